What follows belongs to an exercise in optimizing a design on an open flow for small area and a short achievable clock period; a production flow would make more cautious choices.
RTL that was checked went through simulation tests only; none was proved equivalent to the original.
Runs are listed by start time; runs that overlapped did not see each other's results, and the first one shown may already differ from the original design.
Not every run is shown, and edits may drop behaviour that the tests do not exercise.
Only the layout flow was run in runs 2, 4 to 10, 12, 13, 20 and 21; the RTL was not checked for function there.
Power and IR drop assume default switching activity.

==> design.v <==
`timescale 1ns / 1ps
module delay
#
(
parameter DELAY = 1,
parameter WIDTH = 1
)
(
input rstn,
input clk,
input [WIDTH-1:0] a,
output [WIDTH-1:0] c
);
integer i;
reg [WIDTH-1:0] a_delay[DELAY];
assign c = a_delay[DELAY-1];
always @(posedge clk)
  if (!rstn)
    for (int i = 0; i < DELAY; i = i + 1)
      a_delay[i] <= 0;
  else
    begin
      a_delay[0] <= a;
      for (int i = 1; i < DELAY; i = i + 1)
        a_delay[i] <= a_delay[i-1];
    end
endmodule
`timescale 1ns / 1ps
module leading_zero_count
#
(
parameter WIDTH = 64
)
(
input [WIDTH-1:0] a,
output reg [$clog2(WIDTH):0] c
);
integer i;
always @(a)
  begin
    c = WIDTH;
    for (i = 0; i < WIDTH; i = i + 1)
      if (a[i]) c = WIDTH - 1 - i;
  end
endmodule
`timescale 1ns / 1ps
module integer_divide
#(
parameter WIDTH = 32
)
(
input rstn,
input clk,
input in_valid,
input [WIDTH-1:0] dividend,
input [WIDTH-1:0] divisor,
output out_valid,
output reg [WIDTH-1:0] quotient,
output reg [WIDTH-1:0] remainder
);
reg [2*WIDTH-1:0] dividend_copy[WIDTH+1];
reg [2*WIDTH-1:0] divisor_copy[WIDTH+1];
reg [WIDTH-1:0] result[WIDTH+1];
integer i;
always @(posedge clk)
  if (!rstn)
    for (i = 0; i < WIDTH+1; i = i + 1)
      begin
        dividend_copy[i] <= 0;
        divisor_copy[i] <= {WIDTH*2{1'b1}};
        result[i] <= 0;
      end
  else
    begin
      if (divisor != 0)
        begin
          dividend_copy[0] <= {{WIDTH{1'b0}},dividend};
          divisor_copy[0] <= {1'b0,divisor,{{WIDTH-1{1'b0}}}};
          result[0] <= 0;
        end
      else
        begin
          dividend_copy[0] <= 0;
          divisor_copy[0] <= {WIDTH*2{1'b1}};
          result[0] <= 0;
        end
      for (int i = 1; i < WIDTH+1; i = i + 1)
        begin
          if (dividend_copy[i-1] >= divisor_copy[i-1])
            begin
              dividend_copy[i] <= dividend_copy[i-1] - divisor_copy[i-1];
              result[i] <= result[i-1] | 1 << (WIDTH-i);
            end
          else
            begin
              dividend_copy[i] <= dividend_copy[i-1];
              result[i] <= result[i-1];
            end
          divisor_copy[i] <= {1'b0,divisor_copy[i-1][2*WIDTH-1:1]};
        end
    end
always @(posedge clk)
  if (!rstn)
    quotient <= 0;
  else
    quotient <= result[WIDTH];
 always @(posedge clk)
   if (!rstn)
     remainder <= 0;
   else
     remainder <= dividend_copy[WIDTH];  
delay #(.DELAY(WIDTH+2), .WIDTH(1))
     delay_outv
     (
     .rstn(rstn),
     .clk(clk),
     .a(in_valid),
     .c(out_valid)
     );      
endmodule
`timescale 1ns / 1ps
module half_add(
input rstn,
input clk,
input in_valid,
input [15:0] a,
input [15:0] b,
output reg out_valid,
output wire [15:0] c
);
localparam SUM_SHIFT = 24 - 12;
reg [15:0] c_int;
wire [23:0] sum;
wire a_zero;
wire b_zero;
wire expa_gt_expb;
wire expb_gt_expa;
wire mana_gt_manb;
wire manb_gt_mana;
wire a_gt_b;
wire [3:0] ashift;
wire [3:0] bshift;
wire minus;
wire extra_leading_zero_bit_for_exact_power_of_two;
wire [4:0] leading_zeros;
assign c = c_int;
assign a_zero = (a[14:10] == 5'b0) ? 1 : 0; 
assign b_zero = (b[14:10] == 5'b0) ? 1 : 0;     
assign expa_gt_expb = (a[14:10] > b[14:10]) ? 1 : 0;
assign expb_gt_expa = (b[14:10] > a[14:10]) ? 1 : 0;
assign mana_gt_manb = (a[9:0] > b[9:0]) ? 1 : 0;
assign manb_gt_mana = (b[9:0] > a[9:0]) ? 1 : 0;
assign a_gt_b = (expa_gt_expb | (!expb_gt_expa & mana_gt_manb));
assign ashift = expb_gt_expa ? 
                    (b[14:10] - a[14:10] < 11) ? b[14:10] - a[14:10] : 11
                    : 0;
assign bshift = expa_gt_expb ? 
                    (a[14:10] - b[14:10] < 11) ? a[14:10] - b[14:10] : 11                     
                    : 0;                    
assign minus = ((a[15] != b[15]) & (!a_zero & !b_zero));  
always @(posedge clk)
  out_valid <= in_valid;                    
always @(posedge clk)
  if (!rstn)
    c_int[15] <= 0;
  else
    c_int[15] <= (a[15] == b[15]) ? a[15] :
             expa_gt_expb ? a[15] :
             expb_gt_expa ? b[15] :
             mana_gt_manb ? a[15] : 
             manb_gt_mana ? b[15] : 0;
always @(posedge clk)
  if (!rstn)
    c_int[14:10] <= 0;
  else             
    c_int[14:10] <= (leading_zeros < 20) ?
                    expb_gt_expa ?
                    b[14:10] + (5'b1 - leading_zeros):
                    a[14:10] + (5'b1 - leading_zeros):
                    0;
always @(posedge clk)
  if (!rstn)
    c_int[9:0] <= 0;
  else
    c_int[9:0] <= (leading_zeros < 24) ?
                       (leading_zeros < 13) ?
                            sum >> (13 - leading_zeros):
                            sum << (leading_zeros - 13): 
                       0;
assign sum = (minus) ?
                (a_gt_b) ?
                    ({1'b1,a[9:0]} << (SUM_SHIFT - ashift)) - ({1'b1,b[9:0]} << (SUM_SHIFT - bshift)) :
                    ({1'b1,b[9:0]} << (SUM_SHIFT - bshift)) - ({1'b1,a[9:0]} << (SUM_SHIFT - ashift)) :
                (a_zero) ?
                    (b_zero) ?
                         0 :
                    ({1'b1,b[9:0]} << (SUM_SHIFT - bshift)) :
                (b_zero) ?
                    ({1'b1,a[9:0]} << (SUM_SHIFT - ashift)) :
                    ({1'b1,a[9:0]} << (SUM_SHIFT - ashift)) + ({1'b1,b[9:0]} << (SUM_SHIFT - bshift));            
leading_zero_count #(.WIDTH(24))
leading_zero_count1
(
.a(sum),
.c({extra_leading_zero_bit_for_exact_power_of_two,leading_zeros})
);
endmodule
`timescale 1ns / 1ps
module half_multiply(
input rstn,
input clk,
input in_valid,
input [15:0] a,
input [15:0] b,
output reg out_valid,
output reg [15:0] c
);
reg [21:0] temp;
reg sign;
reg [5:0] exp;
reg in_valid_d;
wire [5:0] exp_minus_E;
wire [5:0] exp_minus_F;
always @(posedge clk)
  in_valid_d <= in_valid;
always @(posedge clk)
  out_valid <= in_valid_d;
always @(posedge clk)
  if ((a == 0) | (b==0))
    temp <= 0;
  else
    temp <= {10'b1,a[9:0]} * {10'b1,b[9:0]};
always @(posedge clk)
  sign <= a[15] ^ b[15];
always @(posedge clk)
  if (!rstn)
    c[15] <= 0;
  else
    c[15] <= sign;
always @(posedge clk)
  exp <= {1'b0,a[14:10]} + {1'b0,b[14:10]};
assign exp_minus_E = exp - 6'h0E;
assign exp_minus_F = exp - 6'h0F;
always @(posedge clk)
  if (!rstn)
    c[14:10] <= 0;
  else
    if (temp[21])
      c[14:10] <= (exp < 5'he) ? 5'h0 : (exp > (6'b011111 + 6'h0E)) ? 5'b11111 : exp_minus_E[4:0]; 
    else
      if (temp == 0)
        c[14:10] <= 0;
      else
        c[14:10] <= (exp < 5'hf) ? 5'h0 : (exp > (6'b011111 + 6'h0F)) ? 5'b11111 : exp_minus_F[4:0];    
always @(posedge clk)
  if (!rstn)
    c[9:0] <= 0;
  else
    if (temp[21])
      c[9:0] <= (exp < 5'hE) ? 10'h0 : (exp > (6'b011111 + 6'h0E)) ? 10'h3FF : temp  >> 11;
    else
      c[9:0] <= (exp < 5'hF) ? 10'h0 : (exp > (6'b011111 + 6'h0F)) ? 10'h3FF : temp  >> 10;
endmodule
`timescale 1ns / 1ps
module half_divide(
input rstn,
input clk,
input in_valid,
input [15:0] a,
input [15:0] b,
output out_valid,
output [15:0] c
);
reg c_sign;
reg [4:0] c_exp;
wire [9:0] c_mantissa;
wire c_sign_d;
wire [4:0] c_exp_d;
wire [4:0] c_exp_corrected;
wire [21:0] quotient;
wire [4:0] leading_zeros;
wire extra_leading_zero_bit_for_exact_power_of_two;
wire [10:0] a_in;
wire [10:0] b_in;
wire a_zero;
wire b_zero;
assign a_zero = a[14:10] == 0;
assign b_zero = b[14:10] == 0;
assign a_in = (a_zero) ?
                0 :
                {1'b1,a[9:0]};
assign b_in = (b_zero) ?
                0 :
                {1'b1,b[9:0]};
assign c = {c_sign_d,c_exp_corrected,c_mantissa};          
assign c_mantissa = (leading_zeros == 22) ?
                        0 :
                        (leading_zeros == 10) ?
                        quotient >> 1 :
                        quotient << leading_zeros - 11;
assign c_exp_corrected = (leading_zeros == 22) ?
                        0 :
                        c_exp_d - (leading_zeros - 10);
always @(posedge clk)
  if (!rstn)
    c_sign <= 0;
  else
    c_sign <= a[15] ^ b[15];
always @(posedge clk)
      if (!rstn)
        c_exp <= 0;
      else
        c_exp <= (!a_zero & !b_zero) ?
            15 + a[14:10] - b[14:10] :
            0;  
integer_divide
#(
.WIDTH(22)
)
integer_divide1
(
.rstn(rstn),
.clk(clk),
.in_valid(in_valid),
.dividend({a_in,11'b0}),
.divisor({11'b0,b_in}),
.out_valid(out_valid),
.quotient(quotient),
.remainder()
);
leading_zero_count #(.WIDTH(22))
leading_zero_count1
(
.a(quotient),
.c({extra_leading_zero_bit_for_exact_power_of_two,leading_zeros})
);    
delay #(.DELAY(23), .WIDTH(1))
delay_sign1
(
.rstn(rstn),
.clk(clk),
.a(c_sign),
.c(c_sign_d)
); 
delay #(.DELAY(23), .WIDTH(5))
delay_exp1
(
.rstn(rstn),
.clk(clk),
.a(c_exp),
.c(c_exp_d)
);   
endmodule
`timescale 1ns / 1ps
module half_integer_part(
input rstn,
input clk,
input in_valid,
input [15:0] a,
output reg out_valid,
output reg [15:0] c
);
int half_bit_offset;
assign half_bit_offset = (a[14:10] > 13) ? 
                            10 - (a[14:10] - 14) :
                            10;  
always @(posedge clk)
  if (!rstn)
    out_valid <= 0;
  else
    out_valid <= in_valid;
always @(posedge clk)
  if (!rstn)
    c <= 0;
  else
    c <= (a[14:10] > 14) ?
            {a[15:10], ((a[9:0] >> (half_bit_offset + 1)) << (half_bit_offset + 1))} :
            0;
endmodule
`timescale 1ns / 1ps
module half_two_int_power(
input rstn,
input clk,
input in_valid,
input [15:0] a,
output reg out_valid,
output reg [15:0] c
);
wire [4:0] exp;
assign exp = (a[14:10] > 14) ?
                (a[15]) ?
                    15 - ({1'b1,a[9:0]} >> (11 - (a[14:10] - 14) )) :
                    15 + ({1'b1,a[9:0]} >> (11 - (a[14:10] - 14) )) :
                15;
 always @(posedge clk)
   if (!rstn)     
     out_valid <= 0;
   else
     out_valid <= in_valid;          
always @(posedge clk)
  if (!rstn)
    c <= 0;
  else
    c <= {1'b0, exp , 10'b0 };
endmodule
`timescale 1ns / 1ps
module half_pade_approximation_exp(
input rstn,
input clk,
input [15:0] fpart,
output [15:0] x
);
wire [15:0] fpart_sqr;
wire [15:0] fm_exp2_q[2];
wire [15:0] fm_exp2_p[3];
wire [15:0] px,px2,px3,px4,px5;
wire [15:0] qx,qx2,qx3;
wire [15:0] qx3_m_px5;
wire [15:0] px5_d_qx3_m_px5;
wire [15:0] px5_d_qx3_m_px5_m_2;
wire [15:0] px5_d1, qx3_d4;
wire [15:0] fpart_sqr_d1, fpart_sqr_d3;
wire [15:0] fpart_d8;
assign fm_exp2_q[0] = 16'h5b49;  
assign fm_exp2_q[1] = 16'h6c44;  
assign fm_exp2_p[0] = 16'h25e9;  
assign fm_exp2_p[1] = 16'h4d0c;  
assign fm_exp2_p[2] = 16'h65e9;  
half_multiply half_multiply1(
.rstn(rstn),
.clk(clk),
.in_valid(1'b1),
.a(fpart),
.b(fpart),
.out_valid(),
.c(fpart_sqr)
);      
half_multiply half_multiply2(
.rstn(rstn),
.clk(clk),
.in_valid(1'b1),
.a(fm_exp2_p[0]),
.b(fpart_sqr),
.out_valid(),
.c(px)
); 
half_add half_add1(
.rstn(rstn),
.clk(clk),
.in_valid(1'b1),
.a(px),
.b(fm_exp2_p[1]),
.out_valid(),
.c(px2)
);
half_add half_add2(
.rstn(rstn),
.clk(clk),
.in_valid(1'b1),
.a(fpart_sqr),
.b(fm_exp2_q[0]),
.out_valid(),
.c(qx)
);
delay #(.DELAY(1), .WIDTH(16))
delay_fpart_sqr1
(
.rstn(rstn),
.clk(clk),
.a(fpart_sqr),
.c(fpart_sqr_d1)
); 
delay #(.DELAY(3), .WIDTH(16))
delay_fpart_sqr3
(
.rstn(rstn),
.clk(clk),
.a(fpart_sqr),
.c(fpart_sqr_d3)
); 
half_multiply half_multiply3(
.rstn(rstn),
.clk(clk),
.in_valid(1'b1),
.a(px2),
.b(fpart_sqr_d3),
.out_valid(),
.c(px3)
); 
half_add half_add3(
.rstn(rstn),
.clk(clk),
.in_valid(1'b1),
.a(px3),
.b(fm_exp2_p[2]),
.out_valid(),
.c(px4)
);
half_multiply half_multiply4(
.rstn(rstn),
.clk(clk),
.in_valid(1'b1),
.a(qx),
.b(fpart_sqr_d1),
.out_valid(),
.c(qx2)
); 
half_add half_add4(
.rstn(rstn),
.clk(clk),
.in_valid(1'b1),
.a(qx2),
.b(fm_exp2_q[1]),
.out_valid(),
.c(qx3)
);
delay #(.DELAY(8), .WIDTH(16))
delay_fpart_8
(
.rstn(rstn),
.clk(clk),
.a(fpart),
.c(fpart_d8)
); 
half_multiply half_multiply5(
.rstn(rstn),
.clk(clk),
.in_valid(1'b1),
.a(px4),
.b(fpart_d8),
.out_valid(),
.c(px5)
); 
delay #(.DELAY(4), .WIDTH(16))
delay_qx3_d4
(
.rstn(rstn),
.clk(clk),
.a(qx3),
.c(qx3_d4)
); 
delay #(.DELAY(1), .WIDTH(16))
delay_px5_d1
(
.rstn(rstn),
.clk(clk),
.a(px5),
.c(px5_d1)
); 
half_add half_add5(
.rstn(rstn),
.clk(clk),
.in_valid(1'b1),
.a(qx3_d4),
.b({~px5[15],px5[14:0]}),
.out_valid(),
.c(qx3_m_px5)
);
half_divide half_divide1(
.rstn(rstn),
.clk(clk),
.a(px5_d1),
.b(qx3_m_px5),
.c(px5_d_qx3_m_px5)
);
half_multiply half_multiply6(
.rstn(rstn),
.clk(clk),
.in_valid(1'b1),
.a(16'h4000),   
.b(px5_d_qx3_m_px5),
.out_valid(),
.c(px5_d_qx3_m_px5_m_2)
); 
half_add half_add6(
.rstn(rstn),
.clk(clk),
.in_valid(1'b1),
.a(16'h3c00),  
.b(px5_d_qx3_m_px5_m_2),
.out_valid(),
.c(x)
);
endmodule
`timescale 1ns / 1ps
module half_fm_exp2(
input rstn,
input clk,
input in_valid,
input [15:0] a,
output out_valid,
output reg [15:0] c
);
reg [15:0] a_d;
reg [15:0] a_d2;
wire [15:0] ipart;
wire [15:0] fpart;
wire [15:0] epart;
wire [15:0] x;
wire [15:0] epart_d;
wire [15:0] pos_or_neg_one_half;
wire [15:0] a_plus_or_minus_one_half;    
wire out_valid_sa1; 
wire out_valid_ips;
wire out_valid_sa2;
wire out_valid_2ips;
assign pos_or_neg_one_half = (a[15]) ?
        16'hb800 :  
        16'h3800;   
always @(posedge clk)
  a_d <= a;                                                                                     
always @(posedge clk)
  a_d2 <= a_d;                    
half_add half_add1(
.rstn(rstn),
.clk(clk),
.in_valid(in_valid),
.a(a),
.b(pos_or_neg_one_half),
.out_valid(out_valid_sa1),
.c(a_plus_or_minus_one_half)
);
half_integer_part half_integer_part1(
.rstn(rstn),
.clk(clk),
.in_valid(out_valid_sa1),
.a(a_plus_or_minus_one_half),
.out_valid(out_valid_ips),
.c(ipart)
); 
half_add half_add2(
.rstn(rstn),
.clk(clk),
.in_valid(out_valid_ips),
.a(a_d2),
.b({~ipart[15],ipart[14:0]}),
.out_valid(out_valid_sa2),
.c(fpart)
);
half_two_int_power half_two_int_power1(
.rstn(rstn),
.clk(clk),
.in_valid(out_valid_ips),
.a(ipart),
.out_valid(out_valid_2ips),
.c(epart)
);
half_pade_approximation_exp half_pade_approximation_exp1(
.rstn(rstn),
.clk(clk),
.fpart(fpart),
.x(x)
);
delay #(.DELAY(38), .WIDTH(16))
delay_epart
(
.rstn(rstn),
.clk(clk),
.a(epart),
.c(epart_d)
); 
delay #(.DELAY(38), .WIDTH(1))
delay_outv
(
.rstn(rstn),
.clk(clk),
.a(out_valid_2ips),
.c(out_valid_epart_d)
); 
half_multiply half_multiply1(
.rstn(rstn),
.clk(clk),
.in_valid(out_valid_epart_d),
.a(epart_d),
.b(x),
.out_valid(out_valid),
.c(c)
);
endmodule
`timescale 1ns / 1ps
module half_exp(
input rstn,
input clk,
input in_valid,
input [15:0] a,
output out_valid,
output [15:0] c
);
wire out_valid_m1;
wire [15:0] a_x_log2e;
wire [15:0] a_in;
assign a_in = (a[15] == 1) ?
                 (a[14:10] > 17) ?
                    16'b1100100000000000 :  
                    a :
                 (a[14:10] > 17) ?
                    16'b0100100000000000 :  
                    a;
half_multiply half_multiply1(
.rstn(rstn),
.clk(clk),
.in_valid(in_valid),
.a(a_in),
.b(16'h3dc5),  
.out_valid(out_valid_m1),
.c(a_x_log2e)
); 
half_fm_exp2 half_fm_exp2_1(
.rstn(rstn),
.clk(clk),
.in_valid(out_valid_m1),
.a(a_x_log2e),
.out_valid(out_valid),
.c(c)
);
endmodule
`timescale 1ns / 1ps
module half_sigmoid(
input rstn,
input clk,
input in_valid,
input [15:0] a,
output out_valid,
output [15:0] c
);
wire [15:0] m_a;
wire [15:0] exp_m_a;
wire [15:0] exp_m_a_p1;
wire out_valid_exp;
wire out_valid_exp_m_ap1;
assign m_a = (a[14:10]==0) ?
                0:
                {{~a[15],a[14:0]}};
half_exp half_exp1(
.rstn(rstn),
.clk(clk),
.in_valid(in_valid),
.a(m_a),
.out_valid(out_valid_exp),
.c(exp_m_a)
);
half_add half_add(
.rstn(rstn),
.clk(clk),
.in_valid(out_valid_exp),
.a(exp_m_a),
.b(16'h3c00),  
.out_valid(out_valid_exp_m_ap1),
.c(exp_m_a_p1)
);
half_divide half_divide1(
.rstn(rstn),
.clk(clk),
.in_valid(out_valid_exp_m_ap1),
.a(16'h3c00),  
.b(exp_m_a_p1),
.out_valid(out_valid),
.c(c)
);
endmodule
==> run.sh <==
#!/bin/bash
# synth_recipe.tcl (not shown) runs the flow's synth.tcl, then flattens the netlist and writes it again
# the make line also repeats each setting of config.mk as NAME=value (left out here)
make -C /OpenROAD-flow-scripts/flow DESIGN_CONFIG=/design/flow/config.mk WORK_HOME=/design/flow/orfs CLKGATE_MAP_FILE= SYNTH_SCRIPT=/design/flow/synth_recipe.tcl finish
==> config.mk <==
export PLATFORM = sky130hd
export DESIGN_NAME = half_sigmoid
export DESIGN_NICKNAME = half_sigmoid
export VERILOG_FILES = /design/flow/design.v
export SDC_FILE = /design/flow/constraint.sdc
export NUM_CORES = 8
export LEC_CHECK = 0
export CAP_MARGIN = 20
export CORE_MARGIN = 2
export CORE_UTILIZATION = 40
export SLEW_MARGIN = 20
==> constraint.sdc <==
create_clock -name core_clock -period 9.5 [get_ports {clk}]
set_input_delay 1.9000 -clock core_clock [delete_from_list [all_inputs] [get_ports {clk}]]
set_output_delay 1.9000 -clock core_clock [all_outputs]
set_load 0.01 [all_outputs]
==> summary.txt, run 1 <==
Status
  – Status: complete, no violations

Power and ir drop
  – Pwr Density: 230 mW/mm^2
  – Peak VDD IR: 0.948 mV
  – Lkg Pwr: 148 nW

Cells and area
  – NumNets Final: 37600
  – Commonest cells after routing, fill and taps aside: 4218 x dfxtp_1, 3735 x nor2_1, 2798 x ha_1
  – Commonest non-fill, non-tap cell in the layout: dfxtp_1
  – P&R area growth vs syn: 11.1%
  – Layout cells sized above 1: 6.61%

Routing
  – TritonRoute pass-1 iters: 8
  – Post-DR vias/cell: 5.41
  – Post-Route WL: 790000 microns
  – Post-route DRC: 0
  – Vias post-DR: 240000
  – Post-DRT Antenna Nets: 0
  – WL per Instance: 17.8 microns
  – Number of DRC markers in iteration 0: 15500

Floorplan
  – Die W: 847 microns
  – Die height: 847 microns
  – Die ar.: 0.717 sq mm
  – Initial core utilization: 40.1%
  – I/O pins: 36
  – Rows: 309
  – Core box area: 0.708 sq mm

Logic synthesis
  – FFs w/ async S/R, synth: 0%
  – EDFF count, synth: 0
  – Syn_area_per_cell: 8.28 sq um
  – Register bit total from synthesis: 4220
  – Sequential area share after synthesis: 29.7%
  – Post-synth design cell area: 0.284 sq mm
  – Synthesis warning total: 32
  – Synth unique cells: 143
  – Top FF cell, synth: dfxtp_1
  – Post-Syn Instances: 34300

STA
  – Fin worst setup slack: 487 ps
  – Fin. max-slew vios: 0
  – Skew final: 79.0 ps
  – Max-slew headroom: 19.2%
  – Worst hold slack: 316 ps
  – Slew @ Worst Pin: 1200 ps
  – RSZ-0062 raised after global routing: yes
  – Period minus WS final: 9010 ps
  – Fin. Hold Viols: 0
  – Period utilization: 94.9%
  – Finish-stage setup viols: 0
  – Fmax: 0.111 GHz

Place
  – Dpl hpwl: 609000 microns
  – Setup WS pre-CTS: 290 ps
  – PortBufs: 35
  – Gpl congestion: 0.939

Worst setup path
  – CP endpoint: half_exp1.half_fm_exp2_1.half_add2.c_int[9]$_SDFF_PN0_
  – CP max stage delay: 480 ps
  – Crit path max fanout: 9
  – WP data required: 10390 ps
  – Crit path capture type: flip-flop
  – Worst R2R Path Depth: 40
  – Crit Reg-Reg Endpoint: half_exp1.half_fm_exp2_1.half_add2.c_int[9]$_SDFF_PN0_
  – Startpoint types: flip-flop
  – WP buf/inv: 7
  – Critical path class: reg2reg
  – R2R Path Start: half_exp1.half_fm_exp2_1.half_integer_part1.c[10]$_SDFF_PN0_
  – Number of cells on the critical path: 40
  – FF-to-FF setup slack: 490 ps
  – CP Launch Point: half_exp1.half_fm_exp2_1.half_integer_part1.c[10]$_SDFF_PN0_
  – CP max stage cell: or3_1
  – WP data arrival: 9900 ps
  – CP top delay family: compound AO/OA/AOI/OAI gates

CTS
  – Clock buffer count from CTS: 475
  – CTS tree: built
  – Clk sinks: 4220
  – Hold_buf cts: 0
  – Clk latency of the worst-skew pair: 1080 ps
  – CTS H-tree depth: 5
  – CTS clk-pin slew, worst paths: 60 ps
  – Clock Path Buffers: 4
  – Root buffer cell: clkbuf_16

Global route
  – Grt total ovfl: 0
  – Largest net degree at the start of global routing: 205
  – Vias in the first global route: 232000
  – Antenna violations before repair: 37
  – First-pass GRT wire length: 1260000 microns
  – Total Routing Usage GR: 21.1%

Job
  – Max Cap Viol: 0

Min path
  – Hold Path Class: reg2reg
[cells in the mapped netlist, types with 63 or more instances]
cell	n	area (sq um)
a211o_1	78	683
a211oi_1	351	2640
a21boi_0	199	1490
a21o_1	1080	8110
a21oi_1	2542	12700
a31o_2	66	578
a31oi_1	251	1570
and2_1	1682	10500
and3_1	235	1470
and4_1	63	552
buf_1	109	409
clkbuf_1	1157	4340
dfxtp_1	4220	84500
fa_1	449	8990
ha_1	2804	35100
inv_1	2217	8320
mux2_2	93	1050
mux2i_1	1503	15000
nand2_1	2559	9610
nand2b_1	376	2350
nand3_1	687	3440
nand4_1	350	2190
nor2_1	3741	14000
nor2b_1	375	2350
nor3_1	594	2970
nor4_1	177	1110
o211ai_1	212	1590
o21a_1	274	2060
o21ai_0	1582	7920
o21bai_1	324	2430
o22ai_1	140	876
o31a_1	83	727
o31ai_1	183	1370
or2_2	178	1110
or3_1	196	1230
xnor2_1	1214	10600
xor2_1	624	5470
[what timing repair did]
item | CTS | global route
hold endpoints to repair | 0 | 0
endpoints found under the setup margin | 0 | 76
buffers inserted | 0 | 4
resized for setup | 0 | 57
[kinds of logic (layout without fill, tap and decap cells)]
| kind of cell | count (synthesis) | after routing | synth area share (%) |
|---|---|---|---|
| mux | 1650 | 1650 | 6.09 |
| simple gates | 11500 | 11500 | 19.5 |
| buf+inv | 3585 | 3995 | 4.81 |
| other cells | 2 | 143 | 0.00264 |
| fa+ha+maj | 3253 | 3253 | 15.5 |
| compound gates | 8257 | 8257 | 18.7 |
| xor+xnor | 1844 | 1844 | 5.70 |
| flops | 4220 | 4220 | 29.7 |
[worst reg2reg max path, delay by kind of cell (launching register included)]
kind	cells	cell delay, ps
buffers and inverters	7	840
AND/OR/NAND/NOR	5	1080
AO/OA/AOI/OAI	21	4610
adder cells (fa/ha/maj)	5	1370
multiplexers	2	540
flip-flops	1	350
[stage by stage]
step	std cells	area (sq um)	setup TNS [ps]	total power, mW	utilization, %
after CTS	44200	315000	0	72.8	44.5
final	44300	316000	0	72.6	44.6
after global placement	43300	298000	0	52.8	42.1
after floorplan	34300	284000	0	41.7	-
after global routing	44300	316000	-6.80	77.2	44.6
after detailed placement	43300	298000	0	52.7	42.1
[area by class of cell]
class | count | area (sq um)
Inverter | 2238 | 8420
Clock buffer | 627 | 13300
Sequential cell | 4220 | 84500
Tap cell | 9485 | 11900
Timing Repair Buffer | 873 | 6980
Fill cell | 70000 | 392000
Multi-Input combinational cell | 26500 | 187000
Clock inverter | 257 | 3700
Antenna cell | 128 | 320
[worst min-delay path by stage]
stage                                                                   start  slack, ps  cells after the start                                         to
floorplan           half_exp1.half_fm_exp2_1.half_multiply1.out_valid$_DFF_P_        310                      0                 half_add.out_valid$_DFF_P_
global placement                      half_exp1.half_fm_exp2_1.a_d[3]$_DFF_P_        310                      0   half_exp1.half_fm_exp2_1.a_d2[3]$_DFF_P_
detailed placement                   half_exp1.half_fm_exp2_1.a_d[15]$_DFF_P_        310                      0  half_exp1.half_fm_exp2_1.a_d2[15]$_DFF_P_
CTS                                   half_exp1.half_fm_exp2_1.a_d[7]$_DFF_P_        320                      0   half_exp1.half_fm_exp2_1.a_d2[7]$_DFF_P_
global route                          half_exp1.half_fm_exp2_1.a_d[1]$_DFF_P_        330                      0   half_exp1.half_fm_exp2_1.a_d2[1]$_DFF_P_
finish                                half_exp1.half_fm_exp2_1.a_d[7]$_DFF_P_        320                      0   half_exp1.half_fm_exp2_1.a_d2[7]$_DFF_P_
[layer usage]
layer / track usage (%) / share of wire (%)
met1: 28.4 / 46
met2: 35.8 / 46
met3: 1.86 / 3.9
met4: 6.39 / 3.2
met5: 0 / 0.0016
[power by group]
part / internal [mW] / switching, mW / total (mW) / leakage [nW]
clock: 11.9 / 7.87 / 19.7 / 8.27
sequential: 18.4 / 0.810 / 19.2 / 34.1
combinational: 13.6 / 20.1 / 33.7 / 106
--- run 2: outline of the changes from run 1 ---
design.v: 760 -> 1206 lines; modules unchanged: 0
  recip_rom: new, 1031 lines, shown in part
  half_sigmoid: edited, 43 -> 175 lines, not shown
  removed: delay, leading_zero_count, integer_divide, half_add, half_multiply, half_divide, half_integer_part, half_two_int_power, half_pade_approximation_exp, half_fm_exp2, half_exp
  code outside the modules changed too, not shown
==> module recip_rom as of run 2, first 71 of 1031 lines <==
module recip_rom(input [9:0] m, output reg [9:0] r);
always @* begin
  case (m)
    10'd0: r = 10'd0;
    10'd1: r = 10'd1022;
    10'd2: r = 10'd1020;
    10'd3: r = 10'd1018;
    10'd4: r = 10'd1016;
    10'd5: r = 10'd1014;
    10'd6: r = 10'd1012;
    10'd7: r = 10'd1010;
    10'd8: r = 10'd1008;
    10'd9: r = 10'd1006;
    10'd10: r = 10'd1004;
    10'd11: r = 10'd1002;
    10'd12: r = 10'd1000;
    10'd13: r = 10'd998;
    10'd14: r = 10'd996;
    10'd15: r = 10'd994;
    10'd16: r = 10'd992;
    10'd17: r = 10'd990;
    10'd18: r = 10'd988;
    10'd19: r = 10'd986;
    10'd20: r = 10'd984;
    10'd21: r = 10'd982;
    10'd22: r = 10'd980;
    10'd23: r = 10'd979;
    10'd24: r = 10'd977;
    10'd25: r = 10'd975;
    10'd26: r = 10'd973;
    10'd27: r = 10'd971;
    10'd28: r = 10'd969;
    10'd29: r = 10'd967;
    10'd30: r = 10'd965;
    10'd31: r = 10'd963;
    10'd32: r = 10'd961;
    10'd33: r = 10'd960;
    10'd34: r = 10'd958;
    10'd35: r = 10'd956;
    10'd36: r = 10'd954;
    10'd37: r = 10'd952;
    10'd38: r = 10'd950;
    10'd39: r = 10'd948;
    10'd40: r = 10'd947;
    10'd41: r = 10'd945;
    10'd42: r = 10'd943;
    10'd43: r = 10'd941;
    10'd44: r = 10'd939;
    10'd45: r = 10'd937;
    10'd46: r = 10'd935;
    10'd47: r = 10'd934;
    10'd48: r = 10'd932;
    10'd49: r = 10'd930;
    10'd50: r = 10'd928;
    10'd51: r = 10'd926;
    10'd52: r = 10'd925;
    10'd53: r = 10'd923;
    10'd54: r = 10'd921;
    10'd55: r = 10'd919;
    10'd56: r = 10'd917;
    10'd57: r = 10'd916;
    10'd58: r = 10'd914;
    10'd59: r = 10'd912;
    10'd60: r = 10'd910;
    10'd61: r = 10'd908;
    10'd62: r = 10'd907;
    10'd63: r = 10'd905;
    10'd64: r = 10'd903;
    10'd65: r = 10'd901;
    10'd66: r = 10'd899;
    10'd67: r = 10'd898;
==> run 2 against run 1 <==
Against the previous run: the run now fails in synthesis (1_2_yosys).
==> summary.txt, run 2 <==
Status
  – Status: aborted with a tool error (was complete, no violations)
  – Halt Stage: synthesis (1_2_yosys)
  – Error: ERROR: TCL interpreter returned an error: Source files actually used in the design:

Logic synthesis
  – Synthesis warning total: 11 (was 32)
==> inputs of run 3 (changes only) <==
==> design.v (replaced) <==
module recip_rom(input [9:0] m, output [9:0] r);
localparam [10239:0] TBL = 10240'h1004020080300c0401005014060180701c08020090240a0280b02c0c0300d0340e0380f03c1004011044120481304c14050150541605c1706018064190681a06c1b0701c0741d0781e07c1f08021084220882308c240902509426098270a0280a4290a82a0ac2b0b02c0b42d0b82f0bc300c0310c4320c8330d0340d4350d8360dc370e0390e43a0e83b0ec3c0f03d0f83e0fc3f10040104411084310c44110451144611c4712048124491284b12c4c1304d1384e13c4f14050144521485314c54154551585615c57160591645a1685b1705c1745d1785f17c60180611886218c631906519466198671a0681a4691a86b1ac6c1b06d1b86e1bc701c0711c4721cc731d0741d4761d8771e0781e4791e87b1ec7c1f47d1f87f1fc80200812088220c84210852188621c87220892248a22c8b2308d2348e23c8f240902449224893250942549625897260982649a2689b2709c2749e2789f280a0284a2288a3290a4294a6298a72a0a82a4aa2a8ab2b0ad2b4ae2bcaf2c0b12c4b22ccb32d0b52d4b62dcb82e0b92e8ba2ecbc2f0bd2f8bf2fcc0304c1308c330cc4314c6318c7320c8324ca32ccb330cd338ce33cd0340d1348d334cd4354d5358d7360d8364da36cdb370dd378de37ce0384e1388e3390e4394e639ce73a0e93a8ea3acec3b4ed3b8ef3c0f03c4f23ccf33d0f53d8f73dcf83e4fa3e8fb3f0fd3f4fe3fd004050140903411054150641d08421094290b4310c4350e43d104411144913451144551645d18465194691b4711d4751e47d204852248923491254992649d284a52a4ad2b4b12d4b92f4c1304c5324cd344d5364d9374e1394e93b4f13c4f53e4fd4050542509435114551947521495254a52d4c5354e53d5054151549535515555957561585655a56d5c5755e57d60581615896359165599675a1695a96b5ad6c5b56e5bd705c5725cd745d5765dd775e1795e97b5f17d5f97f60181609836118561987621886258a62d8c6358e63d906459264d946559665d986659a66d9c6759e67da0685a268da4695a669da86a5aa6adac6b5ae6bdb06c5b26cdb46d5b66ddb86e5ba6edbc6f5be6fdc0705c270dc4715c671dc9729cb731cd739cf741d1749d3751d5759d7761d976ddc775de77de0785e278de4795e67a1e97a9eb7b1ed7b9ef7c1f17c9f47d5f67ddf87e5fa7edfd7f9ff8020180a038120681e088260a82e0c83a0f8421184a138521685e188661a86e1d87a1f8822188a248962689e288a62b8b22d8ba2f8c6328ce348d6378e2398ea3c8f63e8fe4090a439124591e489264a92e4d93a4f9425294e54956579625996a5c9765e9826198a639966699e689aa6b9b26e9be709ca739d2759de789e67b9f27d9fe80a0683a1285a1e88a268ba328da3e90a4693a5295a5e98a669ba729da7ea0a8aa3a92a6a9ea9aaaabab6aeabeb1acab4ad6b6ae2b9aeebcafabfb02c2b0ec5b1ac8b26cab32cdb3ed0b4ad3b56d6b62d9b6adcb76dfb82e2b8ee5b9ae8ba6ebbb2eebbef1bcaf4bd6f7be2fabeefdbfb00c0703c1706c2309c2f0cc3b0fc4713c5316c5f19c6b1cc7b1fc8722c9325c9f29cab2ccb72fcc732cd336cdf39ceb3ccfb3fd0743d1346d2349d2f4dd3b50d4b53d5757d635ad735dd7f61d8f64d9b68da76bdb76fdc372dd375ddf79def7cdfb80e0b83e1787e278be338ee4392e5395e5f99e6f9de7ba0e8ba4e9ba7ea7abeb7afec7b3ed3b6ee3baef3bef03c1f0fc5f1fc9f2fcdf3fd1f4fd4f5bd8f6bdcf7be0f8be4f9be8fabecfbbf0fcbf4fdbf8febfcff800;
assign r = TBL[m*10 +: 10];
endmodule
module half_sigmoid(
input rstn,
input clk,
input in_valid,
input [15:0] a,
output out_valid,
output [15:0] c
);
localparam DROWS = 3;               
localparam DSTG  = (12 + DROWS - 1) / DROWS;
localparam LAT   = 7 + DSTG;        
reg [LAT:0] vpipe;
always @(posedge clk)
  if (!rstn) vpipe <= 0;
  else       vpipe <= {vpipe[LAT-1:0], in_valid};
assign out_valid = vpipe[LAT];
reg [15:0] a_r;
always @(posedge clk) a_r <= a;
wire        s_a = a_r[15];
wire [4:0]  E_a = a_r[14:10];
wire [10:0] N_a = {1'b1, a_r[9:0]};
wire [21:0] t_a = N_a * 11'd1477;
wire        t21 = t_a[21];
wire [10:0] ym_a = t21 ? t_a[21:11] : t_a[20:10];
wire [4:0]  ey_a = E_a + {4'b0, t21};
reg  [2:0]  code_a;
always @* begin
  if (E_a >= 5'd18)      code_a = s_a ? 3'd5 : 3'd4;
  else if (E_a <= 5'd4)  code_a = (!s_a && E_a == 5'd1 && a_r[9:1] == 9'd0) ? 3'd7 : 3'd6;
  else                   code_a = 3'd0;
end
reg [10:0] ym_1; reg [4:0] ey_1; reg sy_1; reg [2:0] code_1;
always @(posedge clk) begin
  ym_1 <= ym_a; ey_1 <= ey_a; sy_1 <= ~s_a; code_1 <= code_a;
end
wire        big_b = ey_1 >= 5'd14;
wire [2:0]  ysh_b = ey_1[2:0] - 3'd6;           
wire [14:0] Y_b   = {4'b0, ym_1} << ysh_b;
wire [3:0]  ip_b  = Y_b[14:11] + {3'b0, Y_b[10]};
wire [10:0] Fa_b  = Y_b[10] ? (11'd0 - Y_b[10:0]) : Y_b[10:0];
wire        Fz_b  = (Y_b[10:0] == 11'd0);
reg  [3:0]  lz_b;
integer ib;
always @* begin
  lz_b = 4'd11;
  for (ib = 0; ib < 11; ib = ib + 1)
    if (Fa_b[ib]) lz_b = 4'd10 - ib[3:0];
end
wire [10:0] Fn_b = Fa_b << lz_b;
wire [10:0] fm_b = big_b ? Fn_b : ym_1;
wire [4:0]  fe_b = big_b ? (5'd14 - {1'b0, lz_b}) : ey_1;
wire        fs_b = big_b ? (sy_1 ^ Y_b[10]) : sy_1;
wire        fz_b = big_b & Fz_b;
wire [4:0]  ipv_b = big_b ? (sy_1 ? (5'd0 - {1'b0, ip_b}) : {1'b0, ip_b}) : 5'd0;
reg [10:0] fm_2; reg [4:0] fe_2; reg fs_2, fz_2; reg [4:0] ipv_2; reg [2:0] code_2;
always @(posedge clk) begin
  fm_2 <= fm_b; fe_2 <= fe_b; fs_2 <= fs_b; fz_2 <= fz_b; ipv_2 <= ipv_b; code_2 <= code_1;
end
wire [14:0] fmag_c = {fe_2, fm_2[9:0]};
wire [2:0] j_c = (fmag_c >= 15'h3320) + (fmag_c >= 15'h350a) + (fmag_c >= 15'h362c) +
                 (fmag_c >= 15'h3720) + (fmag_c >= 15'h37f7);
wire [3:0] k_c = (fmag_c >= 15'h3032) + (fmag_c >= 15'h31ee) + (fmag_c >= 15'h3343) +
                 (fmag_c >= 15'h3432) + (fmag_c >= 15'h34b0) + (fmag_c >= 15'h3523) +
                 (fmag_c >= 15'h358c) + (fmag_c >= 15'h35ee) + (fmag_c >= 15'h364a) +
                 (fmag_c >= 15'h36a1) + (fmag_c >= 15'h36f4) + (fmag_c >= 15'h3743) +
                 (fmag_c >= 15'h378f) + (fmag_c >= 15'h37d8);
wire [21:0] tp_c = fm_2 * (11'd1513 + {8'b0, j_c});
wire        tp21 = tp_c[21];
wire [10:0] mp_c = tp21 ? tp_c[21:11] : tp_c[20:10];
wire [4:0]  ep_c = fe_2 + 5'd10 + {4'b0, tp21};
reg [10:0] mp_3; reg [4:0] ep_3; reg [3:0] k_3; reg fs_3, fz_3; reg [4:0] ipv_3; reg [2:0] code_3;
always @(posedge clk) begin
  mp_3 <= mp_c; ep_3 <= ep_c; k_3 <= k_c; fs_3 <= fs_2; fz_3 <= fz_2; ipv_3 <= ipv_2; code_3 <= code_2;
end
wire [4:0]  epe_d = (ep_3 < 5'd16) ? 5'd16 : ep_3;
wire [3:0]  sh_d  = 5'd25 - epe_d;               
wire [10:0] pint_d = mp_3 >> sh_d;
wire [10:0] msk_d  = ~(11'h7ff << sh_d);
wire        stk_d  = |(mp_3 & msk_d);
wire [12:0] q3_d   = {(11'd1092 + {7'b0, k_3}), 2'b00};
wire [12:0] n_d    = fs_3 ? (q3_d + {2'b0, pint_d}) : (q3_d - {2'b0, pint_d} - {12'b0, stk_d});
wire        e27_d  = n_d[12];
wire [10:0] Mq_d   = e27_d ? n_d[12:2] : n_d[11:1];
reg [10:0] drem [0:DSTG];
reg [10:0] dden [0:DSTG];
reg [11:0] dq   [0:DSTG];
reg [4:0]  dep  [0:DSTG];
reg        de27 [0:DSTG];
reg        dfs  [0:DSTG];
reg        dfz  [0:DSTG];
reg [4:0]  dipv [0:DSTG];
reg [2:0]  dcode[0:DSTG];
always @(posedge clk) begin
  drem[0] <= mp_3; dden[0] <= Mq_d; dq[0] <= 12'd0; dep[0] <= ep_3; de27[0] <= e27_d;
  dfs[0] <= fs_3; dfz[0] <= fz_3; dipv[0] <= ipv_3; dcode[0] <= code_3;
end
genvar gs;
generate for (gs = 0; gs < DSTG; gs = gs + 1) begin : dstage
  reg [10:0] rem_o; reg [11:0] q_o;
  reg [11:0] r2; reg [12:0] df;
  integer rr, bit_i;
  always @* begin
    rem_o = drem[gs]; q_o = dq[gs];
    for (rr = 0; rr < DROWS; rr = rr + 1) begin
      bit_i = 11 - (gs*DROWS + rr);
      if (bit_i >= 0) begin
        if (bit_i == 11) r2 = {1'b0, rem_o};
        else             r2 = {rem_o, 1'b0};
        df = {1'b0, r2} - {2'b0, dden[gs]};
        if (!df[12]) begin q_o[bit_i] = 1'b1; rem_o = df[10:0]; end
        else         begin q_o[bit_i] = 1'b0; rem_o = r2[10:0]; end
      end
    end
  end
  always @(posedge clk) begin
    drem[gs+1] <= rem_o; dq[gs+1] <= q_o; dden[gs+1] <= dden[gs];
    dep[gs+1] <= dep[gs]; de27[gs+1] <= de27[gs]; dfs[gs+1] <= dfs[gs];
    dfz[gs+1] <= dfz[gs]; dipv[gs+1] <= dipv[gs]; dcode[gs+1] <= dcode[gs];
  end
end endgenerate
wire [11:0] q12_f = dq[DSTG];
wire [4:0]  ep_f  = dep[DSTG];
wire        bq_f  = q12_f[11];
wire [10:0] dm_f  = bq_f ? q12_f[11:1] : q12_f[10:0];
wire [4:0]  ed_f  = ep_f - 5'd11 - {4'b0, de27[DSTG]} - {4'b0, ~bq_f};
wire [3:0]  sr_f  = 5'd14 - ed_f;                
wire [3:0]  k2_f  = 5'd13 - ed_f;                
wire [10:0] dpos_f = dm_f >> sr_f;
wire [10:0] dneg_f = dm_f >> k2_f;
wire        dstk_f = |(dm_f & ~(11'h7ff << k2_f));
wire [11:0] X_f = dfz[DSTG] ? 12'd2048 :
                  (!dfs[DSTG] ? (12'd2048 + {dpos_f, 1'b0}) :
                                (12'd2048 - {1'b0, dneg_f} - {11'b0, dstk_f}));
reg [11:0] X_6; reg [4:0] ipv_6; reg [2:0] code_6;
always @(posedge clk) begin
  X_6 <= X_f; ipv_6 <= dipv[DSTG]; code_6 <= dcode[DSTG];
end
wire        ipneg_g = ipv_6[4];
wire        ipz_g   = (ipv_6 == 5'd0);
wire [4:0]  nsh_g   = 5'd1 - ipv_6;              
wire [11:0] Xs_g    = X_6 >> nsh_g;
wire [3:0]  psh_g   = 4'd12 - ipv_6[3:0];        
wire [13:0] S_g     = {1'b0, X_6, 1'b0} + (14'd1 << psh_g);
reg  [9:0]  p1m_g; reg [4:0] ep1_g;
always @* begin
  if (ipneg_g || ipz_g) begin
    if (ipz_g && X_6[11]) begin p1m_g = {1'b0, X_6[10:2]}; ep1_g = 5'd16; end
    else                  begin p1m_g = Xs_g[9:0];         ep1_g = 5'd15; end
  end else begin
    if (S_g[13])      begin p1m_g = S_g[12:3]; ep1_g = ipv_6 + 5'd16; end
    else if (S_g[12]) begin p1m_g = S_g[11:2]; ep1_g = ipv_6 + 5'd15; end
    else              begin p1m_g = S_g[10:1]; ep1_g = ipv_6 + 5'd14; end
  end
end
reg [9:0] p1m_7; reg [4:0] ep1_7; reg [2:0] code_7;
always @(posedge clk) begin
  p1m_7 <= p1m_g; ep1_7 <= ep1_g; code_7 <= code_6;
end
wire [9:0] rcp_h;
recip_rom u_rom(.m(p1m_7), .r(rcp_h));
wire [4:0] ce_h = (p1m_7 == 10'd0) ? (5'd30 - ep1_7) : (5'd29 - ep1_7);
reg [15:0] c_h;
always @* begin
  case (code_7)
    3'd4:    c_h = 16'h3c00;
    3'd5:    c_h = 16'h0d81;
    3'd6:    c_h = 16'h3800;
    3'd7:    c_h = 16'hf801;
    default: c_h = {1'b0, ce_h, rcp_h};
  endcase
end
reg [15:0] c_r;
always @(posedge clk) c_r <= c_h;
assign c = c_r;
endmodule
==> run 3 against run 2 <==
Against the previous run: now clean on timing, DRC and antenna.
==> summary.txt, run 3 <==
Floorplan
  – Initial core utilization: 40.4%
  – Die ar.: 0.0820 sq mm
  – Core box area: 0.0790 sq mm
  – I/O pins: 36
  – Die W: 286 microns
  – Die height: 286 microns
  – Rows: 103

Logic synthesis
  – EDFF count, synth: 0
  – Post-synth design cell area: 0.0319 sq mm
  – Synthesis warning total: 10 (was 11)
  – Sequential area share after synthesis: 22.0%
  – Cell with the most instances after synthesis: ha_1
  – FFs w/ async S/R, synth: 0%
  – Top cells by count, synth: 395 x ha_1, 362 x inv_1, 351 x dfxtp_1, 340 x nor2_1, 320 x nand2_1
  – Synth unique cells: 97
  – Top post-synthesis cells by area: dfxtp_1 22%, ha_1 15%, fa_1 6.4%, o21ai_0 4.7%, a21oi_1 4.4%
  – Top FF cell, synth: dfxtp_1
  – Area share of the largest cell type after synthesis: 22.0%
  – Register bit total from synthesis: 351
  – Leading area contributor after synthesis: dfxtp_1
  – Post-Syn Instances: 3921
  – Syn_area_per_cell: 8.13 sq um

CTS
  – Root buffer cell: clkbuf_16
  – CTS H-tree depth: 2
  – Hold_buf cts: 0
  – Clock Path Buffers: 3
  – Clock buffer count from CTS: 44
  – Clk latency of the worst-skew pair: 590 ps
  – CTS tree: built
  – Clk sinks: 351
  – CTS clk-pin slew, worst paths: 60 ps

Global route
  – Antenna violations before repair: 0
  – First-pass GRT wire length: 140000 microns
  – Largest net degree at the start of global routing: 82
  – Total Routing Usage GR: 20.6%
  – Grt total ovfl: 0
  – Vias in the first global route: 26700

Cells and area
  – Layout cells sized above 1: 7.61%
  – NumNets Final: 4374
  – P&R area growth vs syn: 8.67%
  – Area of the multi-input gates: 0.0227 sq mm
  – # diodes: 0
  – Commonest cells after routing, fill and taps aside: 395 x ha_1, 362 x inv_1, 346 x dfxtp_1
  – Final instance area: 0.0347 sq mm
  – Fill count: 7857
  – Area taken by flip-flops and latches: 0.00704 sq mm
  – Commonest non-fill, non-tap cell in the layout: ha_1
  – Final cell count without fillers: 4942
  – Largest regs: dden (44), drem (44), dq (30)

STA
  – RSZ-0062 raised after global routing: no
  – Period utilization: 93.1%
  – Period minus WS final: 8850 ps
  – Fin. max-slew vios: 0
  – Setup TNS: 0 ps
  – Skew final: 24.2 ps
  – Fmax: 0.113 GHz
  – Max-slew headroom: 26.7%
  – Slew @ Worst Pin: 1090 ps
  – Finish-stage setup viols: 0
  – Fin. Hold Viols: 0

Routing
  – Post-DRT Antenna Nets: 0
  – Post-Route WL: 84800 microns
  – Number of DRC markers in iteration 0: 2555
  – Vias post-DR: 27700
  – WL per Instance: 17.2 microns
  – Post-route DRC: 0
  – Post-DR vias/cell: 5.61
  – TritonRoute pass-1 iters: 8

Worst setup path
  – Critical path class: reg2reg
  – Startpoint types: flip-flop
  – Crit path max fanout: 11
  – CP max stage cell: fa_2
  – WP buf/inv: 10
  – Crit path capture type: flip-flop
  – Crit path top cell by count: inv_1
  – WP data required: 10000 ps
  – CP top delay family: adder cells
  – CP max stage delay: 670 ps
  – WP data arrival: 9350 ps

Place
  – Inst Count DP: 4862
  – Placed inst area: 0.0331 sq mm
  – PortBufs: 35
  – Gpl congestion: 0.948
  – Dpl hpwl: 63700 microns

Min path
  – Hold Path Class: reg2reg

Job
  – Max Cap Viol: 0

Status
  – Status: complete, no violations (was aborted with a tool error)
==> run 3: repair_timing <==
action                                 in CTS  in global routing
endpoints found under the hold margin       0                  0
resized for setup                           0                  2
buffers inserted                            0                  0
setup endpoints to repair                   0                  1
==> run 3: cells by family after synthesis <==
group	after synthesis	share of synthesized area (%)
other	1	0.0118
adders and majority gates	498	21.9
and+or+nand+nor	1065	15.3
AOI/OAI and AO/OA	1100	22.0
xor gates and xnor gates	139	3.82
DFF	351	22.0
muxes	208	8.09
buffers and inverters	559	6.81
==> run 3: layer usage <==
metal  part of all wire (%)  vias to the layer above  GRT usage (%)
met1                     47                    12900           29.0
met4                    2.8                        0           6.37
met5                      0                        -              0
met2                     44                      921           32.0
li1                       -                    13700              -
met3                    6.9                      184           3.40
==> run 3: area by class of cell <==
type	instances	area share, %
repair buffers	79	1.96
flip-flops and latches	351	20.3
clock inverters	30	0.993
multi-input cells	3011	65.5
well taps	1050	3.79
inverters	371	4.02
clock buffers	50	3.39
==> run 3: stage by stage <==
step	worst slack, ps	utilization [%]	hold WS [ps]
2_1_floorplan	849	-	310
3_3_place_gp	650	41.9	310
3_5_place_dp	548	41.9	312
4_1_cts	473	43.8	317
5_1_grt	88.1	43.9	326
6_report	652	43.9	309
==> run 3: worst register-to-register path: cells and delay by family (launching register included) <==
| kind | cells | cell delay [ps] |
|---|---|---|
| AO/OA/AOI/OAI | 11 | 2200 |
| XOR/XNOR | 2 | 320 |
| adder cells (fa/ha/maj) | 13 | 4560 |
| buffers and inverters | 10 | 890 |
| flip-flops | 1 | 400 |
| AND/OR/NAND/NOR | 3 | 380 |
==> run 3: path summary, 6_finish.rpt <==
check        slack (ps)  cells past startpoint       startpoint         endpoint
max reg2reg         650                     39  fm_2[6]$_DFF_P_  ep_3[4]$_DFF_P_
max                 650                     39  fm_2[6]$_DFF_P_  ep_3[4]$_DFF_P_
min reg2reg         310                      0   dfs[3]$_DFF_P_   dfs[4]$_DFF_P_
min                 310                      0   dfs[3]$_DFF_P_   dfs[4]$_DFF_P_
Power of run 3 is not shown: default switching activity piles up to over one toggle a cycle in this logic, so the estimate is an artifact.
--- run 4: outline of the changes from run 3 ---
design.v: 179 -> 178 lines; modules unchanged: 1
  half_sigmoid: edited, 175 -> 174 lines, shown in part
==> module half_sigmoid, changes in run 4, first 47 of 217 lines <==
@@ -8,5 +8,5 @@
 );
-localparam DROWS = 3;               
-localparam DSTG  = (12 + DROWS - 1) / DROWS;
-localparam LAT   = 7 + DSTG;        
+localparam DROWS = 2;                           
+localparam DSTG  = (12 + DROWS - 1) / DROWS;    
+localparam LAT   = 8 + DSTG;                    
 reg [LAT:0] vpipe;
@@ -16,27 +16,26 @@
 assign out_valid = vpipe[LAT];
-reg [15:0] a_r;
-always @(posedge clk) a_r <= a;
-wire        s_a = a_r[15];
-wire [4:0]  E_a = a_r[14:10];
-wire [10:0] N_a = {1'b1, a_r[9:0]};
-wire [21:0] t_a = N_a * 11'd1477;
-wire        t21 = t_a[21];
-wire [10:0] ym_a = t21 ? t_a[21:11] : t_a[20:10];
-wire [4:0]  ey_a = E_a + {4'b0, t21};
-reg  [2:0]  code_a;
-always @* begin
-  if (E_a >= 5'd18)      code_a = s_a ? 3'd5 : 3'd4;
-  else if (E_a <= 5'd4)  code_a = (!s_a && E_a == 5'd1 && a_r[9:1] == 9'd0) ? 3'd7 : 3'd6;
-  else                   code_a = 3'd0;
+wire [4:0] E_i   = a[14:10];
+wire       clp_i = (E_i > 5'd17);
+reg  [9:0] M_0; reg [4:0] E_0; reg s_0, sp_0;
+always @(posedge clk) begin
+  M_0  <= clp_i ? 10'd0 : a[9:0];
+  E_0  <= clp_i ? 5'd18 : E_i;
+  s_0  <= a[15];
+  sp_0 <= (a[15:1] == 15'h0200);
 end
-reg [10:0] ym_1; reg [4:0] ey_1; reg sy_1; reg [2:0] code_1;
+wire        ez_a = (E_0 == 5'd0);
+wire [21:0] N_a  = {11'b0, 1'b1, M_0};
+wire [21:0] t_a  = (N_a << 10) + (N_a << 9) - (N_a << 6) + (N_a << 2) + N_a;
+wire        t21  = t_a[21];
+wire [10:0] ym_a = ez_a ? 11'd0 : (t21 ? t_a[21:11] : t_a[20:10]);
+reg [10:0] ym_1; reg [4:0] E_1; reg t21_1, sy_1, sp_1;
 always @(posedge clk) begin
-  ym_1 <= ym_a; ey_1 <= ey_a; sy_1 <= ~s_a; code_1 <= code_a;
+  ym_1 <= ym_a; E_1 <= E_0; t21_1 <= t21 & ~ez_a; sy_1 <= ~s_0; sp_1 <= sp_0;
 end
-wire        big_b = ey_1 >= 5'd14;
-wire [2:0]  ysh_b = ey_1[2:0] - 3'd6;           
--- a/config.mk
+++ b/config.mk
@@ -7,2 +7,3 @@
 export LEC_CHECK = 0
+export ABC_AREA = 1
 export CAP_MARGIN = 20
==> run 4 against run 3 <==
Against the previous run: global-route usage grew 1.6 points; critical endpoint is now X_6[11]$_DFF_P_; routed wire length rose by 9.1%; cell count up 13%; area after synthesis up 0.47%; utilization rose by 0.67 points; worst hold slack worse by 2.4 ps; sequential share of layout area rose by 5.4 points; critical path depth decreased by 12.
==> summary.txt, run 4 <==
Worst setup path
  – WP data arrival: 6140 ps (was 9350 ps)
  – R2R Path Start: dq[6][11]$_DFF_P_ (was fm_2[6]$_DFF_P_)
  – CP max stage cell: dfxtp_1 (was fa_2)
  – Startpoint types: flip-flop (unchanged)
  – Crit path capture type: flip-flop (unchanged)
  – CP Launch Point: dq[6][11]$_DFF_P_ (was fm_2[6]$_DFF_P_)
  – WP data required: 10030 ps (was 10000 ps)
  – CP max stage delay: 540 ps (was 670 ps)
  – Critical path class: reg2reg (unchanged)
  – CP top delay family: adder cells (unchanged)
  – Crit Reg-Reg Endpoint: X_6[11]$_DFF_P_ (was ep_3[4]$_DFF_P_)
  – Crit path max fanout: 14 (was 11)
  – WP buf/inv: 7 (was 10)
  – FF-to-FF setup slack: 3890 ps (was 650 ps)
  – Worst R2R Path Depth: 27 (was 39)

STA
  – Setup TNS: 0 ps (unchanged)
  – Period minus WS final: 5610 ps (was 8850 ps)
  – Fin. Hold Viols: 0 (unchanged)
  – Finish-stage setup viols: 0 (unchanged)
  – Max-slew headroom: 27.0% (was 26.7%)
  – Fin. max-slew vios: 0 (unchanged)
  – Skew final: 23.0 ps (was 24.2 ps)
  – Fmax: 0.178 GHz (was 0.113 GHz)
  – RSZ-0062 raised after global routing: no (unchanged)
  – Slew @ Worst Pin: 1090 ps (about the same)
  – Period utilization: 59.0% (was 93.1%)

CTS
  – Root buffer cell: clkbuf_16 (unchanged)
  – CTS tree: built (unchanged)
  – Hold_buf cts: 0 (unchanged)
  – Clock buffer count from CTS: 51 (was 44)
  – Clk latency of the worst-skew pair: 620 ps (was 590 ps)
  – Post-CTS Setup Inserts: 0 (unchanged)
  – Clk sinks: 452 (was 351)
  – CTS H-tree depth: 2 (unchanged)
  – CTS clk-pin slew, worst paths: 70 ps (was 60 ps)
  – Post-cts resize count: 0 (unchanged)
  – Clock Path Buffers: 3 (unchanged)

Logic synthesis
  – Sequential area share after synthesis: 28.2% (was 22.0%)
  – Top FF cell, synth: dfxtp_1 (unchanged)
  – Synthesis warning total: 8 (was 10)
  – Simple-gate share of the synthesized area: 20.9% (was 15.3%)
  – EDFF count, synth: 0 (unchanged)
  – Area share of the largest cell type after synthesis: 28.2% (was 22.0%)
  – Leading area contributor after synthesis: dfxtp_1 (unchanged)
  – FFs w/ async S/R, synth: 0% (unchanged)
  – Largest family of logic cells by synthesized area: simple AND/OR/NAND/NOR gates (was compound AO/OA/AOI/OAI gates)
  – Synth Area in Adders: 17.6% (was 21.9%)
  – Top cells by count, synth: 900 x nand2_1, 677 x inv_1, 452 x dfxtp_1, 403 x o21ai_0, 363 x nor2_1 (was 395 x ha_1, 362 x inv_1, 351 x dfxtp_1, 340 x nor2_1, 320 x nand2_1)
  – Register bit total from synthesis: 452 (was 351)
  – Xor and xnor area share after synthesis: 4.75% (was 3.82%)
  – Post-Syn Instances: 4490 (was 3921)
  – Syn_area_per_cell: 7.14 sq um (was 8.13 sq um)
  – Mux contribution to synthesized area: 0.0937% (was 8.09%)
  – Synth unique cells: 67 (was 97)
  – Post-synth design cell area: 0.0320 sq mm (was 0.0319 sq mm)
  – Cell with the most instances after synthesis: nand2_1 (was ha_1)
  – Top post-synthesis cells by area: dfxtp_1 28%, ha_1 14%, nand2_1 11%, inv_1 7.9%, o21ai_0 6.3% (was dfxtp_1 22%, ha_1 15%, fa_1 6.4%, o21ai_0 4.7%, a21oi_1 4.4%)
  – Compound-Gate Fraction of Synth Area: 18.6% (was 22.0%)

Cells and area
  – Commonest non-fill, non-tap cell in the layout: nand2_1 (was ha_1)
  – Layout cells sized above 1: 4.53% (was 7.61%)
  – Commonest cells after routing, fill and taps aside: 900 x nand2_1, 676 x inv_1, 451 x dfxtp_1 (was 395 x ha_1, 362 x inv_1, 346 x dfxtp_1)
  – NumNets Final: 4920 (was 4374)
  – P&R area growth vs syn: 9.98% (was 8.67%)
  – Largest regs: dden (66), drem (66), dq (42) (was dden (44), drem (44), dq (30))

Place
  – PortBufs: 35 (unchanged)
  – Dpl hpwl: 69900 microns (was 63700 microns)
  – Gpl congestion: 0.980 (was 0.948)

Floorplan
  – Initial core utilization: 40.5% (was 40.4%)
  – Core box area: 0.0791 sq mm (was 0.0790 sq mm)
  – I/O pins: 36 (unchanged)
  – Rows: 103 (unchanged)
  – Die ar.: 0.0824 sq mm (was 0.0820 sq mm)
  – Die height: 287 microns (was 286 microns)
  – Die W: 287 microns (was 286 microns)

Routing
  – Post-DR vias/cell: 5.28 (was 5.61)
  – Number of DRC markers in iteration 0: 2548 (was 2555)
  – Post-Route WL: 92600 microns (was 84800 microns)
  – Post-route DRC: 0 (unchanged)
  – Post-DRT Antenna Nets: 0 (unchanged)
  – TritonRoute pass-1 iters: 6 (was 8)
  – WL per Instance: 16.6 microns (was 17.2 microns)
  – Vias post-DR: 29500 (was 27700)

Global route
  – Antenna violations before repair: 0 (unchanged)
  – Total Routing Usage GR: 22.1% (was 20.6%)
  – Grt total ovfl: 0 (unchanged)
  – First-pass GRT wire length: 148000 microns (was 140000 microns)
  – Largest net degree at the start of global routing: 55 (was 82)
  – Vias in the first global route: 27700 (was 26700)

Min path
  – Hold Path End: dedb[6][2]$_DFF_P_ (was dfs[4]$_DFF_P_)
  – Hold depth: 0 (unchanged)
  – Hold Path Class: reg2reg (unchanged)
  – Min-delay src: dedb[5][2]$_DFF_P_ (was dfs[3]$_DFF_P_)

Job
  – Max Cap Viol: 0 (unchanged)

Status
  – Status: complete, no violations (unchanged)
==> run 4: logic make-up after synthesis <==
logic type / Yosys count
simple gates: 1608
compound gates: 1026
buf+inv: 816
flops: 452
fa+ha+maj: 414
xor+xnor: 170
mux: 3
other cells: 1
==> run 4: layout make-up <==
class                      count  area, sq um
antenna                        1         2.50
clock buffer                  65         1410
clock inverter                31          418
fill                        8150        43900
inverter                     699         2630
multi-input combinational   3222        19900
sequential                   452         9050
tap                         1050         1310
timing repair buffer          61          546
==> run 4: how the worst max path moves through the flow <==
stage                       to  depth (start not counted)
3_5_place_dp   X_6[11]$_DFF_P_                         27
6_report       X_6[11]$_DFF_P_                         27
2_1_floorplan  X_6[11]$_DFF_P_                         30
4_1_cts        X_6[11]$_DFF_P_                         27
5_1_grt        X_6[11]$_DFF_P_                         27
3_3_place_gp   X_6[11]$_DFF_P_                         27
==> run 4: stage by stage <==
stage	instance area, sq um	cells	setup WS (ps)	util [%]	hold WS, ps
2_1_floorplan	32000	4490	4640	-	310
3_3_place_gp	33400	5484	3960	42.2	310
3_5_place_dp	33400	5484	3920	42.2	312
4_1_cts	35200	5580	3900	44.5	312
5_1_grt	35200	5580	3100	44.5	325
6_report	35200	5581	3890	44.5	307
==> run 4: per-layer routing <==
layer | GRT usage, % | part of all wire (%) | up-vias
li1 | - | - | 14800
met1 | 30.6 | 46 | 13300
met2 | 34.9 | 44 | 1106
met3 | 3.67 | 7.1 | 222
met4 | 7.63 | 3.0 | 0
met5 | 0 | 0 | -
Power of run 4 is left out for the same reason.
==> inputs of run 5 (changes only) <==
--- a/design.v
+++ b/design.v
@@ -75,6 +75,6 @@
 wire [21:0] tA_c = (F_c << 10) + (F_c << 9) - (F_c << 5) + (F_c << 3) + F_c;
-reg [21:0] tA_3; reg [10:0] fm_3; reg [2:0] j_3; reg [3:0] k_3; reg [4:0] fe_3;
+reg [21:0] tA_3; reg [10:0] fm_3; reg [2:0] j_3; reg [3:0] k_3; reg [4:0] fe10_3;
 reg fs_3, sp_3; reg [4:0] ipv_3;
 always @(posedge clk) begin
-  tA_3 <= tA_c; fm_3 <= fm_2; j_3 <= j_c; k_3 <= k_c; fe_3 <= fe_2;
+  tA_3 <= tA_c; fm_3 <= fm_2; j_3 <= j_c; k_3 <= k_c; fe10_3 <= fe_2 + 5'd10;
   fs_3 <= fs_2; ipv_3 <= ipv_2; sp_3 <= sp_2;
@@ -86,7 +86,7 @@
 wire [10:0] mp_d = tp21 ? tp_d[21:11] : tp_d[20:10];
-wire [4:0]  ep_d = fe_3 + 5'd10 + {4'b0, tp21};
-reg [10:0] mp_4; reg [4:0] ep_4; reg [3:0] k_4; reg fs_4, sp_4; reg [4:0] ipv_4;
+reg [10:0] mp_4; reg [4:0] fe10_4; reg tp21_4; reg [3:0] k_4; reg fs_4, sp_4; reg [4:0] ipv_4;
 always @(posedge clk) begin
-  mp_4 <= mp_d; ep_4 <= ep_d; k_4 <= k_3; fs_4 <= fs_3; ipv_4 <= ipv_3; sp_4 <= sp_3;
+  mp_4 <= mp_d; fe10_4 <= fe10_3; tp21_4 <= tp21; k_4 <= k_3; fs_4 <= fs_3; ipv_4 <= ipv_3; sp_4 <= sp_3;
 end
+wire [4:0]  ep_4   = fe10_4 + {4'b0, tp21_4};
 wire [4:0]  epe_e  = (ep_4 < 5'd16) ? 5'd16 : ep_4;
@@ -100,3 +100,3 @@
 wire [10:0] Mq_e   = e27_e ? n_e[12:2] : n_e[11:1];
-wire [4:0]  edb_e  = ep_4 - 5'd11 - {4'b0, e27_e};
+wire [3:0]  S_e    = 5'd25 - ep_4 + {4'b0, e27_e};
 reg [10:0] drem [0:DSTG];
@@ -104,3 +104,3 @@
 reg [11:0] dq   [0:DSTG];
-reg [4:0]  dedb [0:DSTG];
+reg [3:0]  dS   [0:DSTG];
 reg        dfs  [0:DSTG];
@@ -109,3 +109,3 @@
 always @(posedge clk) begin
-  drem[0] <= mp_4; dden[0] <= Mq_e; dq[0] <= 12'd0; dedb[0] <= edb_e;
+  drem[0] <= mp_4; dden[0] <= Mq_e; dq[0] <= 12'd0; dS[0] <= S_e;
   dfs[0] <= fs_4; dsp[0] <= sp_4; dipv[0] <= ipv_4;
@@ -132,3 +132,3 @@
     drem[gs+1] <= rem_o; dq[gs+1] <= q_o; dden[gs+1] <= dden[gs];
-    dedb[gs+1] <= dedb[gs]; dfs[gs+1] <= dfs[gs]; dsp[gs+1] <= dsp[gs]; dipv[gs+1] <= dipv[gs];
+    dS[gs+1] <= dS[gs]; dfs[gs+1] <= dfs[gs]; dsp[gs+1] <= dsp[gs]; dipv[gs+1] <= dipv[gs];
   end
@@ -137,11 +137,8 @@
 wire        bq_f  = q12_f[11];
-wire [10:0] dm_f  = bq_f ? q12_f[11:1] : q12_f[10:0];
-wire [4:0]  ed_f  = dedb[DSTG] - {4'b0, ~bq_f};
-wire [3:0]  sr_f  = 5'd14 - ed_f;                  
-wire [3:0]  k2_f  = 5'd13 - ed_f;                  
-wire [10:0] dpos_f = dm_f >> sr_f;
-wire [10:0] dneg_f = dm_f >> k2_f;
-wire        dstk_f = |(dm_f & ~(11'h7ff << k2_f));
-wire [11:0] X_f = !dfs[DSTG] ? (12'd2048 + {dpos_f, 1'b0}) :
-                               (12'd2048 - {1'b0, dneg_f} - {11'b0, dstk_f});
+wire [3:0]  S_f   = dS[DSTG];                      
+wire [10:0] Qs_f  = q12_f >> S_f;
+wire [11:0] low_f = q12_f & ~(12'hfff << S_f);
+wire        dstk_f = |{low_f[11:1], low_f[0] & ~bq_f};
+wire [11:0] X_f = !dfs[DSTG] ? (12'd2048 + {1'b0, Qs_f[10:1], 1'b0}) :
+                               (12'd2048 - {1'b0, Qs_f} - {11'b0, dstk_f});
 reg [11:0] X_6; reg [4:0] ipv_6; reg sp_6;
--- a/config.mk
+++ b/config.mk
@@ -11,2 +11,3 @@
 export CORE_UTILIZATION = 40
+export SETUP_SLACK_MARGIN = 5
 export SLEW_MARGIN = 20
==> run 5 against run 4 <==
Against the previous run: still clean; die area down 1.3%; maximum frequency up 32%; routed wire length up 2.1%; critical path depth down 12; critical endpoint is now tA_3[21]$_DFF_P_; highest routed layer unchanged.
==> summary.txt, run 5 <==
Status
  – Status: complete, no violations (unchanged)

Logic synthesis
  – Area share of the largest cell type after synthesis: 28.7% (was 28.2%)
  – Leading area contributor after synthesis: dfxtp_1 (unchanged)
  – Sequential area share after synthesis: 28.7% (was 28.2%)
  – Register bit total from synthesis: 453 (was 452)
  – Top cells by count, synth: 947 x nand2_1, 612 x inv_1, 453 x dfxtp_1, 355 x o21ai_0, 344 x ha_1 (was 900 x nand2_1, 677 x inv_1, 452 x dfxtp_1, 403 x o21ai_0, 363 x nor2_1)
  – Top post-synthesis cells by area: dfxtp_1 29%, ha_1 14%, nand2_1 11%, inv_1 7.3%, o21ai_0 5.6% (was dfxtp_1 28%, ha_1 14%, nand2_1 11%, inv_1 7.9%, o21ai_0 6.3%)
  – Cell with the most instances after synthesis: nand2_1 (unchanged)
  – Syn_area_per_cell: 7.16 sq um (was 7.14 sq um)
  – Top FF cell, synth: dfxtp_1 (unchanged)
  – Synthesis warning total: 8 (unchanged)
  – FFs w/ async S/R, synth: 0% (unchanged)
  – EDFF count, synth: 0 (unchanged)
  – Post-synth design cell area: 0.0316 sq mm (was 0.0320 sq mm)
  – Post-Syn Instances: 4414 (was 4490)
  – Synth unique cells: 71 (was 67)

Worst setup path
  – Crit path capture type: flip-flop (unchanged)
  – CP max stage delay: 660 ps (was 540 ps)
  – WP data required: 9970 ps (was 10030 ps)
  – Critical path class: reg2reg (unchanged)
  – WP data arrival: 4720 ps (was 6140 ps)
  – Crit path max fanout: 10 (was 14)
  – Startpoint types: flip-flop (unchanged)
  – Worst-path cell chain: clkinvlp_4, fa_1, inv_1, fa_1, fa_1, ha_1, nand2_1, o21ai_0, a21oi_1, nand2_1, nand3_1, nand2_1, nand3_1, o311ai_1, xor2_1
  – CP max stage cell: dfxtp_1 (unchanged)

Floorplan
  – Die height: 285 microns (was 287 microns)
  – I/O pins: 36 (unchanged)
  – Die W: 285 microns (was 287 microns)
  – Initial core utilization: 40.2% (was 40.5%)
  – Rows: 103 (unchanged)
  – Die ar.: 0.0813 sq mm (was 0.0824 sq mm)
  – Core box area: 0.0786 sq mm (was 0.0791 sq mm)

Cells and area
  – NumNets Final: 4872 (was 4920)
  – Layout cells sized above 1: 6.95% (was 4.53%)
  – Commonest non-fill, non-tap cell in the layout: nand2_1 (unchanged)
  – P&R area growth vs syn: 12.1% (was 9.98%)
  – Largest regs: dden (66), drem (66), dq (42) (unchanged)
  – Commonest cells after routing, fill and taps aside: 939 x nand2_1, 599 x inv_1, 440 x dfxtp_1 (was 900 x nand2_1, 676 x inv_1, 451 x dfxtp_1)
  – Final cell count without fillers: 5540 (was 5581)

Routing
  – Vias post-DR: 29400 (was 29500)
  – TritonRoute pass-1 iters: 6 (unchanged)
  – Number of DRC markers in iteration 0: 2643 (was 2548)
  – Post-route DRC: 0 (unchanged)
  – Post-DRT Antenna Nets: 0 (unchanged)
  – WL per Instance: 17.1 microns (was 16.6 microns)
  – Post-DR vias/cell: 5.31 (was 5.28)
  – Post-Route WL: 94500 microns (was 92600 microns)

STA
  – Slew @ Worst Pin: 1030 ps (was 1090 ps)
  – Setup TNS: 0 ps (unchanged)
  – Period minus WS final: 4240 ps (was 5610 ps)
  – Worst hold slack: 314 ps (was 307 ps)
  – Finish-stage setup viols: 0 (unchanged)
  – Max-slew headroom: 29.9% (was 27.0%)
  – Fmax: 0.236 GHz (was 0.178 GHz)
  – Skew final: 15.5 ps (was 23.0 ps)
  – Fin. max-slew vios: 0 (unchanged)
  – Fin. Hold Viols: 0 (unchanged)
  – Period utilization: 44.7% (was 59.0%)
  – RSZ-0062 raised after global routing: yes (was no)

Job
  – Max Cap Viol: 0 (unchanged)

CTS
  – Root buffer cell: clkbuf_16 (unchanged)
  – CTS H-tree depth: 2 (unchanged)
  – CTS tree: built (unchanged)
  – Clock Path Buffers: 3 (unchanged)
  – Clock buffer count from CTS: 51 (unchanged)
  – CTS clk-pin slew, worst paths: 60 ps (was 70 ps)
  – Clk latency of the worst-skew pair: 610 ps (was 620 ps)
  – Clk sinks: 453 (was 452)

Global route
  – Grt total ovfl: 0 (unchanged)
  – Largest net degree at the start of global routing: 58 (was 55)
  – Antenna violations before repair: 0 (unchanged)
  – Total Routing Usage GR: 22.5% (was 22.1%)
  – Vias in the first global route: 28200 (was 27700)
  – First-pass GRT wire length: 149000 microns (was 148000 microns)

Place
  – PortBufs: 35 (unchanged)
  – Gpl congestion: 1.03 (was 0.980)
  – Inst Count DP: 5405 (was 5484)
  – Dpl hpwl: 70800 microns (was 69900 microns)

Min path
  – Hold Path Class: reg2reg (unchanged)
## run 5: final timing paths
path                           start          endpoint  slack (ps)  cells past startpoint
setup / recovery     fm_2[6]$_DFF_P_  tA_3[21]$_DFF_P_        5260                     15
setup reg to reg     fm_2[6]$_DFF_P_  tA_3[21]$_DFF_P_        5260                     15
hold reg to reg   dipv[6][3]$_DFF_P_  ipv_6[3]$_DFF_P_         310                      0
hold / removal    dipv[6][3]$_DFF_P_  ipv_6[3]$_DFF_P_         310                      0
## run 5: area by class of cell
cell class	count	area, sq um
antenna	1	2.50
clock buffer	66	1420
clock inverter	29	389
fill	8030	43200
inverter	642	2470
multi-input combinational	3207	20000
sequential	453	9090
tap	1050	1310
timing repair buffer	86	737
timing repair inverter	6	43.8
## run 5: logic make-up (layout without fill, tap and decap cells)
group	after synthesis	in the layout	synth area share, %
simple gates	1671	1673	22.3
flops	453	453	28.7
buf+inv	756	829	9.22
fa+ha+maj	406	406	17.5
mux	7	7	0.222
compound gates	948	948	17.1
xor+xnor	172	172	4.90
other cells	1	2	0.0119
## run 5: worst max-delay path: cells and delay by family, from the launching register on
kind,cells,cell delay [ps]
compound gates,3,730
xor+xnor,1,110
fa+ha+maj,4,1750
buf+inv,2,300
flops,1,660
simple gates,5,550
## run 5: repair_timing
action | 4_1_cts | 5_1_grt
pin swaps | 1 | 20
endpoints found under the setup margin | 81 | 111
buffers inserted | 10 | 21
cloned | 1 | 7
hold buffers | 0 | 0
gates resized for setup | 27 | 90
## run 5: layer usage
metal / global-route usage (%) / vias to the layer above / wire length [microns]
met2: 37.6 / 1115 / 42900
met4: 9.44 / 0 / 4120
li1: - / 14700 / -
met5: 0 / - / 0
met1: 29.1 / 13400 / 41200
met3: 3.30 / 285 / 6280
## run 5: per-stage QoR
stage,instance area (sq um),util (%),setup WS [ps]
floorplan,31600,-,5090
global placement,32900,41.9,4460
detailed placement,32900,41.9,4350
CTS,34900,44.4,5000
global route,35400,45.1,4970
finish,35400,45.1,5260
Power of run 5 is left out for the same reason.
==> inputs of run 6 (changes only) <==
--- a/config.mk
+++ b/config.mk
@@ -7,3 +7,4 @@
 export LEC_CHECK = 0
-export ABC_AREA = 1
+export ABC_AREA = 0
+export ABC_CLOCK_PERIOD_IN_PS = 4000
 export CAP_MARGIN = 20
==> run 6 against run 5 <==
Against the previous run: worst setup slack got worse by 610 ps; worst hold slack got worse by 6.3 ps; sequential share of layout area fell by 2.7 points; area after synthesis rose by 6.8%; synthesized cell count fell by 6.5%; clock skew rose by 4.9 ps; register-to-register slack got worse by 610 ps; flip-flop and latch count did not move; critical path type unchanged.
==> summary.txt, run 6 <==
Logic synthesis
  – Area share of the largest cell type after synthesis: 26.9% (was 28.7%)
  – Post-synth design cell area: 0.0338 sq mm (was 0.0316 sq mm)
  – Synthesis warning total: 8 (unchanged)
  – Synth unique cells: 113 (was 71)
  – Top FF cell, synth: dfxtp_1 (unchanged)
  – FFs w/ async S/R, synth: 0% (unchanged)
  – Top post-synthesis cells by area: dfxtp_1 27%, ha_1 13%, o21ai_0 4.4%, a21oi_1 4.3%, nand2_1 4.0% (was dfxtp_1 29%, ha_1 14%, nand2_1 11%, inv_1 7.3%, o21ai_0 5.6%)
  – Cell with the most instances after synthesis: dfxtp_1 (was nand2_1)
  – Register bit total from synthesis: 453 (unchanged)
  – Top cells by count, synth: 453 x dfxtp_1, 362 x nand2_1, 355 x nor2_1, 344 x ha_1, 331 x inv_1 (was 947 x nand2_1, 612 x inv_1, 453 x dfxtp_1, 355 x o21ai_0, 344 x ha_1)
  – EDFF count, synth: 0 (unchanged)
  – Post-Syn Instances: 4126 (was 4414)
  – Syn_area_per_cell: 8.18 sq um (was 7.16 sq um)
  – Leading area contributor after synthesis: dfxtp_1 (unchanged)
  – Sequential area share after synthesis: 26.9% (was 28.7%)

Place
  – Gpl congestion: 0.960 (was 1.03)
  – PortBufs: 35 (unchanged)
  – Dpl hpwl: 64100 microns (was 70800 microns)

Routing
  – Post-DR vias/cell: 5.73 (was 5.31)
  – TritonRoute pass-1 iters: 7 (was 6)
  – WL per Instance: 17.5 microns (was 17.1 microns)
  – Vias post-DR: 30700 (was 29400)
  – Post-route DRC: 0 (unchanged)
  – Post-DRT Antenna Nets: 0 (unchanged)
  – Number of DRC markers in iteration 0: 2907 (was 2643)
  – Post-Route WL: 94200 microns (was 94500 microns)

Cells and area
  – Fill count: 7983 (was 8030)
  – NumNets Final: 4672 (was 4872)
  – Area of the multi-input gates: 0.0241 sq mm (was 0.0200 sq mm)
  – Commonest non-fill, non-tap cell in the layout: dfxtp_1 (was nand2_1)
  – Commonest cells after routing, fill and taps aside: 400 x dfxtp_1, 353 x nor2_1, 352 x nand2_1 (was 939 x nand2_1, 599 x inv_1, 440 x dfxtp_1)
  – # diodes: 0 (was 1)
  – P&R area growth vs syn: 18.7% (was 12.1%)
  – Area taken by flip-flops and latches: 0.00920 sq mm (was 0.00909 sq mm)
  – Largest regs: dden (66), drem (66), dq (42) (unchanged)
  – Layout cells sized above 1: 18.4% (was 6.95%)

Floorplan
  – Rows: 106 (was 103)
  – Core box area: 0.0836 sq mm (was 0.0786 sq mm)
  – Die W: 294 microns (was 285 microns)
  – I/O pins: 36 (unchanged)
  – Initial core utilization: 40.4% (was 40.2%)
  – Die ar.: 0.0867 sq mm (was 0.0813 sq mm)
  – Die height: 294 microns (was 285 microns)

Global route
  – Vias in the first global route: 29200 (was 28200)
  – Grt total ovfl: 0 (unchanged)
  – Largest net degree at the start of global routing: 88 (was 58)
  – Antenna violations before repair: 3 (was 0)
  – First-pass GRT wire length: 151000 microns (was 149000 microns)
  – Total Routing Usage GR: 20.9% (was 22.5%)

Min path
  – Hold Path Class: reg2reg (unchanged)
  – Hold depth: 0 (unchanged)

Job
  – Max Cap Viol: 0 (unchanged)

CTS
  – Hold_buf cts: 0 (unchanged)
  – Clock buffer count from CTS: 51 (unchanged)
  – CTS H-tree depth: 2 (unchanged)
  – CTS tree: built (unchanged)
  – Clk latency of the worst-skew pair: 600 ps (was 610 ps)
  – CTS clk-pin slew, worst paths: 70 ps (was 60 ps)
  – Root buffer cell: clkbuf_16 (unchanged)
  – Clk sinks: 453 (unchanged)
  – Clock Path Buffers: 3 (unchanged)

Worst setup path
  – WP data required: 9970 ps (about the same)
  – Critical path class: reg2reg (unchanged)
  – WP data arrival: 5330 ps (was 4720 ps)
  – Worst R2R Path Depth: 26 (was 15)
  – Startpoint types: flip-flop (unchanged)
  – Crit path max fanout: 7 (was 10)
  – Crit path capture type: flip-flop (unchanged)

STA
  – Fin. Hold Viols: 0 (unchanged)
  – Period minus WS final: 4860 ps (was 4240 ps)
  – Skew final: 20.3 ps (was 15.5 ps)
  – Period utilization: 51.1% (was 44.7%)
  – Max-slew headroom: 32.8% (was 29.9%)
  – Fmax: 0.206 GHz (was 0.236 GHz)
  – Fin. max-slew vios: 0 (unchanged)
  – Setup TNS: 0 ps (unchanged)
  – Slew @ Worst Pin: 1000 ps (was 1030 ps)
  – RSZ-0062 raised after global routing: yes (unchanged)
  – Finish-stage setup viols: 0 (unchanged)

Status
  – Status: complete, no violations (unchanged)
run 6: changes by cell type in the layout (fill, tap and decap cells not counted), moves of 61 or more:
cell	change
mux2i_1	+63
o21ai_0	-79
nand3_1	-151
xor2_1	-61
mux2_2	+71
inv_1	-291
nand2_1	-587
buf_4	+158
run 6: what timing repair did:
item	4_1_cts	5_1_grt
setup buffers	131	76
resized for setup	157	189
gates cloned	5	3
pin swaps	73	74
endpoints found under the hold margin	0	0
setup endpoints to repair	130	120
run 6: final timing paths:
path / startpoint / to / slack, ps
max: tp21_4$_DFF_P_ / dS[0][3]$_DFF_P_ / 4640
min: ipv_2[4]$_SDFF_PN0_ / ipv_3[4]$_DFF_P_ / 310
max reg2reg: tp21_4$_DFF_P_ / dS[0][3]$_DFF_P_ / 4640
min reg2reg: ipv_2[4]$_SDFF_PN0_ / ipv_3[4]$_DFF_P_ / 310
run 6: critical path, stage by stage (launching register included):
cell and delay, ps:
dfxtp_2 340, ha_4 140, ha_4 150, and3_4 220, mux2i_4 260, ha_4 160, nand2_2 60, or4_4 450
o2111a_4 210, a221o_1 320, o2bb2ai_4 140, ha_2 190, nor2b_4 130, o21ai_2 150, a21boi_1 80, o21ai_1 260
a21oi_2 110, o21ai_2 210, nand2_2 100, a21oi_4 150, and2_4 190, inv_6 50, ha_4 160, o21ai_2 130
xor2_1 150, o21ai_1 80, xnor2_1 120
run 6: cells by family (layout without fill, tap and decap cells):
| kind of cell | Yosys count | in the layout | synth area share [%] |
|---|---|---|---|
| AOI/OAI and AO/OA | 1188 | 1192 | 22.8 |
| and+or+nand+nor | 1183 | 1185 | 16.3 |
| buffers and inverters | 551 | 709 | 6.39 |
| DFF | 453 | 453 | 26.9 |
| adders and majority gates | 410 | 410 | 16.5 |
| muxes | 196 | 196 | 7.30 |
| xor gates and xnor gates | 144 | 144 | 3.74 |
| other | 1 | 1 | 0.0111 |
run 6: layout make-up:
class                   count  area share [%]
clock buffers              65            3.54
inverters                 341            3.36
clock inverters            31            1.03
well taps                1080            3.37
flip-flops and latches    453            23.0
multi-input cells        3128            60.1
repair buffers            272            5.65
run 6: metal layers:
layer,up-vias,wire length (microns),global-route usage (%)
li1,14900,-,-
met2,1170,43600,34.3
met3,234,6380,3.00
met4,4,2870,7.16
met1,14400,41300,27.9
met5,-,22,0
run 6: per-stage QoR:
step	setup slack [ps]	hold WS, ps	std cells	util (%)	cell area [sq um]
detailed placement	3850	312	5059	42.1	35200
floorplan	4590	310	4126	-	34200
global route	4450	316	5370	48.0	40100
global placement	3950	310	5059	42.1	35200
CTS	4770	313	5291	46.3	38700
finish	4640	307	5370	48.0	40100
Power of run 6 is left out for the same reason.
==> inputs of run 7 (changes only) <==
==> flow/run.sh (new file) <==
#!/bin/bash
# standard layout, logged
bash standard.sh > standard.log 2>&1
==> standard.sh (new file) <==
#!/bin/bash
# synth_recipe.tcl (not shown) runs the flow's synth.tcl, then flattens the netlist and writes it again
# the make line also repeats each setting of config.mk as NAME=value (left out here)
make -C /OpenROAD-flow-scripts/flow DESIGN_CONFIG=/design/flow/config.mk WORK_HOME=/design/flow/orfs CLKGATE_MAP_FILE= SYNTH_SCRIPT=/design/flow/synth_recipe.tcl "${@:-finish}"
--- a/config.mk
+++ b/config.mk
@@ -7,4 +7,3 @@
 export LEC_CHECK = 0
-export ABC_AREA = 0
-export ABC_CLOCK_PERIOD_IN_PS = 4000
+export ABC_AREA = 1
 export CAP_MARGIN = 20
removed: run.sh
==> run 7 against run 6 <==
Against the previous run: utilization fell by 2.9 points; via count fell by 4.3%; highest routed layer is now met4; die area fell by 6.2%; critical endpoint is now tA_3[21]$_DFF_P_; first-iteration DRC count fell by 9.1%; cell count rose by 3.2%; register-to-register slack improved by 610 ps.
==> summary.txt, run 7 <==
Global route
  – Total Routing Usage GR: 22.5% (was 20.9%)
  – First-pass GRT wire length: 149000 microns (was 151000 microns)
  – Grt total ovfl: 0 (unchanged)
  – Largest net degree at the start of global routing: 58 (was 88)
  – Antenna violations before repair: 0 (was 3)
  – Vias in the first global route: 28200 (was 29200)

Cells and area
  – Largest regs: dden (66), drem (66), dq (42) (unchanged)
  – Area of the multi-input gates: 0.0200 sq mm (was 0.0241 sq mm)
  – Fill count: 8030 (was 7983)
  – NumNets Final: 4872 (was 4672)
  – P&R area growth vs syn: 12.1% (was 18.7%)
  – Area taken by flip-flops and latches: 0.00909 sq mm (was 0.00920 sq mm)
  – Commonest cells after routing, fill and taps aside: 939 x nand2_1, 599 x inv_1, 440 x dfxtp_1 (was 400 x dfxtp_1, 353 x nor2_1, 352 x nand2_1)
  – Layout cells sized above 1: 6.95% (was 18.4%)
  – Commonest non-fill, non-tap cell in the layout: nand2_1 (was dfxtp_1)

Min path
  – Min-delay src: dipv[6][3]$_DFF_P_ (was ipv_2[4]$_SDFF_PN0_)
  – Hold Path End: ipv_6[3]$_DFF_P_ (was ipv_3[4]$_DFF_P_)
  – Hold depth: 0 (unchanged)
  – Hold Path Class: reg2reg (unchanged)

Status
  – Status: complete, no violations (unchanged)

Logic synthesis
  – Synth unique cells: 71 (was 113)
  – Cell with the most instances after synthesis: nand2_1 (was dfxtp_1)
  – Post-Syn Instances: 4414 (was 4126)
  – Register bit total from synthesis: 453 (unchanged)
  – Syn_area_per_cell: 7.16 sq um (was 8.18 sq um)
  – FFs w/ async S/R, synth: 0% (unchanged)
  – Leading area contributor after synthesis: dfxtp_1 (unchanged)
  – Sequential area share after synthesis: 28.7% (was 26.9%)
  – Top FF cell, synth: dfxtp_1 (unchanged)
  – Area share of the largest cell type after synthesis: 28.7% (was 26.9%)
  – Synthesis warning total: 8 (unchanged)
  – Post-synth design cell area: 0.0316 sq mm (was 0.0338 sq mm)
  – EDFF count, synth: 0 (unchanged)
  – Top cells by count, synth: 947 x nand2_1, 612 x inv_1, 453 x dfxtp_1, 355 x o21ai_0, 344 x ha_1 (was 453 x dfxtp_1, 362 x nand2_1, 355 x nor2_1, 344 x ha_1, 331 x inv_1)
  – Top post-synthesis cells by area: dfxtp_1 29%, ha_1 14%, nand2_1 11%, inv_1 7.3%, o21ai_0 5.6% (was dfxtp_1 27%, ha_1 13%, o21ai_0 4.4%, a21oi_1 4.3%, nand2_1 4.0%)

STA
  – Fin. Hold Viols: 0 (unchanged)
  – Setup TNS: 0 ps (unchanged)
  – Max-slew headroom: 29.9% (was 32.8%)
  – Skew final: 15.5 ps (was 20.3 ps)
  – Period utilization: 44.7% (was 51.1%)
  – Fmax: 0.236 GHz (was 0.206 GHz)
  – Period minus WS final: 4240 ps (was 4860 ps)
  – Fin. max-slew vios: 0 (unchanged)
  – Finish-stage setup viols: 0 (unchanged)
  – Slew @ Worst Pin: 1030 ps (was 1000 ps)
  – RSZ-0062 raised after global routing: yes (unchanged)

Routing
  – Number of DRC markers in iteration 0: 2643 (was 2907)
  – Post-DRT Antenna Nets: 0 (unchanged)
  – Vias post-DR: 29400 (was 30700)
  – TritonRoute pass-1 iters: 6 (was 7)
  – Post-DR vias/cell: 5.31 (was 5.73)
  – WL per Instance: 17.1 microns (was 17.5 microns)
  – Post-route DRC: 0 (unchanged)
  – Post-Route WL: 94500 microns (was 94200 microns)

CTS
  – Clock buffer count from CTS: 51 (unchanged)
  – Clk latency of the worst-skew pair: 610 ps (was 600 ps)
  – Clock Path Buffers: 3 (unchanged)
  – CTS H-tree depth: 2 (unchanged)
  – Clk sinks: 453 (unchanged)
  – CTS tree: built (unchanged)
  – Hold_buf cts: 0 (unchanged)
  – CTS clk-pin slew, worst paths: 60 ps (was 70 ps)
  – Root buffer cell: clkbuf_16 (unchanged)

Floorplan
  – Initial core utilization: 40.2% (was 40.4%)
  – Core box area: 0.0786 sq mm (was 0.0836 sq mm)
  – Die ar.: 0.0813 sq mm (was 0.0867 sq mm)
  – Die W: 285 microns (was 294 microns)
  – Rows: 103 (was 106)
  – I/O pins: 36 (unchanged)
  – Die height: 285 microns (was 294 microns)

Worst setup path
  – R2R Path Start: fm_2[6]$_DFF_P_ (was tp21_4$_DFF_P_)
  – Number of cells on the critical path: 15 (was 26)
  – Crit path capture type: flip-flop (unchanged)
  – CP max stage cell: dfxtp_1 (was or4_4)
  – WP data required: 9970 ps (about the same)
  – Critical path class: reg2reg (unchanged)
  – WP buf/inv: 2 (was 1)
  – Worst R2R Path Depth: 15 (was 26)
  – Crit Reg-Reg Endpoint: tA_3[21]$_DFF_P_ (was dS[0][3]$_DFF_P_)
  – Startpoint types: flip-flop (unchanged)
  – CP top delay family: adder cells (was compound AO/OA/AOI/OAI gates)
  – Worst-path cell chain: clkinvlp_4, fa_1, inv_1, fa_1, fa_1, ha_1, nand2_1, o21ai_0, a21oi_1, nand2_1, nand3_1, nand2_1, nand3_1, o311ai_1, xor2_1
  – Crit path max fanout: 10 (was 7)
  – FF-to-FF setup slack: 5260 ps (was 4640 ps)
  – WP data arrival: 4720 ps (was 5330 ps)
  – CP Launch Point: fm_2[6]$_DFF_P_ (was tp21_4$_DFF_P_)
  – CP max stage delay: 660 ps (was 450 ps)

Place
  – PortBufs: 35 (unchanged)
  – Gpl congestion: 1.03 (was 0.960)
  – Dpl hpwl: 70800 microns (was 64100 microns)

Job
  – Max Cap Viol: 0 (unchanged)
run 7: worst max-delay path by stage:
stage                                    end  slack (ps)
after floorplan             dS[0][2]$_DFF_P_        5090
after global placement      p1m_7[9]$_DFF_P_        4460
after detailed placement    p1m_7[6]$_DFF_P_        4350
after CTS                   p1m_7[6]$_DFF_P_        5000
after global routing      drem[1][7]$_DFF_P_        4970
final                       tA_3[21]$_DFF_P_        5260
run 7: area by class of cell:
| type | count | share of cell area, % |
|---|---|---|
| flip-flops and latches | 453 | 25.6 |
| repair buffers | 86 | 2.08 |
| clock buffers | 66 | 4.01 |
| repair inverters | 6 | 0.124 |
| diodes | 1 | 0.00706 |
| inverters | 642 | 6.98 |
| clock inverters | 29 | 1.10 |
| multi-input cells | 3207 | 56.3 |
| well taps | 1050 | 3.71 |
run 7: logic make-up after synthesis:
| family | after synthesis | share of synthesized area [%] |
|---|---|---|
| AND/OR/NAND/NOR | 1671 | 22.3 |
| AO/OA/AOI/OAI | 948 | 17.1 |
| buffers and inverters | 756 | 9.22 |
| flip-flops | 453 | 28.7 |
| adder cells (fa/ha/maj) | 406 | 17.5 |
| XOR/XNOR | 172 | 4.90 |
| multiplexers | 7 | 0.222 |
| other | 1 | 0.0119 |
run 7: metrics by stage:
step,utilization (%),setup slack [ps],instances,cell area [sq um],hold slack [ps]
3_5_place_dp,41.9,4350,5405,32900,312
3_3_place_gp,41.9,4460,5405,32900,310
5_1_grt,45.1,4970,5539,35400,312
2_1_floorplan,-,5090,4414,31600,310
6_report,45.1,5260,5540,35400,314
4_1_cts,44.4,5000,5511,34900,309
run 7: per-layer routing:
layer | vias to the layer above | track usage [%] | routed length (microns)
li1 | 14700 | - | -
met2 | 1115 | 37.6 | 42900
met1 | 13400 | 29.1 | 41200
met4 | 0 | 9.44 | 4120
met3 | 285 | 3.30 | 6280
met5 | - | 0 | 0
run 7: timing repair:
item | in CTS | in global routing
resized for setup | 27 | 90
setup buffers | 10 | 21
pin swaps | 1 | 20
hold endpoints to repair | 0 | 0
endpoints found under the setup margin | 81 | 111
cloned | 1 | 7
Power of run 7 is left out for the same reason.
==> inputs of run 8 (changes only) <==
==> flow/run.sh (replaced) <==
#!/bin/bash
# standard layout, with timing repair aimed at a 3.5 ns period (setup margin 6 ns at 9.5 ns)
bash standard.sh finish SETUP_SLACK_MARGIN=6 > standard.log 2>&1
==> run 8 against run 7 <==
Against the previous run: via count rose by 7.5%; synthesized cell count did not move; die area did not move; critical path type unchanged; highest routed layer unchanged.
==> summary.txt, run 8 <==
Status
  – Status: complete, no violations (unchanged)

Routing
  – Post-DRT Antenna Nets: 0 (unchanged)
  – WL per Instance: 17.4 microns (was 17.1 microns)
  – TritonRoute pass-1 iters: 6 (unchanged)
  – Number of DRC markers in iteration 0: 2840 (was 2643)
  – Post-Route WL: 102000 microns (was 94500 microns)
  – Post-route DRC: 0 (unchanged)
  – Vias post-DR: 31600 (was 29400)
  – Post-DR vias/cell: 5.39 (was 5.31)

Place
  – Setup WS pre-CTS: 4800 ps (was 4350 ps)
  – Gpl congestion: 1.01 (was 1.03)
  – PortBufs: 35 (unchanged)
  – Dpl hpwl: 67500 microns (was 70800 microns)

Floorplan
  – Die height: 285 microns (unchanged)
  – Die W: 285 microns (unchanged)
  – Die ar.: 0.0813 sq mm (unchanged)
  – I/O pins: 36 (unchanged)
  – Initial core utilization: 40.2% (unchanged)
  – Core box area: 0.0786 sq mm (unchanged)
  – Rows: 103 (unchanged)

Worst setup path
  – Crit Reg-Reg Endpoint: dS[0][2]$_DFF_P_ (was tA_3[21]$_DFF_P_)
  – CP max stage cell: dfxtp_2 (was dfxtp_1)
  – WP data required: 9990 ps (was 9970 ps)
  – Worst R2R Path Depth: 28 (was 15)
  – CP Launch Point: fe10_4[0]$_DFF_P_ (was fm_2[6]$_DFF_P_)
  – Crit path top cell by count: ha_4
  – FF-to-FF setup slack: 5560 ps (was 5260 ps)
  – Crit path max fanout: 6 (was 10)
  – Crit path capture type: flip-flop (unchanged)
  – CP max stage delay: 330 ps (was 660 ps)
  – Critical path class: reg2reg (unchanged)
  – R2R Path Start: fe10_4[0]$_DFF_P_ (was fm_2[6]$_DFF_P_)
  – Startpoint types: flip-flop (unchanged)
  – CP endpoint: dS[0][2]$_DFF_P_ (was tA_3[21]$_DFF_P_)
  – WP data arrival: 4430 ps (was 4720 ps)

Logic synthesis
  – FFs w/ async S/R, synth: 0% (unchanged)
  – Register bit total from synthesis: 453 (unchanged)
  – Top post-synthesis cells by area: dfxtp_1 29%, ha_1 14%, nand2_1 11%, inv_1 7.3%, o21ai_0 5.6% (unchanged)
  – Synthesis warning total: 8 (unchanged)
  – EDFF count, synth: 0 (unchanged)
  – Sequential area share after synthesis: 28.7% (unchanged)
  – Syn_area_per_cell: 7.16 sq um (unchanged)
  – Leading area contributor after synthesis: dfxtp_1 (unchanged)
  – Cell with the most instances after synthesis: nand2_1 (unchanged)
  – Post-Syn Instances: 4414 (unchanged)
  – Area share of the largest cell type after synthesis: 28.7% (unchanged)
  – Top FF cell, synth: dfxtp_1 (unchanged)
  – Synth unique cells: 71 (unchanged)
  – Top cells by count, synth: 947 x nand2_1, 612 x inv_1, 453 x dfxtp_1, 355 x o21ai_0, 344 x ha_1 (unchanged)
  – Post-synth design cell area: 0.0316 sq mm (unchanged)

Cells and area
  – Layout cells sized above 1: 25.4% (was 6.95%)
  – Largest regs: dden (66), drem (66), dq (42) (unchanged)
  – Commonest cells after routing, fill and taps aside: 794 x nand2_1, 525 x inv_1, 399 x dfxtp_1 (was 939 x nand2_1, 599 x inv_1, 440 x dfxtp_1)
  – Final core area utilization: 52.7% (was 45.1%)
  – Area of the multi-input gates: 0.0231 sq mm (was 0.0200 sq mm)
  – NumNets Final: 5202 (was 4872)
  – Fill count: 7305 (was 8030)
  – Area taken by flip-flops and latches: 0.00919 sq mm (was 0.00909 sq mm)
  – Commonest non-fill, non-tap cell in the layout: nand2_1 (unchanged)
  – P&R area growth vs syn: 31.0% (was 12.1%)

STA
  – Setup TNS: 0 ps (unchanged)
  – Period minus WS final: 3940 ps (was 4240 ps)
  – Fin. Hold Viols: 0 (unchanged)
  – Fmax: 0.254 GHz (was 0.236 GHz)
  – Slew @ Worst Pin: 1150 ps (was 1030 ps)
  – Fin. max-slew vios: 0 (unchanged)
  – Fin worst setup slack: 5560 ps (was 5260 ps)
  – Period utilization: 41.4% (was 44.7%)
  – Worst hold slack: 311 ps (was 314 ps)
  – Skew final: 26.9 ps (was 15.5 ps)
  – Max-slew headroom: 21.2% (was 29.9%)
  – RSZ-0062 raised after global routing: yes (unchanged)
  – Finish-stage setup viols: 0 (unchanged)

Min path
  – Hold Path Class: reg2reg (unchanged)

Global route
  – Antenna violations before repair: 0 (unchanged)
  – Largest net degree at the start of global routing: 72 (was 58)
  – Grt total ovfl: 0 (unchanged)
  – Vias in the first global route: 29700 (was 28200)
  – First-pass GRT wire length: 155000 microns (was 149000 microns)
  – Total Routing Usage GR: 23.3% (was 22.5%)

CTS
  – Clk latency of the worst-skew pair: 630 ps (was 610 ps)
  – Clock buffer count from CTS: 52 (was 51)
  – Root buffer cell: clkbuf_16 (unchanged)
  – CTS tree: built (unchanged)
  – CTS H-tree depth: 2 (unchanged)
  – Clock Path Buffers: 3 (unchanged)
  – CTS clk-pin slew, worst paths: 60 ps (about the same)
  – Clk sinks: 453 (unchanged)

Job
  – Max Cap Viol: 0 (unchanged)
-- run 8: through the flow --
| stage | cell area [sq um] | cells |
|---|---|---|
| finish | 41400 | 5867 |
| global route | 41400 | 5866 |
| CTS | 38300 | 5715 |
| detailed placement | 33300 | 5400 |
| global placement | 33300 | 5400 |
| floorplan | 32100 | 4414 |
-- run 8: per-layer routing --
metal	vias to the layer above	track usage, %	part of all wire (%)
met5	-	0	0
li1	15300	-	-
met3	327	4.06	7.3
met1	14600	29.5	41
met2	1346	39.2	47
met4	0	9.80	4.5
-- run 8: cells by family (layout without fill, tap and decap cells) --
kind of cell	Yosys count	after routing	share of synthesized area [%]
AOI/OAI and AO/OA	948	948	17.1
xor gates and xnor gates	172	172	4.90
adders and majority gates	406	406	17.5
buffers and inverters	756	1149	9.22
DFF	453	453	28.7
muxes	7	7	0.222
other	1	2	0.0119
and+or+nand+nor	1671	1680	22.3
-- run 8: worst min-delay path by stage --
| stage | startpoint | endpoint | slack, ps | cells after the start |
|---|---|---|---|---|
| final | dq[2][10]$_DFF_P_ | dq[3][10]$_DFF_P_ | 310 | 0 |
| after global routing | dfs[5]$_DFF_P_ | dfs[6]$_DFF_P_ | 320 | 0 |
| after CTS | dq[2][10]$_DFF_P_ | dq[3][10]$_DFF_P_ | 310 | 0 |
| after detailed placement | dipv[6][1]$_DFF_P_ | ipv_6[1]$_DFF_P_ | 310 | 0 |
| after global placement | dS[5][2]$_DFF_P_ | dS[6][2]$_DFF_P_ | 310 | 0 |
| after floorplan | dipv[6][1]$_DFF_P_ | ipv_6[1]$_DFF_P_ | 310 | 0 |
-- run 8: cell type report --
type / count / area share [%]
multi-input cells: 3214 / 55.8
inverters: 642 / 6.35
well taps: 1050 / 3.17
repair buffers: 400 / 8.06
flip-flops and latches: 453 / 22.2
repair inverters: 14 / 0.269
clock buffers: 65 / 3.38
diodes: 1 / 0.00604
clock inverters: 28 / 0.776
-- run 8: what timing repair did --
item	CTS	global route
hold buffers	0	0
buffers inserted	205	145
pin swaps	191	265
setup endpoints to repair	152	143
cloned	17	6
gates resized for setup	416	531
-- run 8: critical path, delay by kind of cell (launching register included) --
kind                     cells  cell delay (ps)
AO/OA/AOI/OAI                3              290
XOR/XNOR                     2              400
adder cells (fa/ha/maj)      6             1250
buffers and inverters        6              480
flip-flops                   1              330
AND/OR/NAND/NOR             11             1060
Power of run 8 is left out for the same reason.
==> inputs of run 9 (changes only) <==
==> flow/run.sh (replaced) <==
#!/bin/bash
# Standard ORFS layout, except that after the standard synthesis the
# combinational logic between the registers is re-mapped by ABC for area
# (flip-flops, their names and cell types are kept as synthesis made them).
set -euo pipefail
RES=$PWD/orfs/results/$FLOW_PLATFORM/half_sigmoid/base
YOSYS=$FLOW_HOME/../tools/install/yosys/bin/yosys
bash standard.sh synth > synth.log 2>&1
cp $RES/1_2_yosys.v $RES/1_2_yosys_std.v
LIB=$FLOW_HOME/platforms/$FLOW_PLATFORM/lib/sky130_fd_sc_hd__tt_025C_1v80.lib \
IN=$RES/1_2_yosys_std.v OUT=$RES/1_2_yosys.v TOP=$FLOW_TOP \
  $YOSYS -c flow/remap.tcl > remap.log 2>&1
bash standard.sh > standard.log 2>&1
==> flow/remap.tcl (new file) <==
yosys -import
set lib $::env(LIB)
set dont {}
foreach c {probe_p_8 probec_p_8} { lappend dont -dont_use sky130_fd_sc_hd__$c }
lappend dont -dont_use {sky130_fd_sc_hd__lpflow_*} -dont_use {sky130_fd_sc_hd__fill_*}
read_liberty -ignore_miss_func $lib
read_verilog $::env(IN)
hierarchy -top $::env(TOP)
set seq {}
foreach m [split [string trim [tee -q -s result.string select -list-mod =A:liberty_cell]] "\n"] { }
# keep flip-flops and tie cells as cells
foreach c [split [exec grep -o {sky130_fd_sc_hd__\(df\|conb\|dl\|sdf\|ed\)[a-z0-9_]*} $::env(IN) | sort -u] "\n"] {
  if {$c ne ""} { setattr -mod -set keep_hierarchy 1 $c; lappend seq $c }
}
flatten
opt_clean
abc -liberty $lib {*}$dont -script "+strash;dch,-f;map,-a;topo"
opt_clean -purge
foreach c $seq { blackbox $c }
hierarchy -top $::env(TOP)
hilomap -singleton -hicell sky130_fd_sc_hd__conb_1 HI -locell sky130_fd_sc_hd__conb_1 LO
splitnets
opt_clean -purge
tee -o $::env(OUT).stat stat -liberty $lib
write_verilog -noattr -noexpr -nohex -nodec $::env(OUT)
==> run 9 against run 8 <==
Against the previous run: design area decreased by 8.4%; first-iteration DRC count decreased by 11%; register-to-register slack got worse by 1200 ps; die area decreased by 13%; highest routed layer unchanged; still clean; worst setup slack got worse by 1200 ps.
==> summary.txt, run 9 <==
CTS
  – CTS H-tree depth: 2 (unchanged)
  – Clock buffer count from CTS: 53 (was 52)
  – Hold_buf cts: 0 (unchanged)
  – Root buffer cell: clkbuf_16 (unchanged)
  – CTS clk-pin slew, worst paths: 60 ps (about the same)
  – Clk sinks: 453 (unchanged)
  – Clock Path Buffers: 3 (unchanged)
  – Clk latency of the worst-skew pair: 650 ps (was 630 ps)
  – CTS tree: built (unchanged)

Cells and area
  – Commonest non-fill, non-tap cell in the layout: nor2_1 (was nand2_1)
  – # diodes: 0 (was 1)
  – P&R area growth vs syn: 38.4% (was 31.0%)
  – Layout cells sized above 1: 24.9% (was 25.4%)
  – NumNets Final: 4992 (was 5202)
  – Final instance area: 0.0379 sq mm (was 0.0414 sq mm)
  – Largest regs: dden (66), drem (66), dq (42) (unchanged)
  – Commonest cells after routing, fill and taps aside: 897 x nor2_1, 650 x clkinv_1, 588 x nand2_1 (was 794 x nand2_1, 525 x inv_1, 399 x dfxtp_1)

Floorplan
  – Rows: 95 (was 103)
  – I/O pins: 36 (unchanged)
  – Die W: 266 microns (was 285 microns)
  – Die ar.: 0.0706 sq mm (was 0.0813 sq mm)
  – Core box area: 0.0675 sq mm (was 0.0786 sq mm)
  – Initial core utilization: 40.6% (was 40.2%)
  – Die height: 266 microns (was 285 microns)

STA
  – Finish-stage setup viols: 0 (unchanged)
  – Period minus WS final: 5120 ps (was 3940 ps)
  – Slew @ Worst Pin: 872 ps (was 1150 ps)
  – Fin. max-slew vios: 0 (unchanged)
  – Max-slew headroom: 41.7% (was 21.2%)
  – Worst hold slack: 302 ps (was 311 ps)
  – Fin. Hold Viols: 0 (unchanged)
  – Skew final: 43.9 ps (was 26.9 ps)
  – Period utilization: 53.9% (was 41.4%)
  – Setup TNS: 0 ps (unchanged)
  – RSZ-0062 raised after global routing: yes (unchanged)
  – Fmax: 0.195 GHz (was 0.254 GHz)

Min path
  – Hold depth: 0 (unchanged)
  – Hold Path Class: reg2reg (unchanged)
  – Hold Path End: ipv_4[2]$_DFF_P_ (was dq[3][10]$_DFF_P_)
  – Min-delay src: ipv_3[2]$_DFF_P_ (was dq[2][10]$_DFF_P_)

Global route
  – Vias in the first global route: 28500 (was 29700)
  – Grt total ovfl: 0 (unchanged)
  – Antenna violations before repair: 3 (was 0)
  – Largest net degree at the start of global routing: 41 (was 72)
  – First-pass GRT wire length: 149000 microns (was 155000 microns)
  – Total Routing Usage GR: 26.1% (was 23.3%)

Worst setup path
  – CP max stage cell: dfxtp_4 (was dfxtp_2)
  – Crit Reg-Reg Endpoint: drem[1][8]$_DFF_P_ (was dS[0][2]$_DFF_P_)
  – FF-to-FF setup slack: 4380 ps (was 5560 ps)
  – Startpoint types: flip-flop (unchanged)
  – Crit path top cell by count: nor2_1 (was ha_4)
  – CP top delay family: compound AO/OA/AOI/OAI gates (was adder cells)
  – Worst R2R Path Depth: 35 (was 28)
  – Critical path class: reg2reg (unchanged)
  – CP max stage delay: 370 ps (was 330 ps)
  – Crit path max fanout: 8 (was 6)
  – Crit path capture type: flip-flop (unchanged)
  – R2R Path Start: dden[0][1]$_DFF_P_ (was fe10_4[0]$_DFF_P_)
  – WP data arrival: 5670 ps (was 4430 ps)
  – WP data required: 10050 ps (was 9990 ps)
  – WP buf/inv: 4 (was 6)

Place
  – Placed inst area: 0.0297 sq mm (was 0.0333 sq mm)
  – Dpl hpwl: 63000 microns (was 67500 microns)
  – PortBufs: 35 (unchanged)
  – Gpl congestion: 1.01 (about the same)

Routing
  – Post-route DRC: 0 (unchanged)
  – Post-DRT Antenna Nets: 0 (unchanged)
  – Post-DR vias/cell: 5.27 (was 5.39)
  – TritonRoute pass-1 iters: 10 (was 6)
  – Post-Route WL: 99000 microns (was 102000 microns)
  – Number of DRC markers in iteration 0: 2514 (was 2840)
  – WL per Instance: 16.8 microns (was 17.4 microns)
  – Vias post-DR: 31000 (was 31600)

Logic synthesis
  – Post-Syn Instances: 4370 (was 4414)
  – Post-synth design cell area: 0.0274 sq mm (was 0.0316 sq mm)
  – Synthesis warning total: 8 (unchanged)
  – Syn_area_per_cell: 6.27 sq um (was 7.16 sq um)

Job
  – Max Cap Viol: 0 (unchanged)

Status
  – Status: complete, no violations (unchanged)
-- run 9: metal layers --
metal / global-route usage [%] / part of all wire [%] / up-vias
met5: 0 / 0 / -
met4: 11.2 / 5.1 / 0
met3: 4.38 / 6.9 / 322
met2: 42.8 / 46 / 1110
met1: 33.7 / 42 / 14100
li1: - / - / 15500
-- run 9: what timing repair did --
action	in CTS	in global routing
resized for setup	343	443
setup endpoints to repair	131	131
pin swaps	150	188
gates cloned	11	3
setup buffers	354	115
-- run 9: worst max-delay path by stage --
stage	from	end	slack, ps	depth (start not counted)
after floorplan	dden[0][0]$_DFF_P_	drem[1][8]$_DFF_P_	4520	35
after global placement	dden[0][1]$_DFF_P_	drem[1][8]$_DFF_P_	4020	35
after detailed placement	dden[0][1]$_DFF_P_	drem[1][8]$_DFF_P_	3920	35
after CTS	dden[4][0]$_DFF_P_	drem[5][1]$_DFF_P_	4610	39
after global routing	dden[0][1]$_DFF_P_	drem[1][4]$_DFF_P_	4040	35
final	dden[0][1]$_DFF_P_	drem[1][8]$_DFF_P_	4380	35
-- run 9: metrics by stage --
stage | util [%] | cells | setup WS [ps]
2_1_floorplan | - | 4370 | 4520
3_3_place_gp | 44.0 | 5307 | 4020
3_5_place_dp | 44.0 | 5307 | 3920
4_1_cts | 52.6 | 5769 | 4610
5_1_grt | 56.2 | 5888 | 4040
6_report | 56.2 | 5888 | 4380
-- run 9: final cells by class --
type / count / area (sq um)
Clock buffer: 71 / 1500
Clock inverter: 26 / 380
Fill cell: 6194 / 29600
Inverter: 775 / 3240
Multi-Input combinational cell: 3151 / 18100
Sequential cell: 453 / 9200
Tap cell: 873 / 1090
Timing Repair Buffer: 536 / 4430
Timing Repair inverter: 3 / 33.8
Power of run 9 is left out for the same reason.
==> inputs of run 10 (changes only) <==
--- a/flow/remap.tcl
+++ b/flow/remap.tcl
@@ -16,3 +16,3 @@
 opt_clean
-abc -liberty $lib {*}$dont -script "+strash;dch,-f;map,-a;topo"
+abc -liberty $lib {*}$dont -script "+strash;dch,-f;map,-B,0.9;topo"
 opt_clean -purge
==> run 10 against run 9 <==
Against the previous run: sequential share of layout area increased by 3.1 points; cell count increased by 3.3%; worst hold slack improved by 8.2 ps; design area decreased by 13%; area after synthesis increased by 7.9%; clock skew decreased by 13 ps; worst setup slack improved by 910 ps; maximum frequency increased by 22%; routed wire length decreased by 9.9%; die area increased by 7.8%; synthesized cell count increased by 14%; critical endpoint is now c_r[2]$_SDFF_PP0_; highest routed layer unchanged.
==> summary.txt, run 10 <==
Status
  – Status: complete, no violations (unchanged)

Global route
  – Vias in the first global route: 28900 (was 28500)
  – Grt total ovfl: 0 (unchanged)
  – Largest net degree at the start of global routing: 42 (was 41)
  – Total Routing Usage GR: 23.2% (was 26.1%)
  – First-pass GRT wire length: 145000 microns (was 149000 microns)
  – Antenna violations before repair: 1 (was 3)

Logic synthesis
  – Post-synth design cell area: 0.0296 sq mm (was 0.0274 sq mm)
  – Syn_area_per_cell: 5.95 sq um (was 6.27 sq um)
  – Synthesis warning total: 8 (unchanged)
  – Post-Syn Instances: 4971 (was 4370)

Worst setup path
  – WP data required: 10000 ps (was 10050 ps)
  – Crit path top cell by count: nand2_1 (was nor2_1)
  – CP max stage cell: o41ai_1 (was dfxtp_4)
  – Crit path max fanout: 11 (was 8)
  – Crit path capture type: flip-flop (unchanged)
  – Critical path class: reg2reg (unchanged)
  – Worst-path cell chain: clkinv_1, nor2_1, clkinv_1, nand2_1, nand2_1, nand2_1, a21oi_1, o41ai_1, o2111ai_1, a32o_1
  – WP data arrival: 4710 ps (was 5670 ps)
  – Startpoint types: flip-flop (unchanged)
  – CP max stage delay: 700 ps (was 370 ps)

STA
  – Period utilization: 44.3% (was 53.9%)
  – Fin. max-slew vios: 0 (unchanged)
  – Setup TNS: 0 ps (unchanged)
  – Fin. Hold Viols: 0 (unchanged)
  – Finish-stage setup viols: 0 (unchanged)
  – Period minus WS final: 4210 ps (was 5120 ps)
  – Skew final: 31.3 ps (was 43.9 ps)
  – Slew @ Worst Pin: 995 ps (was 872 ps)
  – Max-slew headroom: 33.5% (was 41.7%)
  – RSZ-0062 raised after global routing: no (was yes)
  – Fmax: 0.238 GHz (was 0.195 GHz)

CTS
  – Clk sinks: 453 (unchanged)
  – CTS clk-pin slew, worst paths: 70 ps (was 60 ps)
  – Clock buffer count from CTS: 49 (was 53)
  – CTS tree: built (unchanged)
  – Clock Path Buffers: 3 (unchanged)
  – Post-CTS Setup Inserts: 0 (was 354)
  – Clk latency of the worst-skew pair: 620 ps (was 650 ps)
  – Root buffer cell: clkbuf_16 (unchanged)
  – CTS H-tree depth: 2 (unchanged)

Place
  – Gpl congestion: 1.02 (was 1.01)
  – PortBufs: 35 (unchanged)
  – Dpl hpwl: 68000 microns (was 63000 microns)

Min path
  – Hold Path Class: reg2reg (unchanged)

Routing
  – Met2 wire length: 39300 microns (was 45200 microns)
  – DR top layer: met4 (unchanged)
  – WL met1: 39200 microns (was 42000 microns)
  – WL per Instance: 14.7 microns (was 16.8 microns)
  – Post-DR vias/cell: 5.17 (was 5.27)
  – Met3 WL post-DR: 6950 microns (was 6810 microns)
  – Number of DRC markers in iteration 0: 2496 (was 2514)
  – Vias post-DR: 31400 (was 31000)
  – Post-DRT Antenna Nets: 0 (unchanged)
  – TritonRoute pass-1 iters: 6 (was 10)
  – Post-Route WL: 89200 microns (was 99000 microns)
  – Post-route DRC: 0 (unchanged)

Floorplan
  – Core box area: 0.0731 sq mm (was 0.0675 sq mm)
  – Die height: 276 microns (was 266 microns)
  – I/O pins: 36 (unchanged)
  – Rows: 99 (was 95)
  – Die ar.: 0.0762 sq mm (was 0.0706 sq mm)
  – Die W: 276 microns (was 266 microns)
  – Initial core utilization: 40.5% (was 40.6%)

Job
  – Max Cap Viol: 0 (unchanged)

Cells and area
  – Largest regs: dden (66), drem (66), dq (42) (unchanged)
  – Layout cells sized above 1: 3.49% (was 24.9%)
  – P&R area growth vs syn: 12.1% (was 38.4%)
  – NumNets Final: 5101 (was 4992)
  – Commonest cells after routing, fill and taps aside: 1666 x nand2_1, 725 x clkinv_1, 546 x nor2_1 (was 897 x nor2_1, 650 x clkinv_1, 588 x nand2_1)
  – Commonest non-fill, non-tap cell in the layout: nand2_1 (was nor2_1)
==> run 10: critical path, delay by kind of cell (launching register included) <==
family          cells  cell delay [ps]
compound gates      4             1480
flops               1              630
buf+inv             2              850
simple gates        4             1110
==> run 10: routing by layer <==
layer | track usage (%) | vias to the layer above
li1 | - | 16400
met1 | 29.6 | 13700
met2 | 38.6 | 1079
met3 | 4.33 | 273
met4 | 9.44 | 0
met5 | 0 | -
==> run 10: final timing paths <==
path / from / end / slack [ps] / cells past startpoint
worst max-delay path: p1m_7[0]$_DFF_P_ / c_r[2]$_SDFF_PP0_ / 5290 / 10
worst min-delay path: dq[5][6]$_DFF_P_ / dq[6][6]$_DFF_P_ / 310 / 0
worst min register to register: dq[5][6]$_DFF_P_ / dq[6][6]$_DFF_P_ / 310 / 0
worst max register to register: p1m_7[0]$_DFF_P_ / c_r[2]$_SDFF_PP0_ / 5290 / 10
==> run 10: cell type report <==
| class | count | area, sq um |
|---|---|---|
| inverters | 730 | 2760 |
| repair buffers | 61 | 546 |
| fillers | 7876 | 39900 |
| clock buffers | 65 | 1410 |
| clock inverters | 26 | 350 |
| flip-flops and latches | 453 | 9070 |
| diodes | 1 | 2.50 |
| multi-input cells | 3787 | 17800 |
| well taps | 959 | 1200 |
==> run 10: metrics by stage <==
step / cells / util (%) / hold slack (ps) / setup slack [ps] / cell area (sq um)
2_1_floorplan: 4971 / - / 310 / 5840 / 29600
3_3_place_gp: 5990 / 42.9 / 310 / 5070 / 31300
3_5_place_dp: 5990 / 42.9 / 312 / 4990 / 31300
4_1_cts: 6081 / 45.3 / 311 / 5090 / 33100
5_1_grt: 6081 / 45.4 / 322 / 5020 / 33200
6_report: 6082 / 45.4 / 310 / 5290 / 33200
==> run 10: what timing repair did <==
action                     in CTS  in global routing
resized for setup               1                 30
hold buffers                    0                  0
setup endpoints to repair       1                 90
Power of run 10 is left out for the same reason.
==> inputs of run 11 (changes only) <==
--- a/design.v
+++ b/design.v
@@ -14,3 +14,3 @@
 localparam DSTG  = (12 + DROWS - 1) / DROWS;    
-localparam LAT   = 8 + DSTG;                    
+localparam LAT   = 7 + DSTG;                    
 reg [LAT:0] vpipe;
@@ -56,16 +56,23 @@
 wire [4:0]  ipv_b = big_b ? (sy_1 ? (5'd0 - {1'b0, ip_b}) : {1'b0, ip_b}) : 5'd0;
-reg [10:0] fm_2; reg [4:0] fe_2; reg fs_2, sp_2; reg [4:0] ipv_2;
-always @(posedge clk) begin
-  fm_2 <= fm_b; fe_2 <= fe_b; fs_2 <= fs_b; ipv_2 <= ipv_b; sp_2 <= sp_1;
-end
-wire [14:0] fmag_c = {fe_2, fm_2[9:0]};
-wire u1 = fmag_c >= 15'h3320, u2 = fmag_c >= 15'h350a, u3 = fmag_c >= 15'h362c,
-     u4 = fmag_c >= 15'h3720, u5 = fmag_c >= 15'h37f7;
-wire [2:0] j_c = {u4, u2 & ~u4, (u1 & ~u2) | (u3 & ~u4) | u5};
-wire v1  = fmag_c >= 15'h3032, v2  = fmag_c >= 15'h31ee, v3  = fmag_c >= 15'h3343,
-     v4  = fmag_c >= 15'h3432, v5  = fmag_c >= 15'h34b0, v6  = fmag_c >= 15'h3523,
-     v7  = fmag_c >= 15'h358c, v8  = fmag_c >= 15'h35ee, v9  = fmag_c >= 15'h364a,
-     v10 = fmag_c >= 15'h36a1, v11 = fmag_c >= 15'h36f4, v12 = fmag_c >= 15'h3743,
-     v13 = fmag_c >= 15'h378f, v14 = fmag_c >= 15'h37d8;
-wire [3:0] k_c = {v8, (v4 & ~v8) | v12,
+wire [14:0] ymag_b = {ey_b, ym_1[9:0]};
+wire u1 = big_b ? (Fa_b >= 11'd456) : (ymag_b >= 15'h3320);
+wire u2 = big_b ? (Fa_b >= 11'd645) : (ymag_b >= 15'h350a);
+wire u3 = big_b ? (Fa_b >= 11'd790) : (ymag_b >= 15'h362c);
+wire u4 = big_b ? (Fa_b >= 11'd912) : (ymag_b >= 15'h3720);
+wire u5 = big_b ? (Fa_b >= 11'd1020) : (ymag_b >= 15'h37f7);
+wire v1  = big_b ? (Fa_b >= 11'd269) : (ymag_b >= 15'h3032);
+wire v2  = big_b ? (Fa_b >= 11'd380) : (ymag_b >= 15'h31ee);
+wire v3  = big_b ? (Fa_b >= 11'd465) : (ymag_b >= 15'h3343);
+wire v4  = big_b ? (Fa_b >= 11'd537) : (ymag_b >= 15'h3432);
+wire v5  = big_b ? (Fa_b >= 11'd600) : (ymag_b >= 15'h34b0);
+wire v6  = big_b ? (Fa_b >= 11'd658) : (ymag_b >= 15'h3523);
+wire v7  = big_b ? (Fa_b >= 11'd710) : (ymag_b >= 15'h358c);
+wire v8  = big_b ? (Fa_b >= 11'd759) : (ymag_b >= 15'h35ee);
+wire v9  = big_b ? (Fa_b >= 11'd805) : (ymag_b >= 15'h364a);
+wire v10 = big_b ? (Fa_b >= 11'd849) : (ymag_b >= 15'h36a1);
+wire v11 = big_b ? (Fa_b >= 11'd890) : (ymag_b >= 15'h36f4);
+wire v12 = big_b ? (Fa_b >= 11'd930) : (ymag_b >= 15'h3743);
+wire v13 = big_b ? (Fa_b >= 11'd968) : (ymag_b >= 15'h378f);
+wire v14 = big_b ? (Fa_b >= 11'd1004) : (ymag_b >= 15'h37d8);
+wire [3:0] k_b = {v8, (v4 & ~v8) | v12,
                   (v2 & ~v4) | (v6 & ~v8) | (v10 & ~v12) | v14,
@@ -73,18 +80,23 @@
                   (v9 & ~v10) | (v11 & ~v12) | (v13 & ~v14)};
+wire [2:0] w_b = {u3, (u1 & ~u3) | u5, ~u1 | (u2 & ~u3) | (u4 & ~u5)};
+reg [10:0] fm_2; reg [4:0] fe_2; reg fs_2, sp_2; reg [4:0] ipv_2; reg [3:0] k_2; reg [2:0] w_2;
+always @(posedge clk) begin
+  fm_2 <= fm_b; fe_2 <= fe_b; fs_2 <= fs_b; ipv_2 <= ipv_b; sp_2 <= sp_1; k_2 <= k_b; w_2 <= w_b;
+end
 wire [21:0] F_c  = {11'b0, fm_2};
-wire [21:0] tA_c = (F_c << 10) + (F_c << 9) - (F_c << 5) + (F_c << 3) + F_c;
-reg [21:0] tA_3; reg [10:0] fm_3; reg [2:0] j_3; reg [3:0] k_3; reg [4:0] fe10_3;
-reg fs_3, sp_3; reg [4:0] ipv_3;
-always @(posedge clk) begin
-  tA_3 <= tA_c; fm_3 <= fm_2; j_3 <= j_c; k_3 <= k_c; fe10_3 <= fe_2 + 5'd10;
-  fs_3 <= fs_2; ipv_3 <= ipv_2; sp_3 <= sp_2;
-end
-wire [21:0] F_d  = {11'b0, fm_3};
-wire [21:0] tp_d = tA_3 + (j_3[0] ? F_d : 22'd0) + (j_3[1] ? (F_d << 1) : 22'd0) +
-                          (j_3[2] ? (F_d << 2) : 22'd0);
-wire        tp21 = tp_d[21];
-wire [10:0] mp_d = tp21 ? tp_d[21:11] : tp_d[20:10];
+wire [21:0] x0 = F_c << 10, x1 = F_c << 9, x2 = ~(F_c << 5), x3 = F_c << 3,
+            x4 = w_2[2] ? (F_c << 2) : 22'd0, x5 = w_2[1] ? (F_c << 1) : 22'd0,
+            x6 = w_2[0] ? F_c : 22'd0;
+wire [21:0] s0 = x0 ^ x1 ^ x2,  c0 = {(x0 & x1) | (x0 & x2) | (x1 & x2), 1'b0};
+wire [21:0] s1 = x3 ^ x4 ^ x5,  c1 = {(x3 & x4) | (x3 & x5) | (x4 & x5), 1'b0};
+wire [21:0] s2 = s0 ^ c0 ^ s1,  c2 = {(s0 & c0) | (s0 & s1) | (c0 & s1), 1'b0};
+wire [21:0] s3 = c1 ^ x6 ^ 22'd1, c3 = {(c1 & x6) | (c1 & 22'd1) | (x6 & 22'd1), 1'b0};
+wire [21:0] s4 = s2 ^ c2 ^ s3,  c4 = {(s2 & c2) | (s2 & s3) | (c2 & s3), 1'b0};
+wire [21:0] s5 = s4 ^ c4 ^ c3,  c5 = {(s4 & c4) | (s4 & c3) | (c4 & c3), 1'b0};
+wire [21:0] tp_c = s5 + c5;
+wire        tp21 = tp_c[21];
+wire [10:0] mp_c = tp21 ? tp_c[21:11] : tp_c[20:10];
 reg [10:0] mp_4; reg [4:0] fe10_4; reg tp21_4; reg [3:0] k_4; reg fs_4, sp_4; reg [4:0] ipv_4;
 always @(posedge clk) begin
-  mp_4 <= mp_d; fe10_4 <= fe10_3; tp21_4 <= tp21; k_4 <= k_3; fs_4 <= fs_3; ipv_4 <= ipv_3; sp_4 <= sp_3;
+  mp_4 <= mp_c; fe10_4 <= fe_2 + 5'd10; tp21_4 <= tp21; k_4 <= k_2; fs_4 <= fs_2; ipv_4 <= ipv_2; sp_4 <= sp_2;
 end
==> run.sh (new file) <==
#!/bin/bash
# synth_recipe.tcl (not shown) runs the flow's synth.tcl, then flattens the netlist and writes it again
# the make line also repeats each setting of config.mk as NAME=value (left out here)
make -C /OpenROAD-flow-scripts/flow DESIGN_CONFIG=/design/flow/config.mk WORK_HOME=/design/flow/orfs CLKGATE_MAP_FILE= SYNTH_SCRIPT=/design/flow/synth_recipe.tcl finish
removed: flow/run.sh
removed: flow/remap.tcl
removed: standard.sh
==> run 11 against run 10 <==
Against the previous run: utilization barely moved; worst setup slack got worse by 67 ps; first-iteration DRC count rose by 28%; via count fell by 5.1%; clock-buffer cell count fell by 8; design area rose by 4.5%; register-to-register slack got worse by 70 ps; largest cell class unchanged.
==> summary.txt, run 11 <==
Routing
  – TritonRoute pass-1 iters: 9 (was 6)
  – Post-Route WL: 93000 microns (was 89200 microns)
  – Post-DR vias/cell: 5.37 (was 5.17)
  – Post-DRT Antenna Nets: 0 (unchanged)
  – WL per Instance: 16.7 microns (was 14.7 microns)
  – Vias post-DR: 29800 (was 31400)
  – Number of DRC markers in iteration 0: 3200 (was 2496)
  – Post-route DRC: 0 (unchanged)

Worst setup path
  – CP max stage cell: fa_1 (was o41ai_1)
  – R2R Path Start: w_2[1]$_DFF_P_ (was p1m_7[0]$_DFF_P_)
  – Crit path capture type: flip-flop (unchanged)
  – WP data arrival: 4730 ps (was 4710 ps)
  – Crit path max fanout: 6 (was 11)
  – CP Launch Point: w_2[1]$_DFF_P_ (was p1m_7[0]$_DFF_P_)
  – Crit Reg-Reg Endpoint: mp_4[1]$_DFF_P_ (was c_r[2]$_SDFF_PP0_)
  – Worst-path cell chain: nand2_1, inv_1, fa_1, fa_1, fa_1, inv_1, fa_1, inv_1, ha_4, nand2_2, nor2_1, nand2_1, o211ai_1, nand2_1, nand3_2, a21o_1, or2_4, nand2_4, clkinvlp_4, nand2_1, o21ai_0 (was clkinv_1, nor2_1, clkinv_1, nand2_1, nand2_1, nand2_1, a21oi_1, o41ai_1, o2111ai_1, a32o_1)
  – Critical path class: reg2reg (unchanged)
  – Startpoint types: flip-flop (unchanged)
  – Worst R2R Path Depth: 21 (was 10)
  – FF-to-FF setup slack: 5220 ps (was 5290 ps)
  – CP max stage delay: 530 ps (was 700 ps)
  – WP data required: 9950 ps (was 10000 ps)

Min path
  – Hold depth: 0 (unchanged)
  – Hold Path End: dipv[1][3]$_DFF_P_ (was dq[6][6]$_DFF_P_)
  – Hold Path Class: reg2reg (unchanged)
  – Min-delay src: dipv[0][3]$_DFF_P_ (was dq[5][6]$_DFF_P_)

Logic synthesis
  – Area share of the largest cell type after synthesis: 26.5%
  – Post-synth design cell area: 0.0309 sq mm (was 0.0296 sq mm)
  – Cell with the most instances after synthesis: nand2_1
  – Synth unique cells: 76
  – Synthesis warning total: 8 (unchanged)
  – Register bit total from synthesis: 409
  – Sequential area share after synthesis: 26.5%
  – Leading area contributor after synthesis: dfxtp_1
  – Top FF cell, synth: dfxtp_1
  – Syn_area_per_cell: 6.94 sq um (was 5.95 sq um)
  – EDFF count, synth: 0
  – Top cells by count, synth: 1027 x nand2_1, 637 x inv_1, 409 x dfxtp_1, 350 x o21ai_0, 323 x nor2_1
  – FFs w/ async S/R, synth: 0%
  – Post-Syn Instances: 4462 (was 4971)
  – Top post-synthesis cells by area: dfxtp_1 26%, ha_1 13%, nand2_1 12%, inv_1 7.7%, o21ai_0 5.7%

Global route
  – Largest net degree at the start of global routing: 67 (was 42)
  – Antenna violations before repair: 0 (was 1)
  – Total Routing Usage GR: 22.9% (was 23.2%)
  – Grt total ovfl: 0 (unchanged)
  – Vias in the first global route: 28000 (was 28900)
  – First-pass GRT wire length: 148000 microns (was 145000 microns)

Cells and area
  – Layout cells sized above 1: 8.42% (was 3.49%)
  – # diodes: 0 (was 1)
  – Final instance area: 0.0347 sq mm (was 0.0332 sq mm)
  – Final core area utilization: 45.4% (about the same)
  – Fill count: 7886 (was 7876)
  – NumNets Final: 4895 (was 5101)
  – Largest regs: dden (66), drem (66), dq (42) (unchanged)
  – P&R area growth vs syn: 12.0% (was 12.1%)
  – Commonest non-fill, non-tap cell in the layout: nand2_1 (unchanged)
  – Commonest cells after routing, fill and taps aside: 1011 x nand2_1, 623 x inv_1, 388 x dfxtp_1 (was 1666 x nand2_1, 725 x clkinv_1, 546 x nor2_1)

Job
  – Max Cap Viol: 0 (unchanged)

Place
  – Dpl hpwl: 70000 microns (was 68000 microns)
  – PortBufs: 35 (unchanged)
  – Gpl congestion: 1.01 (was 1.02)
  – Placed inst area: 0.0322 sq mm (was 0.0313 sq mm)
  – Setup WS pre-CTS: 4310 ps (was 4990 ps)

STA
  – Finish-stage setup viols: 0 (unchanged)
  – Max-slew headroom: 23.4% (was 33.5%)
  – Period utilization: 45.0% (was 44.3%)
  – RSZ-0062 raised after global routing: yes (was no)
  – Fmax: 0.234 GHz (was 0.238 GHz)
  – Setup TNS: 0 ps (unchanged)
  – Period minus WS final: 4280 ps (was 4210 ps)
  – Fin worst setup slack: 5220 ps (was 5290 ps)
  – Fin. max-slew vios: 0 (unchanged)
  – Slew @ Worst Pin: 1140 ps (was 995 ps)
  – Fin. Hold Viols: 0 (unchanged)
  – Skew final: 25.6 ps (was 31.3 ps)

Floorplan
  – Die ar.: 0.0796 sq mm (was 0.0762 sq mm)
  – Rows: 101 (was 99)
  – Die height: 282 microns (was 276 microns)
  – Die W: 282 microns (was 276 microns)
  – I/O pins: 36 (unchanged)
  – Initial core utilization: 40.5% (about the same)
  – Core box area: 0.0763 sq mm (was 0.0731 sq mm)

CTS
  – Clock buffer count from CTS: 46 (was 49)
  – Clk latency of the worst-skew pair: 590 ps (was 620 ps)
  – CTS tree: built (unchanged)
  – Clock Path Buffers: 3 (unchanged)
  – Clk sinks: 409 (was 453)
  – Root buffer cell: clkbuf_16 (unchanged)
  – CTS H-tree depth: 2 (unchanged)
  – CTS clk-pin slew, worst paths: 60 ps (was 70 ps)

Status
  – Status: complete, no violations (unchanged)
[run 11: critical path: cells and delay by family, from the launching register on]
kind	cells	cell delay, ps
buffers and inverters	4	310
DFF	1	370
and+or+nand+nor	9	810
adders and majority gates	5	2310
AOI/OAI and AO/OA	3	360
[run 11: timing repair]
item,CTS,global route
hold endpoints to repair,0,0
gates resized for setup,43,125
setup endpoints to repair,75,125
pin swaps,3,38
cloned,2,2
setup buffers,5,40
hold buffers,0,0
[run 11: cell families (layout without fill, tap and decap cells)]
family	after synthesis	in the layout	share of synthesized area, %
AOI/OAI and AO/OA	952	952	17.9
xor gates and xnor gates	152	152	4.35
other	1	1	0.0121
muxes	5	5	0.162
and+or+nand+nor	1753	1755	23.9
DFF	409	409	26.5
adders and majority gates	384	384	17.1
buffers and inverters	806	868	10.1
[run 11: through the flow]
stage	cells	hold WS (ps)
3_5_place_dp	5424	312
4_1_cts	5513	300
3_3_place_gp	5424	310
5_1_grt	5556	318
6_report	5556	314
2_1_floorplan	4462	310
[run 11: cell type report]
cell class              instances  area, sq um  area share (%)
clock buffers                  57         1260            3.64
clock inverters                25          256           0.740
inverters                     681         2620            7.56
multi-input cells            3249        20100            58.0
flip-flops and latches        409         8240            23.8
well taps                    1030         1290            3.72
repair buffers                103          873            2.52
repair inverters                2         15.0          0.0433
[run 11: how the worst max path moves through the flow]
stage                       endpoint  slack [ps]  cells past startpoint
CTS                  mp_4[9]$_DFF_P_        5010                     18
floorplan            mp_4[1]$_DFF_P_        5020                     21
detailed placement  p1m_7[6]$_DFF_P_        4310                     26
global placement    p1m_7[4]$_DFF_P_        4410                     26
global route        p1m_7[1]$_DFF_P_        4960                     25
finish               mp_4[1]$_DFF_P_        5220                     21
[run 11: per-layer routing]
layer | share of wire (%) | GRT usage (%) | vias up
met5 | 0 | 0 | -
met4 | 4.8 | 10.4 | 0
met3 | 8.4 | 3.84 | 330
met2 | 44 | 36.7 | 1321
met1 | 43 | 30.2 | 13400
li1 | - | - | 14700
Power of run 11 is left out for the same reason.
==> inputs of run 12 (changes only) <==
==> design.v: back to that of run 5 <==
==> flow/run.sh (new file) <==
#!/bin/bash
# Standard ORFS layout, except that after the standard synthesis the
# combinational logic between the registers is re-mapped by ABC for area
# (flip-flops, their names and cell types are kept as synthesis made them).
set -euo pipefail
RES=$PWD/orfs/results/$FLOW_PLATFORM/half_sigmoid/base
YOSYS=$FLOW_HOME/../tools/install/yosys/bin/yosys
bash standard.sh synth > synth.log 2>&1
cp $RES/1_2_yosys.v $RES/1_2_yosys_std.v
LIB=$FLOW_HOME/platforms/$FLOW_PLATFORM/lib/sky130_fd_sc_hd__tt_025C_1v80.lib \
IN=$RES/1_2_yosys_std.v OUT=$RES/1_2_yosys.v TOP=$FLOW_TOP \
  $YOSYS -c flow/remap.tcl > remap.log 2>&1
bash standard.sh > standard.log 2>&1
==> flow/remap.tcl (new file) <==
yosys -import
set lib $::env(LIB)
set dont {}
foreach c {probe_p_8 probec_p_8} { lappend dont -dont_use sky130_fd_sc_hd__$c }
lappend dont -dont_use {sky130_fd_sc_hd__lpflow_*} -dont_use {sky130_fd_sc_hd__fill_*}
read_liberty -ignore_miss_func $lib
read_verilog $::env(IN)
hierarchy -top $::env(TOP)
set seq {}
foreach m [split [string trim [tee -q -s result.string select -list-mod =A:liberty_cell]] "\n"] { }
# keep flip-flops and tie cells as cells
foreach c [split [exec grep -o {sky130_fd_sc_hd__\(df\|conb\|dl\|sdf\|ed\)[a-z0-9_]*} $::env(IN) | sort -u] "\n"] {
  if {$c ne ""} { setattr -mod -set keep_hierarchy 1 $c; lappend seq $c }
}
flatten
opt_clean
abc -liberty $lib {*}$dont -script "+strash;dc2;dch,-f;map,-B,0.9;topo"
opt_clean -purge
foreach c $seq { blackbox $c }
hierarchy -top $::env(TOP)
hilomap -singleton -hicell sky130_fd_sc_hd__conb_1 HI -locell sky130_fd_sc_hd__conb_1 LO
splitnets
opt_clean -purge
tee -o $::env(OUT).stat stat -liberty $lib
write_verilog -noattr -noexpr -nohex -nodec $::env(OUT)
==> standard.sh (new file) <==
#!/bin/bash
# synth_recipe.tcl (not shown) runs the flow's synth.tcl, then flattens the netlist and writes it again
# the make line also repeats each setting of config.mk as NAME=value (left out here)
make -C /OpenROAD-flow-scripts/flow DESIGN_CONFIG=/design/flow/config.mk WORK_HOME=/design/flow/orfs CLKGATE_MAP_FILE= SYNTH_SCRIPT=/design/flow/synth_recipe.tcl "${@:-finish}"
removed: run.sh
==> run 12 against run 11 <==
Against the previous run: cell count increased by 2.7%; flip-flop and latch count up 44; critical path type unchanged; design area fell by 7.1%; critical path depth down 7; maximum frequency fell by 3.7%; largest cell class unchanged; sequential share of layout area rose by 4.5 points; critical endpoint is now c_r[3]$_SDFF_PP0_; clock-buffer cell count is 14 higher.
==> summary.txt, run 12 <==
STA
  – RSZ-0062 raised after global routing: yes (unchanged)
  – Fin. max-slew vios: 0 (unchanged)
  – Skew final: 14.2 ps (was 25.6 ps)
  – Fmax: 0.225 GHz (was 0.234 GHz)
  – Setup TNS: 0 ps (unchanged)
  – Period minus WS final: 4440 ps (was 4280 ps)
  – Period utilization: 46.7% (was 45.0%)
  – Max-slew headroom: 29.0% (was 23.4%)
  – Fin. Hold Viols: 0 (unchanged)
  – Finish-stage setup viols: 0 (unchanged)
  – Slew @ Worst Pin: 1060 ps (was 1140 ps)

Routing
  – Vias post-DR: 29200 (was 29800)
  – WL per Instance: 14.9 microns (was 16.7 microns)
  – Post-route DRC: 0 (unchanged)
  – TritonRoute pass-1 iters: 6 (was 9)
  – Post-DRT Antenna Nets: 0 (unchanged)
  – Post-DR vias/cell: 5.12 (was 5.37)
  – Number of DRC markers in iteration 0: 2132 (was 3200)
  – Post-Route WL: 85300 microns (was 93000 microns)

Worst setup path
  – R2R Path Start: p1m_7[2]$_DFF_P_ (was w_2[1]$_DFF_P_)
  – WP data arrival: 4930 ps (was 4730 ps)
  – Startpoint types: flip-flop (unchanged)
  – Crit path capture type: flip-flop (unchanged)
  – WP data required: 9990 ps (was 9950 ps)
  – Crit path max fanout: 18 (was 6)
  – CP Launch Point: p1m_7[2]$_DFF_P_ (was w_2[1]$_DFF_P_)
  – Critical path class: reg2reg (unchanged)

CTS
  – Clk sinks: 453 (was 409)
  – Root buffer cell: clkbuf_16 (unchanged)
  – Hold_buf cts: 0 (unchanged)
  – CTS tree: built (unchanged)
  – Clk latency of the worst-skew pair: 600 ps (was 590 ps)
  – CTS clk-pin slew, worst paths: 60 ps (about the same)
  – Clock Path Buffers: 3 (unchanged)
  – Clock buffer count from CTS: 51 (was 46)
  – CTS H-tree depth: 2 (unchanged)

Min path
  – Min-delay src: dsp[6]$_DFF_P_ (was dipv[0][3]$_DFF_P_)
  – Hold Path Class: reg2reg (unchanged)

Floorplan
  – Die ar.: 0.0720 sq mm (was 0.0796 sq mm)
  – Core box area: 0.0689 sq mm (was 0.0763 sq mm)
  – I/O pins: 36 (unchanged)
  – Die height: 268 microns (was 282 microns)
  – Initial core utilization: 40.5% (about the same)
  – Rows: 96 (was 101)
  – Die W: 268 microns (was 282 microns)

Place
  – Placed inst area: 0.0296 sq mm (was 0.0322 sq mm)
  – Dpl hpwl: 63100 microns (was 70000 microns)
  – Gpl congestion: 0.994 (was 1.01)
  – PortBufs: 35 (unchanged)

Cells and area
  – Layout cells sized above 1: 7.10% (was 8.42%)
  – # diodes: 0 (unchanged)
  – Commonest non-fill, non-tap cell in the layout: nand2_1 (unchanged)
  – Commonest cells after routing, fill and taps aside: 1415 x nand2_1, 755 x clkinv_1, 486 x nor2_1 (was 1011 x nand2_1, 623 x inv_1, 388 x dfxtp_1)
  – Fill count: 7364 (was 7886)
  – P&R area growth vs syn: 15.3% (was 12.0%)
  – Largest regs: dden (66), drem (66), dq (42) (unchanged)
  – Final instance area: 0.0322 sq mm (was 0.0347 sq mm)
  – Area of the multi-input gates: 0.0165 sq mm (was 0.0201 sq mm)
  – NumNets Final: 4754 (was 4895)
  – Area taken by flip-flops and latches: 0.00910 sq mm (was 0.00824 sq mm)

Global route
  – Vias in the first global route: 26100 (was 28000)
  – Antenna violations before repair: 0 (unchanged)
  – Total Routing Usage GR: 23.0% (was 22.9%)
  – Grt total ovfl: 0 (unchanged)
  – First-pass GRT wire length: 134000 microns (was 148000 microns)
  – Largest net degree at the start of global routing: 42 (was 67)

Logic synthesis
  – Post-synth design cell area: 0.0280 sq mm (was 0.0309 sq mm)
  – Syn_area_per_cell: 6.10 sq um (was 6.94 sq um)
  – Synthesis warning total: 8 (unchanged)
  – Post-Syn Instances: 4583 (was 4462)

Status
  – Status: complete, no violations (unchanged)

Job
  – Max Cap Viol: 0 (unchanged)
[run 12: path summary, 6_finish.rpt]
path | to | slack [ps] | cells after the start
max | c_r[3]$_SDFF_PP0_ | 5060 | 14
min | sp_6$_DFF_P_ | 320 | 0
max reg2reg | c_r[3]$_SDFF_PP0_ | 5060 | 14
min reg2reg | sp_6$_DFF_P_ | 320 | 0
[run 12: critical path, cell delays in order (launching register included)]
cell and delay (ps):
dfxtp_1 660, nor2_1 770, clkinv_1 700, nand2_1 500, clkinv_1 290, nand2_1 120
clkinv_1 120, o21ai_0 170, o2111ai_1 150, nand3_1 140, o311ai_0 200, o21ai_0 210
o21ai_0 160, nand2_1 90, clkinv_1 60
[run 12: repair_timing]
item | 4_1_cts | 5_1_grt
gates resized for setup | 34 | 126
gates cloned | 0 | 10
setup buffers | 3 | 31
setup endpoints to repair | 86 | 135
pin swaps | 0 | 17
[run 12: stage by stage]
stage / worst slack, ps / util (%) / cells / hold slack [ps]
after floorplan: 5290 / - / 4583 / 310
after global routing: 4950 / 46.7 / 5708 / 318
final: 5060 / 46.7 / 5708 / 319
after global placement: 4350 / 43.0 / 5569 / 310
after detailed placement: 4260 / 43.0 / 5569 / 312
after CTS: 5010 / 45.7 / 5667 / 320
[run 12: cell type report]
type / instances / area share [%]
timing repair buffer: 90 / 2.45
inverter: 769 / 9.06
multi-input combinational: 3369 / 51.1
sequential: 453 / 28.2
timing repair inverter: 1 / 0.0233
clock inverter: 24 / 0.819
tap: 931 / 3.61
clock buffer: 71 / 4.66
[run 12: layer usage]
metal | wire length [microns] | global-route usage, % | part of all wire, %
met1 | 39600 | 31.2 | 46
met2 | 36400 | 36.0 | 43
met3 | 6280 | 4.35 | 7.4
met4 | 3140 | 8.56 | 3.7
met5 | 0 | 0 | 0
Power of run 12 is left out for the same reason.
==> inputs of run 13 (changes only) <==
--- a/design.v
+++ b/design.v
@@ -14,3 +14,3 @@
 localparam DSTG  = (12 + DROWS - 1) / DROWS;    
-localparam LAT   = 8 + DSTG;                    
+localparam LAT   = 7 + DSTG;                    
 reg [LAT:0] vpipe;
@@ -56,16 +56,23 @@
 wire [4:0]  ipv_b = big_b ? (sy_1 ? (5'd0 - {1'b0, ip_b}) : {1'b0, ip_b}) : 5'd0;
-reg [10:0] fm_2; reg [4:0] fe_2; reg fs_2, sp_2; reg [4:0] ipv_2;
-always @(posedge clk) begin
-  fm_2 <= fm_b; fe_2 <= fe_b; fs_2 <= fs_b; ipv_2 <= ipv_b; sp_2 <= sp_1;
-end
-wire [14:0] fmag_c = {fe_2, fm_2[9:0]};
-wire u1 = fmag_c >= 15'h3320, u2 = fmag_c >= 15'h350a, u3 = fmag_c >= 15'h362c,
-     u4 = fmag_c >= 15'h3720, u5 = fmag_c >= 15'h37f7;
-wire [2:0] j_c = {u4, u2 & ~u4, (u1 & ~u2) | (u3 & ~u4) | u5};
-wire v1  = fmag_c >= 15'h3032, v2  = fmag_c >= 15'h31ee, v3  = fmag_c >= 15'h3343,
-     v4  = fmag_c >= 15'h3432, v5  = fmag_c >= 15'h34b0, v6  = fmag_c >= 15'h3523,
-     v7  = fmag_c >= 15'h358c, v8  = fmag_c >= 15'h35ee, v9  = fmag_c >= 15'h364a,
-     v10 = fmag_c >= 15'h36a1, v11 = fmag_c >= 15'h36f4, v12 = fmag_c >= 15'h3743,
-     v13 = fmag_c >= 15'h378f, v14 = fmag_c >= 15'h37d8;
-wire [3:0] k_c = {v8, (v4 & ~v8) | v12,
+wire [14:0] ymag_b = {ey_b, ym_1[9:0]};
+wire u1 = big_b ? (Fa_b >= 11'd456) : (ymag_b >= 15'h3320);
+wire u2 = big_b ? (Fa_b >= 11'd645) : (ymag_b >= 15'h350a);
+wire u3 = big_b ? (Fa_b >= 11'd790) : (ymag_b >= 15'h362c);
+wire u4 = big_b ? (Fa_b >= 11'd912) : (ymag_b >= 15'h3720);
+wire u5 = big_b ? (Fa_b >= 11'd1020) : (ymag_b >= 15'h37f7);
+wire v1  = big_b ? (Fa_b >= 11'd269) : (ymag_b >= 15'h3032);
+wire v2  = big_b ? (Fa_b >= 11'd380) : (ymag_b >= 15'h31ee);
+wire v3  = big_b ? (Fa_b >= 11'd465) : (ymag_b >= 15'h3343);
+wire v4  = big_b ? (Fa_b >= 11'd537) : (ymag_b >= 15'h3432);
+wire v5  = big_b ? (Fa_b >= 11'd600) : (ymag_b >= 15'h34b0);
+wire v6  = big_b ? (Fa_b >= 11'd658) : (ymag_b >= 15'h3523);
+wire v7  = big_b ? (Fa_b >= 11'd710) : (ymag_b >= 15'h358c);
+wire v8  = big_b ? (Fa_b >= 11'd759) : (ymag_b >= 15'h35ee);
+wire v9  = big_b ? (Fa_b >= 11'd805) : (ymag_b >= 15'h364a);
+wire v10 = big_b ? (Fa_b >= 11'd849) : (ymag_b >= 15'h36a1);
+wire v11 = big_b ? (Fa_b >= 11'd890) : (ymag_b >= 15'h36f4);
+wire v12 = big_b ? (Fa_b >= 11'd930) : (ymag_b >= 15'h3743);
+wire v13 = big_b ? (Fa_b >= 11'd968) : (ymag_b >= 15'h378f);
+wire v14 = big_b ? (Fa_b >= 11'd1004) : (ymag_b >= 15'h37d8);
+wire [3:0] k_b = {v8, (v4 & ~v8) | v12,
                   (v2 & ~v4) | (v6 & ~v8) | (v10 & ~v12) | v14,
@@ -73,18 +80,23 @@
                   (v9 & ~v10) | (v11 & ~v12) | (v13 & ~v14)};
+wire [2:0] w_b = {u3, (u1 & ~u3) | u5, ~u1 | (u2 & ~u3) | (u4 & ~u5)};
+reg [10:0] fm_2; reg [4:0] fe_2; reg fs_2, sp_2; reg [4:0] ipv_2; reg [3:0] k_2; reg [2:0] w_2;
+always @(posedge clk) begin
+  fm_2 <= fm_b; fe_2 <= fe_b; fs_2 <= fs_b; ipv_2 <= ipv_b; sp_2 <= sp_1; k_2 <= k_b; w_2 <= w_b;
+end
 wire [21:0] F_c  = {11'b0, fm_2};
-wire [21:0] tA_c = (F_c << 10) + (F_c << 9) - (F_c << 5) + (F_c << 3) + F_c;
-reg [21:0] tA_3; reg [10:0] fm_3; reg [2:0] j_3; reg [3:0] k_3; reg [4:0] fe10_3;
-reg fs_3, sp_3; reg [4:0] ipv_3;
-always @(posedge clk) begin
-  tA_3 <= tA_c; fm_3 <= fm_2; j_3 <= j_c; k_3 <= k_c; fe10_3 <= fe_2 + 5'd10;
-  fs_3 <= fs_2; ipv_3 <= ipv_2; sp_3 <= sp_2;
-end
-wire [21:0] F_d  = {11'b0, fm_3};
-wire [21:0] tp_d = tA_3 + (j_3[0] ? F_d : 22'd0) + (j_3[1] ? (F_d << 1) : 22'd0) +
-                          (j_3[2] ? (F_d << 2) : 22'd0);
-wire        tp21 = tp_d[21];
-wire [10:0] mp_d = tp21 ? tp_d[21:11] : tp_d[20:10];
+wire [21:0] x0 = F_c << 10, x1 = F_c << 9, x2 = ~(F_c << 5), x3 = F_c << 3,
+            x4 = w_2[2] ? (F_c << 2) : 22'd0, x5 = w_2[1] ? (F_c << 1) : 22'd0,
+            x6 = w_2[0] ? F_c : 22'd0;
+wire [21:0] s0 = x0 ^ x1 ^ x2,  c0 = {(x0 & x1) | (x0 & x2) | (x1 & x2), 1'b0};
+wire [21:0] s1 = x3 ^ x4 ^ x5,  c1 = {(x3 & x4) | (x3 & x5) | (x4 & x5), 1'b0};
+wire [21:0] s2 = s0 ^ c0 ^ s1,  c2 = {(s0 & c0) | (s0 & s1) | (c0 & s1), 1'b0};
+wire [21:0] s3 = c1 ^ x6 ^ 22'd1, c3 = {(c1 & x6) | (c1 & 22'd1) | (x6 & 22'd1), 1'b0};
+wire [21:0] s4 = s2 ^ c2 ^ s3,  c4 = {(s2 & c2) | (s2 & s3) | (c2 & s3), 1'b0};
+wire [21:0] s5 = s4 ^ c4 ^ c3,  c5 = {(s4 & c4) | (s4 & c3) | (c4 & c3), 1'b0};
+wire [21:0] tp_c = s5 + c5;
+wire        tp21 = tp_c[21];
+wire [10:0] mp_c = tp21 ? tp_c[21:11] : tp_c[20:10];
 reg [10:0] mp_4; reg [4:0] fe10_4; reg tp21_4; reg [3:0] k_4; reg fs_4, sp_4; reg [4:0] ipv_4;
 always @(posedge clk) begin
-  mp_4 <= mp_d; fe10_4 <= fe10_3; tp21_4 <= tp21; k_4 <= k_3; fs_4 <= fs_3; ipv_4 <= ipv_3; sp_4 <= sp_3;
+  mp_4 <= mp_c; fe10_4 <= fe_2 + 5'd10; tp21_4 <= tp21; k_4 <= k_2; fs_4 <= fs_2; ipv_4 <= ipv_2; sp_4 <= sp_2;
 end
@@ -115,3 +127,3 @@
   reg [10:0] rem_o; reg [11:0] q_o;
-  reg [11:0] r2; reg [12:0] df;
+  reg [11:0] r2, df; reg ge;
   integer rr, bit_i;
@@ -124,5 +136,6 @@
         else             r2 = {rem_o, 1'b0};
-        df = {1'b0, r2} - {2'b0, dden[gs]};
-        if (!df[12]) begin q_o[bit_i] = 1'b1; rem_o = df[10:0]; end
-        else         begin q_o[bit_i] = 1'b0; rem_o = r2[10:0]; end
+        df = {1'b0, r2[10:0]} - {1'b0, dden[gs]};
+        ge = r2[11] | ~df[11];
+        q_o[bit_i] = ge;
+        rem_o = ge ? df[10:0] : r2[10:0];
       end
--- a/flow/remap.tcl
+++ b/flow/remap.tcl
@@ -16,3 +16,3 @@
 opt_clean
-abc -liberty $lib {*}$dont -script "+strash;dc2;dch,-f;map,-B,0.9;topo"
+abc -liberty $lib {*}$dont -script "+strash;dch,-f;map,-B,0.9;topo"
 opt_clean -purge
==> run 13 against run 12 <==
Against the previous run: design area rose by 0.42%; utilization fell by 1.2 points; clock-buffer cell count fell by 11; worst hold slack got worse by 3.9 ps; worst setup slack improved by 140 ps; critical path depth fell by 1; cell count rose by 5.6%; synthesized cell count rose by 7.4%; register-to-register slack improved by 140 ps; sequential share of layout area fell by 2.9 points; maximum frequency rose by 3.4%; routed wire length rose by 6.6%; largest cell class unchanged.
==> summary.txt, run 13 <==
CTS
  – CTS H-tree depth: 2 (unchanged)
  – Clk sinks: 409 (was 453)
  – Clock buffer count from CTS: 48 (was 51)
  – CTS clk-pin slew, worst paths: 70 ps (was 60 ps)
  – Clock Path Buffers: 3 (unchanged)
  – Clk latency of the worst-skew pair: 610 ps (was 600 ps)
  – Root buffer cell: clkbuf_16 (unchanged)
  – CTS tree: built (unchanged)

STA
  – Fin. max-slew vios: 0 (unchanged)
  – Skew final: 24.1 ps (was 14.2 ps)
  – Slew @ Worst Pin: 1040 ps (was 1060 ps)
  – Fmax: 0.233 GHz (was 0.225 GHz)
  – Period utilization: 45.2% (was 46.7%)
  – Finish-stage setup viols: 0 (unchanged)
  – Max-slew headroom: 30.7% (was 29.0%)
  – Setup TNS: 0 ps (unchanged)
  – Period minus WS final: 4300 ps (was 4440 ps)
  – RSZ-0062 raised after global routing: no (was yes)
  – Fin. Hold Viols: 0 (unchanged)

Floorplan
  – Die height: 271 microns (was 268 microns)
  – Die ar.: 0.0736 sq mm (was 0.0720 sq mm)
  – Rows: 98 (was 96)
  – Die W: 271 microns (was 268 microns)
  – Core box area: 0.0711 sq mm (was 0.0689 sq mm)
  – Initial core utilization: 40.2% (was 40.5%)
  – I/O pins: 36 (unchanged)

Routing
  – Vias post-DR: 31400 (was 29200)
  – Post-DRT Antenna Nets: 0 (unchanged)
  – TritonRoute pass-1 iters: 8 (was 6)
  – Post-Route WL: 90900 microns (was 85300 microns)
  – Post-route DRC: 0 (unchanged)
  – WL per Instance: 15.1 microns (was 14.9 microns)
  – Number of DRC markers in iteration 0: 2768 (was 2132)
  – Post-DR vias/cell: 5.21 (was 5.12)

Place
  – PortBufs: 35 (unchanged)
  – Dpl hpwl: 70500 microns (was 63100 microns)
  – Gpl congestion: 1.01 (was 0.994)

Worst setup path
  – Crit path max fanout: 50 (was 18)
  – CP max stage delay: 620 ps (was 770 ps)
  – Crit path capture type: flip-flop (unchanged)
  – CP max stage cell: nand2_1 (was nor2_1)
  – WP data required: 9960 ps (was 9990 ps)
  – Startpoint types: flip-flop (unchanged)
  – Worst-path cell chain: buf_4, nand2_1, nand2_1, clkinv_1, nand2_1, clkinv_1, nor2_1, clkinv_1, nand3_1, o2111a_1, o211ai_1, o311ai_0, a31oi_1 (was nor2_1, clkinv_1, nand2_1, clkinv_1, nand2_1, clkinv_1, o21ai_0, o2111ai_1, nand3_1, o311ai_0, o21ai_0, o21ai_0, nand2_1, clkinv_1)
  – Critical path class: reg2reg (unchanged)
  – WP data arrival: 4760 ps (was 4930 ps)

Logic synthesis
  – Post-synth design cell area: 0.0286 sq mm (was 0.0280 sq mm)
  – Syn_area_per_cell: 5.81 sq um (was 6.10 sq um)
  – Synthesis warning total: 8 (unchanged)
  – Post-Syn Instances: 4923 (was 4583)

Cells and area
  – Commonest cells after routing, fill and taps aside: 1640 x nand2_1, 717 x clkinv_1, 569 x nor2_1 (was 1415 x nand2_1, 755 x clkinv_1, 486 x nor2_1)
  – Fill count: 7673 (was 7364)
  – Layout cells sized above 1: 4.57% (was 7.10%)
  – Largest regs: dden (66), drem (66), dq (42) (unchanged)
  – NumNets Final: 5057 (was 4754)
  – P&R area growth vs syn: 13.2% (was 15.3%)
  – Commonest non-fill, non-tap cell in the layout: nand2_1 (unchanged)

Global route
  – Grt total ovfl: 0 (unchanged)
  – Gr busiest metal: met2 (unchanged)
  – Grt met1 use: 33.7% (was 31.2%)
  – Antenna violations before repair: 1 (was 0)
  – Largest net degree at the start of global routing: 51 (was 42)
  – Met3 usage: 3.66% (was 4.35%)
  – First-pass GRT wire length: 150000 microns (was 134000 microns)
  – GR Util met2: 38.9% (was 36.0%)
  – Vias in the first global route: 29000 (was 26100)
  – Total Routing Usage GR: 24.6% (was 23.0%)

Min path
  – Hold Path Class: reg2reg (unchanged)

Job
  – Max Cap Viol: 0 (unchanged)

Status
  – Status: complete, no violations (unchanged)
run 13: critical path, delay by kind of cell, from the launching register on:
family,cells,cell delay [ps]
AO/OA/AOI/OAI,4,870
buffers and inverters,4,1120
flip-flops,1,300
AND/OR/NAND/NOR,5,1830
run 13: per-layer routing:
metal	wire (microns)	part of all wire [%]
met5	0	0
met4	3570	3.9
met3	6250	6.9
met2	39100	43
met1	42000	46
run 13: worst paths after layout:
check | startpoint | endpoint | slack, ps | cells after the start
worst max-delay path | p1m_7[3]$_DFF_P_ | c_r[1]$_SDFF_PP0_ | 5200 | 13
worst max register to register | p1m_7[3]$_DFF_P_ | c_r[1]$_SDFF_PP0_ | 5200 | 13
worst min register to register | dipv[3][3]$_DFF_P_ | dipv[4][3]$_DFF_P_ | 310 | 0
worst min-delay path | dipv[3][3]$_DFF_P_ | dipv[4][3]$_DFF_P_ | 310 | 0
run 13: repair_timing:
item                                    4_1_cts  5_1_grt
resized for setup                             7       51
pin swaps                                     0        1
setup buffers                                 0        2
endpoints found under the setup margin       27      119
hold buffers                                  0        0
run 13: area by class of cell:
class	instances	area, sq um	area share [%]
tap	950	1190	3.67
clock buffer	60	1320	4.07
clock inverter	29	502	1.55
timing repair buffer	65	576	1.78
antenna	1	2.50	0.00773
sequential	409	8200	25.3
multi-input combinational	3790	17800	55.1
inverter	724	2740	8.45
run 13: metrics by stage:
step	cell area [sq um]	cells	setup WS [ps]	hold slack, ps	util (%)
after CTS	32200	6025	4960	319	45.3
after global routing	32400	6027	4970	325	45.5
after global placement	30300	5936	4540	310	42.7
after detailed placement	30300	5936	4510	312	42.7
after floorplan	28600	4923	5080	310	-
final	32400	6028	5200	315	45.5
Power of run 13 is left out for the same reason.
==> inputs of run 14 (changes only) <==
--- a/design.v
+++ b/design.v
@@ -1,4 +1,12 @@
-module recip_rom(input [9:0] m, output [9:0] r);
-localparam [10239:0] TBL = 10240'h1004020080300c0401005014060180701c08020090240a0280b02c0c0300d0340e0380f03c1004011044120481304c14050150541605c1706018064190681a06c1b0701c0741d0781e07c1f08021084220882308c240902509426098270a0280a4290a82a0ac2b0b02c0b42d0b82f0bc300c0310c4320c8330d0340d4350d8360dc370e0390e43a0e83b0ec3c0f03d0f83e0fc3f10040104411084310c44110451144611c4712048124491284b12c4c1304d1384e13c4f14050144521485314c54154551585615c57160591645a1685b1705c1745d1785f17c60180611886218c631906519466198671a0681a4691a86b1ac6c1b06d1b86e1bc701c0711c4721cc731d0741d4761d8771e0781e4791e87b1ec7c1f47d1f87f1fc80200812088220c84210852188621c87220892248a22c8b2308d2348e23c8f240902449224893250942549625897260982649a2689b2709c2749e2789f280a0284a2288a3290a4294a6298a72a0a82a4aa2a8ab2b0ad2b4ae2bcaf2c0b12c4b22ccb32d0b52d4b62dcb82e0b92e8ba2ecbc2f0bd2f8bf2fcc0304c1308c330cc4314c6318c7320c8324ca32ccb330cd338ce33cd0340d1348d334cd4354d5358d7360d8364da36cdb370dd378de37ce0384e1388e3390e4394e639ce73a0e93a8ea3acec3b4ed3b8ef3c0f03c4f23ccf33d0f53d8f73dcf83e4fa3e8fb3f0fd3f4fe3fd004050140903411054150641d08421094290b4310c4350e43d104411144913451144551645d18465194691b4711d4751e47d204852248923491254992649d284a52a4ad2b4b12d4b92f4c1304c5324cd344d5364d9374e1394e93b4f13c4f53e4fd4050542509435114551947521495254a52d4c5354e53d5054151549535515555957561585655a56d5c5755e57d60581615896359165599675a1695a96b5ad6c5b56e5bd705c5725cd745d5765dd775e1795e97b5f17d5f97f60181609836118561987621886258a62d8c6358e63d906459264d946559665d986659a66d9c6759e67da0685a268da4695a669da86a5aa6adac6b5ae6bdb06c5b26cdb46d5b66ddb86e5ba6edbc6f5be6fdc0705c270dc4715c671dc9729cb731cd739cf741d1749d3751d5759d7761d976ddc775de77de0785e278de4795e67a1e97a9eb7b1ed7b9ef7c1f17c9f47d5f67ddf87e5fa7edfd7f9ff8020180a038120681e088260a82e0c83a0f8421184a138521685e188661a86e1d87a1f8822188a248962689e288a62b8b22d8ba2f8c6328ce348d6378e2398ea3c8f63e8fe4090a439124591e489264a92e4d93a4f9425294e54956579625996a5c9765e9826198a639966699e689aa6b9b26e9be709ca739d2759de789e67b9f27d9fe80a0683a1285a1e88a268ba328da3e90a4693a5295a5e98a669ba729da7ea0a8aa3a92a6a9ea9aaaabab6aeabeb1acab4ad6b6ae2b9aeebcafabfb02c2b0ec5b1ac8b26cab32cdb3ed0b4ad3b56d6b62d9b6adcb76dfb82e2b8ee5b9ae8ba6ebbb2eebbef1bcaf4bd6f7be2fabeefdbfb00c0703c1706c2309c2f0cc3b0fc4713c5316c5f19c6b1cc7b1fc8722c9325c9f29cab2ccb72fcc732cd336cdf39ceb3ccfb3fd0743d1346d2349d2f4dd3b50d4b53d5757d635ad735dd7f61d8f64d9b68da76bdb76fdc372dd375ddf79def7cdfb80e0b83e1787e278be338ee4392e5395e5f99e6f9de7ba0e8ba4e9ba7ea7abeb7afec7b3ed3b6ee3baef3bef03c1f0fc5f1fc9f2fcdf3fd1f4fd4f5bd8f6bdcf7be0f8be4f9be8fabecfbbf0fcbf4fdbf8febfcff800;
-assign r = TBL[m*10 +: 10];
+module recip_pl(input [9:0] m, output [11:0] a, output [3:0] d, output corr);
+localparam [1535:0] TA = 1536'h40440840c41041441841c42142542942d43243643b43f44444844d45245645b46046546946e47347947e48248748d49249749d4a24a74ad4b24b84bd4c34c94cf4d44da4e04e64ec4f24f84fe50550b51151851e52552c53253954054754e55555c56356b5725795815895905985a05a85b05b85c05c95d15d95e25eb5f45fd60660f61862162b63463e64865265c66667067b68569069b6a66b16bc6c86d36df6eb6f770370f71c72973674375075e76b7797877967a47b37c27d17e07f0800;
+localparam [767:0] TS = 768'h41041040e39440e39039339439350e4d454e38e61838e5d55585d56156155db7176186186175dc6d77176dd69b71d75d71b79e69e79e79e79e79e99e79e9269a69a68e7927a2aaa89ea9eab2eb2cbaebb0c30bb0d37df5e35df8f7bf7efbdfbe;
+localparam [1023:0] TC = 1024'ha0000400a000008000a000a00004a0000004a0a8a80909a8a004040009040008000800040101000000000000400000004000400041000000000000000000000000010000000000000006000000000606060400200600000002020040124000020202002a000a000000000004040400090004000100400100400000;
+wire [6:0] h = m[9:3];
+wire [2:0] l = m[2:0];
+wire [5:0] s = TS[h*6 +: 6];
+wire [8:0] sl = s * l + 16;
+assign a = TA[h*12 +: 12];
+assign d = sl[8:5];
+assign corr = TC[m];
 endmodule
@@ -14,3 +22,3 @@
 localparam DSTG  = (12 + DROWS - 1) / DROWS;    
-localparam LAT   = 7 + DSTG;                    
+localparam LAT   = 8 + DSTG;                    
 reg [LAT:0] vpipe;
@@ -181,7 +189,11 @@
 end
-wire [9:0] rcp_h;
-recip_rom u_rom(.m(p1m_7), .r(rcp_h));
-wire [4:0] ce_h = (p1m_7 == 10'd0) ? (5'd30 - ep1_7) : (5'd29 - ep1_7);
+wire [11:0] ra_h; wire [3:0] rd_h; wire rc_h;
+recip_pl u_rcp(.m(p1m_7), .a(ra_h), .d(rd_h), .corr(rc_h));
+reg [11:0] ra_8; reg [3:0] rd_8; reg rc_8; reg [4:0] ce_8; reg sp_8;
+always @(posedge clk) begin
+  ra_8 <= ra_h; rd_8 <= rd_h; rc_8 <= rc_h; ce_8 <= 5'd29 - ep1_7; sp_8 <= sp_7;
+end
+wire [11:0] r_i = ra_8 - {8'b0, rd_8} - {11'b0, rc_8};
 reg [15:0] c_r;
-always @(posedge clk) c_r <= sp_7 ? 16'hf801 : {1'b0, ce_h, rcp_h};
+always @(posedge clk) c_r <= sp_8 ? 16'hf801 : {1'b0, ce_8 + {4'b0, r_i[11]}, r_i[9:0]};
 assign c = c_r;
==> run 14 against run 13 <==
Against the previous run: still clean on timing, DRC and antenna; critical endpoint is now rd_8[1]$_DFF_P_; area after synthesis is 2.6% lower; register-to-register slack better by 100 ps; sequential share of layout area is 2.2 points higher; cell count is 3.9% lower; critical path depth is 4 higher; utilization is 0.42 points higher; clock-buffer cell count is 5 lower; design area is 2.5% lower; highest routed layer is now met5; maximum frequency is 2.5% higher.
==> summary.txt, run 14 <==
Worst setup path
  – WP data arrival: 4730 ps (was 4760 ps)
  – Crit Reg-Reg Endpoint: rd_8[1]$_DFF_P_ (was c_r[1]$_SDFF_PP0_)
  – WP data required: 10040 ps (was 9960 ps)
  – Worst R2R Path Depth: 17 (was 13)
  – Startpoint types: flip-flop (unchanged)
  – Crit path capture type: flip-flop (unchanged)
  – Crit path max fanout: 26 (was 50)
  – FF-to-FF setup slack: 5310 ps (was 5200 ps)
  – Critical path class: reg2reg (unchanged)
  – R2R Path Start: p1m_7[8]$_DFF_P_ (was p1m_7[3]$_DFF_P_)

Cells and area
  – # diodes: 0 (was 1)
  – Commonest non-fill, non-tap cell in the layout: nand2_1 (unchanged)
  – P&R area growth vs syn: 13.3% (was 13.2%)
  – Layout cells sized above 1: 4.86% (was 4.57%)
  – Commonest cells after routing, fill and taps aside: 1569 x nand2_1, 695 x clkinv_1, 518 x nor2_1 (was 1640 x nand2_1, 717 x clkinv_1, 569 x nor2_1)
  – NumNets Final: 4838 (was 5057)
  – Largest regs: dden (66), drem (66), dq (42) (unchanged)

Global route
  – Grt total ovfl: 0 (unchanged)
  – Total Routing Usage GR: 21.7% (was 24.6%)
  – Antenna violations before repair: 1 (unchanged)
  – First-pass GRT wire length: 130000 microns (was 150000 microns)
  – Largest net degree at the start of global routing: 32 (was 51)
  – Vias in the first global route: 26100 (was 29000)

Status
  – Status: complete, no violations (unchanged)

Place
  – PortBufs: 35 (unchanged)
  – Gpl congestion: 0.974 (was 1.01)
  – Dpl hpwl: 60700 microns (was 70500 microns)

Floorplan
  – Die height: 268 microns (was 271 microns)
  – Rows: 96 (was 98)
  – Die ar.: 0.0717 sq mm (was 0.0736 sq mm)
  – Die W: 268 microns (was 271 microns)
  – Core box area: 0.0687 sq mm (was 0.0711 sq mm)
  – Initial core utilization: 40.5% (was 40.2%)
  – I/O pins: 36 (unchanged)

STA
  – Max-slew headroom: 35.6% (was 30.7%)
  – Skew final: 19.7 ps (was 24.1 ps)
  – Slew @ Worst Pin: 942 ps (was 1040 ps)
  – RSZ-0062 raised after global routing: yes (was no)
  – Period utilization: 44.1% (was 45.2%)
  – Period minus WS final: 4190 ps (was 4300 ps)
  – Finish-stage setup viols: 0 (unchanged)
  – Setup TNS: 0 ps (unchanged)
  – Fin. max-slew vios: 0 (unchanged)
  – Fmax: 0.238 GHz (was 0.233 GHz)
  – Worst hold slack: 305 ps (was 315 ps)
  – Fin. Hold Viols: 0 (unchanged)

CTS
  – Clock Path Buffers: 3 (unchanged)
  – Root buffer cell: clkbuf_16 (unchanged)
  – Clk sinks: 433 (was 409)
  – Clock buffer count from CTS: 49 (was 48)
  – Clk latency of the worst-skew pair: 610 ps (about the same)
  – CTS clk-pin slew, worst paths: 70 ps (about the same)
  – CTS H-tree depth: 2 (unchanged)
  – CTS tree: built (unchanged)
  – Hold_buf cts: 0 (unchanged)

Job
  – Max Cap Viol: 0 (unchanged)

Routing
  – Post-Route WL: 77600 microns (was 90900 microns)
  – TritonRoute pass-1 iters: 5 (was 8)
  – Vias post-DR: 28800 (was 31400)
  – Number of DRC markers in iteration 0: 1851 (was 2768)
  – Post-DRT Antenna Nets: 0 (unchanged)
  – Post-DR vias/cell: 4.98 (was 5.21)
  – Post-route DRC: 0 (unchanged)
  – WL per Instance: 13.4 microns (was 15.1 microns)

Min path
  – Hold Path Class: reg2reg (unchanged)
  – Min-delay src: dipv[2][4]$_DFF_P_ (was dipv[3][3]$_DFF_P_)
  – Hold Path End: dipv[3][4]$_DFF_P_ (was dipv[4][3]$_DFF_P_)
  – Hold depth: 0 (unchanged)

Logic synthesis
  – Post-Syn Instances: 4709 (was 4923)
  – Syn_area_per_cell: 5.91 sq um (was 5.81 sq um)
  – Post-synth design cell area: 0.0278 sq mm (was 0.0286 sq mm)
  – Synthesis warning total: 8 (unchanged)
[run 14: repair_timing]
item / 4_1_cts / 5_1_grt
pin swaps: 0 / 1
setup endpoints to repair: 52 / 122
setup buffers: 0 / 9
gates resized for setup: 20 / 73
[run 14: how the worst max path moves through the flow]
stage / end / cells after the start / from
floorplan: fm_2[6]$_DFF_P_ / 21 / E_1[0]$_DFF_P_
global placement: fm_2[10]$_DFF_P_ / 20 / E_1[0]$_DFF_P_
detailed placement: fm_2[10]$_DFF_P_ / 20 / E_1[0]$_DFF_P_
CTS: fm_2[10]$_DFF_P_ / 22 / E_1[0]$_DFF_P_
global route: fe_2[2]$_DFF_P_ / 21 / t21_1$_DFF_P_
finish: rd_8[1]$_DFF_P_ / 17 / p1m_7[8]$_DFF_P_
[run 14: cell type report]
class	count	area (sq um)
clock inverter	36	483
timing repair buffer	59	531
sequential	433	8680
tap	931	1160
clock buffer	55	1290
multi-input combinational	3567	16700
fill	7390	37200
inverter	709	2690
[run 14: routing by layer]
| layer | vias up | GRT usage (%) | share of wire [%] |
|---|---|---|---|
| li1 | 15400 | - | - |
| met1 | 12600 | 30.2 | 49 |
| met2 | 661 | 35.0 | 43 |
| met3 | 147 | 2.99 | 5.1 |
| met4 | 2 | 6.05 | 2.6 |
| met5 | - | 0 | 0.015 |
[run 14: through the flow]
step	std cells	util [%]	area, sq um	setup WS (ps)
detailed placement	5690	42.9	29500	3920
floorplan	4709	-	27800	5130
global route	5790	45.9	31600	4980
finish	5790	45.9	31600	5310
CTS	5781	45.5	31300	5010
global placement	5690	42.9	29500	4020
[run 14: critical path: stages, from the launching register on]
cell and delay, ps:
dfxtp_1 310, buf_4 300, clkinv_1 640, nor2_1 620
clkinv_1 320, o311ai_0 470, buf_4 210, nand2_1 70
nand2_1 70, o21ai_0 110, nand2_1 100, or2_2 110
nand2_1 50, xor2_1 130, a21oi_1 250, nand2_1 90
nand2_1 100, xor2_1 140
Power of run 14 is left out for the same reason.
==> inputs of run 15 (changes only) <==
--- a/flow/remap.tcl
+++ b/flow/remap.tcl
@@ -16,3 +16,3 @@
 opt_clean
-abc -liberty $lib {*}$dont -script "+strash;dch,-f;map,-B,0.9;topo"
+abc -liberty $lib {*}$dont -script "+strash;dch,-f;map,-D,2000;topo;buffer;upsize;dnsize"
 opt_clean -purge
==> run 15 against run 14 <==
Against the previous run: flip-flop and latch count unchanged; register-to-register slack got worse by 50 ps; first-iteration DRC count up 56%; design area increased by 3.3%; critical path depth unchanged; area after synthesis is 6.0% higher; clock-buffer cell count increased by 5; clock skew shrank 1.8 ps; sequential share of layout area shrank 0.90 points; global-route usage is 0.72 points lower; highest routed layer is now met4; maximum frequency fell by 1.2%; largest cell class unchanged; still clean on timing, DRC and antenna.
==> summary.txt, run 15 <==
STA
  – Finish-stage setup viols: 0 (unchanged)
  – Fmax: 0.236 GHz (was 0.238 GHz)
  – Period minus WS final: 4240 ps (was 4190 ps)
  – Fin. Hold Viols: 0 (unchanged)
  – Fin worst setup slack: 5260 ps (was 5310 ps)
  – Period utilization: 44.7% (was 44.1%)
  – RSZ-0062 raised after global routing: no (was yes)
  – Fin. max-slew vios: 0 (unchanged)
  – Worst hold slack: 323 ps (was 305 ps)
  – Setup TNS: 0 ps (unchanged)
  – Slew @ Worst Pin: 802 ps (was 942 ps)
  – Skew final: 17.9 ps (was 19.7 ps)
  – Max-slew headroom: 46.4% (was 35.6%)

Logic synthesis
  – Synthesis warning total: 8 (unchanged)
  – Syn_area_per_cell: 6.39 sq um (was 5.91 sq um)
  – Post-Syn Instances: 4619 (was 4709)
  – Post-synth design cell area: 0.0295 sq mm (was 0.0278 sq mm)

Floorplan
  – Rows: 99 (was 96)
  – Die ar.: 0.0760 sq mm (was 0.0717 sq mm)
  – Die W: 276 microns (was 268 microns)
  – Die height: 276 microns (was 268 microns)
  – I/O pins: 36 (unchanged)
  – Initial core utilization: 40.5% (about the same)
  – Core box area: 0.0730 sq mm (was 0.0687 sq mm)

CTS
  – Clk sinks: 433 (unchanged)
  – Hold_buf cts: 0 (unchanged)
  – CTS tree: built (unchanged)
  – CTS H-tree depth: 2 (unchanged)
  – CTS clk-pin slew, worst paths: 60 ps (was 70 ps)
  – Clk latency of the worst-skew pair: 600 ps (was 610 ps)
  – Root buffer cell: clkbuf_16 (unchanged)
  – Clock Path Buffers: 3 (unchanged)
  – Clock buffer count from CTS: 50 (was 49)

Place
  – PortBufs: 35 (unchanged)
  – Setup WS pre-CTS: 5180 ps (was 3920 ps)
  – Gpl congestion: 1.00 (was 0.974)
  – Inst Count DP: 5567 (was 5690)
  – Dpl hpwl: 63800 microns (was 60700 microns)

Global route
  – Met3 usage: 2.72% (was 2.99%)
  – Grt total ovfl: 0 (unchanged)
  – Vias in the first global route: 27300 (was 26100)
  – Largest net degree at the start of global routing: 31 (was 32)
  – Gr busiest metal: met2 (unchanged)
  – First-pass GRT wire length: 133000 microns (was 130000 microns)
  – Total Routing Usage GR: 21.0% (was 21.7%)
  – Antenna violations before repair: 0 (was 1)
  – Grt met1 use: 28.1% (was 30.2%)
  – GR Util met2: 34.6% (was 35.0%)

Routing
  – WL per Instance: 14.4 microns (was 13.4 microns)
  – Post-DRT Antenna Nets: 0 (unchanged)
  – Vias post-DR: 30200 (was 28800)
  – Number of DRC markers in iteration 0: 2879 (was 1851)
  – TritonRoute pass-1 iters: 6 (was 5)
  – Post-DR vias/cell: 5.33 (was 4.98)
  – Post-Route WL: 81500 microns (was 77600 microns)
  – Post-route DRC: 0 (unchanged)

Worst setup path
  – Crit path max fanout: 16 (was 26)
  – Crit path capture type: flip-flop (unchanged)
  – CP max stage delay: 710 ps (was 640 ps)
  – CP max stage cell: dfxtp_1 (was clkinv_1)
  – WP buf/inv: 1 (was 4)
  – Worst-path cell chain: clkinv_1, nand2_1, nand2_1, a21oi_2, nand2_1, nand3_1, o2111ai_1, a21oi_1, nand3_1, nand2_1, xor2_1, nor2_1, o21ai_0, nand2_1, a21boi_0, nand3_1, nand3_1 (was buf_4, clkinv_1, nor2_1, clkinv_1, o311ai_0, buf_4, nand2_1, nand2_1, o21ai_0, nand2_1, or2_2, nand2_1, xor2_1, a21oi_1, nand2_1, nand2_1, xor2_1)
  – WP data arrival: 4780 ps (was 4730 ps)
  – CP top delay family: compound AO/OA/AOI/OAI gates (was buffers and inverters)
  – Crit path top cell by count: nand2_1 (unchanged)
  – Startpoint types: flip-flop (unchanged)
  – Worst R2R Path Depth: 17 (unchanged)
  – Critical path class: reg2reg (unchanged)
  – WP data required: 10040 ps (about the same)
  – Number of cells on the critical path: 17 (unchanged)

Cells and area
  – Largest regs: dden (66), drem (66), dq (42) (unchanged)
  – Commonest non-fill, non-tap cell in the layout: nand2_1 (unchanged)
  – Final cell count without fillers: 5660 (was 5790)
  – Commonest cells after routing, fill and taps aside: 1144 x nand2_1, 565 x nor2_1, 529 x inv_1 (was 1569 x nand2_1, 695 x clkinv_1, 518 x nor2_1)
  – Layout cells sized above 1: 7.28% (was 4.86%)
  – # diodes: 0 (unchanged)
  – NumNets Final: 4679 (was 4838)
  – P&R area growth vs syn: 10.4% (was 13.3%)

Status
  – Status: complete, no violations (unchanged)

Min path
  – Hold depth: 0 (unchanged)
  – Hold Path Class: reg2reg (unchanged)

Job
  – Max Cap Viol: 0 (unchanged)
run 15: final cells by class:
| cell class | instances | area, sq um |
|---|---|---|
| Clock buffer | 60 | 1380 |
| Clock inverter | 33 | 424 |
| Fill cell | 7615 | 40400 |
| Inverter | 574 | 2200 |
| Multi-Input combinational cell | 3557 | 18300 |
| Sequential cell | 433 | 8670 |
| Tap cell | 959 | 1200 |
| Timing Repair Buffer | 44 | 418 |
run 15: worst paths after layout:
| path | end | from | slack, ps |
|---|---|---|---|
| setup / recovery | rd_8[3]$_DFF_P_ | p1m_7[4]$_DFF_P_ | 5260 |
| hold / removal | dsp[0]$_DFF_P_ | sp_4$_DFF_P_ | 320 |
| setup reg to reg | rd_8[3]$_DFF_P_ | p1m_7[4]$_DFF_P_ | 5260 |
| hold reg to reg | dsp[0]$_DFF_P_ | sp_4$_DFF_P_ | 320 |
run 15: layer usage:
metal | share of wire [%] | vias to the layer above
li1 | - | 15600
met1 | 46 | 13400
met2 | 44 | 923
met3 | 6.0 | 194
met4 | 3.1 | 0
met5 | 0 | -
run 15: repair_timing:
action	in CTS	in global routing
endpoints found under the setup margin	0	17
resized for setup	0	6
buffers inserted	0	0
hold endpoints to repair	0	0
run 15: metrics by stage:
stage	utilization [%]	instance area, sq um
floorplan	-	29500
global placement	42.2	30800
detailed placement	42.2	30800
CTS	44.6	32600
global route	44.7	32600
finish	44.7	32600
Power of run 15 is left out for the same reason.
==> inputs of run 16 (changes only) <==
--- a/flow/remap.tcl
+++ b/flow/remap.tcl
@@ -16,3 +16,3 @@
 opt_clean
-abc -liberty $lib {*}$dont -script "+strash;dch,-f;map,-D,2000;topo;buffer;upsize;dnsize"
+abc -liberty $lib {*}$dont -script "+strash;dch,-f;map,-D,2500;topo;buffer;upsize;dnsize"
 opt_clean -purge
==> run 16 against run 15 <==
Against the previous run: global-route usage down 1.3 points; synthesized cell count down 9.5%; critical endpoint is now rd_8[2]$_DFF_P_; via count down 14%; die area down 7.5%; design area down 6.9%; critical path depth up 3; clock skew down 8.0 ps; utilization up 0.33 points; flip-flop and latch count unchanged.
==> summary.txt, run 16 <==
Cells and area
  – P&R area growth vs syn: 11.1% (was 10.4%)
  – Fill count: 7008 (was 7615)
  – Layout cells sized above 1: 8.55% (was 7.28%)
  – NumNets Final: 4260 (was 4679)
  – Area taken by flip-flops and latches: 0.00867 sq mm (about the same)
  – Commonest non-fill, non-tap cell in the layout: nand2_1 (unchanged)
  – Area of the multi-input gates: 0.0162 sq mm (was 0.0183 sq mm)
  – Final cell count without fillers: 5153 (was 5660)
  – Commonest cells after routing, fill and taps aside: 919 x nand2_1, 656 x nor2_1, 529 x inv_1 (was 1144 x nand2_1, 565 x nor2_1, 529 x inv_1)
  – # diodes: 0 (unchanged)
  – Largest regs: dden (66), drem (66), dq (42) (unchanged)

Routing
  – Number of DRC markers in iteration 0: 1839 (was 2879)
  – Post-route DRC: 0 (unchanged)
  – Post-DR vias/cell: 5.06 (was 5.33)
  – TritonRoute pass-1 iters: 7 (was 6)
  – Post-Route WL: 70600 microns (was 81500 microns)
  – Vias post-DR: 26100 (was 30200)
  – WL per Instance: 13.7 microns (was 14.4 microns)
  – Post-DRT Antenna Nets: 0 (unchanged)

CTS
  – Root buffer cell: clkbuf_16 (unchanged)
  – Clock Path Buffers: 3 (unchanged)
  – CTS tree: built (unchanged)
  – Clk sinks: 433 (unchanged)
  – CTS clk-pin slew, worst paths: 70 ps (was 60 ps)
  – CTS H-tree depth: 2 (unchanged)
  – Clk latency of the worst-skew pair: 590 ps (was 600 ps)
  – Clock buffer count from CTS: 49 (was 50)

Global route
  – Vias in the first global route: 24000 (was 27300)
  – Grt total ovfl: 0 (unchanged)
  – Antenna violations before repair: 0 (unchanged)
  – First-pass GRT wire length: 116000 microns (was 133000 microns)
  – Largest net degree at the start of global routing: 30 (was 31)
  – Total Routing Usage GR: 19.7% (was 21.0%)

Floorplan
  – Die height: 265 microns (was 276 microns)
  – Rows: 95 (was 99)
  – I/O pins: 36 (unchanged)
  – Initial core utilization: 40.5% (about the same)
  – Die ar.: 0.0703 sq mm (was 0.0760 sq mm)
  – Die W: 265 microns (was 276 microns)
  – Core box area: 0.0674 sq mm (was 0.0730 sq mm)

Job
  – Max Cap Viol: 0 (unchanged)

Logic synthesis
  – Syn_area_per_cell: 6.53 sq um (was 6.39 sq um)
  – Post-Syn Instances: 4178 (was 4619)
  – Post-synth design cell area: 0.0273 sq mm (was 0.0295 sq mm)
  – Synthesis warning total: 8 (unchanged)

STA
  – Finish-stage setup viols: 0 (unchanged)
  – Skew final: 9.91 ps (was 17.9 ps)
  – RSZ-0062 raised after global routing: yes (was no)
  – Fin. max-slew vios: 0 (unchanged)
  – Period minus WS final: 4250 ps (was 4240 ps)
  – Worst hold slack: 319 ps (was 323 ps)
  – Fin worst setup slack: 5250 ps (was 5260 ps)
  – Fin. Hold Viols: 0 (unchanged)
  – Max-slew headroom: 32.6% (was 46.4%)
  – Period utilization: 44.8% (was 44.7%)
  – Slew @ Worst Pin: 1010 ps (was 802 ps)
  – Setup TNS: 0 ps (unchanged)
  – Fmax: 0.235 GHz (was 0.236 GHz)

Worst setup path
  – CP max stage cell: nor2_1 (was dfxtp_1)
  – Startpoint types: flip-flop (unchanged)
  – Crit path capture type: flip-flop (unchanged)
  – Worst-path cell chain: buf_4, inv_1, buf_4, nor2_1, inv_1, o21ai_0, o31ai_1, nor2_1, inv_1, nor2_1, inv_1, xor2_1, or2_2, nand2_1, xnor2_1, o21a_1, o21ai_0, nor2_1, nor2_1, xor2_1 (was clkinv_1, nand2_1, nand2_1, a21oi_2, nand2_1, nand3_1, o2111ai_1, a21oi_1, nand3_1, nand2_1, xor2_1, nor2_1, o21ai_0, nand2_1, a21boi_0, nand3_1, nand3_1)
  – CP max stage delay: 810 ps (was 710 ps)
  – Critical path class: reg2reg (unchanged)
  – WP data arrival: 4770 ps (was 4780 ps)
  – CP Launch Point: p1m_7[7]$_DFF_P_ (was p1m_7[4]$_DFF_P_)
  – Crit path top cell by count: nor2_1 (was nand2_1)
  – WP data required: 10020 ps (was 10040 ps)
  – FF-to-FF setup slack: 5250 ps (was 5260 ps)
  – Crit path max fanout: 25 (was 16)
  – R2R Path Start: p1m_7[7]$_DFF_P_ (was p1m_7[4]$_DFF_P_)

Status
  – Status: complete, no violations (unchanged)

Min path
  – Min-delay src: dS[0][1]$_DFF_P_ (was sp_4$_DFF_P_)
  – Hold Path Class: reg2reg (unchanged)

Place
  – Setup WS pre-CTS: 4870 ps (was 5180 ps)
  – Inst Count DP: 5049 (was 5567)
  – PortBufs: 35 (unchanged)
  – Gpl congestion: 1.01 (was 1.00)
  – Dpl hpwl: 55100 microns (was 63800 microns)
==> run 16: metal layers <==
metal  part of all wire [%]  GRT usage (%)  up-vias
li1                       -              -    13800
met1                     45           25.3    11500
met2                     46           33.7      658
met3                    5.2           2.42      175
met4                    3.4           7.36        0
met5                      0              0        -
==> run 16: final timing paths <==
| path | depth (start not counted) | to |
|---|---|---|
| worst max-delay path | 20 | rd_8[2]$_DFF_P_ |
| worst min register to register | 0 | dS[1][1]$_DFF_P_ |
| worst max register to register | 20 | rd_8[2]$_DFF_P_ |
| worst min-delay path | 0 | dS[1][1]$_DFF_P_ |
==> run 16: layout make-up <==
| type | count | share of cell area [%] |
|---|---|---|
| Clock buffer | 65 | 4.51 |
| Clock inverter | 25 | 0.759 |
| Inverter | 589 | 7.44 |
| Multi-Input combinational cell | 3110 | 53.3 |
| Sequential cell | 433 | 28.6 |
| Tap cell | 873 | 3.60 |
| Timing Repair Buffer | 58 | 1.77 |
==> run 16: metrics by stage <==
step / utilization [%] / area (sq um)
after detailed placement: 42.3 / 28500
after floorplan: - / 27300
after CTS: 44.6 / 30100
final: 45.0 / 30300
after global routing: 45.0 / 30300
after global placement: 42.3 / 28500
==> run 16: repair_timing <==
action | CTS | global route
gates resized for setup | 1 | 21
setup buffers | 0 | 13
hold buffers | 0 | 0
gates cloned | 0 | 1
setup endpoints to repair | 8 | 54
pin swaps | 0 | 5
==> run 16: worst max-delay path: cells and delay by family (launching register included) <==
| kind | cells | cell delay, ps |
|---|---|---|
| AO/OA/AOI/OAI | 4 | 860 |
| XOR/XNOR | 3 | 370 |
| buffers and inverters | 6 | 940 |
| flip-flops | 1 | 310 |
| AND/OR/NAND/NOR | 7 | 1690 |
Power of run 16 is left out for the same reason.
==> inputs of run 17 (changes only) <==
--- a/flow/run.sh
+++ b/flow/run.sh
@@ -12,2 +12,2 @@
   $YOSYS -c flow/remap.tcl > remap.log 2>&1
-bash standard.sh > standard.log 2>&1
+bash standard.sh finish BUFFER_PORTS_ARGS="-buffer_cell sky130_fd_sc_hd__buf_4" > standard.log 2>&1
--- a/flow/remap.tcl
+++ b/flow/remap.tcl
@@ -16,3 +16,3 @@
 opt_clean
-abc -liberty $lib {*}$dont -script "+strash;dch,-f;map,-D,2500;topo;buffer;upsize;dnsize"
+abc -liberty $lib {*}$dont -script "+strash;dch,-f;map,-D,2000;topo;buffer;upsize;dnsize"
 opt_clean -purge
--- a/config.mk
+++ b/config.mk
@@ -11,2 +11,3 @@
 export CORE_UTILIZATION = 40
+export GPL_TIMING_DRIVEN = 0
 export SETUP_SLACK_MARGIN = 5
==> run 17 against run 16 <==
Against the previous run: register-to-register slack improved by 20 ps; via count rose by 16%; routed wire length rose by 14%; largest cell class unchanged; sequential share of layout area fell by 2.1 points; cell count rose by 11%; global-route usage rose by 1.3 points; highest routed layer unchanged; first-iteration DRC count rose by 27%; maximum frequency rose by 0.53%; clock-buffer cell count fell by 11; die area rose by 8.1%; design area rose by 8.1%; worst hold slack got worse by 15 ps.
==> summary.txt, run 17 <==
Status
  – Status: complete, no violations (unchanged)

Worst setup path
  – WP data arrival: 4770 ps (about the same)
  – CP endpoint: rd_8[3]$_DFF_P_ (was rd_8[2]$_DFF_P_)
  – CP max stage delay: 1030 ps (was 810 ps)
  – Crit Reg-Reg Endpoint: rd_8[3]$_DFF_P_ (was rd_8[2]$_DFF_P_)
  – Critical path class: reg2reg (unchanged)
  – Crit path max fanout: 28 (was 25)
  – Startpoint types: flip-flop (unchanged)
  – Worst R2R Path Depth: 16 (was 20)
  – CP Launch Point: p1m_7[8]$_DFF_P_ (was p1m_7[7]$_DFF_P_)
  – CP top delay family: simple AND/OR/NAND/NOR gates (unchanged)
  – Number of cells on the critical path: 16 (was 20)
  – Worst-path cell chain: inv_1, nor2_1, nand2_1, o22ai_1, a32o_1, nor2_1, inv_1, o21ai_0, nand2_1, xor2_1, nor2_1, o21ai_0, nand2_1, a21boi_0, nand3_1, nand3_1 (was buf_4, inv_1, buf_4, nor2_1, inv_1, o21ai_0, o31ai_1, nor2_1, inv_1, nor2_1, inv_1, xor2_1, or2_2, nand2_1, xnor2_1, o21a_1, o21ai_0, nor2_1, nor2_1, xor2_1)
  – WP data required: 10040 ps (was 10020 ps)
  – CP max stage cell: dfxtp_1 (was nor2_1)
  – Crit path capture type: flip-flop (unchanged)
  – R2R Path Start: p1m_7[8]$_DFF_P_ (was p1m_7[7]$_DFF_P_)
  – WP buf/inv: 2 (was 6)
  – FF-to-FF setup slack: 5270 ps (was 5250 ps)

CTS
  – CTS H-tree depth: 2 (unchanged)
  – Root buffer cell: clkbuf_16 (unchanged)
  – CTS tree: built (unchanged)
  – Clk latency of the worst-skew pair: 610 ps (was 590 ps)
  – Hold_buf cts: 0 (unchanged)
  – Clock buffer count from CTS: 49 (unchanged)
  – Clock Path Buffers: 3 (unchanged)
  – CTS clk-pin slew, worst paths: 60 ps (was 70 ps)
  – Clk sinks: 433 (unchanged)

Min path
  – Hold Path Class: reg2reg (unchanged)

Routing
  – Post-DR vias/cell: 5.29 (was 5.06)
  – Number of DRC markers in iteration 0: 2327 (was 1839)
  – Post-route DRC: 0 (unchanged)
  – Post-DRT Antenna Nets: 0 (unchanged)
  – WL per Instance: 14.1 microns (was 13.7 microns)
  – Vias post-DR: 30200 (was 26100)
  – Post-Route WL: 80600 microns (was 70600 microns)
  – TritonRoute pass-1 iters: 6 (was 7)

Floorplan
  – Core box area: 0.0730 sq mm (was 0.0674 sq mm)
  – Die W: 276 microns (was 265 microns)
  – Die ar.: 0.0760 sq mm (was 0.0703 sq mm)
  – I/O pins: 36 (unchanged)
  – Rows: 99 (was 95)
  – Initial core utilization: 40.5% (about the same)
  – Die height: 276 microns (was 265 microns)

Logic synthesis
  – Post-Syn Instances: 4619 (was 4178)
  – Synthesis warning total: 8 (unchanged)
  – Post-synth design cell area: 0.0295 sq mm (was 0.0273 sq mm)
  – Syn_area_per_cell: 6.39 sq um (was 6.53 sq um)

Global route
  – First-pass GRT wire length: 134000 microns (was 116000 microns)
  – Total Routing Usage GR: 21.0% (was 19.7%)
  – Grt total ovfl: 0 (unchanged)
  – Largest net degree at the start of global routing: 29 (was 30)
  – Vias in the first global route: 28000 (was 24000)
  – Antenna violations before repair: 1 (was 0)

STA
  – Finish-stage setup viols: 0 (unchanged)
  – RSZ-0062 raised after global routing: no (was yes)
  – Skew final: 23.6 ps (was 9.91 ps)
  – Fmax: 0.236 GHz (was 0.235 GHz)
  – Period utilization: 44.5% (was 44.8%)
  – Slew @ Worst Pin: 1080 ps (was 1010 ps)
  – Worst hold slack: 304 ps (was 319 ps)
  – Fin. Hold Viols: 0 (unchanged)
  – Max-slew headroom: 27.9% (was 32.6%)
  – Setup TNS: 0 ps (unchanged)
  – Fin. max-slew vios: 0 (unchanged)
  – Period minus WS final: 4230 ps (was 4250 ps)

Cells and area
  – Final cell count without fillers: 5704 (was 5153)
  – Commonest non-fill, non-tap cell in the layout: nand2_1 (unchanged)
  – P&R area growth vs syn: 11.1% (about the same)
  – Largest regs: dden (66), drem (66), dq (42) (unchanged)
  – Commonest cells after routing, fill and taps aside: 1143 x nand2_1, 563 x nor2_1, 529 x inv_1 (was 919 x nand2_1, 656 x nor2_1, 529 x inv_1)
  – # diodes: 0 (unchanged)
  – Layout cells sized above 1: 8.72% (was 8.55%)
  – NumNets Final: 4724 (was 4260)
  – Fill count: 7623 (was 7008)

Place
  – Dpl hpwl: 63300 microns (was 55100 microns)
  – Gpl congestion: 0.995 (was 1.01)
  – PortBufs: 35 (unchanged)
  – Inst Count DP: 5613 (was 5049)

Job
  – Max Cap Viol: 0 (unchanged)
-- run 17: layer usage --
| metal | vias to the layer above | routed length (microns) | global-route usage, % |
|---|---|---|---|
| met5 | - | 0 | 0 |
| met4 | 0 | 2630 | 7.47 |
| met3 | 181 | 3910 | 2.82 |
| met2 | 786 | 37600 | 36.4 |
| met1 | 13500 | 36400 | 26.5 |
| li1 | 15700 | - | - |
-- run 17: worst reg2reg max path: stages (launching register included) --
cell,delay (ps)
dfxtp_1,1030
inv_1,230
nor2_1,550
nand2_1,350
o22ai_1,270
a32o_1,150
nor2_1,120
inv_1,100
o21ai_0,110
nand2_1,100
xor2_1,190
nor2_1,50
o21ai_0,280
nand2_1,130
a21boi_0,310
nand3_1,120
nand3_1,80
-- run 17: layout make-up --
type,count,area (sq um),share of cell area (%)
Multi-Input combinational cell,3557,18300,55.8
Sequential cell,433,8680,26.5
Inverter,574,2200,6.71
Clock buffer,54,1280,3.92
Tap cell,959,1200,3.66
Clock inverter,37,493,1.50
Buffer,55,372,1.13
Timing Repair Buffer,35,263,0.801
-- run 17: worst min-delay path by stage --
stage | from | end | slack, ps | depth (start not counted)
after detailed placement | dS[4][2]$_DFF_P_ | dS[5][2]$_DFF_P_ | 310 | 0
final | dS[5][3]$_DFF_P_ | dS[6][3]$_DFF_P_ | 300 | 0
after floorplan | dS[0][0]$_DFF_P_ | dS[1][0]$_DFF_P_ | 310 | 0
after global placement | sp_1$_DFF_P_ | sp_2$_DFF_P_ | 310 | 0
after CTS | dS[5][3]$_DFF_P_ | dS[6][3]$_DFF_P_ | 290 | 0
after global routing | dS[5][3]$_DFF_P_ | dS[6][3]$_DFF_P_ | 310 | 0
-- run 17: what timing repair did --
item / in CTS / in global routing
gates resized for setup: 2 / 17
setup endpoints to repair: 2 / 29
setup buffers: 0 / 0
-- run 17: metrics by stage --
stage,instance area (sq um),utilization [%],setup WS (ps)
floorplan,29500,-,6340
global placement,31000,42.5,4790
detailed placement,31000,42.5,4920
CTS,32800,44.9,5050
global route,32800,44.9,5000
finish,32800,44.9,5270
Power of run 17 is left out for the same reason.
==> inputs of run 18 (changes only) <==
--- a/flow/remap.tcl
+++ b/flow/remap.tcl
@@ -16,3 +16,3 @@
 opt_clean
-abc -liberty $lib {*}$dont -script "+strash;dch,-f;map,-D,2000;topo;buffer;upsize;dnsize"
+abc -liberty $lib {*}$dont -script "+strash;dch,-f;map,-D,2500;topo;buffer;upsize;dnsize"
 opt_clean -purge
==> run 18 against run 17 <==
Against the previous run: area after synthesis fell by 7.6%; cell count fell by 9.3%; utilization barely moved; worst hold slack improved by 9.5 ps; maximum frequency fell by 1.9%; register-to-register slack got worse by 80 ps; first-iteration DRC count fell by 39%; sequential share of layout area rose by 2.2 points; highest routed layer unchanged; die area fell by 7.5%; global-route usage fell by 1.5 points; design area fell by 7.6%.
==> summary.txt, run 18 <==
Global route
  – Grt total ovfl: 0 (unchanged)
  – Antenna violations before repair: 0 (was 1)
  – Largest net degree at the start of global routing: 30 (was 29)
  – Total Routing Usage GR: 19.5% (was 21.0%)
  – First-pass GRT wire length: 115000 microns (was 134000 microns)
  – Vias in the first global route: 24300 (was 28000)

Worst setup path
  – CP Launch Point: p1m_7[4]$_DFF_P_ (was p1m_7[8]$_DFF_P_)
  – CP max stage delay: 570 ps (was 1030 ps)
  – R2R Path Start: p1m_7[4]$_DFF_P_ (was p1m_7[8]$_DFF_P_)
  – CP top delay family: simple AND/OR/NAND/NOR gates (unchanged)
  – Worst R2R Path Depth: 21 (was 16)
  – Critical path class: reg2reg (unchanged)
  – Number of cells on the critical path: 21 (was 16)
  – WP data arrival: 4840 ps (was 4770 ps)
  – WP data required: 10030 ps (was 10040 ps)
  – FF-to-FF setup slack: 5190 ps (was 5270 ps)
  – Startpoint types: flip-flop (unchanged)
  – CP max stage cell: dfxtp_2 (was dfxtp_1)
  – Crit path capture type: flip-flop (unchanged)
  – CP endpoint: rd_8[2]$_DFF_P_ (was rd_8[3]$_DFF_P_)
  – Crit path max fanout: 17 (was 28)
  – Crit Reg-Reg Endpoint: rd_8[2]$_DFF_P_ (was rd_8[3]$_DFF_P_)
  – Worst-path cell chain: nand2_1, nand2_1, inv_1, nor2_1, nand2_1, nand2_1, a21oi_1, o31ai_1, nor2_1, inv_1, nor2_1, inv_1, xor2_1, or2_2, nand2_1, xnor2_1, o21a_1, o21ai_0, nor2_1, nor2_1, xor2_1 (was inv_1, nor2_1, nand2_1, o22ai_1, a32o_1, nor2_1, inv_1, o21ai_0, nand2_1, xor2_1, nor2_1, o21ai_0, nand2_1, a21boi_0, nand3_1, nand3_1)
  – WP buf/inv: 3 (was 2)

STA
  – Skew final: 21.1 ps (was 23.6 ps)
  – Setup TNS: 0 ps (unchanged)
  – Finish-stage setup viols: 0 (unchanged)
  – Fin. max-slew vios: 0 (unchanged)
  – Slew @ Worst Pin: 782 ps (was 1080 ps)
  – RSZ-0062 raised after global routing: yes (was no)
  – Fin. Hold Viols: 0 (unchanged)
  – Period minus WS final: 4310 ps (was 4230 ps)
  – Max-slew headroom: 47.8% (was 27.9%)
  – Fmax: 0.232 GHz (was 0.236 GHz)
  – Period utilization: 45.4% (was 44.5%)

Routing
  – Post-route DRC: 0 (unchanged)
  – Post-DR vias/cell: 5.02 (was 5.29)
  – Number of DRC markers in iteration 0: 1419 (was 2327)
  – WL per Instance: 13.3 microns (was 14.1 microns)
  – Post-DRT Antenna Nets: 0 (unchanged)
  – TritonRoute pass-1 iters: 5 (was 6)
  – Vias post-DR: 25900 (was 30200)
  – Post-Route WL: 69000 microns (was 80600 microns)

CTS
  – Clock Path Buffers: 3 (unchanged)
  – Root buffer cell: clkbuf_16 (unchanged)
  – Clk latency of the worst-skew pair: 590 ps (was 610 ps)
  – CTS tree: built (unchanged)
  – Clock buffer count from CTS: 46 (was 49)
  – CTS H-tree depth: 2 (unchanged)
  – CTS clk-pin slew, worst paths: 60 ps (about the same)
  – Clk sinks: 433 (unchanged)

Logic synthesis
  – Synthesis warning total: 8 (unchanged)
  – Post-Syn Instances: 4178 (was 4619)
  – Syn_area_per_cell: 6.53 sq um (was 6.39 sq um)
  – Post-synth design cell area: 0.0273 sq mm (was 0.0295 sq mm)

Cells and area
  – NumNets Final: 4281 (was 4724)
  – # diodes: 0 (unchanged)
  – Layout cells sized above 1: 9.49% (was 8.72%)
  – Commonest non-fill, non-tap cell in the layout: nand2_1 (unchanged)
  – Commonest cells after routing, fill and taps aside: 919 x nand2_1, 654 x nor2_1, 530 x inv_1 (was 1143 x nand2_1, 563 x nor2_1, 529 x inv_1)
  – Largest regs: dden (66), drem (66), dq (42) (unchanged)
  – P&R area growth vs syn: 11.0% (was 11.1%)

Floorplan
  – Initial core utilization: 40.5% (about the same)
  – Core box area: 0.0674 sq mm (was 0.0730 sq mm)
  – Die height: 265 microns (was 276 microns)
  – Rows: 95 (was 99)
  – I/O pins: 36 (unchanged)
  – Die ar.: 0.0703 sq mm (was 0.0760 sq mm)
  – Die W: 265 microns (was 276 microns)

Min path
  – Hold Path Class: reg2reg (unchanged)

Place
  – Gpl congestion: 0.987 (was 0.995)
  – PortBufs: 35 (unchanged)
  – Dpl hpwl: 54700 microns (was 63300 microns)

Status
  – Status: complete, no violations (unchanged)

Job
  – Max Cap Viol: 0 (unchanged)
[run 18: routing by layer]
metal	routed length, microns	GRT usage [%]	up-vias
li1	-	-	13800
met3	3610	2.92	163
met4	2300	7.12	0
met2	32400	34.4	601
met1	30700	23.9	11400
met5	0	0	-
[run 18: worst min-delay path by stage]
stage                                   from                  to  cells after the start
final                       dq[5][9]$_DFF_P_    dq[6][9]$_DFF_P_                      0
after global routing       dq[5][11]$_DFF_P_   dq[6][11]$_DFF_P_                      0
after CTS                   dS[5][0]$_DFF_P_    dS[6][0]$_DFF_P_                      0
after detailed placement    dS[1][2]$_DFF_P_    dS[2][2]$_DFF_P_                      0
after global placement    dipv[1][2]$_DFF_P_  dipv[2][2]$_DFF_P_                      0
after floorplan             dS[0][0]$_DFF_P_    dS[1][0]$_DFF_P_                      0
[run 18: what timing repair did]
action / CTS / global route
endpoints found under the setup margin: 4 / 31
gates resized for setup: 4 / 18
hold buffers: 0 / 0
buffers inserted: 0 / 1
pin swaps: 0 / 1
gates cloned: 0 / 0
[run 18: stage by stage]
step	setup slack [ps]	hold WS, ps	area (sq um)	instances	util [%]
4_1_cts	5030	309	30200	5171	44.9
3_5_place_dp	4580	312	28600	5086	42.5
6_report	5190	314	30300	5172	44.9
3_3_place_gp	4290	310	28600	5086	42.5
2_1_floorplan	5980	310	27300	4178	-
5_1_grt	4980	319	30300	5172	44.9
[run 18: area by class of cell]
| cell class | count | area (sq um) |
|---|---|---|
| clock buffers | 58 | 1270 |
| fillers | 7015 | 37100 |
| well taps | 873 | 1090 |
| flip-flops and latches | 433 | 8690 |
| clock inverters | 27 | 329 |
| repair buffers | 36 | 270 |
| inverters | 589 | 2250 |
| plain buffers | 47 | 314 |
| multi-input cells | 3109 | 16100 |
[run 18: worst reg2reg max path, cell delays in order, from the launching register on]
cell,delay [ps]
dfxtp_2,570
nand2_1,300
nand2_1,370
inv_1,250
nor2_1,410
nand2_1,150
nand2_1,90
a21oi_1,50
o31ai_1,350
nor2_1,140
inv_1,90
nor2_1,50
inv_1,110
xor2_1,80
or2_2,290
nand2_1,80
xnor2_1,60
o21a_1,140
o21ai_0,330
nor2_1,70
nor2_1,120
xor2_1,140
Power of run 18 is left out for the same reason.
==> inputs of run 19 (changes only) <==
==> flow/abc.constr (new file) <==
set_driving_cell sky130_fd_sc_hd__buf_1
set_load 5
--- a/flow/remap.tcl
+++ b/flow/remap.tcl
@@ -16,3 +16,3 @@
 opt_clean
-abc -liberty $lib {*}$dont -script "+strash;dch,-f;map,-D,2500;topo;buffer;upsize;dnsize"
+abc -liberty $lib {*}$dont -script "+strash;dch,-f;map,-D,2500;topo;buffer;upsize;dnsize" -constr flow/abc.constr
 opt_clean -purge
==> run 19 against run 18 <==
Against the previous run: area after synthesis decreased by 0.81%; die area shrank 0.79%; global-route usage is 0.73 points higher; critical endpoint unchanged; clock-buffer cell count grew 1; register-to-register slack barely moved; cell count grew 0.64%.
==> summary.txt, run 19 <==
Global route
  – Grt total ovfl: 0 (unchanged)
  – Largest net degree at the start of global routing: 16 (was 30)
  – Vias in the first global route: 24500 (was 24300)
  – Met3 usage: 2.85% (was 2.92%)
  – Total Routing Usage GR: 20.2% (was 19.5%)
  – GR Util met2: 35.9% (was 34.4%)
  – First-pass GRT wire length: 118000 microns (was 115000 microns)
  – Grt met1 use: 24.8% (was 23.9%)
  – Gr busiest metal: met2 (unchanged)
  – Antenna violations before repair: 0 (unchanged)

Cells and area
  – Commonest non-fill, non-tap cell in the layout: nand2_1 (unchanged)
  – P&R area growth vs syn: 11.1% (was 11.0%)
  – Layout cells sized above 1: 7.87% (was 9.49%)
  – Fill count: 7061 (was 7015)
  – # diodes: 0 (unchanged)
  – Final core area utilization: 44.8% (was 44.9%)
  – Largest regs: dden (66), drem (66), dq (42) (unchanged)
  – Area taken by flip-flops and latches: 0.00867 sq mm (was 0.00869 sq mm)
  – Commonest cells after routing, fill and taps aside: 937 x nand2_1, 670 x nor2_1, 544 x inv_1 (was 919 x nand2_1, 654 x nor2_1, 530 x inv_1)
  – Area of the multi-input gates: 0.0158 sq mm (was 0.0161 sq mm)
  – NumNets Final: 4314 (was 4281)

Floorplan
  – Die ar.: 0.0697 sq mm (was 0.0703 sq mm)
  – Initial core utilization: 40.4% (was 40.5%)
  – I/O pins: 36 (unchanged)
  – Die height: 264 microns (was 265 microns)
  – Core box area: 0.0670 sq mm (was 0.0674 sq mm)
  – Rows: 95 (unchanged)
  – Die W: 264 microns (was 265 microns)

CTS
  – Post-cts resize count: 1 (was 4)
  – CTS clk-pin slew, worst paths: 60 ps (about the same)
  – Clock Path Buffers: 3 (unchanged)
  – Post-CTS Setup Inserts: 0 (unchanged)
  – CTS H-tree depth: 2 (unchanged)
  – Hold_buf cts: 0 (unchanged)
  – CTS tree: built (unchanged)
  – Clk sinks: 433 (unchanged)
  – Clk latency of the worst-skew pair: 600 ps (was 590 ps)
  – Clock buffer count from CTS: 48 (was 46)
  – Root buffer cell: clkbuf_16 (unchanged)

Worst setup path
  – Critical path class: reg2reg (unchanged)
  – CP max stage delay: 600 ps (was 570 ps)
  – Crit path capture type: flip-flop (unchanged)
  – Crit Reg-Reg Endpoint: rd_8[2]$_DFF_P_ (unchanged)
  – R2R Path Start: p1m_7[6]$_DFF_P_ (was p1m_7[4]$_DFF_P_)
  – WP data required: 10010 ps (was 10030 ps)
  – Crit path max fanout: 10 (was 17)
  – Startpoint types: flip-flop (unchanged)
  – Worst-path cell chain: inv_1, clkbuf_1, buf_1, o21ai_0, nand3_1, o2111ai_1, nand2_1, inv_1, nor2_1, inv_1, o21ai_0, xor2_1, a21oi_1, o21a_1, o21ai_1, nor2_1, nor2_1, xor2_1 (was nand2_1, nand2_1, inv_1, nor2_1, nand2_1, nand2_1, a21oi_1, o31ai_1, nor2_1, inv_1, nor2_1, inv_1, xor2_1, or2_2, nand2_1, xnor2_1, o21a_1, o21ai_0, nor2_1, nor2_1, xor2_1)
  – CP max stage cell: clkbuf_1 (was dfxtp_2)
  – WP data arrival: 4810 ps (was 4840 ps)
  – FF-to-FF setup slack: 5200 ps (was 5190 ps)
  – Worst R2R Path Depth: 18 (was 21)

Place
  – Setup WS pre-CTS: 4860 ps (was 4580 ps)
  – Dpl hpwl: 56400 microns (was 54700 microns)
  – Gpl congestion: 0.993 (was 0.987)
  – PortBufs: 35 (unchanged)

STA
  – Setup TNS: 0 ps (unchanged)
  – Fmax: 0.233 GHz (was 0.232 GHz)
  – RSZ-0062 raised after global routing: yes (unchanged)
  – Fin worst setup slack: 5200 ps (was 5190 ps)
  – Skew final: 33.8 ps (was 21.1 ps)
  – Fin. Hold Viols: 0 (unchanged)
  – Max-slew headroom: 45.9% (was 47.8%)
  – Period minus WS final: 4300 ps (was 4310 ps)
  – Finish-stage setup viols: 0 (unchanged)
  – Slew @ Worst Pin: 812 ps (was 782 ps)
  – Fin. max-slew vios: 0 (unchanged)
  – Period utilization: 45.3% (was 45.4%)

Min path
  – Min-delay src: dS[2][0]$_DFF_P_ (was dq[5][9]$_DFF_P_)
  – Hold Path End: dS[3][0]$_DFF_P_ (was dq[6][9]$_DFF_P_)
  – Hold depth: 0 (unchanged)
  – Hold Path Class: reg2reg (unchanged)

Logic synthesis
  – Synthesis warning total: 8 (unchanged)
  – Post-Syn Instances: 4210 (was 4178)
  – Post-synth design cell area: 0.0271 sq mm (was 0.0273 sq mm)
  – Syn_area_per_cell: 6.43 sq um (was 6.53 sq um)

Routing
  – Post-DR vias/cell: 5.04 (was 5.02)
  – TritonRoute pass-1 iters: 6 (was 5)
  – Post-DRT Antenna Nets: 0 (unchanged)
  – Vias post-DR: 26200 (was 25900)
  – Post-route DRC: 0 (unchanged)
  – Post-Route WL: 71300 microns (was 69000 microns)
  – WL per Instance: 13.7 microns (was 13.3 microns)
  – Number of DRC markers in iteration 0: 2118 (was 1419)

Status
  – Status: complete, no violations (unchanged)

Job
  – Max Cap Viol: 0 (unchanged)
run 19: changes by cell type in the layout (fill, tap and decap cells not counted), sizes merged:
cell and change:
inv -3, clkinv +8, clkbuf +22, buf +10, clkinvlp -5, bufinv +1
run 19: layout make-up:
class / count / area share (%)
Multi-Input combinational cell: 3109 / 52.5
Sequential cell: 433 / 28.8
Inverter: 589 / 7.35
Clock buffer: 59 / 4.27
Tap cell: 873 / 3.63
Buffer: 79 / 1.43
Clock inverter: 28 / 1.13
Timing Repair Buffer: 35 / 0.874
run 19: worst max path at each step:
stage | startpoint | endpoint | slack, ps | cells past startpoint
after floorplan | dden[4][1]$_DFF_P_ | drem[5][1]$_DFF_P_ | 6320 | 29
after global placement | p1m_7[4]$_DFF_P_ | rd_8[2]$_DFF_P_ | 4730 | 21
after detailed placement | p1m_7[4]$_DFF_P_ | rd_8[2]$_DFF_P_ | 4860 | 21
after CTS | p1m_7[4]$_DFF_P_ | rd_8[2]$_DFF_P_ | 5040 | 21
after global routing | p1m_7[6]$_DFF_P_ | rd_8[2]$_DFF_P_ | 4980 | 18
final | p1m_7[6]$_DFF_P_ | rd_8[2]$_DFF_P_ | 5200 | 18
run 19: metrics by stage:
stage / hold slack [ps] / area [sq um] / cells
after floorplan: 310 / 27100 / 4210
after global routing: 326 / 30100 / 5205
after CTS: 321 / 30000 / 5205
final: 317 / 30100 / 5205
after global placement: 310 / 28400 / 5118
after detailed placement: 312 / 28400 / 5118
run 19: worst max-delay path: cells and delay by family (launching register included):
family	cells	cell delay (ps)
XOR/XNOR	2	370
buffers and inverters	5	1540
flip-flops	1	310
AND/OR/NAND/NOR	5	760
AO/OA/AOI/OAI	6	1230
run 19: per-layer routing:
metal  wire [microns]  up-vias
met5                0        -
met4             2350        0
met3             3730      165
met2            33900      642
met1            31300    11600
li1                 -    13800
Power of run 19 is left out for the same reason.
==> inputs of run 20 (changes only) <==
--- a/design.v
+++ b/design.v
@@ -1,2 +1,2 @@
-module recip_pl(input [9:0] m, output [11:0] a, output [3:0] d, output corr);
+module recip_pl(input [9:0] m, output [11:0] a, output [5:0] s, output corr);
 localparam [1535:0] TA = 1536'h40440840c41041441841c42142542942d43243643b43f44444844d45245645b46046546946e47347947e48248748d49249749d4a24a74ad4b24b84bd4c34c94cf4d44da4e04e64ec4f24f84fe50550b51151851e52552c53253954054754e55555c56356b5725795815895905985a05a85b05b85c05c95d15d95e25eb5f45fd60660f61862162b63463e64865265c66667067b68569069b6a66b16bc6c86d36df6eb6f770370f71c72973674375075e76b7797877967a47b37c27d17e07f0800;
@@ -5,7 +5,4 @@
 wire [6:0] h = m[9:3];
-wire [2:0] l = m[2:0];
-wire [5:0] s = TS[h*6 +: 6];
-wire [8:0] sl = s * l + 16;
+assign s = TS[h*6 +: 6];
 assign a = TA[h*12 +: 12];
-assign d = sl[8:5];
 assign corr = TC[m];
@@ -105,10 +102,12 @@
 wire        tp21 = tp_c[21];
-wire [10:0] mp_c = tp21 ? tp_c[21:11] : tp_c[20:10];
-reg [10:0] mp_4; reg [4:0] fe10_4; reg tp21_4; reg [3:0] k_4; reg fs_4, sp_4; reg [4:0] ipv_4;
-always @(posedge clk) begin
-  mp_4 <= mp_c; fe10_4 <= fe_2 + 5'd10; tp21_4 <= tp21; k_4 <= k_2; fs_4 <= fs_2; ipv_4 <= ipv_2; sp_4 <= sp_2;
-end
-wire [4:0]  ep_4   = fe10_4 + {4'b0, tp21_4};
-wire [4:0]  epe_e  = (ep_4 < 5'd16) ? 5'd16 : ep_4;
-wire [3:0]  sh_e   = 5'd25 - epe_e;                
+wire [4:0] fe10_c = fe_2 + 5'd10;
+wire [4:0] shA_c  = (fe10_c < 5'd16) ? 5'd9 : (5'd25 - fe10_c);
+wire [4:0] shB_c  = (fe10_c < 5'd15) ? 5'd9 : (5'd24 - fe10_c);
+reg [11:0] tpt_4; reg [3:0] shA_4, shB_4, f15_4; reg tp21_4; reg [3:0] k_4; reg fs_4, sp_4; reg [4:0] ipv_4;
+always @(posedge clk) begin
+  tpt_4 <= tp_c[21:10]; shA_4 <= shA_c[3:0]; shB_4 <= shB_c[3:0]; f15_4 <= 4'd15 - fe_2[3:0];
+  tp21_4 <= tp21; k_4 <= k_2; fs_4 <= fs_2; ipv_4 <= ipv_2; sp_4 <= sp_2;
+end
+wire [10:0] mp_4   = tp21_4 ? tpt_4[11:1] : tpt_4[10:0];
+wire [3:0]  sh_e   = tp21_4 ? shB_4 : shA_4;       
 wire [10:0] pint_e = mp_4 >> sh_e;
@@ -120,3 +119,2 @@
 wire [10:0] Mq_e   = e27_e ? n_e[12:2] : n_e[11:1];
-wire [3:0]  S_e    = 5'd25 - ep_4 + {4'b0, e27_e};
 reg [10:0] drem [0:DSTG];
@@ -125,2 +123,3 @@
 reg [3:0]  dS   [0:DSTG];
+reg        dt21, de27;
 reg        dfs  [0:DSTG];
@@ -129,3 +128,3 @@
 always @(posedge clk) begin
-  drem[0] <= mp_4; dden[0] <= Mq_e; dq[0] <= 12'd0; dS[0] <= S_e;
+  drem[0] <= mp_4; dden[0] <= Mq_e; dq[0] <= 12'd0; dS[0] <= f15_4; dt21 <= tp21_4; de27 <= e27_e;
   dfs[0] <= fs_4; dsp[0] <= sp_4; dipv[0] <= ipv_4;
@@ -153,3 +152,3 @@
     drem[gs+1] <= rem_o; dq[gs+1] <= q_o; dden[gs+1] <= dden[gs];
-    dS[gs+1] <= dS[gs]; dfs[gs+1] <= dfs[gs]; dsp[gs+1] <= dsp[gs]; dipv[gs+1] <= dipv[gs];
+    dS[gs+1] <= (gs == 0) ? (dS[gs] + {3'b0, de27} - {3'b0, dt21}) : dS[gs]; dfs[gs+1] <= dfs[gs]; dsp[gs+1] <= dsp[gs]; dipv[gs+1] <= dipv[gs];
   end
@@ -164,34 +163,35 @@
                                (12'd2048 - {1'b0, Qs_f} - {11'b0, dstk_f});
-reg [11:0] X_6; reg [4:0] ipv_6; reg sp_6;
-always @(posedge clk) begin
-  X_6 <= X_f; ipv_6 <= dipv[DSTG]; sp_6 <= dsp[DSTG];
-end
-wire        ipneg_g = ipv_6[4];
-wire        ipz_g   = (ipv_6 == 5'd0);
-wire [4:0]  nsh_g   = 5'd1 - ipv_6;                
-wire [11:0] Xs_g    = X_6 >> nsh_g;
-wire [3:0]  psh_g   = 4'd12 - ipv_6[3:0];          
-wire [13:0] S_g     = {1'b0, X_6, 1'b0} + (14'd1 << psh_g);
-reg  [9:0]  p1m_g; reg [4:0] ep1_g;
+wire [4:0] ipv_f = dipv[DSTG];
+wire       pos_f = ~ipv_f[4] & (ipv_f != 5'd0);
+wire       zr_f  = (ipv_f == 5'd0);
+wire [4:0] sa_f  = pos_f ? (5'd12 - ipv_f) : (5'd1 - ipv_f);
+reg [11:0] X_6; reg pos_6, zr_6; reg [3:0] sa_6; reg sp_6;
+always @(posedge clk) begin
+  X_6 <= X_f; pos_6 <= pos_f; zr_6 <= zr_f; sa_6 <= sa_f[3:0] | {4{sa_f[4]}}; sp_6 <= dsp[DSTG];
+end
+wire [11:0] Xs_g = X_6 >> sa_6;                      
+wire [13:0] S_g  = {1'b0, X_6, 1'b0} + (14'd1 << sa_6);  
+reg  [9:0]  p1m_g; reg [4:0] ce_g;                    
 always @* begin
-  if (ipneg_g || ipz_g) begin
-    if (ipz_g && X_6[11]) begin p1m_g = {1'b0, X_6[10:2]}; ep1_g = 5'd16; end
-    else                  begin p1m_g = Xs_g[9:0];         ep1_g = 5'd15; end
+  if (!pos_6) begin
+    if (zr_6 && X_6[11]) begin p1m_g = {1'b0, X_6[10:2]}; ce_g = 5'd13; end
+    else                 begin p1m_g = Xs_g[9:0];         ce_g = 5'd14; end
   end else begin
-    if (S_g[13])      begin p1m_g = S_g[12:3]; ep1_g = ipv_6 + 5'd16; end
-    else if (S_g[12]) begin p1m_g = S_g[11:2]; ep1_g = ipv_6 + 5'd15; end
-    else              begin p1m_g = S_g[10:1]; ep1_g = ipv_6 + 5'd14; end
+    if (S_g[13])      begin p1m_g = S_g[12:3]; ce_g = 5'd1 + {1'b0, sa_6}; end
+    else if (S_g[12]) begin p1m_g = S_g[11:2]; ce_g = 5'd2 + {1'b0, sa_6}; end
+    else              begin p1m_g = S_g[10:1]; ce_g = 5'd3 + {1'b0, sa_6}; end
   end
 end
-reg [9:0] p1m_7; reg [4:0] ep1_7; reg sp_7;
-always @(posedge clk) begin
-  p1m_7 <= p1m_g; ep1_7 <= ep1_g; sp_7 <= sp_6;
-end
-wire [11:0] ra_h; wire [3:0] rd_h; wire rc_h;
-recip_pl u_rcp(.m(p1m_7), .a(ra_h), .d(rd_h), .corr(rc_h));
-reg [11:0] ra_8; reg [3:0] rd_8; reg rc_8; reg [4:0] ce_8; reg sp_8;
-always @(posedge clk) begin
-  ra_8 <= ra_h; rd_8 <= rd_h; rc_8 <= rc_h; ce_8 <= 5'd29 - ep1_7; sp_8 <= sp_7;
-end
-wire [11:0] r_i = ra_8 - {8'b0, rd_8} - {11'b0, rc_8};
+reg [9:0] p1m_7; reg [4:0] ce_7; reg sp_7;
+always @(posedge clk) begin
+  p1m_7 <= p1m_g; ce_7 <= ce_g; sp_7 <= sp_6;
+end
+wire [11:0] ra_h; wire [5:0] rs_h; wire rc_h;
+recip_pl u_rcp(.m(p1m_7), .a(ra_h), .s(rs_h), .corr(rc_h));
+reg [11:0] ra_8; reg [5:0] rs_8; reg [2:0] rl_8; reg rc_8; reg [4:0] ce_8; reg sp_8;
+always @(posedge clk) begin
+  ra_8 <= ra_h; rs_8 <= rs_h; rl_8 <= p1m_7[2:0]; rc_8 <= rc_h; ce_8 <= ce_7; sp_8 <= sp_7;
+end
+wire [8:0]  sl_i = rs_8 * rl_8 + 9'd16;
+wire [11:0] r_i  = ra_8 - {8'b0, sl_i[8:5]} - {11'b0, rc_8};
 reg [15:0] c_r;
--- a/flow/run.sh
+++ b/flow/run.sh
@@ -12,2 +12,2 @@
   $YOSYS -c flow/remap.tcl > remap.log 2>&1
-bash standard.sh finish BUFFER_PORTS_ARGS="-buffer_cell sky130_fd_sc_hd__buf_4" > standard.log 2>&1
+bash standard.sh finish BUFFER_PORTS_ARGS="-buffer_cell sky130_fd_sc_hd__buf_4" SETUP_SLACK_MARGIN=6.0 > standard.log 2>&1
==> run 20 against run 19 <==
Against the previous run: still clean on timing, DRC and antenna; maximum frequency up 14%; clock-buffer cell count up 5; routed wire length up 15%; design area up 22%; worst hold slack worse by 9.4 ps; sequential share of layout area down 4.1 points; first-iteration DRC count up 0.42%; die area up 1.6%; area after synthesis up 1.6%; synthesized cell count up 2.3%; critical path type unchanged.
==> summary.txt, run 20 <==
STA
  – Finish-stage setup viols: 0 (unchanged)
  – RSZ-0062 raised after global routing: yes (unchanged)
  – Max-slew headroom: 40.3% (was 45.9%)
  – Fmax: 0.264 GHz (was 0.233 GHz)
  – Period minus WS final: 3780 ps (was 4300 ps)
  – Worst hold slack: 308 ps (was 317 ps)
  – Period utilization: 39.8% (was 45.3%)
  – Fin. max-slew vios: 0 (unchanged)
  – Slew @ Worst Pin: 892 ps (was 812 ps)
  – Setup TNS: 0 ps (unchanged)
  – Skew final: 25.2 ps (was 33.8 ps)
  – Fin. Hold Viols: 0 (unchanged)

Worst setup path
  – Critical path class: reg2reg (unchanged)
  – Crit path capture type: flip-flop (unchanged)
  – Crit path top cell by count: o21ai_2
  – WP data required: 9970 ps (was 10010 ps)
  – CP max stage cell: dfxtp_4 (was clkbuf_1)
  – Crit path max fanout: 5 (was 10)
  – Startpoint types: flip-flop (unchanged)
  – WP buf/inv: 5 (unchanged)
  – CP top delay family: compound AO/OA/AOI/OAI gates (was buffers and inverters)
  – WP data arrival: 4260 ps (was 4810 ps)
  – CP max stage delay: 360 ps (was 600 ps)

CTS
  – CTS clk-pin slew, worst paths: 60 ps (about the same)
  – Clock buffer count from CTS: 48 (unchanged)
  – Hold_buf cts: 0 (unchanged)
  – CTS tree: built (unchanged)
  – CTS H-tree depth: 2 (unchanged)
  – Clk latency of the worst-skew pair: 590 ps (was 600 ps)
  – Root buffer cell: clkbuf_16 (unchanged)
  – Clk sinks: 448 (was 433)
  – Clock Path Buffers: 3 (unchanged)

Cells and area
  – # diodes: 0 (unchanged)
  – Largest regs: dden (66), drem (66), dq (42) (unchanged)
  – Final cell count without fillers: 5674 (was 5205)
  – NumNets Final: 4774 (was 4314)
  – Layout cells sized above 1: 26.8% (was 7.87%)
  – Commonest cells after routing, fill and taps aside: 817 x nand2_1, 602 x nor2_1, 541 x inv_1 (was 937 x nand2_1, 670 x nor2_1, 544 x inv_1)
  – Commonest non-fill, non-tap cell in the layout: nand2_1 (unchanged)
  – P&R area growth vs syn: 33.4% (was 11.1%)
  – Final instance area: 0.0367 sq mm (was 0.0301 sq mm)

Job
  – Max Cap Viol: 0 (unchanged)

Place
  – Placed inst area: 0.0289 sq mm (was 0.0284 sq mm)
  – Dpl hpwl: 56100 microns (was 56400 microns)
  – Gpl congestion: 0.983 (was 0.993)
  – Inst Count DP: 5223 (was 5118)
  – PortBufs: 35 (unchanged)

Global route
  – Total Routing Usage GR: 21.3% (was 20.2%)
  – Vias in the first global route: 26500 (was 24500)
  – Largest net degree at the start of global routing: 15 (was 16)
  – Antenna violations before repair: 1 (was 0)
  – Grt total ovfl: 0 (unchanged)
  – First-pass GRT wire length: 126000 microns (was 118000 microns)

Routing
  – Post-DR vias/cell: 5.09 (was 5.04)
  – Post-Route WL: 81700 microns (was 71300 microns)
  – Number of DRC markers in iteration 0: 2127 (was 2118)
  – Vias post-DR: 28900 (was 26200)
  – WL per Instance: 14.4 microns (was 13.7 microns)
  – Post-DRT Antenna Nets: 0 (unchanged)
  – Post-route DRC: 0 (unchanged)
  – TritonRoute pass-1 iters: 5 (was 6)

Floorplan
  – Die W: 266 microns (was 264 microns)
  – Rows: 96 (was 95)
  – Die ar.: 0.0709 sq mm (was 0.0697 sq mm)
  – Core box area: 0.0683 sq mm (was 0.0670 sq mm)
  – Die height: 266 microns (was 264 microns)
  – Initial core utilization: 40.2% (was 40.4%)
  – I/O pins: 36 (unchanged)

Status
  – Status: complete, no violations (unchanged)

Logic synthesis
  – Post-synth design cell area: 0.0275 sq mm (was 0.0271 sq mm)
  – Syn_area_per_cell: 6.39 sq um (was 6.43 sq um)
  – Synthesis warning total: 8 (unchanged)
  – Post-Syn Instances: 4306 (was 4210)

Min path
  – Hold Path Class: reg2reg (unchanged)
-- run 20: final cells by class --
cell class	instances	area (sq um)
Tap cell	882	1100
Sequential cell	448	9080
Fill cell	6496	31600
Buffer	82	589
Clock inverter	23	313
Multi-Input combinational cell	3169	18600
Clock buffer	64	1370
Timing Repair Buffer	393	3220
Timing Repair inverter	2	15.0
Inverter	611	2370
-- run 20: timing repair --
item | in CTS | in global routing
pin swaps | 117 | 270
gates cloned | 16 | 4
endpoints found under the setup margin | 133 | 140
resized for setup | 382 | 709
setup buffers | 193 | 151
-- run 20: path summary, 6_finish.rpt --
check	start	end	slack (ps)	cells past startpoint
setup / recovery	dden[3][1]$_DFF_P_	drem[4][7]$_DFF_P_	5720	27
hold / removal	dq[3][10]$_DFF_P_	dq[4][10]$_DFF_P_	310	0
setup reg to reg	dden[3][1]$_DFF_P_	drem[4][7]$_DFF_P_	5720	27
hold reg to reg	dq[3][10]$_DFF_P_	dq[4][10]$_DFF_P_	310	0
-- run 20: stage by stage --
step / util [%] / setup WS (ps)
after floorplan: - / 6250
after global placement: 42.2 / 5240
after detailed placement: 42.2 / 5310
after CTS: 48.7 / 5830
after global routing: 53.7 / 5460
final: 53.7 / 5720
-- run 20: layer usage --
layer	vias up	GRT usage (%)	routed length (microns)
met3	184	3.14	3870
met2	731	38.0	40400
met1	13200	25.9	34700
met5	-	0	0
li1	14800	-	-
met4	0	7.55	2630
Power of run 20 is left out for the same reason.
==> inputs of run 21 (changes only) <==
--- a/flow/run.sh
+++ b/flow/run.sh
@@ -12,2 +12,2 @@
   $YOSYS -c flow/remap.tcl > remap.log 2>&1
-bash standard.sh finish BUFFER_PORTS_ARGS="-buffer_cell sky130_fd_sc_hd__buf_4" SETUP_SLACK_MARGIN=6.0 > standard.log 2>&1
+bash standard.sh finish BUFFER_PORTS_ARGS="-buffer_cell sky130_fd_sc_hd__buf_4" SETUP_SLACK_MARGIN=6.3 > standard.log 2>&1
==> run 21 against run 20 <==
Against the previous run: non-clock buffer count grew 206; area after synthesis unchanged; critical path depth up 1; flip-flop and latch count unchanged; still clean; maximum frequency decreased by 0.23%; highest routed layer unchanged; cell count rose by 3.7%; die area is the same; sequential share of layout area fell by 2.0 points.
==> summary.txt, run 21 <==
Status
  – Status: complete, no violations (unchanged)

CTS
  – Clock buffer count from CTS: 50 (was 48)
  – CTS tree: built (unchanged)
  – CTS clk-pin slew, worst paths: 70 ps (was 60 ps)
  – Clk latency of the worst-skew pair: 620 ps (was 590 ps)
  – CTS H-tree depth: 2 (unchanged)
  – Root buffer cell: clkbuf_16 (unchanged)
  – Clock Path Buffers: 3 (unchanged)
  – Hold_buf cts: 0 (unchanged)
  – Clk sinks: 448 (unchanged)

Job
  – Max Cap Viol: 0 (unchanged)

STA
  – Max-slew headroom: 44.1% (was 40.3%)
  – Fin. Hold Viols: 0 (unchanged)
  – Fin. max-slew vios: 0 (unchanged)
  – RSZ-0062 raised after global routing: yes (unchanged)
  – Slew @ Worst Pin: 836 ps (was 892 ps)
  – Finish-stage setup viols: 0 (unchanged)
  – Period utilization: 39.9% (was 39.8%)
  – Fmax: 0.264 GHz (about the same)
  – Skew final: 23.2 ps (was 25.2 ps)
  – Setup TNS: 0 ps (unchanged)
  – Period minus WS final: 3790 ps (was 3780 ps)

Cells and area
  – Layout cells sized above 1: 35.8% (was 26.8%)
  – Area of the multi-input gates: 0.0201 sq mm (was 0.0186 sq mm)
  – Commonest non-fill, non-tap cell in the layout: nand2_1 (unchanged)
  – Fill count: 6019 (was 6496)
  – P&R area growth vs syn: 45.7% (was 33.4%)
  – NumNets Final: 4983 (was 4774)
  – # diodes: 0 (unchanged)
  – Commonest cells after routing, fill and taps aside: 753 x nand2_1, 557 x nor2_1, 508 x inv_1 (was 817 x nand2_1, 602 x nor2_1, 541 x inv_1)
  – Area taken by flip-flops and latches: 0.00913 sq mm (was 0.00908 sq mm)
  – Largest regs: dden (66), drem (66), dq (42) (unchanged)
  – Final core area utilization: 58.6% (was 53.7%)
  – Final cell count without fillers: 5884 (was 5674)

Worst setup path
  – FF-to-FF setup slack: 5710 ps (was 5720 ps)
  – Crit path max fanout: 5 (unchanged)
  – CP max stage cell: dfxtp_2 (was dfxtp_4)
  – WP data required: 10020 ps (was 9970 ps)
  – CP max stage delay: 320 ps (was 360 ps)
  – Critical path class: reg2reg (unchanged)
  – Startpoint types: flip-flop (unchanged)
  – WP buf/inv: 5 (unchanged)
  – Crit path capture type: flip-flop (unchanged)
  – CP top delay family: simple AND/OR/NAND/NOR gates (was compound AO/OA/AOI/OAI gates)
  – WP data arrival: 4310 ps (was 4260 ps)

Routing
  – WL per Instance: 15.4 microns (was 14.4 microns)
  – Post-DR vias/cell: 5.20 (was 5.09)
  – Number of DRC markers in iteration 0: 2048 (was 2127)
  – Post-DRT Antenna Nets: 0 (unchanged)
  – Post-route DRC: 0 (unchanged)
  – Post-Route WL: 90600 microns (was 81700 microns)
  – Vias post-DR: 30600 (was 28900)
  – TritonRoute pass-1 iters: 6 (was 5)

Floorplan
  – Die W: 266 microns (unchanged)
  – I/O pins: 36 (unchanged)
  – Rows: 96 (unchanged)
  – Core box area: 0.0683 sq mm (unchanged)
  – Die height: 266 microns (unchanged)
  – Die ar.: 0.0709 sq mm (unchanged)
  – Initial core utilization: 40.2% (unchanged)

Logic synthesis
  – Post-Syn Instances: 4306 (unchanged)
  – Syn_area_per_cell: 6.39 sq um (unchanged)
  – Synthesis warning total: 8 (unchanged)
  – Post-synth design cell area: 0.0275 sq mm (unchanged)

Min path
  – Hold Path Class: reg2reg (unchanged)

Place
  – Inst Count DP: 5223 (unchanged)
  – Dpl hpwl: 56400 microns (was 56100 microns)
  – Gpl congestion: 0.954 (was 0.983)
  – PortBufs: 35 (unchanged)

Global route
  – Vias in the first global route: 28800 (was 26500)
  – First-pass GRT wire length: 136000 microns (was 126000 microns)
  – Total Routing Usage GR: 23.0% (was 21.3%)
  – Grt total ovfl: 0 (unchanged)
  – Largest net degree at the start of global routing: 16 (was 15)
  – Antenna violations before repair: 0 (was 1)
## run 21: area by class of cell
type | instances | share of cell area, %
Tap cell | 882 | 2.75
Clock buffer | 61 | 3.43
Timing Repair Buffer | 599 | 12.3
Sequential cell | 448 | 22.8
Multi-Input combinational cell | 3170 | 50.2
Timing Repair inverter | 2 | 0.0406
Clock inverter | 29 | 0.859
Buffer | 82 | 1.63
Inverter | 611 | 6.06
## run 21: routing by layer
metal | global-route usage, % | up-vias | routed length [microns]
met4 | 10.6 | 0 | 4180
met3 | 3.03 | 288 | 4260
li1 | - | 15300 | -
met2 | 41.3 | 911 | 45400
met1 | 27.1 | 14100 | 36700
met5 | 0 | - | 0
## run 21: final timing paths
check                         start                 end  cells after the start
max          dden[0][10]$_SDFF_PP1_  drem[1][2]$_DFF_P_                     28
min               dq[5][11]$_DFF_P_   dq[6][11]$_DFF_P_                      0
max reg2reg  dden[0][10]$_SDFF_PP1_  drem[1][2]$_DFF_P_                     28
min reg2reg       dq[5][11]$_DFF_P_   dq[6][11]$_DFF_P_                      0
## run 21: per-stage QoR
step	area [sq um]	setup slack, ps	hold WS, ps
floorplan	27500	6290	310
global placement	28900	5340	310
detailed placement	28900	5400	312
CTS	35900	5840	317
global route	40100	5520	322
finish	40100	5710	317
## run 21: what timing repair did
| action | 4_1_cts | 5_1_grt |
|---|---|---|
| buffers inserted | 372 | 175 |
| pin swaps | 258 | 353 |
| cloned | 21 | 3 |
| endpoints found under the setup margin | 145 | 147 |
| gates resized for setup | 794 | 772 |
Power of run 21 is left out for the same reason.
==> inputs of run 22 (changes only) <==
==> design.v: back to that of run 14 <==
--- a/flow/run.sh
+++ b/flow/run.sh
@@ -12,2 +12,2 @@
   $YOSYS -c flow/remap.tcl > remap.log 2>&1
-bash standard.sh finish BUFFER_PORTS_ARGS="-buffer_cell sky130_fd_sc_hd__buf_4" SETUP_SLACK_MARGIN=6.3 > standard.log 2>&1
+bash standard.sh finish BUFFER_PORTS_ARGS="-buffer_cell sky130_fd_sc_hd__buf_4" SETUP_SLACK_MARGIN=5.7 > standard.log 2>&1
--- a/flow/remap.tcl
+++ b/flow/remap.tcl
@@ -16,3 +16,3 @@
 opt_clean
-abc -liberty $lib {*}$dont -script "+strash;dch,-f;map,-D,2500;topo;buffer;upsize;dnsize" -constr flow/abc.constr
+abc -liberty $lib {*}$dont -script "+strash;dch,-f;map,-D,2500;topo;buffer;upsize;dnsize"
 opt_clean -purge
removed: flow/abc.constr
==> run 22 against run 21 <==
Against the previous run: still clean on timing, DRC and antenna; synthesized cell count down 3.0%; clock-buffer cell count down 3; worst setup slack better by 120 ps; register-to-register slack better by 120 ps; worst hold slack worse by 3.2 ps; critical path depth down 7; cell count down 10%; sequential share of layout area up 4.4 points; via count down 13%; critical path type unchanged; highest routed layer unchanged.
==> summary.txt, run 22 <==
Place
  – Gpl congestion: 0.987 (was 0.954)
  – PortBufs: 35 (unchanged)
  – Dpl hpwl: 54700 microns (was 56400 microns)
  – Setup WS pre-CTS: 4580 ps (was 5400 ps)
  – Inst Count DP: 5086 (was 5223)

Worst setup path
  – R2R Path Start: p1m_7[4]$_DFF_P_ (was dden[0][10]$_SDFF_PP1_)
  – WP buf/inv: 3 (was 5)
  – Startpoint types: flip-flop (unchanged)
  – CP top delay family: simple AND/OR/NAND/NOR gates (unchanged)
  – Critical path class: reg2reg (unchanged)
  – WP data arrival: 4150 ps (was 4310 ps)
  – WP data required: 9980 ps (was 10020 ps)
  – Crit Reg-Reg Endpoint: rd_8[2]$_DFF_P_ (was drem[1][2]$_DFF_P_)
  – Crit path max fanout: 17 (was 5)
  – CP max stage cell: dfxtp_4 (was dfxtp_2)
  – Crit path capture type: flip-flop (unchanged)
  – Worst-path cell chain: nand2_2, nand2_2, inv_1, nor2_2, nand2_1, nand2_1, a21oi_1, o31ai_1, nor2_1, inv_1, nor2_1, inv_1, xor2_1, or2_2, nand2_1, xnor2_1, o21a_1, o21ai_2, nor2_1, nor2_1, xor2_1
  – Crit path top cell by count: nor2_1
  – Worst R2R Path Depth: 21 (was 28)
  – FF-to-FF setup slack: 5830 ps (was 5710 ps)
  – CP max stage delay: 490 ps (was 320 ps)

STA
  – Setup TNS: 0 ps (unchanged)
  – Skew final: 20.2 ps (was 23.2 ps)
  – Period minus WS final: 3670 ps (was 3790 ps)
  – Fin. max-slew vios: 0 (unchanged)
  – Slew @ Worst Pin: 841 ps (was 836 ps)
  – Period utilization: 38.6% (was 39.9%)
  – Finish-stage setup viols: 0 (unchanged)
  – RSZ-0062 raised after global routing: yes (unchanged)
  – Fin worst setup slack: 5830 ps (was 5710 ps)
  – Fmax: 0.273 GHz (was 0.264 GHz)
  – Max-slew headroom: 44.0% (was 44.1%)
  – Fin. Hold Viols: 0 (unchanged)

Routing
  – Post-DR vias/cell: 5.05 (was 5.20)
  – Vias post-DR: 26600 (was 30600)
  – Post-route DRC: 0 (unchanged)
  – TritonRoute pass-1 iters: 6 (unchanged)
  – Number of DRC markers in iteration 0: 1386 (was 2048)
  – Post-Route WL: 71900 microns (was 90600 microns)
  – Post-DRT Antenna Nets: 0 (unchanged)
  – WL per Instance: 13.6 microns (was 15.4 microns)

Cells and area
  – Commonest cells after routing, fill and taps aside: 873 x nand2_1, 598 x nor2_1, 516 x inv_1 (was 753 x nand2_1, 557 x nor2_1, 508 x inv_1)
  – Final core area utilization: 48.1% (was 58.6%)
  – Fill count: 6848 (was 6019)
  – Area of the multi-input gates: 0.0171 sq mm (was 0.0201 sq mm)
  – NumNets Final: 4385 (was 4983)
  – Largest regs: dden (66), drem (66), dq (42) (unchanged)
  – Layout cells sized above 1: 17.9% (was 35.8%)
  – Commonest non-fill, non-tap cell in the layout: nand2_1 (unchanged)
  – Area taken by flip-flops and latches: 0.00881 sq mm (was 0.00913 sq mm)
  – Final cell count without fillers: 5276 (was 5884)
  – P&R area growth vs syn: 18.7% (was 45.7%)
  – # diodes: 0 (unchanged)

Floorplan
  – I/O pins: 36 (unchanged)
  – Rows: 95 (was 96)
  – Die height: 265 microns (was 266 microns)
  – Die W: 265 microns (was 266 microns)
  – Initial core utilization: 40.5% (was 40.2%)
  – Die ar.: 0.0703 sq mm (was 0.0709 sq mm)
  – Core box area: 0.0674 sq mm (was 0.0683 sq mm)

Logic synthesis
  – Post-synth design cell area: 0.0273 sq mm (was 0.0275 sq mm)
  – Syn_area_per_cell: 6.53 sq um (was 6.39 sq um)
  – Post-Syn Instances: 4178 (was 4306)
  – Synthesis warning total: 8 (unchanged)

Min path
  – Hold Path End: dq[6][9]$_DFF_P_ (was dq[6][11]$_DFF_P_)
  – Hold depth: 0 (unchanged)
  – Min-delay src: dq[5][9]$_DFF_P_ (was dq[5][11]$_DFF_P_)
  – Hold Path Class: reg2reg (unchanged)

Global route
  – Grt total ovfl: 0 (unchanged)
  – Vias in the first global route: 24400 (was 28800)
  – First-pass GRT wire length: 116000 microns (was 136000 microns)
  – Total Routing Usage GR: 19.5% (was 23.0%)
  – Largest net degree at the start of global routing: 30 (was 16)
  – Antenna violations before repair: 0 (unchanged)

CTS
  – Hold_buf cts: 0 (unchanged)
  – CTS clk-pin slew, worst paths: 60 ps (was 70 ps)
  – Clk sinks: 433 (was 448)
  – Clock buffer count from CTS: 46 (was 50)
  – Root buffer cell: clkbuf_16 (unchanged)
  – CTS H-tree depth: 2 (unchanged)
  – CTS tree: built (unchanged)
  – Clk latency of the worst-skew pair: 590 ps (was 620 ps)
  – Clock Path Buffers: 3 (unchanged)

Status
  – Status: complete, no violations (unchanged)

Job
  – Max Cap Viol: 0 (unchanged)
[run 22: through the flow]
stage,hold WS (ps),instance area (sq um)
after global placement,310,28600
after global routing,318,32400
final,314,32400
after CTS,309,30500
after floorplan,310,27300
after detailed placement,312,28600
[run 22: repair_timing]
item	CTS	global route
endpoints found under the setup margin	46	134
buffers inserted	10	87
resized for setup	60	377
pin swaps	7	105
gates cloned	0	8
[run 22: cell type report]
cell class | count | share of cell area [%]
Buffer | 47 | 1.15
Clock buffer | 58 | 3.91
Clock inverter | 27 | 1.02
Inverter | 589 | 7.01
Multi-Input combinational cell | 3110 | 52.9
Sequential cell | 433 | 27.2
Tap cell | 873 | 3.37
Timing Repair Buffer | 139 | 3.45
[run 22: metal layers]
layer	up-vias	GRT usage, %	share of wire [%]
met5	-	0	0
met2	621	34.5	48
met4	0	7.30	3.1
met3	156	3.00	5.2
met1	11900	23.9	44
li1	14000	-	-
[run 22: how the worst max path moves through the flow]
stage / slack (ps) / cells after the start / startpoint / end
after detailed placement: 4580 / 20 / p1m_7[4]$_DFF_P_ / rd_8[2]$_DFF_P_
after floorplan: 5980 / 26 / ipv_6[0]$_DFF_P_ / p1m_7[8]$_DFF_P_
after CTS: 5610 / 21 / p1m_7[4]$_DFF_P_ / rd_8[2]$_DFF_P_
after global routing: 5630 / 26 / dden[2][1]$_DFF_P_ / drem[3][1]$_DFF_P_
final: 5830 / 21 / p1m_7[4]$_DFF_P_ / rd_8[2]$_DFF_P_
after global placement: 4290 / 20 / p1m_7[4]$_DFF_P_ / rd_8[2]$_DFF_P_
[run 22: worst reg2reg max path, delay by kind of cell (launching register included)]
kind	cells	cell delay (ps)
buffers and inverters	3	410
XOR/XNOR	3	320
AND/OR/NAND/NOR	11	1650
AO/OA/AOI/OAI	4	680
flip-flops	1	490
Power of run 22 is left out for the same reason.
==> inputs of run 23 (changes only) <==
--- a/design.v
+++ b/design.v
@@ -1,2 +1,2 @@
-module recip_pl(input [9:0] m, output [11:0] a, output [3:0] d, output corr);
+module recip_pl(input [9:0] m, output [11:0] a, output [5:0] s, output corr);
 localparam [1535:0] TA = 1536'h40440840c41041441841c42142542942d43243643b43f44444844d45245645b46046546946e47347947e48248748d49249749d4a24a74ad4b24b84bd4c34c94cf4d44da4e04e64ec4f24f84fe50550b51151851e52552c53253954054754e55555c56356b5725795815895905985a05a85b05b85c05c95d15d95e25eb5f45fd60660f61862162b63463e64865265c66667067b68569069b6a66b16bc6c86d36df6eb6f770370f71c72973674375075e76b7797877967a47b37c27d17e07f0800;
@@ -5,7 +5,4 @@
 wire [6:0] h = m[9:3];
-wire [2:0] l = m[2:0];
-wire [5:0] s = TS[h*6 +: 6];
-wire [8:0] sl = s * l + 16;
+assign s = TS[h*6 +: 6];
 assign a = TA[h*12 +: 12];
-assign d = sl[8:5];
 assign corr = TC[m];
@@ -64,22 +61,12 @@
 wire [4:0]  ipv_b = big_b ? (sy_1 ? (5'd0 - {1'b0, ip_b}) : {1'b0, ip_b}) : 5'd0;
-wire [14:0] ymag_b = {ey_b, ym_1[9:0]};
-wire u1 = big_b ? (Fa_b >= 11'd456) : (ymag_b >= 15'h3320);
-wire u2 = big_b ? (Fa_b >= 11'd645) : (ymag_b >= 15'h350a);
-wire u3 = big_b ? (Fa_b >= 11'd790) : (ymag_b >= 15'h362c);
-wire u4 = big_b ? (Fa_b >= 11'd912) : (ymag_b >= 15'h3720);
-wire u5 = big_b ? (Fa_b >= 11'd1020) : (ymag_b >= 15'h37f7);
-wire v1  = big_b ? (Fa_b >= 11'd269) : (ymag_b >= 15'h3032);
-wire v2  = big_b ? (Fa_b >= 11'd380) : (ymag_b >= 15'h31ee);
-wire v3  = big_b ? (Fa_b >= 11'd465) : (ymag_b >= 15'h3343);
-wire v4  = big_b ? (Fa_b >= 11'd537) : (ymag_b >= 15'h3432);
-wire v5  = big_b ? (Fa_b >= 11'd600) : (ymag_b >= 15'h34b0);
-wire v6  = big_b ? (Fa_b >= 11'd658) : (ymag_b >= 15'h3523);
-wire v7  = big_b ? (Fa_b >= 11'd710) : (ymag_b >= 15'h358c);
-wire v8  = big_b ? (Fa_b >= 11'd759) : (ymag_b >= 15'h35ee);
-wire v9  = big_b ? (Fa_b >= 11'd805) : (ymag_b >= 15'h364a);
-wire v10 = big_b ? (Fa_b >= 11'd849) : (ymag_b >= 15'h36a1);
-wire v11 = big_b ? (Fa_b >= 11'd890) : (ymag_b >= 15'h36f4);
-wire v12 = big_b ? (Fa_b >= 11'd930) : (ymag_b >= 15'h3743);
-wire v13 = big_b ? (Fa_b >= 11'd968) : (ymag_b >= 15'h378f);
-wire v14 = big_b ? (Fa_b >= 11'd1004) : (ymag_b >= 15'h37d8);
+wire [12:0] z_b = big_b ? {Fa_b, 2'b00} :
+                  (ey_b == 5'd13) ? {1'b0, ym_1, 1'b0} :
+                  (ey_b == 5'd12) ? {2'b0, ym_1} : 13'd0;
+wire u1 = z_b >= 13'd1824, u2 = z_b >= 13'd2580, u3 = z_b >= 13'd3160,
+     u4 = z_b >= 13'd3648, u5 = z_b >= 13'd4078;
+wire v1  = z_b >= 13'd1074, v2  = z_b >= 13'd1518, v3  = z_b >= 13'd1859,
+     v4  = z_b >= 13'd2148, v5  = z_b >= 13'd2400, v6  = z_b >= 13'd2630,
+     v7  = z_b >= 13'd2840, v8  = z_b >= 13'd3036, v9  = z_b >= 13'd3220,
+     v10 = z_b >= 13'd3394, v11 = z_b >= 13'd3560, v12 = z_b >= 13'd3718,
+     v13 = z_b >= 13'd3870, v14 = z_b >= 13'd4016;
 wire [3:0] k_b = {v8, (v4 & ~v8) | v12,
@@ -89,5 +76,6 @@
 wire [2:0] w_b = {u3, (u1 & ~u3) | u5, ~u1 | (u2 & ~u3) | (u4 & ~u5)};
-reg [10:0] fm_2; reg [4:0] fe_2; reg fs_2, sp_2; reg [4:0] ipv_2; reg [3:0] k_2; reg [2:0] w_2;
+reg [10:0] fm_2; reg [4:0] fe_2; reg fs_2; reg [4:0] ipv_2; reg [3:0] k_2; reg [2:0] w_2;
 always @(posedge clk) begin
-  fm_2 <= fm_b; fe_2 <= fe_b; fs_2 <= fs_b; ipv_2 <= ipv_b; sp_2 <= sp_1; k_2 <= k_b; w_2 <= w_b;
+  fm_2 <= fm_b; fe_2 <= fe_b; fs_2 <= fs_b; ipv_2 <= sp_1 ? 5'b10000 : ipv_b;    
+  k_2 <= k_b; w_2 <= w_b;
 end
@@ -105,10 +93,12 @@
 wire        tp21 = tp_c[21];
-wire [10:0] mp_c = tp21 ? tp_c[21:11] : tp_c[20:10];
-reg [10:0] mp_4; reg [4:0] fe10_4; reg tp21_4; reg [3:0] k_4; reg fs_4, sp_4; reg [4:0] ipv_4;
+wire [4:0] fe10_c = fe_2 + 5'd10;
+wire [4:0] shA_c  = (fe10_c < 5'd16) ? 5'd9 : (5'd25 - fe10_c);
+wire [4:0] shB_c  = (fe10_c < 5'd15) ? 5'd9 : (5'd24 - fe10_c);
+reg [11:0] tpt_4; reg [3:0] shA_4, shB_4, f15_4; reg tp21_4; reg [3:0] k_4; reg fs_4; reg [4:0] ipv_4;
 always @(posedge clk) begin
-  mp_4 <= mp_c; fe10_4 <= fe_2 + 5'd10; tp21_4 <= tp21; k_4 <= k_2; fs_4 <= fs_2; ipv_4 <= ipv_2; sp_4 <= sp_2;
+  tpt_4 <= tp_c[21:10]; shA_4 <= shA_c[3:0]; shB_4 <= shB_c[3:0]; f15_4 <= 4'd15 - fe_2[3:0];
+  tp21_4 <= tp21; k_4 <= k_2; fs_4 <= fs_2; ipv_4 <= ipv_2;
 end
-wire [4:0]  ep_4   = fe10_4 + {4'b0, tp21_4};
-wire [4:0]  epe_e  = (ep_4 < 5'd16) ? 5'd16 : ep_4;
-wire [3:0]  sh_e   = 5'd25 - epe_e;                
+wire [10:0] mp_4   = tp21_4 ? tpt_4[11:1] : tpt_4[10:0];
+wire [3:0]  sh_e   = tp21_4 ? shB_4 : shA_4;       
 wire [10:0] pint_e = mp_4 >> sh_e;
@@ -120,13 +110,12 @@
 wire [10:0] Mq_e   = e27_e ? n_e[12:2] : n_e[11:1];
-wire [3:0]  S_e    = 5'd25 - ep_4 + {4'b0, e27_e};
 reg [10:0] drem [0:DSTG];
-reg [10:0] dden [0:DSTG];
+reg [9:0]  dden [0:DSTG];     
 reg [11:0] dq   [0:DSTG];
 reg [3:0]  dS   [0:DSTG];
+reg        dt21, de27;
 reg        dfs  [0:DSTG];
-reg        dsp  [0:DSTG];
 reg [4:0]  dipv [0:DSTG];
 always @(posedge clk) begin
-  drem[0] <= mp_4; dden[0] <= Mq_e; dq[0] <= 12'd0; dS[0] <= S_e;
-  dfs[0] <= fs_4; dsp[0] <= sp_4; dipv[0] <= ipv_4;
+  drem[0] <= mp_4; dden[0] <= Mq_e[9:0]; dq[0] <= 12'd0; dS[0] <= f15_4; dt21 <= tp21_4; de27 <= e27_e;
+  dfs[0] <= fs_4; dipv[0] <= ipv_4;
 end
@@ -144,3 +133,3 @@
         else             r2 = {rem_o, 1'b0};
-        df = {1'b0, r2[10:0]} - {1'b0, dden[gs]};
+        df = {1'b0, r2[10:0]} - {2'b01, dden[gs]};
         ge = r2[11] | ~df[11];
@@ -153,3 +142,3 @@
     drem[gs+1] <= rem_o; dq[gs+1] <= q_o; dden[gs+1] <= dden[gs];
-    dS[gs+1] <= dS[gs]; dfs[gs+1] <= dfs[gs]; dsp[gs+1] <= dsp[gs]; dipv[gs+1] <= dipv[gs];
+    dS[gs+1] <= (gs == 0) ? (dS[gs] + {3'b0, de27} - {3'b0, dt21}) : dS[gs]; dfs[gs+1] <= dfs[gs]; dipv[gs+1] <= dipv[gs];
   end
@@ -164,34 +153,35 @@
                                (12'd2048 - {1'b0, Qs_f} - {11'b0, dstk_f});
-reg [11:0] X_6; reg [4:0] ipv_6; reg sp_6;
+wire [4:0] ipv_f = dipv[DSTG];
+wire       pos_f = ~ipv_f[4] & (ipv_f != 5'd0);
+wire       zr_f  = (ipv_f == 5'd0);
+wire [4:0] sa_f  = pos_f ? (5'd12 - ipv_f) : (5'd1 - ipv_f);
+reg [11:0] X_6; reg pos_6, zr_6; reg [3:0] sa_6; reg sp_6;
 always @(posedge clk) begin
-  X_6 <= X_f; ipv_6 <= dipv[DSTG]; sp_6 <= dsp[DSTG];
+  X_6 <= X_f; pos_6 <= pos_f; zr_6 <= zr_f; sa_6 <= sa_f[3:0] | {4{sa_f[4]}}; sp_6 <= (ipv_f == 5'b10000);
 end
-wire        ipneg_g = ipv_6[4];
-wire        ipz_g   = (ipv_6 == 5'd0);
-wire [4:0]  nsh_g   = 5'd1 - ipv_6;                
-wire [11:0] Xs_g    = X_6 >> nsh_g;
-wire [3:0]  psh_g   = 4'd12 - ipv_6[3:0];          
-wire [13:0] S_g     = {1'b0, X_6, 1'b0} + (14'd1 << psh_g);
-reg  [9:0]  p1m_g; reg [4:0] ep1_g;
+wire [11:0] Xs_g = X_6 >> sa_6;                      
+wire [13:0] S_g  = {1'b0, X_6, 1'b0} + (14'd1 << sa_6);  
+reg  [9:0]  p1m_g; reg [4:0] ce_g;                    
 always @* begin
-  if (ipneg_g || ipz_g) begin
-    if (ipz_g && X_6[11]) begin p1m_g = {1'b0, X_6[10:2]}; ep1_g = 5'd16; end
-    else                  begin p1m_g = Xs_g[9:0];         ep1_g = 5'd15; end
+  if (!pos_6) begin
+    if (zr_6 && X_6[11]) begin p1m_g = {1'b0, X_6[10:2]}; ce_g = 5'd13; end
+    else                 begin p1m_g = Xs_g[9:0];         ce_g = 5'd14; end
   end else begin
-    if (S_g[13])      begin p1m_g = S_g[12:3]; ep1_g = ipv_6 + 5'd16; end
-    else if (S_g[12]) begin p1m_g = S_g[11:2]; ep1_g = ipv_6 + 5'd15; end
-    else              begin p1m_g = S_g[10:1]; ep1_g = ipv_6 + 5'd14; end
+    if (S_g[13])      begin p1m_g = S_g[12:3]; ce_g = 5'd1 + {1'b0, sa_6}; end
+    else if (S_g[12]) begin p1m_g = S_g[11:2]; ce_g = 5'd2 + {1'b0, sa_6}; end
+    else              begin p1m_g = S_g[10:1]; ce_g = 5'd3 + {1'b0, sa_6}; end
   end
 end
-reg [9:0] p1m_7; reg [4:0] ep1_7; reg sp_7;
+reg [9:0] p1m_7; reg [4:0] ce_7; reg sp_7;
 always @(posedge clk) begin
-  p1m_7 <= p1m_g; ep1_7 <= ep1_g; sp_7 <= sp_6;
+  p1m_7 <= p1m_g; ce_7 <= ce_g; sp_7 <= sp_6;
 end
-wire [11:0] ra_h; wire [3:0] rd_h; wire rc_h;
-recip_pl u_rcp(.m(p1m_7), .a(ra_h), .d(rd_h), .corr(rc_h));
-reg [11:0] ra_8; reg [3:0] rd_8; reg rc_8; reg [4:0] ce_8; reg sp_8;
+wire [11:0] ra_h; wire [5:0] rs_h; wire rc_h;
+recip_pl u_rcp(.m(p1m_7), .a(ra_h), .s(rs_h), .corr(rc_h));
+reg [11:0] ra_8; reg [5:0] rs_8; reg [2:0] rl_8; reg rc_8; reg [4:0] ce_8; reg sp_8;
 always @(posedge clk) begin
-  ra_8 <= ra_h; rd_8 <= rd_h; rc_8 <= rc_h; ce_8 <= 5'd29 - ep1_7; sp_8 <= sp_7;
+  ra_8 <= ra_h; rs_8 <= rs_h; rl_8 <= p1m_7[2:0]; rc_8 <= rc_h; ce_8 <= ce_7; sp_8 <= sp_7;
 end
-wire [11:0] r_i = ra_8 - {8'b0, rd_8} - {11'b0, rc_8};
+wire [8:0]  sl_i = rs_8 * rl_8 + 9'd16;
+wire [11:0] r_i  = ra_8 - {8'b0, sl_i[8:5]} - {11'b0, rc_8};
 reg [15:0] c_r;
==> flow/abc.constr (new file) <==
set_driving_cell sky130_fd_sc_hd__buf_1
set_load 5
--- a/flow/remap.tcl
+++ b/flow/remap.tcl
@@ -16,3 +16,3 @@
 opt_clean
-abc -liberty $lib {*}$dont -script "+strash;dch,-f;map,-D,2500;topo;buffer;upsize;dnsize"
+abc -liberty $lib {*}$dont -script "+strash;dch,-f;map,-D,2500;topo;buffer;upsize;dnsize" -constr flow/abc.constr
 opt_clean -purge
==> run 23 against run 22 <==
Against the previous run: first-iteration DRC count increased by 25%; critical path type unchanged; clock skew increased by 10 ps; worst hold slack got worse by 12 ps; utilization decreased by 0.072 points; routed wire length decreased by 3.3%; highest routed layer unchanged; flip-flop and latch count unchanged; global-route usage decreased by 0.58 points; area after synthesis decreased by 1.4%; worst setup slack got worse by 10 ps; critical path depth increased by 3.
==> summary.txt, run 23 <==
Global route
  – Total Routing Usage GR: 19.0% (was 19.5%)
  – Grt total ovfl: 0 (unchanged)
  – Largest net degree at the start of global routing: 16 (was 30)
  – First-pass GRT wire length: 112000 microns (was 116000 microns)
  – Antenna violations before repair: 0 (unchanged)
  – Vias in the first global route: 23800 (was 24400)

Floorplan
  – Die ar.: 0.0693 sq mm (was 0.0703 sq mm)
  – Initial core utilization: 40.2% (was 40.5%)
  – I/O pins: 36 (unchanged)
  – Core box area: 0.0669 sq mm (was 0.0674 sq mm)
  – Die W: 263 microns (was 265 microns)
  – Rows: 95 (unchanged)
  – Die height: 263 microns (was 265 microns)

Worst setup path
  – WP buf/inv: 5 (was 3)
  – Crit path capture type: flip-flop (unchanged)
  – CP top delay family: compound AO/OA/AOI/OAI gates (was simple AND/OR/NAND/NOR gates)
  – Startpoint types: flip-flop (unchanged)
  – CP max stage cell: dfxtp_2 (was dfxtp_4)
  – Crit path max fanout: 6 (was 17)
  – CP max stage delay: 340 ps (was 490 ps)
  – WP data arrival: 4170 ps (was 4150 ps)
  – Worst-path cell chain: inv_2, nor2_4, nor4_4, nand2_1, o221ai_2, nand2_1, o21ai_2, a21oi_2, a211oi_2, nor2_4, inv_4, buf_8, nand4_4, a21oi_2, a21o_1, nor2_2, o211ai_2, nand4_2, a31oi_4, o21ai_4, nand2_4, buf_8, buf_8, a21oi_2 (was nand2_2, nand2_2, inv_1, nor2_2, nand2_1, nand2_1, a21oi_1, o31ai_1, nor2_1, inv_1, nor2_1, inv_1, xor2_1, or2_2, nand2_1, xnor2_1, o21a_1, o21ai_2, nor2_1, nor2_1, xor2_1)
  – Critical path class: reg2reg (unchanged)
  – WP data required: 9990 ps (was 9980 ps)

STA
  – Fin. Hold Viols: 0 (unchanged)
  – Max-slew headroom: 34.5% (was 44.0%)
  – Setup TNS: 0 ps (unchanged)
  – Period utilization: 38.7% (was 38.6%)
  – Skew final: 30.7 ps (was 20.2 ps)
  – Slew @ Worst Pin: 979 ps (was 841 ps)
  – RSZ-0062 raised after global routing: yes (unchanged)
  – Finish-stage setup viols: 0 (unchanged)
  – Period minus WS final: 3680 ps (was 3670 ps)
  – Fmax: 0.272 GHz (was 0.273 GHz)
  – Fin. max-slew vios: 0 (unchanged)

CTS
  – Root buffer cell: clkbuf_16 (unchanged)
  – CTS clk-pin slew, worst paths: 60 ps (about the same)
  – Clock buffer count from CTS: 47 (was 46)
  – Hold_buf cts: 0 (unchanged)
  – Clk latency of the worst-skew pair: 610 ps (was 590 ps)
  – CTS tree: built (unchanged)
  – Clk sinks: 433 (unchanged)
  – Clock Path Buffers: 3 (unchanged)
  – CTS H-tree depth: 2 (unchanged)

Place
  – Gpl congestion: 0.977 (was 0.987)
  – Dpl hpwl: 52200 microns (was 54700 microns)
  – PortBufs: 35 (unchanged)

Cells and area
  – Max reg flops: 66
  – Largest regs: drem (66), dden (60), dq (42) (was dden (66), drem (66), dq (42))
  – # diodes: 0 (unchanged)
  – Commonest non-fill, non-tap cell in the layout: nand2_1 (unchanged)
  – Commonest cells after routing, fill and taps aside: 839 x nand2_1, 635 x nor2_1, 574 x inv_1 (was 873 x nand2_1, 598 x nor2_1, 516 x inv_1)
  – P&R area growth vs syn: 19.4% (was 18.7%)
  – Fill count: 6826 (was 6848)
  – Largest reg by FF count: drem
  – Layout cells sized above 1: 15.5% (was 17.9%)
  – NumNets Final: 4360 (was 4385)

Logic synthesis
  – Post-Syn Instances: 4160 (was 4178)
  – Synthesis warning total: 7 (was 8)
  – Syn_area_per_cell: 6.47 sq um (was 6.53 sq um)
  – Post-synth design cell area: 0.0269 sq mm (was 0.0273 sq mm)

Routing
  – Number of DRC markers in iteration 0: 1731 (was 1386)
  – TritonRoute pass-1 iters: 8 (was 6)
  – Post-route DRC: 0 (unchanged)
  – Vias post-DR: 26300 (was 26600)
  – Post-DRT Antenna Nets: 0 (unchanged)
  – Post-DR vias/cell: 5.01 (was 5.05)
  – WL per Instance: 13.2 microns (was 13.6 microns)
  – Post-Route WL: 69500 microns (was 71900 microns)

Status
  – Status: complete, no violations (unchanged)

Min path
  – Hold Path Class: reg2reg (unchanged)

Job
  – Max Cap Viol: 0 (unchanged)
==> run 23: changes by cell type in the layout (fill, tap and decap cells not counted), sizes merged, moves of 16 or more <==
cell,change
inv,+16
nand2,-51
clkbuf,+22
nand3,+27
xor2,+21
==> run 23: path summary, 6_finish.rpt <==
| kind | slack, ps | startpoint | end | cells after the start |
|---|---|---|---|---|
| max | 5820 | dden[2][5]$_DFF_P_ | drem[3][6]$_DFF_P_ | 24 |
| min | 300 | dfs[0]$_DFF_P_ | dfs[1]$_DFF_P_ | 0 |
| max reg2reg | 5820 | dden[2][5]$_DFF_P_ | drem[3][6]$_DFF_P_ | 24 |
| min reg2reg | 300 | dfs[0]$_DFF_P_ | dfs[1]$_DFF_P_ | 0 |
==> run 23: final cells by class <==
type / count / area (sq um) / share of cell area (%)
multi-input combinational: 3047 / 16600 / 51.7
buffer: 71 / 434 / 1.35
sequential: 433 / 8730 / 27.2
clock inverter: 30 / 532 / 1.66
clock buffer: 58 / 1300 / 4.04
inverter: 610 / 2320 / 7.22
timing repair buffer: 131 / 1090 / 3.41
tap: 873 / 1090 / 3.40
==> run 23: per-stage QoR <==
stage	util, %	cell area (sq um)	hold slack (ps)	std cells	setup slack (ps)
6_report	48.0	32100	301	5253	5820
5_1_grt	48.0	32100	313	5253	5520
4_1_cts	45.0	30100	302	5156	5640
3_5_place_dp	42.2	28300	312	5068	5490
3_3_place_gp	42.2	28300	310	5068	5350
2_1_floorplan	-	26900	310	4160	6330
==> run 23: layer usage <==
layer  wire length [microns]  global-route usage, %  vias up
met2                   33500                   33.4      634
li1                        -                      -    13800
met3                    3380                   2.65      164
met5                       0                      0        -
met1                   30300                   23.4    11700
met4                    2380                   7.04        0
==> run 23: what timing repair did <==
item | in CTS | in global routing
pin swaps | 0 | 108
cloned | 0 | 5
buffers inserted | 0 | 92
gates resized for setup | 14 | 376
endpoints found under the setup margin | 30 | 137
Power of run 23 is left out for the same reason.
==> inputs of run 24 (changes only) <==
--- a/flow/remap.tcl
+++ b/flow/remap.tcl
@@ -16,3 +16,3 @@
 opt_clean
-abc -liberty $lib {*}$dont -script "+strash;dch,-f;map,-D,2500;topo;buffer;upsize;dnsize" -constr flow/abc.constr
+abc -liberty $lib {*}$dont -script "+strash;dch,-f;map,-D,3000;topo;buffer;upsize;dnsize" -constr flow/abc.constr
 opt_clean -purge
==> run 24 against run 23 <==
Against the previous run: non-clock buffer count increased by 276; clock skew shrank 1.6 ps; cell count increased by 3.1%; global-route usage increased by 1.7 points; sequential share of layout area down 1.8 points; critical path type unchanged; largest cell class unchanged; highest routed layer unchanged.
==> summary.txt, run 24 <==
Global route
  – Largest net degree at the start of global routing: 16 (unchanged)
  – Total Routing Usage GR: 20.7% (was 19.0%)
  – First-pass GRT wire length: 117000 microns (was 112000 microns)
  – Vias in the first global route: 24600 (was 23800)
  – Antenna violations before repair: 0 (unchanged)
  – Grt total ovfl: 0 (unchanged)

Worst setup path
  – R2R Path Start: dden[1][1]$_DFF_P_ (was dden[2][5]$_DFF_P_)
  – FF-to-FF setup slack: 5470 ps (was 5820 ps)
  – CP max stage cell: dfxtp_2 (unchanged)
  – CP top delay family: buffers and inverters (was compound AO/OA/AOI/OAI gates)
  – Crit Reg-Reg Endpoint: drem[2][4]$_DFF_P_ (was drem[3][6]$_DFF_P_)
  – WP data required: 10020 ps (was 9990 ps)
  – Startpoint types: flip-flop (unchanged)
  – Crit path capture type: flip-flop (unchanged)
  – CP max stage delay: 350 ps (was 340 ps)
  – WP data arrival: 4550 ps (was 4170 ps)
  – Crit path max fanout: 5 (was 6)
  – Worst R2R Path Depth: 31 (was 24)
  – WP buf/inv: 16 (was 5)
  – Number of cells on the critical path: 31 (was 24)
  – Critical path class: reg2reg (unchanged)
  – Crit path top cell by count: buf_4

Place
  – Setup WS pre-CTS: 4930 ps (was 5490 ps)
  – PortBufs: 35 (unchanged)
  – Gpl congestion: 0.976 (was 0.977)
  – Dpl hpwl: 50200 microns (was 52200 microns)

Logic synthesis
  – Syn_area_per_cell: 6.38 sq um (was 6.47 sq um)
  – Synthesis warning total: 7 (unchanged)
  – Post-synth design cell area: 0.0259 sq mm (was 0.0269 sq mm)
  – Post-Syn Instances: 4066 (was 4160)

Cells and area
  – Largest reg by FF count: drem (unchanged)
  – NumNets Final: 4544 (was 4360)
  – Commonest cells after routing, fill and taps aside: 687 x nand2_1, 643 x nor2_1, 564 x inv_1 (was 839 x nand2_1, 635 x nor2_1, 574 x inv_1)
  – Largest regs: drem (66), dden (60), dq (42) (unchanged)
  – P&R area growth vs syn: 33.5% (was 19.4%)
  – Layout cells sized above 1: 25.7% (was 15.5%)
  – # diodes: 0 (unchanged)
  – Max reg flops: 66 (unchanged)
  – Commonest non-fill, non-tap cell in the layout: nand2_1 (unchanged)

STA
  – Setup TNS: 0 ps (unchanged)
  – Slew @ Worst Pin: 996 ps (was 979 ps)
  – Fmax: 0.248 GHz (was 0.272 GHz)
  – Max-slew headroom: 33.1% (was 34.5%)
  – Period minus WS final: 4030 ps (was 3680 ps)
  – Fin. Hold Viols: 0 (unchanged)
  – Skew final: 29.1 ps (was 30.7 ps)
  – Finish-stage setup viols: 0 (unchanged)
  – RSZ-0062 raised after global routing: yes (unchanged)
  – Fin. max-slew vios: 0 (unchanged)
  – Period utilization: 42.4% (was 38.7%)
  – Fin worst setup slack: 5470 ps (was 5820 ps)

Floorplan
  – Core box area: 0.0643 sq mm (was 0.0669 sq mm)
  – Die ar.: 0.0669 sq mm (was 0.0693 sq mm)
  – Rows: 93 (was 95)
  – I/O pins: 36 (unchanged)
  – Initial core utilization: 40.3% (was 40.2%)
  – Die W: 259 microns (was 263 microns)
  – Die height: 259 microns (was 263 microns)

CTS
  – CTS H-tree depth: 2 (unchanged)
  – Clk latency of the worst-skew pair: 590 ps (was 610 ps)
  – Clock Path Buffers: 3 (unchanged)
  – Clock buffer count from CTS: 47 (unchanged)
  – Root buffer cell: clkbuf_16 (unchanged)
  – CTS clk-pin slew, worst paths: 60 ps (about the same)
  – CTS tree: built (unchanged)
  – Clk sinks: 433 (unchanged)

Routing
  – Post-Route WL: 75700 microns (was 69500 microns)
  – Vias post-DR: 27300 (was 26300)
  – Post-DRT Antenna Nets: 0 (unchanged)
  – WL per Instance: 14.0 microns (was 13.2 microns)
  – Post-DR vias/cell: 5.03 (was 5.01)
  – TritonRoute pass-1 iters: 7 (was 8)
  – Post-route DRC: 0 (unchanged)
  – Number of DRC markers in iteration 0: 2129 (was 1731)

Status
  – Status: complete, no violations (unchanged)

Min path
  – Hold depth: 0 (unchanged)
  – Min-delay src: dfs[3]$_DFF_P_ (was dfs[0]$_DFF_P_)
  – Hold Path End: dfs[4]$_DFF_P_ (was dfs[1]$_DFF_P_)
  – Hold Path Class: reg2reg (unchanged)

Job
  – Max Cap Viol: 0 (unchanged)
-- run 24: metal layers --
layer / part of all wire, % / track usage [%] / vias up
li1: - / - / 14000
met1: 43 / 26.6 / 12300
met2: 47 / 35.2 / 821
met3: 6.2 / 3.24 / 202
met4: 3.3 / 7.27 / 0
met5: 0 / 0 / -
-- run 24: layout make-up --
cell class / count / area [sq um]
fillers: 6003 / 29700
plain buffers: 70 / 482
well taps: 855 / 1070
inverters: 636 / 2480
multi-input cells: 2929 / 16800
repair buffers: 408 / 3280
clock buffers: 59 / 1340
clock inverters: 25 / 372
flip-flops and latches: 433 / 8780
-- run 24: repair_timing --
action / in CTS / in global routing
endpoints found under the setup margin: 134 / 136
hold buffers: 0 / 0
buffers inserted: 215 / 143
pin swaps: 114 / 272
gates cloned: 9 / 8
resized for setup: 311 / 625
-- run 24: worst max path at each step --
stage,from,to,slack (ps)
after detailed placement,fm_2[3]$_DFF_P_,tpt_4[11]$_DFF_P_,4930
after CTS,dden[2][1]$_DFF_P_,drem[3][1]$_DFF_P_,5510
after global placement,t21_1$_DFF_P_,k_2[0]$_DFF_P_,4850
final,dden[1][1]$_DFF_P_,drem[2][4]$_DFF_P_,5470
after floorplan,dden[2][0]$_DFF_P_,drem[3][9]$_DFF_P_,5770
after global routing,dden[1][1]$_DFF_P_,drem[2][3]$_DFF_P_,5160
-- run 24: worst reg2reg max path: cells and delay by family (launching register included) --
kind | cells | cell delay [ps]
and+or+nand+nor | 7 | 550
AOI/OAI and AO/OA | 8 | 1120
DFF | 1 | 350
buffers and inverters | 16 | 1940
-- run 24: through the flow --
step / hold slack [ps] / std cells / utilization [%] / instance area (sq um)
after floorplan: 310 / 4066 / - / 25900
after global placement: 310 / 4956 / 42.4 / 27300
after detailed placement: 312 / 4956 / 42.4 / 27300
after CTS: 316 / 5264 / 49.1 / 31600
after global routing: 320 / 5415 / 53.8 / 34700
final: 311 / 5415 / 53.8 / 34700
Power of run 24 is left out for the same reason.
==> inputs of run 25 (changes only) <==
--- a/flow/remap.tcl
+++ b/flow/remap.tcl
@@ -16,3 +16,3 @@
 opt_clean
-abc -liberty $lib {*}$dont -script "+strash;dch,-f;map,-D,3000;topo;buffer;upsize;dnsize" -constr flow/abc.constr
+abc -liberty $lib {*}$dont -script "+strash;dch,-f;map,-D,2500;topo;buffer;upsize;dnsize" -constr flow/abc.constr
 opt_clean -purge
--- a/config.mk
+++ b/config.mk
@@ -10,3 +10,3 @@
 export CORE_MARGIN = 2
-export CORE_UTILIZATION = 40
+export CORE_UTILIZATION = 60
 export GPL_TIMING_DRIVEN = 0
==> run 25 against run 24 <==
Against the previous run: maximum frequency is 3.3% higher; cell count is 8.4% lower; worst hold slack worse by 12 ps; clock-buffer cell count is 1 lower; critical path depth is 3 lower; design area is 8.8% lower; die area is 30% lower; first-iteration DRC count is 11% higher; clock skew hardly changed; worst setup slack better by 130 ps; flip-flop and latch count stayed put; area after synthesis is 3.7% higher; largest cell class unchanged.
==> summary.txt, run 25 <==
STA
  – Fmax: 0.257 GHz (was 0.248 GHz)
  – Finish-stage setup viols: 0 (unchanged)
  – Fin. max-slew vios: 0 (unchanged)
  – Slew @ Worst Pin: 1170 ps (was 996 ps)
  – Fin. Hold Viols: 0 (unchanged)
  – Max-slew headroom: 21.1% (was 33.1%)
  – Period utilization: 41.0% (was 42.4%)
  – Skew final: 29.0 ps (was 29.1 ps)
  – Period minus WS final: 3900 ps (was 4030 ps)
  – RSZ-0062 raised after global routing: yes (unchanged)
  – Setup TNS: 0 ps (unchanged)

Routing
  – Vias post-DR: 27000 (was 27300)
  – Post-DRT Antenna Nets: 0 (unchanged)
  – WL per Instance: 14.3 microns (was 14.0 microns)
  – Number of DRC markers in iteration 0: 2363 (was 2129)
  – TritonRoute pass-1 iters: 7 (unchanged)
  – Post-route DRC: 0 (unchanged)
  – Post-DR vias/cell: 5.44 (was 5.03)
  – Post-Route WL: 70700 microns (was 75700 microns)

CTS
  – Clk latency of the worst-skew pair: 600 ps (was 590 ps)
  – CTS tree: built (unchanged)
  – Clk sinks: 433 (unchanged)
  – CTS clk-pin slew, worst paths: 60 ps (about the same)
  – Root buffer cell: clkbuf_16 (unchanged)
  – Clock Path Buffers: 3 (unchanged)
  – CTS H-tree depth: 2 (unchanged)
  – Clock buffer count from CTS: 46 (was 47)
  – Hold_buf cts: 0 (unchanged)

Cells and area
  – Layout cells sized above 1: 14.9% (was 25.7%)
  – Commonest non-fill, non-tap cell in the layout: nand2_1 (unchanged)
  – Largest reg by FF count: drem (unchanged)
  – NumNets Final: 4350 (was 4544)
  – Commonest cells after routing, fill and taps aside: 838 x nand2_1, 637 x nor2_1, 573 x inv_1 (was 687 x nand2_1, 643 x nor2_1, 564 x inv_1)
  – # diodes: 0 (unchanged)
  – P&R area growth vs syn: 17.4% (was 33.5%)
  – Largest regs: drem (66), dden (60), dq (42) (unchanged)
  – Max reg flops: 66 (unchanged)

Place
  – Dpl hpwl: 50400 microns (was 50200 microns)
  – PortBufs: 35 (unchanged)
  – Gpl congestion: 1.08 (was 0.976)

Min path
  – Hold Path Class: reg2reg (unchanged)

Global route
  – Largest net degree at the start of global routing: 16 (unchanged)
  – Total Routing Usage GR: 27.9% (was 20.7%)
  – Antenna violations before repair: 0 (unchanged)
  – Grt total ovfl: 0 (unchanged)
  – First-pass GRT wire length: 110000 microns (was 117000 microns)
  – Vias in the first global route: 24100 (was 24600)

Floorplan
  – Core box area: 0.0442 sq mm (was 0.0643 sq mm)
  – Die W: 216 microns (was 259 microns)
  – Initial core utilization: 60.8% (was 40.3%)
  – Rows: 77 (was 93)
  – Die ar.: 0.0465 sq mm (was 0.0669 sq mm)
  – I/O pins: 36 (unchanged)
  – Die height: 216 microns (was 259 microns)

Worst setup path
  – WP data required: 9950 ps (was 10020 ps)
  – WP data arrival: 4350 ps (was 4550 ps)
  – Crit path top cell by count: nand2_2 (was buf_4)
  – CP max stage cell: dfxtp_4 (was dfxtp_2)
  – CP max stage delay: 370 ps (was 350 ps)
  – Crit path max fanout: 8 (was 5)
  – Critical path class: reg2reg (unchanged)
  – Crit path capture type: flip-flop (unchanged)
  – Startpoint types: flip-flop (unchanged)

Logic synthesis
  – Post-Syn Instances: 4160 (was 4066)
  – Synthesis warning total: 7 (unchanged)
  – Post-synth design cell area: 0.0269 sq mm (was 0.0259 sq mm)
  – Syn_area_per_cell: 6.47 sq um (was 6.38 sq um)

Status
  – Status: complete, no violations (unchanged)

Job
  – Max Cap Viol: 0 (unchanged)
==> run 25: cell types whose count changed in the layout (fill, tap and decap cells not counted), sizes merged, moves of 10 or more <==
cell and delta:
o21ai -11, nand4 +11, nand2 +81, buf -284, o211ai +14, a21oi +19
xor2 +10, inv -18, nand3 +65, nor2 -64
==> run 25: metal layers <==
| layer | wire length [microns] | GRT usage (%) | vias up |
|---|---|---|---|
| li1 | - | - | 13800 |
| met1 | 29900 | 34.5 | 12000 |
| met2 | 34100 | 49.7 | 945 |
| met3 | 4420 | 3.66 | 217 |
| met4 | 2330 | 9.66 | 0 |
| met5 | 0 | 0 | - |
==> run 25: area by class of cell <==
cell class              instances  area (sq um)
multi-input cells            3049         16800
fillers                      3688         12600
flip-flops and latches        433          8710
inverters                     610          2310
clock buffers                  58          1270
repair buffers                120           955
well taps                     592           741
plain buffers                  71           424
clock inverters                26           397
==> run 25: final timing paths <==
check / startpoint / to / slack, ps / depth (start not counted)
setup reg to reg: dden[3][1]$_DFF_P_ / drem[4][8]$_DFF_P_ / 5600 / 28
hold / removal: dS[2][1]$_DFF_P_ / dS[3][1]$_DFF_P_ / 300 / 0
hold reg to reg: dS[2][1]$_DFF_P_ / dS[3][1]$_DFF_P_ / 300 / 0
setup / recovery: dden[3][1]$_DFF_P_ / drem[4][8]$_DFF_P_ / 5600 / 28
==> run 25: worst max-delay path: cells and delay by family (launching register included) <==
kind	cells	cell delay, ps
AND/OR/NAND/NOR	13	1220
AO/OA/AOI/OAI	13	1940
flip-flops	1	370
buffers and inverters	2	240
==> run 25: per-stage QoR <==
| stage | setup WS, ps | instance area (sq um) | instances | hold WS [ps] | utilization [%] |
|---|---|---|---|---|---|
| finish | 5600 | 31600 | 4959 | 298 | 71.4 |
| global route | 5390 | 31600 | 4959 | 299 | 71.4 |
| CTS | 5620 | 29600 | 4872 | 301 | 67.0 |
| detailed placement | 5600 | 27900 | 4787 | 312 | 63.1 |
| global placement | 5490 | 27900 | 4787 | 310 | 63.1 |
| floorplan | 6330 | 26900 | 4160 | 310 | - |
==> run 25: timing repair <==
| item | in CTS | in global routing |
|---|---|---|
| pin swaps | 1 | 92 |
| setup buffers | 1 | 78 |
| resized for setup | 13 | 360 |
| cloned | 0 | 9 |
| setup endpoints to repair | 32 | 129 |
Power of run 25 is left out for the same reason.
==> inputs of run 26 (changes only) <==
--- a/flow/run.sh
+++ b/flow/run.sh
@@ -12,2 +12,2 @@
   $YOSYS -c flow/remap.tcl > remap.log 2>&1
-bash standard.sh finish BUFFER_PORTS_ARGS="-buffer_cell sky130_fd_sc_hd__buf_4" SETUP_SLACK_MARGIN=5.7 > standard.log 2>&1
+bash standard.sh finish BUFFER_PORTS_ARGS="-buffer_cell sky130_fd_sc_hd__buf_4" SETUP_SLACK_MARGIN=5.8 > standard.log 2>&1
--- a/config.mk
+++ b/config.mk
@@ -10,3 +10,3 @@
 export CORE_MARGIN = 2
-export CORE_UTILIZATION = 60
+export CORE_UTILIZATION = 40
 export GPL_TIMING_DRIVEN = 0
==> run 26 against run 25 <==
Against the previous run: clock-buffer cell count unchanged; sequential share of layout area down 1.0 points; die area up 49%; maximum frequency up 6.2%; routed wire length up 0.73%; worst setup slack better by 230 ps; non-clock buffer count up 50; register-to-register slack better by 230 ps.
==> summary.txt, run 26 <==
Status
  – Status: complete, no violations (unchanged)

Global route
  – Grt total ovfl: 0 (unchanged)
  – First-pass GRT wire length: 112000 microns (was 110000 microns)
  – Total Routing Usage GR: 19.0% (was 27.9%)
  – Antenna violations before repair: 0 (unchanged)
  – Largest net degree at the start of global routing: 16 (unchanged)
  – Vias in the first global route: 23900 (was 24100)

Routing
  – Post-DRT Antenna Nets: 0 (unchanged)
  – Post-Route WL: 71200 microns (was 70700 microns)
  – Vias post-DR: 26700 (was 27000)
  – WL per Instance: 13.5 microns (was 14.3 microns)
  – Post-route DRC: 0 (unchanged)
  – Number of DRC markers in iteration 0: 1605 (was 2363)
  – TritonRoute pass-1 iters: 6 (was 7)
  – Post-DR vias/cell: 5.04 (was 5.44)

Min path
  – Hold Path Class: reg2reg (unchanged)
  – Hold depth: 0 (unchanged)

Cells and area
  – Final instance area: 0.0329 sq mm (was 0.0316 sq mm)
  – NumNets Final: 4401 (was 4350)
  – Largest regs: drem (66), dden (60), dq (42) (unchanged)
  – Layout cells sized above 1: 18.5% (was 14.9%)
  – Max reg flops: 66 (unchanged)
  – Commonest cells after routing, fill and taps aside: 811 x nand2_1, 622 x nor2_1, 560 x inv_1 (was 838 x nand2_1, 637 x nor2_1, 573 x inv_1)
  – Largest reg by FF count: drem (unchanged)
  – Commonest non-fill, non-tap cell in the layout: nand2_1 (unchanged)
  – # diodes: 0 (unchanged)
  – P&R area growth vs syn: 22.4% (was 17.4%)
  – Final core area utilization: 49.2% (was 71.4%)

Worst setup path
  – Worst R2R Path Depth: 27 (was 28)
  – Crit path capture type: flip-flop (unchanged)
  – Crit path max fanout: 5 (was 8)
  – Number of cells on the critical path: 27 (was 28)
  – CP max stage cell: dfxtp_4 (unchanged)
  – WP data required: 9980 ps (was 9950 ps)
  – WP data arrival: 4150 ps (was 4350 ps)
  – WP buf/inv: 3 (was 2)
  – Startpoint types: flip-flop (unchanged)
  – CP max stage delay: 360 ps (was 370 ps)
  – Critical path class: reg2reg (unchanged)
  – CP top delay family: compound AO/OA/AOI/OAI gates (unchanged)

STA
  – Worst hold slack: 297 ps (was 298 ps)
  – Period utilization: 38.6% (was 41.0%)
  – Fmax: 0.272 GHz (was 0.257 GHz)
  – RSZ-0062 raised after global routing: yes (unchanged)
  – Setup TNS: 0 ps (unchanged)
  – Slew @ Worst Pin: 1010 ps (was 1170 ps)
  – Fin. max-slew vios: 0 (unchanged)
  – Max-slew headroom: 32.2% (was 21.1%)
  – Skew final: 32.1 ps (was 29.0 ps)
  – Finish-stage setup viols: 0 (unchanged)
  – Fin. Hold Viols: 0 (unchanged)
  – Period minus WS final: 3670 ps (was 3900 ps)

Place
  – Gpl congestion: 0.977 (was 1.08)
  – PortBufs: 35 (unchanged)
  – Placed inst area: 0.0283 sq mm (was 0.0279 sq mm)
  – Dpl hpwl: 52200 microns (was 50400 microns)

CTS
  – CTS clk-pin slew, worst paths: 60 ps (about the same)
  – Root buffer cell: clkbuf_16 (unchanged)
  – Clock buffer count from CTS: 47 (was 46)
  – Clk sinks: 433 (unchanged)
  – Clock Path Buffers: 3 (unchanged)
  – CTS H-tree depth: 2 (unchanged)
  – CTS tree: built (unchanged)
  – Clk latency of the worst-skew pair: 620 ps (was 600 ps)

Logic synthesis
  – Post-synth design cell area: 0.0269 sq mm (unchanged)
  – Synthesis warning total: 7 (unchanged)
  – Syn_area_per_cell: 6.47 sq um (unchanged)
  – Post-Syn Instances: 4160 (unchanged)

Floorplan
  – Rows: 95 (was 77)
  – I/O pins: 36 (unchanged)
  – Die ar.: 0.0693 sq mm (was 0.0465 sq mm)
  – Core box area: 0.0669 sq mm (was 0.0442 sq mm)
  – Initial core utilization: 40.2% (was 60.8%)
  – Die W: 263 microns (was 216 microns)
  – Die height: 263 microns (was 216 microns)

Job
  – Max Cap Viol: 0 (unchanged)
## run 26: final timing paths
path	startpoint	to	slack [ps]
max	dden[4][1]$_DFF_P_	drem[5][8]$_DFF_P_	5830
min	dfs[0]$_DFF_P_	dfs[1]$_DFF_P_	300
max reg2reg	dden[4][1]$_DFF_P_	drem[5][8]$_DFF_P_	5830
min reg2reg	dfs[0]$_DFF_P_	dfs[1]$_DFF_P_	300
## run 26: worst reg2reg max path, cell delays in order (launching register included)
cell	delay, ps
dfxtp_4	360
inv_4	70
nand2_4	50
a21oi_4	180
nand2_1	90
nand2_2	70
nand2_2	60
a21oi_2	180
nand2_1	80
o21ai_2	80
a21oi_2	100
nor3_4	200
buf_12	140
a21boi_4	80
o21a_1	250
nor2_2	150
a21oi_2	60
nand2_1	80
nand2_2	70
o211ai_2	200
nand3_2	130
nand3_2	90
nand4_1	130
a21oi_2	250
a21oi_4	130
buf_6	160
nand2_2	50
o21ai_1	60
## run 26: routing by layer
layer / track usage [%] / routed length, microns
met5: 0 / 0
met4: 7.29 / 2380
met3: 2.65 / 3560
met2: 33.5 / 34500
met1: 23.4 / 30800
## run 26: per-stage QoR
| stage | worst slack (ps) | cells |
|---|---|---|
| after floorplan | 6330 | 4160 |
| final | 5830 | 5294 |
| after detailed placement | 5490 | 5068 |
| after CTS | 5740 | 5156 |
| after global placement | 5350 | 5068 |
| after global routing | 5570 | 5294 |
## run 26: repair_timing
item | 4_1_cts | 5_1_grt
endpoints found under the setup margin | 62 | 135
buffers inserted | 0 | 127
hold buffers | 0 | 0
gates resized for setup | 47 | 502
pin swaps | 1 | 148
cloned | 0 | 11
## run 26: area by class of cell
type / instances / area [sq um]
clock buffer: 58 / 1300
tap: 873 / 1090
fill: 6731 / 34000
multi-input combinational: 3049 / 17100
sequential: 433 / 8740
timing repair buffer: 170 / 1380
inverter: 610 / 2320
clock inverter: 30 / 532
buffer: 71 / 452
Power of run 26 is left out for the same reason.
==> inputs of run 27 (changes only) <==
--- a/flow/run.sh
+++ b/flow/run.sh
@@ -12,2 +12,2 @@
   $YOSYS -c flow/remap.tcl > remap.log 2>&1
-bash standard.sh finish BUFFER_PORTS_ARGS="-buffer_cell sky130_fd_sc_hd__buf_4" SETUP_SLACK_MARGIN=5.8 > standard.log 2>&1
+bash standard.sh finish BUFFER_PORTS_ARGS="-buffer_cell sky130_fd_sc_hd__buf_4" SETUP_SLACK_MARGIN=5.6 > standard.log 2>&1
==> run 27 against run 26 <==
Against the previous run: still clean on timing, DRC and antenna; maximum frequency up 0.56%; worst setup slack better by 21 ps; synthesized cell count unchanged; utilization down 2.6 points; register-to-register slack better by 20 ps; worst hold slack better by 2.0 ps; area after synthesis unchanged; clock-buffer cell count unchanged; first-iteration DRC count up 7.0%; die area unchanged; largest cell class unchanged.
==> summary.txt, run 27 <==
Cells and area
  – Area of the multi-input gates: 0.0162 sq mm (was 0.0171 sq mm)
  – P&R area growth vs syn: 15.9% (was 22.4%)
  – NumNets Final: 4307 (was 4401)
  – Area taken by flip-flops and latches: 0.00869 sq mm (was 0.00874 sq mm)
  – Largest reg by FF count: drem (unchanged)
  – Layout cells sized above 1: 12.3% (was 18.5%)
  – Max reg flops: 66 (unchanged)
  – # diodes: 0 (unchanged)
  – Fill count: 6904 (was 6731)
  – Commonest cells after routing, fill and taps aside: 858 x nand2_1, 650 x nor2_1, 578 x inv_1 (was 811 x nand2_1, 622 x nor2_1, 560 x inv_1)
  – Commonest non-fill, non-tap cell in the layout: nand2_1 (unchanged)
  – Largest regs: drem (66), dden (60), dq (42) (unchanged)

STA
  – Period utilization: 38.4% (was 38.6%)
  – Slew @ Worst Pin: 946 ps (was 1010 ps)
  – Period minus WS final: 3650 ps (was 3670 ps)
  – Fmax: 0.274 GHz (was 0.272 GHz)
  – RSZ-0062 raised after global routing: yes (unchanged)
  – Fin worst setup slack: 5850 ps (was 5830 ps)
  – Setup TNS: 0 ps (unchanged)
  – Fin. Hold Viols: 0 (unchanged)
  – Fin. max-slew vios: 0 (unchanged)
  – Finish-stage setup viols: 0 (unchanged)
  – Skew final: 30.9 ps (was 32.1 ps)
  – Max-slew headroom: 36.7% (was 32.2%)

Place
  – Setup WS pre-CTS: 5490 ps (unchanged)
  – PortBufs: 35 (unchanged)
  – Gpl congestion: 0.977 (unchanged)
  – Dpl hpwl: 52200 microns (unchanged)

Job
  – Max Cap Viol: 0 (unchanged)

CTS
  – CTS H-tree depth: 2 (unchanged)
  – Clk latency of the worst-skew pair: 610 ps (was 620 ps)
  – Clock Path Buffers: 3 (unchanged)
  – CTS clk-pin slew, worst paths: 60 ps (about the same)
  – Clk sinks: 433 (unchanged)
  – CTS tree: built (unchanged)
  – Clock buffer count from CTS: 47 (unchanged)
  – Root buffer cell: clkbuf_16 (unchanged)
  – Hold_buf cts: 0 (unchanged)

Worst setup path
  – CP max stage delay: 330 ps (was 360 ps)
  – WP data arrival: 4160 ps (was 4150 ps)
  – Crit path max fanout: 10 (was 5)
  – Crit path top cell by count: nand2_1
  – FF-to-FF setup slack: 5850 ps (was 5830 ps)
  – Worst-path cell chain: nand2_1, inv_2, nor2_1, nor2_4, inv_1, buf_2, nand3_1, nand2_1, o21ai_4, buf_12, nand2_1, xnor2_4, o21ai_0, nand2_1, a21oi_1, o21ai_2, nand2_1, nand2_2, o21ai_0, a21oi_1, nor3_1, a221oi_1
  – Critical path class: reg2reg (unchanged)
  – Crit Reg-Reg Endpoint: fm_2[5]$_DFF_P_ (was drem[5][8]$_DFF_P_)
  – WP data required: 10010 ps (was 9980 ps)
  – Startpoint types: flip-flop (unchanged)
  – Worst R2R Path Depth: 22 (was 27)
  – R2R Path Start: E_1[0]$_DFF_P_ (was dden[4][1]$_DFF_P_)
  – Crit path capture type: flip-flop (unchanged)
  – CP max stage cell: dfxtp_1 (was dfxtp_4)

Global route
  – Vias in the first global route: 23800 (was 23900)
  – Antenna violations before repair: 0 (unchanged)
  – Largest net degree at the start of global routing: 16 (unchanged)
  – Grt total ovfl: 0 (unchanged)
  – First-pass GRT wire length: 112000 microns (about the same)
  – Total Routing Usage GR: 19.0% (about the same)

Routing
  – Post-route DRC: 0 (unchanged)
  – Post-DRT Antenna Nets: 0 (unchanged)
  – Vias post-DR: 25900 (was 26700)
  – TritonRoute pass-1 iters: 9 (was 6)
  – Number of DRC markers in iteration 0: 1717 (was 1605)
  – Post-Route WL: 68100 microns (was 71200 microns)
  – WL per Instance: 13.1 microns (was 13.5 microns)
  – Post-DR vias/cell: 4.98 (was 5.04)

Min path
  – Hold Path Class: reg2reg (unchanged)
  – Hold depth: 0 (unchanged)
  – Hold Path End: dfs[1]$_DFF_P_ (unchanged)
  – Min-delay src: dfs[0]$_DFF_P_ (unchanged)

Logic synthesis
  – Synthesis warning total: 7 (unchanged)
  – Post-synth design cell area: 0.0269 sq mm (unchanged)
  – Syn_area_per_cell: 6.47 sq um (unchanged)
  – Post-Syn Instances: 4160 (unchanged)

Floorplan
  – I/O pins: 36 (unchanged)
  – Rows: 95 (unchanged)
  – Die ar.: 0.0693 sq mm (unchanged)
  – Core box area: 0.0669 sq mm (unchanged)
  – Die height: 263 microns (unchanged)
  – Initial core utilization: 40.2% (unchanged)
  – Die W: 263 microns (unchanged)

Status
  – Status: complete, no violations (unchanged)
==> run 27: worst max-delay path, delay by kind of cell, from the launching register on <==
family,cells,cell delay [ps]
xor+xnor,1,270
flops,1,330
simple gates,10,1110
buf+inv,4,530
compound gates,7,1290
==> run 27: cell type report <==
class,instances,area share (%)
sequential,433,27.9
tap,873,3.50
inverter,610,7.41
clock inverter,30,1.71
multi-input combinational,3047,52.1
timing repair buffer,78,1.96
clock buffer,58,4.16
buffer,71,1.30
==> run 27: how the worst max path moves through the flow <==
stage / start / to / slack [ps]
CTS: tpt_4[11]$_DFF_P_ / dden[0][9]$_DFF_P_ / 5600
global placement: p1m_7[4]$_DFF_P_ / ra_8[3]$_DFF_P_ / 5350
detailed placement: tpt_4[11]$_DFF_P_ / dden[0][9]$_DFF_P_ / 5490
finish: E_1[0]$_DFF_P_ / fm_2[5]$_DFF_P_ / 5850
global route: sa_6[1]$_DFF_P_ / ce_7[3]$_SDFF_PN1_ / 5540
floorplan: dden[1][2]$_DFF_P_ / drem[2][3]$_DFF_P_ / 6330
==> run 27: per-stage QoR <==
| step | hold slack, ps | cell area, sq um | utilization [%] | instances |
|---|---|---|---|---|
| global route | 313 | 31200 | 46.6 | 5200 |
| floorplan | 310 | 26900 | - | 4160 |
| finish | 299 | 31200 | 46.6 | 5200 |
| detailed placement | 312 | 28300 | 42.2 | 5068 |
| global placement | 310 | 28300 | 42.2 | 5068 |
| CTS | 302 | 30100 | 45.0 | 5156 |
==> run 27: timing repair <==
item / CTS / global route
gates resized for setup: 4 / 223
gates cloned: 0 / 2
pin swaps: 0 / 42
buffers inserted: 0 / 42
endpoints found under the setup margin: 11 / 120
==> run 27: layer usage <==
layer	vias up	track usage, %	part of all wire, %
li1	13700	-	-
met1	11400	23.4	44
met2	642	33.4	47
met3	171	2.65	4.9
met4	0	7.04	3.4
met5	-	0	0
Power of run 27 is left out for the same reason.
==> inputs of run 28 (changes only) <==
--- a/flow/run.sh
+++ b/flow/run.sh
@@ -12,2 +12,2 @@
   $YOSYS -c flow/remap.tcl > remap.log 2>&1
-bash standard.sh finish BUFFER_PORTS_ARGS="-buffer_cell sky130_fd_sc_hd__buf_4" SETUP_SLACK_MARGIN=5.6 > standard.log 2>&1
+bash standard.sh finish BUFFER_PORTS_ARGS="-buffer_cell sky130_fd_sc_hd__buf_4" SETUP_SLACK_MARGIN=5.5 > standard.log 2>&1
==> run 28 against run 27 <==
Against the previous run: clock-buffer cell count stayed put; worst setup slack worse by 270 ps; critical path depth is 10 lower; via count is 0.46% lower; critical path type unchanged; utilization is 0.85 points lower; maximum frequency is 6.8% lower; synthesized cell count stayed put; sequential share of layout area is 0.46 points higher; cell count is 0.56% lower; die area stayed put; critical endpoint is now ra_8[2]$_DFF_P_.
==> summary.txt, run 28 <==
Worst setup path
  – Crit path capture type: flip-flop (unchanged)
  – CP endpoint: ra_8[2]$_DFF_P_ (was fm_2[5]$_DFF_P_)
  – Number of cells on the critical path: 12 (was 22)
  – CP Launch Point: p1m_7[4]$_DFF_P_ (was E_1[0]$_DFF_P_)
  – Worst R2R Path Depth: 12 (was 22)
  – FF-to-FF setup slack: 5580 ps (was 5850 ps)
  – WP data arrival: 4340 ps (was 4160 ps)
  – Crit Reg-Reg Endpoint: ra_8[2]$_DFF_P_ (was fm_2[5]$_DFF_P_)
  – Worst-path cell chain: clkbuf_1, clkinvlp_4, nor2_2, nor2_1, nor2_1, nor2_1, nand2_1, nor2_1, o32ai_1, nand2_1, o311ai_0, nand3_1 (was nand2_1, inv_2, nor2_1, nor2_4, inv_1, buf_2, nand3_1, nand2_1, o21ai_4, buf_12, nand2_1, xnor2_4, o21ai_0, nand2_1, a21oi_1, o21ai_2, nand2_1, nand2_2, o21ai_0, a21oi_1, nor3_1, a221oi_1)
  – Crit path max fanout: 10 (unchanged)
  – WP buf/inv: 2 (was 4)
  – Crit path top cell by count: nor2_1 (was nand2_1)
  – CP max stage delay: 580 ps (was 330 ps)
  – WP data required: 9930 ps (was 10010 ps)
  – CP max stage cell: clkbuf_1 (was dfxtp_1)
  – R2R Path Start: p1m_7[4]$_DFF_P_ (was E_1[0]$_DFF_P_)
  – Startpoint types: flip-flop (unchanged)
  – CP top delay family: simple AND/OR/NAND/NOR gates (was compound AO/OA/AOI/OAI gates)
  – Critical path class: reg2reg (unchanged)

Logic synthesis
  – Post-synth design cell area: 0.0269 sq mm (unchanged)
  – Syn_area_per_cell: 6.47 sq um (unchanged)
  – Synthesis warning total: 7 (unchanged)
  – Post-Syn Instances: 4160 (unchanged)

Cells and area
  – Largest regs: drem (66), dden (60), dq (42) (unchanged)
  – Largest reg by FF count: drem (unchanged)
  – # diodes: 0 (unchanged)
  – NumNets Final: 4278 (was 4307)
  – Layout cells sized above 1: 10.1% (was 12.3%)
  – Commonest cells after routing, fill and taps aside: 868 x nand2_1, 663 x nor2_1, 583 x inv_1 (was 858 x nand2_1, 650 x nor2_1, 578 x inv_1)
  – P&R area growth vs syn: 13.8% (was 15.9%)
  – Commonest non-fill, non-tap cell in the layout: nand2_1 (unchanged)
  – Max reg flops: 66 (unchanged)

Place
  – Dpl hpwl: 52200 microns (unchanged)
  – PortBufs: 35 (unchanged)
  – Gpl congestion: 0.977 (unchanged)

STA
  – Fmax: 0.255 GHz (was 0.274 GHz)
  – Fin. max-slew vios: 0 (unchanged)
  – Period minus WS final: 3920 ps (was 3650 ps)
  – Max-slew headroom: 31.5% (was 36.7%)
  – Finish-stage setup viols: 0 (unchanged)
  – Skew final: 30.6 ps (was 30.9 ps)
  – RSZ-0062 raised after global routing: yes (unchanged)
  – Period utilization: 41.2% (was 38.4%)
  – Fin. Hold Viols: 0 (unchanged)
  – Setup TNS: 0 ps (unchanged)
  – Slew @ Worst Pin: 1020 ps (was 946 ps)

Min path
  – Hold Path Class: reg2reg (unchanged)

Routing
  – Post-DRT Antenna Nets: 0 (unchanged)
  – Post-route DRC: 0 (unchanged)
  – Post-DR vias/cell: 4.99 (was 4.98)
  – Number of DRC markers in iteration 0: 1805 (was 1717)
  – Vias post-DR: 25800 (was 25900)
  – WL per Instance: 13.0 microns (was 13.1 microns)
  – TritonRoute pass-1 iters: 6 (was 9)
  – Post-Route WL: 67400 microns (was 68100 microns)

CTS
  – Clock buffer count from CTS: 47 (unchanged)
  – CTS clk-pin slew, worst paths: 60 ps (about the same)
  – Clk sinks: 433 (unchanged)
  – CTS H-tree depth: 2 (unchanged)
  – Clock Path Buffers: 3 (unchanged)
  – CTS tree: built (unchanged)
  – Clk latency of the worst-skew pair: 610 ps (about the same)
  – Root buffer cell: clkbuf_16 (unchanged)

Job
  – Max Cap Viol: 0 (unchanged)

Floorplan
  – Rows: 95 (unchanged)
  – Die W: 263 microns (unchanged)
  – I/O pins: 36 (unchanged)
  – Initial core utilization: 40.2% (unchanged)
  – Die ar.: 0.0693 sq mm (unchanged)
  – Die height: 263 microns (unchanged)
  – Core box area: 0.0669 sq mm (unchanged)

Global route
  – Antenna violations before repair: 0 (unchanged)
  – Grt total ovfl: 0 (unchanged)
  – Total Routing Usage GR: 19.0% (about the same)
  – First-pass GRT wire length: 112000 microns (about the same)
  – Largest net degree at the start of global routing: 16 (unchanged)
  – Vias in the first global route: 23800 (about the same)

Status
  – Status: complete, no violations (unchanged)
[run 28: worst min-delay path by stage]
stage | startpoint | to | slack, ps | cells after the start
after global routing | dfs[0]$_DFF_P_ | dfs[1]$_DFF_P_ | 310 | 0
final | dfs[0]$_DFF_P_ | dfs[1]$_DFF_P_ | 300 | 0
after detailed placement | ce_7[2]$_SDFF_PN1_ | ce_8[2]$_DFF_P_ | 310 | 0
after global placement | sp_6$_DFF_P_ | sp_7$_DFF_P_ | 310 | 0
after floorplan | ce_7[0]$_DFF_P_ | ce_8[0]$_DFF_P_ | 310 | 0
after CTS | dfs[0]$_DFF_P_ | dfs[1]$_DFF_P_ | 300 | 0
[run 28: metrics by stage]
stage / setup WS (ps) / std cells / hold WS, ps / area, sq um / util, %
2_1_floorplan: 6330 / 4160 / 310 / 26900 / -
3_3_place_gp: 5350 / 5068 / 310 / 28300 / 42.2
3_5_place_dp: 5490 / 5068 / 312 / 28300 / 42.2
4_1_cts: 5500 / 5156 / 302 / 30100 / 45.0
5_1_grt: 5400 / 5171 / 313 / 30600 / 45.7
6_report: 5580 / 5171 / 298 / 30600 / 45.7
[run 28: metal layers]
metal | up-vias | track usage, % | share of wire [%]
li1 | 13600 | - | -
met1 | 11300 | 23.4 | 45
met2 | 619 | 33.4 | 47
met3 | 174 | 2.65 | 4.8
met4 | 0 | 7.04 | 3.6
met5 | - | 0 | 0
[run 28: cell type report]
class	instances	area (sq um)
Fill cell	6962	36300
Multi-Input combinational cell	3046	15900
Sequential cell	433	8680
Inverter	610	2310
Clock buffer	58	1300
Tap cell	873	1090
Clock inverter	30	532
Timing Repair Buffer	50	388
Buffer	71	385
[run 28: repair_timing]
action	4_1_cts	5_1_grt
setup buffers	0	15
pin swaps	0	14
hold buffers	0	0
setup endpoints to repair	1	104
gates resized for setup	1	120
cloned	0	0
Power of run 28 is left out for the same reason.
==> inputs of run 29 (changes only) <==
--- a/flow/run.sh
+++ b/flow/run.sh
@@ -12,2 +12,2 @@
   $YOSYS -c flow/remap.tcl > remap.log 2>&1
-bash standard.sh finish BUFFER_PORTS_ARGS="-buffer_cell sky130_fd_sc_hd__buf_4" SETUP_SLACK_MARGIN=5.5 > standard.log 2>&1
+bash standard.sh finish BUFFER_PORTS_ARGS="-buffer_cell sky130_fd_sc_hd__buf_4" SETUP_SLACK_MARGIN=5.4 > standard.log 2>&1
==> run 29 against run 28 <==
Against the previous run: still clean; worst setup slack worse by 18 ps; clock skew about the same; non-clock buffer count down 13; sequential share of layout area up 0.31 points; clock-buffer cell count unchanged; utilization down 0.51 points; routed wire length down 0.74%; flip-flop and latch count unchanged; register-to-register slack worse by 20 ps; maximum frequency down 0.46%; via count down 0.56%; worst hold slack better by 1.1 ps.
==> summary.txt, run 29 <==
Min path
  – Hold Path Class: reg2reg (unchanged)
  – Min-delay src: dfs[0]$_DFF_P_ (unchanged)

Job
  – Max Cap Viol: 0 (unchanged)

CTS
  – Hold_buf cts: 0 (unchanged)
  – CTS tree: built (unchanged)
  – CTS clk-pin slew, worst paths: 60 ps (about the same)
  – Clk sinks: 433 (unchanged)
  – Clock buffer count from CTS: 47 (unchanged)
  – Root buffer cell: clkbuf_16 (unchanged)
  – CTS H-tree depth: 2 (unchanged)
  – Clk latency of the worst-skew pair: 620 ps (was 610 ps)
  – Clock Path Buffers: 3 (unchanged)

STA
  – Period utilization: 41.4% (was 41.2%)
  – Fin worst setup slack: 5570 ps (was 5580 ps)
  – Max-slew headroom: 33.5% (was 31.5%)
  – Period minus WS final: 3930 ps (was 3920 ps)
  – Fmax: 0.254 GHz (was 0.255 GHz)
  – Skew final: 30.2 ps (was 30.6 ps)
  – Fin. max-slew vios: 0 (unchanged)
  – Setup TNS: 0 ps (unchanged)
  – Finish-stage setup viols: 0 (unchanged)
  – RSZ-0062 raised after global routing: yes (unchanged)
  – Fin. Hold Viols: 0 (unchanged)
  – Slew @ Worst Pin: 993 ps (was 1020 ps)

Worst setup path
  – Crit path capture type: flip-flop (unchanged)
  – CP Launch Point: p1m_7[4]$_DFF_P_ (unchanged)
  – WP data arrival: 4380 ps (was 4340 ps)
  – Crit path max fanout: 10 (unchanged)
  – Critical path class: reg2reg (unchanged)
  – R2R Path Start: p1m_7[4]$_DFF_P_ (unchanged)
  – Startpoint types: flip-flop (unchanged)
  – WP data required: 9950 ps (was 9930 ps)

Cells and area
  – Layout cells sized above 1: 8.96% (was 10.1%)
  – Max reg flops: 66 (unchanged)
  – Largest regs: drem (66), dden (60), dq (42) (unchanged)
  – Commonest non-fill, non-tap cell in the layout: nand2_1 (unchanged)
  – # diodes: 0 (unchanged)
  – Largest reg by FF count: drem (unchanged)
  – NumNets Final: 4265 (was 4278)
  – P&R area growth vs syn: 12.5% (was 13.8%)
  – Commonest cells after routing, fill and taps aside: 872 x nand2_1, 666 x nor2_1, 587 x inv_1 (was 868 x nand2_1, 663 x nor2_1, 583 x inv_1)

Status
  – Status: complete, no violations (unchanged)

Routing
  – TritonRoute pass-1 iters: 7 (was 6)
  – Number of DRC markers in iteration 0: 1693 (was 1805)
  – WL per Instance: 13.0 microns (about the same)
  – Post-route DRC: 0 (unchanged)
  – Post-Route WL: 66900 microns (was 67400 microns)
  – Post-DR vias/cell: 4.97 (was 4.99)
  – Post-DRT Antenna Nets: 0 (unchanged)
  – Vias post-DR: 25600 (was 25800)

Global route
  – Vias in the first global route: 23800 (about the same)
  – Antenna violations before repair: 0 (unchanged)
  – Grt total ovfl: 0 (unchanged)
  – Largest net degree at the start of global routing: 16 (unchanged)
  – First-pass GRT wire length: 112000 microns (about the same)
  – Total Routing Usage GR: 18.9% (was 19.0%)

Floorplan
  – Initial core utilization: 40.2% (unchanged)
  – Die ar.: 0.0693 sq mm (unchanged)
  – Die height: 263 microns (unchanged)
  – Die W: 263 microns (unchanged)
  – Core box area: 0.0669 sq mm (unchanged)
  – I/O pins: 36 (unchanged)
  – Rows: 95 (unchanged)

Place
  – Dpl hpwl: 52200 microns (unchanged)
  – Setup WS pre-CTS: 5490 ps (unchanged)
  – Gpl congestion: 0.977 (unchanged)
  – PortBufs: 35 (unchanged)

Logic synthesis
  – Syn_area_per_cell: 6.47 sq um (unchanged)
  – Post-synth design cell area: 0.0269 sq mm (unchanged)
  – Post-Syn Instances: 4160 (unchanged)
  – Synthesis warning total: 7 (unchanged)
-- run 29: cell types whose count changed in the layout (fill, tap and decap cells not counted), sizes merged --
cell	previous run	this run
buf	79	71
clkbuf	100	95
clkinv	14	15
clkinvlp	8	4
inv	607	610
-- run 29: path summary, 6_finish.rpt --
path,slack (ps),end,cells past startpoint
min,300,dfs[1]$_DFF_P_,0
max reg2reg,5570,ra_8[3]$_DFF_P_,12
min reg2reg,300,dfs[1]$_DFF_P_,0
max,5570,ra_8[3]$_DFF_P_,12
-- run 29: layout make-up --
class	count	area, sq um
multi-input combinational	3046	15700
inverter	610	2290
clock buffer	58	1300
tap	873	1090
fill	6992	36600
clock inverter	30	532
timing repair buffer	37	278
sequential	433	8670
buffer	71	368
-- run 29: critical path, cell delays in order, from the launching register on --
cell and delay [ps]:
dfxtp_1 310, clkbuf_1 520, clkinv_1 560, nor2_2 510, nor2_1 320, nor2_1 450, nor2_1 190, nand2_1 140
nor2_1 70, nor3_1 320, o21ai_0 120, o311ai_0 110, nand3_1 170
-- run 29: routing by layer --
metal / GRT usage [%] / up-vias / routed length [microns]
met4: 7.04 / 0 / 2360
met2: 33.4 / 636 / 31400
li1: - / 13600 / -
met5: 0 / - / 0
met1: 23.4 / 11200 / 29700
met3: 2.65 / 166 / 3470
-- run 29: per-stage QoR --
step	util [%]	cell area, sq um	hold slack [ps]	std cells
6_report	45.2	30300	299	5158
5_1_grt	45.2	30300	313	5158
4_1_cts	45.0	30100	302	5156
3_5_place_dp	42.2	28300	312	5068
3_3_place_gp	42.2	28300	310	5068
2_1_floorplan	-	26900	310	4160
-- run 29: timing repair --
item                                    in CTS  in global routing
endpoints found under the setup margin       0                 62
gates resized for setup                      0                 53
buffers inserted                             0                  2
Power of run 29 is left out for the same reason.
==> inputs of run 30 (changes only) <==
--- a/flow/run.sh
+++ b/flow/run.sh
@@ -3,3 +3,5 @@
 # combinational logic between the registers is re-mapped by ABC for area
-# (flip-flops, their names and cell types are kept as synthesis made them).
+# (flip-flops, their names and cell types are kept as synthesis made them),
+# the port buffers are buf_4 cells and timing repair aims at a 3.9 ns period
+# (setup margin 5.6 ns at the design's 9.5 ns clock; the SDC is unchanged).
 set -euo pipefail
@@ -12,2 +14,2 @@
   $YOSYS -c flow/remap.tcl > remap.log 2>&1
-bash standard.sh finish BUFFER_PORTS_ARGS="-buffer_cell sky130_fd_sc_hd__buf_4" SETUP_SLACK_MARGIN=5.4 > standard.log 2>&1
+bash standard.sh finish BUFFER_PORTS_ARGS="-buffer_cell sky130_fd_sc_hd__buf_4" SETUP_SLACK_MARGIN=5.6 > standard.log 2>&1
==> run 30 against run 29 <==
Against the previous run: critical path depth increased by 10; maximum frequency increased by 7.8%; design area increased by 3.0%; first-iteration DRC count increased by 1.4%; utilization increased by 1.4 points; synthesized cell count unchanged; global-route usage about the same; worst setup slack improved by 280 ps; still clean on timing, DRC and antenna.
==> summary.txt, run 30 <==
Cells and area
  – # diodes: 0 (unchanged)
  – Area taken by flip-flops and latches: 0.00869 sq mm (was 0.00867 sq mm)
  – Largest reg by FF count: drem (unchanged)
  – Fill count: 6904 (was 6992)
  – P&R area growth vs syn: 15.9% (was 12.5%)
  – Commonest cells after routing, fill and taps aside: 858 x nand2_1, 650 x nor2_1, 578 x inv_1 (was 872 x nand2_1, 666 x nor2_1, 587 x inv_1)
  – Max reg flops: 66 (unchanged)
  – Largest regs: drem (66), dden (60), dq (42) (unchanged)
  – NumNets Final: 4307 (was 4265)
  – Area of the multi-input gates: 0.0162 sq mm (was 0.0157 sq mm)
  – Layout cells sized above 1: 12.3% (was 8.96%)
  – Commonest non-fill, non-tap cell in the layout: nand2_1 (unchanged)

STA
  – Slew @ Worst Pin: 946 ps (was 993 ps)
  – Period utilization: 38.4% (was 41.4%)
  – Max-slew headroom: 36.7% (was 33.5%)
  – Fmax: 0.274 GHz (was 0.254 GHz)
  – Worst hold slack: 299 ps (about the same)
  – Fin. Hold Viols: 0 (unchanged)
  – Setup TNS: 0 ps (unchanged)
  – Skew final: 30.9 ps (was 30.2 ps)
  – RSZ-0062 raised after global routing: yes (unchanged)
  – Fin. max-slew vios: 0 (unchanged)
  – Finish-stage setup viols: 0 (unchanged)
  – Period minus WS final: 3650 ps (was 3930 ps)
  – Fin worst setup slack: 5850 ps (was 5570 ps)

Place
  – Setup WS pre-CTS: 5490 ps (unchanged)
  – Gpl congestion: 0.977 (unchanged)
  – PortBufs: 35 (unchanged)
  – Dpl hpwl: 52200 microns (unchanged)

Worst setup path
  – Crit path capture type: flip-flop (unchanged)
  – Critical path class: reg2reg (unchanged)
  – CP max stage cell: dfxtp_1 (was clkinv_1)
  – Worst-path cell chain: nand2_1, inv_2, nor2_1, nor2_4, inv_1, buf_2, nand3_1, nand2_1, o21ai_4, buf_12, nand2_1, xnor2_4, o21ai_0, nand2_1, a21oi_1, o21ai_2, nand2_1, nand2_2, o21ai_0, a21oi_1, nor3_1, a221oi_1 (was clkbuf_1, clkinv_1, nor2_2, nor2_1, nor2_1, nor2_1, nand2_1, nor2_1, nor3_1, o21ai_0, o311ai_0, nand3_1)
  – WP buf/inv: 4 (was 2)
  – CP max stage delay: 330 ps (was 560 ps)
  – WP data arrival: 4160 ps (was 4380 ps)
  – WP data required: 10010 ps (was 9950 ps)
  – Startpoint types: flip-flop (unchanged)
  – Crit path max fanout: 10 (unchanged)
  – Crit path top cell by count: nand2_1 (was nor2_1)
  – CP top delay family: compound AO/OA/AOI/OAI gates (was simple AND/OR/NAND/NOR gates)

Floorplan
  – Core box area: 0.0669 sq mm (unchanged)
  – Initial core utilization: 40.2% (unchanged)
  – I/O pins: 36 (unchanged)
  – Die ar.: 0.0693 sq mm (unchanged)
  – Die W: 263 microns (unchanged)
  – Die height: 263 microns (unchanged)
  – Rows: 95 (unchanged)

Routing
  – WL per Instance: 13.1 microns (was 13.0 microns)
  – Post-DR vias/cell: 4.98 (was 4.97)
  – Met2 wire length: 32300 microns (was 31400 microns)
  – WL met1: 30100 microns (was 29700 microns)
  – Met3 WL post-DR: 3360 microns (was 3470 microns)
  – TritonRoute pass-1 iters: 9 (was 7)
  – Post-DRT Antenna Nets: 0 (unchanged)
  – Post-route DRC: 0 (unchanged)
  – Post-Route WL: 68100 microns (was 66900 microns)
  – DR top layer: met4 (unchanged)
  – Vias post-DR: 25900 (was 25600)
  – Number of DRC markers in iteration 0: 1717 (was 1693)

Logic synthesis
  – Synthesis warning total: 7 (unchanged)
  – Post-Syn Instances: 4160 (unchanged)
  – Post-synth design cell area: 0.0269 sq mm (unchanged)
  – Syn_area_per_cell: 6.47 sq um (unchanged)

Job
  – Max Cap Viol: 0 (unchanged)

Global route
  – Largest net degree at the start of global routing: 16 (unchanged)
  – First-pass GRT wire length: 112000 microns (about the same)
  – Antenna violations before repair: 0 (unchanged)
  – Grt total ovfl: 0 (unchanged)
  – Vias in the first global route: 23800 (about the same)
  – Total Routing Usage GR: 19.0% (was 18.9%)

CTS
  – CTS H-tree depth: 2 (unchanged)
  – Clk latency of the worst-skew pair: 610 ps (was 620 ps)
  – Clock Path Buffers: 3 (unchanged)
  – Clk sinks: 433 (unchanged)
  – Root buffer cell: clkbuf_16 (unchanged)
  – CTS tree: built (unchanged)
  – CTS clk-pin slew, worst paths: 60 ps (about the same)
  – Hold_buf cts: 0 (unchanged)
  – Clock buffer count from CTS: 47 (unchanged)

Status
  – Status: complete, no violations (unchanged)

Min path
  – Hold Path Class: reg2reg (unchanged)
-- run 30: worst paths after layout --
path | start | end | slack (ps) | cells past startpoint
max | E_1[0]$_DFF_P_ | fm_2[5]$_DFF_P_ | 5850 | 22
min | dfs[0]$_DFF_P_ | dfs[1]$_DFF_P_ | 300 | 0
min reg2reg | dfs[0]$_DFF_P_ | dfs[1]$_DFF_P_ | 300 | 0
max reg2reg | E_1[0]$_DFF_P_ | fm_2[5]$_DFF_P_ | 5850 | 22
-- run 30: area by class of cell --
class | count | share of cell area [%]
multi-input cells | 3047 | 52.1
clock inverters | 30 | 1.71
plain buffers | 71 | 1.30
well taps | 873 | 3.50
flip-flops and latches | 433 | 27.9
repair buffers | 78 | 1.96
inverters | 610 | 7.41
clock buffers | 58 | 4.16
-- run 30: per-layer routing --
layer  up-vias  track usage, %
met5         -               0
met4         0            7.04
met3       171            2.65
met2       642            33.4
met1     11400            23.4
li1      13700               -
-- run 30: through the flow --
stage	std cells	util [%]	cell area, sq um
3_5_place_dp	5068	42.2	28300
6_report	5200	46.6	31200
3_3_place_gp	5068	42.2	28300
4_1_cts	5156	45.0	30100
2_1_floorplan	4160	-	26900
5_1_grt	5200	46.6	31200
-- run 30: what timing repair did --
item	in CTS	in global routing
setup buffers	0	42
endpoints found under the setup margin	11	120
cloned	0	2
resized for setup	4	223
pin swaps	0	42
Power of run 30 is left out for the same reason.
==> inputs of run 31 (changes only) <==
--- a/config.mk
+++ b/config.mk
@@ -11,2 +11,3 @@
 export CORE_UTILIZATION = 40
+export CTS_BUF_LIST = sky130_fd_sc_hd__clkbuf_4 sky130_fd_sc_hd__clkbuf_8
 export GPL_TIMING_DRIVEN = 0
==> run 31 against run 30 <==
Against the previous run: still clean on timing, DRC and antenna; worst setup slack lost 11 ps; die area is the same; area after synthesis is the same; sequential share of layout area grew 0.083 points; synthesized cell count is the same; utilization shrank 0.15 points.
==> summary.txt, run 31 <==
Floorplan
  – I/O pins: 36 (unchanged)
  – Rows: 95 (unchanged)
  – Die height: 263 microns (unchanged)
  – Die W: 263 microns (unchanged)
  – Die ar.: 0.0693 sq mm (unchanged)
  – Core box area: 0.0669 sq mm (unchanged)
  – Initial core utilization: 40.2% (unchanged)

Worst setup path
  – WP data required: 10060 ps (was 10010 ps)
  – Crit Reg-Reg Endpoint: k_2[0]$_DFF_P_ (was fm_2[5]$_DFF_P_)
  – Crit path max fanout: 10 (unchanged)
  – Crit path capture type: flip-flop (unchanged)
  – R2R Path Start: t21_1$_DFF_P_ (was E_1[0]$_DFF_P_)
  – CP max stage cell: o21ai_1 (was dfxtp_1)
  – FF-to-FF setup slack: 5840 ps (was 5850 ps)
  – CP endpoint: k_2[0]$_DFF_P_ (was fm_2[5]$_DFF_P_)
  – Crit path top cell by count: nand2_1 (unchanged)
  – Worst-path cell chain: nor2_1, nor2_4, inv_1, nand2_1, o21ai_1, nand2_4, nand2_1, nor2_2, nand3_1, nand2_2, buf_12, xor2_4, nand2_1, nand2_1, nor2_1, o21ai_0, a211oi_2, o311a_1, nor3_2, o311ai_0 (was nand2_1, inv_2, nor2_1, nor2_4, inv_1, buf_2, nand3_1, nand2_1, o21ai_4, buf_12, nand2_1, xnor2_4, o21ai_0, nand2_1, a21oi_1, o21ai_2, nand2_1, nand2_2, o21ai_0, a21oi_1, nor3_1, a221oi_1)
  – WP data arrival: 4220 ps (was 4160 ps)
  – CP max stage delay: 370 ps (was 330 ps)
  – CP Launch Point: t21_1$_DFF_P_ (was E_1[0]$_DFF_P_)
  – Critical path class: reg2reg (unchanged)
  – Startpoint types: flip-flop (unchanged)
  – Worst R2R Path Depth: 20 (was 22)

Cells and area
  – Commonest cells after routing, fill and taps aside: 860 x nand2_1, 653 x nor2_1, 577 x inv_1 (was 858 x nand2_1, 650 x nor2_1, 578 x inv_1)
  – NumNets Final: 4338 (was 4307)
  – P&R area growth vs syn: 15.5% (was 15.9%)
  – Largest regs: drem (66), dden (60), dq (42) (unchanged)
  – Commonest non-fill, non-tap cell in the layout: nand2_1 (unchanged)
  – Layout cells sized above 1: 13.2% (was 12.3%)
  – Largest reg by FF count: drem (unchanged)
  – Max reg flops: 66 (unchanged)

Logic synthesis
  – Post-Syn Instances: 4160 (unchanged)
  – Post-synth design cell area: 0.0269 sq mm (unchanged)
  – Syn_area_per_cell: 6.47 sq um (unchanged)
  – Synthesis warning total: 7 (unchanged)

Routing
  – WL per Instance: 13.0 microns (was 13.1 microns)
  – Number of DRC markers in iteration 0: 1706 (was 1717)
  – Post-DRT Antenna Nets: 0 (unchanged)
  – Post-DR vias/cell: 4.98 (about the same)
  – Post-route DRC: 0 (unchanged)
  – Vias post-DR: 26100 (was 25900)
  – Post-Route WL: 68500 microns (was 68100 microns)
  – TritonRoute pass-1 iters: 7 (was 9)

Place
  – Dpl hpwl: 52200 microns (unchanged)
  – PortBufs: 35 (unchanged)
  – Gpl congestion: 0.977 (unchanged)

CTS
  – CTS tree: built (unchanged)
  – Root buffer cell: clkbuf_8 (was clkbuf_16)
  – Clk latency of the worst-skew pair: 680 ps (was 610 ps)
  – Clock Path Buffers: 3 (unchanged)
  – CTS H-tree depth: 3 (was 2)
  – CTS clk-pin slew, worst paths: 60 ps (about the same)
  – Clock buffer count from CTS: 75 (was 47)
  – Clk sinks: 433 (unchanged)

STA
  – Fin. Hold Viols: 0 (unchanged)
  – Setup TNS: 0 ps (unchanged)
  – RSZ-0062 raised after global routing: yes (unchanged)
  – Fin. max-slew vios: 0 (unchanged)
  – Skew final: 46.9 ps (was 30.9 ps)
  – Period minus WS final: 3660 ps (was 3650 ps)
  – Period utilization: 38.5% (was 38.4%)
  – Slew @ Worst Pin: 925 ps (was 946 ps)
  – Max-slew headroom: 37.7% (was 36.7%)
  – Finish-stage setup viols: 0 (unchanged)
  – Fmax: 0.273 GHz (was 0.274 GHz)

Global route
  – Grt total ovfl: 0 (unchanged)
  – Vias in the first global route: 24000 (was 23800)
  – First-pass GRT wire length: 112000 microns (about the same)
  – Largest net degree at the start of global routing: 13 (was 16)
  – Antenna violations before repair: 1 (was 0)
  – Total Routing Usage GR: 19.1% (was 19.0%)

Status
  – Status: complete, no violations (unchanged)

Job
  – Max Cap Viol: 0 (unchanged)

Min path
  – Hold Path Class: reg2reg (unchanged)
run 31: final cells by class:
type                    count  area, sq um
inverters                 610         2310
clock buffers             109         1380
plain buffers              71          408
repair buffers             81          643
flip-flops and latches    433         8690
well taps                 873         1090
diodes                      1         2.50
fillers                  6947        35800
clock inverters            24          332
multi-input cells        3047        16200
run 31: worst min-delay path by stage:
stage	slack (ps)	start	cells after the start	end
6_report	290	dfs[5]$_DFF_P_	0	dfs[6]$_DFF_P_
5_1_grt	310	dfs[5]$_DFF_P_	0	dfs[6]$_DFF_P_
4_1_cts	290	dfs[5]$_DFF_P_	0	dfs[6]$_DFF_P_
3_5_place_dp	310	ce_7[2]$_SDFF_PN1_	0	ce_8[2]$_DFF_P_
3_3_place_gp	310	sp_6$_DFF_P_	0	sp_7$_DFF_P_
2_1_floorplan	310	ce_7[0]$_DFF_P_	0	ce_8[0]$_DFF_P_
run 31: critical path, delay by kind of cell, from the launching register on:
| kind | cells | cell delay [ps] |
|---|---|---|
| buf+inv | 2 | 320 |
| flops | 1 | 310 |
| simple gates | 12 | 1520 |
| xor+xnor | 1 | 170 |
| compound gates | 5 | 1220 |
run 31: per-stage QoR:
| stage | setup WS, ps | cells | hold WS (ps) | utilization, % | area [sq um] |
|---|---|---|---|---|---|
| after floorplan | 6330 | 4160 | 310 | - | 26900 |
| final | 5840 | 5249 | 288 | 46.4 | 31100 |
| after global routing | 5540 | 5249 | 306 | 46.4 | 31100 |
| after global placement | 5350 | 5068 | 310 | 42.2 | 28300 |
| after CTS | 5640 | 5201 | 290 | 44.8 | 30000 |
| after detailed placement | 5490 | 5068 | 312 | 42.2 | 28300 |
run 31: layer usage:
metal,wire length [microns],track usage (%),part of all wire (%),up-vias
met5,0,0,0,-
li1,-,-,-,13800
met3,3700,2.91,5.4,166
met4,2210,7.83,3.2,0
met2,32500,33.4,47,633
met1,30100,23.4,44,11500
run 31: timing repair:
action                                  in CTS  in global routing
pin swaps                                    0                 47
setup buffers                                0                 45
gates cloned                                 0                  2
endpoints found under the setup margin      11                119
hold buffers                                 0                  0
resized for setup                            5                217
Power of run 31 is left out for the same reason.
==> inputs of run 32 (changes only) <==
--- a/config.mk
+++ b/config.mk
@@ -11,3 +11,4 @@
 export CORE_UTILIZATION = 40
-export CTS_BUF_LIST = sky130_fd_sc_hd__clkbuf_4 sky130_fd_sc_hd__clkbuf_8
+export CTS_BUF_LIST = sky130_fd_sc_hd__clkbuf_8
+export CTS_CLUSTER_SIZE = 30
 export GPL_TIMING_DRIVEN = 0
==> run 32 against run 31 <==
Against the previous run: still clean on timing, DRC and antenna; sequential share of layout area increased by 0.087 points; critical path depth increased by 2; synthesized cell count unchanged; worst setup slack got worse by 26 ps; non-clock buffer count increased by 1; utilization decreased by 0.14 points; flip-flop and latch count unchanged; critical endpoint is now fm_2[5]$_DFF_P_.
==> summary.txt, run 32 <==
STA
  – Slew @ Worst Pin: 987 ps (was 925 ps)
  – Period minus WS final: 3690 ps (was 3660 ps)
  – RSZ-0062 raised after global routing: yes (unchanged)
  – Fin. max-slew vios: 0 (unchanged)
  – Period utilization: 38.8% (was 38.5%)
  – Max-slew headroom: 34.0% (was 37.7%)
  – Setup TNS: 0 ps (unchanged)
  – Fin. Hold Viols: 0 (unchanged)
  – Skew final: 45.9 ps (was 46.9 ps)
  – Finish-stage setup viols: 0 (unchanged)
  – Fmax: 0.271 GHz (was 0.273 GHz)

Cells and area
  – Max reg flops: 66 (unchanged)
  – Area taken by flip-flops and latches: 0.00869 sq mm (unchanged)
  – Commonest cells after routing, fill and taps aside: 864 x nand2_1, 653 x nor2_1, 597 x inv_1 (was 860 x nand2_1, 653 x nor2_1, 577 x inv_1)
  – Layout cells sized above 1: 12.6% (was 13.2%)
  – Area of the multi-input gates: 0.0162 sq mm (about the same)
  – Largest regs: drem (66), dden (60), dq (42) (unchanged)
  – Commonest non-fill, non-tap cell in the layout: nand2_1 (unchanged)
  – Largest reg by FF count: drem (unchanged)
  – Fill count: 6951 (was 6947)
  – Final core area utilization: 46.3% (was 46.4%)
  – P&R area growth vs syn: 15.2% (was 15.5%)
  – NumNets Final: 4339 (was 4338)
  – Final instance area: 0.0310 sq mm (was 0.0311 sq mm)

Place
  – Placed inst area: 0.0283 sq mm (unchanged)
  – Gpl congestion: 0.977 (unchanged)
  – PortBufs: 35 (unchanged)
  – Dpl hpwl: 52200 microns (unchanged)

Global route
  – Largest net degree at the start of global routing: 13 (unchanged)
  – Vias in the first global route: 24000 (about the same)
  – Total Routing Usage GR: 19.1% (about the same)
  – First-pass GRT wire length: 112000 microns (about the same)
  – Grt total ovfl: 0 (unchanged)
  – Antenna violations before repair: 1 (unchanged)

Floorplan
  – Core box area: 0.0669 sq mm (unchanged)
  – Die ar.: 0.0693 sq mm (unchanged)
  – I/O pins: 36 (unchanged)
  – Die W: 263 microns (unchanged)
  – Initial core utilization: 40.2% (unchanged)
  – Die height: 263 microns (unchanged)
  – Rows: 95 (unchanged)

Routing
  – Post-Route WL: 68300 microns (was 68500 microns)
  – Post-DR vias/cell: 4.98 (about the same)
  – WL per Instance: 13.0 microns (about the same)
  – Post-DRT Antenna Nets: 0 (unchanged)
  – Vias post-DR: 26100 (about the same)
  – TritonRoute pass-1 iters: 8 (was 7)
  – Post-route DRC: 0 (unchanged)
  – Number of DRC markers in iteration 0: 1652 (was 1706)

Worst setup path
  – Crit path max fanout: 10 (unchanged)
  – WP data required: 10070 ps (was 10060 ps)
  – Critical path class: reg2reg (unchanged)
  – Crit path capture type: flip-flop (unchanged)
  – Startpoint types: flip-flop (unchanged)
  – WP data arrival: 4260 ps (was 4220 ps)

CTS
  – Root buffer cell: clkbuf_8 (unchanged)
  – Clock buffer count from CTS: 75 (unchanged)
  – CTS clk-pin slew, worst paths: 60 ps (about the same)
  – Clk sinks: 433 (unchanged)
  – Hold_buf cts: 0 (unchanged)
  – CTS tree: built (unchanged)
  – CTS H-tree depth: 3 (unchanged)
  – Clock Path Buffers: 3 (unchanged)
  – Clk latency of the worst-skew pair: 680 ps (about the same)

Min path
  – Hold Path Class: reg2reg (unchanged)

Job
  – Max Cap Viol: 0 (unchanged)

Logic synthesis
  – Post-synth design cell area: 0.0269 sq mm (unchanged)
  – Synthesis warning total: 7 (unchanged)
  – Post-Syn Instances: 4160 (unchanged)
  – Syn_area_per_cell: 6.47 sq um (unchanged)

Status
  – Status: complete, no violations (unchanged)
run 32: cell count changes in the layout (fill, tap and decap cells not counted), moves of 4 or more:
cell | previous run | this run
nand2_2 | 32 | 28
inv_1 | 577 | 597
nand2_1 | 860 | 864
clkbuf_4 | 25 | 4
run 32: worst max-delay path, cell delays in order (launching register included):
cell	delay (ps)
dfxtp_1	320
nand2_1	60
inv_2	80
nor2_1	60
nor2_4	190
inv_1	100
buf_2	190
nand3_1	120
nand2_1	100
o21ai_4	240
buf_12	150
nand2_1	60
xor2_1	460
nand2_1	130
a21oi_1	190
o21ai_2	110
nand2_1	90
nand2_2	140
nand2_1	90
o21ai_0	110
a21oi_1	250
nor3_1	80
a221oi_1	260
run 32: repair_timing:
| action | in CTS | in global routing |
|---|---|---|
| resized for setup | 5 | 209 |
| setup buffers | 0 | 46 |
| gates cloned | 0 | 2 |
| endpoints found under the setup margin | 11 | 118 |
| pin swaps | 0 | 44 |
run 32: worst paths after layout:
check            startpoint              end  slack (ps)  cells after the start
min reg2reg  dfs[5]$_DFF_P_   dfs[6]$_DFF_P_         290                      0
min          dfs[5]$_DFF_P_   dfs[6]$_DFF_P_         290                      0
max           t21_1$_DFF_P_  fm_2[5]$_DFF_P_        5810                     22
max reg2reg   t21_1$_DFF_P_  fm_2[5]$_DFF_P_        5810                     22
run 32: cell type report:
cell class | instances | area share (%)
Sequential cell | 433 | 28.0
Inverter | 610 | 7.45
Tap cell | 873 | 3.53
Antenna cell | 1 | 0.00808
Clock inverter | 44 | 1.31
Multi-Input combinational cell | 3047 | 52.3
Timing Repair Buffer | 82 | 2.10
Clock buffer | 89 | 3.95
Buffer | 71 | 1.31
run 32: stage by stage:
stage          hold WS, ps  setup slack [ps]  instances
3_3_place_gp           310              5350       5068
2_1_floorplan          310              6330       4160
6_report               289              5810       5250
4_1_cts                298              5630       5201
5_1_grt                308              5550       5250
3_5_place_dp           312              5490       5068
run 32: layer usage:
layer | track usage (%) | routed length, microns | vias to the layer above | share of wire, %
met3 | 2.96 | 3520 | 165 | 5.1
met2 | 33.3 | 32400 | 673 | 47
met5 | 0 | 0 | - | 0
li1 | - | - | 13800 | -
met4 | 7.98 | 2230 | 0 | 3.3
met1 | 23.3 | 30100 | 11500 | 44
Power of run 32 is left out for the same reason.
==> inputs of run 33 (changes only) <==
--- a/design.v
+++ b/design.v
@@ -18,3 +18,3 @@
 localparam DROWS = 2;                           
-localparam DSTG  = (12 + DROWS - 1) / DROWS;    
+localparam DSTG  = (10 + DROWS - 1) / DROWS;    
 localparam LAT   = 8 + DSTG;                    
@@ -130,3 +130,3 @@
       bit_i = 11 - (gs*DROWS + rr);
-      if (bit_i >= 0) begin
+      if (bit_i >= 2) begin
         if (bit_i == 11) r2 = {1'b0, rem_o};
@@ -145,3 +145,3 @@
 end endgenerate
-wire [11:0] q12_f = dq[DSTG];
+wire [11:0] q12_f = {dq[DSTG][11:2], 2'b00};
 wire        bq_f  = q12_f[11];
@@ -150,3 +150,5 @@
 wire [11:0] low_f = q12_f & ~(12'hfff << S_f);
-wire        dstk_f = |{low_f[11:1], low_f[0] & ~bq_f};
+wire [12:0] r2s_f = bq_f ? {1'b0, drem[DSTG], 1'b0} : {drem[DSTG], 2'b00};
+wire        stl_f = r2s_f >= {2'b01, dden[DSTG]};
+wire        dstk_f = (|low_f) | stl_f;
 wire [11:0] X_f = !dfs[DSTG] ? (12'd2048 + {1'b0, Qs_f[10:1], 1'b0}) :
--- a/config.mk
+++ b/config.mk
@@ -11,4 +11,2 @@
 export CORE_UTILIZATION = 40
-export CTS_BUF_LIST = sky130_fd_sc_hd__clkbuf_8
-export CTS_CLUSTER_SIZE = 30
 export GPL_TIMING_DRIVEN = 0
==> run 33 against run 32 <==
Against the previous run: still clean; worst setup slack worse by 110 ps; register-to-register slack got worse by 110 ps; utilization grew 1.8 points; critical path depth stayed put; sequential share of layout area is 0.89 points lower.
==> summary.txt, run 33 <==
Worst setup path
  – R2R Path Start: dden[4][2]$_DFF_P_ (was t21_1$_DFF_P_)
  – Startpoint types: flip-flop (unchanged)
  – FF-to-FF setup slack: 5710 ps (was 5810 ps)
  – Crit path max fanout: 10 (unchanged)
  – Critical path class: reg2reg (unchanged)
  – Worst R2R Path Depth: 22 (unchanged)
  – WP data required: 10000 ps (was 10070 ps)
  – Crit Reg-Reg Endpoint: drem[5][5]$_DFF_P_ (was fm_2[5]$_DFF_P_)
  – WP data arrival: 4300 ps (was 4260 ps)
  – Crit path capture type: flip-flop (unchanged)

STA
  – Fmax: 0.264 GHz (was 0.271 GHz)
  – Slew @ Worst Pin: 923 ps (was 987 ps)
  – Setup TNS: 0 ps (unchanged)
  – Max-slew headroom: 38.2% (was 34.0%)
  – Period utilization: 39.9% (was 38.8%)
  – Period minus WS final: 3790 ps (was 3690 ps)
  – RSZ-0062 raised after global routing: yes (unchanged)
  – Fin. max-slew vios: 0 (unchanged)
  – Fin. Hold Viols: 0 (unchanged)
  – Finish-stage setup viols: 0 (unchanged)
  – Skew final: 25.7 ps (was 45.9 ps)

CTS
  – CTS H-tree depth: 2 (was 3)
  – Hold_buf cts: 0 (unchanged)
  – Clk latency of the worst-skew pair: 580 ps (was 680 ps)
  – CTS clk-pin slew, worst paths: 60 ps (about the same)
  – Clock Path Buffers: 3 (unchanged)
  – Clock buffer count from CTS: 46 (was 75)
  – Root buffer cell: clkbuf_16 (was clkbuf_8)
  – Clk sinks: 410 (was 433)
  – CTS tree: built (unchanged)

Cells and area
  – Largest regs: drem (66), dden (60) (was drem (66), dden (60), dq (42))
  – NumNets Final: 4198 (was 4339)
  – P&R area growth vs syn: 18.7% (was 15.2%)
  – Commonest non-fill, non-tap cell in the layout: nand2_1 (unchanged)
  – Layout cells sized above 1: 13.0% (was 12.6%)
  – Max reg flops: 66 (unchanged)
  – # diodes: 0 (was 1)
  – Largest reg by FF count: drem (unchanged)
  – Commonest cells after routing, fill and taps aside: 839 x nand2_1, 628 x nor2_1, 558 x inv_1 (was 864 x nand2_1, 653 x nor2_1, 597 x inv_1)
  – Fill count: 6422 (was 6951)
  – Final core area utilization: 48.1% (was 46.3%)

Floorplan
  – Die W: 257 microns (was 263 microns)
  – Rows: 92 (was 95)
  – I/O pins: 36 (unchanged)
  – Die ar.: 0.0661 sq mm (was 0.0693 sq mm)
  – Die height: 257 microns (was 263 microns)
  – Core box area: 0.0632 sq mm (was 0.0669 sq mm)
  – Initial core utilization: 40.5% (was 40.2%)

Min path
  – Hold depth: 0 (unchanged)
  – Hold Path End: dS[0][3]$_DFF_P_ (was dfs[6]$_DFF_P_)
  – Hold Path Class: reg2reg (unchanged)
  – Min-delay src: f15_4[3]$_DFF_P_ (was dfs[5]$_DFF_P_)

Routing
  – Post-Route WL: 69100 microns (was 68300 microns)
  – Post-DR vias/cell: 5.10 (was 4.98)
  – Post-DRT Antenna Nets: 0 (unchanged)
  – TritonRoute pass-1 iters: 6 (was 8)
  – Number of DRC markers in iteration 0: 1708 (was 1652)
  – WL per Instance: 13.7 microns (was 13.0 microns)
  – Post-route DRC: 0 (unchanged)
  – Vias post-DR: 25800 (was 26100)

Place
  – Dpl hpwl: 51900 microns (was 52200 microns)
  – Gpl congestion: 1.01 (was 0.977)
  – PortBufs: 35 (unchanged)

Logic synthesis
  – Post-Syn Instances: 4017 (was 4160)
  – Synthesis warning total: 7 (unchanged)
  – Syn_area_per_cell: 6.38 sq um (was 6.47 sq um)
  – Post-synth design cell area: 0.0256 sq mm (was 0.0269 sq mm)

Global route
  – Total Routing Usage GR: 19.7% (was 19.1%)
  – Antenna violations before repair: 0 (was 1)
  – Largest net degree at the start of global routing: 15 (was 13)
  – First-pass GRT wire length: 111000 microns (was 112000 microns)
  – Grt total ovfl: 0 (unchanged)
  – Vias in the first global route: 23300 (was 24000)

Job
  – Max Cap Viol: 0 (unchanged)

Status
  – Status: complete, no violations (unchanged)
-- run 33: how the worst max path moves through the flow --
stage	start	to	slack, ps	cells past startpoint
floorplan	dden[0][2]$_DFF_P_	drem[1][1]$_DFF_P_	6170	25
global placement	E_1[0]$_DFF_P_	fe_2[3]$_DFF_P_	5030	24
detailed placement	E_1[0]$_DFF_P_	fe_2[3]$_DFF_P_	5080	24
CTS	dden[2][2]$_DFF_P_	drem[3][4]$_DFF_P_	5600	26
global route	dden[4][2]$_DFF_P_	drem[5][5]$_DFF_P_	5380	22
finish	dden[4][2]$_DFF_P_	drem[5][5]$_DFF_P_	5710	22
-- run 33: timing repair --
action,in CTS,in global routing
setup buffers,4,66
pin swaps,4,80
hold endpoints to repair,0,0
resized for setup,35,337
cloned,0,9
endpoints found under the setup margin,57,135
-- run 33: metrics by stage --
step                hold slack (ps)  setup slack, ps  area [sq um]  std cells
global route                    327             5380         30400       5063
CTS                             316             5600         28900       4988
finish                          314             5710         30400       5063
detailed placement              312             5080         26900       4898
global placement                310             5030         26900       4898
floorplan                       310             6170         25600       4017
-- run 33: layer usage --
layer	track usage, %	vias to the layer above	part of all wire [%]
met4	7.66	0	3.4
met2	33.8	650	47
met3	2.56	166	5.0
met1	25.1	11600	44
li1	-	13400	-
met5	0	-	0
-- run 33: final cells by class --
class	instances	area (sq um)	area share (%)
clock inverters	33	546	1.79
flip-flops and latches	410	8260	27.2
clock buffers	53	1230	4.04
multi-input cells	2951	15800	52.0
well taps	846	1060	3.48
inverters	585	2210	7.27
repair buffers	113	882	2.90
plain buffers	72	425	1.40
-- run 33: worst max-delay path, cell delays in order, from the launching register on --
cell and delay [ps]:
dfxtp_2 340, inv_2 60, nand2_1 70, nand2_1 80, o21a_1 210, nor2_2 150, o21ai_2 90, a21boi_2 230
nor2_2 80, a21oi_2 190, o211ai_2 140, o21ai_2 120, nand3_4 150, nand3_4 140, clkbuf_4 230, nand3_1 80
o21ai_0 190, xor2_1 260, o21ai_0 220, o21ai_4 260, a21oi_4 110, buf_6 170, o21ai_1 140
Power of run 33 is left out for the same reason.
==> inputs of run 34 (changes only) <==
--- a/flow/run.sh
+++ b/flow/run.sh
@@ -4,4 +4,4 @@
 # (flip-flops, their names and cell types are kept as synthesis made them),
-# the port buffers are buf_4 cells and timing repair aims at a 3.9 ns period
-# (setup margin 5.6 ns at the design's 9.5 ns clock; the SDC is unchanged).
+# the port buffers are buf_4 cells and timing repair aims at a 3.8 ns period
+# (setup margin 5.7 ns at the design's 9.5 ns clock; the SDC is unchanged).
 set -euo pipefail
@@ -14,2 +14,2 @@
   $YOSYS -c flow/remap.tcl > remap.log 2>&1
-bash standard.sh finish BUFFER_PORTS_ARGS="-buffer_cell sky130_fd_sc_hd__buf_4" SETUP_SLACK_MARGIN=5.6 > standard.log 2>&1
+bash standard.sh finish BUFFER_PORTS_ARGS="-buffer_cell sky130_fd_sc_hd__buf_4" SETUP_SLACK_MARGIN=5.7 > standard.log 2>&1
==> run 34 against run 33 <==
Against the previous run: still clean on timing, DRC and antenna; cell count rose by 1.1%; routed wire length grew 1.9%; design area grew 3.1%; worst setup slack got worse by 51 ps; global-route usage up 0.051 points; register-to-register slack got worse by 50 ps; worst hold slack lost 0.87 ps; utilization grew 1.5 points; largest cell class unchanged; highest routed layer unchanged.
==> summary.txt, run 34 <==
STA
  – Period minus WS final: 3850 ps (was 3790 ps)
  – Worst hold slack: 313 ps (was 314 ps)
  – Finish-stage setup viols: 0 (unchanged)
  – Setup TNS: 0 ps (unchanged)
  – Slew @ Worst Pin: 939 ps (was 923 ps)
  – Fin. max-slew vios: 0 (unchanged)
  – Fmax: 0.260 GHz (was 0.264 GHz)
  – Skew final: 29.0 ps (was 25.7 ps)
  – Period utilization: 40.5% (was 39.9%)
  – Max-slew headroom: 37.2% (was 38.2%)
  – RSZ-0062 raised after global routing: yes (unchanged)
  – Fin. Hold Viols: 0 (unchanged)

Worst setup path
  – Crit path capture type: flip-flop (unchanged)
  – WP data arrival: 4360 ps (was 4300 ps)
  – Crit Reg-Reg Endpoint: drem[5][5]$_DFF_P_ (unchanged)
  – Worst-path cell chain: o21ai_2, nand2_1, o21a_1, nor2_2, o21ai_2, a21boi_2, nor2_2, a21oi_2, o211ai_2, o21ai_2, nand3_4, nand3_4, buf_6, nand3_1, o21ai_1, xor2_1, o21ai_0, o21ai_4, a21oi_4, buf_6, o21ai_2 (was inv_2, nand2_1, nand2_1, o21a_1, nor2_2, o21ai_2, a21boi_2, nor2_2, a21oi_2, o211ai_2, o21ai_2, nand3_4, nand3_4, clkbuf_4, nand3_1, o21ai_0, xor2_1, o21ai_0, o21ai_4, a21oi_4, buf_6, o21ai_1)
  – CP Launch Point: dden[4][0]$_DFF_P_ (was dden[4][2]$_DFF_P_)
  – WP data required: 10010 ps (was 10000 ps)
  – FF-to-FF setup slack: 5650 ps (was 5710 ps)
  – R2R Path Start: dden[4][0]$_DFF_P_ (was dden[4][2]$_DFF_P_)
  – Critical path class: reg2reg (unchanged)
  – Number of cells on the critical path: 21 (was 22)
  – CP top delay family: compound AO/OA/AOI/OAI gates (unchanged)
  – CP max stage cell: dfxtp_4 (was dfxtp_2)
  – Crit path top cell by count: o21ai_2
  – Crit path max fanout: 10 (unchanged)
  – WP buf/inv: 2 (was 3)
  – CP max stage delay: 350 ps (was 340 ps)
  – Startpoint types: flip-flop (unchanged)
  – CP endpoint: drem[5][5]$_DFF_P_ (unchanged)
  – Worst R2R Path Depth: 21 (was 22)

Global route
  – Total Routing Usage GR: 19.8% (was 19.7%)
  – Largest net degree at the start of global routing: 15 (unchanged)
  – First-pass GRT wire length: 111000 microns (about the same)
  – Vias in the first global route: 23400 (was 23300)
  – Grt total ovfl: 0 (unchanged)
  – Antenna violations before repair: 0 (unchanged)

Logic synthesis
  – Synthesis warning total: 7 (unchanged)
  – Post-synth design cell area: 0.0256 sq mm (unchanged)
  – Syn_area_per_cell: 6.38 sq um (unchanged)
  – Post-Syn Instances: 4017 (unchanged)

Cells and area
  – NumNets Final: 4255 (was 4198)
  – Layout cells sized above 1: 16.5% (was 13.0%)
  – Largest reg by FF count: drem (unchanged)
  – P&R area growth vs syn: 22.4% (was 18.7%)
  – Largest regs: drem (66), dden (60) (unchanged)
  – Commonest cells after routing, fill and taps aside: 820 x nand2_1, 612 x nor2_1, 545 x inv_1 (was 839 x nand2_1, 628 x nor2_1, 558 x inv_1)
  – Max reg flops: 66 (unchanged)
  – # diodes: 0 (unchanged)
  – Commonest non-fill, non-tap cell in the layout: nand2_1 (unchanged)

Floorplan
  – Die ar.: 0.0661 sq mm (unchanged)
  – Rows: 92 (unchanged)
  – I/O pins: 36 (unchanged)
  – Initial core utilization: 40.5% (unchanged)
  – Die height: 257 microns (unchanged)
  – Core box area: 0.0632 sq mm (unchanged)
  – Die W: 257 microns (unchanged)

Place
  – Gpl congestion: 1.01 (unchanged)
  – PortBufs: 35 (unchanged)
  – Dpl hpwl: 51900 microns (unchanged)

Routing
  – Post-DR vias/cell: 5.13 (was 5.10)
  – TritonRoute pass-1 iters: 9 (was 6)
  – Post-Route WL: 70400 microns (was 69100 microns)
  – Post-route DRC: 0 (unchanged)
  – Vias post-DR: 26300 (was 25800)
  – Number of DRC markers in iteration 0: 1724 (was 1708)
  – Post-DRT Antenna Nets: 0 (unchanged)
  – WL per Instance: 13.8 microns (was 13.7 microns)

CTS
  – Clock buffer count from CTS: 46 (unchanged)
  – CTS tree: built (unchanged)
  – CTS clk-pin slew, worst paths: 60 ps (about the same)
  – Clk sinks: 410 (unchanged)
  – CTS H-tree depth: 2 (unchanged)
  – Hold_buf cts: 0 (unchanged)
  – Clk latency of the worst-skew pair: 590 ps (was 580 ps)
  – Clock Path Buffers: 3 (unchanged)
  – Root buffer cell: clkbuf_16 (unchanged)

Min path
  – Hold Path Class: reg2reg (unchanged)

Status
  – Status: complete, no violations (unchanged)

Job
  – Max Cap Viol: 0 (unchanged)
## run 34: layer usage
| layer | vias to the layer above | part of all wire [%] | global-route usage [%] |
|---|---|---|---|
| met1 | 11900 | 44 | 25.1 |
| met4 | 0 | 3.7 | 7.72 |
| met2 | 697 | 47 | 34.0 |
| li1 | 13500 | - | - |
| met5 | - | 0 | 0 |
| met3 | 197 | 5.1 | 2.62 |
## run 34: worst min path at each step
stage	depth (start not counted)	start	to	slack, ps
final	0	f15_4[3]$_DFF_P_	dS[0][3]$_DFF_P_	310
after global routing	0	f15_4[2]$_DFF_P_	dS[0][2]$_DFF_P_	330
after CTS	0	f15_4[3]$_DFF_P_	dS[0][3]$_DFF_P_	320
after detailed placement	0	dS[1][2]$_DFF_P_	dS[2][2]$_DFF_P_	310
after global placement	0	sp_7$_DFF_P_	sp_8$_DFF_P_	310
after floorplan	0	ce_7[0]$_DFF_P_	ce_8[0]$_DFF_P_	310
## run 34: timing repair
action / in CTS / in global routing
pin swaps: 13 / 130
gates resized for setup: 77 / 452
gates cloned: 0 / 12
setup buffers: 11 / 113
setup endpoints to repair: 98 / 137
## run 34: metrics by stage
| stage | cells | instance area [sq um] | setup WS, ps | utilization [%] |
|---|---|---|---|---|
| 2_1_floorplan | 4017 | 25600 | 6170 | - |
| 3_3_place_gp | 4898 | 26900 | 5030 | 42.6 |
| 3_5_place_dp | 4898 | 26900 | 5080 | 42.6 |
| 6_report | 5120 | 31400 | 5650 | 49.6 |
| 5_1_grt | 5120 | 31400 | 5420 | 49.6 |
| 4_1_cts | 4995 | 29000 | 5700 | 46.0 |
## run 34: worst reg2reg max path, cell delays in order (launching register included)
cell and delay, ps:
dfxtp_4 350, o21ai_2 130, nand2_1 90, o21a_1 190, nor2_2 160, o21ai_2 110, a21boi_2 240, nor2_2 90
a21oi_2 190, o211ai_2 140, o21ai_2 120, nand3_4 150, nand3_4 180, buf_6 180, nand3_1 70, o21ai_1 190
xor2_1 250, o21ai_0 210, o21ai_4 310, a21oi_4 120, buf_6 190, o21ai_2 120
## run 34: layout make-up
type,count,area (sq um)
multi-input combinational,2953,16300
clock buffer,53,1230
sequential,410,8290
clock inverter,33,546
fill,6328,31800
tap,846,1060
buffer,72,447
inverter,585,2230
timing repair buffer,168,1330
Power of run 34 is left out for the same reason.
==> inputs of run 35 (changes only) <==
--- a/flow/run.sh
+++ b/flow/run.sh
@@ -4,4 +4,4 @@
 # (flip-flops, their names and cell types are kept as synthesis made them),
-# the port buffers are buf_4 cells and timing repair aims at a 3.8 ns period
-# (setup margin 5.7 ns at the design's 9.5 ns clock; the SDC is unchanged).
+# the port buffers are buf_4 cells and timing repair aims at a 3.7 ns period
+# (setup margin 5.8 ns at the design's 9.5 ns clock; the SDC is unchanged).
 set -euo pipefail
@@ -14,2 +14,2 @@
   $YOSYS -c flow/remap.tcl > remap.log 2>&1
-bash standard.sh finish BUFFER_PORTS_ARGS="-buffer_cell sky130_fd_sc_hd__buf_4" SETUP_SLACK_MARGIN=5.7 > standard.log 2>&1
+bash standard.sh finish BUFFER_PORTS_ARGS="-buffer_cell sky130_fd_sc_hd__buf_4" SETUP_SLACK_MARGIN=5.8 > standard.log 2>&1
==> run 35 against run 34 <==
Against the previous run: still clean on timing, DRC and antenna; worst setup slack better by 83 ps; synthesized cell count did not move; critical path depth up 3; global-route usage is 0.25 points higher; worst hold slack worse by 0.74 ps; area after synthesis unchanged; clock skew down 2.1 ps; utilization rose by 0.70 points; largest cell class unchanged.
==> summary.txt, run 35 <==
Status
  – Status: complete, no violations (unchanged)

CTS
  – CTS clk-pin slew, worst paths: 60 ps (about the same)
  – CTS H-tree depth: 2 (unchanged)
  – Root buffer cell: clkbuf_16 (unchanged)
  – Clock buffer count from CTS: 46 (unchanged)
  – Clock Path Buffers: 3 (unchanged)
  – Clk latency of the worst-skew pair: 590 ps (about the same)
  – Clk sinks: 410 (unchanged)
  – CTS tree: built (unchanged)

STA
  – Period utilization: 39.6% (was 40.5%)
  – Fmax: 0.266 GHz (was 0.260 GHz)
  – Fin. Hold Viols: 0 (unchanged)
  – Skew final: 26.9 ps (was 29.0 ps)
  – Finish-stage setup viols: 0 (unchanged)
  – Max-slew headroom: 33.1% (was 37.2%)
  – Setup TNS: 0 ps (unchanged)
  – Period minus WS final: 3760 ps (was 3850 ps)
  – RSZ-0062 raised after global routing: yes (unchanged)
  – Slew @ Worst Pin: 1000 ps (was 939 ps)
  – Fin. max-slew vios: 0 (unchanged)

Worst setup path
  – WP data arrival: 4230 ps (was 4360 ps)
  – Crit Reg-Reg Endpoint: drem[5][5]$_DFF_P_ (unchanged)
  – Critical path class: reg2reg (unchanged)
  – Startpoint types: flip-flop (unchanged)
  – Crit path capture type: flip-flop (unchanged)
  – Worst R2R Path Depth: 24 (was 21)
  – Crit path max fanout: 6 (was 10)
  – FF-to-FF setup slack: 5740 ps (was 5650 ps)
  – R2R Path Start: drem[4][1]$_DFF_P_ (was dden[4][0]$_DFF_P_)
  – WP data required: 9970 ps (was 10010 ps)

Routing
  – Post-route DRC: 0 (unchanged)
  – Post-DRT Antenna Nets: 0 (unchanged)
  – WL per Instance: 13.8 microns (about the same)
  – Number of DRC markers in iteration 0: 1746 (was 1724)
  – TritonRoute pass-1 iters: 6 (was 9)
  – Post-DR vias/cell: 5.11 (was 5.13)
  – Post-Route WL: 71400 microns (was 70400 microns)
  – Vias post-DR: 26300 (about the same)

Place
  – Inst Count DP: 4898 (unchanged)
  – Gpl congestion: 1.01 (unchanged)
  – PortBufs: 35 (unchanged)
  – Placed inst area: 0.0269 sq mm (unchanged)
  – Dpl hpwl: 51900 microns (unchanged)

Cells and area
  – Commonest cells after routing, fill and taps aside: 815 x nand2_1, 608 x nor2_1, 539 x inv_1 (was 820 x nand2_1, 612 x nor2_1, 545 x inv_1)
  – Largest reg by FF count: drem (unchanged)
  – Final core area utilization: 50.3% (was 49.6%)
  – Final cell count without fillers: 5155 (was 5120)
  – Max reg flops: 66 (unchanged)
  – Fill count: 6281 (was 6328)
  – Area taken by flip-flops and latches: 0.00832 sq mm (was 0.00829 sq mm)
  – Final instance area: 0.0318 sq mm (was 0.0314 sq mm)
  – P&R area growth vs syn: 24.2% (was 22.4%)
  – Layout cells sized above 1: 18.1% (was 16.5%)
  – # diodes: 0 (unchanged)
  – Commonest non-fill, non-tap cell in the layout: nand2_1 (unchanged)
  – Largest regs: drem (66), dden (60) (unchanged)
  – NumNets Final: 4290 (was 4255)
  – Area of the multi-input gates: 0.0164 sq mm (was 0.0163 sq mm)

Job
  – Max Cap Viol: 0 (unchanged)

Global route
  – Grt total ovfl: 0 (unchanged)
  – Total Routing Usage GR: 20.0% (was 19.8%)
  – Vias in the first global route: 23700 (was 23400)
  – Grt met1 use: 25.4% (was 25.1%)
  – First-pass GRT wire length: 112000 microns (was 111000 microns)
  – GR Util met2: 34.5% (was 34.0%)
  – Gr busiest metal: met2 (unchanged)
  – Met3 usage: 2.56% (was 2.62%)
  – Largest net degree at the start of global routing: 15 (unchanged)
  – Antenna violations before repair: 0 (unchanged)

Floorplan
  – Rows: 92 (unchanged)
  – Die height: 257 microns (unchanged)
  – I/O pins: 36 (unchanged)
  – Core box area: 0.0632 sq mm (unchanged)
  – Initial core utilization: 40.5% (unchanged)
  – Die W: 257 microns (unchanged)
  – Die ar.: 0.0661 sq mm (unchanged)

Logic synthesis
  – Syn_area_per_cell: 6.38 sq um (unchanged)
  – Synthesis warning total: 7 (unchanged)
  – Post-Syn Instances: 4017 (unchanged)
  – Post-synth design cell area: 0.0256 sq mm (unchanged)

Min path
  – Min-delay src: f15_4[3]$_DFF_P_ (unchanged)
  – Hold depth: 0 (unchanged)
  – Hold Path Class: reg2reg (unchanged)
  – Hold Path End: dS[0][3]$_DFF_P_ (unchanged)
[run 35: cell count changes in the layout (fill, tap and decap cells not counted), moves of 7 or more]
cell,delta
a21oi_2,+7
buf_4,+35
dfxtp_1,-7
dfxtp_4,+7
o21ai_0,-10
[run 35: worst max-delay path by stage]
stage                     slack [ps]  depth (start not counted)            endpoint          startpoint
final                           5740                         24  drem[5][5]$_DFF_P_  drem[4][1]$_DFF_P_
after global placement          5030                         24     fe_2[3]$_DFF_P_      E_1[0]$_DFF_P_
after global routing            5490                         21  drem[5][5]$_DFF_P_  drem[4][1]$_DFF_P_
after floorplan                 6170                         25  drem[1][1]$_DFF_P_  dden[0][2]$_DFF_P_
after CTS                       5710                         23     fe_2[3]$_DFF_P_      E_1[0]$_DFF_P_
after detailed placement        5080                         24     fe_2[3]$_DFF_P_      E_1[0]$_DFF_P_
[run 35: worst max-delay path, stage by stage (launching register included)]
cell and delay, ps:
dfxtp_2 340, inv_2 70, nand2_1 70, nand2_2 80, o21a_1 160, nor2_2 60
o21ai_2 180, a21boi_2 90, nor2_2 150, a21oi_2 90, o211ai_2 220, o21ai_2 110
nand3_2 110, nand3_4 120, buf_6 170, o21ai_4 210, xor2_2 200, nand2_1 110
nand4_1 140, nand3_2 130, a31oi_4 250, o21ai_4 130, a21oi_4 240, buf_6 170
o21ai_2 70
[run 35: area by class of cell]
| cell class | count | share of cell area [%] |
|---|---|---|
| Timing Repair Buffer | 204 | 5.05 |
| Clock inverter | 33 | 1.71 |
| Buffer | 72 | 1.48 |
| Multi-Input combinational cell | 2952 | 51.4 |
| Tap cell | 846 | 3.33 |
| Clock buffer | 53 | 3.86 |
| Inverter | 585 | 6.98 |
| Sequential cell | 410 | 26.2 |
[run 35: layer usage]
| layer | part of all wire (%) | vias to the layer above |
|---|---|---|
| met1 | 44 | 11900 |
| li1 | - | 13500 |
| met3 | 4.8 | 203 |
| met4 | 3.8 | 0 |
| met2 | 47 | 684 |
| met5 | 0 | - |
[run 35: per-stage QoR]
step / hold WS, ps / setup WS [ps]
floorplan: 310 / 6170
global placement: 310 / 5030
detailed placement: 312 / 5080
CTS: 316 / 5710
global route: 327 / 5490
finish: 312 / 5740
[run 35: repair_timing]
action,4_1_cts,5_1_grt
resized for setup,143,450
setup endpoints to repair,119,143
hold buffers,0,0
buffers inserted,40,119
cloned,5,7
pin swaps,42,143
Power of run 35 is left out for the same reason.
==> inputs of run 36 (changes only) <==
--- a/flow/run.sh
+++ b/flow/run.sh
@@ -4,4 +4,4 @@
 # (flip-flops, their names and cell types are kept as synthesis made them),
-# the port buffers are buf_4 cells and timing repair aims at a 3.7 ns period
-# (setup margin 5.8 ns at the design's 9.5 ns clock; the SDC is unchanged).
+# the port buffers are buf_4 cells and timing repair aims at a 3.9 ns period
+# (setup margin 5.6 ns at the design's 9.5 ns clock; the SDC is unchanged).
 set -euo pipefail
@@ -14,2 +14,2 @@
   $YOSYS -c flow/remap.tcl > remap.log 2>&1
-bash standard.sh finish BUFFER_PORTS_ARGS="-buffer_cell sky130_fd_sc_hd__buf_4" SETUP_SLACK_MARGIN=5.8 > standard.log 2>&1
+bash standard.sh finish BUFFER_PORTS_ARGS="-buffer_cell sky130_fd_sc_hd__buf_4" SETUP_SLACK_MARGIN=5.6 > standard.log 2>&1
--- a/flow/remap.tcl
+++ b/flow/remap.tcl
@@ -16,3 +16,3 @@
 opt_clean
-abc -liberty $lib {*}$dont -script "+strash;dch,-f;map,-D,2500;topo;buffer;upsize;dnsize" -constr flow/abc.constr
+abc -liberty $lib {*}$dont -script "+strash;dch,-f;map,-D,2800;topo;buffer;upsize;dnsize" -constr flow/abc.constr
 opt_clean -purge
==> run 36 against run 35 <==
Against the previous run: non-clock buffer count increased by 81; critical path depth increased by 4; clock skew increased by 17 ps; global-route usage increased by 0.19 points; clock-buffer cell count increased by 11; worst hold slack got worse by 12 ps; routed wire length decreased by 0.52%; worst setup slack got worse by 310 ps; via count decreased by 0.82%; largest cell class unchanged.
==> summary.txt, run 36 <==
Floorplan
  – Die height: 255 microns (was 257 microns)
  – I/O pins: 36 (unchanged)
  – Initial core utilization: 40.2% (was 40.5%)
  – Die ar.: 0.0650 sq mm (was 0.0661 sq mm)
  – Die W: 255 microns (was 257 microns)
  – Rows: 92 (unchanged)
  – Core box area: 0.0627 sq mm (was 0.0632 sq mm)

Worst setup path
  – CP max stage cell: dfxtp_4 (was dfxtp_2)
  – CP max stage delay: 370 ps (was 340 ps)
  – WP data required: 10000 ps (was 9970 ps)
  – CP Launch Point: drem[3][0]$_SDFF_PP0_ (was drem[4][1]$_DFF_P_)
  – Crit path top cell by count: buf_4 (was o21ai_2)
  – Critical path class: reg2reg (unchanged)
  – Worst R2R Path Depth: 28 (was 24)
  – FF-to-FF setup slack: 5420 ps (was 5740 ps)
  – Startpoint types: flip-flop (unchanged)
  – WP data arrival: 4580 ps (was 4230 ps)
  – Crit path capture type: flip-flop (unchanged)
  – CP endpoint: drem[4][9]$_DFF_P_ (was drem[5][5]$_DFF_P_)
  – R2R Path Start: drem[3][0]$_SDFF_PP0_ (was drem[4][1]$_DFF_P_)
  – Crit Reg-Reg Endpoint: drem[4][9]$_DFF_P_ (was drem[5][5]$_DFF_P_)
  – Crit path max fanout: 5 (was 6)

Cells and area
  – Final core area utilization: 51.1% (was 50.3%)
  – P&R area growth vs syn: 27.1% (was 24.2%)
  – Commonest cells after routing, fill and taps aside: 720 x nand2_1, 612 x nor2_1, 553 x inv_1 (was 815 x nand2_1, 608 x nor2_1, 539 x inv_1)
  – Largest regs: drem (66), dden (60) (unchanged)
  – NumNets Final: 4300 (was 4290)
  – Layout cells sized above 1: 21.0% (was 18.1%)
  – Fill count: 6133 (was 6281)
  – Commonest non-fill, non-tap cell in the layout: nand2_1 (unchanged)
  – Max reg flops: 66 (unchanged)
  – Largest reg by FF count: drem (unchanged)
  – # diodes: 0 (unchanged)
  – Final cell count without fillers: 5160 (was 5155)

Routing
  – Post-Route WL: 71000 microns (was 71400 microns)
  – Post-DRT Antenna Nets: 0 (unchanged)
  – Post-DR vias/cell: 5.06 (was 5.11)
  – TritonRoute pass-1 iters: 6 (unchanged)
  – WL per Instance: 13.8 microns (about the same)
  – Post-route DRC: 0 (unchanged)
  – Vias post-DR: 26100 (was 26300)
  – Number of DRC markers in iteration 0: 1791 (was 1746)

Logic synthesis
  – Synthesis warning total: 7 (unchanged)
  – Post-synth design cell area: 0.0252 sq mm (was 0.0256 sq mm)
  – Post-Syn Instances: 3946 (was 4017)
  – Syn_area_per_cell: 6.39 sq um (was 6.38 sq um)

STA
  – Period minus WS final: 4080 ps (was 3760 ps)
  – Fmax: 0.245 GHz (was 0.266 GHz)
  – Setup TNS: 0 ps (unchanged)
  – Finish-stage setup viols: 0 (unchanged)
  – Fin worst setup slack: 5420 ps (was 5740 ps)
  – Fin. max-slew vios: 0 (unchanged)
  – Skew final: 43.9 ps (was 26.9 ps)
  – Slew @ Worst Pin: 899 ps (was 1000 ps)
  – Fin. Hold Viols: 0 (unchanged)
  – Period utilization: 42.9% (was 39.6%)
  – RSZ-0062 raised after global routing: yes (unchanged)
  – Max-slew headroom: 39.5% (was 33.1%)

CTS
  – Clock buffer count from CTS: 45 (was 46)
  – CTS clk-pin slew, worst paths: 60 ps (about the same)
  – CTS H-tree depth: 2 (unchanged)
  – Hold_buf cts: 0 (unchanged)
  – Clock Path Buffers: 3 (unchanged)
  – CTS tree: built (unchanged)
  – Root buffer cell: clkbuf_16 (unchanged)
  – Clk sinks: 410 (unchanged)
  – Clk latency of the worst-skew pair: 600 ps (was 590 ps)

Global route
  – First-pass GRT wire length: 110000 microns (was 112000 microns)
  – Vias in the first global route: 23600 (was 23700)
  – Grt total ovfl: 0 (unchanged)
  – Largest net degree at the start of global routing: 15 (unchanged)
  – Antenna violations before repair: 0 (unchanged)
  – Total Routing Usage GR: 20.2% (was 20.0%)

Place
  – PortBufs: 35 (unchanged)
  – Gpl congestion: 1.03 (was 1.01)
  – Dpl hpwl: 49900 microns (was 51900 microns)
  – Setup WS pre-CTS: 4850 ps (was 5080 ps)
  – Inst Count DP: 4827 (was 4898)

Job
  – Max Cap Viol: 0 (unchanged)

Status
  – Status: complete, no violations (unchanged)

Min path
  – Hold Path Class: reg2reg (unchanged)
run 36: worst max-delay path: cells and delay by family, from the launching register on:
family	cells	cell delay (ps)
buffers and inverters	11	1430
AO/OA/AOI/OAI	8	940
AND/OR/NAND/NOR	7	660
flip-flops	1	370
adder cells (fa/ha/maj)	1	320
XOR/XNOR	1	260
run 36: stage by stage:
step | hold slack (ps) | area (sq um)
after floorplan | 310 | 25200
after global placement | 310 | 26500
after detailed placement | 312 | 26500
after CTS | 301 | 29600
after global routing | 305 | 32000
final | 301 | 32000
run 36: area by class of cell:
class,count,area (sq um),share of cell area (%)
sequential,410,8310,25.9
inverter,605,2320,7.25
timing repair buffer,286,2260,7.04
clock buffer,64,1290,4.02
buffer,71,435,1.36
clock inverter,16,199,0.621
multi-input combinational,2862,16200,50.5
tap,846,1060,3.30
run 36: worst min path at each step:
stage | cells after the start | endpoint | startpoint | slack (ps)
after global placement | 0 | dipv[4][3]$_DFF_P_ | dipv[3][3]$_DFF_P_ | 310
after CTS | 0 | sp_8$_DFF_P_ | sp_7$_DFF_P_ | 300
final | 0 | sp_8$_DFF_P_ | sp_7$_DFF_P_ | 300
after floorplan | 0 | ce_8[0]$_DFF_P_ | ce_7[0]$_DFF_P_ | 310
after global routing | 0 | dS[0][0]$_DFF_P_ | f15_4[0]$_DFF_P_ | 310
after detailed placement | 0 | dS[4][1]$_DFF_P_ | dS[3][1]$_DFF_P_ | 310
run 36: timing repair:
action	in CTS	in global routing
pin swaps	59	162
setup buffers	122	121
setup endpoints to repair	125	130
cloned	6	4
resized for setup	208	513
run 36: per-layer routing:
layer / wire [microns] / track usage (%)
met2: 35000 / 36.6
met4: 3190 / 9.29
met5: 0 / 0
met1: 29400 / 23.8
met3: 3350 / 2.38
Power of run 36 is left out for the same reason.
==> inputs of run 37 (changes only) <==
--- a/flow/remap.tcl
+++ b/flow/remap.tcl
@@ -16,3 +16,3 @@
 opt_clean
-abc -liberty $lib {*}$dont -script "+strash;dch,-f;map,-D,2800;topo;buffer;upsize;dnsize" -constr flow/abc.constr
+abc -liberty $lib {*}$dont -script "+strash;dch,-f;map,-D,2000;topo;buffer;upsize;dnsize" -constr flow/abc.constr
 opt_clean -purge
==> run 37 against run 36 <==
Against the previous run: via count rose by 5.7%; die area increased by 7.3%; register-to-register slack better by 360 ps; worst hold slack improved by 20 ps; clock-buffer cell count shrank 9; highest routed layer unchanged; routed wire length increased by 2.6%; still clean; design area decreased by 5.6%; synthesized cell count up 8.7%; cell count increased by 2.3%.
==> summary.txt, run 37 <==
Status
  – Status: complete, no violations (unchanged)

CTS
  – CTS tree: built (unchanged)
  – Clock Path Buffers: 3 (unchanged)
  – Clk latency of the worst-skew pair: 590 ps (was 600 ps)
  – CTS H-tree depth: 2 (unchanged)
  – Root buffer cell: clkbuf_16 (unchanged)
  – CTS clk-pin slew, worst paths: 60 ps (about the same)
  – Clk sinks: 410 (unchanged)
  – Clock buffer count from CTS: 45 (unchanged)

Worst setup path
  – WP data required: 9890 ps (was 10000 ps)
  – CP max stage delay: 600 ps (was 370 ps)
  – R2R Path Start: p1m_7[4]$_DFF_P_ (was drem[3][0]$_SDFF_PP0_)
  – Crit path max fanout: 9 (was 5)
  – FF-to-FF setup slack: 5790 ps (was 5420 ps)
  – Crit path top cell by count: nor2_1 (was buf_4)
  – Crit path capture type: flip-flop (unchanged)
  – Startpoint types: flip-flop (unchanged)
  – WP data arrival: 4100 ps (was 4580 ps)
  – Crit Reg-Reg Endpoint: ra_8[3]$_DFF_P_ (was drem[4][9]$_DFF_P_)
  – Critical path class: reg2reg (unchanged)
  – Worst R2R Path Depth: 10 (was 28)
  – CP max stage cell: nor2_1 (was dfxtp_4)
  – Worst-path cell chain: clkbuf_1, inv_1, nor2_1, nor2_1, nor2_1, nor2_1, nand2_1, a31oi_1, o311ai_0, o211ai_1

Cells and area
  – Largest reg by FF count: drem (unchanged)
  – Max reg flops: 66 (unchanged)
  – Fill count: 7212 (was 6133)
  – # diodes: 0 (unchanged)
  – Area of the multi-input gates: 0.0166 sq mm (was 0.0162 sq mm)
  – NumNets Final: 4393 (was 4300)
  – Layout cells sized above 1: 7.01% (was 21.0%)
  – Commonest non-fill, non-tap cell in the layout: nand2_1 (unchanged)
  – Commonest cells after routing, fill and taps aside: 999 x nand2_1, 572 x nor2_1, 536 x inv_1 (was 720 x nand2_1, 612 x nor2_1, 553 x inv_1)
  – Largest regs: drem (66), dden (60) (unchanged)
  – Area taken by flip-flops and latches: 0.00821 sq mm (was 0.00831 sq mm)
  – P&R area growth vs syn: 11.8% (was 27.1%)

Global route
  – Grt total ovfl: 0 (unchanged)
  – Grt met1 use: 25.4% (was 23.8%)
  – First-pass GRT wire length: 121000 microns (was 110000 microns)
  – Largest net degree at the start of global routing: 15 (unchanged)
  – Total Routing Usage GR: 20.3% (was 20.2%)
  – Met3 usage: 2.68% (was 2.38%)
  – Antenna violations before repair: 0 (unchanged)
  – Gr busiest metal: met2 (unchanged)
  – GR Util met2: 36.0% (was 36.6%)
  – Vias in the first global route: 25700 (was 23600)

Routing
  – Vias post-DR: 27600 (was 26100)
  – Number of DRC markers in iteration 0: 1699 (was 1791)
  – Post-DRT Antenna Nets: 0 (unchanged)
  – Post-DR vias/cell: 5.23 (was 5.06)
  – Post-route DRC: 0 (unchanged)
  – TritonRoute pass-1 iters: 7 (was 6)
  – Post-Route WL: 72800 microns (was 71000 microns)
  – WL per Instance: 13.8 microns (about the same)

Min path
  – Hold depth: 0 (unchanged)
  – Hold Path Class: reg2reg (unchanged)
  – Min-delay src: dS[4][2]$_DFF_P_ (was sp_7$_DFF_P_)
  – Hold Path End: dS[5][2]$_DFF_P_ (was sp_8$_DFF_P_)

STA
  – Fin. Hold Viols: 0 (unchanged)
  – Period utilization: 39.1% (was 42.9%)
  – Period minus WS final: 3710 ps (was 4080 ps)
  – Slew @ Worst Pin: 930 ps (was 899 ps)
  – Skew final: 25.8 ps (was 43.9 ps)
  – Fin. max-slew vios: 0 (unchanged)
  – Finish-stage setup viols: 0 (unchanged)
  – Max-slew headroom: 37.8% (was 39.5%)
  – Fmax: 0.269 GHz (was 0.245 GHz)
  – RSZ-0062 raised after global routing: yes (unchanged)
  – Setup TNS: 0 ps (unchanged)

Logic synthesis
  – Synthesis warning total: 7 (unchanged)
  – Post-Syn Instances: 4289 (was 3946)
  – Syn_area_per_cell: 6.31 sq um (was 6.39 sq um)
  – Post-synth design cell area: 0.0271 sq mm (was 0.0252 sq mm)

Floorplan
  – Die W: 264 microns (was 255 microns)
  – I/O pins: 36 (unchanged)
  – Core box area: 0.0670 sq mm (was 0.0627 sq mm)
  – Initial core utilization: 40.4% (was 40.2%)
  – Die height: 264 microns (was 255 microns)
  – Die ar.: 0.0698 sq mm (was 0.0650 sq mm)
  – Rows: 95 (was 92)

Place
  – Dpl hpwl: 57400 microns (was 49900 microns)
  – Gpl congestion: 1.00 (was 1.03)
  – PortBufs: 35 (unchanged)

Job
  – Max Cap Viol: 0 (unchanged)
-- run 37: routing by layer --
layer / up-vias / share of wire (%)
li1: 14400 / -
met1: 12400 / 45
met2: 666 / 47
met3: 149 / 5.1
met4: 0 / 2.9
met5: - / 0
-- run 37: per-stage QoR --
stage / setup slack [ps] / hold WS, ps / cell area (sq um) / cells / utilization, %
3_5_place_dp: 5610 / 312 / 28400 / 5197 / 42.4
3_3_place_gp: 5520 / 310 / 28400 / 5197 / 42.4
2_1_floorplan: 6540 / 310 / 27100 / 4289 / -
4_1_cts: 5640 / 313 / 30000 / 5278 / 44.7
6_report: 5790 / 321 / 30300 / 5281 / 45.1
5_1_grt: 5560 / 326 / 30300 / 5281 / 45.1
-- run 37: critical path: cells and delay by family (launching register included) --
family                 cells  cell delay (ps)
flip-flops                 1              300
buffers and inverters      2              730
AND/OR/NAND/NOR            5             1820
AO/OA/AOI/OAI              3              670
-- run 37: area by class of cell --
type                            count  share of cell area (%)
Multi-Input combinational cell   3242                    55.0
Sequential cell                   410                    27.1
Inverter                          558                    6.96
Clock buffer                       55                    4.01
Tap cell                          873                    3.61
Buffer                             79                    1.28
Clock inverter                     26                    1.09
Timing Repair Buffer               38                   0.943
-- run 37: how the worst max path moves through the flow --
stage	startpoint	endpoint	slack, ps	cells past startpoint
6_report	p1m_7[4]$_DFF_P_	ra_8[3]$_DFF_P_	5790	10
5_1_grt	tpt_4[11]$_DFF_P_	dden[0][0]$_DFF_P_	5560	17
4_1_cts	E_1[0]$_DFF_P_	fm_2[8]$_DFF_P_	5640	19
3_5_place_dp	E_1[0]$_DFF_P_	fm_2[10]$_DFF_P_	5610	19
3_3_place_gp	E_1[0]$_DFF_P_	fm_2[2]$_DFF_P_	5520	19
2_1_floorplan	dden[0][2]$_DFF_P_	drem[1][1]$_DFF_P_	6540	17
-- run 37: what timing repair did --
action / 4_1_cts / 5_1_grt
endpoints found under the setup margin: 5 / 94
buffers inserted: 0 / 3
hold buffers: 0 / 0
gates resized for setup: 3 / 87
pin swaps: 0 / 6
Power of run 37 is left out for the same reason.
==> inputs of run 38 (changes only) <==
--- a/flow/remap.tcl
+++ b/flow/remap.tcl
@@ -16,3 +16,3 @@
 opt_clean
-abc -liberty $lib {*}$dont -script "+strash;dch,-f;map,-D,2000;topo;buffer;upsize;dnsize" -constr flow/abc.constr
+abc -liberty $lib {*}$dont -script "+strash;dch,-f;map,-D,1800;topo;buffer;upsize;dnsize" -constr flow/abc.constr
 opt_clean -purge
==> run 38 against run 37 <==
Against the previous run: utilization down 0.24 points; critical endpoint unchanged; non-clock buffer count rose by 6; worst hold slack got worse by 19 ps; still clean; critical path depth stayed put; design area rose by 1.8%; area after synthesis up 2.5%.
==> summary.txt, run 38 <==
Status
  – Status: complete, no violations (unchanged)

CTS
  – CTS tree: built (unchanged)
  – Hold_buf cts: 0 (unchanged)
  – Root buffer cell: clkbuf_16 (unchanged)
  – CTS clk-pin slew, worst paths: 60 ps (about the same)
  – Clock Path Buffers: 3 (unchanged)
  – Clk latency of the worst-skew pair: 610 ps (was 590 ps)
  – Clock buffer count from CTS: 46 (was 45)
  – Clk sinks: 410 (unchanged)
  – CTS H-tree depth: 2 (unchanged)

Worst setup path
  – Crit path top cell by count: nor2_1 (unchanged)
  – Crit path capture type: flip-flop (unchanged)
  – Crit path max fanout: 9 (unchanged)
  – Worst R2R Path Depth: 10 (unchanged)
  – WP buf/inv: 2 (unchanged)
  – Worst-path cell chain: clkbuf_1, inv_1, nor2_1, nor2_1, nor2_1, nor2_1, nand2_1, a31oi_1, o311ai_0, o211ai_1 (unchanged)
  – Number of cells on the critical path: 10 (unchanged)
  – WP data arrival: 4220 ps (was 4100 ps)
  – CP max stage delay: 670 ps (was 600 ps)
  – WP data required: 9890 ps (about the same)
  – Startpoint types: flip-flop (unchanged)
  – Critical path class: reg2reg (unchanged)
  – CP max stage cell: nor2_1 (unchanged)
  – CP top delay family: simple AND/OR/NAND/NOR gates (unchanged)

Logic synthesis
  – Synthesis warning total: 7 (unchanged)
  – Syn_area_per_cell: 6.34 sq um (was 6.31 sq um)
  – Post-synth design cell area: 0.0277 sq mm (was 0.0271 sq mm)
  – Post-Syn Instances: 4375 (was 4289)

Place
  – PortBufs: 35 (unchanged)
  – Dpl hpwl: 59400 microns (was 57400 microns)
  – Gpl congestion: 0.994 (was 1.00)

STA
  – Fin. max-slew vios: 0 (unchanged)
  – RSZ-0062 raised after global routing: yes (unchanged)
  – Slew @ Worst Pin: 1050 ps (was 930 ps)
  – Setup TNS: 0 ps (unchanged)
  – Period minus WS final: 3830 ps (was 3710 ps)
  – Fmax: 0.261 GHz (was 0.269 GHz)
  – Skew final: 33.3 ps (was 25.8 ps)
  – Period utilization: 40.3% (was 39.1%)
  – Finish-stage setup viols: 0 (unchanged)
  – Max-slew headroom: 28.3% (was 37.8%)
  – Fin. Hold Viols: 0 (unchanged)

Min path
  – Hold Path Class: reg2reg (unchanged)
  – Hold depth: 0 (unchanged)

Cells and area
  – Max reg flops: 66 (unchanged)
  – # diodes: 0 (unchanged)
  – Commonest non-fill, non-tap cell in the layout: nand2_1 (unchanged)
  – Largest reg by FF count: drem (unchanged)
  – Final core area utilization: 44.9% (was 45.1%)
  – Layout cells sized above 1: 6.72% (was 7.01%)
  – P&R area growth vs syn: 11.0% (was 11.8%)
  – Largest regs: drem (66), dden (60) (unchanged)
  – Fill count: 7277 (was 7212)
  – Commonest cells after routing, fill and taps aside: 1080 x nand2_1, 536 x inv_1, 488 x nor2_1 (was 999 x nand2_1, 572 x nor2_1, 536 x inv_1)
  – NumNets Final: 4479 (was 4393)

Job
  – Max Cap Viol: 0 (unchanged)

Floorplan
  – Die ar.: 0.0715 sq mm (was 0.0698 sq mm)
  – Rows: 96 (was 95)
  – Core box area: 0.0686 sq mm (was 0.0670 sq mm)
  – Die W: 267 microns (was 264 microns)
  – Initial core utilization: 40.4% (about the same)
  – Die height: 267 microns (was 264 microns)
  – I/O pins: 36 (unchanged)

Routing
  – Vias post-DR: 28600 (was 27600)
  – Post-DRT Antenna Nets: 0 (unchanged)
  – Post-DR vias/cell: 5.28 (was 5.23)
  – Post-route DRC: 0 (unchanged)
  – TritonRoute pass-1 iters: 6 (was 7)
  – Number of DRC markers in iteration 0: 2323 (was 1699)
  – WL per Instance: 14.1 microns (was 13.8 microns)
  – Post-Route WL: 76300 microns (was 72800 microns)

Global route
  – First-pass GRT wire length: 126000 microns (was 121000 microns)
  – Grt total ovfl: 0 (unchanged)
  – Total Routing Usage GR: 21.0% (was 20.3%)
  – Antenna violations before repair: 1 (was 0)
  – Vias in the first global route: 26200 (was 25700)
  – Largest net degree at the start of global routing: 14 (was 15)
-- run 38: cell count changes in the layout (fill, tap and decap cells not counted), sizes merged, moves of 7 or more --
cell	previous run	this run
nand2	1011	1094
nand4	92	126
or2	42	32
o21bai	16	24
nand3	292	372
nor2	591	494
a211oi	13	20
o21ai	404	393
xor2	119	109
o211ai	50	57
buf	65	78
-- run 38: worst reg2reg max path: cells and delay by family (launching register included) --
| family | cells | cell delay, ps |
|---|---|---|
| simple gates | 5 | 1930 |
| buf+inv | 2 | 740 |
| compound gates | 3 | 660 |
| flops | 1 | 310 |
-- run 38: layout make-up --
cell class / instances / area (sq um) / area share, %
buffer: 86 / 458 / 1.49
clock buffer: 57 / 1260 / 4.10
clock inverter: 24 / 289 / 0.939
inverter: 553 / 2080 / 6.75
multi-input combinational: 3326 / 17100 / 55.4
sequential: 410 / 8210 / 26.7
tap: 931 / 1160 / 3.78
timing repair buffer: 37 / 278 / 0.902
-- run 38: worst paths after layout --
kind                                  startpoint                to  slack [ps]
worst max-delay path            p1m_7[4]$_DFF_P_   ra_8[3]$_DFF_P_        5670
worst min-delay path            dS[2][3]$_DFF_P_  dS[3][3]$_DFF_P_         300
worst max register to register  p1m_7[4]$_DFF_P_   ra_8[3]$_DFF_P_        5670
worst min register to register  dS[2][3]$_DFF_P_  dS[3][3]$_DFF_P_         300
-- run 38: metrics by stage --
step / setup WS [ps] / hold slack (ps) / cells / cell area (sq um)
3_5_place_dp: 5850 / 312 / 5341 / 29200
5_1_grt: 5590 / 312 / 5424 / 30800
4_1_cts: 5830 / 296 / 5422 / 30700
2_1_floorplan: 6710 / 310 / 4375 / 27700
3_3_place_gp: 5590 / 310 / 5341 / 29200
6_report: 5670 / 302 / 5424 / 30800
-- run 38: timing repair --
action / 4_1_cts / 5_1_grt
buffers inserted: 0 / 2
resized for setup: 0 / 22
endpoints found under the setup margin: 0 / 12
-- run 38: metal layers --
| layer | vias up | GRT usage, % | routed length, microns |
|---|---|---|---|
| met2 | 752 | 35.8 | 35000 |
| met3 | 170 | 3.00 | 4190 |
| met1 | 12800 | 26.9 | 34800 |
| met4 | 2 | 7.41 | 2360 |
| li1 | 14900 | - | - |
| met5 | - | 0 | 13 |
Power of run 38 is left out for the same reason.
==> inputs of run 39 (changes only) <==
--- a/flow/remap.tcl
+++ b/flow/remap.tcl
@@ -16,3 +16,3 @@
 opt_clean
-abc -liberty $lib {*}$dont -script "+strash;dch,-f;map,-D,1800;topo;buffer;upsize;dnsize" -constr flow/abc.constr
+abc -liberty $lib {*}$dont -script "+strash;dch,-f;map,-D,2200;topo;buffer;upsize;dnsize" -constr flow/abc.constr
 opt_clean -purge
==> run 39 against run 38 <==
Against the previous run: still clean; sequential share of layout area grew 0.77 points; highest routed layer is now met4; clock-buffer cell count is 4 higher; flip-flop and latch count did not move; worst setup slack better by 190 ps; clock skew shrank 5.5 ps; utilization up 0.51 points; area after synthesis shrank 3.7%; first-iteration DRC count down 16%; die area shrank 3.7%; cell count fell by 6.0%.
==> summary.txt, run 39 <==
Floorplan
  – Initial core utilization: 40.5% (was 40.4%)
  – Rows: 94 (was 96)
  – Die height: 262 microns (was 267 microns)
  – Core box area: 0.0660 sq mm (was 0.0686 sq mm)
  – Die W: 262 microns (was 267 microns)
  – I/O pins: 36 (unchanged)
  – Die ar.: 0.0689 sq mm (was 0.0715 sq mm)

Cells and area
  – P&R area growth vs syn: 12.2% (was 11.0%)
  – Fill count: 6815 (was 7277)
  – Commonest cells after routing, fill and taps aside: 933 x nand2_1, 568 x nor2_1, 510 x inv_1 (was 1080 x nand2_1, 536 x inv_1, 488 x nor2_1)
  – Max reg flops: 66 (unchanged)
  – Largest regs: drem (66), dden (60) (unchanged)
  – Area taken by flip-flops and latches: 0.00822 sq mm (was 0.00821 sq mm)
  – Commonest non-fill, non-tap cell in the layout: nand2_1 (unchanged)
  – Area of the multi-input gates: 0.0162 sq mm (was 0.0171 sq mm)
  – # diodes: 0 (unchanged)
  – Layout cells sized above 1: 9.90% (was 6.72%)
  – Largest reg by FF count: drem (unchanged)
  – Final core area utilization: 45.4% (was 44.9%)
  – NumNets Final: 4215 (was 4479)

CTS
  – Hold_buf cts: 0 (unchanged)
  – CTS H-tree depth: 2 (unchanged)
  – Clock Path Buffers: 3 (unchanged)
  – CTS clk-pin slew, worst paths: 60 ps (about the same)
  – Clk latency of the worst-skew pair: 580 ps (was 610 ps)
  – Root buffer cell: clkbuf_16 (unchanged)
  – CTS tree: built (unchanged)
  – Clock buffer count from CTS: 45 (was 46)
  – Clk sinks: 410 (unchanged)

Place
  – Gpl congestion: 1.02 (was 0.994)
  – Dpl hpwl: 53200 microns (was 59400 microns)
  – PortBufs: 35 (unchanged)

STA
  – Max-slew headroom: 34.1% (was 28.3%)
  – Fin. max-slew vios: 0 (unchanged)
  – Period utilization: 38.3% (was 40.3%)
  – Slew @ Worst Pin: 985 ps (was 1050 ps)
  – Fmax: 0.275 GHz (was 0.261 GHz)
  – RSZ-0062 raised after global routing: yes (unchanged)
  – Setup TNS: 0 ps (unchanged)
  – Period minus WS final: 3640 ps (was 3830 ps)
  – Skew final: 27.9 ps (was 33.3 ps)
  – Finish-stage setup viols: 0 (unchanged)
  – Fin. Hold Viols: 0 (unchanged)

Routing
  – TritonRoute pass-1 iters: 7 (was 6)
  – Post-Route WL: 69000 microns (was 76300 microns)
  – Vias post-DR: 26400 (was 28600)
  – Post-DR vias/cell: 5.17 (was 5.28)
  – WL per Instance: 13.5 microns (was 14.1 microns)
  – Post-route DRC: 0 (unchanged)
  – Number of DRC markers in iteration 0: 1957 (was 2323)
  – Post-DRT Antenna Nets: 0 (unchanged)

Min path
  – Hold depth: 0 (unchanged)
  – Hold Path End: dipv[5][3]$_DFF_P_ (was dS[3][3]$_DFF_P_)
  – Hold Path Class: reg2reg (unchanged)
  – Min-delay src: dipv[4][3]$_DFF_P_ (was dS[2][3]$_DFF_P_)

Worst setup path
  – R2R Path Start: E_1[0]$_DFF_P_ (was p1m_7[4]$_DFF_P_)
  – Crit path max fanout: 9 (unchanged)
  – Worst R2R Path Depth: 19 (was 10)
  – FF-to-FF setup slack: 5860 ps (was 5670 ps)
  – Critical path class: reg2reg (unchanged)
  – WP data arrival: 4090 ps (was 4220 ps)
  – WP data required: 9950 ps (was 9890 ps)
  – Crit path capture type: flip-flop (unchanged)
  – Crit Reg-Reg Endpoint: w_2[0]$_DFF_P_ (was ra_8[3]$_DFF_P_)
  – Startpoint types: flip-flop (unchanged)

Global route
  – Largest net degree at the start of global routing: 15 (was 14)
  – Grt total ovfl: 0 (unchanged)
  – Total Routing Usage GR: 19.6% (was 21.0%)
  – Antenna violations before repair: 0 (was 1)
  – Vias in the first global route: 24300 (was 26200)
  – First-pass GRT wire length: 116000 microns (was 126000 microns)

Logic synthesis
  – Post-Syn Instances: 4105 (was 4375)
  – Post-synth design cell area: 0.0267 sq mm (was 0.0277 sq mm)
  – Syn_area_per_cell: 6.51 sq um (was 6.34 sq um)
  – Synthesis warning total: 7 (unchanged)

Status
  – Status: complete, no violations (unchanged)

Job
  – Max Cap Viol: 0 (unchanged)
==> run 39: through the flow <==
| stage | cells | hold WS (ps) | worst slack (ps) | cell area [sq um] |
|---|---|---|---|---|
| after CTS | 5088 | 292 | 5680 | 29700 |
| after global routing | 5097 | 307 | 5510 | 30000 |
| after global placement | 5004 | 310 | 5650 | 28100 |
| final | 5097 | 299 | 5860 | 30000 |
| after floorplan | 4105 | 310 | 6530 | 26700 |
| after detailed placement | 5004 | 312 | 5770 | 28100 |
==> run 39: worst max path at each step <==
stage | start | endpoint | cells after the start
floorplan | dden[0][1]$_DFF_P_ | drem[1][1]$_DFF_P_ | 20
global placement | p1m_7[4]$_DFF_P_ | ra_8[3]$_DFF_P_ | 10
detailed placement | w_2[1]$_DFF_P_ | tpt_4[11]$_DFF_P_ | 17
CTS | E_1[0]$_DFF_P_ | w_2[0]$_DFF_P_ | 21
global route | E_1[0]$_DFF_P_ | w_2[0]$_DFF_P_ | 21
finish | E_1[0]$_DFF_P_ | w_2[0]$_DFF_P_ | 19
==> run 39: layout make-up <==
cell class	instances	area share [%]
Multi-Input combinational cell	3061	54.0
Sequential cell	410	27.4
Inverter	554	6.97
Clock buffer	61	4.26
Tap cell	864	3.61
Buffer	80	1.47
Timing Repair Buffer	44	1.14
Clock inverter	23	1.11
==> run 39: critical path, cell delays in order (launching register included) <==
cell      delay [ps]
dfxtp_1          330
nand2_1          110
nor2_2           190
or2_0            130
buf_4            210
nand3_1           90
nand2_1          110
inv_1             60
o21ai_2          330
inv_2            140
o21ai_1          130
xor2_1           450
a21boi_2         220
inv_1            120
nor2_1            60
a311oi_1         270
o21ai_1          210
a21oi_1          190
nor2_1            60
o41ai_1           90
==> run 39: timing repair <==
| item | CTS | global route |
|---|---|---|
| setup buffers | 0 | 9 |
| gates resized for setup | 0 | 64 |
| endpoints found under the setup margin | 0 | 48 |
| endpoints found under the hold margin | 0 | 0 |
==> run 39: metal layers <==
metal | routed length (microns) | up-vias | global-route usage, % | share of wire [%]
met5 | 0 | - | 0 | 0
met4 | 2230 | 0 | 6.77 | 3.2
met3 | 3940 | 172 | 2.67 | 5.7
met2 | 31800 | 722 | 33.6 | 46
met1 | 31000 | 11800 | 25.2 | 45
li1 | - | 13700 | - | -
Power of run 39 is left out for the same reason.
==> inputs of run 40 (changes only) <==
--- a/flow/remap.tcl
+++ b/flow/remap.tcl
@@ -16,3 +16,3 @@
 opt_clean
-abc -liberty $lib {*}$dont -script "+strash;dch,-f;map,-D,2200;topo;buffer;upsize;dnsize" -constr flow/abc.constr
+abc -liberty $lib {*}$dont -script "+strash;dch,-f;map,-D,2200;topo;buffer;upsize;dnsize;strash;dch,-f;map,-D,2200;topo;buffer;upsize;dnsize" -constr flow/abc.constr
 opt_clean -purge
==> run 40 against run 39 <==
Against the previous run: first-iteration DRC count down 9.9%; critical endpoint is now k_2[0]$_DFF_P_; utilization up 0.13 points; area after synthesis down 2.8%; worst hold slack better by 11 ps; clock skew down 1.2 ps; non-clock buffer count up 1; critical path depth down 2; maximum frequency down 0.17%; still clean on timing, DRC and antenna; clock-buffer cell count down 5; highest routed layer unchanged; flip-flop and latch count unchanged; design area down 2.2%; synthesized cell count down 1.7%.
==> summary.txt, run 40 <==
STA
  – Fmax: 0.274 GHz (was 0.275 GHz)
  – RSZ-0062 raised after global routing: yes (unchanged)
  – Finish-stage setup viols: 0 (unchanged)
  – Max-slew headroom: 31.2% (was 34.1%)
  – Skew final: 26.7 ps (was 27.9 ps)
  – Period minus WS final: 3650 ps (was 3640 ps)
  – Fin worst setup slack: 5850 ps (was 5860 ps)
  – Fin. max-slew vios: 0 (unchanged)
  – Slew @ Worst Pin: 1030 ps (was 985 ps)
  – Setup TNS: 0 ps (unchanged)
  – Fin. Hold Viols: 0 (unchanged)
  – Period utilization: 38.4% (was 38.3%)

Worst setup path
  – CP endpoint: k_2[0]$_DFF_P_ (was w_2[0]$_DFF_P_)
  – Startpoint types: flip-flop (unchanged)
  – Worst-path cell chain: nand2_2, inv_2, nor2_1, nor2_4, buf_2, nand2_1, o211ai_1, inv_1, clkbuf_1, nand2_1, o22ai_1, a21oi_1, nand2_1, nor2_1, nand2_1, a32oi_1, nand4_1 (was nand2_1, nor2_2, or2_0, buf_4, nand3_1, nand2_1, inv_1, o21ai_2, inv_2, o21ai_1, xor2_1, a21boi_2, inv_1, nor2_1, a311oi_1, o21ai_1, a21oi_1, nor2_1, o41ai_1)
  – CP max stage delay: 410 ps (was 450 ps)
  – Worst R2R Path Depth: 17 (was 19)
  – Number of cells on the critical path: 17 (was 19)
  – CP Launch Point: E_1[0]$_DFF_P_ (unchanged)
  – Crit Reg-Reg Endpoint: k_2[0]$_DFF_P_ (was w_2[0]$_DFF_P_)
  – Critical path class: reg2reg (unchanged)
  – WP data required: 9950 ps (about the same)
  – CP top delay family: simple AND/OR/NAND/NOR gates (was compound AO/OA/AOI/OAI gates)
  – Crit path top cell by count: nand2_1
  – CP max stage cell: a21oi_1 (was xor2_1)
  – Crit path capture type: flip-flop (unchanged)
  – Crit path max fanout: 10 (was 9)
  – FF-to-FF setup slack: 5850 ps (was 5860 ps)
  – WP data arrival: 4100 ps (was 4090 ps)
  – R2R Path Start: E_1[0]$_DFF_P_ (unchanged)
  – WP buf/inv: 4 (unchanged)

Cells and area
  – Final cell count without fillers: 5021 (was 5097)
  – # diodes: 0 (unchanged)
  – Commonest non-fill, non-tap cell in the layout: nand2_1 (unchanged)
  – Largest reg by FF count: drem (unchanged)
  – Max reg flops: 66 (unchanged)
  – Area taken by flip-flops and latches: 0.00822 sq mm (about the same)
  – NumNets Final: 4151 (was 4215)
  – Layout cells sized above 1: 9.12% (was 9.90%)
  – P&R area growth vs syn: 12.9% (was 12.2%)
  – Largest regs: drem (66), dden (60) (unchanged)
  – Area of the multi-input gates: 0.0157 sq mm (was 0.0162 sq mm)
  – Commonest cells after routing, fill and taps aside: 911 x nand2_1, 543 x nor2_1, 495 x inv_1 (was 933 x nand2_1, 568 x nor2_1, 510 x inv_1)
  – Fill count: 6748 (was 6815)

Routing
  – Vias post-DR: 26000 (was 26400)
  – Post-route DRC: 0 (unchanged)
  – WL per Instance: 13.9 microns (was 13.5 microns)
  – Post-Route WL: 69600 microns (was 69000 microns)
  – Post-DRT Antenna Nets: 0 (unchanged)
  – Number of DRC markers in iteration 0: 1763 (was 1957)
  – TritonRoute pass-1 iters: 6 (was 7)
  – Post-DR vias/cell: 5.19 (was 5.17)

Place
  – Dpl hpwl: 53900 microns (was 53200 microns)
  – Inst Count DP: 4926 (was 5004)
  – Gpl congestion: 0.981 (was 1.02)
  – Setup WS pre-CTS: 5640 ps (was 5770 ps)
  – PortBufs: 35 (unchanged)

Global route
  – First-pass GRT wire length: 115000 microns (was 116000 microns)
  – Largest net degree at the start of global routing: 16 (was 15)
  – Grt total ovfl: 0 (unchanged)
  – Vias in the first global route: 24000 (was 24300)
  – Total Routing Usage GR: 20.3% (was 19.6%)
  – Antenna violations before repair: 0 (unchanged)

CTS
  – CTS H-tree depth: 2 (unchanged)
  – CTS tree: built (unchanged)
  – Clock Path Buffers: 3 (unchanged)
  – Clock buffer count from CTS: 45 (unchanged)
  – Clk latency of the worst-skew pair: 590 ps (was 580 ps)
  – Root buffer cell: clkbuf_16 (unchanged)
  – CTS clk-pin slew, worst paths: 60 ps (about the same)
  – Hold_buf cts: 0 (unchanged)
  – Clk sinks: 410 (unchanged)

Floorplan
  – Initial core utilization: 40.3% (was 40.5%)
  – Die height: 259 microns (was 262 microns)
  – Die ar.: 0.0670 sq mm (was 0.0689 sq mm)
  – Rows: 93 (was 94)
  – Core box area: 0.0643 sq mm (was 0.0660 sq mm)
  – Die W: 259 microns (was 262 microns)
  – I/O pins: 36 (unchanged)

Logic synthesis
  – Post-synth design cell area: 0.0260 sq mm (was 0.0267 sq mm)
  – Synthesis warning total: 7 (unchanged)
  – Syn_area_per_cell: 6.43 sq um (was 6.51 sq um)
  – Post-Syn Instances: 4036 (was 4105)

Min path
  – Hold Path Class: reg2reg (unchanged)

Job
  – Max Cap Viol: 0 (unchanged)

Status
  – Status: complete, no violations (unchanged)
## run 40: cell type report
cell class	count	share of cell area [%]
repair buffers	49	1.26
well taps	855	3.65
clock inverters	25	1.14
clock buffers	56	4.26
multi-input cells	3025	53.4
plain buffers	76	1.45
flip-flops and latches	410	28.1
inverters	525	6.74
## run 40: worst min-delay path by stage
stage	slack (ps)	cells after the start	to	startpoint
floorplan	310	0	ce_8[0]$_DFF_P_	ce_7[0]$_DFF_P_
global placement	310	0	dipv[5][0]$_DFF_P_	dipv[4][0]$_DFF_P_
detailed placement	310	0	dfs[1]$_DFF_P_	dfs[0]$_DFF_P_
CTS	310	0	dS[2][3]$_DFF_P_	dS[1][3]$_DFF_P_
global route	320	0	dS[2][3]$_DFF_P_	dS[1][3]$_DFF_P_
finish	310	0	dS[2][3]$_DFF_P_	dS[1][3]$_DFF_P_
## run 40: routing by layer
layer	up-vias	global-route usage, %	wire length, microns
li1	13600	-	-
met4	0	8.09	2380
met2	710	35.3	32700
met5	-	0	0
met1	11600	25.2	30800
met3	170	2.95	3730
## run 40: timing repair
| item | 4_1_cts | 5_1_grt |
|---|---|---|
| pin swaps | 0 | 9 |
| resized for setup | 1 | 91 |
| endpoints found under the hold margin | 0 | 0 |
| gates cloned | 0 | 0 |
| endpoints found under the setup margin | 1 | 102 |
| buffers inserted | 0 | 14 |
## run 40: per-stage QoR
stage | utilization, % | hold slack, ps | instance area [sq um]
floorplan | - | 310 | 26000
global placement | 42.4 | 310 | 27300
detailed placement | 42.4 | 312 | 27300
CTS | 44.9 | 309 | 28900
global route | 45.5 | 319 | 29300
finish | 45.5 | 310 | 29300
Power of run 40 is left out for the same reason.
==> inputs of run 41 (changes only) <==
--- a/flow/remap.tcl
+++ b/flow/remap.tcl
@@ -16,3 +16,3 @@
 opt_clean
-abc -liberty $lib {*}$dont -script "+strash;dch,-f;map,-D,2200;topo;buffer;upsize;dnsize;strash;dch,-f;map,-D,2200;topo;buffer;upsize;dnsize" -constr flow/abc.constr
+abc -liberty $lib {*}$dont -script "+strash;dc2;dch,-f;map,-D,2200;topo;buffer;upsize;dnsize" -constr flow/abc.constr
 opt_clean -purge
==> run 41 against run 40 <==
Against the previous run: via count down 5.0%; flip-flop and latch count unchanged; sequential share of layout area up 0.19 points; utilization up 0.77 points; area after synthesis down 2.1%; register-to-register slack worse by 200 ps; global-route usage down 0.82 points; clock-buffer cell count up 7; maximum frequency down 5.3%; synthesized cell count down 4.1%; critical path depth down 7; cell count down 3.1%; critical endpoint is now ra_8[3]$_DFF_P_; largest cell class unchanged.
==> summary.txt, run 41 <==
Status
  – Status: complete, no violations (unchanged)

CTS
  – Root buffer cell: clkbuf_16 (unchanged)
  – Hold_buf cts: 0 (unchanged)
  – CTS clk-pin slew, worst paths: 60 ps (about the same)
  – Clk latency of the worst-skew pair: 600 ps (was 590 ps)
  – Clock buffer count from CTS: 47 (was 45)
  – Clock Path Buffers: 3 (unchanged)
  – CTS tree: built (unchanged)
  – CTS H-tree depth: 2 (unchanged)
  – Clk sinks: 410 (unchanged)

Job
  – Max Cap Viol: 0 (unchanged)

Place
  – Gpl congestion: 1.00 (was 0.981)
  – PortBufs: 35 (unchanged)
  – Dpl hpwl: 50500 microns (was 53900 microns)
  – Setup WS pre-CTS: 5450 ps (was 5640 ps)
  – Placed inst area: 0.0267 sq mm (was 0.0273 sq mm)

Worst setup path
  – CP max stage cell: a2111oi_0 (was a21oi_1)
  – WP data required: 9880 ps (was 9950 ps)
  – WP buf/inv: 2 (was 4)
  – CP max stage delay: 990 ps (was 410 ps)
  – Crit path top cell by count: nor2_1 (was nand2_1)
  – WP data arrival: 4230 ps (was 4100 ps)
  – Crit path max fanout: 8 (was 10)
  – Crit path capture type: flip-flop (unchanged)
  – Worst-path cell chain: clkbuf_1, nor2_1, nor2_1, inv_1, nor2_1, nor2_1, nand2_1, a21oi_1, a2111oi_0, o311ai_0 (was nand2_2, inv_2, nor2_1, nor2_4, buf_2, nand2_1, o211ai_1, inv_1, clkbuf_1, nand2_1, o22ai_1, a21oi_1, nand2_1, nor2_1, nand2_1, a32oi_1, nand4_1)
  – CP top delay family: simple AND/OR/NAND/NOR gates (unchanged)
  – Startpoint types: flip-flop (unchanged)
  – Critical path class: reg2reg (unchanged)

Logic synthesis
  – Post-synth design cell area: 0.0254 sq mm (was 0.0260 sq mm)
  – Syn_area_per_cell: 6.57 sq um (was 6.43 sq um)
  – Synthesis warning total: 7 (unchanged)
  – Post-Syn Instances: 3870 (was 4036)

STA
  – Fmax: 0.260 GHz (was 0.274 GHz)
  – Fin. Hold Viols: 0 (unchanged)
  – Fin. max-slew vios: 0 (unchanged)
  – Period minus WS final: 3850 ps (was 3650 ps)
  – Period utilization: 40.5% (was 38.4%)
  – Setup TNS: 0 ps (unchanged)
  – Fin worst setup slack: 5650 ps (was 5850 ps)
  – Slew @ Worst Pin: 1250 ps (was 1030 ps)
  – Skew final: 34.2 ps (was 26.7 ps)
  – RSZ-0062 raised after global routing: yes (unchanged)
  – Max-slew headroom: 14.8% (was 31.2%)
  – Finish-stage setup viols: 0 (unchanged)

Global route
  – First-pass GRT wire length: 109000 microns (was 115000 microns)
  – Antenna violations before repair: 0 (unchanged)
  – Grt total ovfl: 0 (unchanged)
  – Total Routing Usage GR: 19.5% (was 20.3%)
  – Vias in the first global route: 22800 (was 24000)
  – Largest net degree at the start of global routing: 14 (was 16)

Floorplan
  – Initial core utilization: 40.4% (was 40.3%)
  – Core box area: 0.0630 sq mm (was 0.0643 sq mm)
  – Die height: 256 microns (was 259 microns)
  – Rows: 92 (was 93)
  – Die ar.: 0.0656 sq mm (was 0.0670 sq mm)
  – Die W: 256 microns (was 259 microns)
  – I/O pins: 36 (unchanged)

Cells and area
  – # diodes: 0 (unchanged)
  – Max reg flops: 66 (unchanged)
  – P&R area growth vs syn: 14.7% (was 12.9%)
  – Final core area utilization: 46.3% (was 45.5%)
  – Largest regs: drem (66), dden (60) (unchanged)
  – Layout cells sized above 1: 12.0% (was 9.12%)
  – NumNets Final: 4003 (was 4151)
  – Final instance area: 0.0292 sq mm (was 0.0293 sq mm)
  – Commonest non-fill, non-tap cell in the layout: nand2_1 (unchanged)
  – Largest reg by FF count: drem (unchanged)
  – Commonest cells after routing, fill and taps aside: 866 x nand2_1, 529 x nor2_1, 481 x inv_1 (was 911 x nand2_1, 543 x nor2_1, 495 x inv_1)

Routing
  – Post-DRT Antenna Nets: 0 (unchanged)
  – Post-DR vias/cell: 5.08 (was 5.19)
  – WL per Instance: 13.6 microns (was 13.9 microns)
  – TritonRoute pass-1 iters: 7 (was 6)
  – Post-Route WL: 66200 microns (was 69600 microns)
  – Post-route DRC: 0 (unchanged)
  – Number of DRC markers in iteration 0: 1516 (was 1763)
  – Vias post-DR: 24700 (was 26000)

Min path
  – Hold Path Class: reg2reg (unchanged)
==> run 41: changes by cell type in the layout (fill, tap and decap cells not counted), moves of 17 or more <==
cell	change
a21oi_1	-31
nand2_1	-45
nand3_1	-80
nand4_1	-21
o211ai_1	-17
o21ai_0	-17
o22ai_1	-20
xor2_1	+26
==> run 41: layout make-up <==
type / instances / area (sq um)
Buffer: 79 / 448
Clock buffer: 63 / 1300
Clock inverter: 22 / 208
Fill cell: 6543 / 33800
Inverter: 510 / 1930
Multi-Input combinational cell: 2872 / 15500
Sequential cell: 410 / 8240
Tap cell: 846 / 1060
Timing Repair Buffer: 64 / 484
==> run 41: worst paths after layout <==
path	start	end	slack, ps	cells past startpoint
hold / removal	dS[4][2]$_DFF_P_	dS[5][2]$_DFF_P_	300	0
setup / recovery	p1m_7[4]$_DFF_P_	ra_8[3]$_DFF_P_	5650	10
setup reg to reg	p1m_7[4]$_DFF_P_	ra_8[3]$_DFF_P_	5650	10
hold reg to reg	dS[4][2]$_DFF_P_	dS[5][2]$_DFF_P_	300	0
==> run 41: timing repair <==
| action | CTS | global route |
|---|---|---|
| cloned | 0 | 3 |
| setup buffers | 1 | 26 |
| resized for setup | 11 | 205 |
| setup endpoints to repair | 12 | 118 |
| pin swaps | 1 | 25 |
==> run 41: per-layer routing <==
layer  track usage [%]  up-vias  routed length, microns
li1                  -    12900                       -
met3              2.26      175                    3190
met2              34.0      602                   31400
met5                 0        -                       0
met4              8.17        0                    2440
met1              24.3    11000                   29200
==> run 41: stage by stage <==
stage | std cells | hold WS, ps
after floorplan | 3870 | 310
after CTS | 4837 | 291
final | 4866 | 303
after global routing | 4866 | 320
after detailed placement | 4751 | 312
after global placement | 4751 | 310
Power of run 41 is left out for the same reason.
==> inputs of run 42 (changes only) <==
--- a/flow/remap.tcl
+++ b/flow/remap.tcl
@@ -16,3 +16,3 @@
 opt_clean
-abc -liberty $lib {*}$dont -script "+strash;dc2;dch,-f;map,-D,2200;topo;buffer;upsize;dnsize" -constr flow/abc.constr
+abc -liberty $lib {*}$dont -script "+strash;dch,-f;map,-D,2200;topo;buffer;upsize;dnsize;strash;dch,-f;map,-D,2200;topo;buffer;upsize;dnsize;strash;dch,-f;map,-D,2200;topo;buffer;upsize;dnsize;strash;dch,-f;map,-D,2200;topo;buffer;upsize;dnsize;strash;dch,-f;map,-D,2200;topo;buffer;upsize;dnsize;strash;dch,-f;map,-D,2200;topo;buffer;upsize;dnsize" -constr flow/abc.constr
 opt_clean -purge
==> run 42 against run 41 <==
Against the previous run: maximum frequency increased by 4.4%; global-route usage increased by 0.62 points; worst hold slack got worse by 14 ps; largest cell class unchanged.
==> summary.txt, run 42 <==
Cells and area
  – Commonest non-fill, non-tap cell in the layout: nand2_1 (unchanged)
  – Max reg flops: 66 (unchanged)
  – # diodes: 0 (unchanged)
  – Largest regs: drem (66), dden (60) (unchanged)
  – Layout cells sized above 1: 9.11% (was 12.0%)
  – Commonest cells after routing, fill and taps aside: 927 x nand2_1, 501 x nor2_1, 499 x inv_1 (was 866 x nand2_1, 529 x nor2_1, 481 x inv_1)
  – Largest reg by FF count: drem (unchanged)
  – NumNets Final: 4067 (was 4003)
  – Final instance area: 0.0288 sq mm (was 0.0292 sq mm)
  – P&R area growth vs syn: 11.8% (was 14.7%)

Worst setup path
  – FF-to-FF setup slack: 5810 ps (was 5650 ps)
  – Critical path class: reg2reg (unchanged)
  – WP data arrival: 4170 ps (was 4230 ps)
  – CP max stage delay: 820 ps (was 990 ps)
  – R2R Path Start: p1m_7[4]$_DFF_P_ (unchanged)
  – Worst R2R Path Depth: 11 (was 10)
  – Crit Reg-Reg Endpoint: ra_8[0]$_DFF_P_ (was ra_8[3]$_DFF_P_)
  – CP Launch Point: p1m_7[4]$_DFF_P_ (unchanged)
  – CP max stage cell: nor2_1 (was a2111oi_0)
  – Startpoint types: flip-flop (unchanged)
  – Crit path max fanout: 10 (was 8)
  – Worst-path cell chain: clkbuf_1, clkinv_1, nor2_1, inv_1, nor2_1, inv_1, a31oi_1, o21ai_0, a31oi_1, nor3_1, a31o_2 (was clkbuf_1, nor2_1, nor2_1, inv_1, nor2_1, nor2_1, nand2_1, a21oi_1, a2111oi_0, o311ai_0)
  – WP data required: 9980 ps (was 9880 ps)
  – Crit path capture type: flip-flop (unchanged)
  – CP endpoint: ra_8[0]$_DFF_P_ (was ra_8[3]$_DFF_P_)

Global route
  – First-pass GRT wire length: 113000 microns (was 109000 microns)
  – Largest net degree at the start of global routing: 16 (was 14)
  – Vias in the first global route: 23600 (was 22800)
  – Total Routing Usage GR: 20.1% (was 19.5%)
  – Antenna violations before repair: 0 (unchanged)
  – Grt total ovfl: 0 (unchanged)

Routing
  – WL per Instance: 13.7 microns (was 13.6 microns)
  – Vias post-DR: 25200 (was 24700)
  – Post-DRT Antenna Nets: 0 (unchanged)
  – Post-Route WL: 67600 microns (was 66200 microns)
  – Post-route DRC: 0 (unchanged)
  – TritonRoute pass-1 iters: 6 (was 7)
  – Number of DRC markers in iteration 0: 1861 (was 1516)
  – Post-DR vias/cell: 5.10 (was 5.08)

CTS
  – Clk latency of the worst-skew pair: 600 ps (about the same)
  – Hold_buf cts: 0 (unchanged)
  – Clk sinks: 410 (unchanged)
  – CTS clk-pin slew, worst paths: 60 ps (about the same)
  – CTS tree: built (unchanged)
  – CTS H-tree depth: 2 (unchanged)
  – Clock buffer count from CTS: 46 (was 47)
  – Root buffer cell: clkbuf_16 (unchanged)
  – Clock Path Buffers: 3 (unchanged)

Logic synthesis
  – Post-Syn Instances: 3957 (was 3870)
  – Post-synth design cell area: 0.0258 sq mm (was 0.0254 sq mm)
  – Synthesis warning total: 7 (unchanged)
  – Syn_area_per_cell: 6.52 sq um (was 6.57 sq um)

STA
  – Fin. max-slew vios: 0 (unchanged)
  – Finish-stage setup viols: 0 (unchanged)
  – Slew @ Worst Pin: 1110 ps (was 1250 ps)
  – Skew final: 40.1 ps (was 34.2 ps)
  – Max-slew headroom: 25.8% (was 14.8%)
  – Period utilization: 38.8% (was 40.5%)
  – Fmax: 0.271 GHz (was 0.260 GHz)
  – Fin. Hold Viols: 0 (unchanged)
  – Setup TNS: 0 ps (unchanged)
  – RSZ-0062 raised after global routing: yes (unchanged)
  – Period minus WS final: 3690 ps (was 3850 ps)

Floorplan
  – Die ar.: 0.0665 sq mm (was 0.0656 sq mm)
  – I/O pins: 36 (unchanged)
  – Initial core utilization: 40.2% (was 40.4%)
  – Die W: 258 microns (was 256 microns)
  – Rows: 93 (was 92)
  – Core box area: 0.0641 sq mm (was 0.0630 sq mm)
  – Die height: 258 microns (was 256 microns)

Place
  – Gpl congestion: 0.994 (was 1.00)
  – Placed inst area: 0.0271 sq mm (was 0.0267 sq mm)
  – Dpl hpwl: 53000 microns (was 50500 microns)
  – PortBufs: 35 (unchanged)

Min path
  – Hold Path Class: reg2reg (unchanged)

Job
  – Max Cap Viol: 0 (unchanged)

Status
  – Status: complete, no violations (unchanged)
-- run 42: how the worst min path moves through the flow --
stage                       from                end  depth (start not counted)
2_1_floorplan    ce_7[0]$_DFF_P_    ce_8[0]$_DFF_P_                          0
3_3_place_gp    dS[1][3]$_DFF_P_   dS[2][3]$_DFF_P_                          0
3_5_place_dp    f15_4[1]$_DFF_P_   dS[0][1]$_DFF_P_                          0
4_1_cts        dq[4][10]$_DFF_P_  dq[5][10]$_DFF_P_                          0
5_1_grt        dq[4][10]$_DFF_P_  dq[5][10]$_DFF_P_                          0
6_report       dq[4][10]$_DFF_P_  dq[5][10]$_DFF_P_                          0
-- run 42: final cells by class --
type / count / area (sq um)
plain buffers: 70 / 393
clock inverters: 29 / 343
well taps: 855 / 1070
clock buffers: 55 / 1230
repair buffers: 43 / 335
fillers: 6752 / 35300
flip-flops and latches: 410 / 8210
multi-input cells: 2943 / 15200
inverters: 534 / 2000
-- run 42: metal layers --
| metal | share of wire (%) | vias up | track usage, % |
|---|---|---|---|
| met1 | 45 | 11200 | 25.1 |
| met2 | 47 | 652 | 35.0 |
| met4 | 3.3 | 0 | 7.32 |
| li1 | - | 13200 | - |
| met5 | 0 | - | 0 |
| met3 | 5.1 | 140 | 2.97 |
-- run 42: what timing repair did --
item                                    4_1_cts  5_1_grt
endpoints found under the setup margin        0       20
buffers inserted                              0        8
gates resized for setup                       0       15
-- run 42: stage by stage --
stage	hold slack (ps)	setup slack, ps	instances	util (%)
6_report	289	5810	4939	45.0
3_3_place_gp	310	5870	4847	42.3
5_1_grt	295	5540	4939	45.0
4_1_cts	290	5820	4931	44.8
3_5_place_dp	312	5900	4847	42.3
2_1_floorplan	310	6630	3957	-
-- run 42: critical path: cells and delay by family (launching register included) --
kind	cells	cell delay [ps]
AO/OA/AOI/OAI	4	740
flip-flops	1	300
buffers and inverters	4	1210
AND/OR/NAND/NOR	3	1320
Power of run 42 is left out for the same reason.
==> inputs of run 43 (changes only) <==
--- a/design.v
+++ b/design.v
@@ -75,3 +75,3 @@
                   (v9 & ~v10) | (v11 & ~v12) | (v13 & ~v14)};
-wire [2:0] w_b = {u3, (u1 & ~u3) | u5, ~u1 | (u2 & ~u3) | (u4 & ~u5)};
+wire [2:0] w_b = {~u4, ~u2 | u4, ~u1 | (u2 & ~u3) | (u4 & ~u5)};
 reg [10:0] fm_2; reg [4:0] fe_2; reg fs_2; reg [4:0] ipv_2; reg [3:0] k_2; reg [2:0] w_2;
@@ -82,12 +82,5 @@
 wire [21:0] F_c  = {11'b0, fm_2};
-wire [21:0] x0 = F_c << 10, x1 = F_c << 9, x2 = ~(F_c << 5), x3 = F_c << 3,
-            x4 = w_2[2] ? (F_c << 2) : 22'd0, x5 = w_2[1] ? (F_c << 1) : 22'd0,
-            x6 = w_2[0] ? F_c : 22'd0;
-wire [21:0] s0 = x0 ^ x1 ^ x2,  c0 = {(x0 & x1) | (x0 & x2) | (x1 & x2), 1'b0};
-wire [21:0] s1 = x3 ^ x4 ^ x5,  c1 = {(x3 & x4) | (x3 & x5) | (x4 & x5), 1'b0};
-wire [21:0] s2 = s0 ^ c0 ^ s1,  c2 = {(s0 & c0) | (s0 & s1) | (c0 & s1), 1'b0};
-wire [21:0] s3 = c1 ^ x6 ^ 22'd1, c3 = {(c1 & x6) | (c1 & 22'd1) | (x6 & 22'd1), 1'b0};
-wire [21:0] s4 = s2 ^ c2 ^ s3,  c4 = {(s2 & c2) | (s2 & s3) | (c2 & s3), 1'b0};
-wire [21:0] s5 = s4 ^ c4 ^ c3,  c5 = {(s4 & c4) | (s4 & c3) | (c4 & c3), 1'b0};
-wire [21:0] tp_c = s5 + c5;
+wire [21:0] u_c  = (F_c << 4) + (w_2[2] ? (F_c << 2) : 22'd0) + (w_2[1] ? (F_c << 1) : 22'd0) +
+                   (w_2[0] ? F_c : 22'd0);
+wire [21:0] tp_c = (F_c << 10) + (F_c << 9) - u_c;
 wire        tp21 = tp_c[21];
==> run 43 against run 42 <==
Against the previous run: routed wire length down 3.5%; maximum frequency rose by 3.2%; area after synthesis is 3.4% lower; register-to-register slack better by 120 ps; critical path type unchanged; largest cell class unchanged; sequential share of layout area rose by 0.70 points; clock-buffer cell count up 4; non-clock buffer count up 9; first-iteration DRC count decreased by 4.2%; clock skew increased by 0.61 ps; via count shrank 4.1%.
==> summary.txt, run 43 <==
Status
  – Status: complete, no violations (unchanged)

Floorplan
  – Die ar.: 0.0643 sq mm (was 0.0665 sq mm)
  – Initial core utilization: 40.4% (was 40.2%)
  – Rows: 91 (was 93)
  – Die height: 254 microns (was 258 microns)
  – Core box area: 0.0616 sq mm (was 0.0641 sq mm)
  – Die W: 254 microns (was 258 microns)
  – I/O pins: 36 (unchanged)

Worst setup path
  – Crit path max fanout: 10 (unchanged)
  – WP data required: 9890 ps (was 9980 ps)
  – CP Launch Point: E_1[0]$_DFF_P_ (was p1m_7[4]$_DFF_P_)
  – FF-to-FF setup slack: 5930 ps (was 5810 ps)
  – R2R Path Start: E_1[0]$_DFF_P_ (was p1m_7[4]$_DFF_P_)
  – WP data arrival: 3970 ps (was 4170 ps)
  – Startpoint types: flip-flop (unchanged)
  – Worst R2R Path Depth: 19 (was 11)
  – Crit path capture type: flip-flop (unchanged)
  – Crit Reg-Reg Endpoint: k_2[1]$_DFF_P_ (was ra_8[0]$_DFF_P_)
  – Critical path class: reg2reg (unchanged)

CTS
  – Clk sinks: 410 (unchanged)
  – Root buffer cell: clkbuf_16 (unchanged)
  – Clk latency of the worst-skew pair: 590 ps (was 600 ps)
  – Hold_buf cts: 0 (unchanged)
  – CTS tree: built (unchanged)
  – Clock Path Buffers: 3 (unchanged)
  – Clock buffer count from CTS: 48 (was 46)
  – CTS H-tree depth: 2 (unchanged)
  – CTS clk-pin slew, worst paths: 60 ps (about the same)

Place
  – Gpl congestion: 1.01 (was 0.994)
  – Dpl hpwl: 50700 microns (was 53000 microns)
  – Setup WS pre-CTS: 5700 ps (was 5900 ps)
  – Inst Count DP: 4679 (was 4847)
  – Placed inst area: 0.0262 sq mm (was 0.0271 sq mm)
  – PortBufs: 35 (unchanged)

STA
  – Fin worst setup slack: 5930 ps (was 5810 ps)
  – RSZ-0062 raised after global routing: no (was yes)
  – Setup TNS: 0 ps (unchanged)
  – Period utilization: 37.6% (was 38.8%)
  – Fin. Hold Viols: 0 (unchanged)
  – Fmax: 0.280 GHz (was 0.271 GHz)
  – Max-slew headroom: 33.3% (was 25.8%)
  – Skew final: 40.7 ps (was 40.1 ps)
  – Period minus WS final: 3570 ps (was 3690 ps)
  – Fin. max-slew vios: 0 (unchanged)
  – Slew @ Worst Pin: 997 ps (was 1110 ps)
  – Finish-stage setup viols: 0 (unchanged)

Logic synthesis
  – Synthesis warning total: 7 (unchanged)
  – Syn_area_per_cell: 6.54 sq um (was 6.52 sq um)
  – Post-Syn Instances: 3807 (was 3957)
  – Post-synth design cell area: 0.0249 sq mm (was 0.0258 sq mm)

Cells and area
  – P&R area growth vs syn: 13.1% (was 11.8%)
  – Final cell count without fillers: 4775 (was 4939)
  – Largest reg by FF count: drem (unchanged)
  – # diodes: 0 (unchanged)
  – Commonest cells after routing, fill and taps aside: 848 x nand2_1, 528 x nor2_1, 507 x inv_1 (was 927 x nand2_1, 501 x nor2_1, 499 x inv_1)
  – Max reg flops: 66 (unchanged)
  – Largest regs: drem (66), dden (60) (unchanged)
  – NumNets Final: 3923 (was 4067)
  – Layout cells sized above 1: 9.29% (was 9.11%)
  – Final instance area: 0.0282 sq mm (was 0.0288 sq mm)
  – Commonest non-fill, non-tap cell in the layout: nand2_1 (unchanged)

Routing
  – Number of DRC markers in iteration 0: 1783 (was 1861)
  – TritonRoute pass-1 iters: 6 (unchanged)
  – Post-DRT Antenna Nets: 0 (unchanged)
  – WL per Instance: 13.7 microns (about the same)
  – Vias post-DR: 24200 (was 25200)
  – Post-Route WL: 65200 microns (was 67600 microns)
  – Post-DR vias/cell: 5.07 (was 5.10)
  – Post-route DRC: 0 (unchanged)

Min path
  – Hold Path Class: reg2reg (unchanged)
  – Min-delay src: dq[3][11]$_DFF_P_ (was dq[4][10]$_DFF_P_)
  – Hold Path End: dq[4][11]$_DFF_P_ (was dq[5][10]$_DFF_P_)
  – Hold depth: 0 (unchanged)

Global route
  – Total Routing Usage GR: 20.4% (was 20.1%)
  – First-pass GRT wire length: 110000 microns (was 113000 microns)
  – Vias in the first global route: 22700 (was 23600)
  – Antenna violations before repair: 0 (unchanged)
  – Largest net degree at the start of global routing: 14 (was 16)
  – Grt total ovfl: 0 (unchanged)

Job
  – Max Cap Viol: 0 (unchanged)
-- run 43: cell type report --
cell class,instances,area (sq um)
fillers,6455,33400
repair buffers,47,353
inverters,528,1980
plain buffers,75,433
clock inverters,25,308
multi-input cells,2794,14500
clock buffers,59,1330
well taps,837,1050
flip-flops and latches,410,8210
-- run 43: stage by stage --
| stage | hold WS [ps] | utilization [%] |
|---|---|---|
| after global placement | 310 | 42.6 |
| after detailed placement | 312 | 42.6 |
| after floorplan | 310 | - |
| after global routing | 287 | 45.7 |
| final | 294 | 45.7 |
| after CTS | 289 | 45.2 |
-- run 43: critical path, cell delays in order (launching register included) --
cell and delay [ps]:
dfxtp_1 320, and2_4 170, nor2_4 140, clkbuf_4 220, o21ai_1 110, nand2_1 80, o21ai_1 110, o21ai_0 430
inv_1 80, nor2_1 140, inv_1 60, o21ai_1 190, xor2_2 230, inv_2 110, o21ai_4 230, nand2_1 140
nor2_2 160, a31oi_1 150, nand3_1 120, nand4_1 170
-- run 43: what timing repair did --
action,4_1_cts,5_1_grt
gates resized for setup,0,70
setup endpoints to repair,0,79
buffers inserted,0,12
-- run 43: how the worst max path moves through the flow --
stage          depth (start not counted)  slack (ps)                  to
5_1_grt                               22        5570  drem[3][7]$_DFF_P_
2_1_floorplan                         22        6520      k_2[0]$_DFF_P_
6_report                              19        5930      k_2[1]$_DFF_P_
3_3_place_gp                          20        5690  dden[0][0]$_DFF_P_
3_5_place_dp                          20        5700  dden[0][0]$_DFF_P_
4_1_cts                               20        5690  dden[0][0]$_DFF_P_
-- run 43: routing by layer --
metal	vias up	GRT usage (%)	share of wire [%]
li1	12700	-	-
met1	10700	26.4	46
met2	602	34.4	46
met3	155	2.87	5.3
met4	0	7.42	3.3
met5	-	0	0
Power of run 43 is left out for the same reason.
==> inputs of run 44 (changes only) <==
--- a/flow/run.sh
+++ b/flow/run.sh
@@ -4,4 +4,4 @@
 # (flip-flops, their names and cell types are kept as synthesis made them),
-# the port buffers are buf_4 cells and timing repair aims at a 3.9 ns period
-# (setup margin 5.6 ns at the design's 9.5 ns clock; the SDC is unchanged).
+# the port buffers are buf_4 cells and timing repair aims at a 3.7 ns period
+# (setup margin 5.8 ns at the design's 9.5 ns clock; the SDC is unchanged).
 set -euo pipefail
@@ -14,2 +14,2 @@
   $YOSYS -c flow/remap.tcl > remap.log 2>&1
-bash standard.sh finish BUFFER_PORTS_ARGS="-buffer_cell sky130_fd_sc_hd__buf_4" SETUP_SLACK_MARGIN=5.6 > standard.log 2>&1
+bash standard.sh finish BUFFER_PORTS_ARGS="-buffer_cell sky130_fd_sc_hd__buf_4" SETUP_SLACK_MARGIN=5.8 > standard.log 2>&1
==> run 44 against run 43 <==
Against the previous run: cell count increased by 0.86%; critical path depth increased by 3; worst setup slack improved by 57 ps; global-route usage unchanged; routed wire length increased by 1.9%; register-to-register slack improved by 60 ps; design area increased by 2.5%; die area unchanged; via count increased by 1.3%; critical path type unchanged; highest routed layer unchanged.
==> summary.txt, run 44 <==
CTS
  – Clk latency of the worst-skew pair: 600 ps (was 590 ps)
  – Clk sinks: 410 (unchanged)
  – CTS tree: built (unchanged)
  – Hold_buf cts: 0 (unchanged)
  – Root buffer cell: clkbuf_16 (unchanged)
  – CTS H-tree depth: 2 (unchanged)
  – CTS clk-pin slew, worst paths: 60 ps (about the same)
  – Clock Path Buffers: 3 (unchanged)
  – Clock buffer count from CTS: 48 (unchanged)

STA
  – RSZ-0062 raised after global routing: yes (was no)
  – Skew final: 46.4 ps (was 40.7 ps)
  – Fin. max-slew vios: 0 (unchanged)
  – Finish-stage setup viols: 0 (unchanged)
  – Fmax: 0.284 GHz (was 0.280 GHz)
  – Fin. Hold Viols: 0 (unchanged)
  – Slew @ Worst Pin: 987 ps (was 997 ps)
  – Max-slew headroom: 34.0% (was 33.3%)
  – Period utilization: 37.0% (was 37.6%)
  – Setup TNS: 0 ps (unchanged)
  – Period minus WS final: 3520 ps (was 3570 ps)

Worst setup path
  – CP top delay family: simple AND/OR/NAND/NOR gates (was compound AO/OA/AOI/OAI gates)
  – Crit path max fanout: 10 (unchanged)
  – WP data required: 9890 ps (about the same)
  – Worst-path cell chain: and2_4, nor2_4, buf_6, nand2_1, o21ai_1, nand2_1, o21ai_1, nor2_2, nor2_1, nand4_1, nor2_1, inv_1, nor2_1, nand2_1, nand2_2, xor2_4, a21oi_4, buf_4, o21ai_1, nor2_1, o21ai_1, nand4_1 (was and2_4, nor2_4, clkbuf_4, o21ai_1, nand2_1, o21ai_1, o21ai_0, inv_1, nor2_1, inv_1, o21ai_1, xor2_2, inv_2, o21ai_4, nand2_1, nor2_2, a31oi_1, nand3_1, nand4_1)
  – WP data arrival: 3910 ps (was 3970 ps)
  – WP buf/inv: 3 (was 4)
  – Worst R2R Path Depth: 22 (was 19)
  – Crit Reg-Reg Endpoint: k_2[1]$_DFF_P_ (unchanged)
  – CP max stage delay: 320 ps (was 430 ps)
  – FF-to-FF setup slack: 5980 ps (was 5930 ps)
  – Startpoint types: flip-flop (unchanged)
  – R2R Path Start: E_1[0]$_DFF_P_ (unchanged)
  – Crit path capture type: flip-flop (unchanged)
  – CP max stage cell: dfxtp_1 (was o21ai_0)
  – Critical path class: reg2reg (unchanged)

Logic synthesis
  – Post-Syn Instances: 3807 (unchanged)
  – Synthesis warning total: 7 (unchanged)
  – Syn_area_per_cell: 6.54 sq um (unchanged)
  – Post-synth design cell area: 0.0249 sq mm (unchanged)

Cells and area
  – Area taken by flip-flops and latches: 0.00823 sq mm (was 0.00821 sq mm)
  – Max reg flops: 66 (unchanged)
  – Commonest non-fill, non-tap cell in the layout: nand2_1 (unchanged)
  – Area of the multi-input gates: 0.0148 sq mm (was 0.0145 sq mm)
  – # diodes: 0 (unchanged)
  – Largest regs: drem (66), dden (60) (unchanged)
  – Commonest cells after routing, fill and taps aside: 838 x nand2_1, 518 x nor2_1, 500 x inv_1 (was 848 x nand2_1, 528 x nor2_1, 507 x inv_1)
  – NumNets Final: 3964 (was 3923)
  – P&R area growth vs syn: 15.9% (was 13.1%)
  – Layout cells sized above 1: 12.0% (was 9.29%)
  – Fill count: 6426 (was 6455)
  – Largest reg by FF count: drem (unchanged)

Place
  – PortBufs: 35 (unchanged)
  – Gpl congestion: 1.01 (unchanged)
  – Dpl hpwl: 50700 microns (unchanged)

Global route
  – Largest net degree at the start of global routing: 14 (unchanged)
  – Total Routing Usage GR: 20.4% (unchanged)
  – Grt total ovfl: 0 (unchanged)
  – First-pass GRT wire length: 110000 microns (unchanged)
  – Vias in the first global route: 22700 (unchanged)
  – Antenna violations before repair: 0 (unchanged)

Job
  – Max Cap Viol: 0 (unchanged)

Floorplan
  – I/O pins: 36 (unchanged)
  – Rows: 91 (unchanged)
  – Die W: 254 microns (unchanged)
  – Initial core utilization: 40.4% (unchanged)
  – Die height: 254 microns (unchanged)
  – Core box area: 0.0616 sq mm (unchanged)
  – Die ar.: 0.0643 sq mm (unchanged)

Status
  – Status: complete, no violations (unchanged)

Min path
  – Hold Path End: dq[4][11]$_DFF_P_ (unchanged)
  – Min-delay src: dq[3][11]$_DFF_P_ (unchanged)
  – Hold depth: 0 (unchanged)
  – Hold Path Class: reg2reg (unchanged)

Routing
  – Number of DRC markers in iteration 0: 1756 (was 1783)
  – WL per Instance: 13.8 microns (was 13.7 microns)
  – TritonRoute pass-1 iters: 6 (unchanged)
  – Vias post-DR: 24500 (was 24200)
  – Post-DRT Antenna Nets: 0 (unchanged)
  – Post-Route WL: 66500 microns (was 65200 microns)
  – Post-route DRC: 0 (unchanged)
  – Post-DR vias/cell: 5.09 (was 5.07)
[run 44: worst max path at each step]
stage	from	to	slack (ps)	cells past startpoint
after floorplan	E_1[0]$_DFF_P_	k_2[0]$_DFF_P_	6520	22
after global placement	tpt_4[11]$_DFF_P_	dden[0][0]$_DFF_P_	5690	20
after detailed placement	tpt_4[11]$_DFF_P_	dden[0][0]$_DFF_P_	5700	20
after CTS	t21_1$_DFF_P_	k_2[1]$_DFF_P_	5800	21
after global routing	rl_8[2]$_DFF_P_	c_r[12]$_SDFF_PP1_	5740	22
final	E_1[0]$_DFF_P_	k_2[1]$_DFF_P_	5980	22
[run 44: timing repair]
item,4_1_cts,5_1_grt
cloned,0,6
setup buffers,0,47
resized for setup,3,197
pin swaps,0,55
setup endpoints to repair,2,120
[run 44: stage by stage]
stage	setup WS (ps)	area [sq um]	hold WS (ps)	cells	util, %
3_3_place_gp	5690	26200	310	4679	42.6
3_5_place_dp	5700	26200	312	4679	42.6
5_1_grt	5740	28900	287	4816	46.9
6_report	5980	28900	291	4816	46.9
2_1_floorplan	6520	24900	310	3807	-
4_1_cts	5800	27900	289	4763	45.2
[run 44: cell type report]
cell class	instances	share of cell area, %
timing repair buffer	86	2.30
buffer	75	1.62
clock buffer	59	4.62
tap	837	3.63
multi-input combinational	2796	51.4
sequential	410	28.5
inverter	528	6.88
clock inverter	25	1.07
[run 44: metal layers]
metal,GRT usage [%],share of wire [%],wire (microns)
met1,26.4,46,30300
met2,34.4,46,30800
met3,2.87,4.9,3280
met4,7.42,3.2,2130
met5,0,0,0
[run 44: worst register-to-register path, cell delays in order, from the launching register on]
cell and delay [ps]:
dfxtp_1 320, and2_4 170, nor2_4 180, buf_6 160
nand2_1 50, o21ai_1 140, nand2_1 80, o21ai_1 130
nor2_2 100, nor2_1 130, nand4_1 130, nor2_1 140
inv_1 70, nor2_1 80, nand2_1 120, nand2_2 150
xor2_4 320, a21oi_4 150, buf_4 190, o21ai_1 160
nor2_1 100, o21ai_1 90, nand4_1 190
Power of run 44 is left out for the same reason.
==> inputs of run 45 (changes only) <==
--- a/flow/run.sh
+++ b/flow/run.sh
@@ -4,4 +4,4 @@
 # (flip-flops, their names and cell types are kept as synthesis made them),
-# the port buffers are buf_4 cells and timing repair aims at a 3.7 ns period
-# (setup margin 5.8 ns at the design's 9.5 ns clock; the SDC is unchanged).
+# the port buffers are buf_4 cells and timing repair aims at a 3.9 ns period
+# (setup margin 5.6 ns at the design's 9.5 ns clock; the SDC is unchanged).
 set -euo pipefail
@@ -14,2 +14,2 @@
   $YOSYS -c flow/remap.tcl > remap.log 2>&1
-bash standard.sh finish BUFFER_PORTS_ARGS="-buffer_cell sky130_fd_sc_hd__buf_4" SETUP_SLACK_MARGIN=5.8 > standard.log 2>&1
+bash standard.sh finish BUFFER_PORTS_ARGS="-buffer_cell sky130_fd_sc_hd__buf_4" SETUP_SLACK_MARGIN=5.6 > standard.log 2>&1
--- a/flow/remap.tcl
+++ b/flow/remap.tcl
@@ -16,3 +16,3 @@
 opt_clean
-abc -liberty $lib {*}$dont -script "+strash;dch,-f;map,-D,2200;topo;buffer;upsize;dnsize;strash;dch,-f;map,-D,2200;topo;buffer;upsize;dnsize;strash;dch,-f;map,-D,2200;topo;buffer;upsize;dnsize;strash;dch,-f;map,-D,2200;topo;buffer;upsize;dnsize;strash;dch,-f;map,-D,2200;topo;buffer;upsize;dnsize;strash;dch,-f;map,-D,2200;topo;buffer;upsize;dnsize" -constr flow/abc.constr
+abc -liberty $lib {*}$dont -script "+strash;dch,-f;map,-D,2000;topo;buffer;upsize;dnsize;strash;dch,-f;map,-D,2000;topo;buffer;upsize;dnsize;strash;dch,-f;map,-D,2000;topo;buffer;upsize;dnsize;strash;dch,-f;map,-D,2000;topo;buffer;upsize;dnsize;strash;dch,-f;map,-D,2000;topo;buffer;upsize;dnsize;strash;dch,-f;map,-D,2000;topo;buffer;upsize;dnsize" -constr flow/abc.constr
 opt_clean -purge
==> run 45 against run 44 <==
Against the previous run: critical path depth did not move; cell count rose by 2.3%; highest routed layer unchanged; die area increased by 2.4%; still clean on timing, DRC and antenna; worst hold slack gained 16 ps; register-to-register slack got worse by 50 ps; largest cell class unchanged; design area down 0.21%.
==> summary.txt, run 45 <==
Status
  – Status: complete, no violations (unchanged)

CTS
  – CTS tree: built (unchanged)
  – Clock Path Buffers: 3 (unchanged)
  – CTS clk-pin slew, worst paths: 60 ps (about the same)
  – Hold_buf cts: 0 (unchanged)
  – CTS H-tree depth: 2 (unchanged)
  – Clk latency of the worst-skew pair: 580 ps (was 600 ps)
  – Root buffer cell: clkbuf_16 (unchanged)
  – Clk sinks: 410 (unchanged)
  – Clock buffer count from CTS: 45 (was 48)

Worst setup path
  – CP max stage cell: nor2_2 (was dfxtp_1)
  – CP top delay family: simple AND/OR/NAND/NOR gates (unchanged)
  – Critical path class: reg2reg (unchanged)
  – WP buf/inv: 2 (was 3)
  – R2R Path Start: E_1[0]$_DFF_P_ (unchanged)
  – Crit path max fanout: 10 (unchanged)
  – Worst-path cell chain: nand2_1, inv_1, nor2_2, clkbuf_4, nand2_1, o21ai_1, nand2_1, o211ai_1, nand3_1, nor2_1, nand2_1, nor2_1, nand3_1, nand2_1, nand2_1, nand2_2, o21ai_0, nor2_2, nand2_1, o211ai_1, nand3_1, nand4_1 (was and2_4, nor2_4, buf_6, nand2_1, o21ai_1, nand2_1, o21ai_1, nor2_2, nor2_1, nand4_1, nor2_1, inv_1, nor2_1, nand2_1, nand2_2, xor2_4, a21oi_4, buf_4, o21ai_1, nor2_1, o21ai_1, nand4_1)
  – WP data required: 10020 ps (was 9890 ps)
  – WP data arrival: 4090 ps (was 3910 ps)
  – Number of cells on the critical path: 22 (unchanged)
  – Crit path capture type: flip-flop (unchanged)
  – Crit Reg-Reg Endpoint: fm_2[8]$_DFF_P_ (was k_2[1]$_DFF_P_)
  – CP max stage delay: 320 ps (about the same)
  – FF-to-FF setup slack: 5930 ps (was 5980 ps)
  – Startpoint types: flip-flop (unchanged)
  – Worst R2R Path Depth: 22 (unchanged)
  – Crit path top cell by count: nand2_1

Routing
  – Post-Route WL: 69700 microns (was 66500 microns)
  – WL per Instance: 14.2 microns (was 13.8 microns)
  – Post-route DRC: 0 (unchanged)
  – TritonRoute pass-1 iters: 6 (unchanged)
  – Post-DRT Antenna Nets: 0 (unchanged)
  – Number of DRC markers in iteration 0: 1946 (was 1756)
  – Post-DR vias/cell: 5.20 (was 5.09)
  – Vias post-DR: 25600 (was 24500)

Cells and area
  – # diodes: 0 (unchanged)
  – Final cell count without fillers: 4927 (was 4816)
  – NumNets Final: 4065 (was 3964)
  – Largest reg by FF count: drem (unchanged)
  – Commonest cells after routing, fill and taps aside: 933 x nand2_1, 513 x nor2_1, 501 x inv_1 (was 838 x nand2_1, 518 x nor2_1, 500 x inv_1)
  – Layout cells sized above 1: 8.65% (was 12.0%)
  – Max reg flops: 66 (unchanged)
  – Commonest non-fill, non-tap cell in the layout: nand2_1 (unchanged)
  – P&R area growth vs syn: 13.0% (was 15.9%)
  – Largest regs: drem (66), dden (60) (unchanged)
  – Final core area utilization: 45.7% (was 46.9%)

Floorplan
  – Die W: 256 microns (was 254 microns)
  – Die ar.: 0.0658 sq mm (was 0.0643 sq mm)
  – Rows: 92 (was 91)
  – Initial core utilization: 40.4% (about the same)
  – I/O pins: 36 (unchanged)
  – Die height: 256 microns (was 254 microns)
  – Core box area: 0.0631 sq mm (was 0.0616 sq mm)

STA
  – Fmax: 0.280 GHz (was 0.284 GHz)
  – Setup TNS: 0 ps (unchanged)
  – Fin. max-slew vios: 0 (unchanged)
  – Period utilization: 37.5% (was 37.0%)
  – Max-slew headroom: 40.0% (was 34.0%)
  – Slew @ Worst Pin: 897 ps (was 987 ps)
  – Skew final: 23.0 ps (was 46.4 ps)
  – Finish-stage setup viols: 0 (unchanged)
  – Period minus WS final: 3570 ps (was 3520 ps)
  – Fin. Hold Viols: 0 (unchanged)
  – RSZ-0062 raised after global routing: yes (unchanged)

Global route
  – Grt total ovfl: 0 (unchanged)
  – First-pass GRT wire length: 115000 microns (was 110000 microns)
  – Vias in the first global route: 23500 (was 22700)
  – Largest net degree at the start of global routing: 16 (was 14)
  – Total Routing Usage GR: 20.8% (was 20.4%)
  – Antenna violations before repair: 0 (unchanged)

Job
  – Max Cap Viol: 0 (unchanged)

Min path
  – Hold Path End: dS[0][0]$_DFF_P_ (was dq[4][11]$_DFF_P_)
  – Hold Path Class: reg2reg (unchanged)
  – Hold depth: 0 (unchanged)
  – Min-delay src: f15_4[0]$_DFF_P_ (was dq[3][11]$_DFF_P_)

Place
  – Dpl hpwl: 54200 microns (was 50700 microns)
  – Gpl congestion: 0.994 (was 1.01)
  – PortBufs: 35 (unchanged)
  – Inst Count DP: 4832 (was 4679)

Logic synthesis
  – Post-synth design cell area: 0.0255 sq mm (was 0.0249 sq mm)
  – Syn_area_per_cell: 6.45 sq um (was 6.54 sq um)
  – Synthesis warning total: 7 (unchanged)
  – Post-Syn Instances: 3951 (was 3807)
run 45: changes by cell type in the layout (fill, tap and decap cells not counted), sizes merged, moves of 7 or more:
| cell | change |
|---|---|
| nand2 | +79 |
| nor2 | -34 |
| buf | -36 |
| inv | -13 |
| xor2 | -7 |
| o21bai | +7 |
| nand4 | +15 |
| clkinv | -7 |
| nand3 | +60 |
run 45: through the flow:
stage | hold WS [ps] | cell area (sq um) | setup WS (ps)
global placement | 310 | 26800 | 5630
floorplan | 310 | 25500 | 6570
CTS | 311 | 28400 | 5640
detailed placement | 312 | 26800 | 5710
finish | 307 | 28800 | 5930
global route | 316 | 28800 | 5550
run 45: final cells by class:
type / count / area (sq um)
clock buffer: 56 / 1260
buffer: 76 / 418
timing repair buffer: 48 / 360
multi-input combinational: 2952 / 15200
clock inverter: 26 / 350
sequential: 410 / 8210
inverter: 513 / 1930
fill: 6727 / 34300
tap: 846 / 1060
run 45: what timing repair did:
action | in CTS | in global routing
setup endpoints to repair | 0 | 66
gates resized for setup | 0 | 81
setup buffers | 0 | 13
run 45: metal layers:
metal / track usage (%) / share of wire [%] / vias up
li1: - / - / 13300
met1: 26.9 / 45 / 11400
met2: 35.0 / 46 / 686
met3: 3.05 / 5.6 / 171
met4: 7.40 / 3.4 / 0
met5: 0 / 0 / -
run 45: how the worst max path moves through the flow:
stage	end	startpoint	slack [ps]
detailed placement	tpt_4[11]$_DFF_P_	w_2[2]$_DFF_P_	5710
global placement	tpt_4[11]$_DFF_P_	w_2[2]$_DFF_P_	5630
global route	tpt_4[9]$_DFF_P_	w_2[2]$_DFF_P_	5550
floorplan	c_r[12]$_SDFF_PP1_	rl_8[2]$_DFF_P_	6570
CTS	tpt_4[11]$_DFF_P_	w_2[2]$_DFF_P_	5640
finish	fm_2[8]$_DFF_P_	E_1[0]$_DFF_P_	5930
Power of run 45 is left out for the same reason.
==> inputs of run 46 (changes only) <==
--- a/flow/remap.tcl
+++ b/flow/remap.tcl
@@ -16,3 +16,3 @@
 opt_clean
-abc -liberty $lib {*}$dont -script "+strash;dch,-f;map,-D,2000;topo;buffer;upsize;dnsize;strash;dch,-f;map,-D,2000;topo;buffer;upsize;dnsize;strash;dch,-f;map,-D,2000;topo;buffer;upsize;dnsize;strash;dch,-f;map,-D,2000;topo;buffer;upsize;dnsize;strash;dch,-f;map,-D,2000;topo;buffer;upsize;dnsize;strash;dch,-f;map,-D,2000;topo;buffer;upsize;dnsize" -constr flow/abc.constr
+abc -liberty $lib {*}$dont -script "+strash;dch,-f;map,-D,2400;topo;buffer;upsize;dnsize;strash;dch,-f;map,-D,2400;topo;buffer;upsize;dnsize;strash;dch,-f;map,-D,2400;topo;buffer;upsize;dnsize;strash;dch,-f;map,-D,2400;topo;buffer;upsize;dnsize;strash;dch,-f;map,-D,2400;topo;buffer;upsize;dnsize;strash;dch,-f;map,-D,2400;topo;buffer;upsize;dnsize" -constr flow/abc.constr
 opt_clean -purge
==> run 46 against run 45 <==
Against the previous run: worst hold slack gained 11 ps; synthesized cell count shrank 5.8%; maximum frequency shrank 2.5%; clock-buffer cell count shrank 1.
==> summary.txt, run 46 <==
Worst setup path
  – CP max stage cell: a2111oi_0 (was nor2_2)
  – WP data arrival: 4060 ps (was 4090 ps)
  – CP top delay family: simple AND/OR/NAND/NOR gates (unchanged)
  – Critical path class: reg2reg (unchanged)
  – Startpoint types: flip-flop (unchanged)
  – CP max stage delay: 770 ps (was 320 ps)
  – Crit path top cell by count: nor2_1 (was nand2_1)
  – Worst-path cell chain: clkbuf_1, inv_1, nor2_1, nor2_1, nor2_2, nor2_1, a2111oi_0, o32ai_1 (was nand2_1, inv_1, nor2_2, clkbuf_4, nand2_1, o21ai_1, nand2_1, o211ai_1, nand3_1, nor2_1, nand2_1, nor2_1, nand3_1, nand2_1, nand2_1, nand2_2, o21ai_0, nor2_2, nand2_1, o211ai_1, nand3_1, nand4_1)
  – WP buf/inv: 2 (unchanged)
  – Crit path max fanout: 10 (unchanged)
  – WP data required: 9900 ps (was 10020 ps)
  – Crit path capture type: flip-flop (unchanged)

Cells and area
  – Commonest non-fill, non-tap cell in the layout: nand2_1 (unchanged)
  – P&R area growth vs syn: 14.3% (was 13.0%)
  – # diodes: 0 (unchanged)
  – Largest reg by FF count: drem (unchanged)
  – Layout cells sized above 1: 10.7% (was 8.65%)
  – Final core area utilization: 46.1% (was 45.7%)
  – NumNets Final: 3857 (was 4065)
  – Max reg flops: 66 (unchanged)
  – Largest regs: drem (66), dden (60) (unchanged)
  – Commonest cells after routing, fill and taps aside: 792 x nand2_1, 563 x nor2_1, 479 x inv_1 (was 933 x nand2_1, 513 x nor2_1, 501 x inv_1)

STA
  – Slew @ Worst Pin: 814 ps (was 897 ps)
  – Fin. max-slew vios: 0 (unchanged)
  – Fmax: 0.273 GHz (was 0.280 GHz)
  – Finish-stage setup viols: 0 (unchanged)
  – Fin worst setup slack: 5840 ps (was 5930 ps)
  – Skew final: 15.8 ps (was 23.0 ps)
  – Period utilization: 38.5% (was 37.5%)
  – Fin. Hold Viols: 0 (unchanged)
  – Period minus WS final: 3660 ps (was 3570 ps)
  – Worst hold slack: 318 ps (was 307 ps)
  – RSZ-0062 raised after global routing: no (was yes)
  – Max-slew headroom: 44.3% (was 40.0%)
  – Setup TNS: 0 ps (unchanged)

Logic synthesis
  – Post-synth design cell area: 0.0243 sq mm (was 0.0255 sq mm)
  – Synthesis warning total: 7 (unchanged)
  – Syn_area_per_cell: 6.53 sq um (was 6.45 sq um)
  – Post-Syn Instances: 3723 (was 3951)

Place
  – Gpl congestion: 1.01 (was 0.994)
  – Dpl hpwl: 48100 microns (was 54200 microns)
  – PortBufs: 35 (unchanged)
  – Setup WS pre-CTS: 5500 ps (was 5710 ps)

Floorplan
  – Die W: 250 microns (was 256 microns)
  – I/O pins: 36 (unchanged)
  – Die height: 250 microns (was 256 microns)
  – Die ar.: 0.0627 sq mm (was 0.0658 sq mm)
  – Initial core utilization: 40.3% (was 40.4%)
  – Core box area: 0.0602 sq mm (was 0.0631 sq mm)
  – Rows: 90 (was 92)

Global route
  – Antenna violations before repair: 0 (unchanged)
  – Largest net degree at the start of global routing: 16 (unchanged)
  – Grt total ovfl: 0 (unchanged)
  – Total Routing Usage GR: 19.5% (was 20.8%)
  – Vias in the first global route: 21800 (was 23500)
  – First-pass GRT wire length: 104000 microns (was 115000 microns)

Status
  – Status: complete, no violations (unchanged)

CTS
  – Clock Path Buffers: 3 (unchanged)
  – Clock buffer count from CTS: 45 (unchanged)
  – CTS H-tree depth: 2 (unchanged)
  – CTS tree: built (unchanged)
  – CTS clk-pin slew, worst paths: 60 ps (about the same)
  – Clk latency of the worst-skew pair: 570 ps (was 580 ps)
  – Clk sinks: 410 (unchanged)
  – Root buffer cell: clkbuf_16 (unchanged)

Min path
  – Hold Path Class: reg2reg (unchanged)

Routing
  – TritonRoute pass-1 iters: 6 (unchanged)
  – Post-route DRC: 0 (unchanged)
  – Vias post-DR: 23800 (was 25600)
  – Post-DRT Antenna Nets: 0 (unchanged)
  – WL per Instance: 13.5 microns (was 14.2 microns)
  – Post-DR vias/cell: 5.12 (was 5.20)
  – Number of DRC markers in iteration 0: 1776 (was 1946)
  – Post-Route WL: 62700 microns (was 69700 microns)

Job
  – Max Cap Viol: 0 (unchanged)
-- run 46: path summary, 6_finish.rpt --
path | from | to | slack, ps | cells after the start
setup / recovery | p1m_7[3]$_DFF_P_ | ra_8[3]$_DFF_P_ | 5840 | 8
hold / removal | dS[2][2]$_DFF_P_ | dS[3][2]$_DFF_P_ | 320 | 0
setup reg to reg | p1m_7[3]$_DFF_P_ | ra_8[3]$_DFF_P_ | 5840 | 8
hold reg to reg | dS[2][2]$_DFF_P_ | dS[3][2]$_DFF_P_ | 320 | 0
-- run 46: worst register-to-register path, stage by stage (launching register included) --
cell and delay, ps:
dfxtp_1 300, clkbuf_1 480, inv_1 320, nor2_1 590, nor2_1 190, nor2_2 410, nor2_1 180, a2111oi_0 770
o32ai_1 250
-- run 46: layout make-up --
class | instances | area, sq um
plain buffers | 69 | 378
clock buffers | 55 | 1200
clock inverters | 27 | 287
fillers | 6192 | 32500
inverters | 499 | 1880
multi-input cells | 2745 | 14300
flip-flops and latches | 410 | 8230
well taps | 782 | 978
repair buffers | 68 | 523
-- run 46: per-stage QoR --
stage / cell area, sq um / instances
final: 27800 / 4655
after global routing: 27800 / 4655
after CTS: 27100 / 4622
after detailed placement: 25500 / 4540
after global placement: 25500 / 4540
after floorplan: 24300 / 3723
-- run 46: repair_timing --
item	4_1_cts	5_1_grt
gates resized for setup	9	147
setup endpoints to repair	8	124
pin swaps	0	26
hold buffers	0	0
setup buffers	0	33
-- run 46: per-layer routing --
| layer | GRT usage [%] | share of wire [%] | vias up |
|---|---|---|---|
| met4 | 7.99 | 3.9 | 0 |
| met5 | 0 | 0 | - |
| met3 | 3.18 | 5.8 | 175 |
| li1 | - | - | 12400 |
| met1 | 24.6 | 44 | 10600 |
| met2 | 33.1 | 46 | 673 |
Power of run 46 is left out for the same reason.
==> inputs of run 47 (changes only) <==
--- a/flow/remap.tcl
+++ b/flow/remap.tcl
@@ -16,3 +16,3 @@
 opt_clean
-abc -liberty $lib {*}$dont -script "+strash;dch,-f;map,-D,2400;topo;buffer;upsize;dnsize;strash;dch,-f;map,-D,2400;topo;buffer;upsize;dnsize;strash;dch,-f;map,-D,2400;topo;buffer;upsize;dnsize;strash;dch,-f;map,-D,2400;topo;buffer;upsize;dnsize;strash;dch,-f;map,-D,2400;topo;buffer;upsize;dnsize;strash;dch,-f;map,-D,2400;topo;buffer;upsize;dnsize" -constr flow/abc.constr
+abc -liberty $lib {*}$dont -script "+strash;dch,-f;map,-D,2200;topo;buffer;upsize;dnsize;strash;dch,-f;map,-D,2200;topo;buffer;upsize;dnsize;strash;dch,-f;map,-D,2200;topo;buffer;upsize;dnsize;strash;dch,-f;map,-D,2200;topo;buffer;upsize;dnsize;strash;dch,-f;map,-D,2200;topo;buffer;upsize;dnsize;strash;dch,-f;map,-D,2200;topo;buffer;upsize;dnsize" -constr flow/abc.constr
 opt_clean -purge
--- a/config.mk
+++ b/config.mk
@@ -11,2 +11,4 @@
 export CORE_UTILIZATION = 40
+export CTS_BUF_LIST = sky130_fd_sc_hd__clkbuf_8
+export CTS_CLUSTER_SIZE = 30
 export GPL_TIMING_DRIVEN = 0
==> run 47 against run 46 <==
Against the previous run: non-clock buffer count shrank 17; global-route usage grew 0.95 points; via count grew 2.2%; register-to-register slack gained 40 ps; die area grew 2.5%; cell count grew 3.5%; clock skew grew 17 ps; critical endpoint is now k_2[1]$_DFF_P_; highest routed layer unchanged.
==> summary.txt, run 47 <==
Place
  – PortBufs: 35 (unchanged)
  – Dpl hpwl: 50700 microns (was 48100 microns)
  – Gpl congestion: 1.01 (about the same)

Worst setup path
  – WP data arrival: 4080 ps (was 4060 ps)
  – WP data required: 9960 ps (was 9900 ps)
  – Critical path class: reg2reg (unchanged)
  – Crit path capture type: flip-flop (unchanged)
  – Startpoint types: flip-flop (unchanged)
  – Crit path max fanout: 10 (unchanged)

Routing
  – Post-DRT Antenna Nets: 0 (unchanged)
  – Post-route DRC: 0 (unchanged)
  – TritonRoute pass-1 iters: 6 (unchanged)
  – Number of DRC markers in iteration 0: 1966 (was 1776)
  – Vias post-DR: 24300 (was 23800)
  – Post-Route WL: 65300 microns (was 62700 microns)
  – Post-DR vias/cell: 5.05 (was 5.12)
  – WL per Instance: 13.5 microns (about the same)

STA
  – Max-slew headroom: 36.4% (was 44.3%)
  – Slew @ Worst Pin: 950 ps (was 814 ps)
  – Fin. Hold Viols: 0 (unchanged)
  – Fin. max-slew vios: 0 (unchanged)
  – Setup TNS: 0 ps (unchanged)
  – Period minus WS final: 3620 ps (was 3660 ps)
  – Period utilization: 38.1% (was 38.5%)
  – RSZ-0062 raised after global routing: no (unchanged)
  – Fmax: 0.276 GHz (was 0.273 GHz)
  – Skew final: 32.6 ps (was 15.8 ps)
  – Finish-stage setup viols: 0 (unchanged)

Global route
  – Largest net degree at the start of global routing: 11 (was 16)
  – Antenna violations before repair: 1 (was 0)
  – Grt total ovfl: 0 (unchanged)
  – Vias in the first global route: 22800 (was 21800)
  – First-pass GRT wire length: 110000 microns (was 104000 microns)
  – Total Routing Usage GR: 20.5% (was 19.5%)

Floorplan
  – Die ar.: 0.0643 sq mm (was 0.0627 sq mm)
  – Rows: 91 (was 90)
  – Die height: 254 microns (was 250 microns)
  – Die W: 254 microns (was 250 microns)
  – Initial core utilization: 40.4% (was 40.3%)
  – I/O pins: 36 (unchanged)
  – Core box area: 0.0616 sq mm (was 0.0602 sq mm)

Logic synthesis
  – Synthesis warning total: 7 (unchanged)
  – Syn_area_per_cell: 6.54 sq um (was 6.53 sq um)
  – Post-synth design cell area: 0.0249 sq mm (was 0.0243 sq mm)
  – Post-Syn Instances: 3807 (was 3723)

CTS
  – Clk latency of the worst-skew pair: 650 ps (was 570 ps)
  – Clock Path Buffers: 3 (unchanged)
  – CTS tree: built (unchanged)
  – Clk sinks: 410 (unchanged)
  – CTS clk-pin slew, worst paths: 60 ps (about the same)
  – CTS H-tree depth: 3 (was 2)
  – Clock buffer count from CTS: 71 (was 45)
  – Root buffer cell: clkbuf_8 (was clkbuf_16)

Cells and area
  – Fill count: 6523 (was 6192)
  – P&R area growth vs syn: 12.8% (was 14.3%)
  – Commonest cells after routing, fill and taps aside: 848 x nand2_1, 530 x nor2_1, 525 x inv_1 (was 792 x nand2_1, 563 x nor2_1, 479 x inv_1)
  – Largest reg by FF count: drem (unchanged)
  – Max reg flops: 66 (unchanged)
  – NumNets Final: 3944 (was 3857)
  – Commonest non-fill, non-tap cell in the layout: nand2_1 (unchanged)
  – Layout cells sized above 1: 9.84% (was 10.7%)
  – Largest regs: drem (66), dden (60) (unchanged)

Status
  – Status: complete, no violations (unchanged)

Job
  – Max Cap Viol: 0 (unchanged)

Min path
  – Hold Path Class: reg2reg (unchanged)
-- run 47: layout make-up --
type                    instances  area, sq um  share of cell area [%]
repair buffers                 45          338                    1.20
diodes                          1         2.50                 0.00891
plain buffers                  75          429                    1.53
well taps                     837         1050                    3.73
clock buffers                  87         1200                    4.26
inverters                     528         1980                    7.05
clock inverters                43          407                    1.45
multi-input cells            2794        14500                    51.5
flip-flops and latches        410         8210                    29.2
-- run 47: timing repair --
action	CTS	global route
gates resized for setup	0	62
setup buffers	0	10
endpoints found under the setup margin	0	81
hold buffers	0	0
-- run 47: layer usage --
metal,track usage (%),vias to the layer above,wire length (microns)
li1,-,12700,-
met1,26.2,10800,29600
met2,34.3,660,29900
met3,3.31,171,3420
met4,8.10,0,2350
met5,0,-,0
-- run 47: through the flow --
stage | instance area, sq um | hold slack [ps] | instances | utilization [%] | worst slack [ps]
3_3_place_gp | 26200 | 310 | 4679 | 42.6 | 5690
5_1_grt | 28100 | 316 | 4820 | 45.6 | 5570
6_report | 28100 | 305 | 4820 | 45.6 | 5880
2_1_floorplan | 24900 | 310 | 3807 | - | 6520
4_1_cts | 27800 | 307 | 4809 | 45.2 | 5730
3_5_place_dp | 26200 | 312 | 4679 | 42.6 | 5700
-- run 47: final timing paths --
| check | cells past startpoint | to | slack, ps | start |
|---|---|---|---|---|
| hold reg to reg | 0 | dS[2][3]$_DFF_P_ | 310 | dS[1][3]$_DFF_P_ |
| setup / recovery | 21 | k_2[1]$_DFF_P_ | 5880 | E_1[0]$_DFF_P_ |
| setup reg to reg | 21 | k_2[1]$_DFF_P_ | 5880 | E_1[0]$_DFF_P_ |
| hold / removal | 0 | dS[2][3]$_DFF_P_ | 310 | dS[1][3]$_DFF_P_ |
-- run 47: critical path, cell delays in order (launching register included) --
cell	delay [ps]
dfxtp_1	320
and2_4	170
nor2_4	140
clkbuf_4	220
nand2_1	60
o21ai_1	140
nand2_1	80
o21ai_1	120
nor2_1	90
a31oi_2	210
nand4_1	130
nor2_1	140
inv_1	60
o21ai_1	190
xor2_2	220
inv_2	100
o21ai_4	230
nand2_1	130
nor2_1	210
a31oi_1	180
nand3_1	120
nand4_1	170
Power of run 47 is left out for the same reason.

==> re-timing with driven ports <==
No port has a modelled driver above. Below, the same layouts with a new extraction and two added sets of constraints.
Step 1: set_driving_cell puts a clkbuf_16 on clk and a buf_2 on each other input, an assumption about the parent block.
Step 2 also shifts input and output timing later by t, the mid clock arrival at the registers, as if the neighbouring blocks saw the same clock.
Slacks: ideal / step 1 / step 2; pairs: ideal / step 1.
run	t (ns)	setup slack, ns	worst setup path at the end	cell pins on the clock port's net
run 1	1.194	0.487 / 0.487 / 0.487	register to register	1
run 3	0.637	0.652 / 0.652 / 0.652	register to register	1
run 4	0.665	3.893 / 3.893 / 3.893	register to register	1
run 5	0.668	5.256 / 5.256 / 5.256	register to register	1
run 6	0.658	4.641 / 4.641 / 4.641	register to register	1
run 7	0.668	5.256 / 5.256 / 5.256	register to register	1
run 8	0.673	5.565 / 5.565 / 5.565	register to register	1
run 9	0.688	4.379 / 4.379 / 4.379	register to register	1
run 10	0.665	5.292 / 5.292 / 5.292	register to register	1
run 11	0.645	5.225 / 5.225 / 5.225	register to register	1
run 12	0.654	5.060 / 5.060 / 5.060	register to register	1
run 13	0.665	5.204 / 5.204 / 5.204	register to register	1
run 14	0.659	5.307 / 5.307 / 5.307	register to register	1
run 15	0.655	5.258 / 5.258 / 5.258	register to register	1
run 16	0.642	5.245 / 5.245 / 5.245	register to register	1
run 17	0.661	5.268 / 5.268 / 5.268	register to register	1
run 18	0.649	5.187 / 5.187 / 5.187	register to register	1
run 19	0.653	5.199 / 5.199 / 5.199	register to register	1
run 20	0.644	5.716 / 5.716 / 5.716	register to register	1
run 21	0.671	5.707 / 5.707 / 5.707	register to register	1
run 22	0.649	5.830 / 5.830 / 5.830	register to register	1
run 23	0.659	5.820 / 5.820 / 5.820	register to register	1
run 24	0.634	5.473 / 5.473 / 5.473	register to register	1
run 25	0.641	5.602 / 5.602 / 5.602	register to register	1
run 26	0.663	5.829 / 5.829 / 5.829	register to register	1
run 27	0.661	5.850 / 5.850 / 5.850	register to register	1
run 28	0.661	5.584 / 5.584 / 5.584	register to register	1
run 29	0.661	5.566 / 5.566 / 5.566	register to register	1
run 30	0.661	5.850 / 5.850 / 5.850	register to register	1
run 31	0.706	5.839 / 5.839 / 5.839	register to register	1
run 32	0.708	5.812 / 5.812 / 5.812	register to register	1
run 33	0.635	5.706 / 5.706 / 5.706	register to register	1
run 34	0.639	5.655 / 5.655 / 5.655	register to register	1
run 35	0.637	5.738 / 5.738 / 5.738	register to register	1
run 36	0.645	5.423 / 5.423 / 5.423	register to register	1
run 37	0.634	5.787 / 5.787 / 5.787	register to register	1
run 38	0.646	5.673 / 5.673 / 5.673	register to register	1
run 39	0.627	5.860 / 5.860 / 5.860	register to register	1
run 40	0.635	5.854 / 5.854 / 5.854	register to register	1
run 41	0.640	5.649 / 5.649 / 5.649	register to register	1
run 42	0.643	5.811 / 5.811 / 5.811	register to register	1
run 43	0.636	5.926 / 5.926 / 5.926	register to register	1
run 44	0.639	5.983 / 5.983 / 5.983	register to register	1
run 45	0.631	5.933 / 5.933 / 5.933	register to register	1
run 46	0.629	5.841 / 5.841 / 5.841	register to register	1
run 47	0.695	5.880 / 5.880 / 5.880	register to register	1
After both steps setup and hold are still met in every run listed.
